What follows belongs to an exercise in optimizing a design on an open flow for small area, a short achievable clock period and few clock cycles; a production flow would make more cautious choices. Where RTL was checked, it was by simulation tests only, not by an equivalence proof against the original. Runs are listed by start time; runs that overlapped did not see each other's results, and the first one shown may already differ from the original design. The series may have gaps, and a smaller design here may also do less where the tests do not look. Function not checked in runs 2 to 12, 15, 34, 36 to 38, 40 to 54, 60 to 69, 72 to 79, 106 to 119, 121, 122, 124, 126, 127 and 137 to 144: the RTL went through the layout flow alone. In runs 16 to 145 the design's own scripts or RTL, not TritonCTS, make the clock network. The clock input has no modelled driver; a real chip could not lean on it and would need a root buffer or a full tree.

--- flow/config.mk ---
export PLATFORM = sky130hd
export DESIGN_NAME = ELA
export DESIGN_NICKNAME = ELA
export VERILOG_FILES = /design/flow/design.v
export SDC_FILE = /design/flow/constraint.sdc
export NUM_CORES = 8
export LEC_CHECK = 0
export CAP_MARGIN = 20
export CORE_MARGIN = 2
export CORE_UTILIZATION = 40
export SLEW_MARGIN = 20
--- flow/constraint.sdc ---
create_clock -name core_clock -period 5.0 [get_ports {clk}]
set_input_delay 1.0000 -clock core_clock [delete_from_list [all_inputs] [get_ports {clk}]]
set_output_delay 1.0000 -clock core_clock [all_outputs]
set_load 0.01 [all_outputs]
--- flow/design.v ---
`timescale 1ns/10ps
module ELA(clk, rst, in_data, data_rd, req, wen, addr, data_wr, done);
	input				clk;
	input				rst;
	input		[7:0]	in_data;
	input		[7:0]	data_rd;
	output				req;
	output		reg		wen;
	output	reg	[9:0]	addr;
	output	reg	[7:0]	data_wr;
	output				done;
	reg [1:0]state, next_state;
	parameter IDLE = 2'b00;
	parameter READ = 2'b01;
	parameter CAL = 2'b10;
	parameter FINISH = 2'b11;
	reg [4:0]i;
	reg [4:0]j;
	reg [2:0]process;
    reg [7:0]min;
	reg ok;
	reg [7:0]data_tmp[0:5];
    reg [8:0]ans_tmp;
	wire [9:0]pos;
    wire [7:0]min1;
    wire [7:0]min2;
    wire [7:0]min3;
    assign min1 = (data_tmp[5] > data_tmp[0]) ? (data_tmp[5] - data_tmp[0]) : (data_tmp[0] - data_tmp[5]);  
    assign min2 = (data_tmp[3] > data_tmp[2]) ? (data_tmp[3] - data_tmp[2]) : (data_tmp[2] - data_tmp[3]);  
    assign min3 = (data_tmp[4] > data_tmp[1]) ? (data_tmp[4] - data_tmp[1]) : (data_tmp[1] - data_tmp[4]);  
	assign pos = (j << 5) + i;
	assign req = (next_state == READ) ? 1'd1 : 1'd0;
	assign done = (state == FINISH) ? 1'd1 : 1'd0;
	always@(posedge clk or posedge rst)begin
		if(rst)
			state <= IDLE;
		else 
			state <= next_state;
	end
	always@(*)begin
		if(rst)
			next_state = IDLE;
		else begin
			case(state)
				IDLE:
					next_state = READ;
				READ:begin
					if( pos == 991 ) next_state = CAL;
					else next_state = READ;  
				end
				CAL:begin
					if( j == 31 ) next_state = FINISH;
					else next_state = CAL;
				end 
				FINISH:
					next_state = FINISH;
				default:    next_state = IDLE;
			endcase
		end 
	end
	always@(posedge clk or posedge rst)begin	
		if(rst)begin
			i <= 0;
			j <= 0;
			ok <= 0;
			wen <= 0;
			addr <= 0;
			data_wr <= 0;
			process <= 0;
            min <= 255;
            data_tmp[5] <= 0;
            data_tmp[4] <= 0;
            data_tmp[3] <= 0;
            data_tmp[2] <= 0;
            data_tmp[1] <= 0;
            data_tmp[0] <= 0;
		end
		else begin
			if(state == READ)begin
				wen <= 1;
				addr <= pos;
				data_wr <= in_data;
				if(i == 31 && j == 30) begin
					j <= 1;
					i <= 0;
				end 
				else if(i == 31)begin
					j <= j + 5'd2;
					i <= 0;
				end
				else
					i <= i + 5'd1;
			end
			else if(state == CAL)begin
				if(ok == 1)begin
					wen <= 1;
					if(i == 31)begin
						j <= j + 5'd2;
						i <= 0;
						data_tmp[5] <= 0;
						data_tmp[4] <= 0;
						data_tmp[3] <= 0;
						data_tmp[2] <= 0;
						data_tmp[1] <= 0;
						data_tmp[0] <= 0;
					end
					else 
						i <= i + 5'd1;
					addr <= pos;
                    data_wr <= { 1'b0, ans_tmp[8:1] };
					ok <= 0;
				end
				else begin
					wen <= 0;
					case(process)
						0:begin
                            addr <= pos - 10'd32;
                            process <= process + 3'd1;
                        end
                        1:begin
                            addr <= pos + 10'd32;
                            data_tmp[3] <= data_rd;
                            process <= process + 3'd1;
                        end
                        2:begin
                            if(i == 5'd0)begin
                                data_tmp[4] <= data_rd;
                                data_tmp[5] <= data_tmp[3];
                                ans_tmp <= data_tmp[3] + data_rd;
                                ok <= 1;
                                process <= 0;
                            end
                            else if (i == 5'd31)begin
                                ans_tmp <= data_tmp[3] + data_tmp[2];
                                process <= 0;
                                ok <= 1;
                            end
                            else begin
                                addr <= pos - 10'd31;
                                data_tmp[2] <= data_rd;
                                process <= process + 3'd1;
                            end
                        end
                        3:begin
                            addr <= pos + 10'd33;
                            data_tmp[1] <= data_rd;
                            process <= process + 3'd1;
                        end
                        4:begin
                            data_tmp[0] <= data_rd;
                            min <= (min2 <= min3) ? min2 : min3;
                            ans_tmp <= (min2 <= min3) ? data_tmp[3] + data_tmp[2] : data_tmp[4] + data_tmp[1];
                            process <= process + 3'd1;
                        end
                        5:begin   
                            ans_tmp <= (min == min2 && min <= min1) ? ans_tmp : ((min >= min1) ? data_tmp[5] + data_tmp[0] : ans_tmp);
                            ok <= 1;
                            process <= 3'd6;
                        end
                        default:begin
                            data_tmp[5] <= data_tmp[3];
                            data_tmp[4] <= data_tmp[2];
                            data_tmp[3] <= data_tmp[1];
                            data_tmp[2] <= data_tmp[0];
                            addr <= pos - 10'd31;
                            process <= (i == 5'd31) ? 3'd2 : 3'd3;
                        end
					endcase
				end
			end
		end
	end
endmodule
--- flow/run.sh ---
#!/bin/bash
# synth_recipe.tcl (not shown) runs the flow's synth.tcl, then flattens the netlist and writes it again
# the make line also repeats each setting of config.mk as NAME=value (left out here)
make -C /OpenROAD-flow-scripts/flow DESIGN_CONFIG=/design/flow/config.mk WORK_HOME=/design/flow/orfs CLKGATE_MAP_FILE= SYNTH_SCRIPT=/design/flow/synth_recipe.tcl finish
==> results_dict.tcl, run 1 <==
set metrics [dict create \
    synth_cell_types 82 \
    fin_crit_sh_pct 91.5 \
    crit_buf_inv 2 \
    slew_viol_final 0 \
    status "complete, no violations" \
    cts_sinks 99 \
    r2r_slack_ns 0.42 \
    initial_core_util_pct 40.7 \
    fp.dieH_um 156 \
    clockRootBuffer "clkbuf_16" \
    antenna_left 0 \
    cts_tree "yes" \
    cp-start-kind "flop" \
    syn-num-nets 1242 \
    nNetsFinal 1271 \
    stdcell_count 1422 \
    area_growth_pct 11.5 \
    antenna_found_initial 1 \
    hold_violations 0 \
    postCtsSetupBuffers 0 \
    ys_ff_latch 99 \
    slowest_delay_ns 0.66 \
    firstDrtPassIters 6 \
    syn-instance-count 1102 \
    final_util_pct 45.4 \
    cp.arrival_ns 4.56 \
    cts_resized 0 \
    synth-main-ff-cell "dfrtp_1" \
    netlist.area_leader.share_pct 22.5 \
    numCtsBuffers 9 \
    min_period_ns 4.58 \
    wl_per_cell_um 18.8 \
    synth_area_leader_cell "dfrtp_1" \
    drc 0 \
    max_freq_mhz 219 \
    drv_cap 0 \
    rows 55 \
    clk_pin_slew_worst_paths_ns 0.07 \
    seq_area_frac_synth_pct 27.4 \
    slew_headroom_pct 32.2 \
    hold_buffers 0 \
    cp_slowest_cell "a31oi_1" \
    worstPathRequired_ns 4.98 \
    fp.dieArea_um2 24300 \
    end_kind "flop" \
    grt_max_degree 61 \
    placedCellCount 1405 \
    viasPerCell 5.55 \
    rsz0062_at_grt "false" \
    cts_htree_levels 3 \
    vias 7894 \
    die_w_um 156 \
    design.core.area_um2 22600 \
    async_flop_share_pct 91.9 \
    grt_pass1_wl_um 42500 \
    drive_gt1_share_pct 8.27 \
    grt_overflow 0 \
    gp_congestion 0.957 \
    path_cells "inv_1 > ha_1 > inv_1 > fa_1 > nand3_1 > a21oi_1 > o22ai_2 > mux2_2 > or3_1 > o21ai_0 > a21oi_1 > xnor2_1 > ha_1 > nand4_1 > nor2_1 > nand3_1 > a211oi_1 > and3_1 > a31oi_1" \
    hold_class "flop to flop" \
    yosys-top-cells-area "dfrtp_1 (23%), ha_1 (15%), nand2_1 (6.3%), o21ai_0 (5.1%), xnor2_1 (4.2%)" \
    wirelength_um 26700 \
    dp_hpwl_um 21400 \
    crit_type "flop to flop" \
    clk_latency_ns 0.36 \
    crit_fanout 9 \
    syn_area_um2 9230 \
    clock_skew_ns 0.0141 \
    path_delay_family "compound AO/OA/AOI/OAI gates" \
    setup_viol 0 \
    tightest_slew_ns 1.01 \
    grt_pass1_vias 7658 \
    clockBufferDepth 2 \
    portBuffers 38 \
    grt_usage_pct 22.6 \
    syn_area_per_cell_um2 8.37 \
    setup_tns_ns 0 \
    dr.first_iter.drc_count 446 \
    synth_edf_count 8 \
    yosys_warnings 2 \
    io_pins 39 \
]
routing by layer:
metal  track usage [%]  vias up  routed length [um]
met5                 0        -                   0
met3              4.25       51                1580
met1              30.3     3694               12200
met2              36.6      236               12200
li1                  -     3913                   -
met4              7.51        0                 725
cell type report:
type,count,area [um2]
fill,2260,12400
sequential,99,2530
multi-input combinational,858,6110
clock inverter,5,60.1
timing repair buffer,70,621
tap,285,357
inverter,93,352
clock buffer,11,254
antenna,1,2.50
worst reg2reg max path: stages, from the launching register on:
cell and delay [ns]:
dfrtp_1 0.41, inv_1 0.07, ha_1 0.13, inv_1 0.06, fa_1 0.39, nand3_1 0.10
a21oi_1 0.08, o22ai_2 0.40, mux2_2 0.42, or3_1 0.35, o21ai_0 0.09, a21oi_1 0.08
xnor2_1 0.19, ha_1 0.28, nand4_1 0.10, nor2_1 0.06, nand3_1 0.09, a211oi_1 0.06
and3_1 0.19, a31oi_1 0.66
path summary, 6_finish.rpt:
| path | to | start | depth (start not counted) |
|---|---|---|---|
| worst min-delay path | addr[1] | addr[1] | 2 |
| max in group asynchronous | data_tmp[2][1] | rst | 3 |
| min in group asynchronous | state[1] | rst | 2 |
| worst max register to register | ans_tmp[4] | data_tmp[5][0] | 19 |
| worst min register to register | addr[1] | addr[1] | 2 |
| worst max-delay path | ans_tmp[4] | data_tmp[5][0] | 19 |
placed cells by master, fill, tap and decap left out, types with 17 or more instances in the layout:
master           count
a211oi_1            27
a21o_1              32
a21oi_1             66
buf_4               32
clkdlybuf4s50_1     38
dfrtp_1             83
ha_1               111
inv_1               91
mux2i_1             30
nand2_1            156
nor2_1              63
nor3_1              17
o21ai_0             94
xnor2_1             44
xor2_1              18
kinds of logic (layout without fill, tap and decap cells):
| kind of cell | count (synthesis) | after routing | share of synthesized area (%) |
|---|---|---|---|
| buffers and inverters | 145 | 179 | 6.52 |
| other | 0 | 1 | 0 |
| xor gates and xnor gates | 62 | 62 | 5.89 |
| and+or+nand+nor | 310 | 310 | 15.1 |
| DFF | 99 | 99 | 27.4 |
| muxes | 42 | 42 | 4.80 |
| adders and majority gates | 122 | 122 | 17.4 |
| AOI/OAI and AO/OA | 322 | 322 | 22.8 |
synth_stat cells, types with 17 or more instances:
master and count:
xnor2_1 44, nor3_1 17, o21ai_0 94, nor2_1 63
dfrtp_1 83, a211oi_1 27, xor2_1 18, nand2_1 156
clkbuf_1 29, mux2i_1 30, a21o_1 33, ha_1 111
inv_1 92, a21oi_1 67
flip-flops by register name, summed over array words and instances (netlist names):
name / cells
min: 8
ans_tmp: 8
i: 5
process: 3
data_tmp: 48
ok: 1
j: 5
addr: 10
wen: 1
data_wr: 8
state: 2
metrics by stage:
| step | instance area (um2) | hold slack, ns | setup WS [ns] |
|---|---|---|---|
| finish | 10300 | 0.480 | 0.424 |
| global route | 10300 | 0.505 | 0.111 |
| CTS | 10300 | 0.488 | 0.293 |
| detailed placement | 9960 | 0.470 | 0.298 |
| global placement | 9960 | 0.460 | 0.423 |
| floorplan | 9230 | 0.471 | 0.806 |
Testbench counts, summed over its fixed seeds: cycles 92,800.
Power of run 1 is not shown: the default activity estimate is doubtful for this run.
--- run 2: outline of the changes from run 1 ---
flow/design.v: 173 -> 104 lines; modules unchanged: 0
  ELA: edited, 172 -> 103 lines, shown in part
==> module ELA, changes in run 2, first 27 of 254 lines <==
@@ -5,164 +5,95 @@
 	input		[7:0]	data_rd;
-	output				req;
-	output		reg		wen;
+	output	reg			req;
+	output	reg			wen;
 	output	reg	[9:0]	addr;
 	output	reg	[7:0]	data_wr;
-	output				done;
-	reg [1:0]state, next_state;
-	parameter IDLE = 2'b00;
-	parameter READ = 2'b01;
-	parameter CAL = 2'b10;
-	parameter FINISH = 2'b11;
-	reg [4:0]i;
-	reg [4:0]j;
-	reg [2:0]process;
-    reg [7:0]min;
-	reg ok;
-	reg [7:0]data_tmp[0:5];
-    reg [8:0]ans_tmp;
-	wire [9:0]pos;
-    wire [7:0]min1;
-    wire [7:0]min2;
-    wire [7:0]min3;
-    assign min1 = (data_tmp[5] > data_tmp[0]) ? (data_tmp[5] - data_tmp[0]) : (data_tmp[0] - data_tmp[5]);  
-    assign min2 = (data_tmp[3] > data_tmp[2]) ? (data_tmp[3] - data_tmp[2]) : (data_tmp[2] - data_tmp[3]);  
==> run 2 against run 1 <==
  * Clock skew down 0.0042 ns
  * Worst hold slack worse by 0.085 ns
  * Count of clock-buffer cells in the layout up 14
==> results_dict.tcl, run 2 <==
set metrics [dict create \
    status "complete, no violations" \
    nClkBuffers 25 \
    dr.first_iter.drc_count 214 \
    wirelength_um 9530 \
    synth_compound_area_share_pct 10.4 \
    path_cells "mux2i_1 > inv_1 > ha_1 > a21o_1 > a211o_1 > o21ai_4 > mux2i_1 > xor2_1" \
    cp_slowest_cell "dfrtp_1" \
    clkCellAreaFrac_pct 10.5 \
    design.seq.count 116 \
    min_path_cells 0 \
    fp.dieArea_um2 14200 \
    clockBufferDepth 2 \
    grt_util_met3_pct 4.21 \
    drive_gt1_share_pct 11.0 \
    fin_hold_ws_ns 0.396 \
    grt_pass1_vias 3301 \
    regArea_um2 3050 \
    ys_ff_latch 116 \
    clock_skew_ns 0.00999 \
    drv_cap 0 \
    num_tap_cells 176 \
    fin_crit_sh_pct 61.2 \
    pre_cts_ws_ns 1.98 \
    tightest_slew_ns 1.01 \
    multiInputGateArea_um2 2010 \
    crit_cells 8 \
    muxShareOfSynthArea_pct 7.07 \
    synth-main-ff-cell "edfxtp_1" \
    cts_sinks 116 \
    rows 42 \
    seq_area_frac_synth_pct 57.7 \
    crit_buf_inv 1 \
    die_w_um 119 \
    largestClassByArea "registers" \
    yosys.area_share.xor_xnor_pct 3.31 \
    portBuffers 38 \
    yosys-top-cells-area "edfxtp_1 (36%), dfxtp_1 (13%), ha_1 (9.0%), dfrtp_1 (8.0%), mux2i_1 (4.7%)" \
    setup_ws_ns 1.94 \
    setup_viol 0 \
    largest_register "addr" \
    vias 3258 \
    met2_length_um 4620 \
    multi_input_area_share_pct 30.9 \
    drc 0 \
    seq_share_pct 46.9 \
    yosys.area_share.simple_pct 6.93 \
    grt_pass1_wl_um 16000 \
    postCtsSetupBuffers 0 \
    cts_tree "yes" \
]
-- run 2: cell types whose count changed in the layout (fill, tap and decap cells not counted), moves of 13 or more --
cell,before,now
a211oi_1,27,3
xnor2_1,44,14
a21oi_1,66,23
nor2_1,63,20
a21o_1,32,4
o21bai_1,14,1
edfxtp_1,8,64
buf_4,32,2
dfrtp_1,83,17
ha_1,111,38
o21ai_0,94,20
inv_1,91,40
nand2_1,156,19
dfxtp_1,0,34
-- run 2: final timing paths --
kind / endpoint / startpoint / slack (ns)
setup reg to reg: dreg[2] / s1 / 1.94
hold / removal: bs[6] / sreg[6] / 0.40
min in group asynchronous: j[0] / rst / 1.02
setup / recovery: dreg[2] / s1 / 1.94
max in group asynchronous: k[3] / rst / 3.52
hold reg to reg: bs[6] / sreg[6] / 0.40
Power of run 2 is not shown: the default activity estimate is doubtful for this run.
==> run 3, diff against run 2 <==
--- a/flow/config.mk
+++ b/flow/config.mk
@@ -10,2 +10,3 @@
 export CORE_UTILIZATION = 40
+export SETUP_SLACK_MARGIN = 2.5
 export SLEW_MARGIN = 20
==> run 3 against run 2 <==
  * Flip-flop and latch count unchanged
  * Clock skew down 0.0031 ns
  * Setup slack better by 0.58 ns
  * Highest routed layer unchanged
  * Die area unchanged
  * Critical path type unchanged
  * Cell count is 1.7% higher
  * Wire length up 6.1%
  * Worst hold slack better by 0.0031 ns
==> results_dict.tcl, run 3 <==
set metrics [dict create \
    status "complete, no violations" \
    clockBufferDepth 2 \
    rows 42 \
    largest_register "addr" \
    seq_area_frac_synth_pct 57.7 \
    nClkBuffers 29 \
    vias 3304 \
    yosys-top-cells-area "edfxtp_1 (36%), dfxtp_1 (13%), ha_1 (9.0%), dfrtp_1 (8.0%), mux2i_1 (4.7%)" \
    multi_input_area_share_pct 32.9 \
    fin_crit_sh_pct 49.7 \
    yosys.area_share.xor_xnor_pct 3.31 \
    dr_wl_met3_um 345 \
    clock_skew_ns 0.00694 \
    wirelength_um 10100 \
    design.seq.count 116 \
    met2_length_um 4980 \
    drc 0 \
    grt_pass1_vias 3339 \
    largestClassByArea "registers" \
    regArea_um2 3060 \
    num_tap_cells 176 \
    synth-main-ff-cell "edfxtp_1" \
    die_w_um 119 \
    cts_tree "yes" \
    drive_gt1_share_pct 18.6 \
    setup_viol 0 \
    grt_pass1_wl_um 16800 \
    clkCellAreaFrac_pct 8.59 \
    dr.first_iter.drc_count 266 \
    grt_util_met3_pct 5.41 \
    fp.dieArea_um2 14200 \
    portBuffers 38 \
    muxShareOfSynthArea_pct 7.07 \
    yosys.area_share.simple_pct 6.93 \
]
run 3: cell counts after synthesis:
No cell type changed its count.
run 3: stage by stage:
step	hold WS (ns)	util (%)	area [um2]	setup slack, ns	instances
final	0.399	51.3	6720	2.52	670
after global routing	0.407	51.3	6720	2.39	670
after CTS	0.399	50.2	6570	2.45	667
after detailed placement	0.389	44.5	5830	1.83	626
after global placement	0.386	44.5	5830	1.92	626
after floorplan	0.386	-	5310	2.46	428
run 3: worst paths after layout:
kind / startpoint / endpoint / slack (ns) / cells after the start
setup / recovery: s1 / dreg[2] / 2.52 / 9
hold / removal: sreg[4] / bs[4] / 0.40 / 0
setup reg to reg: s1 / dreg[2] / 2.52 / 9
hold reg to reg: sreg[4] / bs[4] / 0.40 / 0
max in group asynchronous: rst / s1 / 3.42 / 2
min in group asynchronous: rst / go / 1.03 / 2
run 3: timing repair:
action	CTS	global route
cloned	0	0
gates resized for setup	23	26
setup buffers	9	3
pin swaps	2	4
hold buffers	0	0
setup endpoints to repair	30	28
Power of run 3 is not shown: the default activity estimate is doubtful for this run.
==> run 4, diff against run 3 <==
--- a/flow/config.mk
+++ b/flow/config.mk
@@ -10,3 +10,4 @@
 export CORE_UTILIZATION = 40
-export SETUP_SLACK_MARGIN = 2.5
+export CTS_BUF_LIST = sky130_fd_sc_hd__clkbuf_4
+export CTS_CLUSTER_SIZE = 40
 export SLEW_MARGIN = 20
==> run 4 against run 3 <==
  * Still clean
  * Register-to-register slack worse by 0.56 ns
  * Utilization is 4.0 points lower
  * Worst hold slack better by 0.0015 ns
  * Setup slack worse by 0.56 ns
  * Critical path type unchanged
  * Critical endpoint is now sreg[5]
  * Largest cell class unchanged
==> results_dict.tcl, run 4 <==
set metrics [dict create \
    status "complete, no violations" \
    crit_path_end "sreg[5]" \
    hold_buffers 0 \
    postCtsSetupBuffers 0 \
    portBuffers 38 \
    muxShareOfSynthArea_pct 7.07 \
    fin_hold_ws_ns 0.400 \
    min_to "bs[6]" \
    grt_pass1_wl_um 15600 \
    largestClassByArea "registers" \
    multi_input_area_share_pct 32.5 \
    r2r_cells 8 \
    viasPerCell 4.94 \
    rows 42 \
    vias 3254 \
    clock_skew_ns 0.0225 \
    yosys-top-cells-area "edfxtp_1 (36%), dfxtp_1 (13%), ha_1 (9.0%), dfrtp_1 (8.0%), mux2i_1 (4.7%)" \
    regArea_um2 3050 \
    grt_pass1_vias 3268 \
    design.core.area_um2 13100 \
    die_w_um 119 \
    dr.first_iter.drc_count 221 \
    design.seq.count 116 \
    placedCellCount 627 \
    stdcell_count 659 \
    nClkBuffers 20 \
    clkCellAreaFrac_pct 5.84 \
    path_cells "mux2i_1 > inv_1 > fa_1 > nand2b_1 > a21oi_1 > o21ba_2 > or4_1 > o311ai_0" \
    clockBufferDepth 2 \
    async_flop_share_pct 15.5 \
    slew_headroom_pct 31.1 \
    dr_wl_met3_um 439 \
    setup_viol 0 \
    gp_congestion 0.820 \
    cts_tree "yes" \
    crit_start "s1" \
    drive_gt1_share_pct 10.8 \
    num_tap_cells 176 \
    yosys.area_share.xor_xnor_pct 3.31 \
    rr_startpoint "s1" \
    fin_crit_sh_pct 60.8 \
    wirelength_um 9440 \
    synth-main-ff-cell "edfxtp_1" \
    yosys.area_share.simple_pct 6.93 \
    drc 0 \
    min_path_cells 0 \
    yosys_warnings 1 \
    seq_area_frac_synth_pct 57.7 \
    fp.dieArea_um2 14200 \
]
==> run 4: critical path: cells and delay by family, from the launching register on <==
kind / cells / cell delay (ns)
fa+ha+maj: 1 / 0.47
compound gates: 3 / 0.44
mux: 1 / 0.46
simple gates: 2 / 0.48
buf+inv: 1 / 0.20
flops: 1 / 0.86
==> run 4: per-stage QoR <==
stage	util [%]	cell area [um2]	setup slack, ns
4_1_cts	47.3	6190	1.95
3_5_place_dp	44.6	5830	1.98
2_1_floorplan	-	5290	2.13
5_1_grt	47.3	6190	1.75
6_report	47.3	6190	1.96
3_3_place_gp	44.6	5830	2.04
==> run 4: logic make-up (layout without fill, tap and decap cells) <==
group,after synthesis,after routing
flip-flops,116,116
AO/OA/AOI/OAI,83,83
AND/OR/NAND/NOR,75,75
buffers and inverters,57,112
adder cells (fa/ha/maj),41,41
multiplexers,36,36
XOR/XNOR,20,20
Power of run 4 is not shown: the default activity estimate is doubtful for this run.
--- run 5: outline of the changes from run 4 ---
flow/design.v: 104 -> 103 lines; modules unchanged: 0
  ELA: edited, 103 -> 102 lines, not shown
--- a/flow/config.mk
+++ b/flow/config.mk
@@ -10,4 +10,2 @@
 export CORE_UTILIZATION = 40
-export CTS_BUF_LIST = sky130_fd_sc_hd__clkbuf_4
-export CTS_CLUSTER_SIZE = 40
 export SLEW_MARGIN = 20
==> run 5 against run 4 <==
  * Count of clock-buffer cells in the layout fell by 8
  * Worst hold slack improved by 0.0041 ns
  * Critical path depth fell by 7
  * Cell count fell by 15%
  * Still clean
  * Utilization rose by 0.66 points
  * Largest cell class unchanged
  * Critical path type is now flop to output port
  * Final area fell by 12%
  * Wire length fell by 17%
  * First-iteration DRC count fell by 8.6%
  * Synthesized cell count fell by 12%
==> results_dict.tcl, run 5 <==
set metrics [dict create \
    fin_hold_ws_ns 0.404 \
    status "complete, no violations" \
    crit_cells 1 \
    seq_area_frac_synth_pct 58.0 \
    muxShareOfSynthArea_pct 7.00 \
    regArea_um2 2710 \
    yosys.area_share.simple_pct 7.43 \
    gp_congestion 0.764 \
    stdcell_count 560 \
    portBuffers 38 \
    r2r_cells 9 \
    path_delay_family "buffers and inverters" \
    grt_pass1_vias 2689 \
    viasPerCell 4.76 \
    clockBufferDepth 2 \
    clock_skew_ns 0.00457 \
    design.core.area_um2 11400 \
    final_util_pct 48.0 \
    postCtsSetupBuffers 0 \
    rr_startpoint "xr[0]" \
    die_w_um 112 \
    synth-main-ff-cell "edfxtp_1" \
    setup_ws_ns 2.50 \
    rows 39 \
    pre_cts_ws_ns 2.71 \
    crit_buf_inv 1 \
    drive_gt1_share_pct 12.0 \
    wirelength_um 7790 \
    placed_area_um2 5170 \
    async_flop_share_pct 15.9 \
    hold_buffers 0 \
    final_area_um2 5480 \
    slew_headroom_pct 31.1 \
    dr.first_iter.drc_count 202 \
]
## run 5: cell types whose count changed in the layout (fill, tap and decap cells not counted), moves of 8 or more
cell	delta
mux2i_1	-16
clkbuf_4	-20
o21ai_0	-10
nor2_1	+9
mux2_2	+9
a21oi_1	-9
clkbuf_16	+10
dfxtp_1	+8
edfxtp_1	-16
## run 5: how the worst max path moves through the flow
| stage | slack (ns) | to | startpoint |
|---|---|---|---|
| 5_1_grt | 2.43 | done | done |
| 3_3_place_gp | 2.77 | bs[4] | k[1] |
| 4_1_cts | 2.50 | done | done |
| 2_1_floorplan | 2.86 | bd[0] | s1 |
| 3_5_place_dp | 2.71 | bs[4] | k[1] |
| 6_report | 2.50 | done | done |
## run 5: cell type report
class | count | share of cell area [%]
repair buffers | 39 | 7.08
flip-flops and latches | 107 | 49.4
clock buffers | 12 | 4.70
multi-input cells | 221 | 32.2
clock inverters | 4 | 1.00
inverters | 34 | 2.33
well taps | 143 | 3.26
Power of run 5 is not shown: the default activity estimate is doubtful for this run.
==> run 6, diff against run 5 <==
--- a/flow/config.mk
+++ b/flow/config.mk
@@ -10,2 +10,3 @@
 export CORE_UTILIZATION = 40
+export SETUP_SLACK_MARGIN = 3.0
 export SLEW_MARGIN = 20
==> run 6 against run 5 <==
  * Still clean
  * Synthesized cell count did not move
  * Non-clock buffer count rose by 8
  * Setup slack improved by 0.33 ns
  * Wire length rose by 0.87%
  * Count of clock-buffer cells in the layout fell by 2
==> results_dict.tcl, run 6 <==
set metrics [dict create \
    final_util_pct 49.1 \
    stdcell_count 568 \
    placedCellCount 544 \
    grt_overflow 0 \
    slowest_delay_ns 0.40 \
    wirelength_um 7860 \
    cp-start-kind "flop" \
    crit_start "xr[0]" \
    synth-main-ff-cell "edfxtp_1" \
    fin_hold_ws_ns 0.400 \
    clockBufferDepth 2 \
    drive_gt1_share_pct 18.1 \
    rr_startpoint "xr[0]" \
    dr_wl_met3_um 304 \
    yosys.area_share.simple_pct 7.43 \
    final_area_um2 5610 \
    dr.first_iter.drc_count 130 \
    grt_pass1_vias 2642 \
    synth_compound_area_share_pct 8.07 \
    crit_buf_inv 2 \
    setup_ws_ns 2.83 \
    async_flop_share_pct 15.9 \
    viasPerCell 4.77 \
    regArea_um2 2720 \
    r2r_cells 10 \
    crit_type "flop to flop" \
    slew_headroom_pct 56.1 \
    cts_sinks 107 \
    muxShareOfSynthArea_pct 7.00 \
    cp_slowest_cell "edfxtp_1" \
    io_pins 39 \
    pre_cts_ws_ns 2.82 \
    die_w_um 112 \
    seq_area_frac_synth_pct 58.0 \
    hold_buffers 0 \
    gp_congestion 0.760 \
    r2r_slack_ns 2.83 \
    grt_pass1_wl_um 13000 \
    numCtsBuffers 9 \
    rows 39 \
    portBuffers 38 \
    design.core.area_um2 11400 \
    worstPathRequired_ns 5.24 \
    crit_path_end "dreg[7]" \
    status "complete, no violations" \
    clock_skew_ns 0.00933 \
    placed_area_um2 5170 \
    path_delay_family "compound AO/OA/AOI/OAI gates" \
    crit_cells 10 \
]
run 6: cell counts after synthesis:
Identical to the previous run, type by type.
run 6: area by class of cell:
| cell class | count | share of cell area (%) |
|---|---|---|
| Sequential cell | 107 | 48.4 |
| Clock inverter | 6 | 1.05 |
| Timing Repair Buffer | 47 | 8.12 |
| Inverter | 34 | 2.28 |
| Multi-Input combinational cell | 221 | 32.5 |
| Clock buffer | 10 | 4.46 |
| Tap cell | 143 | 3.19 |
run 6: metal layers:
metal,vias up,track usage [%]
li1,1390,-
met1,1268,17.3
met2,46,21.1
met3,8,5.02
met4,0,3.90
met5,-,0
run 6: repair_timing:
action	CTS	global route
setup buffers	4	4
gates cloned	0	0
gates resized for setup	29	19
endpoints found under the setup margin	47	34
pin swaps	5	8
Power of run 6 is not shown: the default activity estimate is doubtful for this run.
==> run 7, diff against run 6 <==
--- a/flow/config.mk
+++ b/flow/config.mk
@@ -10,2 +10,5 @@
 export CORE_UTILIZATION = 40
+export CTS_BUF_LIST = sky130_fd_sc_hd__clkbuf_8
+export CTS_CLUSTER_DIAMETER = 500
+export CTS_CLUSTER_SIZE = 100
 export SETUP_SLACK_MARGIN = 3.0
==> run 7 against run 6 <==
  * Still clean on timing, DRC and antenna
  * Setup slack lost 0.026 ns
  * Final area decreased by 1.8%
  * Flip-flop and latch count unchanged
  * Count of clock-buffer cells in the layout shrank 1
  * Fmax down 1.2%
  * Register-to-register slack lost 0.03 ns
  * Non-clock buffer count is the same
  * First-iteration DRC count up 22%
  * Critical path type unchanged
  * Critical endpoint unchanged
==> results_dict.tcl, run 7 <==
set metrics [dict create \
    io_pins 39 \
    cts_resized 46 \
    clock_skew_ns 0.0154 \
    grt_overflow 0 \
    regArea_um2 2720 \
    r2r_slack_ns 2.80 \
    design.seq.count 107 \
    postCtsSetupBuffers 4 \
    rr_startpoint "xr[0]" \
    async_flop_share_pct 15.9 \
    status "complete, no violations" \
    nClkBuffers 9 \
    slew_headroom_pct 55.8 \
    largestClassByArea "registers" \
    num_tap_cells 143 \
    yosys.area_share.simple_pct 7.43 \
    path_delay_family "compound AO/OA/AOI/OAI gates" \
    grt_pass1_vias 2665 \
    slowest_delay_ns 0.40 \
    muxShareOfSynthArea_pct 7.00 \
    seq_area_frac_synth_pct 58.0 \
    rows 39 \
    clkCellAreaFrac_pct 3.86 \
    drive_gt1_share_pct 22.1 \
    layout.non_clock_inverters 34 \
    gp_congestion 0.760 \
    worstPathRequired_ns 5.28 \
    cp-start-kind "flop" \
    r2r_cells 10 \
    multi_input_area_share_pct 33.3 \
    clockBufferDepth 2 \
    synth_compound_area_share_pct 8.07 \
    crit_buf_inv 2 \
    cp_slowest_cell "edfxtp_1" \
]
[run 7: metrics by stage]
step | instance area [um2] | std cells | utilization [%] | setup WS (ns)
6_report | 5510 | 568 | 48.3 | 2.80
5_1_grt | 5510 | 568 | 48.3 | 2.71
4_1_cts | 5440 | 564 | 47.6 | 2.87
3_5_place_dp | 5170 | 544 | 45.3 | 2.82
3_3_place_gp | 5170 | 544 | 45.3 | 2.90
2_1_floorplan | 4670 | 375 | - | 2.98
[run 7: routing by layer]
metal | global-route usage, % | wire length, um | vias up
li1 | - | - | 1380
met1 | 17.0 | 3800 | 1270
met2 | 21.2 | 3610 | 41
met3 | 4.70 | 271 | 8
met4 | 3.90 | 89 | 0
met5 | 0 | 0 | -
[run 7: how the worst max path moves through the flow]
stage                from      end  cells past startpoint
floorplan           xr[0]  dreg[7]                     10
CTS                 xr[0]  dreg[7]                     10
detailed placement  xr[0]  dreg[7]                     10
global route        xr[0]  dreg[7]                     10
finish              xr[0]  dreg[7]                     10
global placement    xr[0]  dreg[7]                     10
Power of run 7 is not shown: the default activity estimate is doubtful for this run.
==> run 8, diff against run 7 <==
--- a/flow/design.v
+++ b/flow/design.v
@@ -18,4 +18,5 @@
 	wire [8:0] sum = xr + yr;
-	wire [8:0] dif = {1'b0, xr} - {1'b0, yr};
-	wire [7:0] ad = dif[8] ? -dif[7:0] : dif[7:0];
+	wire [8:0] dxy = {1'b0, xr} - {1'b0, yr};
+	wire [8:0] dyx = {1'b0, yr} - {1'b0, xr};
+	wire [7:0] ad = dxy[8] ? dyx[7:0] : dxy[7:0];
 	wire lt = dreg < bd;
==> run 8 against run 7 <==
  * Die area rose by 5.1%
  * Wire length is 10% higher
  * Synthesized area rose by 5.3%
  * Register-to-register slack improved by 0.06 ns
  * Critical path depth decreased by 2
  * Utilization decreased by 0.15 points
  * Cell count grew 7.6%
  * Setup slack better by 0.064 ns
  * Sequential share of layout area down 2.2 points
==> results_dict.tcl, run 8 <==
set metrics [dict create \
    drive_gt1_share_pct 20.7 \
    nClkBuffers 9 \
    r2r_slack_ns 2.86 \
    crit_path_end "dreg[7]" \
    cts_resized 54 \
    postCtsSetupBuffers 8 \
    synth_edf_count 48 \
    r2r_cells 8 \
    clockBufferDepth 2 \
    hold_class "flop to flop" \
    dr_wl_met3_um 328 \
    nNonClkBuffers 50 \
    num_tap_cells 147 \
    die_w_um 115 \
    cp-start-kind "flop" \
    grtUsageMet1_pct 18.5 \
    wl_met1_um 4170 \
    largestClassByArea "registers" \
    final_util_pct 48.1 \
    cp_slowest_cell "edfxtp_1" \
    largest_reg_flops 10 \
    worstPathRequired_ns 5.28 \
    grt_util_met3_pct 4.53 \
    top_layer "met4" \
    clock_skew_ns 0.0104 \
    grt_pass1_vias 2916 \
    clkCellAreaFrac_pct 3.70 \
    netlist.area_leader.share_pct 29.3 \
    slew_headroom_pct 55.2 \
    seq_area_frac_synth_pct 55.1 \
    top_usage_layer "met2" \
    grt_max_degree 45 \
    status "complete, no violations" \
    min_to "bs[0]" \
    rows 40 \
    regArea_um2 2720 \
    setup_viol 0 \
    design.seq.count 107 \
    gp_congestion 0.912 \
    crit_cells 8 \
    grt_usage_pct 14.0 \
    io_pins 39 \
    crit_start "xr[0]" \
    async_flop_share_pct 15.9 \
    grt_overflow 0 \
    grt_util_met2_pct 22.1 \
    portBuffers 38 \
    slowest_delay_ns 0.46 \
    layout.non_clock_inverters 37 \
]
==> run 8: cell count changes in the layout (fill, tap and decap cells not counted), moves of 5 or more <==
cell      change
inv_1         +5
mux2i_1       +5
nand2_1      +10
ha_2          +6
xnor2_1       -6
nand2b_1      +5
a21oi_2       -6
a21oi_1      +11
o21ai_0       +8
==> run 8: through the flow <==
| stage | cell area, um2 | hold WS [ns] | cells | worst slack [ns] |
|---|---|---|---|---|
| floorplan | 4940 | 0.386 | 413 | 2.98 |
| global placement | 5440 | 0.390 | 584 | 2.81 |
| detailed placement | 5440 | 0.389 | 584 | 2.77 |
| CTS | 5770 | 0.408 | 608 | 2.83 |
| global route | 5780 | 0.415 | 611 | 2.78 |
| finish | 5780 | 0.409 | 611 | 2.86 |
==> run 8: cells by family after synthesis <==
logic type,synth area share (%)
muxes,7.21
xor gates and xnor gates,3.57
DFF,55.1
buffers and inverters,4.25
adders and majority gates,11.2
AOI/OAI and AO/OA,9.68
and+or+nand+nor,9.01
Power of run 8 is not shown: the default activity estimate is doubtful for this run.
==> run 9, diff against run 8 <==
--- a/flow/design.v
+++ b/flow/design.v
@@ -18,5 +18,4 @@
 	wire [8:0] sum = xr + yr;
-	wire [8:0] dxy = {1'b0, xr} - {1'b0, yr};
-	wire [8:0] dyx = {1'b0, yr} - {1'b0, xr};
-	wire [7:0] ad = dxy[8] ? dyx[7:0] : dxy[7:0];
+	wire [8:0] dif = {1'b0, xr} - {1'b0, yr};
+	wire [7:0] ad = dif[8] ? -dif[7:0] : dif[7:0];
 	wire lt = dreg < bd;
--- a/flow/config.mk
+++ b/flow/config.mk
@@ -7,2 +7,3 @@
 export LEC_CHECK = 0
+export ABC_CLOCK_PERIOD_IN_PS = 1500
 export CAP_MARGIN = 20
==> run 9 against run 8 <==
  * Synthesized area decreased by 5.0%
  * Clock skew increased by 0.0050 ns
  * Non-clock buffer count decreased by 3
  * Die area decreased by 4.8%
  * Final area decreased by 4.6%
==> results_dict.tcl, run 9 <==
set metrics [dict create \
    status "complete, no violations" \
    yosys.area_share.xor_xnor_pct 5.60 \
    stdcell_count 568 \
    setup_ws_ns 2.80 \
    portBuffers 38 \
    setup_viol 0 \
    pre_cts_ws_ns 2.82 \
    setup_tns_ns 0 \
    grt_pass1_vias 2665 \
    postCtsSetupBuffers 4 \
    netlist.area_leader.share_pct 30.9 \
    grt_max_degree 48 \
    final_util_pct 48.3 \
    crit_start "xr[0]" \
    io_pins 39 \
    synth_edf_count 48 \
    area_growth_pct 18.1 \
    largest_reg_flops 10 \
    placedCellCount 544 \
    final_area_um2 5510 \
    async_flop_share_pct 15.9 \
    placed_area_um2 5170 \
    synth_top_family_by_area "adder cells" \
    synth_compound_area_share_pct 8.07 \
    clock_skew_ns 0.0154 \
    seq_area_frac_synth_pct 58.0 \
    cp_slowest_cell "edfxtp_1" \
    gp_congestion 0.760 \
    cp.arrival_ns 2.48 \
    die_w_um 112 \
    clockBufferDepth 2 \
    grt_usage_pct 13.2 \
    slowest_delay_ns 0.40 \
    min_to "bs[1]" \
    drive_gt1_share_pct 22.1 \
    rows 39 \
    worstPathRequired_ns 5.28 \
    cts_resized 46 \
    r2r_slack_ns 2.80 \
    r2r_cells 10 \
    crit_cells 10 \
    crit_path_end "dreg[7]" \
    muxShareOfSynthArea_pct 7.00 \
    yosys.area_share.simple_pct 7.43 \
    cp-start-kind "flop" \
    hold_class "flop to flop" \
    synthAdderAreaFrac_pct 9.71 \
    fin_hold_ws_ns 0.405 \
    slew_headroom_pct 55.8 \
]
[run 9: cell count changes after synthesis, sizes merged, moves of 3 or more]
| cell | before | now |
|---|---|---|
| nor2 | 24 | 31 |
| a21o | 4 | 1 |
| nand2b | 9 | 4 |
| inv | 37 | 34 |
| o21bai | 1 | 6 |
| ha | 39 | 33 |
| nand2 | 25 | 15 |
| a21oi | 22 | 16 |
| mux2i | 14 | 9 |
| o21ai | 21 | 13 |
| xnor2 | 14 | 21 |
[run 9: routing by layer]
layer  global-route usage (%)  routed length (um)  up-vias
li1                         -                   -     1380
met1                     17.0                3800     1270
met2                     21.2                3610       41
met3                     4.70                 271        8
met4                     3.90                  89        0
met5                        0                   0        -
[run 9: area by class of cell]
type                    instances  area [um2]  share of cell area, %
flip-flops and latches        107        2720                   49.4
multi-input cells             221        1830                   33.3
repair buffers                 47         437                   7.92
well taps                     143         179                   3.25
inverters                      34         128                   2.32
clock buffers                   9         124                   2.25
clock inverters                 7        88.8                   1.61
Power of run 9 is not shown: the default activity estimate is doubtful for this run.
==> run 10, diff against run 9 <==
--- a/flow/design.v
+++ b/flow/design.v
@@ -16,7 +16,10 @@
 	reg	[7:0]	xr, v, yr, p, q;
-	reg	[7:0]	dreg, sreg, bd, bs;
+	reg	[8:0]	dreg;
+	reg	[7:0]	sreg, bd, bs;
 	wire [8:0] sum = xr + yr;
 	wire [8:0] dif = {1'b0, xr} - {1'b0, yr};
-	wire [7:0] ad = dif[8] ? -dif[7:0] : dif[7:0];
-	wire lt = dreg < bd;
+	wire signed [9:0] ds = {dreg[8], dreg};
+	wire signed [9:0] bp = {2'b00, bd};
+	wire lt = (ds < bp) && (-ds < bp);
+	wire [7:0] ad = dreg[8] ? -dreg[7:0] : dreg[7:0];
 	wire edge_col = (k == 5'd1) || (k == 5'd2);
@@ -25,6 +28,6 @@
 	always @(posedge clk) begin
-		dreg <= ad;
+		dreg <= dif;
 		sreg <= sum[8:1];
 		if (upd) begin
-			bd <= dreg;
+			bd <= ad;
 			bs <= sreg;
--- a/flow/config.mk
+++ b/flow/config.mk
@@ -7,3 +7,2 @@
 export LEC_CHECK = 0
-export ABC_CLOCK_PERIOD_IN_PS = 1500
 export CAP_MARGIN = 20
==> run 10 against run 9 <==
  * Critical path depth stayed put
  * Setup slack worse by 0.16 ns
  * Synthesized area is 4.5% higher
  * Non-clock buffer count is 1 higher
  * Utilization is 0.078 points lower
  * Via count is 13% higher
  * Flip-flop and latch count is 1 higher
  * Worst hold slack better by 0.010 ns
  * Critical path type unchanged
  * Still clean
  * Die area is 4.3% higher
  * First-iteration DRC count is 3.1% lower
  * Global-route usage is 1.9 points higher
  * Count of clock-buffer cells in the layout stayed put
==> results_dict.tcl, run 10 <==
set metrics [dict create \
    status "complete, no violations" \
    dr_wl_met3_um 384 \
    worstPathRequired_ns 5.09 \
    drive_gt1_share_pct 19.3 \
    cp.arrival_ns 2.46 \
    grtUsageMet1_pct 19.2 \
    clockBufferDepth 2 \
    seq_area_frac_synth_pct 56.0 \
    largest_reg_flops 10 \
    grt_util_met2_pct 24.9 \
    top_usage_layer "met2" \
    cts_resized 49 \
    slowest_delay_ns 0.38 \
    crit_path_end "bs[1]" \
    clk_pin_slew_worst_paths_ns 0.12 \
    final_util_pct 48.2 \
    grt_pass1_vias 3073 \
    postCtsSetupBuffers 3 \
    final_area_um2 5760 \
    rows 40 \
    grt_usage_pct 15.1 \
    cp-start-kind "flop" \
    min_to "bs[7]" \
    grt_util_met3_pct 4.71 \
    slew_headroom_pct 57.0 \
    r2r_slack_ns 2.64 \
    crit_cells 10 \
    met2_length_um 4420 \
    antenna_found_initial 0 \
    wl_met1_um 4220 \
    clock_skew_ns 0.0140 \
    syn_area_um2 4870 \
    cp_slowest_cell "dfxtp_2" \
    setup_tns_ns 0 \
    portBuffers 38 \
    io_pins 39 \
    netlist.area_leader.share_pct 29.6 \
    regArea_um2 2740 \
    nNetsFinal 516 \
    async_flop_share_pct 15.7 \
    hold_class "flop to flop" \
    fin_hold_ws_ns 0.415 \
    top_layer "met4" \
    synth-main-ff-cell "edfxtp_1" \
    placed_area_um2 5450 \
    area_growth_pct 18.2 \
    crit_start "dreg[0]" \
    gp_congestion 0.809 \
    multiInputGateArea_um2 2090 \
]
run 10: layout make-up:
cell class | instances | area share (%)
Clock inverter | 7 | 1.28
Multi-Input combinational cell | 254 | 36.2
Sequential cell | 108 | 47.6
Tap cell | 147 | 3.19
Inverter | 35 | 2.28
Clock buffer | 9 | 2.15
Timing Repair Buffer | 48 | 7.29
run 10: through the flow:
stage | instances | setup WS [ns]
floorplan | 406 | 2.83
finish | 608 | 2.64
global placement | 583 | 2.63
detailed placement | 583 | 2.53
global route | 608 | 2.57
CTS | 603 | 2.67
run 10: cells by family after synthesis:
| logic type | share of synthesized area, % |
|---|---|
| XOR/XNOR | 6.11 |
| adder cells (fa/ha/maj) | 11.1 |
| multiplexers | 6.70 |
| flip-flops | 56.0 |
| AO/OA/AOI/OAI | 7.93 |
| AND/OR/NAND/NOR | 8.62 |
| buffers and inverters | 3.57 |
Power of run 10 is not shown: the default activity estimate is doubtful for this run.
==> run 11, diff against run 10 <==
--- a/flow/config.mk
+++ b/flow/config.mk
@@ -13,3 +13,3 @@
 export CTS_CLUSTER_SIZE = 100
-export SETUP_SLACK_MARGIN = 3.0
+export SETUP_SLACK_MARGIN = 3.3
 export SLEW_MARGIN = 20
==> run 11 against run 10 <==
  * Count of clock-buffer cells in the layout did not move
  * Still clean
  * Setup slack improved by 0.029 ns
  * Critical path depth fell by 2
  * Clock skew fell by 0.0025 ns
  * Sequential share of layout area fell by 2.7 points
  * Critical path type unchanged
  * Critical endpoint is now bd[3]
  * Non-clock buffer count rose by 23
  * Wire length rose by 4.8%
  * Final area rose by 6.9%
==> results_dict.tcl, run 11 <==
set metrics [dict create \
    async_flop_share_pct 15.7 \
    grtUsageMet1_pct 19.5 \
    grt_usage_pct 15.6 \
    clockBufferDepth 2 \
    pre_cts_ws_ns 2.52 \
    synth_compound_area_share_pct 7.93 \
    final_util_pct 51.5 \
    clk_pin_slew_worst_paths_ns 0.11 \
    placedCellCount 583 \
    nNetsFinal 539 \
    rows 40 \
    grt_util_met2_pct 25.6 \
    synth_top_family_by_area "adder cells" \
    synthAdderAreaFrac_pct 11.1 \
    multiInputGateArea_um2 2230 \
    regArea_um2 2770 \
    final_area_um2 6160 \
    slowest_delay_ns 0.37 \
    clock_skew_ns 0.0115 \
    wl_met1_um 4380 \
    met2_length_um 4690 \
    synth-main-ff-cell "edfxtp_1" \
    syn_area_um2 4870 \
    synth_edf_count 48 \
    grt_pass1_vias 3221 \
    status "complete, no violations" \
    cp_slowest_cell "dfxtp_4" \
    setup_tns_ns 0 \
    fin_hold_ws_ns 0.412 \
    drive_gt1_share_pct 33.1 \
    seq_area_frac_synth_pct 56.0 \
    yosys.area_share.simple_pct 8.62 \
    largest_register "addr" \
    grt_util_met3_pct 4.50 \
    hold_class "flop to flop" \
    hold_violations 0 \
    dr_wl_met3_um 349 \
    antenna_found_initial 0 \
    muxShareOfSynthArea_pct 6.70 \
    slew_headroom_pct 56.9 \
    cp.arrival_ns 2.42 \
    top_layer "met4" \
    setup_ws_ns 2.67 \
    top_usage_layer "met2" \
    largest_reg_flops 10 \
    gp_congestion 0.817 \
    portBuffers 38 \
    cp-start-kind "flop" \
    yosys.area_share.xor_xnor_pct 6.11 \
]
-- run 11: what timing repair did --
action / in CTS / in global routing
endpoints found under the setup margin: 62 / 55
resized for setup: 131 / 43
pin swaps: 12 / 18
gates cloned: 2 / 0
setup buffers: 23 / 7
-- run 11: worst paths after layout --
| check | start | depth (start not counted) | to | slack [ns] |
|---|---|---|---|---|
| setup / recovery | dreg[0] | 8 | bd[3] | 2.67 |
| hold / removal | sreg[7] | 0 | bs[7] | 0.41 |
| hold reg to reg | sreg[7] | 0 | bs[7] | 0.41 |
| max in group asynchronous | rst | 2 | s1 | 3.53 |
| min in group asynchronous | rst | 2 | vld | 1.00 |
| setup reg to reg | dreg[0] | 8 | bd[3] | 2.67 |
-- run 11: final cells by class --
type,instances,share of cell area [%]
sequential,108,44.9
multi-input combinational,254,36.3
timing repair buffer,71,10.5
tap,147,2.99
inverter,35,2.21
clock buffer,9,2.01
clock inverter,7,1.10
Power of run 11 is not shown: the default activity estimate is doubtful for this run.
==> run 12, diff against run 11 <==
--- a/flow/design.v
+++ b/flow/design.v
@@ -16,10 +16,7 @@
 	reg	[7:0]	xr, v, yr, p, q;
-	reg	[8:0]	dreg;
-	reg	[7:0]	sreg, bd, bs;
+	reg	[7:0]	dreg, sreg, bd, bs;
 	wire [8:0] sum = xr + yr;
 	wire [8:0] dif = {1'b0, xr} - {1'b0, yr};
-	wire signed [9:0] ds = {dreg[8], dreg};
-	wire signed [9:0] bp = {2'b00, bd};
-	wire lt = (ds < bp) && (-ds < bp);
-	wire [7:0] ad = dreg[8] ? -dreg[7:0] : dreg[7:0];
+	wire [7:0] ad = dif[8] ? -dif[7:0] : dif[7:0];
+	wire lt = dreg < bd;
 	wire edge_col = (k == 5'd1) || (k == 5'd2);
@@ -28,6 +25,6 @@
 	always @(posedge clk) begin
-		dreg <= dif;
+		dreg <= ad;
 		sreg <= sum[8:1];
 		if (upd) begin
-			bd <= ad;
+			bd <= dreg;
 			bs <= sreg;
==> run 12 against run 11 <==
  * Critical path depth grew 2
  * Final area fell by 7.7%
  * Non-clock buffer count fell by 11
  * Fmax grew 9.8%
  * Highest routed layer unchanged
  * Utilization shrank 1.7 points
  * Die area is 4.1% lower
  * Sequential share of layout area increased by 3.1 points
  * Cell count is 7.9% lower
  * Register-to-register slack improved by 0.21 ns
==> results_dict.tcl, run 12 <==
set metrics [dict create \
    grt_util_met3_pct 4.54 \
    synth_edf_count 48 \
    crit_path_end "dreg[7]" \
    async_flop_share_pct 15.9 \
    cp.arrival_ns 2.39 \
    grt_usage_pct 13.6 \
    clock_skew_ns 0.0142 \
    postCtsSetupBuffers 13 \
    fin_hold_ws_ns 0.408 \
    rows 39 \
    top_layer "met4" \
    syn_area_um2 4670 \
    hold_class "flop to flop" \
    antenna_found_initial 0 \
    clk_pin_slew_worst_paths_ns 0.10 \
    seq_area_frac_synth_pct 58.0 \
    slowest_delay_ns 0.41 \
    stdcell_count 581 \
    crit_cells 10 \
    antenna_left 0 \
    worstHoldStart "sreg[1]" \
    setup_ws_ns 2.88 \
    grt_pass1_vias 2770 \
    slew_headroom_pct 55.6 \
    r2r_cells 10 \
    r2r_slack_ns 2.88 \
    largest_reg_flops 10 \
    synth-main-ff-cell "edfxtp_1" \
    wl_met1_um 3840 \
    met2_length_um 3920 \
    drive_gt1_share_pct 31.7 \
    clockBufferDepth 2 \
    setup_tns_ns 0 \
    grt_util_met2_pct 22.5 \
    placedCellCount 545 \
    final_util_pct 49.8 \
    worstReg2RegEnd "dreg[7]" \
    gp_congestion 0.761 \
    min_to "bs[1]" \
    pre_cts_ws_ns 2.83 \
    grtUsageMet1_pct 17.4 \
    dr_wl_met3_um 335 \
    crit_start "xr[0]" \
    portBuffers 38 \
    final_area_um2 5680 \
    cp-start-kind "flop" \
    status "complete, no violations" \
    cp_slowest_cell "edfxtp_1" \
    hold_violations 0 \
]
run 12: cell types whose count changed in the layout (fill, tap and decap cells not counted), sizes merged, moves of 4 or more:
| cell | delta |
|---|---|
| buf | -11 |
| ha | -7 |
| nand2 | -7 |
| nor2 | +7 |
| nor3 | -5 |
| o21ai | -5 |
| a21oi | -4 |
| nand2b | -4 |
| xnor2 | -4 |
run 12: logic make-up (layout without fill, tap and decap cells):
family / after synthesis / count (layout) / share of synthesized area (%)
simple gates: 73 / 73 / 7.43
fa+ha+maj: 35 / 35 / 9.71
buf+inv: 47 / 110 / 4.16
xor+xnor: 29 / 29 / 5.60
mux: 30 / 30 / 7.00
compound gates: 54 / 54 / 8.07
flops: 107 / 107 / 58.0
run 12: cell type report:
| type | instances | area (um2) |
|---|---|---|
| multi-input cells | 221 | 1900 |
| flip-flops and latches | 107 | 2730 |
| fillers | 1022 | 5740 |
| clock buffers | 9 | 124 |
| clock inverters | 7 | 57.6 |
| well taps | 143 | 179 |
| repair buffers | 60 | 571 |
| inverters | 34 | 128 |
Power of run 12 is not shown: the default activity estimate is doubtful for this run.
--- run 13: outline of the changes from run 12 ---
flow/design.v: 103 -> 107 lines; modules unchanged: 0
  ELA: edited, 102 -> 106 lines, not shown
==> run 13 against run 12 <==
  * Via count increased by 9.5%
  * First-iteration DRC count grew 4.8%
  * Worst hold slack improved by 0.0061 ns
  * Critical path type unchanged
  * Die area increased by 4.3%
  * Utilization increased by 0.63 points
  * Highest routed layer unchanged
  * Non-clock buffer count rose by 4
  * Clock skew increased by 0.0013 ns
  * Flip-flop and latch count increased by 2
  * Register-to-register slack improved by 0.17 ns
  * Sequential share of layout area decreased by 1.9 points
  * Wire length increased by 5.2%
==> results_dict.tcl, run 13 <==
set metrics [dict create \
    hold_violations 0 \
    synth-main-ff-cell "edfxtp_1" \
    status "complete, no violations" \
    drive_gt1_share_pct 29.0 \
    r2r_slack_ns 3.05 \
    setup_tns_ns 0 \
    grt_pass1_vias 2979 \
    stdcell_count 619 \
    grt_usage_pct 14.4 \
    grtUsageMet1_pct 18.9 \
    pre_cts_ws_ns 2.91 \
    portBuffers 38 \
    setup_ws_ns 3.05 \
    hold_class "flop to flop" \
    clk_pin_slew_worst_paths_ns 0.11 \
    min_to "bs[4]" \
    synth_compound_area_share_pct 8.57 \
    slowest_delay_ns 0.41 \
    top_layer "met4" \
    grt_util_met2_pct 23.5 \
    fin_hold_ws_ns 0.414 \
    async_flop_share_pct 15.6 \
    synthAdderAreaFrac_pct 9.55 \
    yosys.area_share.xor_xnor_pct 6.29 \
    synth_top_family_by_area "adder cells" \
    cp.arrival_ns 2.26 \
    syn_area_um2 4880 \
    grt_util_met3_pct 2.59 \
    dr_wl_met3_um 205 \
    gp_congestion 0.813 \
    synth_edf_count 49 \
    worstReg2RegEnd "dreg[7]" \
    slew_headroom_pct 72.2 \
    wl_met1_um 4050 \
]
run 13: area by class of cell:
cell class                      instances  area (um2)
Sequential cell                       109        2780
Clock inverter                          7        72.6
Multi-Input combinational cell        249        2120
Clock buffer                            9         124
Timing Repair Buffer                   64         613
Inverter                               34         131
Fill cell                            1065        5930
Tap cell                              147         184
run 13: worst max path at each step:
| stage | cells after the start | to | from | slack (ns) |
|---|---|---|---|---|
| finish | 7 | dreg[7] | xr[0] | 3.05 |
| global route | 7 | dreg[7] | xr[0] | 2.95 |
| CTS | 7 | dreg[7] | xr[0] | 3.04 |
| detailed placement | 1 | done | done | 2.91 |
| global placement | 1 | done | done | 2.94 |
| floorplan | 7 | dreg[7] | xr[0] | 3.12 |
run 13: logic make-up (layout without fill, tap and decap cells):
logic type	after synthesis	after routing
flip-flops	109	109
AND/OR/NAND/NOR	91	91
AO/OA/AOI/OAI	61	61
buffers and inverters	49	114
adder cells (fa/ha/maj)	36	36
XOR/XNOR	35	35
multiplexers	26	26
Testbench counts for the RTL of run 13, summed over its fixed seeds: cycles 47,392.
Power of run 13 is not shown: the default activity estimate is doubtful for this run.
==> run 14, diff against run 13 <==
--- a/flow/config.mk
+++ b/flow/config.mk
@@ -13,3 +13,3 @@
 export CTS_CLUSTER_SIZE = 100
-export SETUP_SLACK_MARGIN = 3.3
+export SETUP_SLACK_MARGIN = 3.0
 export SLEW_MARGIN = 20
==> run 14 against run 13 <==
  * Still clean on timing, DRC and antenna
  * Clock skew fell by 0.0036 ns
  * Utilization is 1.5 points lower
  * Sequential share of layout area is 1.3 points higher
  * Synthesized area unchanged
  * Largest cell class unchanged
  * Highest routed layer unchanged
==> results_dict.tcl, run 14 <==
set metrics [dict create \
    status "complete, no violations" \
    clk_pin_slew_worst_paths_ns 0.10 \
    dr.first_iter.drc_count 180 \
    setup_ws_ns 2.95 \
    cp_slowest_cell "edfxtp_1" \
    largest_reg_flops 10 \
    synth-main-ff-cell "edfxtp_1" \
    hold_violations 0 \
    r2r_slack_ns 2.95 \
    cp.arrival_ns 2.37 \
    grt_pass1_vias 2877 \
    min_to "bs[0]" \
    grt_overflow 0 \
    portBuffers 38 \
    stdcell_count 611 \
    crit_fanout 3 \
    grt_util_met3_pct 3.18 \
    antenna_left 0 \
    syn_area_um2 4880 \
    crit_path_end "dreg[7]" \
    drive_gt1_share_pct 20.9 \
    setup_tns_ns 0 \
    pre_cts_ws_ns 2.74 \
    top_layer "met4" \
    netlist.area_leader.share_pct 30.2 \
    worstHoldStart "sreg[0]" \
    gp_congestion 0.801 \
    worstPathRequired_ns 5.32 \
    ys_ff_latch 109 \
    slowest_delay_ns 0.41 \
    async_flop_share_pct 15.6 \
    crit_cells 7 \
    fin_hold_ws_ns 0.418 \
    viasPerCell 4.90 \
    dr_wl_met3_um 286 \
    hold_class "flop to flop" \
    synth_area_leader_cell "edfxtp_1" \
    grt_usage_pct 14.0 \
    yosys.cell_count.top_type "edfxtp_1" \
    synth_edf_count 49 \
    grtUsageMet1_pct 19.1 \
    wl_met1_um 4420 \
    clockRootBuffer "clkbuf_8" \
    grt_util_met2_pct 21.3 \
    rsz0062_at_grt "true" \
    io_pins 39 \
    crit_start "xr[0]" \
    worstReg2RegEnd "dreg[7]" \
    slew_headroom_pct 54.5 \
]
## run 14: cells by family (layout without fill, tap and decap cells)
family          Yosys count  after routing  share of synthesized area, %
simple gates             91             91                          9.16
buf+inv                  49            106                          4.08
fa+ha+maj                36             36                          9.55
flops                   109            109                          56.6
mux                      26             26                          5.80
compound gates           61             61                          8.57
xor+xnor                 35             35                          6.29
## run 14: area by class of cell
class	instances	area [um2]
Clock buffer	10	138
Clock inverter	6	72.6
Fill cell	1077	6110
Inverter	34	128
Multi-Input combinational cell	249	2030
Sequential cell	109	2770
Tap cell	147	184
Timing Repair Buffer	56	531
## run 14: repair_timing
| action | in CTS | in global routing |
|---|---|---|
| gates cloned | 0 | 0 |
| resized for setup | 52 | 31 |
| endpoints found under the setup margin | 52 | 28 |
| pin swaps | 5 | 11 |
| setup buffers | 8 | 9 |
| hold buffers | 0 | 0 |
Power of run 14 is not shown: the default activity estimate is doubtful for this run.
--- run 15: outline of the changes from run 14 ---
flow/design.v: 107 -> 103 lines; modules unchanged: 0
  ELA: edited, 106 -> 102 lines, not shown
new, not shown: flow/flow/run.sh
new, not shown: flow/flow/cts.tcl
removed: flow/run.sh
==> flow/standard.sh (new file) <==
#!/bin/bash
# synth_recipe.tcl (not shown) runs the flow's synth.tcl, then flattens the netlist and writes it again
# the make line also repeats each setting of config.mk as NAME=value (left out here)
make -C /OpenROAD-flow-scripts/flow DESIGN_CONFIG=/design/flow/config.mk WORK_HOME=/design/flow/orfs CLKGATE_MAP_FILE= SYNTH_SCRIPT=/design/flow/synth_recipe.tcl "${@:-finish}"
--- a/flow/config.mk
+++ b/flow/config.mk
@@ -10,6 +10,3 @@
 export CORE_UTILIZATION = 40
-export CTS_BUF_LIST = sky130_fd_sc_hd__clkbuf_8
-export CTS_CLUSTER_DIAMETER = 500
-export CTS_CLUSTER_SIZE = 100
-export SETUP_SLACK_MARGIN = 3.0
+export SETUP_SLACK_MARGIN = 3.3
 export SLEW_MARGIN = 20
==> run 15 against run 14 <==
  * The run now fails in clock tree synthesis (4_1_cts)
  * Synthesized cell count decreased by 7.9%
  * Synthesized area decreased by 4.3%
==> results_dict.tcl, run 15 <==
set metrics [dict create \
    async_flop_share_pct 15.9 \
    yosys_warnings 1 \
    firstError "[ERROR STA-0100] unsupported object type Port." \
    yosys.area_share.xor_xnor_pct 5.60 \
    initial_core_util_pct 40.9 \
    dp_hpwl_um 5380 \
    muxShareOfSynthArea_pct 7.00 \
    rows 39 \
    gp_congestion 0.761 \
    io_pins 39 \
    yosys.area_share.simple_pct 7.43 \
    synth_top_family_by_area "adder cells" \
    ys_top_cells_by_count "edfxtp_1 (48), dfxtp_1 (42), ha_1 (33), inv_1 (33), nor2_1 (29)" \
    synth_edf_count 48 \
    syn-num-nets 428 \
    yosys.cell_count.top_type "edfxtp_1" \
    synth_area_leader_cell "edfxtp_1" \
    die_w_um 112 \
    synth_compound_area_share_pct 8.07 \
    ys_ff_latch 107 \
    syn-instance-count 375 \
    haltStage "clock tree synthesis (4_1_cts)" \
    synth_cell_types 55 \
    status "did not finish" \
    syn_area_per_cell_um2 12.4 \
    fp.dieH_um 112 \
    yosys-top-cells-area "edfxtp_1 (31%), dfxtp_1 (18%), ha_1 (8.8%), dfrtp_1 (8.6%), mux2_2 (4.8%)" \
    seq_area_frac_synth_pct 58.0 \
    synthAdderAreaFrac_pct 9.71 \
    portBuffers 38 \
    netlist.area_leader.share_pct 30.9 \
    synth-main-ff-cell "edfxtp_1" \
    syn_area_um2 4670 \
]
-- run 15: cell families after synthesis --
logic type,after synthesis
xor+xnor,29
compound gates,54
mux,30
simple gates,73
flops,107
buf+inv,47
fa+ha+maj,35
-- run 15: worst min path at each step --
stage / to / depth (start not counted) / start
after detailed placement: bs[7] / 0 / sreg[7]
after global placement: bs[1] / 0 / sreg[1]
after floorplan: bs[0] / 0 / sreg[0]
-- run 15: stage by stage --
step                instances  setup slack [ns]  hold slack [ns]  cell area (um2)
detailed placement        545              2.83            0.389             5190
floorplan                 375              2.98            0.386             4680
global placement          545              2.89            0.389             5190
--- run 16: outline of the changes from run 15 ---
flow/design.v: 103 -> 107 lines; modules unchanged: 0
  ELA: edited, 102 -> 106 lines, not shown
--- a/flow/flow/cts.tcl
+++ b/flow/flow/cts.tcl
@@ -37,4 +37,3 @@
   set block [ord::get_db_block]
-  set clknet [[get_net -of_objects [get_ports clk]] name]
-  set clknet [$block findNet $clknet]
+  set clknet [[$block findBTerm clk] getNet]
   set master [[ord::get_db] findMaster $bufname]
--- a/flow/config.mk
+++ b/flow/config.mk
@@ -10,3 +10,3 @@
 export CORE_UTILIZATION = 40
-export SETUP_SLACK_MARGIN = 3.3
+export SETUP_SLACK_MARGIN = 3.5
 export SLEW_MARGIN = 20
==> run 16 against run 15 <==
  * Synthesized area grew 4.5%
  * Now clean on timing, DRC and antenna
  * Synthesized cell count grew 8.5%
==> results_dict.tcl, run 16 <==
set metrics [dict create \
    status "complete, no violations" \
    top_regs "addr x10, bd x9, dreg x9" \
    seq_area_frac_synth_pct 56.6 \
    yosys.area_share.simple_pct 9.16 \
    syn_area_per_cell_um2 12.0 \
    worstHoldStart "sreg[0]" \
    max_freq_mhz 490 \
    synth_cell_types 47 \
    fp.dieH_um 114 \
    crit_type "flop to flop" \
    ys_top_cells_by_count "edfxtp_1 (49), dfxtp_1 (43), ha_1 (34)" \
    yosys.cell_count.top_type "edfxtp_1" \
    synth_edf_count 49 \
    syn-instance-count 407 \
    initial_core_util_pct 40.8 \
    yosys-top-cells-area "edfxtp_1 (30%), dfxtp_1 (18%), dfrtp_1 (8.7%), ha_1 (8.7%), mux2_2 (4.2%)" \
    diodes 0 \
    portBuffers 38 \
    setup_ws_ns 2.96 \
    synth_area_leader_cell "edfxtp_1" \
    vias 3099 \
    syn-num-nets 461 \
    async_flop_share_pct 15.6 \
    ys_ff_latch 109 \
    syn_area_um2 4880 \
    netlist.area_leader.share_pct 30.2 \
    pre_cts_ws_ns 2.91 \
    synth_top_family_by_area "adder cells" \
    dp_hpwl_um 6230 \
    die_w_um 114 \
    gp_congestion 0.856 \
    regArea_um2 2780 \
    grt_pass1_wl_um 15400 \
    hold_class "flop to flop" \
    yosys.area_share.xor_xnor_pct 6.29 \
    end_kind "flop" \
    synth-main-ff-cell "edfxtp_1" \
    yosys_warnings 1 \
    clock_skew_ns 0.0144 \
    synthAdderAreaFrac_pct 9.55 \
    synth_compound_area_share_pct 8.57 \
    placedCellCount 579 \
    largest_reg_flops 10 \
    rows 40 \
    placed_area_um2 5450 \
    postCtsSetupBuffers 27 \
    muxShareOfSynthArea_pct 5.80 \
    antenna_left 0 \
    crit_fanout 3 \
]
==> run 16: cell types whose count changed after synthesis, sizes merged, moves of 4 or more <==
cell    before  now
nor2        31   17
nand2       15   28
o21ai       13   20
nor3         3    9
o211ai       0    5
nor4         1    5
xor2         8   12
==> run 16: worst reg2reg max path, delay by kind of cell, from the launching register on <==
| family | cells | cell delay [ns] |
|---|---|---|
| adder cells (fa/ha/maj) | 2 | 0.61 |
| flip-flops | 1 | 0.41 |
| AO/OA/AOI/OAI | 4 | 0.76 |
| XOR/XNOR | 1 | 0.20 |
==> run 16: cell type report <==
cell class / count / share of cell area [%]
buffer: 4 / 1.63
inverter: 34 / 2.14
multi-input combinational: 249 / 37.1
sequential: 109 / 45.3
tap: 147 / 2.99
timing repair buffer: 75 / 10.9
==> run 16: metal layers <==
metal,global-route usage (%),part of all wire (%)
met3,1.01,3.8
met4,1.63,0.64
met5,0,0
met1,19.0,44
met2,26.7,52
Testbench counts for the RTL of run 16, summed over its fixed seeds: cycles 47,392.
Power of run 16 is not shown: the default activity estimate is doubtful for this run.
==> run 17, diff against run 16 <==
--- a/flow/config.mk
+++ b/flow/config.mk
@@ -10,3 +10,3 @@
 export CORE_UTILIZATION = 40
-export SETUP_SLACK_MARGIN = 3.5
+export SETUP_SLACK_MARGIN = 3.3
 export SLEW_MARGIN = 20
==> run 17 against run 16 <==
  * Setup slack gained 0.088 ns
  * Still clean on timing, DRC and antenna
  * Wire length shrank 9.8%
  * Critical path type unchanged
  * First-iteration DRC count grew 5.1%
==> results_dict.tcl, run 17 <==
set metrics [dict create \
    top_usage_layer "met2" \
    placed_area_um2 5420 \
    netlist.area_leader.share_pct 30.2 \
    largestClassByArea "registers" \
    dp_hpwl_um 5650 \
    crit_type "flop to flop" \
    hold_class "flop to flop" \
    gp_congestion 0.813 \
    layout.non_clock_inverters 34 \
    seq_share_pct 47.2 \
    vias 2983 \
    setup_ws_ns 3.05 \
    synth_area_leader_cell "edfxtp_1" \
    design.seq.count 109 \
    met2_length_um 4220 \
    pre_cts_ws_ns 2.91 \
    clock_skew_ns 0.0305 \
    die_w_um 114 \
    async_flop_share_pct 15.6 \
    grt_util_met2_pct 22.8 \
    yosys-top-cells-area "edfxtp_1 (30%), dfxtp_1 (18%), dfrtp_1 (8.7%), ha_1 (8.7%), mux2_2 (4.2%)" \
    status "complete, no violations" \
    max_freq_mhz 512 \
    seq_area_frac_synth_pct 56.6 \
    wl_met1_um 3900 \
    multi_input_area_share_pct 36.6 \
    crit_fanout 3 \
    fp.dieH_um 114 \
    antenna_left 0 \
    synth-main-ff-cell "edfxtp_1" \
    end_kind "flop" \
    synth_edf_count 49 \
    top_regs "addr x10, bd x9, dreg x9" \
    rows 40 \
    regArea_um2 2780 \
    yosys.cell_count.top_type "edfxtp_1" \
    top_layer "met4" \
    num_tap_cells 147 \
    syn_area_um2 4880 \
    largest_reg_flops 10 \
    grt_util_met3_pct 1.01 \
    yosys_warnings 1 \
    placedCellCount 579 \
    portBuffers 38 \
    synth_cell_types 47 \
    num-multi-input-gates 249 \
    syn-num-nets 461 \
    ys_top_cells_by_count "edfxtp_1 (49), dfxtp_1 (43), ha_1 (34)" \
    diodes 0 \
]
-- run 17: cells by family after synthesis --
kind of cell | Yosys count | synth area share, %
AOI/OAI and AO/OA | 61 | 8.57
xor gates and xnor gates | 35 | 6.29
adders and majority gates | 36 | 9.55
buffers and inverters | 49 | 4.08
DFF | 109 | 56.6
muxes | 26 | 5.80
and+or+nand+nor | 91 | 9.16
-- run 17: worst paths after layout --
kind / from / end / slack (ns) / depth (start not counted)
hold reg to reg: sreg[6] / bs[6] / 0.39 / 0
hold / removal: sreg[6] / bs[6] / 0.39 / 0
setup / recovery: yr[0] / dreg[7] / 3.05 / 8
max in group asynchronous: rst / k[1] / 3.55 / 2
min in group asynchronous: rst / j[3] / 1.16 / 2
setup reg to reg: yr[0] / dreg[7] / 3.05 / 8
-- run 17: what timing repair did --
item,in CTS,in global routing
setup buffers,15,9
gates resized for setup,120,33
endpoints found under the hold margin,0,0
gates cloned,0,2
endpoints found under the setup margin,84,43
pin swaps,10,18
Power of run 17 is not shown: the default activity estimate is doubtful for this run.
==> run 18, diff against run 17 <==
--- a/flow/design.v
+++ b/flow/design.v
@@ -19,4 +19,24 @@
 	reg	[7:0]	sreg, bs;
-	wire [8:0] sum = xr + yr;
-	wire [8:0] e = {1'b0, xr} + {1'b0, ~yr};
+	wire [7:0] yn = ~yr;
+	wire [7:0] sp = xr ^ yr;	 
+	wire [7:0] ep = xr ^ yn;	 
+	reg [7:0] sg, sq, eg, eq;	 
+	integer l, i, t;
+	always @(*) begin
+		sg = xr & yr;
+		sq = sp;
+		eg = xr & yn;
+		eq = ep;
+		for (l = 0; l < 3; l = l + 1)
+			for (i = 0; i < 8; i = i + 1)
+				if ((i >> l) & 1) begin
+					t = ((i >> (l + 1)) << (l + 1)) + (1 << l) - 1;
+					sg[i] = sg[i] | (sq[i] & sg[t]);
+					sq[i] = sq[i] & sq[t];
+					eg[i] = eg[i] | (eq[i] & eg[t]);
+					eq[i] = eq[i] & eq[t];
+				end
+	end
+	wire [8:0] sum = {sg[7], sp ^ {sg[6:0], 1'b0}};
+	wire [8:0] e = {eg[7], ep ^ {eg[6:0], 1'b0}};
 	wire [7:0] m = e[8] ? e[7:0] : ~e[7:0];
==> run 18 against run 17 <==
  * Flip-flop and latch count is the same
  * Clock skew grew 0.010 ns
  * Sequential share of layout area grew 2.8 points
  * Final area shrank 5.6%
  * Synthesized area shrank 3.4%
  * Cell count shrank 8.0%
  * Highest routed layer unchanged
==> results_dict.tcl, run 18 <==
set metrics [dict create \
    yosys.area_share.simple_pct 6.27 \
    r2r_slack_ns 2.93 \
    multi_input_area_share_pct 34.6 \
    largest_reg_flops 10 \
    netlist.area_leader.share_pct 31.2 \
    rr_startpoint "xr[0]" \
    die_w_um 113 \
    clock_skew_ns 0.0408 \
    yosys.area_share.xor_xnor_pct 6.14 \
    yosys-top-cells-area "edfxtp_1 (31%), dfxtp_1 (18%), dfrtp_1 (9.0%), ha_1 (8.5%), mux2_2 (4.5%)" \
    fp.dieH_um 113 \
    diodes 0 \
    portBuffers 38 \
    syn_area_um2 4710 \
    vias 2701 \
    muxShareOfSynthArea_pct 6.88 \
    hold_violations 0 \
    dp_hpwl_um 5330 \
    crit_start "xr[0]" \
    layout.non_clock_inverters 36 \
    min_to "bs[4]" \
    synth_compound_area_share_pct 7.04 \
    regArea_um2 2780 \
    seq_area_frac_synth_pct 58.5 \
    syn-num-nets 428 \
    ys_top_cells_by_count "edfxtp_1 (49), dfxtp_1 (43), inv_1 (35)" \
    min_path_cells 0 \
    worstHoldStart "sreg[4]" \
    seq_share_pct 50.0 \
    status "complete, no violations" \
    crit_cells 6 \
    async_flop_share_pct 15.6 \
    synth_area_leader_cell "edfxtp_1" \
    end_kind "flop" \
    design.seq.count 109 \
    synthAdderAreaFrac_pct 11.0 \
    placedCellCount 541 \
    yosys_warnings 1 \
    synth_cell_types 44 \
    crit_type "flop to flop" \
    synth-main-ff-cell "edfxtp_1" \
    synth_top_family_by_area "adder cells" \
    rows 39 \
    synth_edf_count 49 \
    antenna_left 0 \
    max_freq_mhz 484 \
    num_tap_cells 143 \
    hold_class "flop to flop" \
    gp_congestion 0.765 \
]
run 18: stage by stage:
stage	hold slack (ns)	util [%]	area [um2]	worst slack (ns)
floorplan	0.386	-	4740	2.96
global placement	0.387	45.9	5260	2.87
detailed placement	0.389	45.9	5260	2.82
CTS	0.410	48.5	5560	2.87
global route	0.420	48.5	5560	2.84
finish	0.409	48.5	5560	2.93
run 18: routing by layer:
layer,up-vias,GRT usage [%],wire length [um]
li1,1361,-,-
met3,4,1.03,232
met4,0,0.894,74
met5,-,0,0
met2,30,21.0,3680
met1,1306,17.0,3650
run 18: worst register-to-register path, delay by kind of cell, from the launching register on:
family	cells	cell delay (ns)
compound gates	2	0.41
flops	1	0.41
xor+xnor	1	0.14
fa+ha+maj	3	1.05
run 18: repair_timing:
action,CTS,global route
setup buffers,13,1
resized for setup,110,27
cloned,1,0
pin swaps,8,9
endpoints found under the setup margin,88,55
Testbench counts for the RTL of run 18, summed over its fixed seeds: cycles 47,392.
Power of run 18 is not shown: the default activity estimate is doubtful for this run.
==> run 19, diff against run 18 <==
--- a/flow/design.v
+++ b/flow/design.v
@@ -19,24 +19,4 @@
 	reg	[7:0]	sreg, bs;
-	wire [7:0] yn = ~yr;
-	wire [7:0] sp = xr ^ yr;	 
-	wire [7:0] ep = xr ^ yn;	 
-	reg [7:0] sg, sq, eg, eq;	 
-	integer l, i, t;
-	always @(*) begin
-		sg = xr & yr;
-		sq = sp;
-		eg = xr & yn;
-		eq = ep;
-		for (l = 0; l < 3; l = l + 1)
-			for (i = 0; i < 8; i = i + 1)
-				if ((i >> l) & 1) begin
-					t = ((i >> (l + 1)) << (l + 1)) + (1 << l) - 1;
-					sg[i] = sg[i] | (sq[i] & sg[t]);
-					sq[i] = sq[i] & sq[t];
-					eg[i] = eg[i] | (eq[i] & eg[t]);
-					eq[i] = eq[i] & eq[t];
-				end
-	end
-	wire [8:0] sum = {sg[7], sp ^ {sg[6:0], 1'b0}};
-	wire [8:0] e = {eg[7], ep ^ {eg[6:0], 1'b0}};
+	wire [8:0] sum = xr + yr;
+	wire [8:0] e = {1'b0, xr} + {1'b0, ~yr};
 	wire [7:0] m = e[8] ? e[7:0] : ~e[7:0];
==> flow/flow/env.sh (new file) <==
export BUFFER_PORTS_ARGS="-buffer_cell sky130_fd_sc_hd__buf_1"
==> run 19 against run 18 <==
  * Critical path depth increased by 1
  * Fmax grew 4.1%
  * Synthesized cell count up 9.4%
  * Critical path type unchanged
==> results_dict.tcl, run 19 <==
set metrics [dict create \
    status "complete, no violations" \
    design.seq.count 109 \
    netlist.area_leader.share_pct 30.2 \
    met2_length_um 4520 \
    async_flop_share_pct 15.6 \
    portBuffers 38 \
    synth_cell_types 47 \
    seq_share_pct 47.7 \
    placed_area_um2 5180 \
    synth_area_leader_cell "edfxtp_1" \
    end_kind "flop" \
    rows 40 \
    largest_reg_flops 10 \
    yosys.area_share.xor_xnor_pct 6.29 \
    fin_hold_ws_ns 0.406 \
    yosys-top-cells-area "edfxtp_1 (30%), dfxtp_1 (18%), dfrtp_1 (8.7%), ha_1 (8.7%), mux2_2 (4.2%)" \
    synth_edf_count 49 \
    pre_cts_ws_ns 2.95 \
    wl_met1_um 4060 \
    layout.non_clock_inverters 34 \
    die_w_um 114 \
    hold_violations 0 \
    placedCellCount 579 \
    regArea_um2 2780 \
    grt_util_met2_pct 24.3 \
    synth_compound_area_share_pct 8.57 \
    yosys_warnings 1 \
    grt_util_met3_pct 1.06 \
    syn_area_um2 4880 \
    muxShareOfSynthArea_pct 5.80 \
    top_layer "met4" \
    dp_hpwl_um 5900 \
    synthAdderAreaFrac_pct 9.55 \
    multi_input_area_share_pct 37.3 \
    grtUsageMet1_pct 17.9 \
    synth-main-ff-cell "edfxtp_1" \
    synth_top_family_by_area "adder cells" \
    max_freq_mhz 504 \
    syn-num-nets 461 \
    gp_congestion 0.777 \
    clock_skew_ns 0.0253 \
    hold_class "flop to flop" \
    num_tap_cells 147 \
    crit_type "flop to flop" \
    seq_area_frac_synth_pct 56.6 \
    fp.dieH_um 114 \
    diodes 0 \
    ys_top_cells_by_count "edfxtp_1 (49), dfxtp_1 (43), ha_1 (34)" \
    final_area_um2 5820 \
]
==> run 19: cell count changes in the layout (fill, tap and decap cells not counted), moves of 8 or more <==
| cell | delta |
|---|---|
| buf_2 | -13 |
| clkdlybuf4s50_1 | -9 |
| dlygate4sd2_1 | -8 |
| buf_6 | +8 |
| mux2_4 | -8 |
| buf_1 | +27 |
==> run 19: path summary, 6_finish.rpt <==
check	from	end	slack, ns	cells past startpoint
max	xr[0]	dreg[7]	3.01	7
min	sreg[7]	bs[7]	0.41	0
max reg2reg	xr[0]	dreg[7]	3.01	7
min reg2reg	sreg[7]	bs[7]	0.41	0
max in group asynchronous	rst	done	3.63	2
min in group asynchronous	rst	s0	0.88	2
==> run 19: what timing repair did <==
action,in CTS,in global routing
gates cloned,2,0
resized for setup,37,39
setup endpoints to repair,45,54
pin swaps,13,13
buffers inserted,16,7
Testbench counts for the RTL of run 19, summed over its fixed seeds: cycles 47,392.
Power of run 19 is not shown: the default activity estimate is doubtful for this run.
--- run 20: outline of the changes from run 19 ---
changed, not shown: flow/flow/cts.tcl
==> flow/flow/env.sh (replaced) <==
export ADDER_MAP_FILE=""
==> run 20 against run 19 <==
  * Utilization is 3.5 points higher
  * Critical path depth is 1 lower
  * Setup slack worse by 0.17 ns
  * Clock skew is 0.019 ns lower
==> results_dict.tcl, run 20 <==
set metrics [dict create \
    status "complete, no violations" \
    synth_area_leader_cell "edfxtp_1" \
    synth_top_family_by_area "simple AND/OR/NAND/NOR gates" \
    slew_viol_final 0 \
    placed_area_um2 5060 \
    crit_type "flop to flop" \
    placedCellCount 525 \
    r2r_cells 6 \
    synth_edf_count 49 \
    synth_compound_area_share_pct 7.25 \
    synthAdderAreaFrac_pct 3.26 \
    grt_util_met2_pct 24.7 \
    synth-main-ff-cell "edfxtp_1" \
    num_tap_cells 140 \
    portBuffers 38 \
    gp_congestion 0.803 \
    hold_violations 0 \
    syn-num-nets 382 \
    multi_input_area_share_pct 32.4 \
    grt_pass1_wl_um 13600 \
    seq_share_pct 49.1 \
    design.seq.count 109 \
    postCtsSetupBuffers 33 \
    cts_resized 133 \
    min_path_cells 0 \
    grt_max_degree 29 \
    grtUsageMet1_pct 19.9 \
    muxShareOfSynthArea_pct 6.53 \
    yosys.area_share.xor_xnor_pct 9.18 \
    seq_area_frac_synth_pct 61.5 \
    hold_class "flop to flop" \
    layout.non_clock_inverters 16 \
    fin_hold_ws_ns 0.411 \
    max_freq_mhz 463 \
    crit_cells 6 \
    netlist.area_leader.share_pct 32.8 \
    end_kind "flop" \
    fp.dieH_um 110 \
    dp_hpwl_um 4940 \
    cp-start-kind "flop" \
    synth_cell_types 49 \
    grt_util_met3_pct 0.889 \
    yosys_warnings 1 \
    clock_skew_ns 0.00608 \
    yosys-top-cells-area "edfxtp_1 (33%), dfxtp_1 (19%), dfrtp_1 (9.5%), xnor2_1 (5.3%), xor2_1 (3.9%)" \
    diodes 0 \
    die_w_um 110 \
    final_area_um2 5680 \
    syn_area_um2 4490 \
]
-- run 20: cell count changes after synthesis, sizes merged, moves of 5 or more --
cell and delta:
ha -34, inv -19, maj3 +14, clkbuf +8, xor2 +8, a21oi -7, buf -6, nand2b +6
o21ai -6, nand2 -5, o21bai -5
-- run 20: path summary, 6_finish.rpt --
check                        start  endpoint  slack [ns]
setup / recovery             xr[1]   dreg[5]        2.84
max in group asynchronous      rst        s1        3.58
hold / removal             sreg[1]     bs[1]        0.41
min in group asynchronous      rst      j[2]        1.16
setup reg to reg             xr[1]   dreg[5]        2.84
hold reg to reg            sreg[1]     bs[1]        0.41
-- run 20: per-layer routing --
metal / part of all wire [%] / vias up
li1: - / 1404
met1: 48 / 1343
met2: 48 / 28
met3: 3.0 / 6
met4: 0.92 / 0
met5: 0 / -
Power of run 20 is not shown: the default activity estimate is doubtful for this run.
==> run 21, diff against run 20 <==
--- a/flow/design.v
+++ b/flow/design.v
@@ -19,4 +19,24 @@
 	reg	[7:0]	sreg, bs;
-	wire [8:0] sum = xr + yr;
-	wire [8:0] e = {1'b0, xr} + {1'b0, ~yr};
+	wire [7:0] yn = ~yr;
+	wire [7:0] sp = xr ^ yr;	 
+	wire [7:0] ep = xr ^ yn;	 
+	reg [7:0] sg, sq, eg, eq;	 
+	integer l, i, t;
+	always @(*) begin
+		sg = xr & yr;
+		sq = sp;
+		eg = xr & yn;
+		eq = ep;
+		for (l = 0; l < 3; l = l + 1)
+			for (i = 0; i < 8; i = i + 1)
+				if ((i >> l) & 1) begin
+					t = ((i >> (l + 1)) << (l + 1)) + (1 << l) - 1;
+					sg[i] = sg[i] | (sq[i] & sg[t]);
+					sq[i] = sq[i] & sq[t];
+					eg[i] = eg[i] | (eq[i] & eg[t]);
+					eq[i] = eq[i] & eq[t];
+				end
+	end
+	wire [8:0] sum = {sg[7], sp ^ {sg[6:0], 1'b0}};
+	wire [8:0] e = {eg[7], ep ^ {eg[6:0], 1'b0}};
 	wire [7:0] m = e[8] ? e[7:0] : ~e[7:0];
removed: flow/flow/env.sh
==> run 21 against run 20 <==
  * Wire length is 8.0% lower
  * Global-route usage is 2.0 points lower
  * Register-to-register slack better by 0.05 ns
  * Fmax is 2.6% higher
  * Setup slack better by 0.055 ns
  * Critical endpoint is now dreg[7]
  * Highest routed layer unchanged
==> results_dict.tcl, run 21 <==
set metrics [dict create \
    status "complete, no violations" \
    rr_startpoint "xr[0]" \
    num_tap_cells 143 \
    top_layer "met4" \
    cts_resized 118 \
    synth-main-ff-cell "edfxtp_1" \
    fp.dieH_um 113 \
    dr_wl_met3_um 221 \
    met2_length_um 3740 \
    clock_skew_ns 0.0125 \
    grt_max_degree 37 \
    crit_cells 9 \
    max_freq_mhz 475 \
    slew_viol_final 0 \
    crit_path_end "dreg[7]" \
    netlist.area_leader.share_pct 31.2 \
    gp_congestion 0.765 \
    synth_area_leader_cell "edfxtp_1" \
    grt_util_met2_pct 20.9 \
    wl_met1_um 3720 \
    design.seq.count 109 \
    grtUsageMet1_pct 17.2 \
    grt_util_met3_pct 1.03 \
    yosys-top-cells-area "edfxtp_1 (31%), dfxtp_1 (18%), dfrtp_1 (9.0%), ha_1 (8.5%), mux2_2 (4.5%)" \
    r2r_cells 9 \
    synth_edf_count 49 \
    grt_pass1_vias 2609 \
    r2r_slack_ns 2.89 \
    synth_cell_types 44 \
    seq_area_frac_synth_pct 58.5 \
    end_kind "flop" \
    yosys_warnings 1 \
    placed_area_um2 5260 \
    dp_hpwl_um 5330 \
    ys_top_cells_by_count "edfxtp_1 (49), dfxtp_1 (43), inv_1 (35)" \
    portBuffers 38 \
    seq_share_pct 49.3 \
    crit_type "flop to flop" \
    syn-instance-count 372 \
    hold_violations 0 \
    hold_class "flop to flop" \
    crit_start "xr[0]" \
    final_area_um2 5630 \
    postCtsSetupBuffers 14 \
    largestClassByArea "registers" \
    layout.non_clock_inverters 36 \
    die_w_um 113 \
    grt_pass1_wl_um 12900 \
    syn_area_um2 4710 \
]
## run 21: cell families (layout without fill, tap and decap cells)
family                     Yosys count  in the layout  share of synthesized area (%)
buffers and inverters               50            100                           4.09
adders and majority gates           38             38                           11.0
DFF                                109            109                           58.5
muxes                               30             30                           6.88
xor gates and xnor gates            33             33                           6.14
and+or+nand+nor                     61             61                           6.27
AOI/OAI and AO/OA                   51             51                           7.04
## run 21: worst min path at each step
| stage | start | endpoint | slack (ns) | cells after the start |
|---|---|---|---|---|
| 2_1_floorplan | sreg[0] | bs[0] | 0.39 | 0 |
| 3_5_place_dp | sreg[0] | bs[0] | 0.39 | 0 |
| 6_report | sreg[0] | bs[0] | 0.41 | 0 |
| 4_1_cts | sreg[0] | bs[0] | 0.41 | 0 |
| 5_1_grt | sreg[1] | bs[1] | 0.42 | 0 |
| 3_3_place_gp | sreg[2] | bs[2] | 0.39 | 0 |
Testbench counts for the RTL of run 21, summed over its fixed seeds: cycles 47,392.
Power of run 21 is not shown: the default activity estimate is doubtful for this run.
==> run 22, diff against run 21 <==
==> flow/flow/env.sh (new file) <==
export ADDER_MAP_FILE=""
==> run 22 against run 21 <==
  * Largest cell class unchanged
  * Worst hold slack worse by 0.00078 ns
  * Wire length up 4.1%
  * Fmax down 16%
  * First-iteration DRC count up 22%
  * Utilization up 1.5 points
  * Critical path type unchanged
  * Global-route usage up 1.4 points
  * Clock skew up 0.00063 ns
  * Setup slack worse by 0.39 ns
  * Final area down 1.7%
  * Critical path depth down 2
  * Synthesized cell count up 0.54%
==> results_dict.tcl, run 22 <==
set metrics [dict create \
    syn_area_um2 4520 \
    rr_startpoint "dreg[0]" \
    seq_area_frac_synth_pct 61.0 \
    end_kind "flop" \
    portBuffers 38 \
    status "complete, no violations" \
    grt_pass1_wl_um 13100 \
    placed_area_um2 5080 \
    slew_viol_final 0 \
    min_path_cells 0 \
    yosys.area_share.simple_pct 8.88 \
    synth_edf_count 49 \
    hold_violations 0 \
    yosys-top-cells-area "edfxtp_1 (33%), dfxtp_1 (19%), dfrtp_1 (9.4%), xnor2_1 (6.6%), mux2_2 (4.7%)" \
    gp_congestion 0.790 \
    min_to "bs[0]" \
    fp.dieH_um 110 \
    worstHoldStart "sreg[0]" \
    clock_skew_ns 0.0132 \
    synth_cell_types 45 \
    netlist.area_leader.share_pct 32.5 \
    ys_top_cells_by_count "edfxtp_1 (49), dfxtp_1 (43), xnor2_1 (34)" \
    grt_pass1_vias 2691 \
    synthAdderAreaFrac_pct 3.29 \
    yosys_warnings 1 \
    yosys.area_share.xor_xnor_pct 9.30 \
    synth_compound_area_share_pct 7.53 \
    r2r_cells 7 \
    synth_top_family_by_area "XOR/XNOR gates" \
    r2r_slack_ns 2.50 \
    synth-main-ff-cell "edfxtp_1" \
    dp_hpwl_um 5000 \
    grt_max_degree 38 \
    synth_area_leader_cell "edfxtp_1" \
]
==> run 22: cell count changes after synthesis, sizes merged, moves of 5 or more <==
cell,before,now
nor2,14,28
maj3,0,14
fa,6,0
inv,36,20
buf,5,0
clkbuf,9,17
ha,32,0
xnor2,22,34
nand2,21,27
==> run 22: repair_timing <==
action                                  in CTS  in global routing
pin swaps                                    7                 10
gates resized for setup                    127                 14
endpoints found under the setup margin      84                 40
hold endpoints to repair                     0                  0
buffers inserted                            25                  6
==> run 22: final cells by class <==
class | count | area (um2) | area share [%]
plain buffers | 4 | 100 | 1.81
inverters | 20 | 78.8 | 1.42
multi-input cells | 228 | 1820 | 32.8
flip-flops and latches | 109 | 2780 | 50.2
well taps | 140 | 175 | 3.16
repair buffers | 70 | 587 | 10.6
==> run 22: layer usage <==
metal / wire, um / part of all wire, % / global-route usage (%)
met1: 3750 / 46 / 18.7
met2: 3950 / 49 / 23.5
met3: 209 / 2.6 / 0.588
met4: 174 / 2.2 / 2.68
met5: 0 / 0 / 0
Power of run 22 is not shown: the default activity estimate is doubtful for this run.
==> run 23, diff against run 22 <==
--- a/flow/config.mk
+++ b/flow/config.mk
@@ -10,3 +10,3 @@
 export CORE_UTILIZATION = 40
-export SETUP_SLACK_MARGIN = 3.3
+export SETUP_SLACK_MARGIN = 3.2
 export SLEW_MARGIN = 20
removed: flow/flow/env.sh
==> run 23 against run 22 <==
  * Still clean
  * Die area increased by 4.0%
  * Wire length increased by 2.7%
  * Final area increased by 2.2%
  * Global-route usage decreased by 0.55 points
  * Via count decreased by 2.5%
  * Flip-flop and latch count unchanged
  * Setup slack improved by 0.43 ns
  * Critical endpoint is now dreg[0]
  * Largest cell class unchanged
==> results_dict.tcl, run 23 <==
set metrics [dict create \
    grt_pass1_wl_um 13800 \
    met2_length_um 3860 \
    worstHoldStart "sreg[3]" \
    placedCellCount 540 \
    grtUsageMet1_pct 18.3 \
    slew_viol_final 0 \
    yosys.area_share.xor_xnor_pct 6.14 \
    setup_viol 0 \
    synth-main-ff-cell "edfxtp_1" \
    top_usage_layer "met2" \
    clk_pin_slew_worst_paths_ns 0.10 \
    synthAdderAreaFrac_pct 11.0 \
    synth_compound_area_share_pct 7.04 \
    rows 39 \
    yosys.area_share.simple_pct 6.27 \
    netlist.area_leader.share_pct 31.2 \
    status "complete, no violations" \
    synth_top_family_by_area "adder cells" \
    io_pins 39 \
    yosys.cell_count.top_type "edfxtp_1" \
    syn_area_um2 4710 \
    r2r_slack_ns 2.94 \
    setup_ws_ns 2.94 \
    yosys_warnings 1 \
    hold_violations 0 \
    seq_area_frac_synth_pct 58.5 \
    dp_hpwl_um 5480 \
    end_kind "flop" \
    rr_startpoint "xr[0]" \
    fp.dieH_um 113 \
    ys_top_cells_by_count "edfxtp_1 (49), dfxtp_1 (43), inv_1 (35)" \
    gp_congestion 0.811 \
    wl_met1_um 4010 \
    synth_area_leader_cell "edfxtp_1" \
    dr_wl_met3_um 332 \
    top_layer "met4" \
    placed_area_um2 5240 \
    synth_cell_types 44 \
    grt_util_met2_pct 22.1 \
    antenna_left 0 \
    stdcell_count 560 \
    grt_max_degree 37 \
    portBuffers 38 \
    synth_edf_count 49 \
    grt_usage_pct 12.9 \
    clock_skew_ns 0.0103 \
    grt_pass1_vias 2742 \
    grt_util_met3_pct 1.24 \
    diodes 0 \
]
[run 23: path summary, 6_finish.rpt]
kind                       depth (start not counted)  endpoint
max                                                8   dreg[0]
min                                                0     bs[3]
max reg2reg                                        8   dreg[0]
min reg2reg                                        0     bs[3]
max in group asynchronous                          2        s1
min in group asynchronous                          2      j[2]
[run 23: cell families after synthesis]
| family | Yosys count |
|---|---|
| compound gates | 51 |
| xor+xnor | 33 |
| fa+ha+maj | 38 |
| buf+inv | 50 |
| flops | 109 |
| mux | 30 |
| simple gates | 61 |
[run 23: timing repair]
action	in CTS	in global routing
gates resized for setup	41	40
buffers inserted	11	3
setup endpoints to repair	71	61
gates cloned	0	2
hold buffers	0	0
pin swaps	11	16
[run 23: final cells by class]
| type | instances | area, um2 |
|---|---|---|
| buffer | 4 | 100 |
| fill | 1007 | 5810 |
| inverter | 36 | 141 |
| multi-input combinational | 213 | 1900 |
| sequential | 109 | 2770 |
| tap | 143 | 179 |
| timing repair buffer | 55 | 567 |
Power of run 23 is not shown: the default activity estimate is doubtful for this run.
==> run 24, diff against run 23 <==
--- a/flow/design.v
+++ b/flow/design.v
@@ -19,24 +19,4 @@
 	reg	[7:0]	sreg, bs;
-	wire [7:0] yn = ~yr;
-	wire [7:0] sp = xr ^ yr;	 
-	wire [7:0] ep = xr ^ yn;	 
-	reg [7:0] sg, sq, eg, eq;	 
-	integer l, i, t;
-	always @(*) begin
-		sg = xr & yr;
-		sq = sp;
-		eg = xr & yn;
-		eq = ep;
-		for (l = 0; l < 3; l = l + 1)
-			for (i = 0; i < 8; i = i + 1)
-				if ((i >> l) & 1) begin
-					t = ((i >> (l + 1)) << (l + 1)) + (1 << l) - 1;
-					sg[i] = sg[i] | (sq[i] & sg[t]);
-					sq[i] = sq[i] & sq[t];
-					eg[i] = eg[i] | (eq[i] & eg[t]);
-					eq[i] = eq[i] & eq[t];
-				end
-	end
-	wire [8:0] sum = {sg[7], sp ^ {sg[6:0], 1'b0}};
-	wire [8:0] e = {eg[7], ep ^ {eg[6:0], 1'b0}};
+	wire [8:0] sum = xr + yr;
+	wire [8:0] e = {1'b0, xr} + {1'b0, ~yr};
 	wire [7:0] m = e[8] ? e[7:0] : ~e[7:0];
--- a/flow/config.mk
+++ b/flow/config.mk
@@ -10,3 +10,3 @@
 export CORE_UTILIZATION = 40
-export SETUP_SLACK_MARGIN = 3.2
+export SETUP_SLACK_MARGIN = 3.0
 export SLEW_MARGIN = 20
==> run 24 against run 23 <==
  * Still clean
  * Final area is 0.88% lower
  * Setup slack better by 0.023 ns
  * Sequential share of layout area grew 0.37 points
  * Fmax up 1.1%
  * First-iteration DRC count shrank 21%
  * Utilization is 2.5 points lower
  * Wire length increased by 1.9%
  * Flip-flop and latch count stayed put
  * Synthesized area grew 3.5%
  * Register-to-register slack gained 0.02 ns
  * Critical path depth decreased by 1
  * Highest routed layer unchanged
==> results_dict.tcl, run 24 <==
set metrics [dict create \
    syn_area_um2 4880 \
    met2_length_um 3890 \
    postCtsSetupBuffers 5 \
    syn_area_per_cell_um2 12.0 \
    grtUsageMet1_pct 18.4 \
    regArea_um2 2770 \
    grt_util_met2_pct 21.5 \
    yosys_warnings 1 \
    end_kind "flop" \
    clock_skew_ns 0.00547 \
    hold_violations 0 \
    ys_top_cells_by_count "edfxtp_1 (49), dfxtp_1 (43), ha_1 (34)" \
    portBuffers 38 \
    io_pins 39 \
    hold_buffers 0 \
    status "complete, no violations" \
    fill_cells 1098 \
    gp_congestion 0.801 \
    clk_pin_slew_worst_paths_ns 0.10 \
    grt_pass1_wl_um 13800 \
    async_flop_share_pct 15.6 \
    wl_met1_um 4280 \
    syn-instance-count 407 \
    rows 40 \
    synth-main-ff-cell "edfxtp_1" \
    top_layer "met4" \
    setup_viol 0 \
    slew_viol_final 0 \
    fp.dieH_um 114 \
    dr.first_iter.drc_count 107 \
    synth_area_leader_cell "edfxtp_1" \
    crit_fanout 4 \
    seq_area_frac_synth_pct 56.6 \
    antenna_found_initial 0 \
    synth_cell_types 47 \
    wirelength_um 8470 \
    ys_ff_latch 109 \
    placed_area_um2 5380 \
    dp_hpwl_um 5820 \
    multiInputGateArea_um2 1960 \
    setup_ws_ns 2.96 \
    grt_pass1_vias 2779 \
    placedCellCount 578 \
    stdcell_count 593 \
    netlist.area_leader.share_pct 30.2 \
    yosys.cell_count.top_type "edfxtp_1" \
    dr_wl_met3_um 205 \
    top_usage_layer "met2" \
    cp-start-kind "flop" \
]
## run 24: final cells by class
class	instances	share of cell area, %
repair buffers	50	8.43
multi-input cells	249	34.9
inverters	34	2.27
flip-flops and latches	109	49.3
plain buffers	4	1.78
well taps	147	3.28
## run 24: cell families (layout without fill, tap and decap cells)
kind of cell             Yosys count  count (layout)  synth area share [%]
flip-flops                       109             109                  56.6
AND/OR/NAND/NOR                   91              91                  9.16
AO/OA/AOI/OAI                     61              61                  8.57
buffers and inverters             49              88                  4.08
adder cells (fa/ha/maj)           36              36                  9.55
XOR/XNOR                          35              35                  6.29
multiplexers                      26              26                  5.80
## run 24: worst paths after layout
path                       startpoint       to  slack [ns]  cells past startpoint
setup reg to reg                xr[0]  dreg[7]        2.96                      7
hold / removal                sreg[3]    bs[3]        0.41                      0
setup / recovery                xr[0]  dreg[7]        2.96                      7
hold reg to reg               sreg[3]    bs[3]        0.41                      0
min in group asynchronous         rst     k[1]        1.24                      2
max in group asynchronous         rst       s1        3.26                      2
Testbench counts for the RTL of run 24, summed over its fixed seeds: cycles 47,392.
Power of run 24 is not shown: the default activity estimate is doubtful for this run.
==> run 25, diff against run 24 <==
--- a/flow/design.v
+++ b/flow/design.v
@@ -19,4 +19,24 @@
 	reg	[7:0]	sreg, bs;
-	wire [8:0] sum = xr + yr;
-	wire [8:0] e = {1'b0, xr} + {1'b0, ~yr};
+	wire [7:0] yn = ~yr;
+	wire [7:0] sp = xr ^ yr;	 
+	wire [7:0] ep = xr ^ yn;	 
+	reg [7:0] sg, sq, eg, eq;	 
+	integer l, i, t;
+	always @(*) begin
+		sg = xr & yr;
+		sq = sp;
+		eg = xr & yn;
+		eq = ep;
+		for (l = 0; l < 3; l = l + 1)
+			for (i = 0; i < 8; i = i + 1)
+				if ((i >> l) & 1) begin
+					t = ((i >> (l + 1)) << (l + 1)) + (1 << l) - 1;
+					sg[i] = sg[i] | (sq[i] & sg[t]);
+					sq[i] = sq[i] & sq[t];
+					eg[i] = eg[i] | (eq[i] & eg[t]);
+					eq[i] = eq[i] & eq[t];
+				end
+	end
+	wire [8:0] sum = {sg[7], sp ^ {sg[6:0], 1'b0}};
+	wire [8:0] e = {eg[7], ep ^ {eg[6:0], 1'b0}};
 	wire [7:0] m = e[8] ? e[7:0] : ~e[7:0];
==> run 25 against run 24 <==
  * Wire length decreased by 6.6%
  * Highest routed layer unchanged
  * Synthesized area decreased by 3.4%
  * Via count decreased by 9.1%
  * First-iteration DRC count increased by 12%
  * Flip-flop and latch count unchanged
  * Synthesized cell count decreased by 8.6%
==> results_dict.tcl, run 25 <==
set metrics [dict create \
    synth-main-ff-cell "edfxtp_1" \
    yosys.area_share.simple_pct 6.27 \
    dp_hpwl_um 5310 \
    status "complete, no violations" \
    placed_area_um2 5230 \
    multi_input_area_share_pct 33.6 \
    antenna_found_initial 0 \
    yosys_warnings 1 \
    num_tap_cells 143 \
    rows 39 \
    regArea_um2 2760 \
    multiInputGateArea_um2 1850 \
    portBuffers 38 \
    layout.non_clock_inverters 36 \
    grt_pass1_wl_um 13300 \
    syn_area_per_cell_um2 12.7 \
    top_layer "met4" \
    synth_area_leader_cell "edfxtp_1" \
    synthAdderAreaFrac_pct 11.0 \
    syn_area_um2 4710 \
    fill_cells 1021 \
    largestClassByArea "registers" \
    yosys.cell_count.top_type "edfxtp_1" \
    async_flop_share_pct 15.6 \
    cp-start-kind "flop" \
    ys_ff_latch 109 \
    ys_top_cells_by_count "edfxtp_1 (49), dfxtp_1 (43), inv_1 (35)" \
    syn-instance-count 372 \
    crit_fanout 7 \
    stdcell_count 554 \
    synth_compound_area_share_pct 7.04 \
    muxShareOfSynthArea_pct 6.88 \
    seq_area_frac_synth_pct 58.5 \
    clock_skew_ns 0.0114 \
    netlist.area_leader.share_pct 31.2 \
    io_pins 39 \
    synth_top_family_by_area "adder cells" \
    hold_buffers 0 \
    min_path_cells 0 \
    top_usage_layer "met2" \
    yosys.area_share.xor_xnor_pct 6.14 \
    design.seq.count 109 \
    r2r_cells 7 \
    setup_ws_ns 2.91 \
    seq_share_pct 50.2 \
    slew_viol_final 0 \
    end_kind "flop" \
    clk_pin_slew_worst_paths_ns 0.10 \
    grt_util_met2_pct 21.8 \
]
## run 25: changes by cell type in the layout (fill, tap and decap cells not counted), moves of 4 or more
cell / change
xnor2_2: +4
nand3_1: -5
nor2b_1: -5
xnor2_1: -5
nand2_1: -7
o21ai_0: -5
o21bai_1: -4
## run 25: final timing paths
path / from / end
worst max-delay path: xr[2] / dreg[2]
worst min register to register: sreg[2] / bs[2]
min in group asynchronous: rst / nreq
max in group asynchronous: rst / s1
worst max register to register: xr[2] / dreg[2]
worst min-delay path: sreg[2] / bs[2]
## run 25: critical path, delay by kind of cell (launching register included)
| kind | cells | cell delay [ns] |
|---|---|---|
| adders and majority gates | 1 | 0.39 |
| AOI/OAI and AO/OA | 4 | 0.82 |
| buffers and inverters | 1 | 0.17 |
| xor gates and xnor gates | 1 | 0.12 |
| DFF | 1 | 0.52 |
## run 25: repair_timing
item / in CTS / in global routing
pin swaps: 11 / 8
resized for setup: 27 / 13
setup buffers: 7 / 3
setup endpoints to repair: 50 / 14
Testbench counts for the RTL of run 25, summed over its fixed seeds: cycles 47,392.
Power of run 25 is not shown: the default activity estimate is doubtful for this run.
==> run 26, diff against run 25 <==
--- a/flow/design.v
+++ b/flow/design.v
@@ -19,24 +19,4 @@
 	reg	[7:0]	sreg, bs;
-	wire [7:0] yn = ~yr;
-	wire [7:0] sp = xr ^ yr;	 
-	wire [7:0] ep = xr ^ yn;	 
-	reg [7:0] sg, sq, eg, eq;	 
-	integer l, i, t;
-	always @(*) begin
-		sg = xr & yr;
-		sq = sp;
-		eg = xr & yn;
-		eq = ep;
-		for (l = 0; l < 3; l = l + 1)
-			for (i = 0; i < 8; i = i + 1)
-				if ((i >> l) & 1) begin
-					t = ((i >> (l + 1)) << (l + 1)) + (1 << l) - 1;
-					sg[i] = sg[i] | (sq[i] & sg[t]);
-					sq[i] = sq[i] & sq[t];
-					eg[i] = eg[i] | (eq[i] & eg[t]);
-					eq[i] = eq[i] & eq[t];
-				end
-	end
-	wire [8:0] sum = {sg[7], sp ^ {sg[6:0], 1'b0}};
-	wire [8:0] e = {eg[7], ep ^ {eg[6:0], 1'b0}};
+	wire [8:0] sum = xr + yr;
+	wire [8:0] e = {1'b0, xr} + {1'b0, ~yr};
 	wire [7:0] m = e[8] ? e[7:0] : ~e[7:0];
--- a/flow/config.mk
+++ b/flow/config.mk
@@ -10,3 +10,3 @@
 export CORE_UTILIZATION = 40
-export SETUP_SLACK_MARGIN = 3.0
+export SETUP_SLACK_MARGIN = 3.2
 export SLEW_MARGIN = 20
==> run 26 against run 25 <==
  * Die area grew 3.4%
  * Critical path depth is the same
  * First-iteration DRC count shrank 10%
  * Via count grew 11%
  * Utilization shrank 0.42 points
  * Critical endpoint is now dreg[6]
==> results_dict.tcl, run 26 <==
set metrics [dict create \
    status "complete, no violations" \
    netlist.area_leader.share_pct 30.2 \
    crit_start "xr[0]" \
    cts_resized 38 \
    cp.arrival_ns 2.07 \
    slew_viol_final 0 \
    muxShareOfSynthArea_pct 5.80 \
    seq_area_frac_synth_pct 56.6 \
    top_layer "met4" \
    crit_path_end "dreg[6]" \
    yosys.area_share.simple_pct 9.16 \
    portBuffers 38 \
    yosys.area_share.xor_xnor_pct 6.29 \
    yosys_warnings 1 \
    path_delay_family "compound AO/OA/AOI/OAI gates" \
    multi_input_area_share_pct 35.9 \
    async_flop_share_pct 15.6 \
    regArea_um2 2770 \
    crit_cells 7 \
    ys_ff_latch 109 \
    grt_pass1_wl_um 13600 \
    crit_buf_inv 0 \
    synth-main-ff-cell "edfxtp_1" \
    synth_area_leader_cell "edfxtp_1" \
    seq_share_pct 48.6 \
    postCtsSetupBuffers 7 \
    syn-num-nets 461 \
    synthAdderAreaFrac_pct 9.55 \
    placed_area_um2 5410 \
    fill_cells 1095 \
    synth_top_family_by_area "adder cells" \
    top_usage_layer "met2" \
    multiInputGateArea_um2 2050 \
    synth_compound_area_share_pct 8.57 \
    ys_top_cells_by_count "edfxtp_1 (49), dfxtp_1 (43), ha_1 (34)" \
    stdcell_count 593 \
    clock_skew_ns 0.0188 \
    design.seq.count 109 \
    syn_area_um2 4880 \
    layout.non_clock_inverters 34 \
    rows 40 \
    rr_startpoint "xr[0]" \
    r2r_cells 7 \
    setup_ws_ns 3.01 \
    largestClassByArea "registers" \
    num_tap_cells 147 \
    syn-instance-count 407 \
    end_kind "flop" \
    antenna_found_initial 0 \
]
==> run 26: cell types whose count changed in the layout (fill, tap and decap cells not counted), sizes merged, moves of 4 or more <==
cell	before	now
fa	6	2
nand2	21	28
o21ai	16	20
nor2b	1	6
clkdlybuf4s15	0	7
dlygate4sd2	20	11
nand3	1	6
==> run 26: kinds of logic after synthesis <==
| family | Yosys count |
|---|---|
| muxes | 26 |
| DFF | 109 |
| buffers and inverters | 49 |
| xor gates and xnor gates | 35 |
| adders and majority gates | 36 |
| and+or+nand+nor | 91 |
| AOI/OAI and AO/OA | 61 |
==> run 26: how the worst min path moves through the flow <==
stage	from	depth (start not counted)	end	slack [ns]
2_1_floorplan	sreg[0]	0	bs[0]	0.39
3_3_place_gp	sreg[5]	0	bs[5]	0.39
3_5_place_dp	sreg[0]	0	bs[0]	0.39
4_1_cts	sreg[3]	0	bs[3]	0.41
5_1_grt	sreg[7]	0	bs[7]	0.41
6_report	sreg[3]	0	bs[3]	0.40
Testbench counts for the RTL of run 26, summed over its fixed seeds: cycles 47,392.
Power of run 26 is not shown: the default activity estimate is doubtful for this run.
==> run 27, diff against run 26 <==
--- a/flow/config.mk
+++ b/flow/config.mk
@@ -9,3 +9,3 @@
 export CORE_MARGIN = 2
-export CORE_UTILIZATION = 40
+export CORE_UTILIZATION = 55
 export SETUP_SLACK_MARGIN = 3.2
==> run 27 against run 26 <==
  * First-iteration DRC count fell by 17%
  * Sequential share of layout area is 0.17 points higher
  * Setup slack worse by 0.021 ns
  * Via count shrank 1.2%
  * Cell count decreased by 6.4%
  * Register-to-register slack worse by 0.02 ns
  * Still clean
  * Clock skew is 0.0066 ns lower
==> results_dict.tcl, run 27 <==
set metrics [dict create \
    yosys.area_share.xor_xnor_pct 6.29 \
    muxShareOfSynthArea_pct 5.80 \
    initial_core_util_pct 56.2 \
    rows 34 \
    seq_share_pct 48.8 \
    crit_fanout 3 \
    grt_util_met3_pct 1.43 \
    syn_area_um2 4880 \
    end_kind "flop" \
    largestClassByArea "registers" \
    syn-instance-count 407 \
    slew_viol_final 0 \
    synth_compound_area_share_pct 8.57 \
    design.seq.count 109 \
    grt_util_met2_pct 30.4 \
    hold_class "flop to flop" \
    ys_ff_latch 109 \
    top_usage_layer "met2" \
    yosys_warnings 1 \
    placed_area_um2 5360 \
    netlist.area_leader.share_pct 30.2 \
    clk_pin_slew_worst_paths_ns 0.10 \
    setup_viol 0 \
    regArea_um2 2770 \
    yosys.area_share.simple_pct 9.16 \
    yosys-top-cells-area "edfxtp_1 (30%), dfxtp_1 (18%), dfrtp_1 (8.7%), ha_1 (8.7%), mux2_2 (4.2%)" \
    grt_pass1_wl_um 13900 \
    status "complete, no violations" \
    fin_hold_ws_ns 0.412 \
    multiInputGateArea_um2 2060 \
    ys_top_cells_by_count "edfxtp_1 (49), dfxtp_1 (43), ha_1 (34)" \
    fill_cells 699 \
    synthAdderAreaFrac_pct 9.55 \
    path_delay_family "compound AO/OA/AOI/OAI gates" \
    stdcell_count 555 \
    syn-num-nets 461 \
    synth-main-ff-cell "edfxtp_1" \
    clock_skew_ns 0.0122 \
    setup_ws_ns 2.99 \
    seq_area_frac_synth_pct 56.6 \
    synth_area_leader_cell "edfxtp_1" \
    wl_met1_um 3890 \
    num_tap_cells 108 \
    max_freq_mhz 497 \
    portBuffers 38 \
    multi_input_area_share_pct 36.4 \
    yosys.cell_count.top_type "edfxtp_1" \
    crit_buf_inv 0 \
    cp.arrival_ns 2.08 \
]
[run 27: worst paths after layout]
check                        start  endpoint  depth (start not counted)
hold reg to reg            sreg[5]     bs[5]                          0
max in group asynchronous      rst      done                          2
hold / removal             sreg[5]     bs[5]                          0
min in group asynchronous      rst      k[3]                          2
setup reg to reg             xr[0]   dreg[7]                          7
setup / recovery             xr[0]   dreg[7]                          7
[run 27: logic make-up (layout without fill, tap and decap cells)]
family / Yosys count / after routing
muxes: 26 / 26
buffers and inverters: 49 / 89
DFF: 109 / 109
adders and majority gates: 36 / 36
xor gates and xnor gates: 35 / 35
and+or+nand+nor: 91 / 91
AOI/OAI and AO/OA: 61 / 61
[run 27: timing repair]
action | 4_1_cts | 5_1_grt
setup endpoints to repair | 60 | 44
pin swaps | 7 | 10
hold buffers | 0 | 0
hold endpoints to repair | 0 | 0
resized for setup | 41 | 32
setup buffers | 9 | 2
Power of run 27 is not shown: the default activity estimate is doubtful for this run.
==> run 28, diff against run 27 <==
--- a/flow/config.mk
+++ b/flow/config.mk
@@ -9,3 +9,3 @@
 export CORE_MARGIN = 2
-export CORE_UTILIZATION = 55
+export CORE_UTILIZATION = 70
 export SETUP_SLACK_MARGIN = 3.2
==> run 28 against run 27 <==
  * Die area decreased by 21%
  * Final area rose by 0.68%
  * Critical path type unchanged
  * Cell count down 4.1%
==> results_dict.tcl, run 28 <==
set metrics [dict create \
    status "complete, no violations" \
    max_freq_mhz 488 \
    synth-main-ff-cell "edfxtp_1" \
    cp.arrival_ns 2.15 \
    crit_type "flop to flop" \
    yosys-top-cells-area "edfxtp_1 (30%), dfxtp_1 (18%), dfrtp_1 (8.7%), ha_1 (8.7%), mux2_2 (4.2%)" \
    setup_tns_ns 0 \
    wl_met1_um 3850 \
    fin_hold_ws_ns 0.418 \
    muxShareOfSynthArea_pct 5.80 \
    syn-num-nets 461 \
    rr_startpoint "xr[0]" \
    fp.dieH_um 87.5 \
    placed_area_um2 5320 \
    grt_util_met2_pct 45.0 \
    synthAdderAreaFrac_pct 9.55 \
    grt_pass1_wl_um 15000 \
    min_path_cells 0 \
    synth_compound_area_share_pct 8.57 \
    rsz0062_at_grt "true" \
    yosys.area_share.xor_xnor_pct 6.29 \
    end_kind "flop" \
    crit_start "xr[0]" \
    seq_area_frac_synth_pct 56.6 \
    netlist.area_leader.share_pct 30.2 \
    crit_fanout 3 \
    yosys.area_share.simple_pct 9.16 \
    worstHoldStart "sreg[3]" \
    worstReg2RegEnd "dreg[7]" \
    worstPathRequired_ns 5.10 \
    r2r_cells 7 \
    synth_area_leader_cell "edfxtp_1" \
    syn-instance-count 407 \
    syn_area_um2 4880 \
    hold_violations 0 \
    stdcell_count 532 \
    ys_top_cells_by_count "edfxtp_1 (49), dfxtp_1 (43), ha_1 (34)" \
    setup_viol 0 \
    clk_pin_slew_worst_paths_ns 0.10 \
    grtUsageMet1_pct 31.9 \
    ys_ff_latch 109 \
    clock_skew_ns 0.0129 \
    initial_core_util_pct 72.2 \
    yosys_warnings 1 \
    top_usage_layer "met2" \
    slew_viol_final 0 \
    crit_path_end "dreg[7]" \
    min_to "bs[3]" \
    tightest_slew_ns 0.474 \
]
## run 28: cell counts after synthesis
No cell type changed its count.
## run 28: repair_timing
action                     in CTS  in global routing
setup endpoints to repair      60                 62
buffers inserted               14                  2
gates cloned                    0                  1
hold buffers                    0                  0
resized for setup              50                 25
pin swaps                      15                 11
## run 28: cell type report
type / instances / area (um2)
well taps: 80 / 100
fillers: 377 / 1050
flip-flops and latches: 109 / 2770
plain buffers: 4 / 100
multi-input cells: 249 / 2070
repair buffers: 56 / 538
inverters: 34 / 131
## run 28: cells by family (layout without fill, tap and decap cells)
group / Yosys count / count (layout)
AOI/OAI and AO/OA: 61 / 61
xor gates and xnor gates: 35 / 35
adders and majority gates: 36 / 36
buffers and inverters: 49 / 94
DFF: 109 / 109
muxes: 26 / 26
and+or+nand+nor: 91 / 91
## run 28: critical path, delay by kind of cell, from the launching register on
kind                       cells  cell delay [ns]
AOI/OAI and AO/OA              4             0.76
xor gates and xnor gates       1             0.16
adders and majority gates      2             0.60
DFF                            1             0.46
Power of run 28 is not shown: the default activity estimate is doubtful for this run.
==> run 29, diff against run 28 <==
--- a/flow/config.mk
+++ b/flow/config.mk
@@ -9,3 +9,4 @@
 export CORE_MARGIN = 2
-export CORE_UTILIZATION = 70
+export CORE_UTILIZATION = 55
+export PLACE_DENSITY = 0.8
 export SETUP_SLACK_MARGIN = 3.2
==> run 29 against run 28 <==
  * Register-to-register slack better by 0.08 ns
  * Critical endpoint unchanged
  * Clock skew is 0.0067 ns higher
  * Synthesized area stayed put
  * Still clean on timing, DRC and antenna
  * Worst hold slack worse by 0.021 ns
  * Via count is 3.3% lower
  * Fmax is 4.0% higher
  * Flip-flop and latch count stayed put
  * Final area is 2.2% higher
  * Global-route usage is 7.9 points lower
==> results_dict.tcl, run 29 <==
set metrics [dict create \
    grt_pass1_wl_um 13800 \
    crit_path_end "dreg[7]" \
    setup_tns_ns 0 \
    yosys.area_share.simple_pct 9.16 \
    hold_violations 0 \
    synth_compound_area_share_pct 8.57 \
    fp.dieH_um 98.2 \
    synth_area_leader_cell "edfxtp_1" \
    largest_reg_flops 10 \
    worstReg2RegEnd "dreg[7]" \
    setup_viol 0 \
    clock_skew_ns 0.0196 \
    fill_cells 630 \
    rr_startpoint "xr[0]" \
    max_freq_mhz 508 \
    worstHoldStart "sreg[5]" \
    syn_area_um2 4880 \
    syn-num-nets 461 \
    crit_cells 7 \
    min_path_cells 0 \
    min_to "bs[5]" \
    rsz0062_at_grt "true" \
    worstPathRequired_ns 5.10 \
    postCtsSetupBuffers 12 \
    grt_pass1_vias 3023 \
    muxShareOfSynthArea_pct 5.80 \
    synth-main-ff-cell "edfxtp_1" \
    netlist.area_leader.share_pct 30.2 \
    crit_start "xr[0]" \
    clk_pin_slew_worst_paths_ns 0.10 \
    synthAdderAreaFrac_pct 9.55 \
    status "complete, no violations" \
    crit_buf_inv 0 \
    drive_gt1_share_pct 20.2 \
    crit_fanout 4 \
    ys_ff_latch 109 \
    crit_type "flop to flop" \
    cts_resized 45 \
    pre_cts_ws_ns 2.91 \
    syn-instance-count 407 \
    hold_buffers 0 \
    initial_core_util_pct 56.2 \
    multiInputGateArea_um2 2100 \
    r2r_cells 7 \
    regArea_um2 2780 \
    synth_cell_types 47 \
    yosys_warnings 1 \
    yosys.area_share.xor_xnor_pct 6.29 \
    path_delay_family "compound AO/OA/AOI/OAI gates" \
]
## run 29: cell counts after synthesis
No cell type changed its count.
## run 29: layer usage
layer,vias up,track usage [%],part of all wire (%)
met1,1474,22.0,43
met5,-,0,0
met3,9,1.15,3.2
met4,0,2.74,1.4
li1,1502,-,-
met2,41,31.5,52
## run 29: per-stage QoR
| stage | hold slack (ns) | cell area (um2) | cells |
|---|---|---|---|
| final | 0.398 | 5830 | 563 |
| after global routing | 0.413 | 5830 | 563 |
| after CTS | 0.408 | 5630 | 555 |
| after detailed placement | 0.390 | 5350 | 539 |
| after global placement | 0.391 | 5350 | 539 |
| after floorplan | 0.386 | 4900 | 407 |
## run 29: final cells by class
| cell class | instances | share of cell area [%] |
|---|---|---|
| timing repair buffer | 59 | 10.2 |
| multi-input combinational | 249 | 35.9 |
| sequential | 109 | 47.6 |
| tap | 108 | 2.32 |
| inverter | 34 | 2.25 |
| buffer | 4 | 1.72 |
Power of run 29 is not shown: the default activity estimate is doubtful for this run.
==> run 30, diff against run 29 <==
--- a/flow/config.mk
+++ b/flow/config.mk
@@ -9,3 +9,3 @@
 export CORE_MARGIN = 2
-export CORE_UTILIZATION = 55
+export CORE_UTILIZATION = 40
 export PLACE_DENSITY = 0.8
==> run 30 against run 29 <==
  * Still clean
  * Final area increased by 0.36%
  * Register-to-register slack got worse by 0.03 ns
  * Critical endpoint unchanged
  * Cell count is 6.4% higher
  * Wire length increased by 10%
  * Critical path depth unchanged
  * Die area increased by 36%
  * Sequential share of layout area decreased by 0.28 points
  * Setup slack got worse by 0.029 ns
  * Via count up 1.7%
  * Flip-flop and latch count unchanged
  * Synthesized cell count stayed put
  * First-iteration DRC count is 44% higher
==> results_dict.tcl, run 30 <==
set metrics [dict create \
    dr_wl_met3_um 411 \
    synth-main-ff-cell "edfxtp_1" \
    crit_buf_inv 0 \
    max_freq_mhz 500 \
    path_delay_family "compound AO/OA/AOI/OAI gates" \
    top_layer "met4" \
    crit_fanout 4 \
    cts_resized 50 \
    status "complete, no violations" \
    grt_pass1_vias 3051 \
    hold_violations 0 \
    ys_ff_latch 109 \
    grt_util_met3_pct 0.900 \
    initial_core_util_pct 40.8 \
    synth_area_leader_cell "edfxtp_1" \
    crit_type "flop to flop" \
    largest_reg_flops 10 \
    wl_met1_um 4060 \
    synth_cell_types 47 \
    pre_cts_ws_ns 2.91 \
    postCtsSetupBuffers 10 \
    placedCellCount 578 \
    placed_area_um2 5400 \
    rsz0062_at_grt "true" \
    hold_buffers 0 \
    fin_hold_ws_ns 0.413 \
    syn-instance-count 407 \
    setup_viol 0 \
    stdcell_count 599 \
    clock_skew_ns 0.0118 \
    fp.dieH_um 114 \
    grtUsageMet1_pct 18.2 \
    final_area_um2 5850 \
    grt_util_met2_pct 25.1 \
]
[run 30: cell counts after synthesis]
No cell type changed its count.
[run 30: worst paths after layout]
check                      slack, ns  startpoint  cells after the start      end
min in group asynchronous       1.16         rst                      2     k[0]
max in group asynchronous       3.56         rst                      2       s1
max reg2reg                     3.00       xr[0]                      7  dreg[7]
min reg2reg                     0.41     sreg[6]                      0    bs[6]
min                             0.41     sreg[6]                      0    bs[6]
max                             3.00       xr[0]                      7  dreg[7]
[run 30: cells by family after synthesis]
kind of cell,Yosys count,synth area share [%]
AO/OA/AOI/OAI,61,8.57
buffers and inverters,49,4.08
adder cells (fa/ha/maj),36,9.55
flip-flops,109,56.6
XOR/XNOR,35,6.29
multiplexers,26,5.80
AND/OR/NAND/NOR,91,9.16
[run 30: final cells by class]
class                   count  area, um2
well taps                 147        184
flip-flops and latches    109       2770
repair buffers             56        551
fillers                  1013       6110
plain buffers               4        100
inverters                  34        131
multi-input cells         249       2120
Power of run 30 is not shown: the default activity estimate is doubtful for this run.
==> run 31, diff against run 30 <==
==> flow/flow/run.sh (replaced) <==
#!/bin/bash
# Own layout flow: the standard ORFS flow (standard.sh), except that
# - the clock tree is built by flow/cts.tcl, a copy of ORFS's cts.tcl whose
#   TritonCTS call is replaced by one level of clock buffers fed by the clock
#   port (manual_clock_tree there);
# - flow/env.sh may set MAKEVARS, extra ORFS variables for the steps after
#   synthesis. Synthesis is the standard one, unchanged.
# Every tool's output goes to a log in this folder.
set -euo pipefail
W=$(pwd)
rm -rf "$W/scripts"
cp -r "$FLOW_HOME/scripts" "$W/scripts"
cp "$W/flow/cts.tcl" "$W/scripts/cts.tcl"
export SCRIPTS_DIR="$W/scripts"
export CLKTREE_NBUF=4
export CLKTREE_BUF=sky130_fd_sc_hd__clkbuf_16
MAKEVARS=()
if [ -f "$W/flow/env.sh" ]; then source "$W/flow/env.sh"; fi
bash standard.sh synth > "$W/flow_synth.log" 2>&1
for step in floorplan place cts finish; do
  bash standard.sh "${MAKEVARS[@]}" $step > "$W/flow_$step.log" 2>&1
done
test -s "$W/out/final.def"
==> flow/flow/env.sh (new file) <==
export BUFFER_PORTS_ARGS="-buffer_cell sky130_fd_sc_hd__buf_2"
--- a/flow/config.mk
+++ b/flow/config.mk
@@ -10,3 +10,2 @@
 export CORE_UTILIZATION = 40
-export PLACE_DENSITY = 0.8
 export SETUP_SLACK_MARGIN = 3.2
==> run 31 against run 30 <==
  * Register-to-register slack is essentially flat
  * Wire length shrank 11%
  * Still clean on timing, DRC and antenna
  * Global-route usage shrank 1.4 points
  * First-iteration DRC count shrank 39%
  * Synthesized area is the same
  * Critical endpoint unchanged
  * Via count shrank 3.9%
  * Cell count grew 0.33%
==> results_dict.tcl, run 31 <==
set metrics [dict create \
    status "complete, no violations" \
    grt_util_met2_pct 21.7 \
    setup_viol 0 \
    rsz0062_at_grt "true" \
    grt_usage_pct 12.3 \
    wl_per_cell_um 14.0 \
    fin_crit_sh_pct 39.8 \
    final_area_um2 5710 \
    worstHoldStart "sreg[3]" \
    rr_startpoint "xr[0]" \
    syn-instance-count 407 \
    clock_skew_ns 0.0106 \
    crit_path_end "dreg[7]" \
    grtUsageMet1_pct 17.1 \
    largest_reg_flops 10 \
    fp.dieH_um 114 \
    end_kind "flop" \
    synth-main-ff-cell "edfxtp_1" \
    hold_violations 0 \
    min_to "bs[3]" \
    mostFrequentLayoutCells "edfxtp_1 (49), dfxtp_1 (38), buf_2 (38), inv_1 (31), nand2_1 (28)" \
    placed_area_um2 5220 \
    initial_core_util_pct 40.8 \
    synth_area_leader_cell "edfxtp_1" \
    hold_buffers 0 \
    placedCellCount 579 \
    ys_ff_latch 109 \
    io_pins 39 \
    crit_type "flop to flop" \
    syn-num-nets 461 \
    grt_util_met3_pct 0.741 \
    stdcell_count 601 \
    fin_hold_ws_ns 0.410 \
    crit_fanout 4 \
    wirelength_um 8400 \
    grt_pass1_vias 2854 \
    r2r_cells 7 \
    diodes 0 \
    min_path_cells 0 \
    synth_cell_types 47 \
    dr_wl_met3_um 156 \
    crit_start "xr[0]" \
    tightest_slew_ns 0.667 \
    worstReg2RegEnd "dreg[7]" \
    pre_cts_ws_ns 2.92 \
    top_regs "addr x10, bd x9, dreg x9" \
    max_freq_mhz 503 \
    r2r_slack_ns 3.01 \
    wl_met1_um 3980 \
]
==> run 31: cell counts after synthesis <==
No cell type changed its count.
==> run 31: cells by family (layout without fill, tap and decap cells) <==
logic type	count (synthesis)	count (layout)	share of synthesized area, %
compound gates	61	61	8.57
mux	26	26	5.80
simple gates	91	91	9.16
xor+xnor	35	35	6.29
flops	109	109	56.6
fa+ha+maj	36	36	9.55
buf+inv	49	96	4.08
==> run 31: area by class of cell <==
type / count / area (um2)
well taps: 147 / 184
repair buffers: 58 / 403
flip-flops and latches: 109 / 2770
plain buffers: 4 / 100
fillers: 1082 / 6250
multi-input cells: 249 / 2130
inverters: 34 / 128
==> run 31: repair_timing <==
action | CTS | global route
resized for setup | 18 | 30
cloned | 0 | 2
setup buffers | 7 | 9
pin swaps | 10 | 11
setup endpoints to repair | 31 | 41
==> run 31: critical path, delay by kind of cell, from the launching register on <==
family,cells,cell delay [ns]
AO/OA/AOI/OAI,4,0.76
adder cells (fa/ha/maj),2,0.59
flip-flops,1,0.42
XOR/XNOR,1,0.16
Power of run 31 is not shown: the default activity estimate is doubtful for this run.
==> run 32, diff against run 31 <==
==> flow/flow/env.sh (replaced) <==
export BUFFER_PORTS_ARGS="-buffer_cell sky130_fd_sc_hd__buf_2"; MAKEVARS=(MATCH_CELL_FOOTPRINT=0)
--- a/flow/config.mk
+++ b/flow/config.mk
@@ -10,3 +10,3 @@
 export CORE_UTILIZATION = 40
-export SETUP_SLACK_MARGIN = 3.2
+export SETUP_SLACK_MARGIN = 3.4
 export SLEW_MARGIN = 20
==> run 32 against run 31 <==
  * Highest routed layer unchanged
  * Worst hold slack improved by 0.0064 ns
  * Clock skew decreased by 0.00083 ns
  * Critical path depth decreased by 2
  * Largest cell class unchanged
  * Wire length up 3.0%
==> results_dict.tcl, run 32 <==
set metrics [dict create \
    crit_path_end "dreg[7]" \
    grt_pass1_vias 2941 \
    synth-main-ff-cell "edfxtp_1" \
    crit_fanout 5 \
    status "complete, no violations" \
    r2r_slack_ns 3.00 \
    grt_util_met3_pct 0.847 \
    fill_cells 1079 \
    r2r_cells 5 \
    diodes 0 \
    ys_ff_latch 109 \
    mostFrequentLayoutCells "edfxtp_1 (49), dfxtp_1 (33), inv_1 (30), buf_2 (28), nand2_1 (27)" \
    wirelength_um 8660 \
    path_cells "ha_1 > a21oi_1 > o211ai_1 > o41ai_1 > xor2_1" \
    io_pins 39 \
    path_delay_family "compound AO/OA/AOI/OAI gates" \
    tightest_slew_ns 0.688 \
    worstReg2RegEnd "dreg[7]" \
    setup_viol 0 \
    rr_startpoint "xr[1]" \
    top_regs "addr x10, bd x9, dreg x9" \
    cts_resized 53 \
    grt_util_met2_pct 23.0 \
    fp.dieH_um 114 \
    dr_wl_met3_um 197 \
    grt_usage_pct 13.1 \
    postCtsSetupBuffers 19 \
    hold_violations 0 \
    syn-num-nets 461 \
    worstHoldStart "sreg[0]" \
    crit_start "xr[1]" \
    wl_met1_um 4110 \
    max_freq_mhz 501 \
    grtUsageMet1_pct 18.4 \
    pre_cts_ws_ns 2.92 \
    crit_type "flop to flop" \
    clock_skew_ns 0.00980 \
    crit_buf_inv 0 \
    synth_cell_types 47 \
    crit_cells 5 \
    end_kind "flop" \
    regArea_um2 2780 \
    wl_per_cell_um 14.1 \
    placedCellCount 579 \
    rsz0062_at_grt "true" \
    min_path_cells 0 \
    largest_reg_flops 10 \
    syn-instance-count 407 \
    synth_area_leader_cell "edfxtp_1" \
]
## run 32: cell count changes in the layout (fill, tap and decap cells not counted), moves of 3 or more
cell,delta
buf_2,-10
dfxtp_1,-5
ha_2,+3
dfrtp_2,+3
dfxtp_2,+4
buf_6,+14
buf_4,+7
dfrtp_1,-3
## run 32: cell families after synthesis
logic type	after synthesis	synth area share, %
AOI/OAI and AO/OA	61	8.57
xor gates and xnor gates	35	6.29
adders and majority gates	36	9.55
buffers and inverters	49	4.08
DFF	109	56.6
muxes	26	5.80
and+or+nand+nor	91	9.16
## run 32: through the flow
stage	hold WS, ns	utilization (%)	cell area, um2
4_1_cts	0.419	48.0	5740
3_3_place_gp	0.389	43.7	5230
6_report	0.416	49.8	5960
5_1_grt	0.428	49.8	5960
3_5_place_dp	0.393	43.7	5230
2_1_floorplan	0.386	-	4920
## run 32: area by class of cell
type	instances	area share (%)
plain buffers	4	1.68
repair buffers	70	9.70
inverters	34	2.14
multi-input cells	249	36.7
flip-flops and latches	109	46.7
well taps	147	3.09
Power of run 32 is not shown: the default activity estimate is doubtful for this run.
==> run 33, diff against run 32 <==
--- a/flow/config.mk
+++ b/flow/config.mk
@@ -10,3 +10,3 @@
 export CORE_UTILIZATION = 40
-export SETUP_SLACK_MARGIN = 3.4
+export SETUP_SLACK_MARGIN = 3.2
 export SLEW_MARGIN = 20
==> run 33 against run 32 <==
  * Wire length decreased by 3.0%
  * Flip-flop and latch count unchanged
  * First-iteration DRC count decreased by 0.64%
  * Utilization decreased by 2.1 points
  * Critical path depth increased by 2
  * Largest cell class unchanged
==> results_dict.tcl, run 33 <==
set metrics [dict create \
    muxShareOfSynthArea_pct 5.80 \
    crit_start "xr[0]" \
    cts_resized 18 \
    pre_cts_ws_ns 2.92 \
    fp.dieH_um 114 \
    yosys_warnings 1 \
    wl_per_cell_um 14.0 \
    syn-instance-count 407 \
    placedCellCount 579 \
    io_pins 39 \
    tightest_slew_ns 0.667 \
    status "complete, no violations" \
    setup_viol 0 \
    diodes 0 \
    path_delay_family "compound AO/OA/AOI/OAI gates" \
    crit_cells 7 \
    synth_top_family_by_area "adder cells" \
    synth-main-ff-cell "edfxtp_1" \
    synth_area_leader_cell "edfxtp_1" \
    met2_length_um 4150 \
    dr_wl_met3_um 156 \
    rr_startpoint "xr[0]" \
    end_kind "flop" \
    postCtsSetupBuffers 7 \
    ys_ff_latch 109 \
    hold_class "flop to flop" \
    yosys.area_share.xor_xnor_pct 6.29 \
    wl_met1_um 3980 \
    largest_reg_flops 10 \
    portBuffers 38 \
    final_util_pct 47.7 \
    placed_area_um2 5220 \
    fill_cells 1082 \
    setup_ws_ns 3.01 \
    worstHoldStart "sreg[3]" \
    crit_buf_inv 0 \
    rsz0062_at_grt "true" \
    clock_skew_ns 0.0106 \
    synth_compound_area_share_pct 8.57 \
    setup_tns_ns 0 \
    regArea_um2 2770 \
    syn-num-nets 461 \
    r2r_cells 7 \
    yosys.area_share.simple_pct 9.16 \
    wirelength_um 8400 \
    path_cells "ha_2 > fa_2 > a21oi_4 > o221ai_4 > o21a_1 > o41ai_2 > xor2_1" \
    fin_hold_ws_ns 0.410 \
    min_path_cells 0 \
    mostFrequentLayoutCells "edfxtp_1 (49), dfxtp_1 (38), buf_2 (38), inv_1 (31), nand2_1 (28)" \
]
## run 33: cell counts after synthesis
Identical to the previous run, type by type.
## run 33: per-layer routing
layer  GRT usage, %  up-vias
met5              0        -
met4           1.87        0
met1           17.1     1414
met3          0.741       10
met2           21.7       32
li1               -     1499
## run 33: path summary, 6_finish.rpt
| kind | to | slack (ns) |
|---|---|---|
| min in group asynchronous | k[4] | 0.91 |
| worst max-delay path | dreg[7] | 3.01 |
| max in group asynchronous | s1 | 3.59 |
| worst min register to register | bs[3] | 0.41 |
| worst max register to register | dreg[7] | 3.01 |
| worst min-delay path | bs[3] | 0.41 |
## run 33: final cells by class
type                            instances  area share [%]
Buffer                                  4            1.75
Inverter                               34            2.23
Multi-Input combinational cell        249            37.2
Sequential cell                       109            48.5
Tap cell                              147            3.22
Timing Repair Buffer                   58            7.06
Power of run 33 is not shown: the default activity estimate is doubtful for this run.
==> run 34, diff against run 33 <==
--- a/flow/design.v
+++ b/flow/design.v
@@ -20,7 +20,10 @@
 	wire [8:0] sum = xr + yr;
-	wire [8:0] e = {1'b0, xr} + {1'b0, ~yr};
-	wire [7:0] m = e[8] ? e[7:0] : ~e[7:0];
-	wire [10:0] cmp = {2'b00, dreg[7:0], 1'b1} + {~bd[8], ~bd, dreg[8]};
-	wire lt = cmp[10];
-	wire [8:0] dm1 = dreg[8] ? {1'b0, dreg[7:0]} : {1'b0, dreg[7:0]} - 9'd1;
+	wire [8:0] t = {1'b0, xr} + {1'b0, ~yr};
+	wire [7:0] e = dreg[7:0];
+	wire signed [9:0] bds = {bd[8], bd};
+	wire lt1 = $signed({2'b00, e}) < bds;
+	wire [9:0] eb = {2'b00, e} + {bd[8], bd};
+	wire lt0 = $signed(eb) > 10'sd254;
+	wire lt = dreg[8] ? lt1 : lt0;
+	wire [8:0] dm1 = dreg[8] ? {1'b0, e} : 9'd254 - {1'b0, e};
 	wire edge_col = (k == 5'd1) || (k == 5'd2);
@@ -29,3 +32,3 @@
 	always @(posedge clk) begin
-		dreg <= {e[8], m};
+		dreg <= t;
 		sreg <= sum[8:1];
==> flow/flow/env.sh (replaced) <==
export BUFFER_PORTS_ARGS="-buffer_cell sky130_fd_sc_hd__buf_2"
==> run 34 against run 33 <==
  * Flip-flop and latch count unchanged
  * Critical path depth increased by 3
  * Synthesized cell count increased by 4.9%
  * Critical path type unchanged
  * Final area increased by 2.5%
  * Setup slack got worse by 0.86 ns
  * Via count increased by 7.1%
  * Register-to-register slack got worse by 0.86 ns
  * Utilization decreased by 0.78 points
  * Critical endpoint is now bd[5]
  * Largest cell class unchanged
  * Clock skew increased by 0.0033 ns
  * Still clean on timing, DRC and antenna
  * Worst hold slack improved by 0.0023 ns
==> results_dict.tcl, run 34 <==
set metrics [dict create \
    setup_viol 0 \
    status "complete, no violations" \
    crit_buf_inv 2 \
    top_usage_layer "met2" \
    min_to "bs[5]" \
    tightest_slew_ns 0.672 \
    wirelength_um 9110 \
    r2r_slack_ns 2.15 \
    postCtsSetupBuffers 11 \
    synth_area_leader_cell "edfxtp_1" \
    wl_per_cell_um 14.0 \
    rsz0062_at_grt "true" \
    setup_tns_ns 0 \
    synth-main-ff-cell "edfxtp_1" \
    clock_skew_ns 0.0139 \
    cts_resized 31 \
    worstHoldStart "sreg[5]" \
    fill_cells 1136 \
    portBuffers 38 \
    regArea_um2 2770 \
    met2_length_um 4530 \
    largest_reg_flops 10 \
    min_path_cells 0 \
    diodes 0 \
    ys_ff_latch 109 \
    grt_util_met3_pct 0.623 \
    r2r_cells 10 \
    crit_cells 10 \
    path_delay_family "compound AO/OA/AOI/OAI gates" \
    fp.dieH_um 116 \
    hold_class "flop to flop" \
    wl_met1_um 4260 \
    dr_wl_met3_um 172 \
    grt_util_met2_pct 24.4 \
]
-- run 34: through the flow --
stage	cells	instance area, um2	utilization [%]	worst slack (ns)
3_5_place_dp	629	5440	43.6	1.77
4_1_cts	644	5750	46.2	2.13
5_1_grt	650	5850	47.0	2.05
2_1_floorplan	427	5080	-	2.11
3_3_place_gp	628	5430	43.5	1.69
6_report	650	5850	47.0	2.15
-- run 34: kinds of logic (layout without fill, tap and decap cells) --
logic type | Yosys count | after routing | synth area share [%]
AND/OR/NAND/NOR | 87 | 87 | 8.28
multiplexers | 29 | 29 | 6.25
buffers and inverters | 49 | 100 | 4.22
XOR/XNOR | 32 | 32 | 5.55
flip-flops | 109 | 109 | 54.6
adder cells (fa/ha/maj) | 45 | 45 | 11.6
AO/OA/AOI/OAI | 76 | 76 | 9.45
-- run 34: area by class of cell --
type	instances	area share, %
inverters	38	2.48
multi-input cells	269	38.5
plain buffers	4	1.71
repair buffers	58	6.37
well taps	172	3.68
flip-flops and latches	109	47.3
Power of run 34 is not shown: the default activity estimate is doubtful for this run.
==> run 35, diff against run 34 <==
--- a/flow/design.v
+++ b/flow/design.v
@@ -19,11 +19,28 @@
 	reg	[7:0]	sreg, bs;
-	wire [8:0] sum = xr + yr;
-	wire [8:0] t = {1'b0, xr} + {1'b0, ~yr};
-	wire [7:0] e = dreg[7:0];
-	wire signed [9:0] bds = {bd[8], bd};
-	wire lt1 = $signed({2'b00, e}) < bds;
-	wire [9:0] eb = {2'b00, e} + {bd[8], bd};
-	wire lt0 = $signed(eb) > 10'sd254;
-	wire lt = dreg[8] ? lt1 : lt0;
-	wire [8:0] dm1 = dreg[8] ? {1'b0, e} : 9'd254 - {1'b0, e};
+	wire [7:0] yn = ~yr;
+	wire [7:0] sp = xr ^ yr;	 
+	wire [7:0] ep = xr ^ yn;	 
+	reg [7:0] sg, sq, eg, eq;	 
+	integer l, i, t;
+	always @(*) begin
+		sg = xr & yr;
+		sq = sp;
+		eg = xr & yn;
+		eq = ep;
+		for (l = 0; l < 3; l = l + 1)
+			for (i = 0; i < 8; i = i + 1)
+				if ((i >> l) & 1) begin
+					t = ((i >> (l + 1)) << (l + 1)) + (1 << l) - 1;
+					sg[i] = sg[i] | (sq[i] & sg[t]);
+					sq[i] = sq[i] & sq[t];
+					eg[i] = eg[i] | (eq[i] & eg[t]);
+					eq[i] = eq[i] & eq[t];
+				end
+	end
+	wire [8:0] sum = {sg[7], sp ^ {sg[6:0], 1'b0}};
+	wire [8:0] e = {eg[7], ep ^ {eg[6:0], 1'b0}};
+	wire [7:0] m = e[8] ? e[7:0] : ~e[7:0];
+	wire [10:0] cmp = {2'b00, dreg[7:0], 1'b1} + {~bd[8], ~bd, dreg[8]};
+	wire lt = cmp[10];
+	wire [8:0] dm1 = dreg[8] ? {1'b0, dreg[7:0]} : {1'b0, dreg[7:0]} - 9'd1;
 	wire edge_col = (k == 5'd1) || (k == 5'd2);
@@ -32,3 +49,3 @@
 	always @(posedge clk) begin
-		dreg <= t;
+		dreg <= {e[8], m};
 		sreg <= sum[8:1];
==> run 35 against run 34 <==
  * Fmax grew 37%
  * Synthesized area shrank 6.6%
  * Utilization is 0.65 points higher
  * Sequential share of layout area grew 3.4 points
  * Flip-flop and latch count unchanged
  * First-iteration DRC count decreased by 12%
  * Setup slack improved by 0.78 ns
  * Wire length decreased by 12%
  * Register-to-register slack gained 0.78 ns
  * Clock skew shrank 0.0027 ns
  * Via count fell by 13%
  * Die area shrank 6.4%
==> results_dict.tcl, run 35 <==
set metrics [dict create \
    status "complete, no violations" \
    largestClassByArea "registers" \
    hold_class "flop to flop" \
    grt_util_met3_pct 0.864 \
    fill_cells 1013 \
    postCtsSetupBuffers 12 \
    worstReg2RegEnd "dreg[5]" \
    diodes 0 \
    num-multi-input-gates 213 \
    crit_fanout 2 \
    wl_met1_um 3800 \
    design.seq.count 109 \
    synth_area_leader_cell "edfxtp_1" \
    final_area_um2 5460 \
    wirelength_um 8060 \
    multi_input_area_share_pct 34.5 \
    seq_share_pct 50.7 \
    r2r_slack_ns 2.93 \
    min_path_cells 0 \
    ys_ff_latch 109 \
    fp.dieH_um 113 \
    setup_ws_ns 2.93 \
    pre_cts_ws_ns 2.85 \
    layout.non_clock_inverters 36 \
    cp-start-kind "flop" \
    met2_length_um 3900 \
    yosys.cell_count.top_type "edfxtp_1" \
    die_w_um 113 \
    r2r_cells 7 \
    final_util_pct 47.6 \
    wl_per_cell_um 14.4 \
    regArea_um2 2770 \
    num_tap_cells 143 \
    placedCellCount 540 \
    setup_tns_ns 0 \
    vias 2758 \
    stdcell_count 560 \
    min_to "bs[3]" \
    dr_wl_met3_um 188 \
    largest_reg_flops 10 \
    design.core.area_um2 11500 \
    synth-main-ff-cell "edfxtp_1" \
    clock_skew_ns 0.0112 \
    cts_resized 24 \
    top_usage_layer "met2" \
    placed_area_um2 5050 \
    synth_edf_count 49 \
    portBuffers 38 \
    setup_viol 0 \
]
-- run 35: cell families after synthesis --
logic type	Yosys count	share of synthesized area (%)
multiplexers	30	6.88
AND/OR/NAND/NOR	61	6.27
flip-flops	109	58.5
buffers and inverters	50	4.09
AO/OA/AOI/OAI	51	7.04
XOR/XNOR	33	6.14
adder cells (fa/ha/maj)	38	11.0
-- run 35: worst max path at each step --
stage	start	to	slack, ns	cells past startpoint
floorplan	xr[0]	dreg[4]	2.96	6
global placement	xr[0]	dreg[5]	2.86	7
detailed placement	xr[0]	dreg[3]	2.85	7
CTS	xr[0]	dreg[2]	2.90	8
global route	xr[0]	dreg[4]	2.82	6
finish	xr[0]	dreg[5]	2.93	7
-- run 35: worst max-delay path, cell delays in order, from the launching register on --
cell and delay (ns):
edfxtp_1 0.41, ha_2 0.20, fa_2 0.35, a21o_1 0.18, a21o_2 0.22, fa_2 0.35
xnor2_2 0.14, xnor2_1 0.12
Testbench counts for the RTL of run 35, summed over its fixed seeds: cycles 47,392.
Power of run 35 is not shown: the default activity estimate is doubtful for this run.
--- run 36: outline of the changes from run 35 ---
flow/design.v: 127 -> 110 lines; modules unchanged: 0
  ELA: edited, 126 -> 109 lines, not shown
--- a/flow/config.mk
+++ b/flow/config.mk
@@ -10,3 +10,3 @@
 export CORE_UTILIZATION = 40
-export SETUP_SLACK_MARGIN = 3.2
+export SETUP_SLACK_MARGIN = 3.0
 export SLEW_MARGIN = 20
==> run 36 against run 35 <==
  * Still clean
  * Global-route usage rose by 0.24 points
  * Wire length rose by 10%
  * Setup slack worse by 0.66 ns
  * Clock skew is essentially flat
  * Via count is 14% higher
  * Cell count grew 14%
  * Utilization decreased by 2.3 points
  * Critical endpoint is now bs[3]
  * Highest routed layer unchanged
==> results_dict.tcl, run 36 <==
set metrics [dict create \
    status "complete, no violations" \
    synth-main-ff-cell "edfxtp_1" \
    synth_cell_types 52 \
    muxShareOfSynthArea_pct 6.25 \
    vias 3132 \
    portBuffers 38 \
    path_delay_family "compound AO/OA/AOI/OAI gates" \
    largest_reg_flops 10 \
    min_path_cells 0 \
    path_cells "ha_2 > fa_2 > nor2b_4 > o21ba_1 > or3_1 > a211oi_2 > a32oi_1 > o41ai_4 > buf_6" \
    synthAdderAreaFrac_pct 11.6 \
    wl_met1_um 4220 \
    hold_class "flop to flop" \
    design.core.area_um2 12500 \
    slew_headroom_pct 55.9 \
    ys_top_cells_by_count "edfxtp_1 (49), dfxtp_1 (43), ha_1 (42)" \
    setup_viol 0 \
    crit_cells 9 \
    yosys.area_share.simple_pct 8.28 \
    crit_fanout 9 \
    fill_cells 1167 \
    syn-num-nets 490 \
    ys_ff_latch 109 \
    synth_top_family_by_area "adder cells" \
    postCtsSetupBuffers 4 \
    pre_cts_ws_ns 1.91 \
    setup_ws_ns 2.26 \
    viasPerCell 4.91 \
    r2r_cells 9 \
    cts_resized 7 \
    yosys.area_share.xor_xnor_pct 5.55 \
    fin_crit_sh_pct 54.7 \
    slowest_delay_ns 0.42 \
    die_w_um 116 \
    crit_buf_inv 1 \
    wl_per_cell_um 13.9 \
    met2_length_um 4340 \
    setup_tns_ns 0 \
    cp_slowest_cell "edfxtp_1" \
    synth_edf_count 49 \
    diodes 0 \
    grt_util_met3_pct 0.623 \
    fp.dieH_um 116 \
    top_usage_layer "met2" \
    cp-start-kind "flop" \
    synth_compound_area_share_pct 9.45 \
    crit_type "flop to flop" \
    synth_area_leader_cell "edfxtp_1" \
    yosys.cell_count.top_type "edfxtp_1" \
]
## run 36: per-stage QoR
stage / hold slack (ns) / area (um2) / std cells / util (%)
after CTS: 0.416 / 5580 / 637 / 44.8
after global placement: 0.387 / 5420 / 628 / 43.5
final: 0.413 / 5640 / 638 / 45.3
after detailed placement: 0.390 / 5440 / 629 / 43.6
after floorplan: 0.386 / 5070 / 427 / -
after global routing: 0.423 / 5640 / 638 / 45.3
## run 36: worst paths after layout
| check | to | slack, ns |
|---|---|---|
| worst min-delay path | bs[3] | 0.41 |
| worst min register to register | bs[3] | 0.41 |
| max in group asynchronous | s1 | 3.63 |
| worst max-delay path | bs[3] | 2.26 |
| min in group asynchronous | done | 0.91 |
| worst max register to register | bs[3] | 2.26 |
## run 36: layout make-up
cell class	instances	area share, %
repair buffers	46	4.63
plain buffers	4	1.77
inverters	38	2.53
well taps	172	3.81
multi-input cells	269	38.2
flip-flops and latches	109	49.0
Power of run 36 is not shown: the default activity estimate is doubtful for this run.
--- run 37: outline of the changes from run 36 ---
flow/design.v: 110 -> 126 lines; modules unchanged: 0
  ELA: edited, 109 -> 125 lines, not shown
--- a/flow/config.mk
+++ b/flow/config.mk
@@ -10,3 +10,3 @@
 export CORE_UTILIZATION = 40
-export SETUP_SLACK_MARGIN = 3.0
+export SETUP_SLACK_MARGIN = 3.2
 export SLEW_MARGIN = 20
==> run 37 against run 36 <==
  * Highest routed layer unchanged
  * Synthesized cell count shrank 10%
  * Fmax grew 21%
  * Synthesized area shrank 4.7%
  * Clock skew shrank 0.00061 ns
  * Utilization grew 1.5 points
  * Flip-flop and latch count is the same
  * Final area shrank 1.7%
  * Critical path type unchanged
  * Worst hold slack lost 0.0080 ns
==> results_dict.tcl, run 37 <==
set metrics [dict create \
    synth_compound_area_share_pct 7.52 \
    ys_ff_latch 109 \
    met2_length_um 4070 \
    worstReg2RegEnd "bd[1]" \
    fin_hold_ws_ns 0.405 \
    crit_path_end "bd[1]" \
    hold_class "flop to flop" \
    diodes 0 \
    fp.dieH_um 114 \
    ys_top_cells_by_count "edfxtp_1 (49), dfxtp_1 (43), inv_1 (41)" \
    wl_per_cell_um 14.2 \
    portBuffers 38 \
    min_path_cells 0 \
    vias 2840 \
    pre_cts_ws_ns 2.40 \
    path_cells "inv_2 > ha_4 > or4_4 > a21oi_2 > a211oi_2 > a211oi_4 > buf_6 > clkbuf_16" \
    setup_tns_ns 0 \
    yosys.area_share.simple_pct 6.89 \
    synth-main-ff-cell "edfxtp_1" \
    die_w_um 114 \
    cp_slowest_cell "or4_4" \
    yosys.area_share.xor_xnor_pct 4.55 \
    syn-num-nets 448 \
    fill_cells 1052 \
    grt_util_met3_pct 0.903 \
    synth_area_leader_cell "edfxtp_1" \
    status "complete, no violations" \
    muxShareOfSynthArea_pct 6.56 \
    synth_cell_types 50 \
    top_usage_layer "met2" \
    fin_crit_sh_pct 45.1 \
    min_to "bs[2]" \
    design.core.area_um2 11900 \
    largest_reg_flops 10 \
]
## run 37: cell type report
cell class | instances | area share [%]
sequential | 109 | 49.9
multi-input combinational | 223 | 35.6
timing repair buffer | 52 | 6.52
tap | 147 | 3.32
inverter | 42 | 2.84
buffer | 4 | 1.80
## run 37: critical path: cells and delay by family, from the launching register on
kind                     cells  cell delay [ns]
adder cells (fa/ha/maj)      1             0.21
flip-flops                   1             0.42
AND/OR/NAND/NOR              1             0.52
buffers and inverters        3             0.41
AO/OA/AOI/OAI                3             0.43
## run 37: repair_timing
item,in CTS,in global routing
pin swaps,9,10
setup buffers,4,6
hold buffers,0,0
cloned,0,2
setup endpoints to repair,38,34
resized for setup,12,22
## run 37: stage by stage
| step | instances | cell area, um2 | utilization [%] |
|---|---|---|---|
| detailed placement | 561 | 5170 | 43.6 |
| floorplan | 384 | 4820 | - |
| global route | 577 | 5550 | 46.8 |
| CTS | 569 | 5350 | 45.1 |
| finish | 577 | 5550 | 46.8 |
| global placement | 561 | 5170 | 43.6 |
Power of run 37 is not shown: the default activity estimate is doubtful for this run.
==> run 38, diff against run 37 <==
--- a/flow/config.mk
+++ b/flow/config.mk
@@ -10,3 +10,3 @@
 export CORE_UTILIZATION = 40
-export SETUP_SLACK_MARGIN = 3.2
+export SETUP_SLACK_MARGIN = 3.4
 export SLEW_MARGIN = 20
==> run 38 against run 37 <==
  * Still clean on timing, DRC and antenna
  * Synthesized cell count unchanged
  * Synthesized area unchanged
  * Die area unchanged
  * Register-to-register slack better by 0.02 ns
  * Final area up 4.2%
  * Global-route usage up 0.67 points
  * Flip-flop and latch count unchanged
  * Fmax up 1.0%
  * Clock skew down 0.0013 ns
  * Sequential share of layout area down 1.7 points
  * First-iteration DRC count down 20%
==> results_dict.tcl, run 38 <==
set metrics [dict create \
    seq_share_pct 48.2 \
    status "complete, no violations" \
    design.core.area_um2 11900 \
    clock_skew_ns 0.00934 \
    num_tap_cells 147 \
    slew_viol_final 0 \
    synth_cell_types 50 \
    diodes 0 \
    wl_per_cell_um 14.5 \
    grt_util_met3_pct 0.956 \
    cp-start-kind "flop" \
    grt_usage_pct 12.9 \
    dp_hpwl_um 5380 \
    hold_class "flop to flop" \
    mostFrequentLayoutCells "edfxtp_1 (49), inv_1 (37), ha_1 (35), dfxtp_1 (28), buf_2 (26)" \
    largestClassByArea "registers" \
    vias 2869 \
    r2r_slack_ns 2.77 \
    synth_compound_area_share_pct 7.52 \
    top_usage_layer "met2" \
    fin_crit_sh_pct 44.6 \
    portBuffers 38 \
    multi_input_area_share_pct 34.7 \
    syn_area_per_cell_um2 12.5 \
    fp.dieH_um 114 \
    yosys.area_share.simple_pct 6.89 \
    layout.non_clock_inverters 42 \
    synth_area_leader_cell "edfxtp_1" \
    ys_ff_latch 109 \
    yosys.area_share.xor_xnor_pct 4.55 \
    fill_cells 1051 \
    num-multi-input-gates 223 \
    syn-num-nets 448 \
    min_path_cells 0 \
    min_to "bs[3]" \
    die_w_um 114 \
    crit_path_end "bs[3]" \
    fp.dieArea_um2 12900 \
    cts_resized 31 \
    muxShareOfSynthArea_pct 6.56 \
    ys_top_cells_by_count "edfxtp_1 (49), dfxtp_1 (43), inv_1 (41)" \
    top_layer "met4" \
    viasPerCell 4.88 \
    synth-main-ff-cell "edfxtp_1" \
    grt_util_met2_pct 23.7 \
    design.seq.count 109 \
    met2_length_um 4310 \
    postCtsSetupBuffers 15 \
    largest_reg_flops 10 \
]
## run 38: stage by stage
step | hold slack (ns) | setup WS, ns | std cells | cell area, um2 | util [%]
after floorplan | 0.386 | 2.70 | 384 | 4840 | -
after global placement | 0.387 | 2.37 | 560 | 5180 | 43.6
after detailed placement | 0.390 | 2.34 | 560 | 5180 | 43.6
after CTS | 0.414 | 2.77 | 579 | 5540 | 46.7
after global routing | 0.424 | 2.72 | 588 | 5780 | 48.7
final | 0.411 | 2.77 | 588 | 5780 | 48.7
## run 38: worst max-delay path: stages, from the launching register on
cell       delay (ns)
edfxtp_1         0.37
inv_1            0.05
ha_1             0.30
or4_4            0.52
a21oi_2          0.13
a211oi_2         0.09
a211oi_4         0.18
buf_6            0.16
clkbuf_16        0.16
## run 38: logic make-up after synthesis
kind of cell    after synthesis
mux                          29
simple gates                 67
compound gates               56
buf+inv                      52
fa+ha+maj                    46
flops                       109
xor+xnor                     25
Power of run 38 is not shown: the default activity estimate is doubtful for this run.
==> run 39, diff against run 38 <==
--- a/flow/design.v
+++ b/flow/design.v
@@ -41,5 +41,6 @@
 	wire [8:0] e = {eg[7], ep ^ {eg[6:0], 1'b0}};
-	wire [7:0] de = dreg[7:0];
-	wire lt = ~bd[8] & (dreg[8] ? (de < bd[7:0]) : (de >= ~bd[7:0]));
-	wire [8:0] dm1 = dreg[8] ? {1'b0, de} : 9'd254 - {1'b0, de};
+	wire [7:0] m = e[8] ? e[7:0] : ~e[7:0];
+	wire [10:0] cmp = {2'b00, dreg[7:0], 1'b1} + {~bd[8], ~bd, dreg[8]};
+	wire lt = cmp[10];
+	wire [8:0] dm1 = dreg[8] ? {1'b0, dreg[7:0]} : {1'b0, dreg[7:0]} - 9'd1;
 	wire edge_col = (k == 5'd1) || (k == 5'd2);
@@ -48,3 +49,3 @@
 	always @(posedge clk) begin
-		dreg <= e;
+		dreg <= {e[8], m};
 		sreg <= sum[8:1];
--- a/flow/config.mk
+++ b/flow/config.mk
@@ -10,3 +10,3 @@
 export CORE_UTILIZATION = 40
-export SETUP_SLACK_MARGIN = 3.4
+export SETUP_SLACK_MARGIN = 3.0
 export SLEW_MARGIN = 20
==> run 39 against run 38 <==
  * Die area decreased by 2.0%
  * Synthesized area decreased by 2.1%
  * First-iteration DRC count decreased by 4.7%
  * Sequential share of layout area rose by 3.8 points
  * Largest cell class unchanged
  * Highest routed layer unchanged
==> results_dict.tcl, run 39 <==
set metrics [dict create \
    multi_input_area_share_pct 34.4 \
    yosys.area_share.xor_xnor_pct 6.14 \
    layout.non_clock_inverters 36 \
    fp.dieH_um 113 \
    max_freq_mhz 486 \
    largestClassByArea "registers" \
    synth_area_leader_cell "edfxtp_1" \
    crit_path_end "dreg[5]" \
    crit_top_cell "fa_2" \
    ys_top_cells_by_count "edfxtp_1 (49), dfxtp_1 (43), inv_1 (35)" \
    cts_resized 8 \
    die_w_um 113 \
    yosys.area_share.simple_pct 6.27 \
    yosys.cell_count.top_type "edfxtp_1" \
    design.core.area_um2 11500 \
    crit_cells 7 \
    synth-main-ff-cell "edfxtp_1" \
    path_delay_family "adder cells" \
    num_tap_cells 143 \
    muxShareOfSynthArea_pct 6.88 \
    grt_usage_pct 12.0 \
    hold_class "flop to flop" \
    synth_compound_area_share_pct 7.04 \
    placed_area_um2 5050 \
    status "complete, no violations" \
    diodes 0 \
    slowest_delay_ns 0.40 \
    fp.dieArea_um2 12700 \
    syn_area_per_cell_um2 12.7 \
    slew_viol_final 0 \
    postCtsSetupBuffers 6 \
    design.seq.count 109 \
    portBuffers 38 \
    ys_ff_latch 109 \
    path_cells "ha_2 > fa_2 > a21o_1 > a21o_2 > fa_2 > xnor2_2 > xnor2_1" \
    grt_overflow 0 \
    wl_per_cell_um 13.7 \
    cp-start-kind "flop" \
    min_path_cells 0 \
    clock_skew_ns 0.00641 \
    dp_hpwl_um 5440 \
    synth_cell_types 44 \
    min_to "bs[2]" \
    top_regs "addr x10, bd x9, dreg x9" \
    fin_crit_sh_pct 41.1 \
    setup_viol 0 \
    syn-num-nets 428 \
    r2r_slack_ns 2.94 \
    seq_share_pct 52.0 \
]
[run 39: layer usage]
| layer | vias to the layer above | global-route usage (%) | part of all wire, % |
|---|---|---|---|
| met5 | - | 0 | 0 |
| met4 | 0 | 1.22 | 1.1 |
| met3 | 6 | 1.24 | 2.9 |
| met2 | 32 | 21.8 | 48 |
| met1 | 1252 | 16.1 | 48 |
| li1 | 1344 | - | - |
[run 39: cells by family after synthesis]
family,Yosys count
flip-flops,109
AND/OR/NAND/NOR,61
AO/OA/AOI/OAI,51
buffers and inverters,50
adder cells (fa/ha/maj),38
XOR/XNOR,33
multiplexers,30
[run 39: through the flow]
stage	worst slack, ns	cells	hold slack [ns]	util [%]
2_1_floorplan	2.96	372	0.386	-
3_3_place_gp	2.77	541	0.389	44.0
3_5_place_dp	2.71	541	0.390	44.0
4_1_cts	2.88	551	0.412	45.9
5_1_grt	2.85	555	0.419	46.3
6_report	2.94	555	0.412	46.3
Testbench counts for the RTL of run 39, summed over its fixed seeds: cycles 47,392.
Power of run 39 is not shown: the default activity estimate is doubtful for this run.
==> run 40, diff against run 39 <==
--- a/flow/design.v
+++ b/flow/design.v
@@ -41,6 +41,7 @@
 	wire [8:0] e = {eg[7], ep ^ {eg[6:0], 1'b0}};
-	wire [7:0] m = e[8] ? e[7:0] : ~e[7:0];
-	wire [10:0] cmp = {2'b00, dreg[7:0], 1'b1} + {~bd[8], ~bd, dreg[8]};
-	wire lt = cmp[10];
-	wire [8:0] dm1 = dreg[8] ? {1'b0, dreg[7:0]} : {1'b0, dreg[7:0]} - 9'd1;
+	wire [7:0] de = dreg[7:0];
+	wire [10:0] cmp1 = {2'b00, de, 1'b1} + {~bd[8], ~bd, 1'b1};
+	wire [10:0] cmp0 = {2'b00, ~de, 1'b1} + {~bd[8], ~bd, 1'b0};
+	wire lt = dreg[8] ? cmp1[10] : cmp0[10];
+	wire [8:0] dm1 = dreg[8] ? {1'b0, de} : {1'b0, ~de} - 9'd1;
 	wire edge_col = (k == 5'd1) || (k == 5'd2);
@@ -49,3 +50,3 @@
 	always @(posedge clk) begin
-		dreg <= {e[8], m};
+		dreg <= e;
 		sreg <= sum[8:1];
==> run 40 against run 39 <==
  * Flip-flop and latch count did not move
  * Setup slack improved by 0.027 ns
  * Critical path depth did not move
  * Cell count rose by 4.7%
  * Register-to-register slack improved by 0.03 ns
  * Via count rose by 7.4%
  * Synthesized area rose by 2.3%
  * Worst hold slack improved by 0.0011 ns
  * Utilization rose by 0.50 points
  * Sequential share of layout area fell by 2.0 points
  * Die area rose by 2.2%
  * First-iteration DRC count rose by 18%
==> results_dict.tcl, run 40 <==
set metrics [dict create \
    syn_area_per_cell_um2 12.4 \
    wl_met1_um 4020 \
    synth-main-ff-cell "edfxtp_1" \
    crit_buf_inv 2 \
    hold_class "flop to flop" \
    synth_edf_count 49 \
    path_delay_family "compound AO/OA/AOI/OAI gates" \
    grt_overflow 0 \
    fin_hold_ws_ns 0.413 \
    synth_cell_types 46 \
    slowest_delay_ns 0.43 \
    top_regs "addr x10, bd x9, dreg x9" \
    cp-start-kind "flop" \
    design.core.area_um2 11900 \
    fin_crit_sh_pct 40.6 \
    placed_area_um2 5170 \
    met2_length_um 4050 \
    min_period_ns 2.03 \
    crit_cells 7 \
    final_util_pct 46.8 \
    clock_skew_ns 0.0106 \
    max_freq_mhz 493 \
    setup_viol 0 \
    min_path_cells 0 \
    placedCellCount 566 \
    dp_hpwl_um 5700 \
    path_cells "inv_1 > ha_1 > nand2_1 > a211oi_2 > nor4_2 > a311o_2 > clkbuf_16" \
    yosys.cell_count.top_type "edfxtp_1" \
    fp.dieH_um 114 \
    wl_per_cell_um 14.3 \
    setup_ws_ns 2.97 \
    grt_max_degree 37 \
    stdcell_count 581 \
    slew_viol_final 0 \
    ys_ff_latch 109 \
    status "complete, no violations" \
    top_layer "met4" \
    dr_wl_met3_um 200 \
    grt_usage_pct 12.3 \
    die_w_um 114 \
    r2r_slack_ns 2.97 \
    syn-num-nets 451 \
    grt_pass1_vias 2759 \
    pre_cts_ws_ns 2.73 \
    portBuffers 38 \
    synth_area_leader_cell "edfxtp_1" \
    ys_top_cells_by_count "edfxtp_1 (49), inv_1 (44), dfxtp_1 (43)" \
    diodes 0 \
    crit_path_end "bd[0]" \
]
-- run 40: routing by layer --
metal | vias up | GRT usage (%)
met5 | - | 0
met2 | 31 | 21.4
met4 | 0 | 0.894
li1 | 1424 | -
met3 | 5 | 0.850
met1 | 1370 | 17.7
-- run 40: cell type report --
cell class | instances | area, um2
plain buffers | 4 | 100
fillers | 1077 | 6320
multi-input cells | 226 | 2000
well taps | 147 | 184
repair buffers | 51 | 322
inverters | 44 | 165
flip-flops and latches | 109 | 2770
-- run 40: cells by family after synthesis --
kind of cell / share of synthesized area, %
compound gates: 7.04
xor+xnor: 4.55
fa+ha+maj: 12.4
buf+inv: 4.26
flops: 57.2
mux: 6.52
simple gates: 8.03
-- run 40: what timing repair did --
item / in CTS / in global routing
resized for setup: 8 / 31
cloned: 0 / 1
pin swaps: 2 / 7
buffers inserted: 3 / 7
setup endpoints to repair: 20 / 22
hold buffers: 0 / 0
Power of run 40 is not shown: the default activity estimate is doubtful for this run.
==> run 41, diff against run 40 <==
--- a/flow/config.mk
+++ b/flow/config.mk
@@ -10,3 +10,3 @@
 export CORE_UTILIZATION = 40
-export SETUP_SLACK_MARGIN = 3.0
+export SETUP_SLACK_MARGIN = 3.2
 export SLEW_MARGIN = 20
==> run 41 against run 40 <==
  * Still clean on timing, DRC and antenna
  * Register-to-register slack better by 0.07 ns
  * First-iteration DRC count is 2.5% lower
  * Cell count is 0.34% higher
  * Critical path depth stayed put
  * Utilization is 0.18 points higher
  * Global-route usage is 0.51 points higher
  * Highest routed layer unchanged
  * Wire length is 0.50% lower
  * Critical path type unchanged
  * Synthesized cell count stayed put
==> results_dict.tcl, run 41 <==
set metrics [dict create \
    top_layer "met4" \
    hold_buffers 0 \
    top_usage_layer "met2" \
    syn_area_per_cell_um2 12.4 \
    synthAdderAreaFrac_pct 12.4 \
    path_cells "inv_2 > ha_4 > a21o_1 > a211o_1 > nor4_1 > a311o_2 > buf_12" \
    synth_top_family_by_area "adder cells" \
    multi_input_area_share_pct 36.4 \
    slew_viol_final 0 \
    yosys.area_share.xor_xnor_pct 4.55 \
    fin_crit_sh_pct 39.1 \
    ys_top_cells_by_count "edfxtp_1 (49), inv_1 (44), dfxtp_1 (43)" \
    grt_util_met3_pct 0.797 \
    num-multi-input-gates 226 \
    portBuffers 38 \
    fp.dieH_um 114 \
    wl_met1_um 3810 \
    max_freq_mhz 511 \
    grt_util_met2_pct 23.6 \
    cp-start-kind "flop" \
    fill_cells 1054 \
    grtUsageMet1_pct 16.9 \
    multiInputGateArea_um2 2030 \
    num_tap_cells 147 \
    grt_overflow 0 \
    status "complete, no violations" \
    postCtsSetupBuffers 10 \
    dp_hpwl_um 5860 \
    hold_class "flop to flop" \
    grt_usage_pct 12.8 \
    met2_length_um 4140 \
    synth_edf_count 49 \
    ys_ff_latch 109 \
    regArea_um2 2770 \
]
run 41: cell counts after synthesis:
No cell type changed its count.
run 41: metrics by stage:
stage	cells	setup slack, ns	util (%)	area [um2]	hold slack [ns]
finish	583	3.04	46.9	5570	0.412
global route	583	3.01	46.9	5570	0.417
CTS	580	3.06	46.1	5460	0.414
detailed placement	566	2.79	43.7	5190	0.390
global placement	566	2.89	43.7	5190	0.387
floorplan	389	3.11	-	4840	0.386
run 41: final timing paths:
path	to	depth (start not counted)	from	slack (ns)
worst max-delay path	bs[0]	7	bd[6]	3.04
worst min-delay path	bs[2]	0	sreg[2]	0.41
worst max register to register	bs[0]	7	bd[6]	3.04
worst min register to register	bs[2]	0	sreg[2]	0.41
max in group asynchronous	k[3]	2	rst	3.64
min in group asynchronous	s0	2	rst	0.91
run 41: worst max-delay path: cells and delay by family, from the launching register on:
family	cells	cell delay, ns
compound gates	3	0.63
flops	1	0.39
buf+inv	2	0.24
fa+ha+maj	1	0.22
simple gates	1	0.18
Power of run 41 is not shown: the default activity estimate is doubtful for this run.
--- run 42: outline of the changes from run 41 ---
flow/design.v: 128 -> 117 lines; modules unchanged: 0
  ELA: edited, 127 -> 116 lines, not shown
==> run 42 against run 41 <==
  * Wire length grew 10%
  * Setup slack worse by 1.0 ns
  * Cell count fell by 1.7%
  * Clock skew shrank 0.0027 ns
  * Global-route usage up 1.3 points
  * First-iteration DRC count shrank 5.2%
  * Critical path depth rose by 8
  * Die area decreased by 2.9%
  * Critical path type unchanged
  * Highest routed layer unchanged
==> results_dict.tcl, run 42 <==
set metrics [dict create \
    status "complete, no violations" \
    synthAdderAreaFrac_pct 12.3 \
    portBuffers 38 \
    fin_crit_sh_pct 59.4 \
    cp-start-kind "flop" \
    pre_cts_ws_ns 1.60 \
    grt_usage_pct 14.1 \
    placed_area_um2 5040 \
    num-multi-input-gates 218 \
    grt_overflow 0 \
    fill_cells 1016 \
    postCtsSetupBuffers 24 \
    hold_class "flop to flop" \
    ys_top_cells_by_count "edfxtp_1 (49), inv_1 (35), dfxtp_1 (33), ha_1 (33)" \
    grt_pass1_vias 2827 \
    regArea_um2 2610 \
    fp.dieH_um 112 \
    crit_buf_inv 1 \
    clock_skew_ns 0.00827 \
    wl_met1_um 4360 \
    slew_viol_final 0 \
    dp_hpwl_um 5790 \
    multi_input_area_share_pct 37.7 \
    grt_util_met3_pct 0.972 \
    multiInputGateArea_um2 2140 \
    viasPerCell 4.95 \
    placedCellCount 536 \
    yosys.cell_count.top_type "edfxtp_1" \
    min_path_cells 0 \
    top_regs "addr x10, bd x9, dreg x9" \
    num_tap_cells 143 \
    r2r_cells 15 \
    cp_slowest_cell "dfrtp_4" \
    fin_hold_ws_ns 0.411 \
    path_delay_family "adder cells" \
    yosys.area_share.xor_xnor_pct 6.27 \
    async_flop_share_pct 18.0 \
    met2_length_um 4450 \
    top_usage_layer "met2" \
    max_freq_mhz 337 \
    syn-num-nets 427 \
    top_layer "met4" \
    stdcell_count 573 \
    final_area_um2 5680 \
    syn_area_per_cell_um2 12.7 \
    crit_cells 15 \
    final_util_pct 49.7 \
    hold_buffers 0 \
    grtUsageMet1_pct 20.6 \
]
==> run 42: cell types whose count changed after synthesis, moves of 3 or more <==
cell,delta
inv_1,-9
nor2b_1,-7
xnor2_1,-9
a21o_1,+4
xor2_1,+10
o21bai_1,+4
dfxtp_1,-10
nor2_1,-10
ha_1,-5
mux2_2,+3
a31oi_1,-3
xnor2_2,+4
==> run 42: final timing paths <==
kind | start | end | slack, ns
max in group asynchronous | rst | s0 | 3.55
max reg2reg | s1 | wen | 2.03
min | sreg[3] | bs[3] | 0.41
min in group asynchronous | rst | addr[5] | 0.93
min reg2reg | sreg[3] | bs[3] | 0.41
max | s1 | wen | 2.03
==> run 42: cell families (layout without fill, tap and decap cells) <==
logic type | after synthesis | count (layout)
flops | 100 | 100
simple gates | 53 | 53
mux | 33 | 33
xor+xnor | 30 | 30
buf+inv | 50 | 112
fa+ha+maj | 41 | 41
compound gates | 61 | 61
Power of run 42 is not shown: the default activity estimate is doubtful for this run.
==> run 43, diff against run 42 <==
--- a/flow/config.mk
+++ b/flow/config.mk
@@ -10,3 +10,3 @@
 export CORE_UTILIZATION = 40
-export SETUP_SLACK_MARGIN = 3.2
+export SETUP_SLACK_MARGIN = 3.0
 export SLEW_MARGIN = 20
==> run 43 against run 42 <==
  * Critical endpoint unchanged
  * Worst hold slack better by 0.0054 ns
  * Setup slack worse by 0.16 ns
  * Register-to-register slack worse by 0.16 ns
  * Die area stayed put
  * Largest cell class unchanged
  * Still clean on timing, DRC and antenna
  * Critical path type unchanged
  * Critical path depth stayed put
  * Synthesized area stayed put
==> results_dict.tcl, run 43 <==
set metrics [dict create \
    dr_wl_met3_um 268 \
    fin_hold_ws_ns 0.416 \
    met2_length_um 4260 \
    min_path_cells 0 \
    pre_cts_ws_ns 1.59 \
    yosys.cell_count.top_type "edfxtp_1" \
    viasPerCell 4.95 \
    stdcell_count 560 \
    dp_hpwl_um 5770 \
    fp.dieH_um 112 \
    top_regs "addr x10, bd x9, dreg x9" \
    slew_viol_final 0 \
    wirelength_um 8860 \
    cp_slowest_cell "dfrtp_4" \
    hold_class "flop to flop" \
    setup_viol 0 \
    grt_util_met3_pct 0.702 \
    top_layer "met4" \
    path_delay_family "adder cells" \
    setup_ws_ns 1.87 \
    async_flop_share_pct 18.0 \
    grt_pass1_vias 2797 \
    cp-start-kind "flop" \
    final_area_um2 5510 \
    placed_area_um2 5030 \
    grtUsageMet1_pct 19.7 \
    r2r_cells 15 \
    status "complete, no violations" \
    worstHoldStart "sreg[0]" \
    r2r_slack_ns 1.87 \
    final_util_pct 48.2 \
    synthAdderAreaFrac_pct 12.3 \
    min_to "bs[0]" \
    syn_area_per_cell_um2 12.7 \
    syn-num-nets 427 \
    top_usage_layer "met2" \
    fin_crit_sh_pct 62.5 \
    rr_startpoint "s1" \
    clock_skew_ns 0.00867 \
    ys_top_cells_by_count "edfxtp_1 (49), inv_1 (35), dfxtp_1 (33), ha_1 (33)" \
    grt_usage_pct 13.6 \
    grt_overflow 0 \
    crit_start "s1" \
    diodes 0 \
    yosys.area_share.xor_xnor_pct 6.27 \
    placedCellCount 536 \
    max_freq_mhz 320 \
    portBuffers 38 \
    worstReg2RegEnd "wen" \
]
==> run 43: cell counts after synthesis <==
No cell type changed its count.
==> run 43: repair_timing <==
| item | 4_1_cts | 5_1_grt |
|---|---|---|
| pin swaps | 18 | 23 |
| setup endpoints to repair | 33 | 34 |
| setup buffers | 12 | 8 |
| gates resized for setup | 16 | 30 |
| hold buffers | 0 | 0 |
==> run 43: layout make-up <==
class | count | area [um2]
fillers | 1069 | 5910
inverters | 36 | 135
well taps | 143 | 179
plain buffers | 4 | 100
flip-flops and latches | 100 | 2600
repair buffers | 59 | 395
multi-input cells | 218 | 2100
==> run 43: how the worst max path moves through the flow <==
stage	to	slack, ns	depth (start not counted)
after floorplan	wen	1.89	16
after global placement	wen	1.70	15
after detailed placement	wen	1.59	15
after CTS	wen	1.93	15
after global routing	wen	1.79	15
final	wen	1.87	15
Power of run 43 is not shown: the default activity estimate is doubtful for this run.
--- run 44: outline of the changes from run 43 ---
flow/design.v: 117 -> 115 lines; modules unchanged: 0
  ELA: edited, 116 -> 114 lines, not shown
==> run 44 against run 43 <==
  * Still clean
  * Flip-flop and latch count is 2 lower
  * Register-to-register slack better by 0.94 ns
  * Via count is 2.5% lower
  * Clock skew is 0.0036 ns higher
  * Synthesized area is 4.0% lower
  * Sequential share of layout area is 0.67 points higher
  * Worst hold slack worse by 0.0065 ns
  * Die area is 3.8% lower
  * Setup slack better by 0.94 ns
  * Critical path depth is 7 lower
  * Final area is 3.2% lower
  * First-iteration DRC count is 9.8% higher
==> results_dict.tcl, run 44 <==
set metrics [dict create \
    placedCellCount 524 \
    portBuffers 38 \
    multiInputGateArea_um2 1930 \
    slew_viol_final 0 \
    min_to "bs[4]" \
    grt_overflow 0 \
    fp.dieH_um 110 \
    placed_area_um2 4880 \
    cp_slowest_cell "edfxtp_1" \
    num_tap_cells 140 \
    multi_input_area_share_pct 36.1 \
    stdcell_count 548 \
    yosys.area_share.xor_xnor_pct 5.46 \
    fin_crit_sh_pct 43.7 \
    cts_resized 12 \
    pre_cts_ws_ns 2.29 \
    postCtsSetupBuffers 17 \
    largestClassByArea "registers" \
    top_regs "addr x10, bd x9, dreg x9" \
    grt_pass1_vias 2816 \
    path_delay_family "compound AO/OA/AOI/OAI gates" \
    syn_area_per_cell_um2 12.7 \
    clock_skew_ns 0.0123 \
    seq_share_pct 47.9 \
    ys_top_cells_by_count "edfxtp_1 (49), inv_1 (39), dfxtp_1 (33)" \
    r2r_cells 8 \
    syn-num-nets 411 \
    wirelength_um 8390 \
    final_util_pct 49.0 \
    hold_buffers 0 \
    layout.non_clock_inverters 39 \
    min_path_cells 0 \
    async_flop_share_pct 16.3 \
    status "complete, no violations" \
    grt_usage_pct 14.2 \
    yosys.cell_count.top_type "edfxtp_1" \
    crit_start "xr[0]" \
    hold_class "flop to flop" \
    diodes 0 \
    rr_startpoint "xr[0]" \
    worstHoldStart "sreg[4]" \
    cp-start-kind "flop" \
    viasPerCell 4.93 \
    setup_viol 0 \
    worstReg2RegEnd "dreg[0]" \
    setup_ws_ns 2.82 \
    design.seq.count 98 \
    num-multi-input-gates 208 \
    dp_hpwl_um 5420 \
]
[run 44: cell types whose count changed after synthesis, moves of 3 or more]
cell / change
dfrtp_1: -10
inv_1: +4
nand3_1: +3
dfstp_2: +8
o21bai_1: -3
xnor2_1: +4
nand2_1: -6
a21oi_1: +3
o21ai_0: +3
mux2_2: -3
xnor2_2: -4
nor2_1: -3
[run 44: how the worst max path moves through the flow]
stage	end	slack [ns]	depth (start not counted)
after floorplan	addr[4]	2.65	11
after global placement	addr[9]	2.32	10
after detailed placement	addr[9]	2.29	10
after CTS	dreg[1]	2.87	8
after global routing	addr[9]	2.71	10
final	dreg[0]	2.82	8
[run 44: metal layers]
layer	routed length, um	share of wire, %	GRT usage, %	up-vias
met2	4000	48	24.9	36
met4	111	1.3	1.72	0
met5	0	0	0	-
met1	4030	48	19.6	1327
li1	-	-	-	1331
met3	254	3.0	1.24	10
Power of run 44 is not shown: the default activity estimate is doubtful for this run.
==> run 45, diff against run 44 <==
--- a/flow/config.mk
+++ b/flow/config.mk
@@ -10,3 +10,3 @@
 export CORE_UTILIZATION = 40
-export SETUP_SLACK_MARGIN = 3.0
+export SETUP_SLACK_MARGIN = 3.2
 export SLEW_MARGIN = 20
==> run 45 against run 44 <==
  * Still clean on timing, DRC and antenna
  * Global-route usage grew 0.19 points
  * Cell count is 4.2% higher
  * Synthesized area is the same
  * Via count up 4.5%
  * Sequential share of layout area fell by 2.6 points
  * First-iteration DRC count decreased by 22%
  * Critical path depth did not move
  * Flip-flop and latch count unchanged
  * Utilization rose by 2.8 points
  * Wire length up 2.7%
  * Critical endpoint unchanged
  * Highest routed layer unchanged
==> results_dict.tcl, run 45 <==
set metrics [dict create \
    status "complete, no violations" \
    top_layer "met4" \
    setup_viol 0 \
    io_pins 39 \
    grt_usage_pct 14.4 \
    top_regs "addr x10, bd x9, dreg x9" \
    largestClassByArea "registers" \
    multi_input_area_share_pct 35.0 \
    syn-num-nets 411 \
    num-multi-input-gates 208 \
    path_delay_family "compound AO/OA/AOI/OAI gates" \
    pre_cts_ws_ns 2.23 \
    grt_pass1_vias 2819 \
    ys_top_cells_by_count "edfxtp_1 (49), inv_1 (39), dfxtp_1 (33)" \
    clock_skew_ns 0.0127 \
    worstHoldStart "sreg[6]" \
    wl_met1_um 4060 \
    final_util_pct 51.8 \
    placed_area_um2 4880 \
    seq_share_pct 45.3 \
    grt_overflow 0 \
    end_kind "flop" \
    yosys.cell_count.top_type "edfxtp_1" \
    dr_wl_met3_um 294 \
    design.seq.count 98 \
    rows 38 \
    wirelength_um 8620 \
    placedCellCount 524 \
    worstReg2RegEnd "dreg[0]" \
    layout.non_clock_inverters 39 \
    multiInputGateArea_um2 1970 \
    crit_type "flop to flop" \
    stdcell_count 571 \
    portBuffers 38 \
    postCtsSetupBuffers 29 \
    cts_resized 40 \
    hold_class "flop to flop" \
    cp-start-kind "flop" \
    r2r_cells 8 \
    num_tap_cells 140 \
    max_freq_mhz 462 \
    setup_ws_ns 2.83 \
    min_path_cells 0 \
    slew_viol_final 0 \
    min_to "bs[6]" \
    met2_length_um 4060 \
    rr_startpoint "xr[0]" \
    diodes 0 \
    fin_crit_sh_pct 43.3 \
]
run 45: metal layers:
| layer | global-route usage [%] | up-vias |
|---|---|---|
| met1 | 20.0 | 1371 |
| met3 | 0.771 | 15 |
| met5 | 0 | - |
| li1 | - | 1392 |
| met2 | 24.8 | 47 |
| met4 | 2.98 | 0 |
run 45: logic make-up after synthesis:
family / after synthesis / synth area share, %
and+or+nand+nor: 52 / 5.91
AOI/OAI and AO/OA: 58 / 8.28
muxes: 31 / 7.44
DFF: 98 / 56.6
buffers and inverters: 48 / 4.04
xor gates and xnor gates: 28 / 5.46
adders and majority gates: 39 / 12.2
run 45: how the worst max path moves through the flow:
stage	start	to	slack, ns	cells after the start
after global routing	xr[0]	dreg[0]	2.72	8
final	xr[0]	dreg[0]	2.83	8
after floorplan	s1	addr[4]	2.65	11
after detailed placement	s1	addr[9]	2.23	10
after global placement	s1	addr[9]	2.30	10
after CTS	xr[0]	dreg[4]	2.84	6
Power of run 45 is not shown: the default activity estimate is doubtful for this run.
==> run 46, diff against run 45 <==
--- a/flow/design.v
+++ b/flow/design.v
@@ -76,2 +76,3 @@
 		data_wr <= s1 ? bs : in_data;
+		addr <= (!main && !wen) ? 10'd991 : {rowp, colp};
 	end
@@ -82,3 +83,2 @@
 			s2 <= 1'b0;
-			addr <= 10'd990;
 			nreq <= 1'b0;
@@ -90,3 +90,2 @@
 		end else begin
-			addr <= {rowp, colp};
 			if (!main) begin
--- a/flow/config.mk
+++ b/flow/config.mk
@@ -10,3 +10,3 @@
 export CORE_UTILIZATION = 40
-export SETUP_SLACK_MARGIN = 3.2
+export SETUP_SLACK_MARGIN = 3.0
 export SLEW_MARGIN = 20
==> run 46 against run 45 <==
  * Still clean on timing, DRC and antenna
  * Die area down 1.8%
  * Synthesized area fell by 1.9%
  * Via count down 7.2%
  * Register-to-register slack is essentially flat
  * Critical path depth did not move
  * Cell count shrank 5.8%
  * Synthesized cell count fell by 2.0%
  * First-iteration DRC count shrank 25%
  * Sequential share of layout area rose by 2.9 points
==> results_dict.tcl, run 46 <==
set metrics [dict create \
    status "complete, no violations" \
    synthAdderAreaFrac_pct 12.4 \
    synth_top_family_by_area "adder cells" \
    worstReg2RegEnd "dreg[4]" \
    top_regs "addr x10, bd x9, dreg x9" \
    yosys.area_share.xor_xnor_pct 5.57 \
    min_to "bs[2]" \
    portBuffers 38 \
    worstHoldStart "sreg[2]" \
    fin_crit_sh_pct 43.5 \
    synth_compound_area_share_pct 8.24 \
    multiInputGateArea_um2 1880 \
    design.seq.count 98 \
    yosys.area_share.simple_pct 5.83 \
    min_path_cells 0 \
    syn-num-nets 404 \
    setup_viol 0 \
    num_tap_cells 140 \
    netlist.area_leader.share_pct 33.4 \
    largestClassByArea "registers" \
    setup_ws_ns 2.83 \
    io_pins 39 \
    stdcell_count 538 \
    yosys.cell_count.top_type "edfxtp_1" \
    wirelength_um 8250 \
    clock_skew_ns 0.0171 \
    pre_cts_ws_ns 2.46 \
    layout.non_clock_inverters 39 \
    end_kind "flop" \
    placedCellCount 515 \
    max_freq_mhz 460 \
    grt_usage_pct 14.1 \
    synth_edf_count 49 \
    rows 38 \
    crit_type "flop to flop" \
    cp-start-kind "flop" \
    diodes 0 \
    slew_viol_final 0 \
    rr_startpoint "xr[0]" \
    die_w_um 109 \
    crit_fanout 3 \
    muxShareOfSynthArea_pct 7.33 \
    path_delay_family "compound AO/OA/AOI/OAI gates" \
    multi_input_area_share_pct 36.3 \
    r2r_cells 8 \
    hold_class "flop to flop" \
    ys_top_cells_by_count "edfxtp_1 (49), dfxtp_1 (43), inv_1 (39)" \
    cp_slowest_cell "edfxtp_1" \
    largest_register "addr" \
]
==> run 46: worst max-delay path by stage <==
stage           from  endpoint  cells past startpoint
3_3_place_gp      s1   addr[9]                     10
4_1_cts        xr[0]   dreg[4]                      6
5_1_grt        xr[0]   dreg[4]                      8
3_5_place_dp      s1   addr[9]                     10
2_1_floorplan     s1   addr[9]                     11
6_report       xr[0]   dreg[4]                      8
==> run 46: metal layers <==
metal  GRT usage (%)  part of all wire, %
met1            19.5                   48
met2            25.3                   49
met3           0.658                  1.8
met4            1.28                 0.99
met5               0                    0
==> run 46: through the flow <==
stage	area (um2)	utilization, %
after floorplan	4460	-
after CTS	5070	47.0
after global placement	4770	44.2
after detailed placement	4770	44.2
after global routing	5180	48.0
final	5180	48.0
==> run 46: timing repair <==
action                     in CTS  in global routing
hold buffers                    0                  0
setup endpoints to repair      35                 34
buffers inserted               13                  5
gates resized for setup        12                 16
pin swaps                      13                  6
cloned                          0                  1
Power of run 46 is not shown: the default activity estimate is doubtful for this run.
--- run 47: outline of the changes from run 46 ---
flow/design.v: 114 -> 124 lines; modules unchanged: 0
  ELA: edited, 113 -> 123 lines, not shown
==> run 47 against run 46 <==
  * Synthesized area is 6.0% higher
  * Flip-flop and latch count is 9 higher
  * Utilization is 1.1 points lower
  * Cell count is 2.4% higher
  * Fmax is 4.5% lower
  * Final area is 3.4% higher
  * Sequential share of layout area is 2.6 points higher
  * Register-to-register slack worse by 0.10 ns
  * Wire length is 3.8% lower
==> results_dict.tcl, run 47 <==
set metrics [dict create \
    status "complete, no violations" \
    muxShareOfSynthArea_pct 6.94 \
    crit_path_end "bs[2]" \
    min_path_cells 0 \
    crit_cells 7 \
    max_freq_mhz 439 \
    top_regs "addr x10, bd x9, dreg x9" \
    crit_start "k[0]" \
    diodes 0 \
    final_area_um2 5350 \
    placed_area_um2 5040 \
    num_tap_cells 143 \
    grt_usage_pct 12.5 \
    io_pins 39 \
    crit_type "flop to flop" \
    yosys.area_share.simple_pct 6.51 \
    min_to "bs[4]" \
    crit_fanout 5 \
    setup_viol 0 \
    stdcell_count 551 \
    multiInputGateArea_um2 1920 \
    ys_top_cells_by_count "edfxtp_1 (49), dfxtp_1 (43), ha_1 (32), inv_1 (32), xnor2_1 (22)" \
    cp_slowest_cell "dfstp_2" \
    portBuffers 38 \
    largest_register "addr" \
    layout.non_clock_inverters 32 \
    yosys.cell_count.top_type "edfxtp_1" \
    hold_class "flop to flop" \
    wl_per_cell_um 14.4 \
    worstReg2RegEnd "bs[2]" \
    synth_compound_area_share_pct 7.83 \
    syn-num-nets 418 \
    end_kind "flop" \
    placedCellCount 532 \
    multi_input_area_share_pct 35.9 \
    worstHoldStart "sreg[4]" \
    rows 39 \
    synth_top_family_by_area "adder cells" \
    path_delay_family "compound AO/OA/AOI/OAI gates" \
    fin_crit_sh_pct 45.5 \
    largestClassByArea "registers" \
    final_util_pct 46.9 \
    wirelength_um 7930 \
    synth_edf_count 49 \
    hold_buffers 0 \
    r2r_slack_ns 2.72 \
    die_w_um 112 \
    setup_ws_ns 2.72 \
    yosys.area_share.xor_xnor_pct 5.82 \
]
[run 47: changes by cell type after synthesis, moves of 3 or more]
cell	delta
a211oi_1	+5
a21o_1	-8
a21oi_1	-6
dfrtp_1	+4
dfstp_2	+5
inv_1	-7
nand4_1	-3
nor2_1	+6
nor4_1	-3
o21ai_0	+4
xnor2_1	+6
xor2_1	-3
[run 47: worst register-to-register path: stages, from the launching register on]
cell,delay [ns]
dfstp_2,0.55
inv_2,0.05
ha_4,0.15
or2_4,0.24
a2111o_1,0.43
a211oi_4,0.26
buf_6,0.15
a211o_4,0.16
[run 47: routing by layer]
metal	wire, um	GRT usage (%)
met1	3820	18.3
met2	3810	21.4
met3	195	0.594
met4	115	1.71
met5	0	0
[run 47: what timing repair did]
item | in CTS | in global routing
setup buffers | 7 | 6
gates cloned | 2 | 0
setup endpoints to repair | 36 | 29
pin swaps | 7 | 9
resized for setup | 6 | 12
Power of run 47 is not shown: the default activity estimate is doubtful for this run.
--- run 48: outline of the changes from run 47 ---
flow/design.v: 124 -> 114 lines; modules unchanged: 0
  ELA: edited, 123 -> 113 lines, not shown
--- a/flow/config.mk
+++ b/flow/config.mk
@@ -10,3 +10,3 @@
 export CORE_UTILIZATION = 40
-export SETUP_SLACK_MARGIN = 3.0
+export SETUP_SLACK_MARGIN = 3.2
 export SLEW_MARGIN = 20
==> run 48 against run 47 <==
  * Sequential share of layout area down 3.8 points
  * Synthesized cell count down 4.1%
  * Synthesized area down 5.7%
  * First-iteration DRC count down 53%
  * Wire length up 4.4%
==> results_dict.tcl, run 48 <==
set metrics [dict create \
    wl_met1_um 3780 \
    portBuffers 38 \
    muxShareOfSynthArea_pct 7.33 \
    min_path_cells 0 \
    max_freq_mhz 477 \
    crit_start "xr[0]" \
    final_area_um2 5320 \
    nNetsFinal 468 \
    status "complete, no violations" \
    ys_top_cells_by_count "edfxtp_1 (49), dfxtp_1 (43), inv_1 (39)" \
    r2r_cells 6 \
    dr_wl_met3_um 274 \
    hold_class "flop to flop" \
    met2_length_um 4040 \
    syn-num-nets 404 \
    min_to "bs[6]" \
    seq_area_frac_synth_pct 56.4 \
    synth_compound_area_share_pct 8.24 \
    crit_path_end "dreg[4]" \
    diodes 0 \
    die_w_um 109 \
    synth_edf_count 49 \
    grt_pass1_vias 2740 \
    largest_register "addr" \
    clock_skew_ns 0.00952 \
    top_regs "addr x10, bd x9, dreg x9" \
    end_kind "flop" \
    io_pins 39 \
    worstHoldStart "sreg[6]" \
    grt_usage_pct 14.4 \
    top_layer "met4" \
    placed_area_um2 4780 \
    gp_congestion 0.773 \
    crit_type "flop to flop" \
    wirelength_um 8280 \
    yosys-top-cells-area "edfxtp_1 (33%), dfxtp_1 (20%), ha_1 (8.8%), mux2_2 (4.6%), fa_1 (3.6%)" \
    synth_top_family_by_area "adder cells" \
    worstReg2RegEnd "dreg[4]" \
    yosys.cell_count.top_type "edfxtp_1" \
    crit_fanout 2 \
    path_delay_family "adder cells" \
    yosys_warnings 1 \
    yosys.area_share.xor_xnor_pct 5.57 \
    stdcell_count 549 \
    fin_crit_sh_pct 41.9 \
    crit_cells 6 \
    cp_slowest_cell "fa_2" \
    wl_per_cell_um 15.1 \
    grt_max_degree 26 \
]
==> run 48: what timing repair did <==
item	in CTS	in global routing
setup buffers	21	7
pin swaps	18	11
resized for setup	35	10
cloned	2	0
hold buffers	0	0
hold endpoints to repair	0	0
endpoints found under the setup margin	46	41
==> run 48: cell type report <==
class                   count  area, um2  share of cell area, %
plain buffers               4        100                   1.88
inverters                  39        146                   2.75
multi-input cells         202       1930                   36.2
flip-flops and latches     98       2500                   47.0
well taps                 140        175                   3.29
repair buffers             66        470                   8.84
==> run 48: through the flow <==
step                worst slack, ns  utilization (%)
floorplan                      2.92                -
global placement               2.55             44.3
detailed placement             2.47             44.3
CTS                            2.89             48.5
global route                   2.82             49.3
finish                         2.90             49.3
==> run 48: per-layer routing <==
| layer | up-vias | track usage (%) |
|---|---|---|
| li1 | 1330 | - |
| met3 | 12 | 1.20 |
| met2 | 35 | 26.2 |
| met4 | 0 | 2.56 |
| met1 | 1290 | 18.8 |
| met5 | - | 0 |
Power of run 48 is not shown: the default activity estimate is doubtful for this run.
==> run 49, diff against run 48 <==
--- a/flow/design.v
+++ b/flow/design.v
@@ -47,6 +47,7 @@
 	wire [8:0] e = {eg[7], ep ^ {eg[6:0], 1'b0}};
-	wire [7:0] m = e[8] ? e[7:0] : ~e[7:0];
-	wire [10:0] cmp = {2'b00, dreg[7:0], 1'b1} + {~bd[8], ~bd, dreg[8]};
-	wire lt = cmp[10];
-	wire [8:0] dm1 = dreg[8] ? {1'b0, dreg[7:0]} : {1'b0, dreg[7:0]} - 9'd1;
+	wire [7:0] de = dreg[7:0];
+	wire [10:0] cmp1 = {2'b00, de, 1'b1} + {~bd[8], ~bd, 1'b1};
+	wire [10:0] cmp0 = {2'b00, ~de, 1'b1} + {~bd[8], ~bd, 1'b0};
+	wire lt = dreg[8] ? cmp1[10] : cmp0[10];
+	wire [8:0] dm1 = dreg[8] ? {1'b0, de} : {1'b0, ~de} - 9'd1;
 	wire edge_col = s2 ? (col[4:1] == 4'hf) : (col == 5'd1 || col == 5'd2);
@@ -54,3 +55,3 @@
 	always @(posedge clk) begin
-		dreg <= {e[8], m};
+		dreg <= e;
 		sreg <= sum[8:1];
==> run 49 against run 48 <==
  * Fmax rose by 5.2%
  * Global-route usage barely moved
  * Synthesized cell count rose by 3.5%
  * Critical path type unchanged
  * Setup slack improved by 0.10 ns
  * Cell count rose by 1.6%
  * Critical path depth rose by 2
  * Wire length rose by 4.3%
  * Synthesized area rose by 1.7%
  * Utilization rose by 0.90 points
  * Clock skew barely moved
==> results_dict.tcl, run 49 <==
set metrics [dict create \
    wirelength_um 8640 \
    worstReg2RegEnd "bs[3]" \
    hold_class "flop to flop" \
    grt_max_degree 40 \
    final_util_pct 50.2 \
    grt_usage_pct 14.4 \
    crit_type "flop to flop" \
    synth_compound_area_share_pct 8.44 \
    status "complete, no violations" \
    crit_fanout 7 \
    hold_buffers 0 \
    postCtsSetupBuffers 12 \
    synth_edf_count 49 \
    cp_slowest_cell "edfxtp_1" \
    min_path_cells 0 \
    crit_path_end "bs[3]" \
    r2r_cells 8 \
    top_regs "addr x10, bd x9, dreg x9" \
    path_delay_family "compound AO/OA/AOI/OAI gates" \
    ys_top_cells_by_count "edfxtp_1 (49), dfxtp_1 (43), inv_1 (43)" \
    setup_ws_ns 3.01 \
    portBuffers 38 \
    yosys_warnings 1 \
    nNetsFinal 483 \
    end_kind "flop" \
    syn-num-nets 422 \
    min_to "bs[6]" \
    yosys.area_share.xor_xnor_pct 4.50 \
    die_w_um 110 \
    yosys.cell_count.top_type "edfxtp_1" \
    clock_skew_ns 0.00925 \
    muxShareOfSynthArea_pct 6.54 \
    max_freq_mhz 502 \
    io_pins 39 \
]
==> run 49: area by class of cell <==
| cell class | count | area [um2] | share of cell area, % |
|---|---|---|---|
| plain buffers | 4 | 100 | 1.83 |
| inverters | 44 | 165 | 3.02 |
| multi-input cells | 208 | 2060 | 37.7 |
| flip-flops and latches | 98 | 2520 | 46.0 |
| well taps | 140 | 175 | 3.20 |
| repair buffers | 64 | 452 | 8.26 |
==> run 49: layer usage <==
metal  vias to the layer above  routed length, um  global-route usage [%]
met2                        32               4070                    24.7
met4                         0                 90                    1.27
li1                       1359                  -                       -
met5                         -                  0                       0
met1                      1339               4210                    20.7
met3                         7                272                    1.13
==> run 49: per-stage QoR <==
step / hold slack [ns] / cells / area (um2)
finish: 0.411 / 558 / 5470
global placement: 0.389 / 529 / 4900
CTS: 0.412 / 545 / 5250
detailed placement: 0.389 / 529 / 4900
global route: 0.423 / 558 / 5470
floorplan: 0.386 / 359 / 4600
Power of run 49 is not shown: the default activity estimate is doubtful for this run.
==> run 50, diff against run 49 <==
--- a/flow/config.mk
+++ b/flow/config.mk
@@ -10,3 +10,3 @@
 export CORE_UTILIZATION = 40
-export SETUP_SLACK_MARGIN = 3.2
+export SETUP_SLACK_MARGIN = 3.0
 export SLEW_MARGIN = 20
==> run 50 against run 49 <==
  * Fmax fell by 4.2%
  * Critical path depth down 1
  * Worst hold slack worse by 0.00057 ns
  * Cell count is 0.54% lower
  * Critical path type unchanged
  * Sequential share of layout area increased by 0.93 points
  * Register-to-register slack worse by 0.09 ns
  * Clock skew grew 0.00085 ns
  * First-iteration DRC count fell by 25%
  * Final area down 2.5%
  * Global-route usage is 0.065 points higher
==> results_dict.tcl, run 50 <==
set metrics [dict create \
    grtUsageMet1_pct 21.9 \
    top_layer "met4" \
    seq_share_pct 46.9 \
    top_usage_layer "met2" \
    placed_area_um2 4850 \
    multi_input_area_share_pct 36.9 \
    status "complete, no violations" \
    crit_type "flop to flop" \
    layout.non_clock_inverters 44 \
    cp_slowest_cell "o32ai_2" \
    met2_length_um 4070 \
    wl_met1_um 4210 \
    largestClassByArea "registers" \
    top_regs "addr x10, bd x9, dreg x9" \
    portBuffers 38 \
    end_kind "flop" \
    yosys.cell_count.top_type "edfxtp_1" \
    grt_util_met3_pct 1.19 \
    design.seq.count 98 \
    grt_util_met2_pct 23.7 \
    stdcell_count 555 \
    final_util_pct 49.0 \
    max_freq_mhz 480 \
    nNetsFinal 480 \
    io_pins 39 \
    clock_skew_ns 0.0101 \
    fin_hold_ws_ns 0.410 \
    multiInputGateArea_um2 1970 \
    syn-num-nets 422 \
    num-multi-input-gates 209 \
    final_area_um2 5330 \
    path_delay_family "compound AO/OA/AOI/OAI gates" \
    synth_edf_count 49 \
    crit_fanout 8 \
]
[run 50: cell families (layout without fill, tap and decap cells)]
| logic type | count (synthesis) | after routing | synth area share [%] |
|---|---|---|---|
| fa+ha+maj | 45 | 45 | 13.9 |
| simple gates | 55 | 55 | 6.29 |
| buf+inv | 53 | 108 | 4.86 |
| xor+xnor | 23 | 23 | 4.50 |
| compound gates | 58 | 59 | 8.44 |
| flops | 98 | 98 | 55.4 |
| mux | 27 | 27 | 6.54 |
[run 50: path summary, 6_finish.rpt]
check	startpoint	endpoint	slack [ns]	cells past startpoint
setup / recovery	dreg[6]	bs[3]	2.92	7
hold / removal	sreg[3]	bs[3]	0.41	0
setup reg to reg	dreg[6]	bs[3]	2.92	7
hold reg to reg	sreg[3]	bs[3]	0.41	0
max in group asynchronous	rst	s0	4.04	2
min in group asynchronous	rst	s0	0.74	2
[run 50: what timing repair did]
action,CTS,global route
buffers inserted,9,10
endpoints found under the setup margin,24,27
resized for setup,25,16
pin swaps,6,15
hold buffers,0,0
gates cloned,2,1
Power of run 50 is not shown: the default activity estimate is doubtful for this run.
==> run 51, diff against run 50 <==
--- a/flow/design.v
+++ b/flow/design.v
@@ -93,5 +93,5 @@
 				wen <= 1'b1;
-				if (addr == 10'd30)
+				if (wen && addr == 10'd30)
 					nreq <= 1'b1;
-				if (addr == 10'd31)
+				if (wen && addr == 10'd31)
 					s0 <= 1'b1;
==> run 51 against run 50 <==
  * Flip-flop and latch count stayed put
  * Via count grew 2.6%
  * Cell count is 3.4% higher
  * Critical path depth rose by 4
  * Wire length increased by 2.5%
  * Sequential share of layout area is 1.5 points lower
  * Global-route usage increased by 0.49 points
  * Utilization increased by 1.8 points
==> results_dict.tcl, run 51 <==
set metrics [dict create \
    slew_viol_final 0 \
    slew_headroom_pct 72.7 \
    setup_viol 0 \
    yosys.area_share.xor_xnor_pct 4.50 \
    synth_edf_count 49 \
    synth_top_family_by_area "adder cells" \
    top_regs "addr x10, bd x9, dreg x9" \
    clk_latency_ns 0.16 \
    grt_usage_pct 14.9 \
    grt_pass1_wl_um 14300 \
    fp.dieH_um 110 \
    cp.arrival_ns 2.19 \
    fin_hold_ws_ns 0.413 \
    antenna_found_initial 0 \
    cp_slowest_cell "dfrtp_2" \
    ys_ff_latch 98 \
    crit_fanout 2 \
    syn-num-nets 423 \
    seq_area_frac_synth_pct 55.5 \
    status "complete, no violations" \
    final_area_um2 5530 \
    max_freq_mhz 466 \
    yosys.cell_count.top_type "edfxtp_1" \
    final_util_pct 50.8 \
    wl_per_cell_um 15.7 \
    synth-main-ff-cell "edfxtp_1" \
    wirelength_um 9020 \
    nNetsFinal 499 \
    crit_type "flop to flop" \
    tightest_slew_ns 0.406 \
    yosys.area_share.simple_pct 6.74 \
    path_delay_family "compound AO/OA/AOI/OAI gates" \
    fp.dieArea_um2 12000 \
    diodes 0 \
    synth_compound_area_share_pct 7.97 \
    fill_cells 957 \
    clock_skew_ns 0.0128 \
    netlist.area_leader.share_pct 32.9 \
    synthAdderAreaFrac_pct 13.9 \
    muxShareOfSynthArea_pct 6.55 \
    io_pins 39 \
    async_flop_share_pct 6.12 \
    syn-instance-count 360 \
    hold_buffers 0 \
    placed_area_um2 4820 \
    end_kind "flop" \
    stdcell_count 574 \
    yosys_warnings 1 \
    portBuffers 38 \
]
run 51: path summary, 6_finish.rpt:
path	from	endpoint	slack [ns]	depth (start not counted)
worst min-delay path	sreg[7]	bs[7]	0.41	0
worst min register to register	sreg[7]	bs[7]	0.41	0
worst max register to register	s2	addr[9]	2.86	11
worst max-delay path	s2	addr[9]	2.86	11
min in group asynchronous	rst	done	0.74	2
max in group asynchronous	rst	s0	4.04	2
run 51: final cells by class:
class | count | area, um2 | area share (%)
plain buffers | 4 | 100 | 1.81
multi-input cells | 212 | 2040 | 36.9
flip-flops and latches | 98 | 2510 | 45.4
inverters | 43 | 161 | 2.92
repair buffers | 77 | 543 | 9.83
well taps | 140 | 175 | 3.17
run 51: timing repair:
item	in CTS	in global routing
pin swaps	14	30
gates resized for setup	31	41
setup buffers	25	12
cloned	2	1
endpoints found under the setup margin	30	28
run 51: layer usage:
metal	track usage (%)	part of all wire [%]
met2	24.5	47
met4	1.81	0.84
met3	1.13	3.7
met5	0	0
met1	22.4	48
Power of run 51 is not shown: the default activity estimate is doubtful for this run.
==> run 52, diff against run 51 <==
--- a/flow/config.mk
+++ b/flow/config.mk
@@ -10,3 +10,3 @@
 export CORE_UTILIZATION = 40
-export SETUP_SLACK_MARGIN = 3.0
+export SETUP_SLACK_MARGIN = 3.2
 export SLEW_MARGIN = 20
==> run 52 against run 51 <==
  * Critical path type unchanged
  * Fmax rose by 0.31%
  * Via count rose by 2.0%
  * Final area fell by 0.11%
  * Register-to-register slack barely moved
==> results_dict.tcl, run 52 <==
set metrics [dict create \
    yosys.area_share.simple_pct 6.74 \
    ys_ff_latch 98 \
    io_pins 39 \
    grt_usage_pct 15.0 \
    wl_met1_um 4400 \
    nNetsFinal 493 \
    postCtsSetupBuffers 25 \
    crit_start "s1" \
    max_freq_mhz 468 \
    netlist.area_leader.share_pct 32.9 \
    clock_skew_ns 0.0145 \
    rr_startpoint "s1" \
    grt_util_met3_pct 0.711 \
    r2r_cells 10 \
    synth_edf_count 49 \
    diodes 0 \
    yosys.area_share.xor_xnor_pct 4.50 \
    wl_per_cell_um 16.2 \
    crit_fanout 3 \
    seq_share_pct 45.5 \
    design.seq.count 98 \
    cp_slowest_cell "dfrtp_4" \
    status "complete, no violations" \
    num-multi-input-gates 212 \
    synth_top_family_by_area "adder cells" \
    muxShareOfSynthArea_pct 6.55 \
    top_regs "addr x10, bd x9, dreg x9" \
    met2_length_um 4370 \
    dr_wl_met3_um 199 \
    synth_compound_area_share_pct 7.97 \
    largestClassByArea "registers" \
    fp.dieH_um 110 \
    syn-instance-count 360 \
    grt_util_met2_pct 26.0 \
    top_layer "met4" \
    fin_hold_ws_ns 0.415 \
    multi_input_area_share_pct 37.5 \
    layout.non_clock_inverters 43 \
    grtUsageMet1_pct 21.0 \
    slew_viol_final 0 \
    yosys_warnings 1 \
    grt_pass1_wl_um 14300 \
    worstReg2RegEnd "addr[9]" \
    regArea_um2 2510 \
    end_kind "flop" \
    clk_latency_ns 0.16 \
    num_tap_cells 140 \
    r2r_slack_ns 2.86 \
    antenna_found_initial 0 \
]
## run 52: cell counts after synthesis
Identical to the previous run, type by type.
## run 52: cells by family (layout without fill, tap and decap cells)
kind of cell	count (synthesis)	count (layout)
compound gates	56	58
xor+xnor	23	23
fa+ha+maj	45	45
buf+inv	52	118
flops	98	98
mux	27	27
simple gates	59	59
## run 52: worst max-delay path: cells and delay by family (launching register included)
kind	cells	cell delay [ns]
simple gates	3	0.21
flops	1	0.52
buf+inv	1	0.14
xor+xnor	2	0.27
compound gates	2	0.32
fa+ha+maj	2	0.56
## run 52: how the worst min path moves through the flow
stage          cells after the start  endpoint     from
3_5_place_dp                       0     bs[1]  sreg[1]
5_1_grt                            0     bs[6]  sreg[6]
4_1_cts                            0     bs[1]  sreg[1]
2_1_floorplan                      0     bs[0]  sreg[0]
6_report                           0     bs[1]  sreg[1]
3_3_place_gp                       0     bs[1]  sreg[1]
Power of run 52 is not shown: the default activity estimate is doubtful for this run.
==> run 53, diff against run 52 <==
--- a/flow/design.v
+++ b/flow/design.v
@@ -47,7 +47,6 @@
 	wire [8:0] e = {eg[7], ep ^ {eg[6:0], 1'b0}};
-	wire [7:0] de = dreg[7:0];
-	wire [10:0] cmp1 = {2'b00, de, 1'b1} + {~bd[8], ~bd, 1'b1};
-	wire [10:0] cmp0 = {2'b00, ~de, 1'b1} + {~bd[8], ~bd, 1'b0};
-	wire lt = dreg[8] ? cmp1[10] : cmp0[10];
-	wire [8:0] dm1 = dreg[8] ? {1'b0, de} : {1'b0, ~de} - 9'd1;
+	wire [7:0] m = e[8] ? e[7:0] : ~e[7:0];
+	wire [10:0] cmp = {2'b00, dreg[7:0], 1'b1} + {~bd[8], ~bd, dreg[8]};
+	wire lt = cmp[10];
+	wire [8:0] dm1 = dreg[8] ? {1'b0, dreg[7:0]} : {1'b0, dreg[7:0]} - 9'd1;
 	wire edge_col = s2 ? (col[4:1] == 4'hf) : (col == 5'd1 || col == 5'd2);
@@ -55,3 +54,3 @@
 	always @(posedge clk) begin
-		dreg <= e;
+		dreg <= {e[8], m};
 		sreg <= sum[8:1];
--- a/flow/config.mk
+++ b/flow/config.mk
@@ -10,3 +10,3 @@
 export CORE_UTILIZATION = 40
-export SETUP_SLACK_MARGIN = 3.2
+export SETUP_SLACK_MARGIN = 3.0
 export SLEW_MARGIN = 20
==> run 53 against run 52 <==
  * Fmax is 1.1% lower
  * Critical endpoint unchanged
  * Die area is 1.4% lower
  * Utilization is 0.81 points lower
  * Global-route usage hardly changed
  * Via count is 4.0% lower
  * Cell count is 3.0% lower
  * Wire length is 5.8% lower
  * First-iteration DRC count is 34% lower
  * Clock skew is 0.0032 ns lower
  * Still clean on timing, DRC and antenna
  * Critical path depth is 1 lower
  * Final area is 2.4% lower
  * Synthesized area is 1.4% lower
==> results_dict.tcl, run 53 <==
set metrics [dict create \
    nNetsFinal 470 \
    fp.dieH_um 109 \
    diodes 0 \
    wl_met1_um 4200 \
    synth_edf_count 49 \
    r2r_cells 9 \
    min_to "bs[2]" \
    final_common_cell "edfxtp_1" \
    hold_class "flop to flop" \
    worstHoldStart "sreg[2]" \
    stdcell_count 551 \
    grt_util_met2_pct 24.7 \
    grtUsageMet1_pct 22.0 \
    path_delay_family "flip-flops" \
    crit_buf_inv 2 \
    fill_cells 934 \
    antenna_left 0 \
    ys_ff_latch 98 \
    dr_wl_met3_um 312 \
    worstReg2RegEnd "addr[9]" \
    syn-instance-count 351 \
    grt_usage_pct 15.0 \
    grt_pass1_wl_um 14100 \
    cp_slowest_cell "dfrtp_2" \
    top_layer "met4" \
    io_pins 39 \
    postCtsSetupBuffers 16 \
    largest_register "addr" \
    crit_fanout 5 \
    drc 0 \
    status "complete, no violations" \
    largest_reg_flops 10 \
    clk_latency_ns 0.16 \
    syn_area_per_cell_um2 12.6 \
    end_kind "flop" \
    regArea_um2 2510 \
    r2r_slack_ns 2.84 \
    grt_util_met3_pct 1.26 \
    wl_per_cell_um 15.7 \
    drive_gt1_share_pct 34.1 \
    fin_hold_ws_ns 0.413 \
    min_path_cells 0 \
    placed_area_um2 4780 \
    clock_skew_ns 0.0113 \
    yosys_warnings 1 \
    antenna_found_initial 0 \
    met2_length_um 4000 \
    slew_viol_final 0 \
    rr_startpoint "s1" \
]
[run 53: changes by cell type after synthesis, sizes merged, moves of 4 or more]
cell    before  now
a31oi        5    1
nor3        10    3
xor2         6   12
ha          37   31
clkbuf       4    8
[run 53: final cells by class]
cell class	count	area share (%)
Timing Repair Buffer	64	8.57
Multi-Input combinational cell	205	36.9
Buffer	4	1.86
Tap cell	140	3.25
Inverter	40	2.83
Sequential cell	98	46.6
[run 53: worst max path at each step]
stage	startpoint	end	slack, ns	cells after the start
3_3_place_gp	dreg[0]	bd[2]	2.59	6
2_1_floorplan	s1	addr[9]	2.73	11
4_1_cts	addr[3]	addr[9]	2.85	10
6_report	s1	addr[9]	2.84	9
5_1_grt	s1	addr[9]	2.74	10
3_5_place_dp	s0	addr[9]	2.52	7
[run 53: kinds of logic after synthesis]
| family | share of synthesized area (%) |
|---|---|
| simple gates | 6.50 |
| mux | 7.35 |
| xor+xnor | 5.56 |
| compound gates | 7.61 |
| flops | 56.3 |
| fa+ha+maj | 12.4 |
| buf+inv | 4.26 |
Power of run 53 is not shown: the default activity estimate is doubtful for this run.
==> run 54, diff against run 53 <==
--- a/flow/config.mk
+++ b/flow/config.mk
@@ -10,3 +10,3 @@
 export CORE_UTILIZATION = 40
-export SETUP_SLACK_MARGIN = 3.0
+export SETUP_SLACK_MARGIN = 3.2
 export SLEW_MARGIN = 20
==> run 54 against run 53 <==
  * Setup slack gained 0.016 ns
  * Flip-flop and latch count did not move
  * First-iteration DRC count down 3.1%
  * Synthesized area did not move
  * Fmax increased by 0.74%
  * Wire length down 1.2%
  * Register-to-register slack improved by 0.02 ns
  * Critical endpoint unchanged
  * Largest cell class unchanged
==> results_dict.tcl, run 54 <==
set metrics [dict create \
    status "complete, no violations" \
    yosys.area_share.xor_xnor_pct 5.56 \
    nNetsFinal 482 \
    path_delay_family "simple AND/OR/NAND/NOR gates" \
    largest_reg_flops 10 \
    ys_ff_latch 98 \
    top_layer "met4" \
    clk_latency_ns 0.17 \
    slew_headroom_pct 61.6 \
    placed_area_um2 4790 \
    syn_area_per_cell_um2 12.6 \
    clock_skew_ns 0.0121 \
    grtUsageMet1_pct 21.1 \
    min_path_cells 0 \
    yosys.area_share.simple_pct 6.50 \
    final_common_cell "edfxtp_1" \
    fp.dieH_um 109 \
    syn-instance-count 351 \
    min_to "bs[7]" \
    stdcell_count 563 \
    grt_util_met3_pct 0.956 \
    synthAdderAreaFrac_pct 12.4 \
    synth_compound_area_share_pct 7.60 \
    slowest_delay_ns 0.38 \
    grt_usage_pct 14.5 \
    synth_edf_count 49 \
    fin_hold_ws_ns 0.410 \
    antenna_found_initial 0 \
    worstHoldStart "sreg[7]" \
    r2r_cells 10 \
    antenna_left 0 \
    end_kind "flop" \
    dr_wl_met3_um 231 \
    cp_slowest_cell "dfxtp_4" \
    wl_per_cell_um 15.2 \
    met2_length_um 4200 \
    largest_register "addr" \
    slew_viol_final 0 \
    muxShareOfSynthArea_pct 7.35 \
    postCtsSetupBuffers 24 \
    crit_fanout 6 \
    drive_gt1_share_pct 39.0 \
    rr_startpoint "addr[1]" \
    io_pins 39 \
    worstReg2RegEnd "addr[9]" \
    grt_pass1_wl_um 13700 \
    crit_buf_inv 2 \
    grt_util_met2_pct 24.8 \
    hold_class "flop to flop" \
]
-- run 54: worst max path at each step --
stage,start,endpoint,slack (ns),depth (start not counted)
2_1_floorplan,s1,addr[9],2.73,11
3_3_place_gp,dreg[0],bs[4],2.55,6
3_5_place_dp,s0,addr[9],2.45,7
4_1_cts,addr[3],addr[9],2.83,10
5_1_grt,addr[1],addr[9],2.72,10
6_report,addr[1],addr[9],2.86,10
-- run 54: layout make-up --
class / instances / area (um2)
timing repair buffer: 76 / 578
fill: 943 / 5250
sequential: 98 / 2510
tap: 140 / 175
buffer: 4 / 100
multi-input combinational: 205 / 2020
inverter: 40 / 153
-- run 54: cell families (layout without fill, tap and decap cells) --
group / after synthesis / after routing
muxes: 30 / 30
adders and majority gates: 39 / 39
xor gates and xnor gates: 28 / 28
buffers and inverters: 50 / 120
AOI/OAI and AO/OA: 51 / 53
and+or+nand+nor: 55 / 55
DFF: 98 / 98
Power of run 54 is not shown: the default activity estimate is doubtful for this run.
--- run 55: outline of the changes from run 54 ---
flow/design.v: 114 -> 127 lines; modules unchanged: 0
  ELA: edited, 113 -> 126 lines, not shown
--- a/flow/config.mk
+++ b/flow/config.mk
@@ -9,4 +9,4 @@
 export CORE_MARGIN = 2
-export CORE_UTILIZATION = 40
-export SETUP_SLACK_MARGIN = 3.2
+export CORE_UTILIZATION = 30
+export SETUP_SLACK_MARGIN = 3.0
 export SLEW_MARGIN = 20
==> run 55 against run 54 <==
  * Still clean
  * Register-to-register slack improved by 0.06 ns
  * Setup slack improved by 0.056 ns
  * Synthesized area grew 6.8%
  * Critical endpoint is now dreg[5]
==> results_dict.tcl, run 55 <==
set metrics [dict create \
    hold_buffers 0 \
    antenna_left 0 \
    diodes 0 \
    io_pins 39 \
    fill_cells 1481 \
    syn-instance-count 372 \
    grt_util_met2_pct 16.8 \
    seq_share_pct 51.2 \
    end_kind "flop" \
    clk_latency_ns 0.17 \
    final_common_cell "edfxtp_1" \
    largest_register "addr" \
    ys_ff_latch 109 \
    synth_compound_area_share_pct 7.04 \
    min_to "bs[6]" \
    multiInputGateArea_um2 1840 \
    worstHoldStart "sreg[6]" \
    multi_input_area_share_pct 34.1 \
    worstReg2RegEnd "dreg[5]" \
    nNetsFinal 468 \
    slew_headroom_pct 55.8 \
    r2r_cells 7 \
    muxShareOfSynthArea_pct 6.88 \
    yosys.area_share.xor_xnor_pct 6.14 \
    drive_gt1_share_pct 23.2 \
    grt_pass1_wl_um 12900 \
    layout.non_clock_inverters 36 \
    synth_edf_count 49 \
    antenna_found_initial 0 \
    crit_path_end "dreg[5]" \
    synthAdderAreaFrac_pct 11.0 \
    num_tap_cells 211 \
    crit_start "xr[0]" \
    num-multi-input-gates 213 \
    syn_area_per_cell_um2 12.7 \
    grt_usage_pct 9.26 \
    crit_fanout 2 \
    fp.dieH_um 129 \
    design.seq.count 109 \
    yosys.area_share.simple_pct 6.27 \
    rr_startpoint "xr[0]" \
    grtUsageMet1_pct 12.5 \
    largestClassByArea "registers" \
    hold_class "flop to flop" \
    status "complete, no violations" \
    grt_util_met3_pct 0.991 \
    largest_reg_flops 10 \
    wl_per_cell_um 12.6 \
    clock_skew_ns 0.0113 \
]
run 55: through the flow:
step / cell area [um2] / setup slack (ns) / util [%] / std cells / hold WS, ns
finish: 5400 / 2.91 / 35.4 / 621 / 0.413
floorplan: 4720 / 2.96 / - / 372 / 0.386
global placement: 5130 / 2.80 / 33.7 / 609 / 0.390
CTS: 5350 / 2.86 / 35.1 / 620 / 0.414
detailed placement: 5130 / 2.75 / 33.7 / 609 / 0.390
global route: 5400 / 2.81 / 35.4 / 621 / 0.421
run 55: critical path, stage by stage (launching register included):
cell      delay, ns
edfxtp_1       0.42
ha_2           0.19
fa_2           0.35
a21o_1         0.19
a21o_2         0.22
fa_2           0.35
xnor2_2        0.15
xnor2_1        0.13
run 55: layer usage:
layer	part of all wire [%]	routed length [um]
met4	0.75	59
met5	0	0
met2	49	3830
met1	47	3650
met3	3.9	303
run 55: timing repair:
action	4_1_cts	5_1_grt
gates resized for setup	7	9
endpoints found under the setup margin	26	16
setup buffers	7	1
pin swaps	7	9
Testbench counts for the RTL of run 55, summed over its fixed seeds: cycles 47,392.
Power of run 55 is not shown: the default activity estimate is doubtful for this run.
==> run 56, diff against run 55 <==
==> flow/flow/env.sh (replaced) <==
export BUFFER_PORTS_ARGS="-buffer_cell sky130_fd_sc_hd__buf_2"; MAKEVARS=(RECOVER_POWER=50)
--- a/flow/config.mk
+++ b/flow/config.mk
@@ -9,3 +9,3 @@
 export CORE_MARGIN = 2
-export CORE_UTILIZATION = 30
+export CORE_UTILIZATION = 40
 export SETUP_SLACK_MARGIN = 3.0
==> run 56 against run 55 <==
  * The layout now fails its checks (capacitance limit, slew limit)
  * Utilization increased by 11 points
  * Clock skew decreased by 0.0048 ns
  * Worst hold slack got worse by 0.0011 ns
  * Sequential share of layout area increased by 0.93 points
  * Wire length decreased by 2.9%
==> results_dict.tcl, run 56 <==
set metrics [dict create \
    status "complete, but fails checks" \
    so_faults "capacitance limit, slew limit" \
    synth_edf_count 49 \
    fin_hold_ws_ns 0.412 \
    fp.dieH_um 113 \
    final_util_pct 46.2 \
    cp_slowest_cell "clkbuf_1" \
    placedCellCount 541 \
    slew_headroom_pct -12.4 \
    layout.non_clock_inverters 36 \
    drive_gt1_share_pct 21.6 \
    design.seq.count 109 \
    met2_length_um 3630 \
    nNetsFinal 470 \
    drv_cap 2 \
    io_pins 39 \
    antenna_found_initial 0 \
    multiInputGateArea_um2 1820 \
    min_period_ns 2.78 \
    clock_skew_ns 0.00642 \
    slew_viol_final 64 \
    synth_cell_types 44 \
    num_tap_cells 143 \
    cp.arrival_ns 2.63 \
    r2r_cells 2 \
    grt_util_met3_pct 1.24 \
    stdcell_count 555 \
    grtUsageMet1_pct 16.1 \
    final_common_cell "edfxtp_1" \
    dr_wl_met3_um 224 \
    seq_share_pct 52.1 \
    largestClassByArea "registers" \
    largest_register "addr" \
    hold_class "flop to flop" \
    hold_buffers 0 \
    grt_usage_pct 12.0 \
    largest_reg_flops 10 \
    diodes 0 \
    syn-instance-count 372 \
    ys_ff_latch 109 \
    syn_area_per_cell_um2 12.7 \
    num-multi-input-gates 213 \
    grt_util_met2_pct 21.8 \
    pre_cts_ws_ns 2.71 \
    top_layer "met4" \
    placed_area_um2 5050 \
    antenna_left 0 \
    fill_cells 1023 \
    wl_met1_um 3680 \
]
run 56: final timing paths:
kind / startpoint / endpoint / slack [ns]
hold / removal: sreg[2] / bs[2] / 0.41
min in group asynchronous: rst / j[3] / 0.91
setup reg to reg: s1 / xr[1] / 2.22
max in group asynchronous: rst / wen / 3.67
setup / recovery: s1 / xr[1] / 2.22
hold reg to reg: sreg[2] / bs[2] / 0.41
run 56: cell families after synthesis:
logic type,count (synthesis),share of synthesized area [%]
buf+inv,50,4.09
fa+ha+maj,38,11.0
compound gates,51,7.04
flops,109,58.5
mux,30,6.88
xor+xnor,33,6.14
simple gates,61,6.27
run 56: repair_timing:
action                                  in CTS  in global routing
pin swaps                                    9                  5
setup buffers                                6                  4
endpoints found under the setup margin      26                 14
resized for setup                            8                  3
run 56: critical path, delay by kind of cell, from the launching register on:
kind	cells	cell delay, ns
buf+inv	1	1.16
flops	1	0.85
simple gates	1	0.45
Power of run 56 is not shown: the default activity estimate is doubtful for this run.
==> run 57, diff against run 56 <==
==> flow/flow/env.sh (replaced) <==
export BUFFER_PORTS_ARGS="-buffer_cell sky130_fd_sc_hd__buf_2"
--- a/flow/config.mk
+++ b/flow/config.mk
@@ -10,3 +10,3 @@
 export CORE_UTILIZATION = 40
-export SETUP_SLACK_MARGIN = 3.0
+export SETUP_SLACK_MARGIN = 2.8
 export SLEW_MARGIN = 20
==> run 57 against run 56 <==
  * Clock skew up 0.0043 ns
  * Now clean on timing, DRC and antenna
  * Setup slack improved by 0.66 ns
  * Synthesized area stayed put
  * Register-to-register slack improved by 0.66 ns
  * Wire length is 0.80% higher
  * Cell count is 0.90% lower
  * Flip-flop and latch count unchanged
  * Fmax increased by 31%
  * Global-route usage is essentially flat
  * Sequential share of layout area increased by 0.79 points
  * Die area stayed put
  * Critical path depth rose by 5
==> results_dict.tcl, run 57 <==
set metrics [dict create \
    viasPerCell 4.83 \
    drive_gt1_share_pct 20.1 \
    antenna_left 0 \
    synth_area_leader_cell "edfxtp_1" \
    r2r_slack_ns 2.88 \
    final_util_pct 45.5 \
    end_kind "flop" \
    cp_slowest_cell "edfxtp_1" \
    top_layer "met4" \
    gp_congestion 0.769 \
    io_pins 39 \
    r2r_cells 7 \
    crit_cells 7 \
    hold_class "flop to flop" \
    path_delay_family "adder cells" \
    stdcell_count 550 \
    hold_buffers 0 \
    slew_viol_final 0 \
    die_w_um 113 \
    worstReg2RegEnd "dreg[5]" \
    crit_start "xr[0]" \
    ys_ff_latch 109 \
    diodes 0 \
    largest_reg_flops 10 \
    min_to "bs[1]" \
    grtUsageMet1_pct 16.6 \
    drv_cap 0 \
    largest_register "addr" \
    grt_util_met2_pct 21.2 \
    placedCellCount 541 \
    synth_edf_count 49 \
    fin_hold_ws_ns 0.413 \
    worstHoldStart "sreg[1]" \
    grt_usage_pct 12.0 \
    wl_met1_um 3610 \
    crit_buf_inv 0 \
    status "complete, no violations" \
    drc 0 \
    slew_headroom_pct 55.4 \
    met2_length_um 3740 \
    syn-instance-count 372 \
    antenna_found_initial 0 \
    grt_util_met3_pct 1.08 \
    dr_wl_met3_um 231 \
    rr_startpoint "xr[0]" \
    pre_cts_ws_ns 2.71 \
    clock_skew_ns 0.0107 \
    fp.dieH_um 113 \
    synth_cell_types 44 \
]
run 57: cell counts after synthesis:
No cell type changed its count.
run 57: worst reg2reg max path, cell delays in order (launching register included):
cell and delay (ns):
edfxtp_1 0.42, ha_2 0.21, fa_2 0.34, a21o_1 0.19, a21o_2 0.22, fa_2 0.35, xnor2_2 0.15, xnor2_1 0.13
run 57: what timing repair did:
action / 4_1_cts / 5_1_grt
pin swaps: 3 / 5
buffers inserted: 3 / 2
gates cloned: 0 / 0
resized for setup: 5 / 3
endpoints found under the setup margin: 24 / 8
run 57: logic make-up (layout without fill, tap and decap cells):
family,Yosys count,count (layout),synth area share (%)
flops,109,109,58.5
compound gates,51,51,7.04
xor+xnor,33,33,6.14
mux,30,30,6.88
simple gates,61,61,6.27
buf+inv,50,85,4.09
fa+ha+maj,38,38,11.0
run 57: cell type report:
cell class	instances	area (um2)
well taps	143	179
repair buffers	45	250
flip-flops and latches	109	2760
multi-input cells	213	1790
fillers	1072	6250
inverters	36	135
plain buffers	4	100
Power of run 57 is not shown: the default activity estimate is doubtful for this run.
==> run 58, diff against run 57 <==
--- a/flow/config.mk
+++ b/flow/config.mk
@@ -10,3 +10,3 @@
 export CORE_UTILIZATION = 40
-export SETUP_SLACK_MARGIN = 2.8
+export SETUP_SLACK_MARGIN = 3.1
 export SLEW_MARGIN = 20
==> run 58 against run 57 <==
  * Still clean
  * Critical path depth did not move
  * Setup slack better by 0.023 ns
  * Register-to-register slack better by 0.02 ns
  * Wire length down 0.13%
  * Final area grew 1.8%
  * Via count up 0.41%
  * First-iteration DRC count is 0.86% higher
  * Synthesized cell count stayed put
  * Highest routed layer unchanged
==> results_dict.tcl, run 58 <==
set metrics [dict create \
    postCtsSetupBuffers 7 \
    ys_ff_latch 109 \
    largest_reg_flops 10 \
    top_layer "met4" \
    end_kind "flop" \
    fill_cells 1033 \
    yosys.area_share.simple_pct 6.27 \
    synth_area_leader_cell "edfxtp_1" \
    multiInputGateArea_um2 1850 \
    synthAdderAreaFrac_pct 11.0 \
    hold_violations 0 \
    placedCellCount 541 \
    yosys_warnings 1 \
    final_util_pct 46.3 \
    io_pins 39 \
    pre_cts_ws_ns 2.81 \
    drv_cap 0 \
    met2_length_um 3500 \
    slew_headroom_pct 54.5 \
    r2r_cells 7 \
    status "complete, no violations" \
    synth_edf_count 49 \
    dr.first_iter.drc_count 117 \
    dr_wl_met3_um 282 \
    synth_cell_types 44 \
    cp_slowest_cell "edfxtp_1" \
    design.core.area_um2 11500 \
    antenna_left 0 \
    yosys.area_share.xor_xnor_pct 6.14 \
    cts_resized 8 \
    hold_buffers 0 \
    slew_viol_final 0 \
    clock_skew_ns 0.00864 \
    muxShareOfSynthArea_pct 6.88 \
    stdcell_count 552 \
    gp_congestion 0.764 \
    diodes 0 \
    grt_usage_pct 12.4 \
    path_delay_family "adder cells" \
    die_w_um 113 \
    crit_buf_inv 0 \
    hold_class "flop to flop" \
    syn-num-nets 428 \
    largest_register "addr" \
    fp.dieH_um 113 \
    antenna_found_initial 0 \
    drc 0 \
    synth_top_family_by_area "adder cells" \
    fin_hold_ws_ns 0.414 \
]
-- run 58: cell counts after synthesis --
Identical to the previous run, type by type.
-- run 58: path summary, 6_finish.rpt --
check	start	end	slack, ns
worst min register to register	sreg[6]	bs[6]	0.41
worst min-delay path	sreg[6]	bs[6]	0.41
max in group asynchronous	rst	done	3.60
min in group asynchronous	rst	j[3]	0.92
worst max-delay path	xr[0]	dreg[5]	2.90
worst max register to register	xr[0]	dreg[5]	2.90
-- run 58: area by class of cell --
cell class                      instances  area share (%)
Multi-Input combinational cell        213            34.8
Tap cell                              143            3.37
Timing Repair Buffer                   47            5.33
Inverter                               36            2.55
Sequential cell                       109            52.1
Buffer                                  4            1.89
-- run 58: routing by layer --
layer / up-vias / track usage [%]
li1: 1352 / -
met1: 1265 / 18.3
met2: 41 / 20.6
met3: 8 / 1.19
met4: 0 / 1.38
met5: - / 0
Power of run 58 is not shown: the default activity estimate is doubtful for this run.
==> run 59, diff against run 58 <==
--- a/flow/config.mk
+++ b/flow/config.mk
@@ -10,3 +10,3 @@
 export CORE_UTILIZATION = 40
-export SETUP_SLACK_MARGIN = 3.1
+export SETUP_SLACK_MARGIN = 2.9
 export SLEW_MARGIN = 20
==> run 59 against run 58 <==
  * Final area down 0.68%
  * Utilization is 0.32 points lower
  * Wire length up 1.6%
  * Via count shrank 0.56%
  * First-iteration DRC count fell by 19%
  * Worst hold slack got worse by 0.0016 ns
  * Synthesized cell count stayed put
  * Critical path depth did not move
  * Sequential share of layout area is 0.29 points higher
  * Highest routed layer unchanged
==> results_dict.tcl, run 59 <==
set metrics [dict create \
    area_growth_pct 11.9 \
    synthAdderAreaFrac_pct 11.0 \
    slew_viol_final 0 \
    muxShareOfSynthArea_pct 6.88 \
    dp_hpwl_um 5370 \
    max_freq_mhz 477 \
    drc 0 \
    postCtsSetupBuffers 4 \
    slew_headroom_pct 55.6 \
    design.core.area_um2 11500 \
    min_to "bs[3]" \
    status "complete, no violations" \
    crit_start "xr[0]" \
    clock_skew_ns 0.00476 \
    hold_class "flop to flop" \
    end_kind "flop" \
    largest_register "addr" \
    largest_reg_flops 10 \
    synth_edf_count 49 \
    synth_cell_types 44 \
    syn-instance-count 372 \
    yosys.area_share.simple_pct 6.27 \
    synth_area_leader_cell "edfxtp_1" \
    r2r_slack_ns 2.90 \
    mostFrequentLayoutCells "edfxtp_1 (49), dfxtp_1 (42), buf_2 (38), inv_1 (35), ha_1 (31)" \
    fill_cells 1032 \
    r2r_cells 7 \
    dr.first_iter.drc_count 95 \
    syn-num-nets 428 \
    cts_resized 5 \
    clk_latency_ns 0.16 \
    gp_congestion 0.759 \
    die_w_um 113 \
    ys_ff_latch 109 \
    synth_top_family_by_area "adder cells" \
    fp.dieH_um 113 \
    rr_startpoint "xr[0]" \
    antenna_left 0 \
    fin_hold_ws_ns 0.412 \
    worstReg2RegEnd "dreg[5]" \
    drv_cap 0 \
    crit_path_end "dreg[5]" \
    diodes 0 \
    io_pins 39 \
    hold_buffers 0 \
    antenna_found_initial 0 \
    yosys_warnings 1 \
    hold_violations 0 \
    worstHoldStart "sreg[3]" \
]
==> run 59: metal layers <==
layer	vias up	share of wire, %	global-route usage [%]
li1	1337	-	-
met1	1270	48	17.2
met2	37	48	20.8
met3	7	3.1	1.19
met4	0	1.3	1.54
met5	-	0	0
==> run 59: metrics by stage <==
stage	worst slack (ns)	utilization (%)	cells
floorplan	2.91	-	372
global placement	2.78	44.0	541
detailed placement	2.76	44.0	541
finish	2.90	46.0	550
CTS	2.87	45.4	549
global route	2.80	46.0	550
==> run 59: critical path: stages, from the launching register on <==
cell and delay, ns:
edfxtp_1 0.42, ha_2 0.21, fa_2 0.34, a21o_1 0.19, a21o_2 0.20, fa_2 0.36, xnor2_2 0.15, xnor2_1 0.13
==> run 59: layout make-up <==
cell class              instances  area (um2)  share of cell area, %
plain buffers                   4         100                   1.90
inverters                      36         135                   2.56
multi-input cells             213        1830                   34.6
flip-flops and latches        109        2760                   52.3
well taps                     143         179                   3.39
repair buffers                 45         272                   5.15
Power of run 59 is not shown: the default activity estimate is doubtful for this run.
==> run 60, diff against run 59 <==
--- a/flow/design.v
+++ b/flow/design.v
@@ -11,5 +11,6 @@
 	output	reg			done;
-	reg			main, vld, nreq;
+	reg			nreq;
 	assign req = ~nreq;
 	reg			s0, s1, s2;
+	wire		main = s0 | s1 | s2;
 	reg	[4:0]	k;
@@ -84,4 +85,2 @@
 		if (rst) begin
-			main <= 1'b0;
-			vld <= 1'b0;
 			s0 <= 1'b0;
@@ -89,3 +88,3 @@
 			s2 <= 1'b0;
-			k <= 5'd0;
+			k <= 5'd31;
 			j <= 4'd0;
@@ -98,7 +97,5 @@
 		end else if (!main) begin
-			vld <= ~nreq;
-			if (vld) k <= k1;
-			wen <= vld;
-			if (vld && k == 5'd31) begin
-				main <= 1'b1;
+			k <= k1;
+			wen <= 1'b1;
+			if (wen && k == 5'd31) begin
 				s2 <= 1'b1;
@@ -119,3 +116,3 @@
 					done <= 1'b1;
-					main <= 1'b0;
+					s0 <= 1'b0;
 					wen <= 1'b0;
==> run 60 against run 59 <==
  * Worst hold slack barely moved
  * Fmax fell by 5.8%
  * Critical path depth did not move
  * Critical path type unchanged
  * First-iteration DRC count rose by 32%
  * Sequential share of layout area fell by 0.87 points
  * Utilization rose by 0.23 points
  * Wire length fell by 0.94%
  * Synthesized area fell by 0.93%
  * Still clean on timing, DRC and antenna
  * Die area fell by 0.90%
==> results_dict.tcl, run 60 <==
set metrics [dict create \
    status "complete, no violations" \
    design.seq.count 107 \
    top_layer "met4" \
    r2r_cells 7 \
    syn-instance-count 362 \
    hold_buffers 0 \
    gp_congestion 0.728 \
    pre_cts_ws_ns 2.69 \
    drv_cap 0 \
    synth_edf_count 49 \
    met2_length_um 3670 \
    postCtsSetupBuffers 9 \
    slew_headroom_pct 56.2 \
    cts_resized 8 \
    rr_startpoint "k[0]" \
    hold_class "flop to flop" \
    ys_ff_latch 107 \
    grt_util_met2_pct 22.5 \
    clk_latency_ns 0.17 \
    clock_skew_ns 0.0128 \
    antenna_left 0 \
    synth_cell_types 52 \
    num_tap_cells 143 \
    area_growth_pct 13.1 \
    slowest_delay_ns 0.55 \
    largest_register "addr" \
    largest_reg_flops 10 \
    fill_cells 1070 \
    multiInputGateArea_um2 1880 \
    top_usage_layer "met2" \
    yosys_warnings 1 \
    crit_start "k[0]" \
    wl_met1_um 3800 \
    io_pins 39 \
    syn-num-nets 418 \
    setup_ws_ns 2.77 \
    dp_hpwl_um 5160 \
    fp.dieH_um 112 \
    mostFrequentLayoutCells "edfxtp_1 (49), dfxtp_1 (42), buf_2 (38), inv_1 (30), ha_1 (29)" \
    path_delay_family "compound AO/OA/AOI/OAI gates" \
    num-multi-input-gates 213 \
    drc 0 \
    design.core.area_um2 11400 \
    hold_violations 0 \
    seq_share_pct 51.5 \
    largestClassByArea "registers" \
    end_kind "flop" \
    crit_path_end "bd[5]" \
    dr.first_iter.drc_count 125 \
]
==> run 60: how the worst min path moves through the flow <==
stage	slack, ns	cells past startpoint	startpoint	endpoint
floorplan	0.39	0	sreg[0]	bs[0]
global placement	0.39	0	sreg[6]	bs[6]
detailed placement	0.39	0	sreg[0]	bs[0]
CTS	0.41	0	sreg[0]	bs[0]
global route	0.43	0	sreg[6]	bs[6]
finish	0.41	0	sreg[7]	bs[7]
==> run 60: cell families (layout without fill, tap and decap cells) <==
group	count (synthesis)	count (layout)	synth area share, %
muxes	30	30	6.94
and+or+nand+nor	57	57	6.51
buffers and inverters	44	86	3.59
adders and majority gates	38	38	11.2
xor gates and xnor gates	31	31	5.82
DFF	107	107	58.2
AOI/OAI and AO/OA	55	57	7.83
==> run 60: through the flow <==
stage	std cells	utilization (%)
floorplan	362	-
global placement	533	44.1
detailed placement	533	44.1
CTS	548	46.1
global route	549	46.2
finish	549	46.2
Power of run 60 is not shown: the default activity estimate is doubtful for this run.
==> run 61, diff against run 60 <==
--- a/flow/config.mk
+++ b/flow/config.mk
@@ -10,3 +10,3 @@
 export CORE_UTILIZATION = 40
-export SETUP_SLACK_MARGIN = 2.9
+export SETUP_SLACK_MARGIN = 3.1
 export SLEW_MARGIN = 20
==> run 61 against run 60 <==
  * Still clean on timing, DRC and antenna
  * Global-route usage shrank 0.94 points
  * Clock skew grew 0.0040 ns
  * Cell count rose by 1.1%
  * Synthesized cell count stayed put
  * Wire length grew 3.7%
  * Worst hold slack got worse by 0.0056 ns
  * Die area unchanged
  * Critical path type unchanged
  * Largest cell class unchanged
  * Highest routed layer unchanged
==> results_dict.tcl, run 61 <==
set metrics [dict create \
    largest_reg_flops 10 \
    synth_edf_count 49 \
    synthAdderAreaFrac_pct 11.2 \
    antenna_found_initial 0 \
    dp_hpwl_um 5200 \
    antenna_left 0 \
    num-multi-input-gates 213 \
    hold_buffers 0 \
    yosys.area_share.xor_xnor_pct 5.82 \
    postCtsSetupBuffers 7 \
    status "complete, no violations" \
    clock_skew_ns 0.0169 \
    wl_per_cell_um 14.4 \
    cp.arrival_ns 2.13 \
    drc 0 \
    gp_congestion 0.725 \
    synth_cell_types 52 \
    end_kind "flop" \
    muxShareOfSynthArea_pct 6.94 \
    yosys_warnings 1 \
    synth-main-ff-cell "edfxtp_1" \
    dr.first_iter.drc_count 103 \
    seq_share_pct 49.8 \
    slew_headroom_pct 59.3 \
    top_layer "met4" \
    largestClassByArea "registers" \
    fp.dieH_um 112 \
    hold_class "flop to flop" \
    drv_cap 0 \
    wl_met1_um 3910 \
    multiInputGateArea_um2 2000 \
    area_growth_pct 17.0 \
    clk_latency_ns 0.17 \
    max_freq_mhz 445 \
    met2_length_um 3770 \
    grt_util_met2_pct 20.1 \
    syn-instance-count 362 \
    clk_pin_slew_worst_paths_ns 0.10 \
    fill_cells 1021 \
    design.seq.count 107 \
    io_pins 39 \
    hold_violations 0 \
    yosys.area_share.simple_pct 6.51 \
    design.core.area_um2 11400 \
    synth_top_family_by_area "adder cells" \
    ys_ff_latch 107 \
    final_util_pct 47.8 \
    pre_cts_ws_ns 2.73 \
    top_usage_layer "met2" \
]
run 61: path summary, 6_finish.rpt:
path | startpoint | slack (ns) | cells past startpoint | end
max in group asynchronous | rst | 3.69 | 2 | s1
worst min-delay path | sreg[1] | 0.41 | 0 | bs[1]
worst max register to register | k[0] | 2.75 | 6 | bs[6]
worst max-delay path | k[0] | 2.75 | 6 | bs[6]
worst min register to register | sreg[1] | 0.41 | 0 | bs[1]
min in group asynchronous | rst | 0.88 | 2 | nreq
run 61: through the flow:
| step | hold WS (ns) | area [um2] | std cells |
|---|---|---|---|
| final | 0.407 | 5460 | 555 |
| after global routing | 0.422 | 5460 | 555 |
| after CTS | 0.412 | 5260 | 546 |
| after detailed placement | 0.391 | 5050 | 533 |
| after global placement | 0.388 | 5050 | 533 |
| after floorplan | 0.386 | 4720 | 362 |
run 61: critical path: stages (launching register included):
cell and delay (ns):
dfstp_2 0.55, inv_2 0.05, ha_4 0.15, or2_4 0.23, a2111o_1 0.42, a211oi_4 0.29
a211o_4 0.26
Power of run 61 is not shown: the default activity estimate is doubtful for this run.
==> run 62, diff against run 61 <==
--- a/flow/config.mk
+++ b/flow/config.mk
@@ -10,3 +10,3 @@
 export CORE_UTILIZATION = 40
-export SETUP_SLACK_MARGIN = 3.1
+export SETUP_SLACK_MARGIN = 3.2
 export SLEW_MARGIN = 20
==> run 62 against run 61 <==
  * Still clean on timing, DRC and antenna
  * Register-to-register slack improved by 0.03 ns
  * Sequential share of layout area increased by 0.52 points
  * Worst hold slack improved by 0.0049 ns
  * Global-route usage increased by 0.43 points
  * Largest cell class unchanged
  * Highest routed layer unchanged
==> results_dict.tcl, run 62 <==
set metrics [dict create \
    status "complete, no violations" \
    hold_violations 0 \
    max_freq_mhz 452 \
    hold_buffers 0 \
    clk_pin_slew_worst_paths_ns 0.10 \
    top_layer "met4" \
    area_growth_pct 15.8 \
    grt_overflow 0 \
    placed_area_um2 5050 \
    cp.arrival_ns 2.08 \
    drv_cap 0 \
    clock_skew_ns 0.0133 \
    slew_headroom_pct 58.5 \
    wl_per_cell_um 14.2 \
    grt_util_met2_pct 20.6 \
    fin_hold_ws_ns 0.412 \
    stdcell_count 553 \
    synth_cell_types 52 \
    wirelength_um 7880 \
    met2_length_um 3710 \
    yosys_warnings 1 \
    largest_reg_flops 10 \
    dp_hpwl_um 5260 \
    wl_met1_um 3870 \
    cp_slowest_cell "dfstp_2" \
    netlist.area_leader.share_pct 31.5 \
    synth-main-ff-cell "edfxtp_1" \
    gp_congestion 0.706 \
    ys_ff_latch 107 \
    syn_area_per_cell_um2 12.9 \
    final_util_pct 47.3 \
    path_cells "inv_2 > ha_4 > or2_4 > a2111o_1 > a211oi_4 > a211o_4" \
    end_kind "flop" \
    final_area_um2 5410 \
    antenna_left 0 \
    io_pins 39 \
    clk_latency_ns 0.17 \
    antenna_found_initial 0 \
    placedCellCount 533 \
    slowest_delay_ns 0.55 \
    postCtsSetupBuffers 12 \
    top_usage_layer "met2" \
    async_flop_share_pct 14.0 \
    pre_cts_ws_ns 2.71 \
    fp.dieH_um 112 \
    path_delay_family "compound AO/OA/AOI/OAI gates" \
    drc 0 \
    crit_buf_inv 1 \
    dr.first_iter.drc_count 143 \
]
-- run 62: cell counts after synthesis --
Identical to the previous run, type by type.
-- run 62: path summary, 6_finish.rpt --
kind,startpoint,to,slack [ns],cells past startpoint
worst max-delay path,k[0],bs[6],2.79,6
worst min-delay path,sreg[7],bs[7],0.41,0
worst max register to register,k[0],bs[6],2.79,6
worst min register to register,sreg[7],bs[7],0.41,0
max in group asynchronous,rst,s1,3.67,2
min in group asynchronous,rst,s2,0.89,2
-- run 62: layout make-up --
class	instances	area (um2)
buffer	4	100
fill	1055	6010
inverter	32	120
multi-input combinational	212	1950
sequential	107	2720
tap	143	179
timing repair buffer	55	333
-- run 62: logic make-up after synthesis --
kind of cell | Yosys count | share of synthesized area, %
xor gates and xnor gates | 31 | 5.82
AOI/OAI and AO/OA | 55 | 7.83
adders and majority gates | 38 | 11.2
and+or+nand+nor | 57 | 6.51
muxes | 30 | 6.94
DFF | 107 | 58.2
buffers and inverters | 44 | 3.59
Power of run 62 is not shown: the default activity estimate is doubtful for this run.
--- run 63: outline of the changes from run 62 ---
flow/design.v: 124 -> 114 lines; modules unchanged: 0
  ELA: edited, 123 -> 113 lines, not shown
--- a/flow/config.mk
+++ b/flow/config.mk
@@ -10,3 +10,3 @@
 export CORE_UTILIZATION = 40
-export SETUP_SLACK_MARGIN = 3.2
+export SETUP_SLACK_MARGIN = 2.9
 export SLEW_MARGIN = 20
==> run 63 against run 62 <==
  * Still clean
  * Die area shrank 5.3%
  * Sequential share of layout area down 2.4 points
  * Global-route usage up 1.5 points
  * First-iteration DRC count decreased by 39%
  * Via count up 0.52%
==> results_dict.tcl, run 63 <==
set metrics [dict create \
    status "complete, no violations" \
    placedCellCount 520 \
    final_util_pct 48.5 \
    end_kind "flop" \
    max_freq_mhz 463 \
    worstReg2RegEnd "addr[9]" \
    final_common_cell "edfxtp_1" \
    stdcell_count 545 \
    clock_skew_ns 0.00718 \
    area_growth_pct 18.7 \
    clk_latency_ns 0.16 \
    rr_startpoint "addr[1]" \
    dp_hpwl_um 5650 \
    async_flop_share_pct 6.12 \
    placed_area_um2 4770 \
    slew_headroom_pct 50.4 \
    postCtsSetupBuffers 14 \
    worstHoldStart "sreg[0]" \
    largest_reg_flops 10 \
    dr.first_iter.drc_count 87 \
    hold_buffers 0 \
    met2_length_um 3990 \
    cp.arrival_ns 2.22 \
    synth-main-ff-cell "edfxtp_1" \
    path_delay_family "compound AO/OA/AOI/OAI gates" \
    path_cells "nor4_4 > a21oi_2 > inv_1 > ha_1 > a21o_1 > a21oi_2 > xor2_1 > mux2_2" \
    syn_area_per_cell_um2 12.6 \
    grt_overflow 0 \
    gp_congestion 0.747 \
    r2r_slack_ns 2.84 \
    fp.dieH_um 109 \
    antenna_left 0 \
    cp_slowest_cell "dfxtp_4" \
    wl_met1_um 4020 \
    drv_cap 0 \
    grt_util_met2_pct 24.2 \
    clk_pin_slew_worst_paths_ns 0.09 \
    wirelength_um 8370 \
    fin_hold_ws_ns 0.412 \
    min_to "bs[0]" \
    yosys_warnings 1 \
    final_area_um2 5240 \
    min_path_cells 0 \
    r2r_cells 8 \
    io_pins 39 \
    synth_cell_types 43 \
    top_usage_layer "met2" \
    wl_per_cell_um 15.4 \
    crit_buf_inv 1 \
]
run 63: kinds of logic (layout without fill, tap and decap cells):
logic type / Yosys count / count (layout) / share of synthesized area [%]
xor gates and xnor gates: 28 / 28 / 5.56
buffers and inverters: 50 / 102 / 4.26
DFF: 98 / 98 / 56.3
and+or+nand+nor: 55 / 55 / 6.50
AOI/OAI and AO/OA: 51 / 53 / 7.61
adders and majority gates: 39 / 39 / 12.4
muxes: 30 / 30 / 7.35
run 63: final cells by class:
type / count / area (um2)
Timing Repair Buffer: 58 / 398
Inverter: 40 / 150
Tap cell: 140 / 175
Multi-Input combinational cell: 205 / 1900
Fill cell: 963 / 5560
Sequential cell: 98 / 2510
Buffer: 4 / 100
run 63: worst max path at each step:
stage                     depth (start not counted)  endpoint     from
after floorplan                                  11   addr[9]       s1
after global placement                            7   addr[9]       s0
after detailed placement                          7   addr[9]       s0
after CTS                                         9   addr[9]       s1
after global routing                             10   addr[9]  addr[1]
final                                             8   addr[9]  addr[1]
Power of run 63 is not shown: the default activity estimate is doubtful for this run.
==> run 64, diff against run 63 <==
--- a/flow/config.mk
+++ b/flow/config.mk
@@ -10,3 +10,3 @@
 export CORE_UTILIZATION = 40
-export SETUP_SLACK_MARGIN = 2.9
+export SETUP_SLACK_MARGIN = 3.1
 export SLEW_MARGIN = 20
==> run 64 against run 63 <==
  * Wire length increased by 2.0%
  * Utilization increased by 2.0 points
  * Via count increased by 0.59%
  * Synthesized cell count unchanged
  * Worst hold slack got worse by 0.00074 ns
  * Register-to-register slack got worse by 0.05 ns
  * Die area unchanged
==> results_dict.tcl, run 64 <==
set metrics [dict create \
    status "complete, no violations" \
    area_growth_pct 23.6 \
    rr_startpoint "s2" \
    wl_per_cell_um 15.4 \
    multi_input_area_share_pct 37.4 \
    hold_buffers 0 \
    crit_start "s2" \
    crit_path_end "addr[9]" \
    top_usage_layer "met2" \
    fin_hold_ws_ns 0.411 \
    regArea_um2 2510 \
    num-multi-input-gates 205 \
    min_path_cells 0 \
    synth-main-ff-cell "edfxtp_1" \
    clk_latency_ns 0.17 \
    max_freq_mhz 452 \
    worstHoldStart "sreg[3]" \
    placed_area_um2 4780 \
    end_kind "flop" \
    yosys_warnings 1 \
    drv_cap 0 \
    async_flop_share_pct 6.12 \
    stdcell_count 556 \
    largest_reg_flops 10 \
    final_area_um2 5450 \
    clk_pin_slew_worst_paths_ns 0.11 \
    dr.first_iter.drc_count 148 \
    final_util_pct 50.5 \
    design.seq.count 98 \
    cp.arrival_ns 2.28 \
    r2r_slack_ns 2.79 \
    fill_cells 925 \
    slew_headroom_pct 68.1 \
    layout.non_clock_inverters 40 \
    final_common_cell "edfxtp_1" \
    synth_compound_area_share_pct 7.60 \
    dp_hpwl_um 5410 \
    muxShareOfSynthArea_pct 7.35 \
    fp.dieH_um 109 \
    grt_util_met2_pct 25.9 \
    synthAdderAreaFrac_pct 12.4 \
    min_to "bs[3]" \
    r2r_cells 11 \
    grt_overflow 0 \
    wl_met1_um 4030 \
    yosys.area_share.simple_pct 6.50 \
    yosys.area_share.xor_xnor_pct 5.56 \
    seq_share_pct 46.0 \
    largestClassByArea "registers" \
]
[run 64: cell counts after synthesis]
Identical to the previous run, type by type.
[run 64: repair_timing]
| item | 4_1_cts | 5_1_grt |
|---|---|---|
| cloned | 2 | 0 |
| endpoints found under the hold margin | 0 | 0 |
| gates resized for setup | 51 | 23 |
| buffers inserted | 20 | 10 |
| pin swaps | 23 | 22 |
| endpoints found under the setup margin | 39 | 37 |
[run 64: critical path: stages, from the launching register on]
cell and delay [ns]:
dfrtp_2 0.48, buf_6 0.14, nor2_4 0.12, nor2_1 0.06
ha_2 0.17, inv_1 0.07, fa_2 0.21, inv_2 0.03
a21o_1 0.17, a21oi_2 0.12, xor2_1 0.21, mux2_4 0.32
[run 64: kinds of logic (layout without fill, tap and decap cells)]
kind of cell / count (synthesis) / after routing
flip-flops: 98 / 98
AND/OR/NAND/NOR: 55 / 55
AO/OA/AOI/OAI: 51 / 53
buffers and inverters: 50 / 113
adder cells (fa/ha/maj): 39 / 39
multiplexers: 30 / 30
XOR/XNOR: 28 / 28
Power of run 64 is not shown: the default activity estimate is doubtful for this run.
==> run 65, diff against run 64 <==
--- a/flow/design.v
+++ b/flow/design.v
@@ -47,6 +47,7 @@
 	wire [8:0] e = {eg[7], ep ^ {eg[6:0], 1'b0}};
-	wire [7:0] m = e[8] ? e[7:0] : ~e[7:0];
-	wire [10:0] cmp = {2'b00, dreg[7:0], 1'b1} + {~bd[8], ~bd, dreg[8]};
-	wire lt = cmp[10];
-	wire [8:0] dm1 = dreg[8] ? {1'b0, dreg[7:0]} : {1'b0, dreg[7:0]} - 9'd1;
+	wire [7:0] de = dreg[7:0];
+	wire [10:0] cmp1 = {2'b00, de, 1'b1} + {~bd[8], ~bd, 1'b1};
+	wire [10:0] cmp0 = {2'b00, ~de, 1'b1} + {~bd[8], ~bd, 1'b0};
+	wire lt = dreg[8] ? cmp1[10] : cmp0[10];
+	wire [8:0] dm1 = dreg[8] ? {1'b0, de} : {1'b0, ~de} - 9'd1;
 	wire edge_col = s2 ? (col[4:1] == 4'hf) : (col == 5'd1 || col == 5'd2);
@@ -54,3 +55,3 @@
 	always @(posedge clk) begin
-		dreg <= {e[8], m};
+		dreg <= e;
 		sreg <= sum[8:1];
--- a/flow/config.mk
+++ b/flow/config.mk
@@ -10,3 +10,3 @@
 export CORE_UTILIZATION = 40
-export SETUP_SLACK_MARGIN = 3.1
+export SETUP_SLACK_MARGIN = 2.9
 export SLEW_MARGIN = 20
==> run 65 against run 64 <==
  * Still clean on timing, DRC and antenna
  * Cell count rose by 1.1%
  * Synthesized cell count rose by 2.6%
  * Global-route usage rose by 0.27 points
  * Wire length rose by 6.9%
  * Die area rose by 1.4%
  * Utilization fell by 1.3 points
  * Sequential share of layout area rose by 0.81 points
  * First-iteration DRC count fell by 39%
  * Flip-flop and latch count did not move
  * Critical path type unchanged
  * Critical endpoint unchanged
  * Largest cell class unchanged
==> results_dict.tcl, run 65 <==
set metrics [dict create \
    status "complete, no violations" \
    crit_top_cell "xnor2_1" \
    async_flop_share_pct 6.12 \
    yosys.area_share.xor_xnor_pct 4.50 \
    fin_hold_ws_ns 0.410 \
    clk_pin_slew_worst_paths_ns 0.10 \
    yosys.area_share.simple_pct 6.74 \
    fp.dieH_um 110 \
    postCtsSetupBuffers 15 \
    path_delay_family "compound AO/OA/AOI/OAI gates" \
    dr.first_iter.drc_count 90 \
    worstHoldStart "sreg[2]" \
    min_to "bs[2]" \
    muxShareOfSynthArea_pct 6.55 \
    crit_start "s1" \
    path_cells "a31o_4 > or2_4 > fa_2 > a21o_1 > a21oi_2 > xnor2_1 > xnor2_1 > nand2_1" \
    cts_resized 24 \
    yosys_warnings 1 \
    area_growth_pct 19.9 \
    max_freq_mhz 460 \
    hold_buffers 0 \
    slowest_delay_ns 0.53 \
    synthAdderAreaFrac_pct 13.9 \
    rr_startpoint "s1" \
    final_common_cell "edfxtp_1" \
    grt_overflow 0 \
    slew_headroom_pct 70.9 \
    crit_cells 8 \
    synth-main-ff-cell "edfxtp_1" \
    r2r_slack_ns 2.83 \
    synth_compound_area_share_pct 7.97 \
    cp_slowest_cell "dfrtp_4" \
    r2r_cells 8 \
    cp.arrival_ns 2.23 \
]
-- run 65: cell types whose count changed in the layout (fill, tap and decap cells not counted), moves of 4 or more --
cell,delta
o21bai_1,+4
buf_6,-4
a21oi_2,-5
dfxtp_1,-4
nor3_1,+6
fa_1,+5
a31oi_1,+4
fa_2,-5
a21oi_1,+4
xor2_1,-5
dfxtp_2,+6
ha_1,+7
-- run 65: layout make-up --
cell class                 count  area, um2
multi-input combinational    212       1990
buffer                         4        100
fill                         973       5530
tap                          140        175
inverter                      43        161
timing repair buffer          65        428
sequential                    98       2510
-- run 65: routing by layer --
metal	up-vias	wire (um)	track usage, %
met1	1364	4290	21.2
met2	39	4490	24.9
met5	-	0	0
li1	1377	-	-
met3	9	237	1.13
met4	0	112	2.35
-- run 65: worst reg2reg max path: cells and delay by family (launching register included) --
kind	cells	cell delay, ns
AOI/OAI and AO/OA	3	0.58
xor gates and xnor gates	2	0.30
adders and majority gates	1	0.38
DFF	1	0.53
and+or+nand+nor	2	0.30
Power of run 65 is not shown: the default activity estimate is doubtful for this run.
==> run 66, diff against run 65 <==
--- a/flow/config.mk
+++ b/flow/config.mk
@@ -10,3 +10,3 @@
 export CORE_UTILIZATION = 40
-export SETUP_SLACK_MARGIN = 2.9
+export SETUP_SLACK_MARGIN = 3.1
 export SLEW_MARGIN = 20
==> run 66 against run 65 <==
  * Cell count stayed put
  * Critical endpoint unchanged
  * Global-route usage is 0.39 points higher
  * First-iteration DRC count is 14% higher
  * Die area stayed put
  * Register-to-register slack hardly changed
  * Largest cell class unchanged
  * Still clean
  * Wire length is 0.43% lower
==> results_dict.tcl, run 66 <==
set metrics [dict create \
    status "complete, no violations" \
    synth-main-ff-cell "edfxtp_1" \
    setup_viol 0 \
    async_flop_share_pct 6.12 \
    portBuffers 38 \
    cp.arrival_ns 2.21 \
    yosys_warnings 1 \
    yosys.area_share.xor_xnor_pct 4.50 \
    mostFrequentLayoutCells "edfxtp_1 (49), inv_1 (38), buf_2 (38), dfxtp_1 (36), ha_1 (31)" \
    crit_start "s1" \
    multiInputGateArea_um2 2000 \
    synth_compound_area_share_pct 7.97 \
    largestClassByArea "registers" \
    regArea_um2 2500 \
    min_to "bs[1]" \
    hold_buffers 0 \
    firstDrtPassIters 4 \
    synth_cell_types 42 \
    r2r_cells 8 \
    cp-start-kind "flop" \
    max_freq_mhz 462 \
    clock_skew_ns 0.0101 \
    num-multi-input-gates 212 \
    num_tap_cells 140 \
    rows 38 \
    rr_startpoint "s1" \
    muxShareOfSynthArea_pct 6.55 \
    grt_overflow 0 \
    multi_input_area_share_pct 37.1 \
    worstHoldStart "sreg[1]" \
    seq_area_frac_synth_pct 55.5 \
    fill_cells 959 \
    synthAdderAreaFrac_pct 13.9 \
    wl_per_cell_um 16.2 \
    nNetsFinal 487 \
    clk_pin_slew_worst_paths_ns 0.10 \
    slew_headroom_pct 50.1 \
    dr.first_iter.drc_count 103 \
    design.seq.count 98 \
    area_growth_pct 20.7 \
    r2r_slack_ns 2.83 \
    seq_share_pct 46.4 \
    final_common_cell "edfxtp_1" \
    grt_usage_pct 15.1 \
    layout.non_clock_inverters 43 \
    design.core.area_um2 10900 \
    yosys.area_share.simple_pct 6.74 \
    antenna_found_initial 0 \
    fp.dieH_um 110 \
]
## run 66: per-layer routing
layer	global-route usage [%]	vias up	share of wire, %
met3	1.07	6	2.4
met1	22.5	1385	50
li1	-	1374	-
met5	0	-	0
met2	25.3	45	47
met4	1.27	0	0.84
## run 66: timing repair
action	4_1_cts	5_1_grt
setup buffers	15	12
cloned	2	0
setup endpoints to repair	36	28
pin swaps	11	21
resized for setup	33	15
## run 66: worst max-delay path: stages, from the launching register on
cell and delay (ns):
dfrtp_4 0.52, a31o_4 0.24, or2_4 0.26, fa_2 0.37
a21o_1 0.17, a21oi_2 0.14, xnor2_1 0.14, xnor2_1 0.14
nand2_1 0.06
## run 66: per-stage QoR
step                hold WS [ns]  worst slack (ns)  utilization [%]  area [um2]  std cells
floorplan                  0.386              2.76                -        4530        360
global placement           0.390              2.41             44.4        4840        529
detailed placement         0.389              2.32             44.4        4840        529
CTS                        0.413              2.86             47.9        5220        550
global route               0.430              2.74             49.6        5400        562
finish                     0.417              2.83             49.6        5400        562
Power of run 66 is not shown: the default activity estimate is doubtful for this run.
--- run 67: outline of the changes from run 66 ---
flow/design.v: 115 -> 128 lines; modules unchanged: 0
  ELA: edited, 114 -> 127 lines, not shown
--- a/flow/config.mk
+++ b/flow/config.mk
@@ -10,3 +10,3 @@
 export CORE_UTILIZATION = 40
-export SETUP_SLACK_MARGIN = 3.1
+export SETUP_SLACK_MARGIN = 2.9
 export SLEW_MARGIN = 20
==> run 67 against run 66 <==
  * Setup slack better by 0.089 ns
  * Still clean
  * Utilization is 3.6 points lower
  * Flip-flop and latch count is 12 higher
  * Critical endpoint is now bs[5]
==> results_dict.tcl, run 67 <==
set metrics [dict create \
    final_area_um2 5300 \
    crit_buf_inv 0 \
    rr_startpoint "dreg[7]" \
    path_cells "ha_1 > or3b_2 > a211oi_4 > a211o_1 > a31o_4" \
    placedCellCount 544 \
    path_delay_family "compound AO/OA/AOI/OAI gates" \
    design.core.area_um2 11500 \
    grt_overflow 0 \
    antenna_found_initial 0 \
    slew_headroom_pct 51.5 \
    wl_met1_um 3680 \
    min_to "bs[3]" \
    synth-main-ff-cell "edfxtp_1" \
    cp_slowest_cell "or3b_2" \
    portBuffers 38 \
    dr.first_iter.drc_count 88 \
    placed_area_um2 5100 \
    fin_hold_ws_ns 0.412 \
    grtUsageMet1_pct 17.1 \
    dr_wl_met3_um 275 \
    synth_cell_types 51 \
    rows 39 \
    setup_ws_ns 2.92 \
    ys_top_cells_by_count "edfxtp_1 (49), dfxtp_1 (44), ha_1 (32), inv_1 (32), xnor2_1 (23)" \
    clock_skew_ns 0.0140 \
    r2r_slack_ns 2.92 \
    stdcell_count 552 \
    grt_util_met2_pct 22.3 \
    met2_length_um 3850 \
    status "complete, no violations" \
    crit_cells 5 \
    firstDrtPassIters 15 \
    yosys_warnings 1 \
    worstHoldStart "sreg[3]" \
    crit_start "dreg[7]" \
    grt_usage_pct 12.5 \
    top_usage_layer "met2" \
    r2r_cells 5 \
    top_regs "addr x10, bd x9, dreg x9" \
    seq_area_frac_synth_pct 58.3 \
    setup_viol 0 \
    cp.arrival_ns 1.95 \
    clk_pin_slew_worst_paths_ns 0.10 \
    mostFrequentLayoutCells "edfxtp_1 (49), dfxtp_1 (43), buf_2 (38), inv_1 (32), ha_1 (31)" \
    pre_cts_ws_ns 2.75 \
    wl_per_cell_um 14.4 \
    top_layer "met4" \
    async_flop_share_pct 15.5 \
    fp.dieH_um 113 \
]
==> run 67: cell families after synthesis <==
group / after synthesis / share of synthesized area [%]
AND/OR/NAND/NOR: 69 / 7.53
multiplexers: 31 / 7.01
flip-flops: 110 / 58.3
adder cells (fa/ha/maj): 38 / 10.9
buffers and inverters: 46 / 3.78
AO/OA/AOI/OAI: 49 / 6.64
XOR/XNOR: 32 / 5.88
==> run 67: what timing repair did <==
| action | 4_1_cts | 5_1_grt |
|---|---|---|
| cloned | 0 | 1 |
| gates resized for setup | 9 | 6 |
| endpoints found under the hold margin | 0 | 0 |
| endpoints found under the setup margin | 25 | 26 |
| buffers inserted | 1 | 2 |
| hold buffers | 0 | 0 |
| pin swaps | 3 | 2 |
==> run 67: cell type report <==
type	instances	area (um2)
inverters	32	120
fillers	1059	6220
multi-input cells	220	1880
plain buffers	4	100
repair buffers	43	231
well taps	143	179
flip-flops and latches	110	2780
Power of run 67 is not shown: the default activity estimate is doubtful for this run.
==> run 68, diff against run 67 <==
--- a/flow/config.mk
+++ b/flow/config.mk
@@ -10,3 +10,3 @@
 export CORE_UTILIZATION = 40
-export SETUP_SLACK_MARGIN = 2.9
+export SETUP_SLACK_MARGIN = 3.0
 export SLEW_MARGIN = 20
==> run 68 against run 67 <==
  * Still clean
  * Wire length down 3.1%
  * Die area unchanged
  * Global-route usage down 0.27 points
  * First-iteration DRC count is 11% higher
  * Sequential share of layout area down 0.31 points
  * Utilization is 0.34 points higher
  * Critical path type unchanged
  * Critical endpoint is now dreg[5]
  * Largest cell class unchanged
  * Highest routed layer unchanged
==> results_dict.tcl, run 68 <==
set metrics [dict create \
    path_cells "ha_2 > fa_2 > a21o_1 > a21o_1 > fa_2 > xor2_1 > xnor2_1" \
    fp.dieArea_um2 12800 \
    fp.dieH_um 113 \
    synth_top_family_by_area "adder cells" \
    clock_skew_ns 0.00686 \
    stdcell_count 555 \
    grt_usage_pct 12.3 \
    largestClassByArea "registers" \
    async_flop_share_pct 15.5 \
    status "complete, no violations" \
    clk_pin_slew_worst_paths_ns 0.10 \
    fin_hold_ws_ns 0.412 \
    synth-main-ff-cell "edfxtp_1" \
    layout.non_clock_inverters 32 \
    cp.arrival_ns 2.10 \
    seq_share_pct 52.2 \
    design.core.area_um2 11500 \
    pre_cts_ws_ns 2.84 \
    synth_cell_types 51 \
    path_delay_family "adder cells" \
    ys_top_cells_by_count "edfxtp_1 (49), dfxtp_1 (44), ha_1 (32), inv_1 (32), xnor2_1 (23)" \
    multiInputGateArea_um2 1900 \
    slew_headroom_pct 55.9 \
    setup_viol 0 \
    grtUsageMet1_pct 17.7 \
    grt_overflow 0 \
    placed_area_um2 5110 \
    synth_compound_area_share_pct 6.64 \
    antenna_found_initial 0 \
    wl_per_cell_um 13.9 \
    num-multi-input-gates 221 \
    wl_met1_um 3710 \
    syn-num-nets 431 \
    fill_cells 1066 \
    muxShareOfSynthArea_pct 7.01 \
    seq_area_frac_synth_pct 58.3 \
    regArea_um2 2780 \
    yosys_warnings 1 \
    num_tap_cells 143 \
    cp_slowest_cell "edfxtp_1" \
    yosys.area_share.simple_pct 7.53 \
    top_usage_layer "met2" \
    met2_length_um 3730 \
    firstDrtPassIters 15 \
    dr_wl_met3_um 209 \
    setup_ws_ns 2.95 \
    yosys.area_share.xor_xnor_pct 5.88 \
    crit_buf_inv 0 \
    dr.first_iter.drc_count 98 \
]
[run 68: cell counts after synthesis]
Identical to the previous run, type by type.
[run 68: final timing paths]
kind / from / end / slack [ns] / cells after the start
max reg2reg: xr[0] / dreg[5] / 2.95 / 7
max: xr[0] / dreg[5] / 2.95 / 7
min: sreg[5] / bs[5] / 0.41 / 0
min reg2reg: sreg[5] / bs[5] / 0.41 / 0
max in group asynchronous: rst / s1 / 3.59 / 2
min in group asynchronous: rst / done / 0.91 / 2
[run 68: logic make-up after synthesis]
logic type / after synthesis
flops: 110
simple gates: 69
compound gates: 49
buf+inv: 46
fa+ha+maj: 38
xor+xnor: 32
mux: 31
[run 68: what timing repair did]
action	4_1_cts	5_1_grt
resized for setup	7	8
pin swaps	7	4
setup endpoints to repair	26	30
hold buffers	0	0
endpoints found under the hold margin	0	0
buffers inserted	3	2
gates cloned	2	0
Power of run 68 is not shown: the default activity estimate is doubtful for this run.
==> run 69, diff against run 68 <==
--- a/flow/config.mk
+++ b/flow/config.mk
@@ -10,3 +10,3 @@
 export CORE_UTILIZATION = 40
-export SETUP_SLACK_MARGIN = 3.0
+export SETUP_SLACK_MARGIN = 3.1
 export SLEW_MARGIN = 20
==> run 69 against run 68 <==
  * Setup slack worse by 0.011 ns
  * Via count is 1.9% lower
  * First-iteration DRC count is 4.1% higher
  * Critical path type unchanged
  * Critical endpoint unchanged
==> results_dict.tcl, run 69 <==
set metrics [dict create \
    pre_cts_ws_ns 2.85 \
    slew_headroom_pct 55.1 \
    r2r_cells 7 \
    postCtsSetupBuffers 8 \
    yosys_warnings 1 \
    clk_pin_slew_worst_paths_ns 0.10 \
    stdcell_count 558 \
    clock_skew_ns 0.0145 \
    dr_wl_met3_um 192 \
    multiInputGateArea_um2 1930 \
    num_tap_cells 143 \
    regArea_um2 2790 \
    grt_usage_pct 12.5 \
    rr_startpoint "xr[0]" \
    cp.arrival_ns 2.12 \
    grtUsageMet1_pct 17.2 \
    r2r_slack_ns 2.94 \
    fin_hold_ws_ns 0.412 \
    worstReg2RegEnd "dreg[5]" \
    seq_share_pct 51.0 \
    cp_slowest_cell "edfxtp_1" \
    met2_length_um 3930 \
    path_delay_family "adder cells" \
    final_area_um2 5470 \
    fp.dieH_um 113 \
    fp.dieArea_um2 12800 \
    seq_area_frac_synth_pct 58.3 \
    layout.non_clock_inverters 32 \
    ys_top_cells_by_count "edfxtp_1 (49), dfxtp_1 (44), ha_1 (32), inv_1 (32), xnor2_1 (23)" \
    worstHoldStart "sreg[6]" \
    design.core.area_um2 11500 \
    min_path_cells 0 \
    cts_resized 10 \
    async_flop_share_pct 15.5 \
    synth_cell_types 51 \
    placedCellCount 544 \
    placed_area_um2 5120 \
    firstDrtPassIters 4 \
    crit_buf_inv 0 \
    top_usage_layer "met2" \
    antenna_found_initial 0 \
    num-multi-input-gates 219 \
    fill_cells 1036 \
    grt_overflow 0 \
    min_to "bs[6]" \
    status "complete, no violations" \
    setup_ws_ns 2.94 \
    hold_buffers 0 \
    synth-main-ff-cell "edfxtp_1" \
]
[run 69: cell counts after synthesis]
No cell type changed its count.
[run 69: how the worst max path moves through the flow]
stage	cells after the start	slack, ns	start	endpoint
6_report	7	2.94	xr[0]	dreg[5]
5_1_grt	7	2.85	xr[0]	dreg[5]
4_1_cts	7	2.92	xr[0]	dreg[5]
3_5_place_dp	8	2.85	yr[0]	dreg[5]
3_3_place_gp	7	2.92	xr[0]	dreg[5]
2_1_floorplan	7	2.98	xr[0]	dreg[5]
[run 69: logic make-up (layout without fill, tap and decap cells)]
kind of cell | after synthesis | in the layout | share of synthesized area (%)
compound gates | 49 | 49 | 6.64
xor+xnor | 32 | 32 | 5.88
fa+ha+maj | 38 | 38 | 10.9
buf+inv | 46 | 86 | 3.78
flops | 110 | 110 | 58.3
mux | 31 | 31 | 7.01
simple gates | 69 | 69 | 7.53
Power of run 69 is not shown: the default activity estimate is doubtful for this run.
==> run 70, diff against run 69 <==
--- a/flow/design.v
+++ b/flow/design.v
@@ -17,3 +17,3 @@
 	reg	[7:0]	xr, v, yr, p, q;
-	reg	[8:0]	dreg, bd;
+	reg	[7:0]	dreg, bd;
 	reg	[7:0]	sreg, bs;
@@ -40,7 +40,7 @@
 	wire [8:0] sum = {sg[7], sp ^ {sg[6:0], 1'b0}};
-	wire [8:0] e = {eg[7], ep ^ {eg[6:0], 1'b0}};
-	wire [7:0] m = e[8] ? e[7:0] : ~e[7:0];
-	wire [10:0] cmp = {2'b00, dreg[7:0], 1'b1} + {~bd[8], ~bd, dreg[8]};
-	wire lt = cmp[10];
-	wire [8:0] dm1 = dreg[8] ? {1'b0, dreg[7:0]} : {1'b0, dreg[7:0]} - 9'd1;
+	wire [7:0] e0 = ep ^ {eg[6:0], 1'b0};
+	wire [7:0] e1 = ep ^ {eg[6:0] | eq[6:0], 1'b1};
+	wire [7:0] dm = eg[7] ? e0 : ~e1;
+	wire bzero = &bd;
+	wire lt = ~bzero & ((&dreg) | (dreg < bd));
 	reg cen;
@@ -49,6 +49,6 @@
 	always @(posedge clk) begin
-		dreg <= {e[8], m};
+		dreg <= dm;
 		sreg <= sum[8:1];
 		if (upd) begin
-			bd <= dm1;
+			bd <= dreg;
 			bs <= sreg;
--- a/flow/config.mk
+++ b/flow/config.mk
@@ -10,3 +10,3 @@
 export CORE_UTILIZATION = 40
-export SETUP_SLACK_MARGIN = 3.1
+export SETUP_SLACK_MARGIN = 3.0
 export SLEW_MARGIN = 20
==> run 70 against run 69 <==
  * Still clean
  * Setup slack gained 0.042 ns
  * Sequential share of layout area grew 0.29 points
  * Synthesized cell count grew 1.3%
  * Die area shrank 0.60%
  * First-iteration DRC count grew 53%
  * Worst hold slack gained 0.0040 ns
  * Register-to-register slack gained 0.04 ns
  * Global-route usage grew 0.33 points
  * Largest cell class unchanged
==> results_dict.tcl, run 70 <==
set metrics [dict create \
    synthAdderAreaFrac_pct 11.0 \
    muxShareOfSynthArea_pct 7.71 \
    top_usage_layer "met2" \
    num_tap_cells 143 \
    hold_violations 0 \
    crit_buf_inv 3 \
    async_flop_share_pct 15.7 \
    yosys.area_share.xor_xnor_pct 4.25 \
    seq_area_frac_synth_pct 57.6 \
    grtUsageMet1_pct 19.3 \
    syn_area_per_cell_um2 12.5 \
    design.core.area_um2 11500 \
    rows 39 \
    ys_top_cells_by_count "edfxtp_1 (48), dfxtp_1 (43), inv_1 (36)" \
    area_growth_pct 12.6 \
    grt_usage_pct 12.9 \
    fp.dieH_um 113 \
    postCtsSetupBuffers 9 \
    placed_area_um2 5070 \
    fp.dieArea_um2 12700 \
    cp.arrival_ns 2.08 \
    cp_slowest_cell "dfxtp_2" \
    yosys_warnings 1 \
    status "complete, no violations" \
    regArea_um2 2730 \
    seq_share_pct 51.3 \
    clk_pin_slew_worst_paths_ns 0.11 \
    yosys.area_share.simple_pct 7.82 \
    r2r_slack_ns 2.98 \
    syn-instance-count 380 \
    firstDrtPassIters 7 \
    synth_top_family_by_area "adder cells" \
    met2_length_um 3770 \
    synth_compound_area_share_pct 7.47 \
    path_delay_family "adder cells" \
    cts_resized 7 \
    synth-main-ff-cell "edfxtp_1" \
    synth_cell_types 50 \
    layout.non_clock_inverters 37 \
    slew_headroom_pct 55.0 \
    num-multi-input-gates 223 \
    clock_skew_ns 0.00921 \
    largestClassByArea "registers" \
    grt_overflow 0 \
    dr_wl_met3_um 224 \
    final_area_um2 5330 \
    fill_cells 1031 \
    netlist.area_leader.share_pct 30.4 \
    multiInputGateArea_um2 1870 \
]
## run 70: changes by cell type in the layout (fill, tap and decap cells not counted), moves of 3 or more
cell / change
buf_12: -4
inv_1: +3
xnor2_1: -6
nand4_1: +8
buf_4: +7
nor2b_1: -5
nor2_1: +6
## run 70: through the flow
step	worst slack [ns]	hold slack, ns	utilization (%)	instances
final	2.98	0.416	46.5	568
after global routing	2.90	0.424	46.5	568
after CTS	2.94	0.419	45.9	564
after detailed placement	2.74	0.401	44.2	551
after global placement	2.82	0.390	44.2	551
after floorplan	2.97	0.386	-	380
## run 70: final timing paths
| check | start | to | cells after the start |
|---|---|---|---|
| worst max register to register | yr[0] | dreg[5] | 11 |
| worst min-delay path | sreg[4] | bs[4] | 0 |
| max in group asynchronous | rst | s1 | 2 |
| min in group asynchronous | rst | vld | 2 |
| worst min register to register | sreg[4] | bs[4] | 0 |
| worst max-delay path | yr[0] | dreg[5] | 11 |
Testbench counts for the RTL of run 70, summed over its fixed seeds: cycles 47,392.
Power of run 70 is not shown: the default activity estimate is doubtful for this run.
==> run 71, diff against run 70 <==
--- a/flow/config.mk
+++ b/flow/config.mk
@@ -10,3 +10,3 @@
 export CORE_UTILIZATION = 40
-export SETUP_SLACK_MARGIN = 3.0
+export SETUP_SLACK_MARGIN = 3.1
 export SLEW_MARGIN = 20
==> run 71 against run 70 <==
  * Critical endpoint is now dreg[7]
  * Setup slack worse by 0.072 ns
  * Via count down 0.47%
  * Cell count unchanged
  * Flip-flop and latch count unchanged
  * Critical path depth down 1
  * Still clean
  * Die area unchanged
  * Final area up 0.89%
  * First-iteration DRC count down 9.6%
  * Wire length down 5.0%
  * Critical path type unchanged
==> results_dict.tcl, run 71 <==
set metrics [dict create \
    status "complete, no violations" \
    top_usage_layer "met2" \
    met2_length_um 3610 \
    r2r_slack_ns 2.91 \
    crit_start "xr[0]" \
    dr_wl_met3_um 232 \
    worstReg2RegEnd "dreg[7]" \
    min_path_cells 0 \
    yosys_warnings 1 \
    fill_cells 1032 \
    synth_cell_types 50 \
    fp.dieArea_um2 12700 \
    cp_slowest_cell "edfxtp_1" \
    pre_cts_ws_ns 2.81 \
    slew_headroom_pct 55.8 \
    r2r_cells 10 \
    grt_util_met2_pct 20.6 \
    async_flop_share_pct 15.7 \
    clock_skew_ns 0.0162 \
    yosys.cell_count.top_type "edfxtp_1" \
    area_growth_pct 13.6 \
    worstHoldStart "sreg[2]" \
    initial_core_util_pct 41.3 \
    seq_area_frac_synth_pct 57.6 \
    rr_startpoint "xr[0]" \
    hold_violations 0 \
    design.core.area_um2 11500 \
    cp.arrival_ns 2.14 \
    rows 39 \
    min_to "bs[2]" \
    multiInputGateArea_um2 1880 \
    path_delay_family "adder cells" \
    clk_pin_slew_worst_paths_ns 0.11 \
    postCtsSetupBuffers 9 \
    syn-instance-count 380 \
    fin_crit_sh_pct 41.9 \
    synth-main-ff-cell "edfxtp_1" \
    nNetsFinal 483 \
    ys_top_cells_by_count "edfxtp_1 (48), dfxtp_1 (43), inv_1 (36)" \
    crit_cells 10 \
    firstDrtPassIters 5 \
    grtUsageMet1_pct 19.1 \
    netlist.area_leader.share_pct 30.4 \
    crit_buf_inv 3 \
    grt_usage_pct 12.5 \
    syn_area_per_cell_um2 12.5 \
    regArea_um2 2740 \
    fp.dieH_um 113 \
    cts_resized 17 \
]
[run 71: logic make-up (layout without fill, tap and decap cells)]
family	Yosys count	count (layout)	share of synthesized area [%]
AND/OR/NAND/NOR	77	77	7.82
adder cells (fa/ha/maj)	38	38	11.0
multiplexers	34	34	7.71
buffers and inverters	49	94	4.20
XOR/XNOR	23	23	4.25
AO/OA/AOI/OAI	51	51	7.47
flip-flops	108	108	57.6
[run 71: stage by stage]
step / hold WS [ns] / cells / instance area (um2) / utilization, %
2_1_floorplan: 0.386 / 380 / 4750 / -
3_5_place_dp: 0.389 / 551 / 5070 / 44.2
5_1_grt: 0.419 / 568 / 5380 / 46.9
3_3_place_gp: 0.390 / 551 / 5070 / 44.2
4_1_cts: 0.415 / 564 / 5300 / 46.2
6_report: 0.412 / 568 / 5380 / 46.9
[run 71: area by class of cell]
class,instances,area share (%)
well taps,143,3.32
inverters,37,2.58
multi-input cells,223,35.0
plain buffers,4,1.86
flip-flops and latches,108,50.9
repair buffers,53,6.37
Power of run 71 is not shown: the default activity estimate is doubtful for this run.
==> run 72, diff against run 71 <==
--- a/flow/design.v
+++ b/flow/design.v
@@ -45,4 +45,4 @@
 	wire lt = ~bzero & ((&dreg) | (dreg < bd));
-	reg cen;
-	wire upd = s1 | (lt & cen);
+	wire edge_col = (k == 5'd1) || (k == 5'd2);
+	wire upd = s1 | (lt & ~edge_col & (s2 | s0));
 	wire [4:0] k1 = k + 5'd1;
@@ -70,3 +70,2 @@
 		end
-		cen <= s1 ? (k[4:1] != 4'd0) : s2 ? (k != 5'd1 && k != 5'd2) : 1'b0;
 		data_wr <= s1 ? bs : in_data;
--- a/flow/config.mk
+++ b/flow/config.mk
@@ -10,3 +10,3 @@
 export CORE_UTILIZATION = 40
-export SETUP_SLACK_MARGIN = 3.1
+export SETUP_SLACK_MARGIN = 2.9
 export SLEW_MARGIN = 20
==> run 72 against run 71 <==
  * First-iteration DRC count decreased by 42%
  * Final area down 0.72%
  * Global-route usage rose by 0.23 points
==> results_dict.tcl, run 72 <==
set metrics [dict create \
    status "complete, no violations" \
    min_path_cells 0 \
    placed_area_um2 5040 \
    met2_length_um 4020 \
    area_growth_pct 14.0 \
    grt_usage_pct 12.7 \
    rr_startpoint "xr[0]" \
    netlist.area_leader.share_pct 30.7 \
    path_delay_family "adder cells" \
    seq_area_frac_synth_pct 57.8 \
    grtUsageMet1_pct 18.3 \
    clk_pin_slew_worst_paths_ns 0.11 \
    async_flop_share_pct 15.9 \
    worstReg2RegEnd "dreg[5]" \
    syn-instance-count 372 \
    syn_area_per_cell_um2 12.6 \
    synth_cell_types 50 \
    grt_util_met2_pct 21.8 \
    firstDrtPassIters 5 \
    syn-num-nets 428 \
    slew_headroom_pct 54.7 \
    rows 39 \
    hold_violations 0 \
    final_area_um2 5340 \
    drv_cap 0 \
    synth-main-ff-cell "edfxtp_1" \
    r2r_cells 9 \
    fp.dieArea_um2 12600 \
    fill_cells 1055 \
    fin_crit_sh_pct 42.2 \
    crit_buf_inv 2 \
    cp-start-kind "flop" \
    stdcell_count 561 \
    r2r_slack_ns 2.89 \
    final_util_pct 46.8 \
    grt_pass1_wl_um 13500 \
    postCtsSetupBuffers 6 \
    design.core.area_um2 11400 \
    top_usage_layer "met2" \
    cp.arrival_ns 2.17 \
    grt_util_met3_pct 0.972 \
    ys_top_cells_by_count "edfxtp_1 (48), dfxtp_1 (42), inv_1 (35)" \
    cts_resized 9 \
    initial_core_util_pct 41.1 \
    worstHoldStart "sreg[7]" \
    cp_slowest_cell "fa_2" \
    yosys.cell_count.top_type "edfxtp_1" \
    min_to "bs[7]" \
    fin_hold_ws_ns 0.413 \
]
## run 72: final cells by class
class                           count  area, um2  share of cell area, %
Timing Repair Buffer               53        323                   6.04
Multi-Input combinational cell    218       1890                   35.3
Inverter                           36        135                   2.53
Buffer                              4        100                   1.87
Tap cell                          143        179                   3.35
Sequential cell                   107       2720                   50.9
## run 72: cell families (layout without fill, tap and decap cells)
family / Yosys count / after routing / share of synthesized area (%)
fa+ha+maj: 38 / 38 / 11.1
compound gates: 59 / 59 / 8.41
buf+inv: 47 / 93 / 3.90
mux: 31 / 31 / 7.15
xor+xnor: 22 / 22 / 4.11
flops: 107 / 107 / 57.8
simple gates: 68 / 68 / 7.58
## run 72: worst max-delay path by stage
| stage | start | to | cells after the start |
|---|---|---|---|
| floorplan | xr[0] | dreg[5] | 9 |
| global placement | bd[5] | bs[6] | 6 |
| detailed placement | bd[5] | bs[7] | 6 |
| CTS | yr[3] | dreg[5] | 9 |
| global route | yr[0] | dreg[5] | 10 |
| finish | xr[0] | dreg[5] | 9 |
Power of run 72 is not shown: the default activity estimate is doubtful for this run.
==> run 73, diff against run 72 <==
--- a/flow/config.mk
+++ b/flow/config.mk
@@ -10,3 +10,3 @@
 export CORE_UTILIZATION = 40
-export SETUP_SLACK_MARGIN = 2.9
+export SETUP_SLACK_MARGIN = 3.0
 export SLEW_MARGIN = 20
==> run 73 against run 72 <==
  * Fmax is essentially flat
  * Still clean on timing, DRC and antenna
  * Register-to-register slack is essentially flat
  * Clock skew shrank 0.0050 ns
  * Via count grew 1.2%
  * Synthesized area is the same
  * Sequential share of layout area shrank 0.79 points
==> results_dict.tcl, run 73 <==
set metrics [dict create \
    firstDrtPassIters 4 \
    area_growth_pct 15.7 \
    min_path_cells 0 \
    muxShareOfSynthArea_pct 7.15 \
    top_usage_layer "met2" \
    path_delay_family "adder cells" \
    synth_compound_area_share_pct 8.41 \
    grt_overflow 0 \
    crit_cells 10 \
    cp-start-kind "flop" \
    stdcell_count 563 \
    design.core.area_um2 11400 \
    async_flop_share_pct 15.9 \
    placed_area_um2 5040 \
    clk_pin_slew_worst_paths_ns 0.10 \
    hold_violations 0 \
    drive_gt1_share_pct 27.4 \
    grt_util_met3_pct 0.702 \
    min_period_ns 2.11 \
    met2_length_um 4150 \
    final_util_pct 47.5 \
    synthAdderAreaFrac_pct 11.1 \
    status "complete, no violations" \
    fin_crit_sh_pct 42.2 \
    crit_buf_inv 3 \
    rows 39 \
    synth-main-ff-cell "edfxtp_1" \
    initial_core_util_pct 41.1 \
    syn-num-nets 428 \
    cp.arrival_ns 2.16 \
    diodes 0 \
    r2r_cells 10 \
    grt_pass1_wl_um 13300 \
    worstHoldStart "sreg[1]" \
    fp.dieArea_um2 12600 \
    seq_area_frac_synth_pct 57.8 \
    crit_start "xr[0]" \
    netlist.area_leader.share_pct 30.7 \
    die_w_um 112 \
    cp_slowest_cell "fa_2" \
    drv_cap 0 \
    fin_hold_ws_ns 0.414 \
    yosys.area_share.xor_xnor_pct 4.11 \
    final_area_um2 5420 \
    antenna_found_initial 0 \
    yosys.cell_count.top_type "edfxtp_1" \
    synth_top_family_by_area "adder cells" \
    grt_util_met2_pct 23.5 \
    slew_headroom_pct 55.3 \
]
-- run 73: cell counts after synthesis --
Identical to the previous run, type by type.
-- run 73: worst paths after layout --
path	end	slack, ns
setup / recovery	dreg[5]	2.89
hold / removal	bs[1]	0.41
setup reg to reg	dreg[5]	2.89
hold reg to reg	bs[1]	0.41
max in group asynchronous	s1	3.58
min in group asynchronous	k[2]	0.92
-- run 73: layout make-up --
| type | instances | area (um2) |
|---|---|---|
| repair buffers | 55 | 368 |
| flip-flops and latches | 107 | 2720 |
| inverters | 36 | 135 |
| well taps | 143 | 179 |
| multi-input cells | 218 | 1920 |
| fillers | 1044 | 5990 |
| plain buffers | 4 | 100 |
-- run 73: repair_timing --
item / 4_1_cts / 5_1_grt
pin swaps: 5 / 11
buffers inserted: 10 / 5
setup endpoints to repair: 28 / 32
resized for setup: 14 / 21
gates cloned: 0 / 1
Power of run 73 is not shown: the default activity estimate is doubtful for this run.
==> run 74, diff against run 73 <==
--- a/flow/config.mk
+++ b/flow/config.mk
@@ -10,3 +10,3 @@
 export CORE_UTILIZATION = 40
-export SETUP_SLACK_MARGIN = 3.0
+export SETUP_SLACK_MARGIN = 3.1
 export SLEW_MARGIN = 20
==> run 74 against run 73 <==
  * Global-route usage rose by 0.66 points
  * Sequential share of layout area rose by 0.26 points
  * Cell count fell by 0.36%
  * Worst hold slack barely moved
  * Setup slack improved by 0.081 ns
  * First-iteration DRC count fell by 5.3%
  * Final area fell by 0.46%
  * Synthesized cell count did not move
  * Critical endpoint is now sreg[6]
  * Fmax rose by 4.0%
  * Register-to-register slack improved by 0.08 ns
==> results_dict.tcl, run 74 <==
set metrics [dict create \
    design.seq.count 107 \
    r2r_cells 9 \
    muxShareOfSynthArea_pct 7.15 \
    synthAdderAreaFrac_pct 11.1 \
    drv_cap 0 \
    crit_start "xr[0]" \
    synth-main-ff-cell "edfxtp_1" \
    hold_violations 0 \
    rows 39 \
    cp-start-kind "flop" \
    num_tap_cells 143 \
    num-multi-input-gates 218 \
    final_util_pct 47.3 \
    placed_area_um2 5060 \
    fp.dieArea_um2 12600 \
    design.core.area_um2 11400 \
    multi_input_area_share_pct 35.9 \
    clk_pin_slew_worst_paths_ns 0.10 \
    cp_slowest_cell "edfxtp_1" \
    cp.arrival_ns 2.12 \
    final_area_um2 5400 \
    seq_share_pct 50.4 \
    fin_crit_sh_pct 40.5 \
    largestClassByArea "registers" \
    drive_gt1_share_pct 26.6 \
    yosys.cell_count.top_type "edfxtp_1" \
    crit_buf_inv 2 \
    die_w_um 112 \
    path_delay_family "compound AO/OA/AOI/OAI gates" \
    initial_core_util_pct 41.1 \
    status "complete, no violations" \
    syn-num-nets 428 \
    fin_hold_ws_ns 0.414 \
    crit_path_end "sreg[6]" \
    grt_overflow 0 \
    r2r_slack_ns 2.97 \
    stdcell_count 561 \
    fill_cells 1056 \
    async_flop_share_pct 15.9 \
    seq_area_frac_synth_pct 57.8 \
    layout.non_clock_inverters 36 \
    synth_cell_types 50 \
    multiInputGateArea_um2 1940 \
    syn_area_per_cell_um2 12.6 \
    min_period_ns 2.03 \
    antenna_found_initial 0 \
    crit_cells 9 \
    firstDrtPassIters 4 \
    slowest_delay_ns 0.43 \
]
-- run 74: repair_timing --
action	in CTS	in global routing
endpoints found under the setup margin	34	29
buffers inserted	13	1
resized for setup	22	4
pin swaps	13	0
hold endpoints to repair	0	0
-- run 74: metal layers --
metal | GRT usage, % | vias up | wire length (um) | part of all wire (%)
li1 | - | 1381 | - | -
met5 | 0 | - | 0 | 0
met3 | 0.918 | 3 | 273 | 3.3
met4 | 0.569 | 0 | 48 | 0.58
met1 | 18.8 | 1348 | 3970 | 48
met2 | 23.2 | 43 | 4050 | 49
-- run 74: worst min path at each step --
stage                     endpoint  startpoint  cells after the start  slack, ns
after detailed placement     bs[3]     sreg[3]                      0       0.39
final                        bs[4]     sreg[4]                      0       0.41
after floorplan              bs[0]     sreg[0]                      0       0.39
after global routing         bs[4]     sreg[4]                      0       0.42
after global placement       bs[4]     sreg[4]                      0       0.39
after CTS                    bs[5]     sreg[5]                      0       0.41
Power of run 74 is not shown: the default activity estimate is doubtful for this run.
==> run 75, diff against run 74 <==
--- a/flow/design.v
+++ b/flow/design.v
@@ -17,3 +17,3 @@
 	reg	[7:0]	xr, v, yr, p, q;
-	reg	[7:0]	dreg, bd;
+	reg	[8:0]	dreg, bd;
 	reg	[7:0]	sreg, bs;
@@ -42,5 +42,4 @@
 	wire [7:0] e1 = ep ^ {eg[6:0] | eq[6:0], 1'b1};
-	wire [7:0] dm = eg[7] ? e0 : ~e1;
-	wire bzero = &bd;
-	wire lt = ~bzero & ((&dreg) | (dreg < bd));
+	wire [8:0] dm = {eq[7], eg[7] ? e0 : ~e1};
+	wire lt = $signed(dreg) < $signed(bd);
 	wire edge_col = (k == 5'd1) || (k == 5'd2);
--- a/flow/config.mk
+++ b/flow/config.mk
@@ -10,3 +10,3 @@
 export CORE_UTILIZATION = 40
-export SETUP_SLACK_MARGIN = 3.1
+export SETUP_SLACK_MARGIN = 2.9
 export SLEW_MARGIN = 20
==> run 75 against run 74 <==
  * Highest routed layer unchanged
  * Die area grew 0.44%
  * Still clean on timing, DRC and antenna
  * Setup slack lost 0.12 ns
  * Synthesized cell count is 0.81% lower
  * Synthesized area is 0.45% higher
  * Critical path depth grew 1
==> results_dict.tcl, run 75 <==
set metrics [dict create \
    yosys_warnings 1 \
    async_flop_share_pct 15.6 \
    viasPerCell 4.93 \
    synth_compound_area_share_pct 6.99 \
    setup_viol 0 \
    firstDrtPassIters 5 \
    pre_cts_ws_ns 2.67 \
    fin_crit_sh_pct 42.9 \
    top_usage_layer "met2" \
    final_area_um2 5420 \
    diodes 0 \
    wl_met1_um 3710 \
    drive_gt1_share_pct 28.6 \
    syn_area_per_cell_um2 12.8 \
    crit_start "xr[0]" \
    muxShareOfSynthArea_pct 7.73 \
    clk_pin_slew_worst_paths_ns 0.10 \
    fin_hold_ws_ns 0.413 \
    path_delay_family "adder cells" \
    fp.dieArea_um2 12700 \
    rows 39 \
    worstHoldStart "sreg[4]" \
    stdcell_count 562 \
    top_layer "met4" \
    grtUsageMet1_pct 16.4 \
    final_util_pct 47.2 \
    synthAdderAreaFrac_pct 11.3 \
    drv_cap 0 \
    met2_length_um 4350 \
    slowest_delay_ns 0.40 \
    status "complete, no violations" \
    syn-num-nets 426 \
    grt_overflow 0 \
    wirelength_um 8400 \
    portBuffers 38 \
    synth_area_leader_cell "edfxtp_1" \
    synth-main-ff-cell "edfxtp_1" \
    fill_cells 1034 \
    placed_area_um2 5050 \
    cp-start-kind "flop" \
    synth_cell_types 47 \
    seq_area_frac_synth_pct 58.6 \
    hold_violations 0 \
    dr_wl_met3_um 228 \
    design.core.area_um2 11500 \
    cp.arrival_ns 2.21 \
    antenna_found_initial 0 \
    initial_core_util_pct 41.1 \
    grt_util_met2_pct 24.8 \
]
## run 75: cell families (layout without fill, tap and decap cells)
family,count (synthesis),in the layout
flip-flops,109,109
XOR/XNOR,23,23
buffers and inverters,51,99
adder cells (fa/ha/maj),39,39
multiplexers,34,34
AND/OR/NAND/NOR,66,68
AO/OA/AOI/OAI,47,47
## run 75: cell type report
cell class                 count  area, um2  area share [%]
sequential                   109       2770            51.1
tap                          143        179            3.30
buffer                         4        100            1.85
inverter                      38        143            2.63
timing repair buffer          57        333            6.14
multi-input combinational    211       1890            35.0
## run 75: final timing paths
kind                            cells past startpoint      end  slack, ns
max in group asynchronous                           2       s1       3.61
worst max register to register                     10  dreg[5]       2.85
min in group asynchronous                           2     j[3]       0.91
worst min-delay path                                0    bs[4]       0.41
worst min register to register                      0    bs[4]       0.41
worst max-delay path                               10  dreg[5]       2.85
## run 75: what timing repair did
item,in CTS,in global routing
setup endpoints to repair,24,27
cloned,1,1
hold endpoints to repair,0,0
pin swaps,9,11
resized for setup,13,20
buffers inserted,7,10
Power of run 75 is not shown: the default activity estimate is doubtful for this run.
==> run 76, diff against run 75 <==
--- a/flow/config.mk
+++ b/flow/config.mk
@@ -10,3 +10,3 @@
 export CORE_UTILIZATION = 40
-export SETUP_SLACK_MARGIN = 2.9
+export SETUP_SLACK_MARGIN = 3.0
 export SLEW_MARGIN = 20
==> run 76 against run 75 <==
  * Clock skew up 0.0027 ns
  * Sequential share of layout area is 0.64 points lower
  * First-iteration DRC count rose by 64%
  * Synthesized area is the same
  * Via count hardly changed
  * Utilization up 0.58 points
  * Synthesized cell count did not move
  * Flip-flop and latch count unchanged
  * Largest cell class unchanged
  * Highest routed layer unchanged
==> results_dict.tcl, run 76 <==
set metrics [dict create \
    status "complete, no violations" \
    rows 39 \
    worstHoldStart "sreg[2]" \
    slowest_delay_ns 0.45 \
    firstDrtPassIters 4 \
    postCtsSetupBuffers 11 \
    setup_viol 0 \
    cp-start-kind "flop" \
    synth-main-ff-cell "edfxtp_1" \
    min_to "bs[2]" \
    initial_core_util_pct 41.1 \
    synthAdderAreaFrac_pct 11.3 \
    drv_cap 0 \
    top_layer "met4" \
    largest_register "addr" \
    hold_violations 0 \
    grt_overflow 0 \
    min_period_ns 2.12 \
    path_delay_family "compound AO/OA/AOI/OAI gates" \
    dr_wl_met3_um 275 \
    crit_start "xr[5]" \
    synth_area_leader_cell "edfxtp_1" \
    portBuffers 38 \
    crit_cells 7 \
    syn_area_per_cell_um2 12.8 \
    r2r_cells 7 \
    viasPerCell 4.97 \
    r2r_slack_ns 2.88 \
    met2_length_um 4320 \
    syn-num-nets 426 \
    fill_cells 1041 \
    fp.dieArea_um2 12700 \
    synth_compound_area_share_pct 6.99 \
    clk_pin_slew_worst_paths_ns 0.11 \
    final_area_um2 5480 \
    wl_met1_um 3720 \
    cts_resized 21 \
    yosys_warnings 1 \
    antenna_found_initial 0 \
    crit_fanout 7 \
    seq_area_frac_synth_pct 58.6 \
    synth_cell_types 47 \
    cp.arrival_ns 2.22 \
    diodes 0 \
    worstReg2RegEnd "dreg[6]" \
    drive_gt1_share_pct 29.2 \
    yosys.area_share.simple_pct 6.91 \
    placed_area_um2 5050 \
    fin_crit_sh_pct 42.3 \
]
[run 76: cell counts after synthesis]
No cell type changed its count.
[run 76: metal layers]
metal / global-route usage [%] / vias to the layer above
li1: - / 1365
met1: 17.4 / 1338
met2: 24.7 / 61
met3: 0.864 / 7
met4: 1.46 / 0
met5: 0 / -
[run 76: per-stage QoR]
step                setup slack [ns]  hold slack [ns]  cells  util [%]
floorplan                       2.89            0.386    369         -
global placement                2.77            0.388    539      44.0
detailed placement              2.73            0.391    539      44.0
CTS                             2.89            0.415    554      46.5
global route                    2.79            0.418    558      47.8
finish                          2.88            0.410    558      47.8
[run 76: final cells by class]
type / count / area [um2] / area share [%]
inverter: 38 / 143 / 2.60
timing repair buffer: 55 / 372 / 6.78
buffer: 4 / 100 / 1.83
tap: 143 / 179 / 3.26
multi-input combinational: 209 / 1920 / 35.1
sequential: 109 / 2770 / 50.5
Power of run 76 is not shown: the default activity estimate is doubtful for this run.
==> run 77, diff against run 76 <==
--- a/flow/config.mk
+++ b/flow/config.mk
@@ -10,3 +10,3 @@
 export CORE_UTILIZATION = 40
-export SETUP_SLACK_MARGIN = 3.0
+export SETUP_SLACK_MARGIN = 3.1
 export SLEW_MARGIN = 20
==> run 77 against run 76 <==
  * Worst hold slack better by 0.0030 ns
  * Via count decreased by 0.51%
  * Sequential share of layout area increased by 0.12 points
  * Synthesized area unchanged
  * Critical path depth is the same
  * Synthesized cell count is the same
  * Die area did not move
  * Register-to-register slack improved by 0.06 ns
  * Cell count up 1.3%
  * Final area fell by 0.18%
  * Fmax increased by 2.8%
  * Wire length hardly changed
  * Highest routed layer unchanged
==> results_dict.tcl, run 77 <==
set metrics [dict create \
    worstHoldStart "sreg[4]" \
    slowest_delay_ns 0.45 \
    grt_util_met3_pct 0.864 \
    met2_length_um 4260 \
    vias 2757 \
    design.core.area_um2 11500 \
    hold_violations 0 \
    grtUsageMet1_pct 17.2 \
    yosys_warnings 1 \
    clock_skew_ns 0.00862 \
    portBuffers 38 \
    clk_pin_slew_worst_paths_ns 0.11 \
    crit_path_end "dreg[6]" \
    top_layer "met4" \
    status "complete, no violations" \
    drive_gt1_share_pct 30.6 \
    wl_met1_um 3810 \
    rows 39 \
    initial_core_util_pct 41.1 \
    fp.dieH_um 113 \
    top_usage_layer "met2" \
    syn-num-nets 426 \
    r2r_cells 7 \
    yosys.area_share.simple_pct 6.91 \
    cp.arrival_ns 2.17 \
    grt_util_met2_pct 24.5 \
    drv_cap 0 \
    crit_start "xr[5]" \
    seq_area_frac_synth_pct 58.6 \
    fin_crit_sh_pct 41.2 \
    min_period_ns 2.06 \
    fin_hold_ws_ns 0.413 \
    path_delay_family "compound AO/OA/AOI/OAI gates" \
    fp.dieArea_um2 12700 \
    largest_register "addr" \
    synthAdderAreaFrac_pct 11.3 \
    crit_cells 7 \
    diodes 0 \
    min_to "bs[4]" \
    viasPerCell 4.88 \
    worstReg2RegEnd "dreg[6]" \
    cp-start-kind "flop" \
    crit_fanout 4 \
    synth-main-ff-cell "edfxtp_1" \
    dr_wl_met3_um 241 \
    synth_cell_types 47 \
    grt_overflow 0 \
    antenna_found_initial 0 \
    firstDrtPassIters 4 \
]
## run 77: changes by cell type in the layout (fill, tap and decap cells not counted), sizes merged
cell	change
buf	+6
nand2	+2
clkbuf	-1
## run 77: timing repair
action | 4_1_cts | 5_1_grt
cloned | 2 | 0
gates resized for setup | 33 | 7
hold endpoints to repair | 0 | 0
setup endpoints to repair | 29 | 31
pin swaps | 13 | 6
setup buffers | 18 | 2
## run 77: area by class of cell
| class | count | area, um2 |
|---|---|---|
| fill | 1009 | 5990 |
| sequential | 109 | 2770 |
| multi-input combinational | 211 | 1910 |
| timing repair buffer | 60 | 372 |
| tap | 143 | 179 |
| inverter | 38 | 143 |
| buffer | 4 | 100 |
## run 77: metrics by stage
stage / area (um2) / utilization (%) / cells / worst slack (ns)
floorplan: 4730 / - / 369 / 2.90
finish: 5470 / 47.7 / 565 / 2.94
global placement: 5050 / 44.1 / 539 / 2.76
detailed placement: 5050 / 44.1 / 539 / 2.72
CTS: 5420 / 47.3 / 563 / 2.96
global route: 5470 / 47.7 / 565 / 2.83
Power of run 77 is not shown: the default activity estimate is doubtful for this run.
==> run 78, diff against run 77 <==
--- a/flow/design.v
+++ b/flow/design.v
@@ -40,14 +40,16 @@
 	wire [8:0] sum = {sg[7], sp ^ {sg[6:0], 1'b0}};
-	wire [7:0] e0 = ep ^ {eg[6:0], 1'b0};
-	wire [7:0] e1 = ep ^ {eg[6:0] | eq[6:0], 1'b1};
-	wire [8:0] dm = {eq[7], eg[7] ? e0 : ~e1};
-	wire lt = $signed(dreg) < $signed(bd);
-	wire edge_col = (k == 5'd1) || (k == 5'd2);
-	wire upd = s1 | (lt & ~edge_col & (s2 | s0));
+	wire [8:0] e = {eg[7], ep ^ {eg[6:0], 1'b0}};
+	wire [7:0] de = dreg[7:0];
+	wire [10:0] cmp1 = {2'b00, de, 1'b1} + {~bd[8], ~bd, 1'b1};
+	wire [10:0] cmp0 = {2'b00, ~de, 1'b1} + {~bd[8], ~bd, 1'b0};
+	wire lt = dreg[8] ? cmp1[10] : cmp0[10];
+	wire [8:0] dm1 = dreg[8] ? {1'b0, de} : {1'b0, ~de} - 9'd1;
+	reg cen;
+	wire upd = s1 | (lt & cen);
 	wire [4:0] k1 = k + 5'd1;
 	always @(posedge clk) begin
-		dreg <= dm;
+		dreg <= e;
 		sreg <= sum[8:1];
 		if (upd) begin
-			bd <= dreg;
+			bd <= dm1;
 			bs <= sreg;
@@ -69,2 +71,3 @@
 		end
+		cen <= s1 ? (k[4:1] != 4'd0) : s2 ? (k != 5'd1 && k != 5'd2) : 1'b0;
 		data_wr <= s1 ? bs : in_data;
--- a/flow/config.mk
+++ b/flow/config.mk
@@ -10,3 +10,3 @@
 export CORE_UTILIZATION = 40
-export SETUP_SLACK_MARGIN = 3.1
+export SETUP_SLACK_MARGIN = 2.7
 export SLEW_MARGIN = 20
==> run 78 against run 77 <==
  * Final area decreased by 1.6%
  * Sequential share of layout area grew 1.1 points
  * Worst hold slack about the same
  * Setup slack got worse by 0.19 ns
  * First-iteration DRC count fell by 7.3%
  * Cell count rose by 1.4%
  * Via count is 3.5% higher
  * Critical path type unchanged
==> results_dict.tcl, run 78 <==
set metrics [dict create \
    status "complete, no violations" \
    grt_util_met3_pct 0.794 \
    cp.arrival_ns 2.15 \
    fin_hold_ws_ns 0.413 \
    largest_register "addr" \
    rows 40 \
    setup_ws_ns 2.75 \
    min_to "bs[3]" \
    fill_cells 1071 \
    antenna_found_initial 0 \
    final_util_pct 45.0 \
    fp.dieH_um 115 \
    cp-start-kind "flop" \
    final_area_um2 5380 \
    max_freq_mhz 444 \
    viasPerCell 4.98 \
    min_period_ns 2.25 \
    path_delay_family "compound AO/OA/AOI/OAI gates" \
    crit_path_end "bd[8]" \
    crit_start "dreg[6]" \
    top_usage_layer "met2" \
    placed_area_um2 5240 \
    drive_gt1_share_pct 17.8 \
    pre_cts_ws_ns 2.63 \
    stdcell_count 573 \
    firstDrtPassIters 6 \
    end_kind "flop" \
    clk_pin_slew_worst_paths_ns 0.11 \
    synthAdderAreaFrac_pct 12.2 \
    fin_crit_sh_pct 45.1 \
    drv_cap 0 \
    vias 2854 \
    grtUsageMet1_pct 19.1 \
    crit_cells 7 \
    seq_area_frac_synth_pct 56.8 \
    yosys_warnings 1 \
    worstHoldStart "sreg[3]" \
    clock_skew_ns 0.00656 \
    grt_overflow 0 \
    mostFrequentLayoutCells "edfxtp_1 (49), inv_1 (45), dfxtp_1 (44), ha_1 (38), buf_2 (38)" \
    design.core.area_um2 12000 \
    portBuffers 38 \
    crit_fanout 9 \
    diodes 0 \
    syn-num-nets 453 \
    r2r_cells 7 \
    worstReg2RegEnd "bd[8]" \
    synth-main-ff-cell "edfxtp_1" \
    grt_util_met2_pct 22.3 \
]
-- run 78: what timing repair did --
item / CTS / global route
setup buffers: 0 / 2
endpoints found under the hold margin: 0 / 0
pin swaps: 0 / 1
setup endpoints to repair: 17 / 17
gates resized for setup: 1 / 0
-- run 78: kinds of logic after synthesis --
logic type,Yosys count
XOR/XNOR,24
AO/OA/AOI/OAI,52
adder cells (fa/ha/maj),44
multiplexers,31
buffers and inverters,56
AND/OR/NAND/NOR,74
flip-flops,110
-- run 78: cell type report --
class                           count  area, um2  area share [%]
Timing Repair Buffer               42        245            4.56
Buffer                              4        100            1.86
Inverter                           45        169            3.14
Multi-Input combinational cell    225       1910            35.4
Tap cell                          147        184            3.42
Sequential cell                   110       2780            51.6
-- run 78: layer usage --
layer | vias to the layer above | wire, um
li1 | 1416 | -
met5 | - | 0
met1 | 1387 | 4250
met4 | 0 | 133
met2 | 40 | 3990
met3 | 11 | 205
Power of run 78 is not shown: the default activity estimate is doubtful for this run.
==> run 79, diff against run 78 <==
--- a/flow/config.mk
+++ b/flow/config.mk
@@ -10,3 +10,3 @@
 export CORE_UTILIZATION = 40
-export SETUP_SLACK_MARGIN = 2.7
+export SETUP_SLACK_MARGIN = 2.8
 export SLEW_MARGIN = 20
==> run 79 against run 78 <==
  * Wire length increased by 0.96%
  * Critical path depth did not move
  * Cell count up 0.17%
  * Final area is 0.77% higher
  * Utilization grew 0.35 points
  * Setup slack better by 0.12 ns
  * Fmax is 5.8% higher
  * Critical path type unchanged
  * Critical endpoint is now bd[0]
  * Largest cell class unchanged
==> results_dict.tcl, run 79 <==
set metrics [dict create \
    viasPerCell 4.96 \
    fill_cells 1062 \
    num_tap_cells 147 \
    status "complete, no violations" \
    vias 2846 \
    synth-main-ff-cell "edfxtp_1" \
    fin_crit_sh_pct 42.6 \
    multiInputGateArea_um2 1940 \
    seq_share_pct 51.2 \
    setup_ws_ns 2.87 \
    drv_cap 0 \
    final_util_pct 45.3 \
    r2r_cells 7 \
    layout.non_clock_inverters 45 \
    stdcell_count 574 \
    placed_area_um2 5240 \
    worstHoldStart "sreg[3]" \
    final_area_um2 5420 \
    wl_met1_um 4230 \
    die_w_um 115 \
    crit_fanout 9 \
    largestClassByArea "registers" \
    antenna_found_initial 0 \
    max_freq_mhz 470 \
    cts_resized 2 \
    clock_skew_ns 0.00619 \
    diodes 0 \
    design.seq.count 110 \
    fin_hold_ws_ns 0.413 \
    multi_input_area_share_pct 35.8 \
    fp.dieArea_um2 13100 \
    cp-start-kind "flop" \
    top_layer "met4" \
    seq_area_frac_synth_pct 56.8 \
    clk_pin_slew_worst_paths_ns 0.11 \
    min_to "bs[3]" \
    path_delay_family "simple AND/OR/NAND/NOR gates" \
    drive_gt1_share_pct 19.0 \
    portBuffers 38 \
    largest_register "addr" \
    fp.dieH_um 115 \
    regArea_um2 2780 \
    num-multi-input-gates 225 \
    postCtsSetupBuffers 2 \
    met2_length_um 4060 \
    mostFrequentLayoutCells "edfxtp_1 (49), inv_1 (45), dfxtp_1 (44), buf_2 (38), ha_1 (37)" \
    design.core.area_um2 12000 \
    end_kind "flop" \
    worstReg2RegEnd "bd[0]" \
]
==> run 79: cell counts after synthesis <==
No cell type changed its count.
==> run 79: per-layer routing <==
metal / GRT usage [%] / vias to the layer above
met5: 0 / -
met4: 1.63 / 0
met3: 0.794 / 9
met2: 23.0 / 37
met1: 19.1 / 1382
li1: - / 1418
==> run 79: cell families after synthesis <==
logic type | synth area share (%)
AOI/OAI and AO/OA | 7.63
xor gates and xnor gates | 4.30
adders and majority gates | 12.2
buffers and inverters | 4.45
DFF | 56.8
muxes | 6.83
and+or+nand+nor | 7.80
==> run 79: how the worst max path moves through the flow <==
stage,startpoint,to,slack [ns],depth (start not counted)
2_1_floorplan,dreg[6],bd[0],2.87,5
3_3_place_gp,dreg[2],bs[3],2.67,6
3_5_place_dp,dreg[2],bs[5],2.63,6
4_1_cts,dreg[6],bs[0],2.83,7
5_1_grt,dreg[7],bs[0],2.80,7
6_report,dreg[7],bd[0],2.87,7
Power of run 79 is not shown: the default activity estimate is doubtful for this run.
==> run 80, diff against run 79 <==
--- a/flow/design.v
+++ b/flow/design.v
@@ -17,3 +17,3 @@
 	reg	[7:0]	xr, v, yr, p, q;
-	reg	[8:0]	dreg, bd;
+	reg	[7:0]	dreg, bd;
 	reg	[7:0]	sreg, bs;
@@ -40,8 +40,7 @@
 	wire [8:0] sum = {sg[7], sp ^ {sg[6:0], 1'b0}};
-	wire [8:0] e = {eg[7], ep ^ {eg[6:0], 1'b0}};
-	wire [7:0] de = dreg[7:0];
-	wire [10:0] cmp1 = {2'b00, de, 1'b1} + {~bd[8], ~bd, 1'b1};
-	wire [10:0] cmp0 = {2'b00, ~de, 1'b1} + {~bd[8], ~bd, 1'b0};
-	wire lt = dreg[8] ? cmp1[10] : cmp0[10];
-	wire [8:0] dm1 = dreg[8] ? {1'b0, de} : {1'b0, ~de} - 9'd1;
+	wire [7:0] e0 = ep ^ {eg[6:0], 1'b0};
+	wire [7:0] e1 = ep ^ {eg[6:0] | eq[6:0], 1'b1};
+	wire [7:0] dm = eg[7] ? e0 : ~e1;
+	wire bzero = &bd;
+	wire lt = ~bzero & ((&dreg) | (dreg < bd));
 	reg cen;
@@ -50,6 +49,6 @@
 	always @(posedge clk) begin
-		dreg <= e;
+		dreg <= dm;
 		sreg <= sum[8:1];
 		if (upd) begin
-			bd <= dm1;
+			bd <= dreg;
 			bs <= sreg;
--- a/flow/config.mk
+++ b/flow/config.mk
@@ -10,3 +10,3 @@
 export CORE_UTILIZATION = 40
-export SETUP_SLACK_MARGIN = 2.8
+export SETUP_SLACK_MARGIN = 2.7
 export SLEW_MARGIN = 20
==> run 80 against run 79 <==
  * Flip-flop and latch count fell by 2
  * Global-route usage fell by 0.48 points
  * Clock skew is 0.0084 ns higher
  * Largest cell class unchanged
  * Via count fell by 4.4%
  * Sequential share of layout area grew 1.5 points
  * Setup slack lost 0.060 ns
==> results_dict.tcl, run 80 <==
set metrics [dict create \
    fp.dieH_um 113 \
    stdcell_count 556 \
    yosys.cell_count.top_type "edfxtp_1" \
    fill_cells 1049 \
    largest_register "addr" \
    status "complete, no violations" \
    mostFrequentLayoutCells "edfxtp_1 (48), dfxtp_1 (43), buf_2 (38), inv_1 (36), ha_1 (32)" \
    top_usage_layer "met2" \
    design.seq.count 108 \
    final_area_um2 5180 \
    num-multi-input-gates 223 \
    design.core.area_um2 11500 \
    synth_compound_area_share_pct 7.47 \
    muxShareOfSynthArea_pct 7.71 \
    fin_hold_ws_ns 0.413 \
    drv_cap 0 \
    diodes 0 \
    portBuffers 38 \
    vias 2722 \
    wl_met1_um 3880 \
    final_util_pct 45.1 \
    num_tap_cells 143 \
    placed_area_um2 5060 \
    clk_pin_slew_worst_paths_ns 0.11 \
    synth_top_family_by_area "adder cells" \
    seq_share_pct 52.8 \
    die_w_um 113 \
    synth-main-ff-cell "edfxtp_1" \
    synthAdderAreaFrac_pct 11.0 \
    met2_length_um 3930 \
    seq_area_frac_synth_pct 57.6 \
    yosys.area_share.xor_xnor_pct 4.25 \
    regArea_um2 2730 \
    largestClassByArea "registers" \
    grt_util_met2_pct 23.2 \
    viasPerCell 4.90 \
    setup_ws_ns 2.81 \
    yosys.area_share.simple_pct 7.82 \
    clock_skew_ns 0.0146 \
    crit_fanout 4 \
    top_layer "met4" \
    drive_gt1_share_pct 18.9 \
    end_kind "flop" \
    fp.dieArea_um2 12700 \
    antenna_found_initial 0 \
    layout.non_clock_inverters 37 \
    cp-start-kind "flop" \
    multi_input_area_share_pct 35.0 \
    grt_util_met3_pct 0.857 \
]
## run 80: changes by cell type in the layout (fill, tap and decap cells not counted), sizes merged, moves of 4 or more
cell / change
nand2: +4
nor2b: -4
or4: -4
a21oi: +4
nand4: +8
ha: -6
inv: -8
nor2: +4
a31oi: -4
## run 80: path summary, 6_finish.rpt
path,depth (start not counted),startpoint,endpoint,slack [ns]
max,11,yr[0],dreg[5],2.81
min,0,sreg[6],bs[6],0.41
max reg2reg,11,yr[0],dreg[5],2.81
min reg2reg,0,sreg[6],bs[6],0.41
max in group asynchronous,2,rst,s1,3.61
min in group asynchronous,2,rst,k[4],0.91
## run 80: repair_timing
action	CTS	global route
endpoints found under the setup margin	0	18
setup buffers	0	1
resized for setup	0	2
## run 80: critical path: stages, from the launching register on
cell and delay, ns:
dfxtp_1 0.35, inv_1 0.06, ha_1 0.12, inv_1 0.05, fa_1 0.41, nand3b_1 0.20
nand2_2 0.12, inv_2 0.06, fa_1 0.37, o21ai_0 0.08, mux2i_1 0.11, xor2_1 0.15
Testbench counts for the RTL of run 80, summed over its fixed seeds: cycles 47,392.
Power of run 80 is not shown: the default activity estimate is doubtful for this run.
==> run 81, diff against run 80 <==
--- a/flow/config.mk
+++ b/flow/config.mk
@@ -10,3 +10,3 @@
 export CORE_UTILIZATION = 40
-export SETUP_SLACK_MARGIN = 2.7
+export SETUP_SLACK_MARGIN = 2.8
 export SLEW_MARGIN = 20
==> run 81 against run 80 <==
  * Worst hold slack worse by 0.00082 ns
  * Via count is 0.55% higher
  * Clock skew is 0.00053 ns lower
  * Die area stayed put
  * Global-route usage hardly changed
  * First-iteration DRC count is 10% higher
  * Setup slack better by 0.044 ns
  * Synthesized area stayed put
  * Fmax is 2.1% higher
  * Synthesized cell count stayed put
  * Cell count is 0.54% higher
  * Sequential share of layout area is 0.39 points lower
==> results_dict.tcl, run 81 <==
set metrics [dict create \
    crit_fanout 3 \
    min_path_cells 0 \
    top_usage_layer "met2" \
    mostFrequentLayoutCells "edfxtp_1 (48), dfxtp_1 (41), buf_2 (38), inv_1 (36), ha_1 (32)" \
    crit_buf_inv 3 \
    postCtsSetupBuffers 1 \
    setup_ws_ns 2.85 \
    grt_util_met2_pct 23.3 \
    drv_cap 0 \
    crit_top_cell "inv_1" \
    fp.dieH_um 113 \
    fill_cells 1046 \
    seq_area_frac_synth_pct 57.6 \
    crit_start "yr[0]" \
    stdcell_count 559 \
    cp_slowest_cell "fa_2" \
    cts_resized 1 \
    final_area_um2 5220 \
    drive_gt1_share_pct 20.4 \
    path_cells "inv_1 > ha_1 > inv_1 > fa_2 > nand3b_1 > nand2_2 > inv_2 > fa_1 > o21ai_0 > mux2i_1 > xor2_1" \
    worstReg2RegEnd "dreg[5]" \
    status "complete, no violations" \
    grt_util_met3_pct 0.857 \
    die_w_um 113 \
    slowest_delay_ns 0.38 \
    clk_pin_slew_worst_paths_ns 0.11 \
    clock_skew_ns 0.0141 \
    diodes 0 \
    synth-main-ff-cell "edfxtp_1" \
    vias 2737 \
    antenna_found_initial 0 \
    final_util_pct 45.5 \
    largest_register "addr" \
    design.core.area_um2 11500 \
]
## run 81: cell counts after synthesis
No cell type changed its count.
## run 81: routing by layer
layer | vias to the layer above | wire length (um)
li1 | 1378 | -
met1 | 1305 | 3960
met2 | 47 | 3970
met3 | 7 | 247
met4 | 0 | 119
met5 | - | 0
## run 81: cell families (layout without fill, tap and decap cells)
| group | count (synthesis) | count (layout) | share of synthesized area [%] |
|---|---|---|---|
| AOI/OAI and AO/OA | 51 | 51 | 7.47 |
| xor gates and xnor gates | 23 | 23 | 4.25 |
| adders and majority gates | 38 | 38 | 11.0 |
| buffers and inverters | 49 | 85 | 4.20 |
| DFF | 108 | 108 | 57.6 |
| muxes | 34 | 34 | 7.71 |
| and+or+nand+nor | 77 | 77 | 7.82 |
## run 81: area by class of cell
class | instances | area [um2] | share of cell area (%)
sequential | 108 | 2730 | 52.4
multi-input combinational | 223 | 1820 | 34.9
timing repair buffer | 44 | 248 | 4.75
tap | 143 | 179 | 3.43
inverter | 37 | 139 | 2.66
buffer | 4 | 100 | 1.92
Power of run 81 is not shown: the default activity estimate is doubtful for this run.
==> run 82, diff against run 81 <==
--- a/flow/config.mk
+++ b/flow/config.mk
@@ -10,3 +10,3 @@
 export CORE_UTILIZATION = 40
-export SETUP_SLACK_MARGIN = 2.8
+export SETUP_SLACK_MARGIN = 2.9
 export SLEW_MARGIN = 20
==> run 82 against run 81 <==
  * Synthesized cell count unchanged
  * Register-to-register slack improved by 0.11 ns
  * Cell count is the same
  * Critical endpoint is now sreg[6]
  * Highest routed layer unchanged
  * Die area stayed put
  * Still clean
  * Sequential share of layout area down 0.13 points
  * Clock skew shrank 0.00072 ns
  * Wire length down 0.28%
  * Utilization up 0.13 points
  * Synthesized area did not move
  * Worst hold slack improved by 0.0010 ns
==> results_dict.tcl, run 82 <==
set metrics [dict create \
    drive_gt1_share_pct 21.6 \
    crit_fanout 3 \
    grt_util_met2_pct 23.3 \
    clock_skew_ns 0.0134 \
    vias 2735 \
    setup_ws_ns 2.96 \
    stdcell_count 559 \
    fp.dieH_um 113 \
    diodes 0 \
    synth-main-ff-cell "edfxtp_1" \
    status "complete, no violations" \
    min_path_cells 0 \
    grt_util_met3_pct 0.857 \
    top_usage_layer "met2" \
    grt_overflow 0 \
    mostFrequentLayoutCells "edfxtp_1 (48), dfxtp_1 (40), buf_2 (38), inv_1 (36), ha_1 (30)" \
    die_w_um 113 \
    crit_buf_inv 2 \
    final_util_pct 45.7 \
    cp_slowest_cell "fa_1" \
    wirelength_um 8280 \
    dr_wl_met3_um 258 \
    slowest_delay_ns 0.40 \
    final_area_um2 5240 \
    wl_met1_um 3930 \
    gp_congestion 0.847 \
    largest_register "addr" \
    crit_top_cell "o21bai_1" \
    drv_cap 0 \
    clk_pin_slew_worst_paths_ns 0.10 \
    hold_class "flop to flop" \
    met2_length_um 3980 \
    antenna_found_initial 0 \
    design.core.area_um2 11500 \
]
==> run 82: cell counts after synthesis <==
Identical to the previous run, type by type.
==> run 82: worst paths after layout <==
path                         start       to  slack, ns
max                          xr[0]  sreg[6]       2.96
min                        sreg[6]    bs[6]       0.41
max reg2reg                  xr[0]  sreg[6]       2.96
min reg2reg                sreg[6]    bs[6]       0.41
max in group asynchronous      rst       s1       3.61
min in group asynchronous      rst     k[4]       0.91
==> run 82: kinds of logic after synthesis <==
kind of cell / share of synthesized area, %
mux: 7.71
compound gates: 7.47
simple gates: 7.82
flops: 57.6
buf+inv: 4.20
xor+xnor: 4.25
fa+ha+maj: 11.0
==> run 82: layout make-up <==
class	count	area (um2)
buffer	4	100
fill	1048	6230
inverter	37	139
multi-input combinational	223	1830
sequential	108	2740
tap	143	179
timing repair buffer	44	251
==> run 82: repair_timing <==
action	4_1_cts	5_1_grt
setup buffers	2	2
gates resized for setup	3	10
pin swaps	1	3
endpoints found under the setup margin	22	26
Power of run 82 is not shown: the default activity estimate is doubtful for this run.
==> run 83, diff against run 82 <==
--- a/flow/config.mk
+++ b/flow/config.mk
@@ -9,3 +9,3 @@
 export CORE_MARGIN = 2
-export CORE_UTILIZATION = 40
+export CORE_UTILIZATION = 30
 export SETUP_SLACK_MARGIN = 2.9
==> run 83 against run 82 <==
  * Final area increased by 2.7%
  * Register-to-register slack got worse by 0.05 ns
  * Setup slack got worse by 0.048 ns
  * Flip-flop and latch count unchanged
  * Synthesized cell count unchanged
  * Die area increased by 32%
  * Clock skew increased by 0.0013 ns
  * Critical path type unchanged
  * Largest cell class unchanged
==> results_dict.tcl, run 83 <==
set metrics [dict create \
    rr_startpoint "yr[0]" \
    path_delay_family "adder cells" \
    mostFrequentLayoutCells "edfxtp_1 (48), dfxtp_1 (40), buf_2 (38), inv_1 (34), ha_1 (30)" \
    final_util_pct 35.1 \
    wirelength_um 8420 \
    synth_top_family_by_area "adder cells" \
    crit_path_end "dreg[5]" \
    crit_start "yr[0]" \
    synth-main-ff-cell "edfxtp_1" \
    synthAdderAreaFrac_pct 11.0 \
    drive_gt1_share_pct 24.3 \
    clk_pin_slew_worst_paths_ns 0.11 \
    setup_ws_ns 2.91 \
    worstReg2RegEnd "dreg[5]" \
    status "complete, no violations" \
    antenna_found_initial 0 \
    yosys.area_share.simple_pct 7.82 \
    hold_class "flop to flop" \
    diodes 0 \
    yosys-top-cells-area "edfxtp_1 (30%), dfxtp_1 (18%), dfrtp_1 (9.0%), ha_1 (8.4%), mux2_2 (4.8%)" \
    cp_slowest_cell "fa_2" \
    synth_compound_area_share_pct 7.47 \
    die_w_um 130 \
    gp_congestion 0.786 \
    crit_buf_inv 3 \
    final_area_um2 5380 \
    stdcell_count 630 \
    slowest_delay_ns 0.39 \
    crit_top_cell "inv_2" \
    r2r_slack_ns 2.91 \
    worstHoldStart "sreg[5]" \
    drv_cap 0 \
    clock_skew_ns 0.0147 \
    fp.dieH_um 130 \
]
[run 83: how the worst min path moves through the flow]
stage	cells past startpoint	to	slack, ns
2_1_floorplan	0	bs[0]	0.39
3_3_place_gp	0	bs[3]	0.39
3_5_place_dp	0	bs[5]	0.39
4_1_cts	0	bs[5]	0.41
5_1_grt	0	bs[1]	0.42
6_report	0	bs[5]	0.41
[run 83: per-layer routing]
layer | GRT usage [%] | part of all wire, % | vias up
met1 | 14.1 | 48 | 1333
li1 | - | - | 1391
met2 | 16.0 | 46 | 49
met5 | 0 | 0 | -
met4 | 1.71 | 2.1 | 0
met3 | 0.702 | 3.1 | 9
[run 83: repair_timing]
item                                    in CTS  in global routing
setup buffers                                2                  4
gates resized for setup                      2                 22
endpoints found under the setup margin      19                 23
gates cloned                                 0                  1
pin swaps                                    1                 10
[run 83: area by class of cell]
type | count | area (um2)
multi-input combinational | 224 | 1890
tap | 211 | 264
buffer | 4 | 100
inverter | 37 | 139
timing repair buffer | 46 | 254
sequential | 108 | 2730
fill | 1532 | 9940
Power of run 83 is not shown: the default activity estimate is doubtful for this run.
==> run 84, diff against run 83 <==
--- a/flow/config.mk
+++ b/flow/config.mk
@@ -9,3 +9,3 @@
 export CORE_MARGIN = 2
-export CORE_UTILIZATION = 30
+export CORE_UTILIZATION = 50
 export SETUP_SLACK_MARGIN = 2.9
==> run 84 against run 83 <==
  * Still clean
  * First-iteration DRC count fell by 22%
  * Critical path depth unchanged
  * Clock skew increased by 0.0039 ns
  * Wire length is 6.2% lower
  * Cell count down 16%
  * Die area shrank 39%
  * Register-to-register slack gained 0.04 ns
  * Synthesized cell count unchanged
  * Setup slack better by 0.043 ns
  * Worst hold slack lost 0.0011 ns
==> results_dict.tcl, run 84 <==
set metrics [dict create \
    rr_startpoint "yr[0]" \
    top_usage_layer "met2" \
    status "complete, no violations" \
    crit_buf_inv 3 \
    grt_max_degree 37 \
    fill_cells 783 \
    diodes 0 \
    path_delay_family "adder cells" \
    drive_gt1_share_pct 23.4 \
    placedCellCount 519 \
    final_area_um2 5250 \
    stdcell_count 530 \
    wl_met1_um 3510 \
    gp_congestion 0.793 \
    mostFrequentLayoutCells "edfxtp_1 (48), dfxtp_1 (42), buf_2 (38), inv_1 (34), ha_1 (29)" \
    wl_per_cell_um 14.9 \
    setup_viol 0 \
    top_layer "met4" \
    yosys-top-cells-area "edfxtp_1 (30%), dfxtp_1 (18%), dfrtp_1 (9.0%), ha_1 (8.4%), mux2_2 (4.8%)" \
    pre_cts_ws_ns 2.74 \
    crit_start "yr[0]" \
    setup_ws_ns 2.96 \
    max_freq_mhz 489 \
    r2r_slack_ns 2.96 \
    die_w_um 101 \
    met2_length_um 4060 \
    fp.dieH_um 101 \
    grt_usage_pct 16.0 \
    vias 2754 \
    grt_util_met3_pct 0.759 \
    min_path_cells 0 \
    clk_pin_slew_worst_paths_ns 0.11 \
    synth_area_leader_cell "edfxtp_1" \
    grtUsageMet1_pct 21.2 \
    tightest_slew_ns 0.655 \
    clock_skew_ns 0.0186 \
    cp-start-kind "flop" \
    antenna_found_initial 0 \
    slowest_delay_ns 0.39 \
    cp_slowest_cell "fa_2" \
    synth-main-ff-cell "edfxtp_1" \
    dr_wl_met3_um 180 \
    drv_cap 0 \
    grt_util_met2_pct 30.1 \
    worstHoldStart "sreg[7]" \
    final_util_pct 57.1 \
    r2r_cells 11 \
    hold_class "flop to flop" \
    wirelength_um 7900 \
]
## run 84: what timing repair did
item / CTS / global route
pin swaps: 1 / 6
setup endpoints to repair: 18 / 27
setup buffers: 4 / 3
hold buffers: 0 / 0
resized for setup: 4 / 16
## run 84: worst paths after layout
kind,to
min,bs[7]
max reg2reg,dreg[5]
min reg2reg,bs[7]
min in group asynchronous,k[0]
max,dreg[5]
max in group asynchronous,s1
## run 84: cells by family after synthesis
kind of cell	synth area share, %
simple gates	7.82
mux	7.71
fa+ha+maj	11.0
compound gates	7.47
xor+xnor	4.25
buf+inv	4.20
flops	57.6
## run 84: final cells by class
| cell class | count | area [um2] | area share [%] |
|---|---|---|---|
| plain buffers | 4 | 100 | 1.91 |
| inverters | 37 | 141 | 2.69 |
| multi-input cells | 223 | 1870 | 35.5 |
| flip-flops and latches | 108 | 2730 | 52.0 |
| well taps | 111 | 139 | 2.65 |
| repair buffers | 47 | 274 | 5.22 |
Power of run 84 is not shown: the default activity estimate is doubtful for this run.
==> run 85, diff against run 84 <==
==> flow/flow/env.sh (replaced) <==
export BUFFER_PORTS_ARGS="-buffer_cell sky130_fd_sc_hd__buf_1"
--- a/flow/config.mk
+++ b/flow/config.mk
@@ -9,3 +9,3 @@
 export CORE_MARGIN = 2
-export CORE_UTILIZATION = 50
+export CORE_UTILIZATION = 40
 export SETUP_SLACK_MARGIN = 2.9
==> run 85 against run 84 <==
  * Still clean on timing, DRC and antenna
  * Cell count up 5.8%
  * Clock skew down 0.011 ns
  * Global-route usage down 3.2 points
  * Wire length up 3.6%
  * Critical path depth unchanged
  * Via count up 0.69%
  * Final area down 0.19%
  * Utilization down 11 points
  * Die area up 24%
  * Critical path type unchanged
==> results_dict.tcl, run 85 <==
set metrics [dict create \
    multi_input_area_share_pct 35.6 \
    drive_gt1_share_pct 13.9 \
    largestClassByArea "registers" \
    path_delay_family "adder cells" \
    tightest_slew_ns 0.688 \
    mostFrequentLayoutCells "edfxtp_1 (48), dfxtp_1 (41), buf_1 (38), inv_1 (34), ha_1 (29)" \
    setup_viol 0 \
    antenna_found_initial 0 \
    cts_resized 4 \
    wirelength_um 8180 \
    max_freq_mhz 479 \
    design.seq.count 108 \
    gp_congestion 0.862 \
    synth-main-ff-cell "edfxtp_1" \
    cp_slowest_cell "edfxtp_1" \
    hold_class "flop to flop" \
    wl_per_cell_um 14.6 \
    placedCellCount 551 \
    status "complete, no violations" \
    die_w_um 113 \
    regArea_um2 2740 \
    layout.non_clock_inverters 37 \
    fill_cells 1059 \
    grt_usage_pct 12.8 \
    vias 2773 \
    hold_buffers 0 \
    clk_pin_slew_worst_paths_ns 0.10 \
    stdcell_count 561 \
    yosys-top-cells-area "edfxtp_1 (30%), dfxtp_1 (18%), dfrtp_1 (9.0%), ha_1 (8.4%), mux2_2 (4.8%)" \
    pre_cts_ws_ns 2.76 \
    slowest_delay_ns 0.36 \
    multiInputGateArea_um2 1870 \
    postCtsSetupBuffers 2 \
    drv_cap 0 \
]
-- run 85: logic make-up (layout without fill, tap and decap cells) --
kind of cell / Yosys count / after routing / share of synthesized area (%)
multiplexers: 34 / 34 / 7.71
buffers and inverters: 49 / 87 / 4.20
AND/OR/NAND/NOR: 77 / 77 / 7.82
XOR/XNOR: 23 / 23 / 4.25
adder cells (fa/ha/maj): 38 / 38 / 11.0
flip-flops: 108 / 108 / 57.6
AO/OA/AOI/OAI: 51 / 51 / 7.47
-- run 85: final timing paths --
path	cells after the start	slack [ns]	to	startpoint
max	11	2.91	dreg[5]	xr[0]
min	0	0.41	bs[4]	sreg[4]
max reg2reg	11	2.91	dreg[5]	xr[0]
min reg2reg	0	0.41	bs[4]	sreg[4]
max in group asynchronous	2	3.60	s1	rst
min in group asynchronous	2	0.90	wen	rst
-- run 85: routing by layer --
layer	vias up	global-route usage, %	wire length, um
met5	-	0	0
met4	0	1.71	126
met3	8	0.750	254
met2	53	23.2	4020
met1	1325	17.5	3790
li1	1387	-	-
Power of run 85 is not shown: the default activity estimate is doubtful for this run.
==> run 86, diff against run 85 <==
==> flow/flow/env.sh (replaced) <==
export BUFFER_PORTS_ARGS="-buffer_cell sky130_fd_sc_hd__buf_4"
==> run 86 against run 85 <==
  * Clock skew increased by 0.0059 ns
  * Critical endpoint unchanged
  * Synthesized area unchanged
  * Synthesized cell count unchanged
  * Cell count unchanged
  * Global-route usage decreased by 0.47 points
  * Fmax decreased by 0.33%
  * Final area increased by 2.1%
  * Highest routed layer unchanged
  * First-iteration DRC count decreased by 2.6%
  * Critical path type unchanged
  * Sequential share of layout area decreased by 1.2 points
  * Setup slack got worse by 0.0069 ns
  * Die area unchanged
  * Via count decreased by 0.40%
==> results_dict.tcl, run 86 <==
set metrics [dict create \
    multi_input_area_share_pct 34.4 \
    die_w_um 113 \
    regArea_um2 2730 \
    pre_cts_ws_ns 2.75 \
    met2_length_um 3880 \
    placedCellCount 551 \
    top_layer "met4" \
    drive_gt1_share_pct 22.2 \
    clk_pin_slew_worst_paths_ns 0.11 \
    synth-main-ff-cell "edfxtp_1" \
    grt_usage_pct 12.3 \
    tightest_slew_ns 0.652 \
    wl_met1_um 3640 \
    setup_viol 0 \
    worstPathRequired_ns 5.06 \
    grt_util_met3_pct 0.696 \
    slowest_delay_ns 0.40 \
    grt_util_met2_pct 22.6 \
    yosys-top-cells-area "edfxtp_1 (30%), dfxtp_1 (18%), dfrtp_1 (9.0%), ha_1 (8.4%), mux2_2 (4.8%)" \
    rows 39 \
    stdcell_count 561 \
    layout.non_clock_inverters 37 \
    cp_slowest_cell "fa_2" \
    vias 2762 \
    largestClassByArea "registers" \
    design.seq.count 108 \
    fill_cells 1069 \
    wirelength_um 7920 \
    status "complete, no violations" \
    multiInputGateArea_um2 1840 \
    wl_per_cell_um 14.1 \
    syn_area_um2 4740 \
    antenna_found_initial 0 \
    yosys.cell_count.top_type "edfxtp_1" \
]
run 86: cell counts after synthesis:
Identical to the previous run, type by type.
run 86: worst paths after layout:
check	startpoint	end	slack, ns	cells after the start
worst min register to register	sreg[0]	bs[0]	0.41	0
worst max register to register	yr[0]	dreg[5]	2.90	11
max in group asynchronous	rst	s1	3.62	2
worst min-delay path	sreg[0]	bs[0]	0.41	0
min in group asynchronous	rst	wen	0.92	2
worst max-delay path	yr[0]	dreg[5]	2.90	11
run 86: cell families after synthesis:
group                      after synthesis  synth area share (%)
muxes                                   34                  7.71
and+or+nand+nor                         77                  7.82
adders and majority gates               38                  11.0
DFF                                    108                  57.6
xor gates and xnor gates                23                  4.25
buffers and inverters                   49                  4.20
AOI/OAI and AO/OA                       51                  7.47
run 86: what timing repair did:
action | 4_1_cts | 5_1_grt
gates cloned | 0 | 0
setup endpoints to repair | 18 | 22
pin swaps | 1 | 6
resized for setup | 3 | 11
buffers inserted | 3 | 3
Power of run 86 is not shown: the default activity estimate is doubtful for this run.
==> run 87, diff against run 86 <==
==> flow/flow/env.sh (replaced) <==
export BUFFER_PORTS_ARGS="-buffer_cell sky130_fd_sc_hd__buf_2"
--- a/flow/config.mk
+++ b/flow/config.mk
@@ -10,3 +10,3 @@
 export CORE_UTILIZATION = 40
-export SETUP_SLACK_MARGIN = 2.9
+export SETUP_SLACK_MARGIN = 2.95
 export SLEW_MARGIN = 20
==> run 87 against run 86 <==
  * Cell count rose by 0.53%
  * Critical path type unchanged
  * Setup slack improved by 0.12 ns
  * Still clean on timing, DRC and antenna
  * Critical endpoint unchanged
  * Synthesized area unchanged
  * Synthesized cell count did not move
==> results_dict.tcl, run 87 <==
set metrics [dict create \
    syn_area_um2 4740 \
    clk_pin_slew_worst_paths_ns 0.11 \
    drive_gt1_share_pct 23.5 \
    wl_per_cell_um 13.8 \
    worstPathRequired_ns 5.06 \
    design.core.area_um2 11500 \
    grt_util_met3_pct 0.750 \
    met2_length_um 3570 \
    synth_compound_area_share_pct 7.47 \
    min_path_cells 0 \
    fill_cells 1052 \
    setup_viol 0 \
    antenna_found_initial 0 \
    r2r_slack_ns 3.02 \
    multiInputGateArea_um2 1860 \
    synthAdderAreaFrac_pct 11.0 \
    min_to "bs[0]" \
    path_delay_family "adder cells" \
    cp.arrival_ns 2.04 \
    hold_buffers 0 \
    slowest_delay_ns 0.37 \
    grt_pass1_wl_um 13300 \
    vias 2797 \
    wl_met1_um 3900 \
    synth_top_family_by_area "adder cells" \
    regArea_um2 2740 \
    grt_usage_pct 12.4 \
    worstHoldStart "sreg[0]" \
    cp_slowest_cell "edfxtp_1" \
    yosys.area_share.xor_xnor_pct 4.25 \
    rr_startpoint "xr[0]" \
    yosys.area_share.simple_pct 7.82 \
    status "complete, no violations" \
    synth-main-ff-cell "edfxtp_1" \
    cts_resized 4 \
    rows 39 \
    yosys.cell_count.top_type "edfxtp_1" \
    ys_ff_latch 108 \
    worstReg2RegEnd "dreg[5]" \
    yosys-top-cells-area "edfxtp_1 (30%), dfxtp_1 (18%), dfrtp_1 (9.0%), ha_1 (8.4%), mux2_2 (4.8%)" \
    crit_path_end "dreg[5]" \
    crit_start "xr[0]" \
    tightest_slew_ns 0.669 \
    top_layer "met4" \
    grt_util_met2_pct 20.4 \
    crit_cells 10 \
    muxShareOfSynthArea_pct 7.71 \
    die_w_um 113 \
    wirelength_um 7800 \
]
[run 87: cell type report]
type	count	share of cell area, %
plain buffers	4	1.89
flip-flops and latches	108	51.6
well taps	143	3.37
inverters	37	2.62
multi-input cells	223	35.1
repair buffers	49	5.45
[run 87: cells by family (layout without fill, tap and decap cells)]
logic type	after synthesis	in the layout
mux	34	34
simple gates	77	77
buf+inv	49	90
fa+ha+maj	38	38
flops	108	108
xor+xnor	23	23
compound gates	51	51
[run 87: metrics by stage]
| stage | hold WS, ns | area, um2 | util (%) | setup WS (ns) | cells |
|---|---|---|---|---|---|
| 2_1_floorplan | 0.386 | 4740 | - | 2.97 | 380 |
| 3_3_place_gp | 0.388 | 5070 | 44.2 | 2.82 | 551 |
| 3_5_place_dp | 0.392 | 5070 | 44.2 | 2.68 | 551 |
| 4_1_cts | 0.419 | 5230 | 45.6 | 2.93 | 561 |
| 5_1_grt | 0.431 | 5300 | 46.3 | 2.91 | 564 |
| 6_report | 0.417 | 5300 | 46.3 | 3.02 | 564 |
Power of run 87 is not shown: the default activity estimate is doubtful for this run.
==> run 88, diff against run 87 <==
--- a/flow/config.mk
+++ b/flow/config.mk
@@ -9,4 +9,4 @@
 export CORE_MARGIN = 2
-export CORE_UTILIZATION = 40
-export SETUP_SLACK_MARGIN = 2.95
+export CORE_UTILIZATION = 35
+export SETUP_SLACK_MARGIN = 3.0
 export SLEW_MARGIN = 20
==> run 88 against run 87 <==
  * Sequential share of layout area fell by 0.71 points
  * Final area up 1.3%
  * Critical endpoint unchanged
  * Worst hold slack lost 0.011 ns
  * Fmax shrank 6.0%
  * Cell count up 5.9%
  * Wire length grew 9.9%
  * Critical path type unchanged
  * Critical path depth stayed put
  * Register-to-register slack worse by 0.13 ns
  * First-iteration DRC count rose by 0.79%
==> results_dict.tcl, run 88 <==
set metrics [dict create \
    status "complete, no violations" \
    worstPathRequired_ns 5.05 \
    antenna_found_initial 0 \
    wl_per_cell_um 14.4 \
    grt_util_met2_pct 22.0 \
    multiInputGateArea_um2 1870 \
    regArea_um2 2730 \
    slowest_delay_ns 0.42 \
    grt_pass1_wl_um 14000 \
    viasPerCell 4.74 \
    setup_ws_ns 2.90 \
    crit_path_end "dreg[5]" \
    grt_util_met3_pct 0.943 \
    synth-main-ff-cell "edfxtp_1" \
    crit_start "xr[0]" \
    wl_met1_um 3800 \
    vias 2830 \
    ys_ff_latch 108 \
    clk_pin_slew_worst_paths_ns 0.12 \
    yosys-top-cells-area "edfxtp_1 (30%), dfxtp_1 (18%), dfrtp_1 (9.0%), ha_1 (8.4%), mux2_2 (4.8%)" \
    drv_cap 0 \
    top_layer "met4" \
    netlist.area_leader.share_pct 30.4 \
    pre_cts_ws_ns 2.65 \
    design.core.area_um2 13200 \
    stdcell_count 597 \
    final_area_um2 5370 \
    hold_buffers 0 \
    wirelength_um 8570 \
    rr_startpoint "xr[0]" \
    drive_gt1_share_pct 24.7 \
    fill_cells 1302 \
    grt_usage_pct 11.7 \
    rows 42 \
    die_w_um 120 \
    worstHoldStart "sreg[5]" \
    cp.arrival_ns 2.16 \
    worstReg2RegEnd "dreg[5]" \
    met2_length_um 4380 \
    min_period_ns 2.10 \
    min_to "bs[5]" \
    cts_resized 8 \
    final_util_pct 40.6 \
    placedCellCount 584 \
    placed_area_um2 5110 \
    crit_cells 10 \
    path_delay_family "adder cells" \
    syn_area_um2 4740 \
    min_path_cells 0 \
]
## run 88: cell types whose count changed in the layout (fill, tap and decap cells not counted), moves of 2 or more
cell | before | now
fa_2 | 2 | 4
buf_6 | 1 | 3
ha_2 | 1 | 3
fa_1 | 4 | 2
buf_4 | 9 | 6
ha_1 | 31 | 29
## run 88: cell families after synthesis
group / Yosys count / share of synthesized area [%]
AND/OR/NAND/NOR: 77 / 7.82
flip-flops: 108 / 57.6
XOR/XNOR: 23 / 4.25
multiplexers: 34 / 7.71
AO/OA/AOI/OAI: 51 / 7.47
adder cells (fa/ha/maj): 38 / 11.0
buffers and inverters: 49 / 4.20
## run 88: layout make-up
type                            count  area share, %
Multi-Input combinational cell    223           34.8
Inverter                           37           2.59
Tap cell                          176           4.10
Buffer                              4           1.86
Sequential cell                   108           50.9
Timing Repair Buffer               49           5.75
Power of run 88 is not shown: the default activity estimate is doubtful for this run.
==> run 89, diff against run 88 <==
--- a/flow/design.v
+++ b/flow/design.v
@@ -11,5 +11,6 @@
 	output	reg			done;
-	reg			main, vld, nreq;
+	reg			nreq;
 	assign req = ~nreq;
 	reg			s0, s1, s2;
+	wire		main = s0 | s1 | s2;
 	reg	[4:0]	k;
@@ -85,4 +86,2 @@
 		if (rst) begin
-			main <= 1'b0;
-			vld <= 1'b0;
 			s0 <= 1'b0;
@@ -90,3 +89,3 @@
 			s2 <= 1'b0;
-			k <= 5'd0;
+			k <= 5'd31;
 			j <= 4'd0;
@@ -99,7 +98,5 @@
 		end else if (!main) begin
-			vld <= ~nreq;
-			if (vld) k <= k1;
-			wen <= vld;
-			if (vld && k == 5'd31) begin
-				main <= 1'b1;
+			k <= k1;
+			wen <= 1'b1;
+			if (wen && k == 5'd31) begin
 				s2 <= 1'b1;
@@ -120,3 +117,3 @@
 					done <= 1'b1;
-					main <= 1'b0;
+					s0 <= 1'b0;
 					wen <= 1'b0;
--- a/flow/config.mk
+++ b/flow/config.mk
@@ -9,4 +9,4 @@
 export CORE_MARGIN = 2
-export CORE_UTILIZATION = 35
-export SETUP_SLACK_MARGIN = 3.0
+export CORE_UTILIZATION = 40
+export SETUP_SLACK_MARGIN = 2.9
 export SLEW_MARGIN = 20
==> run 89 against run 88 <==
  * Still clean
  * Synthesized area shrank 2.1%
  * Worst hold slack gained 0.0059 ns
  * Flip-flop and latch count shrank 2
  * Global-route usage grew 1.3 points
  * Final area shrank 2.3%
  * Register-to-register slack gained 0.05 ns
  * Setup slack gained 0.052 ns
  * Critical path depth is the same
==> results_dict.tcl, run 89 <==
set metrics [dict create \
    largestClassByArea "registers" \
    placedCellCount 547 \
    worstPathRequired_ns 5.05 \
    synthAdderAreaFrac_pct 11.2 \
    final_util_pct 46.2 \
    muxShareOfSynthArea_pct 7.74 \
    wl_per_cell_um 14.6 \
    design.seq.count 106 \
    pre_cts_ws_ns 2.64 \
    synth_top_family_by_area "adder cells" \
    num_tap_cells 143 \
    placed_area_um2 4970 \
    cts_resized 7 \
    grt_pass1_wl_um 13800 \
    hold_buffers 0 \
    cp.arrival_ns 2.10 \
    netlist.area_leader.share_pct 31.1 \
    synth_compound_area_share_pct 7.93 \
    design.core.area_um2 11400 \
    drive_gt1_share_pct 25.2 \
    vias 2806 \
    synth-main-ff-cell "edfxtp_1" \
    crit_start "yr[0]" \
    multiInputGateArea_um2 1850 \
    layout.non_clock_inverters 37 \
    die_w_um 112 \
    grt_usage_pct 12.9 \
    ys_ff_latch 106 \
    multi_input_area_share_pct 35.3 \
    stdcell_count 559 \
    min_period_ns 2.05 \
    path_delay_family "adder cells" \
    status "complete, no violations" \
    rr_startpoint "yr[0]" \
]
==> run 89: cell types whose count changed after synthesis, moves of 4 or more <==
cell / change
nor2_1: -4
dfstp_2: +5
nand2_1: +7
xnor2_1: -4
o21ai_0: +4
dfrtp_1: -7
==> run 89: logic make-up (layout without fill, tap and decap cells) <==
kind of cell,Yosys count,count (layout)
flops,106,106
simple gates,73,73
compound gates,57,57
buf+inv,48,88
fa+ha+maj,38,38
mux,33,33
xor+xnor,21,21
==> run 89: path summary, 6_finish.rpt <==
| kind | to | slack (ns) | cells after the start |
|---|---|---|---|
| setup / recovery | dreg[5] | 2.95 | 10 |
| hold / removal | bs[0] | 0.41 | 0 |
| setup reg to reg | dreg[5] | 2.95 | 10 |
| hold reg to reg | bs[0] | 0.41 | 0 |
| max in group asynchronous | s1 | 3.64 | 2 |
| min in group asynchronous | wen | 0.90 | 2 |
==> run 89: per-layer routing <==
metal	routed length [um]	vias to the layer above
li1	-	1382
met1	4070	1371
met2	3720	45
met3	263	8
met4	117	0
met5	0	-
Testbench counts for the RTL of run 89, summed over its fixed seeds: cycles 47,392.
Power of run 89 is not shown: the default activity estimate is doubtful for this run.
==> run 90, diff against run 89 <==
--- a/flow/config.mk
+++ b/flow/config.mk
@@ -10,3 +10,3 @@
 export CORE_UTILIZATION = 40
-export SETUP_SLACK_MARGIN = 2.9
+export SETUP_SLACK_MARGIN = 3.0
 export SLEW_MARGIN = 20
==> run 90 against run 89 <==
  * Wire length decreased by 1.7%
  * Clock skew decreased by 0.00070 ns
  * Register-to-register slack better by 0.04 ns
  * Critical path depth is 1 lower
  * Setup slack improved by 0.036 ns
==> results_dict.tcl, run 90 <==
set metrics [dict create \
    drv_cap 0 \
    cp.arrival_ns 2.06 \
    synth-main-ff-cell "edfxtp_1" \
    synth_edf_count 48 \
    placedCellCount 547 \
    min_to "bs[4]" \
    placed_area_um2 4970 \
    portBuffers 38 \
    largest_register "addr" \
    cts_resized 11 \
    r2r_slack_ns 2.98 \
    dr_wl_met3_um 231 \
    fill_cells 1045 \
    wl_met1_um 3990 \
    wl_per_cell_um 14.2 \
    vias 2782 \
    grt_usage_pct 12.5 \
    multi_input_area_share_pct 35.1 \
    largestClassByArea "registers" \
    design.seq.count 106 \
    worstPathRequired_ns 5.05 \
    multiInputGateArea_um2 1860 \
    met2_length_um 3700 \
    hold_buffers 0 \
    r2r_cells 9 \
    grt_util_met2_pct 20.9 \
    design.core.area_um2 11400 \
    num_tap_cells 143 \
    die_w_um 112 \
    yosys.cell_count.top_type "edfxtp_1" \
    min_path_cells 0 \
    rr_startpoint "xr[0]" \
    stdcell_count 566 \
    pre_cts_ws_ns 2.76 \
    crit_start "xr[0]" \
    drive_gt1_share_pct 27.7 \
    mostFrequentLayoutCells "edfxtp_1 (48), dfxtp_1 (39), buf_2 (38), inv_1 (34), ha_1 (27)" \
    io_pins 39 \
    status "complete, no violations" \
    grt_pass1_wl_um 13100 \
    layout.non_clock_inverters 37 \
    netlist.area_leader.share_pct 31.1 \
    top_layer "met4" \
    min_period_ns 2.02 \
    worstReg2RegEnd "dreg[5]" \
    clock_skew_ns 0.00732 \
    ys_ff_latch 106 \
    top_usage_layer "met2" \
    crit_path_end "dreg[5]" \
]
## run 90: logic make-up after synthesis
group / share of synthesized area, %
AO/OA/AOI/OAI: 7.93
XOR/XNOR: 3.97
adder cells (fa/ha/maj): 11.2
buffers and inverters: 4.02
flip-flops: 57.9
multiplexers: 7.74
AND/OR/NAND/NOR: 7.26
## run 90: through the flow
| step | util, % | hold WS (ns) |
|---|---|---|
| 3_5_place_dp | 43.7 | 0.395 |
| 4_1_cts | 45.4 | 0.416 |
| 2_1_floorplan | - | 0.386 |
| 3_3_place_gp | 43.7 | 0.388 |
| 6_report | 46.5 | 0.413 |
| 5_1_grt | 46.5 | 0.419 |
## run 90: worst max-delay path, cell delays in order, from the launching register on
cell and delay, ns:
edfxtp_1 0.40, ha_2 0.19, inv_2 0.04, fa_2 0.36, o21ai_4 0.18, inv_2 0.08, fa_2 0.36, o21ai_2 0.07
mux2i_1 0.09, xor2_1 0.14
Power of run 90 is not shown: the default activity estimate is doubtful for this run.
==> run 91, diff against run 90 <==
--- a/flow/config.mk
+++ b/flow/config.mk
@@ -10,3 +10,3 @@
 export CORE_UTILIZATION = 40
-export SETUP_SLACK_MARGIN = 3.0
+export SETUP_SLACK_MARGIN = 3.1
 export SLEW_MARGIN = 20
==> run 91 against run 90 <==
  * Critical endpoint unchanged
  * Largest cell class unchanged
  * Worst hold slack lost 0.0012 ns
  * Still clean
  * Highest routed layer unchanged
  * Fmax grew 0.61%
  * Via count grew 1.9%
  * Die area is the same
==> results_dict.tcl, run 91 <==
set metrics [dict create \
    netlist.area_leader.share_pct 31.1 \
    worstReg2RegEnd "dreg[5]" \
    cp.arrival_ns 2.06 \
    r2r_slack_ns 3.00 \
    io_pins 39 \
    drv_cap 0 \
    antenna_left 0 \
    crit_path_end "dreg[5]" \
    clock_skew_ns 0.0112 \
    stdcell_count 565 \
    wl_per_cell_um 15.6 \
    pre_cts_ws_ns 2.84 \
    drive_gt1_share_pct 27.7 \
    path_cells "ha_1 > inv_1 > fa_2 > o21ai_4 > inv_2 > fa_2 > o21ai_0 > mux2i_1 > xor2_1" \
    synth-main-ff-cell "edfxtp_1" \
    rr_startpoint "xr[0]" \
    grt_usage_pct 13.5 \
    min_period_ns 2.00 \
    syn-instance-count 376 \
    min_to "bs[2]" \
    synth_edf_count 48 \
    mostFrequentLayoutCells "edfxtp_1 (48), dfxtp_1 (39), buf_2 (38), inv_1 (34), ha_1 (28)" \
    fin_hold_ws_ns 0.412 \
    yosys_warnings 1 \
    die_w_um 112 \
    yosys.area_share.simple_pct 7.26 \
    grt_pass1_wl_um 14300 \
    yosys.cell_count.top_type "edfxtp_1" \
    placedCellCount 547 \
    slowest_delay_ns 0.40 \
    portBuffers 38 \
    largest_register "addr" \
    synthAdderAreaFrac_pct 11.2 \
    crit_start "xr[0]" \
    path_delay_family "adder cells" \
    crit_cells 9 \
    status "complete, no violations" \
    crit_buf_inv 2 \
    syn-num-nets 432 \
    fin_crit_sh_pct 40.1 \
    vias 2834 \
    r2r_cells 9 \
    min_path_cells 0 \
    design.core.area_um2 11400 \
    synth_compound_area_share_pct 7.93 \
    crit_top_cell "fa_2" \
    synth_top_family_by_area "adder cells" \
    muxShareOfSynthArea_pct 7.74 \
    worstPathRequired_ns 5.06 \
]
[run 91: cell counts after synthesis]
No cell type changed its count.
[run 91: repair_timing]
item,in CTS,in global routing
gates resized for setup,21,11
endpoints found under the setup margin,45,31
cloned,0,0
hold buffers,0,0
pin swaps,7,3
buffers inserted,8,6
[run 91: cell type report]
type	instances	area, um2
fillers	1042	6020
flip-flops and latches	106	2700
multi-input cells	222	1880
repair buffers	53	353
well taps	143	179
inverters	37	139
plain buffers	4	100
[run 91: per-layer routing]
| layer | track usage [%] | routed length, um | vias up |
|---|---|---|---|
| li1 | - | - | 1398 |
| met1 | 19.2 | 4270 | 1384 |
| met2 | 23.8 | 4180 | 43 |
| met3 | 0.762 | 232 | 9 |
| met4 | 1.40 | 124 | 0 |
| met5 | 0 | 0 | - |
[run 91: stage by stage]
step	area, um2	util [%]
global route	5350	47.1
global placement	4980	43.8
detailed placement	4980	43.8
CTS	5230	46.0
finish	5350	47.1
floorplan	4650	-
Power of run 91 is not shown: the default activity estimate is doubtful for this run.
==> run 92, diff against run 91 <==
--- a/flow/config.mk
+++ b/flow/config.mk
@@ -9,4 +9,4 @@
 export CORE_MARGIN = 2
-export CORE_UTILIZATION = 40
-export SETUP_SLACK_MARGIN = 3.1
+export CORE_UTILIZATION = 50
+export SETUP_SLACK_MARGIN = 3.0
 export SLEW_MARGIN = 20
==> run 92 against run 91 <==
  * Register-to-register slack got worse by 0.03 ns
  * Worst hold slack barely moved
  * Flip-flop and latch count stayed put
  * Clock skew decreased by 0.0032 ns
  * Utilization rose by 10 points
  * Cell count down 6.0%
  * Critical path type unchanged
  * Global-route usage increased by 2.0 points
  * First-iteration DRC count down 59%
  * Fmax down 1.5%
  * Critical path depth unchanged
==> results_dict.tcl, run 92 <==
set metrics [dict create \
    status "complete, no violations" \
    largest_register "addr" \
    fin_hold_ws_ns 0.412 \
    portBuffers 38 \
    top_usage_layer "met2" \
    multiInputGateArea_um2 1830 \
    wl_met1_um 3900 \
    mostFrequentLayoutCells "edfxtp_1 (48), dfxtp_1 (41), buf_2 (38), inv_1 (35), ha_1 (28)" \
    grtUsageMet1_pct 23.6 \
    clock_skew_ns 0.00808 \
    drive_gt1_share_pct 24.8 \
    num-multi-input-gates 222 \
    min_path_cells 0 \
    path_delay_family "adder cells" \
    syn-instance-count 376 \
    die_w_um 100 \
    final_util_pct 57.2 \
    pre_cts_ws_ns 2.78 \
    multi_input_area_share_pct 35.1 \
    yosys.cell_count.top_type "edfxtp_1" \
    synth_edf_count 48 \
    met2_length_um 3720 \
    crit_buf_inv 2 \
    grt_usage_pct 15.5 \
    min_period_ns 2.03 \
    vias 2731 \
    min_to "bs[6]" \
    top_layer "met4" \
    grt_util_met2_pct 25.7 \
    wl_per_cell_um 14.8 \
    path_cells "ha_2 > inv_2 > fa_2 > o21ai_4 > inv_2 > fa_2 > o21ai_1 > mux2i_1 > xor2_1" \
    dr_wl_met3_um 164 \
    grt_util_met3_pct 0.696 \
    worstReg2RegEnd "dreg[5]" \
    seq_share_pct 51.6 \
    r2r_slack_ns 2.97 \
    final_area_um2 5210 \
    rr_startpoint "xr[0]" \
    design.seq.count 106 \
    grt_pass1_wl_um 12700 \
    fill_cells 785 \
    layout.non_clock_inverters 37 \
    syn-num-nets 432 \
    regArea_um2 2690 \
    antenna_left 0 \
    r2r_cells 9 \
    fin_crit_sh_pct 40.7 \
    worstPathRequired_ns 5.06 \
    dp_hpwl_um 5570 \
]
-- run 92: repair_timing --
item	in CTS	in global routing
buffers inserted	8	3
setup endpoints to repair	22	27
gates cloned	0	0
gates resized for setup	12	9
pin swaps	5	2
-- run 92: logic make-up after synthesis --
group,count (synthesis),synth area share (%)
mux,33,7.74
xor+xnor,21,3.97
compound gates,57,7.93
buf+inv,48,4.02
fa+ha+maj,38,11.2
flops,106,57.9
simple gates,73,7.26
-- run 92: how the worst max path moves through the flow --
| stage | from | endpoint | depth (start not counted) |
|---|---|---|---|
| CTS | xr[0] | dreg[5] | 9 |
| finish | xr[0] | dreg[5] | 9 |
| detailed placement | bd[5] | bd[1] | 7 |
| global placement | bd[5] | bs[0] | 7 |
| global route | xr[0] | dreg[5] | 9 |
| floorplan | bd[5] | bd[0] | 7 |
Power of run 92 is not shown: the default activity estimate is doubtful for this run.
==> run 93, diff against run 92 <==
--- a/flow/config.mk
+++ b/flow/config.mk
@@ -9,4 +9,4 @@
 export CORE_MARGIN = 2
-export CORE_UTILIZATION = 50
-export SETUP_SLACK_MARGIN = 3.0
+export CORE_UTILIZATION = 40
+export SETUP_SLACK_MARGIN = 3.05
 export SLEW_MARGIN = 20
==> run 93 against run 92 <==
  * Still clean on timing, DRC and antenna
  * Cell count grew 6.8%
  * Setup slack improved by 0.058 ns
  * Die area increased by 24%
  * Utilization decreased by 10 points
  * Flip-flop and latch count unchanged
  * Sequential share of layout area decreased by 1.2 points
==> results_dict.tcl, run 93 <==
set metrics [dict create \
    r2r_slack_ns 3.02 \
    wl_per_cell_um 14.9 \
    worstReg2RegEnd "dreg[5]" \
    fin_hold_ws_ns 0.408 \
    min_to "bs[0]" \
    setup_viol 0 \
    ys_top_cells_by_count "edfxtp_1 (48), dfxtp_1 (43), inv_1 (36)" \
    cp_slowest_cell "edfxtp_1" \
    mostFrequentLayoutCells "edfxtp_1 (48), dfxtp_1 (39), buf_2 (38), inv_1 (34)" \
    path_delay_family "adder cells" \
    grt_max_degree 49 \
    placed_area_um2 4970 \
    vias 2810 \
    grt_pass1_wl_um 14400 \
    largest_register "addr" \
    antenna_left 0 \
    rr_startpoint "xr[0]" \
    hold_violations 0 \
    status "complete, no violations" \
    crit_start "xr[0]" \
    largest_reg_flops 10 \
    yosys.cell_count.top_type "edfxtp_1" \
    syn-num-nets 432 \
    crit_cells 9 \
    io_pins 39 \
    final_util_pct 47.1 \
    crit_path_end "dreg[5]" \
    drive_gt1_share_pct 29.7 \
    r2r_cells 9 \
    fin_crit_sh_pct 39.5 \
    min_period_ns 1.98 \
    crit_buf_inv 2 \
    syn-instance-count 376 \
    dp_hpwl_um 5900 \
    dr.first_iter.drc_count 157 \
    cts_resized 12 \
    clock_skew_ns 0.0115 \
    portBuffers 38 \
    worstPathRequired_ns 5.05 \
    min_path_cells 0 \
    grt_usage_pct 13.8 \
    clk_latency_ns 0.17 \
    nNetsFinal 482 \
    synth_edf_count 48 \
    final_area_um2 5360 \
    die_w_um 112 \
    postCtsSetupBuffers 9 \
    path_cells "ha_2 > inv_2 > fa_2 > o21ai_4 > inv_2 > fa_2 > o21ai_0 > mux2i_1 > xor2_1" \
    synth_area_leader_cell "edfxtp_1" \
]
[run 93: cell counts after synthesis]
No cell type changed its count.
[run 93: through the flow]
stage,instances,worst slack (ns)
global route,567,2.86
floorplan,376,3.06
CTS,560,2.95
finish,567,3.02
detailed placement,547,2.87
global placement,547,2.88
[run 93: cells by family after synthesis]
logic type | Yosys count | synth area share [%]
buffers and inverters | 48 | 4.02
xor gates and xnor gates | 21 | 3.97
muxes | 33 | 7.74
AOI/OAI and AO/OA | 57 | 7.93
adders and majority gates | 38 | 11.2
and+or+nand+nor | 73 | 7.26
DFF | 106 | 57.9
[run 93: cell type report]
class                   count  area [um2]
fillers                  1024        6010
flip-flops and latches    106        2700
multi-input cells         222        1900
repair buffers             55         343
well taps                 143         179
inverters                  37         139
plain buffers               4         100
[run 93: layer usage]
metal	vias up	global-route usage [%]	wire, um
met3	9	0.653	239
met2	50	23.0	3890
li1	1398	-	-
met1	1353	20.5	4190
met4	0	1.73	126
met5	-	0	0
Power of run 93 is not shown: the default activity estimate is doubtful for this run.
==> run 94, diff against run 93 <==
--- a/flow/config.mk
+++ b/flow/config.mk
@@ -9,4 +9,4 @@
 export CORE_MARGIN = 2
-export CORE_UTILIZATION = 40
-export SETUP_SLACK_MARGIN = 3.05
+export CORE_UTILIZATION = 45
+export SETUP_SLACK_MARGIN = 3.0
 export SLEW_MARGIN = 20
==> run 94 against run 93 <==
  * Cell count down 1.9%
  * Setup slack worse by 0.075 ns
  * First-iteration DRC count down 36%
  * Utilization up 4.8 points
  * Sequential share of layout area up 0.57 points
  * Final area down 1.3%
  * Critical endpoint is now dreg[7]
  * Highest routed layer unchanged
==> results_dict.tcl, run 94 <==
set metrics [dict create \
    r2r_cells 9 \
    syn-num-nets 432 \
    grt_util_met3_pct 0.866 \
    dr.first_iter.drc_count 101 \
    worstPathRequired_ns 5.04 \
    status "complete, no violations" \
    clk_pin_slew_worst_paths_ns 0.10 \
    fin_crit_sh_pct 41.0 \
    placedCellCount 540 \
    nNetsFinal 478 \
    vias 2772 \
    clock_skew_ns 0.00471 \
    die_w_um 106 \
    syn-instance-count 376 \
    final_area_um2 5290 \
    rr_startpoint "yr[0]" \
    hold_violations 0 \
    dp_hpwl_um 5510 \
    mostFrequentLayoutCells "edfxtp_1 (48), dfxtp_1 (40), buf_2 (38), inv_1 (34)" \
    r2r_slack_ns 2.95 \
    grt_usage_pct 13.9 \
    clk_latency_ns 0.16 \
    ys_top_cells_by_count "edfxtp_1 (48), dfxtp_1 (43), inv_1 (36)" \
    cts_resized 12 \
    largest_register "addr" \
    pre_cts_ws_ns 2.71 \
    portBuffers 38 \
    min_period_ns 2.05 \
    grt_max_degree 49 \
    grtUsageMet1_pct 20.7 \
    stdcell_count 556 \
    top_usage_layer "met2" \
    io_pins 39 \
    setup_ws_ns 2.95 \
    final_util_pct 51.9 \
    largest_reg_flops 10 \
    crit_start "yr[0]" \
    grt_util_met2_pct 23.5 \
    drive_gt1_share_pct 26.9 \
    min_to "bs[2]" \
    postCtsSetupBuffers 8 \
    placed_area_um2 4960 \
    top_layer "met4" \
    synth_edf_count 48 \
    crit_path_end "dreg[7]" \
    dr_wl_met3_um 207 \
    synth_area_leader_cell "edfxtp_1" \
    fin_hold_ws_ns 0.412 \
    met2_length_um 4000 \
]
[run 94: cell counts after synthesis]
Identical to the previous run, type by type.
[run 94: layout make-up]
cell class              count  area, um2  share of cell area [%]
well taps                 136        170                    3.22
multi-input cells         222       1860                    35.2
inverters                  37        139                    2.63
flip-flops and latches    106       2690                    50.9
plain buffers               4        100                    1.89
repair buffers             51        325                    6.15
[run 94: kinds of logic (layout without fill, tap and decap cells)]
kind of cell	Yosys count	in the layout	share of synthesized area [%]
xor+xnor	21	21	3.97
compound gates	57	57	7.93
simple gates	73	73	7.26
buf+inv	48	92	4.02
flops	106	106	57.9
fa+ha+maj	38	38	11.2
mux	33	33	7.74
[run 94: worst max-delay path: stages (launching register included)]
cell,delay [ns]
dfxtp_4,0.36
inv_2,0.04
ha_2,0.16
inv_2,0.04
fa_2,0.39
o21ai_4,0.20
inv_2,0.08
o21a_4,0.24
a211oi_1,0.27
o211ai_1,0.15
Power of run 94 is not shown: the default activity estimate is doubtful for this run.
==> run 95, diff against run 94 <==
--- a/flow/config.mk
+++ b/flow/config.mk
@@ -9,4 +9,4 @@
 export CORE_MARGIN = 2
-export CORE_UTILIZATION = 45
-export SETUP_SLACK_MARGIN = 3.0
+export CORE_UTILIZATION = 40
+export SETUP_SLACK_MARGIN = 2.95
 export SLEW_MARGIN = 20
==> run 95 against run 94 <==
  * Critical path type unchanged
  * Cell count is 0.90% higher
  * Still clean on timing, DRC and antenna
  * Via count increased by 1.9%
  * Synthesized cell count is the same
  * Die area is 12% higher
==> results_dict.tcl, run 95 <==
set metrics [dict create \
    antenna_found_initial 0 \
    num_tap_cells 143 \
    path_delay_family "adder cells" \
    nNetsFinal 476 \
    vias 2824 \
    largest_reg_flops 10 \
    io_pins 39 \
    yosys.area_share.xor_xnor_pct 3.97 \
    grt_max_degree 49 \
    ys_top_cells_by_count "edfxtp_1 (48), dfxtp_1 (43), inv_1 (36)" \
    yosys.area_share.simple_pct 7.26 \
    drive_gt1_share_pct 25.4 \
    grt_util_met3_pct 0.871 \
    grtUsageMet1_pct 19.6 \
    hold_violations 0 \
    crit_start "yr[0]" \
    multiInputGateArea_um2 1850 \
    largestClassByArea "registers" \
    dp_hpwl_um 5820 \
    clk_latency_ns 0.16 \
    portBuffers 38 \
    worstPathRequired_ns 5.08 \
    muxShareOfSynthArea_pct 7.74 \
    syn-num-nets 432 \
    dr.first_iter.drc_count 139 \
    regArea_um2 2700 \
    slew_headroom_pct 58.5 \
    crit_buf_inv 3 \
    syn-instance-count 376 \
    slowest_delay_ns 0.37 \
    dr_wl_met3_um 237 \
    largest_register "addr" \
    path_cells "inv_2 > ha_2 > inv_1 > fa_2 > o21ai_4 > inv_2 > o21a_4 > or3_4 > o211ai_1" \
    clock_skew_ns 0.00653 \
    status "complete, no violations" \
    seq_share_pct 51.2 \
    grt_usage_pct 13.0 \
    synth_edf_count 48 \
    cts_resized 14 \
    min_period_ns 1.99 \
    crit_top_cell "inv_2" \
    design.seq.count 106 \
    mostFrequentLayoutCells "edfxtp_1 (48), dfxtp_1 (39), buf_2 (38), inv_1 (35), ha_1 (29)" \
    synth_area_leader_cell "edfxtp_1" \
    top_layer "met4" \
    clk_pin_slew_worst_paths_ns 0.10 \
    postCtsSetupBuffers 5 \
    synthAdderAreaFrac_pct 11.2 \
    synth_top_family_by_area "adder cells" \
]
==> run 95: cell types whose count changed in the layout (fill, tap and decap cells not counted), sizes merged <==
cell  before  now
buf       51   49
==> run 95: path summary, 6_finish.rpt <==
| check | end | slack, ns | depth (start not counted) |
|---|---|---|---|
| max | dreg[7] | 3.01 | 9 |
| min | bs[0] | 0.41 | 0 |
| max reg2reg | dreg[7] | 3.01 | 9 |
| min reg2reg | bs[0] | 0.41 | 0 |
| max in group asynchronous | s1 | 3.65 | 2 |
| min in group asynchronous | wen | 0.89 | 2 |
==> run 95: per-stage QoR <==
stage	hold WS, ns	std cells	worst slack [ns]	util, %	area, um2
final	0.412	561	3.01	46.3	5260
after global routing	0.425	561	2.87	46.3	5260
after CTS	0.414	556	2.95	45.5	5170
after detailed placement	0.390	547	2.64	43.7	4970
after global placement	0.389	547	2.82	43.7	4970
after floorplan	0.386	376	2.97	-	4640
Power of run 95 is not shown: the default activity estimate is doubtful for this run.
==> run 96, diff against run 95 <==
--- a/flow/config.mk
+++ b/flow/config.mk
@@ -7,3 +7,3 @@
 export LEC_CHECK = 0
-export CAP_MARGIN = 20
+export CAP_MARGIN = 0
 export CORE_MARGIN = 2
@@ -11,2 +11,2 @@
 export SETUP_SLACK_MARGIN = 2.95
-export SLEW_MARGIN = 20
+export SLEW_MARGIN = 0
==> run 96 against run 95 <==
  * Register-to-register slack barely moved
  * Synthesized cell count unchanged
  * Critical path depth stayed put
  * Synthesized area unchanged
  * Global-route usage unchanged
==> results_dict.tcl, run 96 <==
set metrics [dict create \
    multiInputGateArea_um2 1850 \
    clock_skew_ns 0.00653 \
    largestClassByArea "registers" \
    stdcell_count 561 \
    ys_top_cells_by_count "edfxtp_1 (48), dfxtp_1 (43), inv_1 (36)" \
    hold_violations 0 \
    clk_pin_slew_worst_paths_ns 0.10 \
    worstPathRequired_ns 5.08 \
    pre_cts_ws_ns 2.64 \
    regArea_um2 2700 \
    synth_area_leader_cell "edfxtp_1" \
    cts_resized 14 \
    mostFrequentLayoutCells "edfxtp_1 (48), dfxtp_1 (39), buf_2 (38), inv_1 (35), ha_1 (29)" \
    dp_hpwl_um 5820 \
    grt_pass1_vias 2825 \
    drv_cap 0 \
    setup_ws_ns 3.01 \
    slew_headroom_pct 58.5 \
    drive_gt1_share_pct 25.4 \
    largest_register "addr" \
    syn-instance-count 376 \
    portBuffers 38 \
    rsz0062_at_grt "true" \
    path_cells "inv_2 > ha_2 > inv_1 > fa_2 > o21ai_4 > inv_2 > o21a_4 > or3_4 > o211ai_1" \
    antenna_found_initial 0 \
    status "complete, no violations" \
    cp.arrival_ns 2.08 \
    largest_reg_flops 10 \
    io_pins 39 \
    synth_edf_count 48 \
    dr.first_iter.drc_count 139 \
    seq_share_pct 51.2 \
    design.seq.count 106 \
    grt_max_degree 49 \
    final_area_um2 5260 \
    num_tap_cells 143 \
    postCtsSetupBuffers 5 \
    slowest_delay_ns 0.37 \
    syn-num-nets 432 \
    final_util_pct 46.3 \
    min_period_ns 1.99 \
    placed_area_um2 4970 \
    grt_usage_pct 13.0 \
    die_w_um 112 \
    clk_latency_ns 0.16 \
    vias 2824 \
    fill_cells 1041 \
    crit_buf_inv 3 \
    nNetsFinal 476 \
]
-- run 96: cell counts after synthesis --
Identical to the previous run, type by type.
-- run 96: logic make-up after synthesis --
kind of cell    Yosys count  synth area share (%)
flops                   106                  57.9
simple gates             73                  7.26
compound gates           57                  7.93
buf+inv                  48                  4.02
fa+ha+maj                38                  11.2
mux                      33                  7.74
xor+xnor                 21                  3.97
-- run 96: path summary, 6_finish.rpt --
kind                            endpoint  slack, ns  cells past startpoint    start
min in group asynchronous            wen       0.89                      2      rst
worst max register to register   dreg[7]       3.01                      9    yr[0]
worst min register to register     bs[0]       0.41                      0  sreg[0]
worst max-delay path             dreg[7]       3.01                      9    yr[0]
worst min-delay path               bs[0]       0.41                      0  sreg[0]
max in group asynchronous             s1       3.65                      2      rst
-- run 96: layer usage --
metal / track usage (%) / vias up / routed length [um]
met4: 1.56 / 0 / 117
met2: 21.4 / 44 / 3750
li1: - / 1387 / -
met5: 0 / - / 0
met1: 19.6 / 1385 / 4110
met3: 0.871 / 8 / 237
Power of run 96 is not shown: the default activity estimate is doubtful for this run.
==> run 97, diff against run 96 <==
--- a/flow/config.mk
+++ b/flow/config.mk
@@ -7,6 +7,7 @@
 export LEC_CHECK = 0
-export CAP_MARGIN = 0
+export CAP_MARGIN = 20
 export CORE_MARGIN = 2
 export CORE_UTILIZATION = 40
+export GPL_TIMING_DRIVEN = 0
 export SETUP_SLACK_MARGIN = 2.95
-export SLEW_MARGIN = 0
+export SLEW_MARGIN = 20
==> run 97 against run 96 <==
  * Flip-flop and latch count stayed put
  * Worst hold slack improved by 0.00058 ns
  * Via count is 0.85% lower
  * Utilization down 0.11 points
  * Sequential share of layout area about the same
  * Wire length up 6.7%
  * Synthesized area stayed put
  * Critical path depth stayed put
  * Cell count up 1.6%
  * Clock skew rose by 0.0049 ns
  * Still clean
  * Global-route usage is 0.56 points higher
  * Die area unchanged
==> results_dict.tcl, run 97 <==
set metrics [dict create \
    rsz0062_at_grt "true" \
    grt_pass1_vias 2787 \
    stdcell_count 570 \
    dp_hpwl_um 6250 \
    met2_length_um 3900 \
    synthAdderAreaFrac_pct 11.2 \
    portBuffers 38 \
    antenna_found_initial 0 \
    largest_reg_flops 10 \
    crit_buf_inv 2 \
    ys_top_cells_by_count "edfxtp_1 (48), dfxtp_1 (43), inv_1 (36)" \
    slowest_delay_ns 0.39 \
    syn-num-nets 432 \
    dr_wl_met3_um 374 \
    synth_area_leader_cell "edfxtp_1" \
    final_area_um2 5250 \
    clk_latency_ns 0.17 \
    nNetsFinal 485 \
    synth_edf_count 48 \
    setup_ws_ns 2.99 \
    postCtsSetupBuffers 6 \
    placed_area_um2 5010 \
    mostFrequentLayoutCells "edfxtp_1 (48), buf_2 (42), dfxtp_1 (41), inv_1 (35), ha_1 (30)" \
    path_cells "ha_1 > inv_1 > fa_2 > o21ai_4 > inv_2 > fa_2 > o21ai_0 > mux2i_1 > xor2_1" \
    drv_cap 0 \
    dr.first_iter.drc_count 115 \
    vias 2800 \
    status "complete, no violations" \
    synth_compound_area_share_pct 7.93 \
    pre_cts_ws_ns 2.34 \
    syn-instance-count 376 \
    min_period_ns 2.01 \
    muxShareOfSynthArea_pct 7.74 \
    drive_gt1_share_pct 24.4 \
]
-- run 97: final timing paths --
kind                       cells after the start  slack [ns]       to  startpoint
min                                            0        0.41    bs[6]     sreg[6]
max in group asynchronous                      2        3.64       s1         rst
min in group asynchronous                      2        0.89     done         rst
min reg2reg                                    0        0.41    bs[6]     sreg[6]
max                                            9        2.99  dreg[5]       xr[0]
max reg2reg                                    9        2.99  dreg[5]       xr[0]
-- run 97: area by class of cell --
type | instances | area (um2)
fill | 1050 | 6120
sequential | 106 | 2690
multi-input combinational | 222 | 1820
timing repair buffer | 47 | 270
tap | 143 | 179
buffer | 15 | 153
inverter | 37 | 139
-- run 97: metal layers --
| metal | vias to the layer above | global-route usage, % |
|---|---|---|
| li1 | 1402 | - |
| met1 | 1341 | 20.6 |
| met3 | 6 | 1.25 |
| met2 | 51 | 22.1 |
| met4 | 0 | 1.23 |
| met5 | - | 0 |
Power of run 97 is not shown: the default activity estimate is doubtful for this run.
==> run 98, diff against run 97 <==
--- a/flow/config.mk
+++ b/flow/config.mk
@@ -10,3 +10,3 @@
 export CORE_UTILIZATION = 40
-export GPL_TIMING_DRIVEN = 0
+export GPL_ROUTABILITY_DRIVEN = 0
 export SETUP_SLACK_MARGIN = 2.95
==> run 98 against run 97 <==
  * Synthesized area did not move
  * Cell count shrank 1.6%
  * Synthesized cell count is the same
  * Register-to-register slack gained 0.02 ns
  * Critical path depth stayed put
  * Largest cell class unchanged
  * Wire length down 6.3%
==> results_dict.tcl, run 98 <==
set metrics [dict create \
    grtUsageMet1_pct 19.6 \
    ys_top_cells_by_count "edfxtp_1 (48), dfxtp_1 (43), inv_1 (36)" \
    path_cells "inv_2 > ha_2 > inv_1 > fa_2 > o21ai_4 > inv_2 > o21a_4 > or3_4 > o211ai_1" \
    design.seq.count 106 \
    status "complete, no violations" \
    num-multi-input-gates 222 \
    synth_area_leader_cell "edfxtp_1" \
    largestClassByArea "registers" \
    min_to "bs[0]" \
    crit_start "yr[0]" \
    drv_cap 0 \
    syn-num-nets 432 \
    met2_length_um 3750 \
    nNetsFinal 476 \
    dr.first_iter.drc_count 139 \
    grt_pass1_vias 2825 \
    min_period_ns 1.99 \
    rsz0062_at_grt "true" \
    worstHoldStart "sreg[0]" \
    clk_latency_ns 0.16 \
    fin_crit_sh_pct 39.9 \
    fill_cells 1041 \
    syn-instance-count 376 \
    regArea_um2 2700 \
    postCtsSetupBuffers 5 \
    synth_top_family_by_area "adder cells" \
    wl_per_cell_um 14.6 \
    grt_util_met3_pct 0.871 \
    worstReg2RegEnd "dreg[7]" \
    rr_startpoint "yr[0]" \
    r2r_cells 9 \
    synth_compound_area_share_pct 7.93 \
    antenna_left 0 \
    drive_gt1_share_pct 25.4 \
    muxShareOfSynthArea_pct 7.74 \
    seq_share_pct 51.2 \
    synth_edf_count 48 \
    vias 2824 \
    top_usage_layer "met2" \
    multiInputGateArea_um2 1850 \
    portBuffers 38 \
    grt_util_met2_pct 21.4 \
    layout.non_clock_inverters 37 \
    cts_resized 14 \
    dp_hpwl_um 5820 \
    wirelength_um 8210 \
    largest_reg_flops 10 \
    top_layer "met4" \
    num_tap_cells 143 \
]
==> run 98: cell count changes in the layout (fill, tap and decap cells not counted), moves of 2 or more <==
cell | previous run | this run
buf_2 | 42 | 38
clkbuf_1 | 4 | 0
clkbuf_2 | 2 | 0
dfxtp_1 | 41 | 39
==> run 98: critical path, delay by kind of cell, from the launching register on <==
family / cells / cell delay, ns
flip-flops: 1 / 0.35
AO/OA/AOI/OAI: 3 / 0.52
adder cells (fa/ha/maj): 2 / 0.52
AND/OR/NAND/NOR: 1 / 0.36
buffers and inverters: 3 / 0.17
==> run 98: per-stage QoR <==
step / hold WS (ns) / util [%] / cell area, um2 / worst slack (ns) / instances
after floorplan: 0.386 / - / 4640 / 2.97 / 376
after global placement: 0.389 / 43.7 / 4970 / 2.82 / 547
after detailed placement: 0.390 / 43.7 / 4970 / 2.64 / 547
after CTS: 0.414 / 45.5 / 5170 / 2.95 / 556
after global routing: 0.425 / 46.3 / 5260 / 2.87 / 561
final: 0.412 / 46.3 / 5260 / 3.01 / 561
Power of run 98 is not shown: the default activity estimate is doubtful for this run.
==> run 99, diff against run 98 <==
--- a/flow/config.mk
+++ b/flow/config.mk
@@ -10,3 +10,3 @@
 export CORE_UTILIZATION = 40
-export GPL_ROUTABILITY_DRIVEN = 0
+export PLACE_DENSITY = 0.7
 export SETUP_SLACK_MARGIN = 2.95
==> run 99 against run 98 <==
  * Register-to-register slack about the same
  * Global-route usage down 0.16 points
  * Synthesized area unchanged
  * Sequential share of layout area up 0.46 points
  * Die area unchanged
  * First-iteration DRC count up 35%
  * Via count down 0.35%
  * Worst hold slack worse by 0.0016 ns
  * Critical path type unchanged
  * Largest cell class unchanged
==> results_dict.tcl, run 99 <==
set metrics [dict create \
    status "complete, no violations" \
    crit_path_end "dreg[5]" \
    placedCellCount 547 \
    fin_crit_sh_pct 40.0 \
    wl_per_cell_um 14.4 \
    pre_cts_ws_ns 2.63 \
    grt_overflow 0 \
    r2r_cells 9 \
    seq_area_frac_synth_pct 57.9 \
    crit_cells 9 \
    min_period_ns 2.00 \
    path_cells "ha_1 > inv_1 > fa_2 > o21ai_4 > inv_2 > fa_2 > o21ai_1 > mux2i_1 > xor2_1" \
    synth_area_leader_cell "edfxtp_1" \
    placed_area_um2 4970 \
    crit_type "flop to flop" \
    worstHoldStart "sreg[3]" \
    nNetsFinal 473 \
    drive_gt1_share_pct 22.9 \
    worstReg2RegEnd "dreg[5]" \
    min_to "bs[3]" \
    hold_class "flop to flop" \
    crit_start "xr[0]" \
    fill_cells 1060 \
    clk_latency_ns 0.17 \
    grt_pass1_vias 2828 \
    crit_buf_inv 2 \
    final_util_pct 45.8 \
    syn-instance-count 376 \
    multiInputGateArea_um2 1820 \
    drv_cap 0 \
    final_area_um2 5200 \
    vias 2814 \
    ys_top_cells_by_count "edfxtp_1 (48), dfxtp_1 (43), inv_1 (36)" \
    fin_hold_ws_ns 0.411 \
    largest_reg_flops 10 \
    antenna_left 0 \
    dp_hpwl_um 5820 \
    fp.dieH_um 112 \
    stdcell_count 558 \
    setup_ws_ns 3.00 \
    portBuffers 38 \
    syn_area_per_cell_um2 12.3 \
    fp.dieArea_um2 12500 \
    setup_viol 0 \
    syn-num-nets 432 \
    dr.first_iter.drc_count 188 \
    rr_startpoint "xr[0]" \
    path_delay_family "adder cells" \
    wirelength_um 8030 \
]
==> run 99: kinds of logic after synthesis <==
logic type | share of synthesized area, %
flops | 57.9
simple gates | 7.26
compound gates | 7.93
buf+inv | 4.02
fa+ha+maj | 11.2
mux | 7.74
xor+xnor | 3.97
==> run 99: area by class of cell <==
class / count / share of cell area [%]
timing repair buffer: 46 / 5.29
buffer: 4 / 1.92
tap: 143 / 3.44
inverter: 37 / 2.67
sequential: 106 / 51.7
multi-input combinational: 222 / 35.0
==> run 99: layer usage <==
layer | track usage (%) | up-vias | part of all wire, %
met3 | 0.599 | 7 | 3.2
met1 | 17.9 | 1376 | 46
met2 | 22.9 | 49 | 49
met5 | 0 | - | 0
met4 | 1.65 | 0 | 1.2
li1 | - | 1382 | -
==> run 99: timing repair <==
action	in CTS	in global routing
pin swaps	3	4
setup buffers	5	2
gates resized for setup	10	8
setup endpoints to repair	22	25
hold buffers	0	0
Power of run 99 is not shown: the default activity estimate is doubtful for this run.
==> run 100, diff against run 99 <==
--- a/flow/config.mk
+++ b/flow/config.mk
@@ -10,4 +10,4 @@
 export CORE_UTILIZATION = 40
-export PLACE_DENSITY = 0.7
 export SETUP_SLACK_MARGIN = 2.95
 export SLEW_MARGIN = 20
+export TNS_END_PERCENT = 0
==> run 100 against run 99 <==
  * Still clean
  * Register-to-register slack got worse by 0.06 ns
  * Worst hold slack improved by 0.0017 ns
  * Synthesized area did not move
  * Utilization barely moved
  * Via count fell by 0.36%
  * Die area did not move
  * Critical path type unchanged
==> results_dict.tcl, run 100 <==
set metrics [dict create \
    grt_overflow 0 \
    ys_top_cells_by_count "edfxtp_1 (48), dfxtp_1 (43), inv_1 (36)" \
    muxShareOfSynthArea_pct 7.74 \
    min_period_ns 2.05 \
    setup_viol 0 \
    drv_cap 0 \
    fin_crit_sh_pct 41.1 \
    fin_hold_ws_ns 0.412 \
    synth_area_leader_cell "edfxtp_1" \
    syn-instance-count 376 \
    hold_class "flop to flop" \
    hold_buffers 0 \
    worstReg2RegEnd "dreg[5]" \
    nNetsFinal 473 \
    fill_cells 1043 \
    portBuffers 38 \
    wirelength_um 8130 \
    status "complete, no violations" \
    num_tap_cells 143 \
    viasPerCell 5.03 \
    crit_start "yr[0]" \
    multi_input_area_share_pct 35.0 \
    dr.first_iter.drc_count 171 \
    seq_area_frac_synth_pct 57.9 \
    synth_top_family_by_area "adder cells" \
    crit_type "flop to flop" \
    seq_share_pct 51.7 \
    wl_per_cell_um 14.6 \
    syn-num-nets 432 \
    crit_path_end "dreg[5]" \
    postCtsSetupBuffers 4 \
    drive_gt1_share_pct 23.9 \
    multiInputGateArea_um2 1820 \
    grt_pass1_vias 2809 \
    synthAdderAreaFrac_pct 11.2 \
    yosys.area_share.simple_pct 7.26 \
    cts_resized 5 \
    clk_latency_ns 0.16 \
    largestClassByArea "registers" \
    yosys_warnings 1 \
    antenna_left 0 \
    worstHoldStart "sreg[0]" \
    yosys.area_share.xor_xnor_pct 3.97 \
    syn_area_per_cell_um2 12.3 \
    dp_hpwl_um 5820 \
    min_to "bs[0]" \
    slowest_delay_ns 0.42 \
    largest_reg_flops 10 \
    vias 2804 \
]
## run 100: cell counts after synthesis
No cell type changed its count.
## run 100: through the flow
stage / worst slack, ns / cell area (um2) / instances / util [%]
final: 2.95 / 5210 / 558 / 45.8
after global routing: 2.85 / 5210 / 558 / 45.8
after CTS: 2.88 / 5130 / 555 / 45.2
after detailed placement: 2.64 / 4970 / 547 / 43.7
after global placement: 2.82 / 4970 / 547 / 43.7
after floorplan: 2.97 / 4640 / 376 / -
## run 100: worst max-delay path: cells and delay by family (launching register included)
kind                       cells  cell delay [ns]
adders and majority gates      3             0.90
DFF                            1             0.35
AOI/OAI and AO/OA              2             0.27
buffers and inverters          3             0.18
xor gates and xnor gates       1             0.15
muxes                          1             0.09
## run 100: per-layer routing
metal  up-vias  GRT usage [%]  share of wire (%)
met5         -              0                  0
met4         0           1.56                1.4
met3         8          0.871                3.2
met2        49           21.3                 45
met1      1365           19.5                 50
li1       1382              -                  -
Power of run 100 is not shown: the default activity estimate is doubtful for this run.
==> run 101, diff against run 100 <==
--- a/flow/config.mk
+++ b/flow/config.mk
@@ -10,4 +10,4 @@
 export CORE_UTILIZATION = 40
+export PLACE_DENSITY = 0.6
 export SETUP_SLACK_MARGIN = 2.95
 export SLEW_MARGIN = 20
-export TNS_END_PERCENT = 0
==> run 101 against run 100 <==
  * Still clean on timing, DRC and antenna
  * Final area is 1.0% higher
  * Flip-flop and latch count stayed put
  * Fmax increased by 3.0%
  * Worst hold slack is essentially flat
  * First-iteration DRC count down 19%
  * Synthesized area is the same
  * Sequential share of layout area fell by 0.46 points
  * Critical path depth is 1 lower
  * Global-route usage up 0.058 points
  * Setup slack improved by 0.060 ns
  * Die area unchanged
  * Clock skew is essentially flat
==> results_dict.tcl, run 101 <==
set metrics [dict create \
    syn-instance-count 376 \
    clk_latency_ns 0.16 \
    fin_crit_sh_pct 39.9 \
    antenna_left 0 \
    viasPerCell 5.03 \
    setup_viol 0 \
    nNetsFinal 476 \
    yosys_warnings 1 \
    crit_path_end "dreg[7]" \
    final_area_um2 5260 \
    fill_cells 1041 \
    final_util_pct 46.3 \
    min_to "bs[0]" \
    placedCellCount 547 \
    fp.dieArea_um2 12500 \
    vias 2824 \
    worstReg2RegEnd "dreg[7]" \
    largest_reg_flops 10 \
    num_tap_cells 143 \
    largestClassByArea "registers" \
    crit_start "yr[0]" \
    hold_class "flop to flop" \
    placed_area_um2 4970 \
    pre_cts_ws_ns 2.64 \
    syn_area_per_cell_um2 12.3 \
    wl_per_cell_um 14.6 \
    syn-num-nets 432 \
    met2_length_um 3750 \
    worstHoldStart "sreg[0]" \
    ys_top_cells_by_count "edfxtp_1 (48), dfxtp_1 (43), inv_1 (36)" \
    status "complete, no violations" \
    grt_util_met2_pct 21.4 \
    dp_hpwl_um 5820 \
    dr_wl_met3_um 237 \
    hold_buffers 0 \
    portBuffers 38 \
    grtUsageMet1_pct 19.6 \
    top_usage_layer "met2" \
    grt_pass1_vias 2825 \
    setup_tns_ns 0 \
    drive_gt1_share_pct 25.4 \
    multiInputGateArea_um2 1850 \
    seq_share_pct 51.2 \
    fin_hold_ws_ns 0.412 \
    grt_util_met3_pct 0.871 \
    dr.first_iter.drc_count 139 \
    min_period_ns 1.99 \
    crit_type "flop to flop" \
    drv_cap 0 \
]
-- run 101: cell counts after synthesis --
No cell type changed its count.
-- run 101: cells by family after synthesis --
family	share of synthesized area, %
XOR/XNOR	3.97
AND/OR/NAND/NOR	7.26
buffers and inverters	4.02
multiplexers	7.74
flip-flops	57.9
AO/OA/AOI/OAI	7.93
adder cells (fa/ha/maj)	11.2
-- run 101: timing repair --
| item | 4_1_cts | 5_1_grt |
|---|---|---|
| buffers inserted | 5 | 5 |
| pin swaps | 3 | 7 |
| setup endpoints to repair | 34 | 26 |
| gates resized for setup | 14 | 15 |
| hold endpoints to repair | 0 | 0 |
-- run 101: worst max-delay path: stages, from the launching register on --
cell and delay [ns]:
dfxtp_2 0.35, inv_2 0.05, ha_2 0.15, inv_1 0.04, fa_2 0.37, o21ai_4 0.19
inv_2 0.08, o21a_4 0.22, or3_4 0.36, o211ai_1 0.11
Power of run 101 is not shown: the default activity estimate is doubtful for this run.
==> run 102, diff against run 101 <==
--- a/flow/config.mk
+++ b/flow/config.mk
@@ -10,3 +10,3 @@
 export CORE_UTILIZATION = 40
-export PLACE_DENSITY = 0.6
+export PLACE_DENSITY = 0.8
 export SETUP_SLACK_MARGIN = 2.95
==> run 102 against run 101 <==
  * First-iteration DRC count is 30% higher
  * Synthesized area unchanged
  * Worst hold slack better by 0.0020 ns
  * Critical path type unchanged
  * Critical path depth unchanged
==> results_dict.tcl, run 102 <==
set metrics [dict create \
    fin_hold_ws_ns 0.414 \
    setup_tns_ns 0 \
    final_area_um2 5220 \
    vias 2795 \
    crit_path_end "dreg[5]" \
    rsz0062_at_grt "true" \
    hold_buffers 0 \
    setup_viol 0 \
    rows 39 \
    fill_cells 994 \
    dp_hpwl_um 5900 \
    worstHoldStart "sreg[5]" \
    pre_cts_ws_ns 2.50 \
    crit_start "xr[0]" \
    crit_top_cell "fa_2" \
    min_period_ns 2.06 \
    fp.dieArea_um2 12500 \
    largest_reg_flops 10 \
    postCtsSetupBuffers 5 \
    cp_slowest_cell "fa_2" \
    syn_area_per_cell_um2 12.3 \
    path_delay_family "adder cells" \
    drv_cap 0 \
    syn-instance-count 376 \
    cts_resized 13 \
    grt_pass1_wl_um 13800 \
    worstReg2RegEnd "dreg[5]" \
    fin_crit_sh_pct 41.2 \
    hold_class "flop to flop" \
    yosys_warnings 1 \
    portBuffers 38 \
    yosys.cell_count.top_type "edfxtp_1" \
    crit_cells 9 \
    viasPerCell 5.01 \
    nNetsFinal 473 \
    placedCellCount 547 \
    min_to "bs[5]" \
    dr.first_iter.drc_count 181 \
    status "complete, no violations" \
    final_util_pct 45.9 \
    antenna_left 0 \
    drive_gt1_share_pct 23.4 \
    r2r_cells 9 \
    path_cells "ha_1 > inv_1 > fa_2 > o21ai_4 > inv_2 > fa_2 > o21ai_0 > mux2i_1 > xor2_1" \
    ys_top_cells_by_count "edfxtp_1 (48), dfxtp_1 (43), inv_1 (36)" \
    slowest_delay_ns 0.39 \
    clk_latency_ns 0.16 \
    wl_per_cell_um 14.7 \
    syn-num-nets 432 \
]
## run 102: metal layers
layer / vias up / part of all wire (%) / GRT usage, % / wire length (um)
met2: 43 / 49 / 23.6 / 4030
met1: 1361 / 47 / 17.5 / 3830
li1: 1384 / - / - / -
met5: - / 0 / 0 / 0
met4: 0 / 1.3 / 1.65 / 109
met3: 7 / 2.6 / 0.762 / 214
## run 102: cells by family (layout without fill, tap and decap cells)
logic type                 count (synthesis)  count (layout)  share of synthesized area (%)
DFF                                      106             106                           57.9
buffers and inverters                     48              87                           4.02
AOI/OAI and AO/OA                         57              57                           7.93
and+or+nand+nor                           73              73                           7.26
muxes                                     33              33                           7.74
adders and majority gates                 38              38                           11.2
xor gates and xnor gates                  21              21                           3.97
## run 102: final cells by class
class	count	area [um2]	share of cell area, %
Tap cell	143	179	3.43
Sequential cell	106	2690	51.6
Buffer	4	100	1.92
Timing Repair Buffer	46	275	5.27
Multi-Input combinational cell	222	1830	35.1
Inverter	37	139	2.66
Power of run 102 is not shown: the default activity estimate is doubtful for this run.
==> run 103, diff against run 102 <==
--- a/flow/config.mk
+++ b/flow/config.mk
@@ -10,4 +10,4 @@
 export CORE_UTILIZATION = 40
-export PLACE_DENSITY = 0.8
-export SETUP_SLACK_MARGIN = 2.95
+export PLACE_DENSITY = 0.7
+export SETUP_SLACK_MARGIN = 3.0
 export SLEW_MARGIN = 20
==> run 103 against run 102 <==
  * Utilization rose by 0.95 points
  * Synthesized area did not move
  * Fmax rose by 2.0%
  * Global-route usage rose by 0.17 points
  * Flip-flop and latch count did not move
  * Critical path type unchanged
==> results_dict.tcl, run 103 <==
set metrics [dict create \
    grt_util_met2_pct 23.0 \
    synth-main-ff-cell "edfxtp_1" \
    largest_reg_flops 10 \
    min_to "bs[6]" \
    syn_area_per_cell_um2 12.3 \
    final_area_um2 5330 \
    clk_latency_ns 0.17 \
    final_util_pct 46.9 \
    antenna_left 0 \
    status "complete, no violations" \
    yosys-top-cells-area "edfxtp_1 (31%), dfxtp_1 (19%), ha_1 (8.6%), dfrtp_1 (5.4%), mux2_2 (4.6%)" \
    placedCellCount 547 \
    dr.first_iter.drc_count 184 \
    cts_resized 18 \
    slew_headroom_pct 57.4 \
    grt_util_met3_pct 0.544 \
    wl_met1_um 3950 \
    worstReg2RegEnd "dreg[4]" \
    dp_hpwl_um 5760 \
    placed_area_um2 4970 \
    setup_viol 0 \
    fin_crit_sh_pct 40.4 \
    fp.dieArea_um2 12500 \
    syn-num-nets 432 \
    ys_top_cells_by_count "edfxtp_1 (48), dfxtp_1 (43), inv_1 (36)" \
    dr_wl_met3_um 256 \
    fin_hold_ws_ns 0.412 \
    hold_class "flop to flop" \
    pre_cts_ws_ns 2.77 \
    nNetsFinal 483 \
    setup_tns_ns 0 \
    vias 2834 \
    worstHoldStart "sreg[6]" \
    viasPerCell 4.99 \
    wl_per_cell_um 14.9 \
    crit_path_end "dreg[4]" \
    min_period_ns 2.02 \
    top_usage_layer "met2" \
    syn-instance-count 376 \
    postCtsSetupBuffers 10 \
    r2r_cells 10 \
    portBuffers 38 \
    rows 39 \
    design.core.area_um2 11400 \
    grt_usage_pct 13.1 \
    drv_cap 0 \
    clk_pin_slew_worst_paths_ns 0.10 \
    top_layer "met4" \
    wirelength_um 8480 \
]
-- run 103: cell families (layout without fill, tap and decap cells) --
logic type               count (synthesis)  after routing  synth area share [%]
AO/OA/AOI/OAI                           57             57                  7.93
multiplexers                            33             33                  7.74
XOR/XNOR                                21             21                  3.97
flip-flops                             106            106                  57.9
AND/OR/NAND/NOR                         73             73                  7.26
buffers and inverters                   48             97                  4.02
adder cells (fa/ha/maj)                 38             38                  11.2
-- run 103: area by class of cell --
cell class                 instances  area, um2
tap                              143        179
multi-input combinational        222       1860
buffer                             4        100
timing repair buffer              56        350
sequential                       106       2700
inverter                          37        139
fill                            1040       6040
-- run 103: critical path, cell delays in order, from the launching register on --
cell,delay [ns]
edfxtp_1,0.39
ha_2,0.19
inv_2,0.04
fa_2,0.37
o21ai_4,0.17
inv_2,0.08
buf_4,0.14
buf_4,0.12
and3_2,0.19
nor3_2,0.16
a21oi_1,0.07
Power of run 103 is not shown: the default activity estimate is doubtful for this run.
==> run 104, diff against run 103 <==
--- a/flow/config.mk
+++ b/flow/config.mk
@@ -11,3 +11,3 @@
 export PLACE_DENSITY = 0.7
-export SETUP_SLACK_MARGIN = 3.0
+export SETUP_SLACK_MARGIN = 2.9
 export SLEW_MARGIN = 20
==> run 104 against run 103 <==
  * Still clean on timing, DRC and antenna
  * Clock skew is 0.00054 ns higher
  * Critical path depth shrank 1
  * Die area stayed put
  * Final area is 3.0% lower
  * Flip-flop and latch count did not move
  * Synthesized cell count unchanged
  * Register-to-register slack got worse by 0.04 ns
  * First-iteration DRC count is 0.54% lower
  * Sequential share of layout area increased by 1.4 points
  * Fmax decreased by 1.9%
  * Critical endpoint is now dreg[5]
  * Largest cell class unchanged
==> results_dict.tcl, run 104 <==
set metrics [dict create \
    fin_crit_sh_pct 41.2 \
    hold_class "flop to flop" \
    syn-num-nets 432 \
    status "complete, no violations" \
    r2r_cells 9 \
    crit_path_end "dreg[5]" \
    path_cells "ha_1 > inv_1 > fa_2 > o21ai_4 > inv_2 > fa_1 > o21ai_0 > mux2i_1 > xor2_1" \
    ys_top_cells_by_count "edfxtp_1 (48), dfxtp_1 (43), inv_1 (36)" \
    worstReg2RegEnd "dreg[5]" \
    synth-main-ff-cell "edfxtp_1" \
    wirelength_um 8030 \
    setup_tns_ns 0 \
    setup_viol 0 \
    dr.first_iter.drc_count 183 \
    drv_cap 0 \
    syn_area_per_cell_um2 12.3 \
    crit_buf_inv 2 \
    rows 39 \
    vias 2774 \
    clk_latency_ns 0.17 \
    fin_hold_ws_ns 0.411 \
    crit_cells 9 \
    syn-instance-count 376 \
    grt_usage_pct 12.8 \
    dp_hpwl_um 5820 \
    portBuffers 38 \
    fp.dieArea_um2 12500 \
    placedCellCount 547 \
    design.core.area_um2 11400 \
    cp_slowest_cell "edfxtp_1" \
    path_delay_family "adder cells" \
    viasPerCell 5.01 \
    final_area_um2 5170 \
    final_util_pct 45.5 \
]
## run 104: cell counts after synthesis
No cell type changed its count.
## run 104: cell type report
type,count,area [um2]
buffer,4,100
fill,1062,6200
inverter,37,139
multi-input combinational,222,1820
sequential,106,2690
tap,143,179
timing repair buffer,42,245
## run 104: kinds of logic after synthesis
| family | Yosys count | synth area share (%) |
|---|---|---|
| buffers and inverters | 48 | 4.02 |
| xor gates and xnor gates | 21 | 3.97 |
| DFF | 106 | 57.9 |
| AOI/OAI and AO/OA | 57 | 7.93 |
| adders and majority gates | 38 | 11.2 |
| muxes | 33 | 7.74 |
| and+or+nand+nor | 73 | 7.26 |
## run 104: metal layers
| layer | share of wire (%) | wire length [um] | track usage (%) |
|---|---|---|---|
| met4 | 1.2 | 98 | 1.65 |
| met5 | 0 | 0 | 0 |
| met1 | 47 | 3800 | 18.0 |
| met3 | 2.5 | 203 | 0.599 |
| met2 | 49 | 3930 | 22.9 |
Power of run 104 is not shown: the default activity estimate is doubtful for this run.
==> run 105, diff against run 104 <==
--- a/flow/config.mk
+++ b/flow/config.mk
@@ -9,5 +9,5 @@
 export CORE_MARGIN = 2
-export CORE_UTILIZATION = 40
+export CORE_UTILIZATION = 50
 export PLACE_DENSITY = 0.7
-export SETUP_SLACK_MARGIN = 2.9
+export SETUP_SLACK_MARGIN = 2.95
 export SLEW_MARGIN = 20
==> run 105 against run 104 <==
  * Global-route usage up 3.0 points
  * Cell count down 4.7%
  * Critical endpoint unchanged
  * Wire length down 0.91%
  * Critical path type unchanged
  * Highest routed layer unchanged
  * Clock skew down 0.0091 ns
  * Worst hold slack better by 0.0012 ns
  * First-iteration DRC count down 50%
  * Still clean on timing, DRC and antenna
==> results_dict.tcl, run 105 <==
set metrics [dict create \
    viasPerCell 5.26 \
    grt_util_met2_pct 26.2 \
    yosys.area_share.simple_pct 7.26 \
    drv_cap 0 \
    synth_compound_area_share_pct 7.93 \
    status "complete, no violations" \
    synthAdderAreaFrac_pct 11.2 \
    initial_core_util_pct 50.9 \
    multi_input_area_share_pct 35.8 \
    clk_latency_ns 0.16 \
    dp_hpwl_um 5500 \
    crit_cells 10 \
    yosys_warnings 1 \
    syn-instance-count 376 \
    grtUsageMet1_pct 24.0 \
    setup_viol 0 \
    portBuffers 38 \
    path_cells "inv_4 > ha_4 > inv_2 > fa_2 > o21ai_4 > inv_2 > fa_2 > o21ai_1 > mux2i_1 > xor2_1" \
    setup_tns_ns 0 \
    seq_share_pct 51.4 \
    num-multi-input-gates 222 \
    fin_hold_ws_ns 0.412 \
    fp.dieArea_um2 10100 \
    rows 35 \
    grt_util_met3_pct 0.836 \
    wirelength_um 7960 \
    r2r_cells 10 \
    layout.non_clock_inverters 37 \
    syn-num-nets 432 \
    largestClassByArea "registers" \
    grt_usage_pct 15.8 \
    cp_slowest_cell "fa_2" \
    stdcell_count 528 \
    placedCellCount 515 \
    hold_violations 0 \
    design.core.area_um2 9110 \
    synth-main-ff-cell "edfxtp_1" \
    design.seq.count 106 \
    fin_crit_sh_pct 40.5 \
    final_util_pct 57.6 \
    dr.first_iter.drc_count 92 \
    top_usage_layer "met2" \
    hold_class "flop to flop" \
    yosys.area_share.xor_xnor_pct 3.97 \
    num_tap_cells 111 \
    muxShareOfSynthArea_pct 7.74 \
    vias 2775 \
    fill_cells 750 \
    final_area_um2 5240 \
]
run 105: changes by cell type in the layout (fill, tap and decap cells not counted), moves of 3 or more:
cell | before | now
buf_4 | 2 | 8
inv_1 | 36 | 32
inv_2 | 1 | 4
fa_1 | 5 | 2
fa_2 | 1 | 4
run 105: final timing paths:
check	startpoint	end	slack, ns
worst max-delay path	yr[0]	dreg[5]	2.98
worst min-delay path	sreg[6]	bs[6]	0.41
worst max register to register	yr[0]	dreg[5]	2.98
worst min register to register	sreg[6]	bs[6]	0.41
max in group asynchronous	rst	s1	3.63
min in group asynchronous	rst	done	0.90
run 105: what timing repair did:
| action | 4_1_cts | 5_1_grt |
|---|---|---|
| pin swaps | 3 | 11 |
| buffers inserted | 5 | 4 |
| gates resized for setup | 11 | 25 |
| setup endpoints to repair | 21 | 25 |
run 105: per-layer routing:
metal / part of all wire [%] / vias up
met5: 0 / -
met3: 2.7 / 5
met1: 50 / 1344
li1: - / 1388
met2: 46 / 38
met4: 1.1 / 0
Power of run 105 is not shown: the default activity estimate is doubtful for this run.
==> run 106, diff against run 105 <==
--- a/flow/design.v
+++ b/flow/design.v
@@ -16,3 +16,5 @@
 	reg	[4:0]	k;
-	reg	[3:0]	j;
+	wire [3:0] rf = addr[9:6];
+	wire klow = (k[4:2] == 3'd0) & ~(k[1] & k[0]);	 
+	wire last = addr[5] & klow & (rf == 4'd14);	 
 	reg	[7:0]	xr, v, yr, p, q;
@@ -77,8 +79,6 @@
 			addr[9:6] <= 4'd0;
+		else if (s0 || (s1 && k[4:1] == 4'd0))
+			addr[9:6] <= rf - 4'd1;
 		else if (s2)
-			addr[9:6] <= j + 4'd1;
-		else if (s1 && k[4:1] == 4'd0)
-			addr[9:6] <= j - 4'd1;
-		else
-			addr[9:6] <= j;
+			addr[9:6] <= rf + ((addr[5] & klow) ? 4'd2 : 4'd1);
 	end
@@ -90,3 +90,2 @@
 			k <= 5'd31;
-			j <= 4'd0;
 			nreq <= 1'b0;
@@ -109,9 +108,7 @@
 			nreq <= ~s0;
-			if (s1) begin
+			if (s1)
 				k <= k1;
-				if (k == 5'd31) j <= j + 4'd1;
-			end
 			if (s2) begin
-				wen <= (j != 4'd15);
-				if (j == 4'd15 && k == 5'd2) begin
+				wen <= ~last;
+				if (last && k == 5'd2) begin
 					done <= 1'b1;
--- a/flow/config.mk
+++ b/flow/config.mk
@@ -9,4 +9,3 @@
 export CORE_MARGIN = 2
-export CORE_UTILIZATION = 50
-export PLACE_DENSITY = 0.7
+export CORE_UTILIZATION = 40
 export SETUP_SLACK_MARGIN = 2.95
==> run 106 against run 105 <==
  * Flip-flop and latch count fell by 4
  * Wire length rose by 5.9%
  * Synthesized cell count is 1.3% lower
  * Critical path depth grew 1
  * Highest routed layer unchanged
==> results_dict.tcl, run 106 <==
set metrics [dict create \
    vias 2814 \
    setup_viol 0 \
    crit_cells 11 \
    grt_pass1_wl_um 13900 \
    worstReg2RegEnd "addr[9]" \
    firstDrtPassIters 7 \
    final_area_um2 5330 \
    portBuffers 38 \
    seq_area_frac_synth_pct 56.4 \
    netlist.area_leader.share_pct 31.5 \
    setup_ws_ns 2.77 \
    grt_usage_pct 13.3 \
    cp_slowest_cell "dfstp_2" \
    crit_start "k[2]" \
    dp_hpwl_um 5830 \
    syn-instance-count 371 \
    drc 0 \
    cts_resized 17 \
    rows 39 \
    min_to "bs[6]" \
    postCtsSetupBuffers 15 \
    status "complete, no violations" \
    r2r_slack_ns 2.77 \
    initial_core_util_pct 40.6 \
    hold_violations 0 \
    mostFrequentLayoutCells "edfxtp_1 (48), dfxtp_1 (40), buf_2 (38), inv_1 (31), ha_1 (26)" \
    synth-main-ff-cell "edfxtp_1" \
    fin_crit_sh_pct 44.6 \
    gp_congestion 0.843 \
    clk_latency_ns 0.16 \
    r2r_cells 11 \
    nNetsFinal 486 \
    hold_class "flop to flop" \
    design.core.area_um2 11300 \
    crit_path_end "addr[9]" \
    worstPathRequired_ns 5.04 \
    syn-num-nets 429 \
    path_cells "inv_2 > ha_4 > and4bb_2 > nor2_4 > nand4b_1 > ha_2 > inv_2 > a21o_1 > a21o_1 > mux2i_1 > o311ai_1" \
    wirelength_um 8420 \
    die_w_um 111 \
    viasPerCell 4.95 \
    dr.first_iter.drc_count 114 \
    yosys_warnings 1 \
    wl_per_cell_um 14.8 \
    cp-start-kind "flop" \
    rr_startpoint "k[2]" \
    drv_cap 0 \
    fp.dieArea_um2 12300 \
    setup_tns_ns 0 \
]
run 106: final cells by class:
class	count	area (um2)
fill	1036	5940
sequential	102	2590
multi-input combinational	220	1930
timing repair buffer	62	390
tap	143	179
inverter	38	145
buffer	4	100
run 106: cell families after synthesis:
group,count (synthesis),synth area share (%)
buf+inv,49,4.51
fa+ha+maj,40,12.1
flops,102,56.4
simple gates,76,8.25
mux,30,7.05
compound gates,57,8.42
xor+xnor,17,3.25
run 106: metrics by stage:
stage | util, % | hold WS [ns] | instances
3_5_place_dp | 43.9 | 0.390 | 543
4_1_cts | 46.2 | 0.405 | 562
2_1_floorplan | - | 0.386 | 371
6_report | 47.3 | 0.414 | 569
3_3_place_gp | 43.9 | 0.387 | 543
5_1_grt | 47.3 | 0.421 | 569
run 106: routing by layer:
layer	part of all wire [%]	global-route usage [%]	vias to the layer above	wire (um)
li1	-	-	1403	-
met1	47	19.3	1363	3980
met2	48	22.6	38	4060
met3	3.3	1.31	10	278
met4	1.2	1.50	0	105
met5	0	0	-	0
Power of run 106 is not shown: the default activity estimate is doubtful for this run.
==> run 107, diff against run 106 <==
--- a/flow/config.mk
+++ b/flow/config.mk
@@ -10,3 +10,3 @@
 export CORE_UTILIZATION = 40
-export SETUP_SLACK_MARGIN = 2.95
+export SETUP_SLACK_MARGIN = 3.0
 export SLEW_MARGIN = 20
==> run 107 against run 106 <==
  * Worst hold slack hardly changed
  * Via count is 0.25% higher
  * Clock skew is 0.0052 ns higher
  * Fmax is 1.2% higher
  * Critical path type unchanged
  * Critical endpoint is now addr[7]
==> results_dict.tcl, run 107 <==
set metrics [dict create \
    status "complete, no violations" \
    firstDrtPassIters 4 \
    final_util_pct 47.9 \
    worstReg2RegEnd "addr[7]" \
    drv_cap 0 \
    fill_cells 1014 \
    rr_startpoint "k[2]" \
    initial_core_util_pct 40.6 \
    top_layer "met4" \
    cp_slowest_cell "dfstp_2" \
    grt_usage_pct 13.4 \
    syn-num-nets 429 \
    yosys_warnings 1 \
    rows 39 \
    crit_cells 10 \
    wl_met1_um 4050 \
    syn-instance-count 371 \
    multiInputGateArea_um2 1960 \
    fin_crit_sh_pct 44.1 \
    gp_congestion 0.822 \
    synth-main-ff-cell "edfxtp_1" \
    num-multi-input-gates 220 \
    worstPathRequired_ns 5.05 \
    crit_start "k[2]" \
    portBuffers 38 \
    seq_area_frac_synth_pct 56.4 \
    multi_input_area_share_pct 36.4 \
    dr_wl_met3_um 196 \
    dp_hpwl_um 5760 \
    largestClassByArea "registers" \
    seq_share_pct 48.0 \
    cp-start-kind "flop" \
    hold_class "flop to flop" \
    drc 0 \
    r2r_slack_ns 2.80 \
    setup_viol 0 \
    nNetsFinal 489 \
    dr.first_iter.drc_count 112 \
    layout.non_clock_inverters 38 \
    fp.dieArea_um2 12300 \
    num_tap_cells 143 \
    fin_hold_ws_ns 0.414 \
    min_to "bs[3]" \
    path_cells "inv_2 > ha_4 > and4bb_2 > nor2_4 > nand4b_1 > ha_2 > inv_2 > fa_2 > inv_1 > o21ai_0" \
    vias 2821 \
    netlist.area_leader.share_pct 31.5 \
    crit_path_end "addr[7]" \
    regArea_um2 2590 \
    design.seq.count 102 \
]
-- run 107: cell count changes in the layout (fill, tap and decap cells not counted), sizes merged --
| cell | before | now |
|---|---|---|
| buf | 62 | 65 |
-- run 107: per-layer routing --
layer  vias up  GRT usage, %
met3         7         0.765
met5         -             0
met1      1365          19.0
met2        38          23.6
li1       1411             -
met4         0          1.25
-- run 107: cells by family (layout without fill, tap and decap cells) --
kind of cell	after synthesis	in the layout	share of synthesized area [%]
flip-flops	102	102	56.4
AND/OR/NAND/NOR	76	76	8.25
AO/OA/AOI/OAI	57	57	8.42
buffers and inverters	49	107	4.51
adder cells (fa/ha/maj)	40	40	12.1
multiplexers	30	30	7.05
XOR/XNOR	17	17	3.25
-- run 107: what timing repair did --
| action | in CTS | in global routing |
|---|---|---|
| gates cloned | 0 | 0 |
| gates resized for setup | 25 | 24 |
| pin swaps | 14 | 10 |
| hold buffers | 0 | 0 |
| buffers inserted | 17 | 8 |
| endpoints found under the setup margin | 29 | 31 |
Power of run 107 is not shown: the default activity estimate is doubtful for this run.
==> run 108, diff against run 107 <==
--- a/flow/config.mk
+++ b/flow/config.mk
@@ -10,3 +10,3 @@
 export CORE_UTILIZATION = 40
-export SETUP_SLACK_MARGIN = 3.0
+export SETUP_SLACK_MARGIN = 3.05
 export SLEW_MARGIN = 20
==> run 108 against run 107 <==
  * Synthesized cell count unchanged
  * Critical path depth unchanged
  * Utilization up 0.17 points
  * Via count is 0.35% lower
  * Synthesized area stayed put
  * Setup slack got worse by 0.0074 ns
  * Sequential share of layout area fell by 0.14 points
  * Flip-flop and latch count unchanged
  * Critical path type unchanged
  * Largest cell class unchanged
==> results_dict.tcl, run 108 <==
set metrics [dict create \
    status "complete, no violations" \
    rows 39 \
    worstReg2RegEnd "addr[9]" \
    largest_register "addr" \
    drv_cap 0 \
    design.core.area_um2 11300 \
    rr_startpoint "k[2]" \
    synth_area_leader_cell "edfxtp_1" \
    dp_hpwl_um 5740 \
    syn-instance-count 371 \
    path_cells "inv_2 > ha_4 > and4bb_2 > nor2_4 > inv_4 > ha_4 > a21o_1 > a21o_1 > mux2i_1 > o311ai_1" \
    crit_cells 10 \
    crit_path_end "addr[9]" \
    yosys_warnings 1 \
    grt_usage_pct 13.5 \
    vias 2811 \
    end_kind "flop" \
    r2r_slack_ns 2.79 \
    dr.first_iter.drc_count 160 \
    hold_class "flop to flop" \
    r2r_cells 10 \
    portBuffers 38 \
    worstPathRequired_ns 5.07 \
    setup_tns_ns 0 \
    fin_crit_sh_pct 44.2 \
    max_freq_mhz 452 \
    synth-main-ff-cell "edfxtp_1" \
    gp_congestion 0.882 \
    seq_area_frac_synth_pct 56.4 \
    cp-start-kind "flop" \
    setup_ws_ns 2.79 \
    stdcell_count 569 \
    cp_slowest_cell "dfstp_2" \
    grt_pass1_wl_um 14100 \
    setup_viol 0 \
    final_util_pct 48.1 \
    min_to "bs[3]" \
    fp.dieArea_um2 12300 \
    crit_buf_inv 2 \
    firstDrtPassIters 4 \
    initial_core_util_pct 40.6 \
    drc 0 \
    antenna_left 0 \
    fin_hold_ws_ns 0.409 \
    nNetsFinal 486 \
    netlist.area_leader.share_pct 31.5 \
    syn-num-nets 429 \
    crit_start "k[2]" \
    min_period_ns 2.21 \
]
run 108: cell counts after synthesis:
No cell type changed its count.
run 108: layout make-up:
type / instances / area (um2)
fill: 988 / 5860
sequential: 102 / 2590
inverter: 38 / 145
tap: 143 / 179
buffer: 4 / 100
timing repair buffer: 61 / 382
multi-input combinational: 221 / 2020
run 108: kinds of logic after synthesis:
logic type               share of synthesized area [%]
AO/OA/AOI/OAI                                     8.42
AND/OR/NAND/NOR                                   8.25
adder cells (fa/ha/maj)                           12.1
flip-flops                                        56.4
multiplexers                                      7.05
buffers and inverters                             4.51
XOR/XNOR                                          3.25
run 108: layer usage:
layer	vias up	wire length [um]	track usage [%]	part of all wire, %
met5	-	0	0	0
met1	1351	4090	19.5	48
met4	0	91	1.33	1.1
li1	1398	-	-	-
met2	53	4040	23.3	47
met3	9	292	0.929	3.4
run 108: what timing repair did:
action                                  CTS  global route
gates resized for setup                  37            18
pin swaps                                24             5
buffers inserted                         18             3
endpoints found under the setup margin   29            26
hold buffers                              0             0
gates cloned                              1             0
Power of run 108 is not shown: the default activity estimate is doubtful for this run.
==> run 109, diff against run 108 <==
--- a/flow/config.mk
+++ b/flow/config.mk
@@ -10,3 +10,4 @@
 export CORE_UTILIZATION = 40
-export SETUP_SLACK_MARGIN = 3.05
+export PLACE_DENSITY = 0.7
+export SETUP_SLACK_MARGIN = 2.95
 export SLEW_MARGIN = 20
==> run 109 against run 108 <==
  * Still clean
  * Critical path depth increased by 1
  * Utilization shrank 0.26 points
  * Synthesized area stayed put
  * Setup slack improved by 0.019 ns
  * Global-route usage up 0.66 points
  * Via count up 2.5%
  * Clock skew rose by 0.0018 ns
  * Fmax up 0.89%
  * Flip-flop and latch count is the same
  * Critical path type unchanged
  * Critical endpoint unchanged
  * Largest cell class unchanged
==> results_dict.tcl, run 109 <==
set metrics [dict create \
    vias 2880 \
    status "complete, no violations" \
    syn-num-nets 429 \
    dr.first_iter.drc_count 158 \
    path_cells "inv_2 > ha_4 > and4bb_2 > nor2_4 > nand4b_1 > ha_2 > inv_2 > a21o_1 > a21o_1 > mux2i_1 > o311ai_1" \
    design.seq.count 102 \
    netlist.area_leader.share_pct 31.5 \
    grt_pass1_wl_um 14600 \
    seq_share_pct 48.0 \
    design.core.area_um2 11300 \
    setup_ws_ns 2.81 \
    seq_area_frac_synth_pct 56.4 \
    min_period_ns 2.19 \
    postCtsSetupBuffers 16 \
    drc 0 \
    r2r_cells 11 \
    setup_viol 0 \
    layout.non_clock_inverters 38 \
    top_layer "met4" \
    multiInputGateArea_um2 1960 \
    grtUsageMet1_pct 19.0 \
    yosys.area_share.xor_xnor_pct 3.25 \
    portBuffers 38 \
    num-multi-input-gates 220 \
    fin_crit_sh_pct 43.8 \
    cts_resized 19 \
    max_freq_mhz 456 \
    gp_congestion 0.856 \
    crit_buf_inv 2 \
    fp.dieArea_um2 12300 \
    yosys_warnings 1 \
    stdcell_count 568 \
    largest_register "addr" \
    cp_slowest_cell "dfstp_2" \
]
-- run 109: cell counts after synthesis --
Identical to the previous run, type by type.
-- run 109: cells by family after synthesis --
logic type,Yosys count
AO/OA/AOI/OAI,57
XOR/XNOR,17
adder cells (fa/ha/maj),40
buffers and inverters,49
flip-flops,102
multiplexers,30
AND/OR/NAND/NOR,76
-- run 109: stage by stage --
step,util (%),instance area [um2]
6_report,47.8,5390
5_1_grt,47.8,5390
4_1_cts,46.5,5250
3_5_place_dp,43.9,4950
3_3_place_gp,43.9,4950
2_1_floorplan,-,4630
-- run 109: worst max path at each step --
stage | startpoint | slack (ns) | cells past startpoint | to
5_1_grt | k[2] | 2.67 | 11 | addr[9]
2_1_floorplan | k[1] | 2.83 | 10 | addr[9]
3_3_place_gp | k[1] | 2.77 | 10 | addr[9]
3_5_place_dp | bd[5] | 2.59 | 7 | bs[3]
6_report | k[2] | 2.81 | 11 | addr[9]
4_1_cts | k[2] | 2.81 | 11 | addr[9]
Power of run 109 is not shown: the default activity estimate is doubtful for this run.
--- run 110: outline of the changes from run 109 ---
flow/design.v: 122 -> 122 lines; modules unchanged: 0
  ELA: edited, 121 -> 121 lines, not shown
--- a/flow/config.mk
+++ b/flow/config.mk
@@ -10,3 +10,2 @@
 export CORE_UTILIZATION = 40
-export PLACE_DENSITY = 0.7
 export SETUP_SLACK_MARGIN = 2.95
==> run 110 against run 109 <==
  * Critical endpoint is now dreg[7]
  * Utilization is 0.37 points lower
  * Sequential share of layout area fell by 0.058 points
  * Highest routed layer unchanged
  * Register-to-register slack improved by 0.08 ns
  * Still clean
==> results_dict.tcl, run 110 <==
set metrics [dict create \
    synth-main-ff-cell "edfxtp_1" \
    drc 0 \
    wl_per_cell_um 15.7 \
    largest_register "addr" \
    tightest_slew_ns 0.516 \
    final_util_pct 47.4 \
    cp_slowest_cell "dfxtp_4" \
    rows 38 \
    fin_crit_sh_pct 42.2 \
    seq_area_frac_synth_pct 55.2 \
    grt_pass1_wl_um 13400 \
    die_w_um 109 \
    gp_congestion 0.821 \
    drive_gt1_share_pct 25.7 \
    dr.first_iter.drc_count 133 \
    hold_buffers 0 \
    placedCellCount 541 \
    hold_class "flop to flop" \
    final_area_um2 5140 \
    yosys-top-cells-area "edfxtp_1 (32%), dfxtp_1 (19%), ha_1 (8.4%), mux2_2 (4.3%), fa_1 (3.6%)" \
    synthAdderAreaFrac_pct 12.0 \
    crit_buf_inv 2 \
    placed_area_um2 4800 \
    path_cells "inv_2 > ha_2 > inv_2 > fa_2 > nand2b_4 > a21oi_2 > o22ai_2 > a221oi_1 > o211ai_1" \
    grt_max_degree 34 \
    min_period_ns 2.11 \
    max_freq_mhz 474 \
    design.core.area_um2 10800 \
    yosys.area_share.xor_xnor_pct 2.76 \
    area_growth_pct 15.6 \
    synth_area_leader_cell "edfxtp_1" \
    top_layer "met4" \
    portBuffers 38 \
    stdcell_count 557 \
    syn-num-nets 428 \
    setup_ws_ns 2.89 \
    postCtsSetupBuffers 7 \
    yosys_warnings 1 \
    final_common_cell "edfxtp_1" \
    fp.dieH_um 109 \
    setup_viol 0 \
    yosys.cell_count.top_type "edfxtp_1" \
    netlist.area_leader.share_pct 32.4 \
    ys_ff_latch 97 \
    vias 2812 \
    cts_resized 21 \
    status "complete, no violations" \
    synth_cell_types 50 \
    fp.dieArea_um2 12000 \
]
## run 110: changes by cell type after synthesis, moves of 4 or more
| cell | change |
|---|---|
| buf_2 | +4 |
| nand2_1 | +7 |
| nor3_1 | -4 |
| dfstp_2 | -5 |
## run 110: area by class of cell
type                    count  area, um2
multi-input cells         226       1930
well taps                 140        175
plain buffers               4        100
repair buffers             50        324
flip-flops and latches     97       2470
fillers                   995       5700
inverters                  40        150
## run 110: worst paths after layout
check | from | to | slack (ns) | cells past startpoint
worst max-delay path | yr[0] | dreg[7] | 2.89 | 9
worst min-delay path | sreg[0] | bs[0] | 0.41 | 0
worst max register to register | yr[0] | dreg[7] | 2.89 | 9
worst min register to register | sreg[0] | bs[0] | 0.41 | 0
max in group asynchronous | rst | s1 | 4.02 | 2
min in group asynchronous | rst | s0 | 0.75 | 2
## run 110: layer usage
layer  track usage [%]  up-vias
li1                  -     1399
met1              20.0     1365
met2              23.7       40
met3             0.830        8
met4              1.36        0
met5                 0        -
Power of run 110 is not shown: the default activity estimate is doubtful for this run.
==> run 111, diff against run 110 <==
--- a/flow/config.mk
+++ b/flow/config.mk
@@ -10,3 +10,3 @@
 export CORE_UTILIZATION = 40
-export SETUP_SLACK_MARGIN = 2.95
+export SETUP_SLACK_MARGIN = 3.0
 export SLEW_MARGIN = 20
==> run 111 against run 110 <==
  * Still clean on timing, DRC and antenna
  * Fmax shrank 1.9%
  * Worst hold slack lost 0.011 ns
  * Synthesized cell count is the same
  * Sequential share of layout area shrank 1.7 points
  * Flip-flop and latch count is the same
  * Utilization grew 1.7 points
  * Critical endpoint is now dreg[5]
  * Largest cell class unchanged
==> results_dict.tcl, run 111 <==
set metrics [dict create \
    yosys-top-cells-area "edfxtp_1 (32%), dfxtp_1 (19%), ha_1 (8.4%), mux2_2 (4.3%), fa_1 (3.6%)" \
    gp_congestion 0.873 \
    wl_per_cell_um 15.1 \
    worstReg2RegEnd "dreg[5]" \
    vias 2853 \
    cp_slowest_cell "fa_2" \
    final_area_um2 5320 \
    postCtsSetupBuffers 12 \
    hold_class "flop to flop" \
    setup_viol 0 \
    worstHoldStart "sreg[3]" \
    largestClassByArea "registers" \
    num-multi-input-gates 225 \
    ys_ff_latch 97 \
    top_layer "met4" \
    layout.non_clock_inverters 40 \
    final_common_cell "edfxtp_1" \
    fp.dieArea_um2 12000 \
    grt_pass1_wl_um 13800 \
    die_w_um 109 \
    regArea_um2 2460 \
    min_path_cells 0 \
    grt_util_met3_pct 0.771 \
    grtUsageMet1_pct 22.0 \
    drive_gt1_share_pct 30.4 \
    synth_cell_types 50 \
    final_util_pct 49.1 \
    fin_crit_sh_pct 43.0 \
    design.seq.count 97 \
    min_period_ns 2.15 \
    area_growth_pct 19.7 \
    num_tap_cells 140 \
    placed_area_um2 4800 \
    r2r_slack_ns 2.85 \
    seq_area_frac_synth_pct 55.2 \
    dr.first_iter.drc_count 133 \
    multi_input_area_share_pct 36.5 \
    placedCellCount 541 \
    rows 38 \
    largest_register "addr" \
    portBuffers 38 \
    yosys.cell_count.top_type "edfxtp_1" \
    status "complete, no violations" \
    stdcell_count 574 \
    hold_buffers 0 \
    grt_max_degree 26 \
    design.core.area_um2 10800 \
    max_freq_mhz 465 \
    synth_area_leader_cell "edfxtp_1" \
]
==> run 111: cell types whose count changed in the layout (fill, tap and decap cells not counted), sizes merged <==
| cell | change |
|---|---|
| buf | +19 |
| bufbuf | +1 |
| a211o | -1 |
| clkbuf | -2 |
==> run 111: worst max-delay path by stage <==
stage / startpoint / end
floorplan: s0 / addr[4]
global placement: s1 / addr[8]
detailed placement: s1 / addr[8]
CTS: xr[0] / dreg[5]
global route: xr[0] / dreg[5]
finish: yr[0] / dreg[5]
==> run 111: critical path, delay by kind of cell, from the launching register on <==
kind            cells  cell delay (ns)
compound gates      2             0.26
fa+ha+maj           3             0.88
buf+inv             2             0.10
flops               1             0.35
simple gates        4             0.42
==> run 111: kinds of logic after synthesis <==
logic type               after synthesis  share of synthesized area (%)
flip-flops                            97                           55.2
buffers and inverters                 50                           4.42
AND/OR/NAND/NOR                       78                           8.44
adder cells (fa/ha/maj)               38                           12.0
AO/OA/AOI/OAI                         65                           9.94
XOR/XNOR                              14                           2.76
multiplexers                          30                           7.23
Power of run 111 is not shown: the default activity estimate is doubtful for this run.
==> run 112, diff against run 111 <==
--- a/flow/config.mk
+++ b/flow/config.mk
@@ -10,3 +10,3 @@
 export CORE_UTILIZATION = 40
-export SETUP_SLACK_MARGIN = 3.0
+export SETUP_SLACK_MARGIN = 3.05
 export SLEW_MARGIN = 20
==> run 112 against run 111 <==
  * Flip-flop and latch count unchanged
  * Setup slack better by 0.0065 ns
  * Final area down 0.66%
  * Utilization down 0.32 points
  * Via count up 0.95%
  * Critical path type unchanged
  * Largest cell class unchanged
  * Still clean
  * Register-to-register slack about the same
==> results_dict.tcl, run 112 <==
set metrics [dict create \
    setup_viol 0 \
    synth_edf_count 48 \
    placed_area_um2 4800 \
    worstPathRequired_ns 5.04 \
    yosys-top-cells-area "edfxtp_1 (32%), dfxtp_1 (19%), ha_1 (8.4%), mux2_2 (4.3%), fa_1 (3.6%)" \
    cp_slowest_cell "edfxtp_1" \
    top_layer "met4" \
    grt_util_met3_pct 0.948 \
    fin_crit_sh_pct 42.9 \
    seq_area_frac_synth_pct 55.2 \
    yosys.cell_count.top_type "edfxtp_1" \
    stdcell_count 569 \
    portBuffers 38 \
    synth_area_leader_cell "edfxtp_1" \
    worstHoldStart "sreg[6]" \
    max_freq_mhz 466 \
    final_area_um2 5290 \
    status "complete, no violations" \
    largest_register "addr" \
    grt_max_degree 29 \
    die_w_um 109 \
    syn-num-nets 428 \
    grt_util_met2_pct 24.2 \
    r2r_slack_ns 2.86 \
    grtUsageMet1_pct 21.5 \
    final_util_pct 48.8 \
    gp_congestion 0.784 \
    final_common_cell "edfxtp_1" \
    crit_buf_inv 1 \
    antenna_found_initial 0 \
    postCtsSetupBuffers 13 \
    min_period_ns 2.14 \
    fp.dieArea_um2 12000 \
    synth_cell_types 50 \
    hold_violations 0 \
    setup_tns_ns 0 \
    dr.first_iter.drc_count 104 \
    crit_start "xr[0]" \
    wl_per_cell_um 15.8 \
    rows 38 \
    design.core.area_um2 10800 \
    vias 2880 \
    placedCellCount 541 \
    path_delay_family "compound AO/OA/AOI/OAI gates" \
    area_growth_pct 18.9 \
    wl_met1_um 4260 \
    ys_ff_latch 97 \
    drive_gt1_share_pct 31.5 \
    hold_buffers 0 \
]
==> run 112: area by class of cell <==
class,instances,area (um2)
Inverter,40,150
Tap cell,140,175
Buffer,4,100
Multi-Input combinational cell,226,1980
Sequential cell,97,2470
Fill cell,991,5550
Timing Repair Buffer,62,415
==> run 112: worst paths after layout <==
kind                            endpoint  cells past startpoint
worst max-delay path             dreg[7]                      8
worst min-delay path               bs[6]                      0
max in group asynchronous             s0                      2
worst min register to register     bs[6]                      0
min in group asynchronous             s1                      2
worst max register to register   dreg[7]                      8
==> run 112: kinds of logic after synthesis <==
family | count (synthesis) | synth area share (%)
flip-flops | 97 | 55.2
AND/OR/NAND/NOR | 78 | 8.44
AO/OA/AOI/OAI | 65 | 9.94
buffers and inverters | 50 | 4.42
adder cells (fa/ha/maj) | 38 | 12.0
multiplexers | 30 | 7.23
XOR/XNOR | 14 | 2.76
Power of run 112 is not shown: the default activity estimate is doubtful for this run.
==> run 113, diff against run 112 <==
--- a/flow/config.mk
+++ b/flow/config.mk
@@ -10,3 +10,4 @@
 export CORE_UTILIZATION = 40
-export SETUP_SLACK_MARGIN = 3.05
+export PLACE_DENSITY = 0.7
+export SETUP_SLACK_MARGIN = 2.95
 export SLEW_MARGIN = 20
==> run 113 against run 112 <==
  * Still clean on timing, DRC and antenna
  * First-iteration DRC count did not move
  * Utilization fell by 0.92 points
  * Clock skew rose by 0.0056 ns
  * Global-route usage rose by 0.42 points
  * Wire length fell by 0.76%
  * Setup slack got worse by 0.073 ns
  * Synthesized area did not move
  * Flip-flop and latch count did not move
  * Sequential share of layout area rose by 0.85 points
  * Die area did not move
  * Critical endpoint is now dreg[5]
  * Largest cell class unchanged
==> results_dict.tcl, run 113 <==
set metrics [dict create \
    synth_edf_count 48 \
    fp.dieArea_um2 12000 \
    final_area_um2 5190 \
    max_freq_mhz 451 \
    stdcell_count 561 \
    status "complete, no violations" \
    final_common_cell "edfxtp_1" \
    postCtsSetupBuffers 10 \
    fin_crit_sh_pct 44.4 \
    final_util_pct 47.9 \
    vias 2892 \
    hold_violations 0 \
    placedCellCount 540 \
    design.core.area_um2 10800 \
    top_layer "met4" \
    setup_viol 0 \
    antenna_found_initial 0 \
    ys_ff_latch 97 \
    crit_buf_inv 2 \
    dr.first_iter.drc_count 104 \
    cp_slowest_cell "fa_2" \
    portBuffers 38 \
    die_w_um 109 \
    seq_area_frac_synth_pct 55.2 \
    rows 38 \
    min_period_ns 2.22 \
    gp_congestion 0.891 \
    crit_start "yr[0]" \
    area_growth_pct 16.7 \
    dr_wl_met3_um 320 \
    grt_util_met3_pct 1.07 \
    worstPathRequired_ns 5.03 \
    worstHoldStart "sreg[3]" \
    setup_tns_ns 0 \
    placed_area_um2 4790 \
    hold_buffers 0 \
    synth_area_leader_cell "edfxtp_1" \
    wl_per_cell_um 15.9 \
    drive_gt1_share_pct 27.8 \
    yosys-top-cells-area "edfxtp_1 (32%), dfxtp_1 (19%), ha_1 (8.4%), mux2_2 (4.3%), fa_1 (3.6%)" \
    synth_cell_types 50 \
    path_delay_family "adder cells" \
    grtUsageMet1_pct 21.0 \
    syn-num-nets 428 \
    cp.arrival_ns 2.24 \
    largest_register "addr" \
    top_usage_layer "met2" \
    grt_max_degree 26 \
    yosys.cell_count.top_type "edfxtp_1" \
]
-- run 113: layout make-up --
cell class / count / area (um2)
multi-input cells: 225 / 1930
inverters: 40 / 153
plain buffers: 4 / 100
flip-flops and latches: 97 / 2470
repair buffers: 55 / 365
well taps: 140 / 175
fillers: 977 / 5650
-- run 113: cell families (layout without fill, tap and decap cells) --
logic type	after synthesis	in the layout	share of synthesized area (%)
flip-flops	97	97	55.2
adder cells (fa/ha/maj)	38	38	12.0
AO/OA/AOI/OAI	65	65	9.94
multiplexers	30	30	7.23
XOR/XNOR	14	14	2.76
AND/OR/NAND/NOR	78	78	8.44
buffers and inverters	50	99	4.42
-- run 113: final timing paths --
check	end	slack [ns]	depth (start not counted)
hold reg to reg	bs[3]	0.41	0
max in group asynchronous	s1	4.04	2
min in group asynchronous	s0	0.74	2
setup / recovery	dreg[5]	2.78	11
setup reg to reg	dreg[5]	2.78	11
hold / removal	bs[3]	0.41	0
Power of run 113 is not shown: the default activity estimate is doubtful for this run.
==> run 114, diff against run 113 <==
--- a/flow/config.mk
+++ b/flow/config.mk
@@ -10,4 +10,3 @@
 export CORE_UTILIZATION = 40
-export PLACE_DENSITY = 0.7
-export SETUP_SLACK_MARGIN = 2.95
+export SETUP_SLACK_MARGIN = 2.9
 export SLEW_MARGIN = 20
==> run 114 against run 113 <==
  * Still clean
  * Synthesized area stayed put
  * Via count is 3.1% lower
  * Flip-flop and latch count unchanged
==> results_dict.tcl, run 114 <==
set metrics [dict create \
    grt_util_met3_pct 0.889 \
    top_layer "met4" \
    largestClassByArea "registers" \
    largest_register "addr" \
    crit_buf_inv 1 \
    seq_area_frac_synth_pct 55.2 \
    final_common_cell "edfxtp_1" \
    drive_gt1_share_pct 25.2 \
    synth_cell_types 50 \
    yosys.area_share.simple_pct 8.44 \
    synth_edf_count 48 \
    num_tap_cells 140 \
    synth_compound_area_share_pct 9.94 \
    final_area_um2 5100 \
    num-multi-input-gates 225 \
    seq_share_pct 48.2 \
    hold_buffers 0 \
    die_w_um 109 \
    design.core.area_um2 10800 \
    portBuffers 38 \
    setup_viol 0 \
    dr_wl_met3_um 246 \
    cp.arrival_ns 2.19 \
    synth_top_family_by_area "adder cells" \
    worstPathRequired_ns 5.04 \
    top_usage_layer "met2" \
    regArea_um2 2460 \
    fill_cells 1018 \
    status "complete, no violations" \
    max_freq_mhz 465 \
    fp.dieArea_um2 12000 \
    wl_per_cell_um 15.6 \
    synth_area_leader_cell "edfxtp_1" \
    cp_slowest_cell "fa_2" \
    rows 38 \
    yosys.area_share.xor_xnor_pct 2.76 \
    design.seq.count 97 \
    area_growth_pct 14.8 \
    vias 2802 \
    yosys-top-cells-area "edfxtp_1 (32%), dfxtp_1 (19%), ha_1 (8.4%), mux2_2 (4.3%), fa_1 (3.6%)" \
    gp_congestion 0.845 \
    postCtsSetupBuffers 4 \
    setup_tns_ns 0 \
    multiInputGateArea_um2 1880 \
    placed_area_um2 4780 \
    muxShareOfSynthArea_pct 7.23 \
    dr.first_iter.drc_count 111 \
    path_delay_family "adder cells" \
    layout.non_clock_inverters 40 \
]
-- run 114: cell counts after synthesis --
Identical to the previous run, type by type.
-- run 114: final timing paths --
path	slack (ns)	cells past startpoint	end	startpoint
worst max-delay path	2.85	10	dreg[5]	xr[0]
worst min-delay path	0.41	0	bs[3]	sreg[3]
worst max register to register	2.85	10	dreg[5]	xr[0]
worst min register to register	0.41	0	bs[3]	sreg[3]
max in group asynchronous	4.02	2	s0	rst
min in group asynchronous	0.75	2	nreq	rst
-- run 114: metrics by stage --
stage          setup WS, ns  hold WS (ns)  utilization [%]  instances
6_report               2.85         0.411             47.1        556
5_1_grt                2.77         0.424             47.1        556
4_1_cts                2.75         0.413             45.5        549
3_5_place_dp           2.59         0.391             44.1        541
3_3_place_gp           2.66         0.387             44.1        541
2_1_floorplan          2.88         0.386                -        372
Power of run 114 is not shown: the default activity estimate is doubtful for this run.
==> run 115, diff against run 114 <==
--- a/flow/config.mk
+++ b/flow/config.mk
@@ -10,3 +10,3 @@
 export CORE_UTILIZATION = 40
-export SETUP_SLACK_MARGIN = 2.9
+export SETUP_SLACK_MARGIN = 2.97
 export SLEW_MARGIN = 20
==> run 115 against run 114 <==
  * Setup slack improved by 0.031 ns
  * Global-route usage fell by 0.27 points
  * First-iteration DRC count rose by 29%
  * Wire length rose by 1.7%
  * Sequential share of layout area fell by 0.60 points
  * Largest cell class unchanged
  * Highest routed layer unchanged
==> results_dict.tcl, run 115 <==
set metrics [dict create \
    design.core.area_um2 10800 \
    muxShareOfSynthArea_pct 7.23 \
    synth_cell_types 50 \
    setup_tns_ns 0 \
    fin_hold_ws_ns 0.416 \
    placed_area_um2 4800 \
    cp.arrival_ns 2.16 \
    yosys.area_share.xor_xnor_pct 2.76 \
    status "complete, no violations" \
    postCtsSetupBuffers 7 \
    placedCellCount 541 \
    cp_slowest_cell "dfxtp_4" \
    synth_area_leader_cell "edfxtp_1" \
    rows 38 \
    stdcell_count 559 \
    max_freq_mhz 472 \
    final_area_um2 5180 \
    yosys-top-cells-area "edfxtp_1 (32%), dfxtp_1 (19%), ha_1 (8.4%), mux2_2 (4.3%), fa_1 (3.6%)" \
    worstPathRequired_ns 5.04 \
    final_common_cell "edfxtp_1" \
    yosys.area_share.simple_pct 8.44 \
    die_w_um 109 \
    synth_compound_area_share_pct 9.94 \
    setup_viol 0 \
    setup_ws_ns 2.88 \
    seq_area_frac_synth_pct 55.2 \
    synth_edf_count 48 \
    gp_congestion 0.821 \
    area_growth_pct 16.5 \
    fp.dieArea_um2 12000 \
    vias 2820 \
    drive_gt1_share_pct 26.5 \
    final_util_pct 47.8 \
    largest_register "addr" \
]
run 115: worst paths after layout:
| kind | end | from | slack (ns) | cells after the start |
|---|---|---|---|---|
| max | dreg[7] | yr[0] | 2.88 | 9 |
| max in group asynchronous | s0 | rst | 4.02 | 2 |
| min | bs[3] | sreg[3] | 0.42 | 0 |
| min in group asynchronous | s1 | rst | 0.74 | 2 |
| min reg2reg | bs[3] | sreg[3] | 0.42 | 0 |
| max reg2reg | dreg[7] | yr[0] | 2.88 | 9 |
run 115: area by class of cell:
class | instances | area (um2) | share of cell area (%)
repair buffers | 52 | 347 | 6.69
multi-input cells | 226 | 1940 | 37.4
plain buffers | 4 | 100 | 1.93
inverters | 40 | 153 | 2.95
well taps | 140 | 175 | 3.38
flip-flops and latches | 97 | 2470 | 47.6
run 115: worst max-delay path, delay by kind of cell, from the launching register on:
family                   cells  cell delay, ns
AO/OA/AOI/OAI                4            0.90
adder cells (fa/ha/maj)      2            0.50
flip-flops                   1            0.36
AND/OR/NAND/NOR              1            0.17
buffers and inverters        2            0.07
Power of run 115 is not shown: the default activity estimate is doubtful for this run.
==> run 116, diff against run 115 <==
--- a/flow/config.mk
+++ b/flow/config.mk
@@ -9,4 +9,4 @@
 export CORE_MARGIN = 2
-export CORE_UTILIZATION = 40
-export SETUP_SLACK_MARGIN = 2.97
+export CORE_UTILIZATION = 45
+export SETUP_SLACK_MARGIN = 2.95
 export SLEW_MARGIN = 20
==> run 116 against run 115 <==
  * Worst hold slack got worse by 0.0047 ns
  * Global-route usage increased by 2.3 points
  * Still clean
  * Cell count decreased by 0.89%
  * Setup slack got worse by 0.0014 ns
  * Sequential share of layout area increased by 0.23 points
  * Wire length increased by 0.57%
  * Critical endpoint is now dreg[5]
  * Flip-flop and latch count unchanged
  * Highest routed layer unchanged
==> results_dict.tcl, run 116 <==
set metrics [dict create \
    largestClassByArea "registers" \
    max_freq_mhz 472 \
    largest_register "addr" \
    stdcell_count 554 \
    worstPathRequired_ns 5.04 \
    worstHoldStart "sreg[5]" \
    synth_edf_count 48 \
    grt_usage_pct 16.4 \
    synth_area_leader_cell "edfxtp_1" \
    drive_gt1_share_pct 27.3 \
    seq_share_pct 47.9 \
    num_tap_cells 133 \
    vias 2770 \
    gp_congestion 0.780 \
    layout.non_clock_inverters 40 \
    cp.arrival_ns 2.16 \
    ys_top_cells_by_count "edfxtp_1 (48), dfxtp_1 (43), inv_1 (40)" \
    final_util_pct 53.2 \
    regArea_um2 2470 \
    multiInputGateArea_um2 1930 \
    area_growth_pct 16.0 \
    drc 0 \
    final_common_cell "edfxtp_1" \
    placedCellCount 533 \
    fin_hold_ws_ns 0.411 \
    setup_viol 0 \
    rr_startpoint "xr[0]" \
    status "complete, no violations" \
    rows 36 \
    setup_ws_ns 2.88 \
    cp_slowest_cell "edfxtp_1" \
    path_delay_family "adder cells" \
    synth_cell_types 50 \
    rsz0062_at_grt "true" \
    final_area_um2 5160 \
    setup_tns_ns 0 \
    multi_input_area_share_pct 37.4 \
    placed_area_um2 4780 \
    seq_area_frac_synth_pct 55.2 \
    design.core.area_um2 9680 \
    met2_length_um 4210 \
    die_w_um 103 \
    fp.dieArea_um2 10700 \
    num-multi-input-gates 226 \
    crit_start "xr[0]" \
    nNetsFinal 479 \
    largest_reg_flops 10 \
    design.seq.count 97 \
    crit_buf_inv 1 \
]
-- run 116: cell counts after synthesis --
No cell type changed its count.
-- run 116: cells by family (layout without fill, tap and decap cells) --
group / after synthesis / after routing / share of synthesized area (%)
xor gates and xnor gates: 14 / 14 / 2.76
muxes: 30 / 30 / 7.23
buffers and inverters: 50 / 98 / 4.42
and+or+nand+nor: 78 / 78 / 8.44
adders and majority gates: 38 / 38 / 12.0
DFF: 97 / 97 / 55.2
AOI/OAI and AO/OA: 65 / 66 / 9.94
-- run 116: final timing paths --
kind	to	slack (ns)	depth (start not counted)
setup / recovery	dreg[5]	2.88	10
min in group asynchronous	nreq	0.74	2
setup reg to reg	dreg[5]	2.88	10
max in group asynchronous	s1	4.04	2
hold reg to reg	bs[5]	0.41	0
hold / removal	bs[5]	0.41	0
-- run 116: timing repair --
action	4_1_cts	5_1_grt
endpoints found under the setup margin	29	27
gates cloned	0	1
gates resized for setup	7	25
pin swaps	1	2
buffers inserted	10	6
Power of run 116 is not shown: the default activity estimate is doubtful for this run.
==> run 117, diff against run 116 <==
--- a/flow/config.mk
+++ b/flow/config.mk
@@ -9,3 +9,3 @@
 export CORE_MARGIN = 2
-export CORE_UTILIZATION = 45
+export CORE_UTILIZATION = 35
 export SETUP_SLACK_MARGIN = 2.95
==> run 117 against run 116 <==
  * Critical path type unchanged
  * Sequential share of layout area down 0.91 points
  * Largest cell class unchanged
  * Setup slack better by 0.044 ns
  * Flip-flop and latch count did not move
  * Via count increased by 1.9%
  * Still clean on timing, DRC and antenna
==> results_dict.tcl, run 117 <==
set metrics [dict create \
    multi_input_area_share_pct 36.9 \
    muxShareOfSynthArea_pct 7.23 \
    crit_path_end "dreg[5]" \
    seq_area_frac_synth_pct 55.2 \
    largest_register "addr" \
    status "complete, no violations" \
    setup_ws_ns 2.92 \
    design.core.area_um2 12500 \
    rsz0062_at_grt "true" \
    multiInputGateArea_um2 1940 \
    cp.arrival_ns 2.12 \
    regArea_um2 2470 \
    final_common_cell "edfxtp_1" \
    crit_start "xr[1]" \
    largest_reg_flops 10 \
    met2_length_um 3920 \
    min_path_cells 0 \
    cp_slowest_cell "edfxtp_1" \
    worstHoldStart "sreg[1]" \
    crit_cells 9 \
    synth_edf_count 48 \
    antenna_found_initial 0 \
    area_growth_pct 18.4 \
    max_freq_mhz 482 \
    synthAdderAreaFrac_pct 12.0 \
    num_tap_cells 172 \
    synth_cell_types 50 \
    synth_area_leader_cell "edfxtp_1" \
    setup_tns_ns 0 \
    die_w_um 117 \
    clk_latency_ns 0.16 \
    min_to "bs[1]" \
    r2r_cells 9 \
    rows 41 \
    num-multi-input-gates 225 \
    gp_congestion 0.807 \
    vias 2824 \
    drc 0 \
    drive_gt1_share_pct 27.9 \
    fp.dieArea_um2 13600 \
    path_delay_family "adder cells" \
    nNetsFinal 478 \
    fp.dieH_um 117 \
    worstPathRequired_ns 5.04 \
    largestClassByArea "registers" \
    grt_usage_pct 12.6 \
    r2r_slack_ns 2.92 \
    layout.non_clock_inverters 40 \
    yosys.area_share.simple_pct 8.44 \
]
[run 117: cell counts after synthesis]
Identical to the previous run, type by type.
[run 117: kinds of logic after synthesis]
group                      count (synthesis)
buffers and inverters                     50
xor gates and xnor gates                  14
and+or+nand+nor                           78
muxes                                     30
DFF                                       97
AOI/OAI and AO/OA                         65
adders and majority gates                 38
[run 117: per-layer routing]
layer / global-route usage [%] / vias up
met4: 1.96 / 0
met2: 20.1 / 50
met1: 19.1 / 1367
met5: 0 / -
li1: - / 1399
met3: 0.934 / 8
[run 117: metrics by stage]
stage                     hold WS, ns  util, %  cells  instance area (um2)
final                           0.403     42.0    592                 5260
after detailed placement        0.392     38.6    572                 4830
after global routing            0.414     42.0    592                 5260
after floorplan                 0.386        -    372                 4480
after CTS                       0.404     41.1    591                 5140
after global placement          0.387     38.6    572                 4830
[run 117: repair_timing]
item                       4_1_cts  5_1_grt
gates resized for setup          8       25
setup endpoints to repair       38       28
setup buffers                   15        1
pin swaps                        1        2
Power of run 117 is not shown: the default activity estimate is doubtful for this run.
--- run 118: outline of the changes from run 117 ---
flow/design.v: 122 -> 119 lines; modules unchanged: 0
  ELA: edited, 121 -> 99 lines, not shown
  ela_eval: new, 19 lines, not shown
--- a/flow/config.mk
+++ b/flow/config.mk
@@ -9,4 +9,5 @@
 export CORE_MARGIN = 2
-export CORE_UTILIZATION = 35
+export CORE_UTILIZATION = 40
 export SETUP_SLACK_MARGIN = 2.95
 export SLEW_MARGIN = 20
+export SYNTH_HIERARCHICAL = 1
==> run 118 against run 117 <==
  * Still clean on timing, DRC and antenna
  * Fmax up 1.3%
  * Register-to-register slack better by 0.03 ns
  * Sequential share of layout area increased by 0.50 points
  * First-iteration DRC count down 5.7%
  * Critical path depth is 1 lower
  * Clock skew grew 0.0022 ns
  * Die area shrank 10%
  * Cell count shrank 5.7%
  * Worst hold slack got worse by 0.0039 ns
==> results_dict.tcl, run 118 <==
set metrics [dict create \
    status "complete, no violations" \
    r2r_slack_ns 2.95 \
    stdcell_count 558 \
    max_freq_mhz 488 \
    worstHoldStart "sreg[4]" \
    min_to "bs[4]" \
    worstPathRequired_ns 5.05 \
    grtUsageMet1_pct 20.2 \
    largest_register "addr" \
    nNetsFinal 473 \
    clk_latency_ns 0.16 \
    placed_area_um2 4830 \
    placedCellCount 540 \
    antenna_found_initial 0 \
    design.core.area_um2 11000 \
    fp.dieH_um 111 \
    min_path_cells 0 \
    area_growth_pct 14.5 \
    muxShareOfSynthArea_pct 7.32 \
    final_util_pct 47.4 \
    viasPerCell 5.02 \
    synth_cell_types 56 \
    dr_wl_met3_um 196 \
    path_delay_family "compound AO/OA/AOI/OAI gates" \
    cp_slowest_cell "nor4_4" \
    drc 0 \
    met2_length_um 4040 \
    final_common_cell "edfxtp_1" \
    grt_util_met2_pct 22.2 \
    rows 38 \
    grt_overflow 0 \
    grt_usage_pct 13.5 \
    vias 2800 \
    yosys.area_share.simple_pct 8.06 \
    synth_edf_count 48 \
    largest_reg_flops 10 \
    r2r_cells 8 \
    setup_tns_ns 0 \
    fp.dieArea_um2 12200 \
    gp_congestion 0.811 \
    synth_area_leader_cell "edfxtp_1" \
    final_area_um2 5200 \
    top_usage_layer "met2" \
    drive_gt1_share_pct 31.1 \
    portBuffers 38 \
    setup_ws_ns 2.95 \
    fin_crit_sh_pct 41.0 \
    rsz0062_at_grt "true" \
    cp-start-kind "flop" \
]
run 118: worst max path at each step:
stage	start	endpoint	depth (start not counted)
after floorplan	s0	addr[4]	11
after global routing	addr[1]	addr[9]	8
after global placement	s0	addr[9]	7
final	addr[1]	addr[9]	8
after detailed placement	s0	addr[9]	7
after CTS	addr[3]	addr[9]	8
run 118: modules after synthesis, one instance, submodules excluded:
module / copies in the design / flops+latches / cells inside / area (um2)
ela_eval: 1 / 0 / 115 / 933
ELA: 1 / 97 / 261 / 3610
run 118: cell type report:
| class | instances | area (um2) | area share [%] |
|---|---|---|---|
| multi-input cells | 227 | 1980 | 38.0 |
| repair buffers | 53 | 337 | 6.47 |
| plain buffers | 4 | 100 | 1.92 |
| well taps | 140 | 175 | 3.37 |
| flip-flops and latches | 97 | 2470 | 47.4 |
| inverters | 37 | 144 | 2.77 |
run 118: repair_timing:
action	CTS	global route
pin swaps	3	17
hold endpoints to repair	0	0
gates resized for setup	14	28
gates cloned	0	0
setup buffers	3	11
endpoints found under the setup margin	26	28
Power of run 118 is not shown: the default activity estimate is doubtful for this run.
==> run 119, diff against run 118 <==
--- a/flow/config.mk
+++ b/flow/config.mk
@@ -10,3 +10,3 @@
 export CORE_UTILIZATION = 40
-export SETUP_SLACK_MARGIN = 2.95
+export SETUP_SLACK_MARGIN = 3.0
 export SLEW_MARGIN = 20
==> run 119 against run 118 <==
  * Critical endpoint unchanged
  * Critical path depth stayed put
  * Flip-flop and latch count stayed put
  * Via count is 0.50% higher
  * Highest routed layer unchanged
==> results_dict.tcl, run 119 <==
set metrics [dict create \
    status "complete, no violations" \
    rows 38 \
    antenna_found_initial 0 \
    placedCellCount 540 \
    worstHoldStart "sreg[3]" \
    firstDrtPassIters 4 \
    grtUsageMet1_pct 20.3 \
    grt_util_met2_pct 22.3 \
    ys_ff_latch 97 \
    path_delay_family "compound AO/OA/AOI/OAI gates" \
    setup_tns_ns 0 \
    fin_crit_sh_pct 40.3 \
    synth_area_leader_cell "edfxtp_1" \
    synth_cell_types 56 \
    synth_edf_count 48 \
    cp_slowest_cell "dfxtp_2" \
    crit_cells 8 \
    min_path_cells 0 \
    viasPerCell 5.03 \
    cts_resized 23 \
    hold_class "flop to flop" \
    final_common_cell "edfxtp_1" \
    cp-start-kind "flop" \
    largest_reg_flops 10 \
    fp.dieArea_um2 12200 \
    r2r_slack_ns 2.98 \
    grt_usage_pct 13.5 \
    crit_start "addr[1]" \
    clk_latency_ns 0.16 \
    area_growth_pct 14.4 \
    crit_type "flop to flop" \
    nNetsFinal 475 \
    top_usage_layer "met2" \
    r2r_cells 8 \
    fp.dieH_um 111 \
    setup_ws_ns 2.98 \
    min_to "bs[3]" \
    postCtsSetupBuffers 9 \
    placed_area_um2 4830 \
    max_freq_mhz 496 \
    portBuffers 38 \
    largest_register "addr" \
    final_util_pct 47.3 \
    worstPathRequired_ns 5.05 \
    design.core.area_um2 11000 \
    gp_congestion 0.811 \
    stdcell_count 560 \
    rsz0062_at_grt "true" \
    grt_overflow 0 \
]
## run 119: layer usage
| layer | vias to the layer above | part of all wire (%) |
|---|---|---|
| met1 | 1349 | 49 |
| met3 | 5 | 3.7 |
| met4 | 0 | 0.92 |
| li1 | 1416 | - |
| met2 | 44 | 47 |
| met5 | - | 0 |
## run 119: layout make-up
class,count,area [um2],share of cell area (%)
multi-input cells,227,1970,37.9
flip-flops and latches,97,2470,47.5
plain buffers,4,100,1.93
inverters,37,144,2.77
well taps,140,175,3.37
repair buffers,55,342,6.57
## run 119: cells by family (layout without fill, tap and decap cells)
family                   Yosys count  count (layout)  synth area share (%)
adder cells (fa/ha/maj)           35              35                  10.3
flip-flops                        97              97                  53.9
multiplexers                      31              31                  7.32
AO/OA/AOI/OAI                     70              70                  11.1
XOR/XNOR                          18              18                  3.47
buffers and inverters             52              96                  5.75
AND/OR/NAND/NOR                   73              73                  8.07
Power of run 119 is not shown: the default activity estimate is doubtful for this run.
==> run 120, diff against run 119 <==
--- a/flow/design.v
+++ b/flow/design.v
@@ -101,13 +101,23 @@
 module ela_eval(x, y, s, d);
-	input [7:0] x, y;
-	output [7:0] s, d;
+	input		[7:0]	x, y;
+	output		[7:0]	s, d;
 	wire [7:0] yn = ~y;
-	wire [7:0] sp = x ^ y; wire [7:0] ep = x ^ yn;
-	reg [7:0] sg, sq, eg, eq, g2, p2, h2, q2; integer l, i;
-	always @(*) begin sg = x & y; sq = sp; eg = x & yn; eq = ep;
-		for (l = 0; l < 3; l = l + 1) begin g2 = sg; p2 = sq; h2 = eg; q2 = eq;
-			for (i = 0; i < 8; i = i + 1) if (i >= (1 << l)) begin
-				g2[i] = sg[i] | (sq[i] & sg[i - (1 << l)]); p2[i] = sq[i] & sq[i - (1 << l)];
-				h2[i] = eg[i] | (eq[i] & eg[i - (1 << l)]); q2[i] = eq[i] & eq[i - (1 << l)]; end
-			sg = g2; sq = p2; eg = h2; eq = q2; end
+	wire [7:0] sp = x ^ y;	 
+	wire [7:0] ep = x ^ yn;	 
+	reg [7:0] sg, sq, eg, eq;	 
+	integer l, i, t;
+	always @(*) begin
+		sg = x & y;
+		sq = sp;
+		eg = x & yn;
+		eq = ep;
+		for (l = 0; l < 3; l = l + 1)
+			for (i = 0; i < 8; i = i + 1)
+				if ((i >> l) & 1) begin
+					t = ((i >> (l + 1)) << (l + 1)) + (1 << l) - 1;
+					sg[i] = sg[i] | (sq[i] & sg[t]);
+					sq[i] = sq[i] & sq[t];
+					eg[i] = eg[i] | (eq[i] & eg[t]);
+					eq[i] = eq[i] & eq[t];
+				end
 	end
==> run 120 against run 119 <==
  * Clock skew is 0.0017 ns lower
  * Still clean
  * Wire length is 3.5% lower
  * First-iteration DRC count down 53%
  * Via count decreased by 4.3%
==> results_dict.tcl, run 120 <==
set metrics [dict create \
    synth_area_leader_cell "edfxtp_1" \
    grt_usage_pct 13.8 \
    synth_cell_types 53 \
    top_layer "met4" \
    largest_register "addr" \
    antenna_found_initial 0 \
    area_growth_pct 17.5 \
    placed_area_um2 4720 \
    max_freq_mhz 490 \
    wl_met1_um 4140 \
    r2r_slack_ns 2.96 \
    synth_compound_area_share_pct 8.12 \
    placedCellCount 522 \
    path_delay_family "adder cells" \
    muxShareOfSynthArea_pct 8.04 \
    cp-start-kind "flop" \
    nNetsFinal 465 \
    grt_util_met2_pct 22.8 \
    dr_wl_met3_um 221 \
    final_common_cell "edfxtp_1" \
    rows 38 \
    stdcell_count 547 \
    crit_start "xr[0]" \
    worstHoldStart "sreg[0]" \
    crit_type "flop to flop" \
    cts_resized 19 \
    grt_overflow 0 \
    largest_reg_flops 10 \
    final_util_pct 47.8 \
    yosys.area_share.simple_pct 7.47 \
    firstDrtPassIters 5 \
    grtUsageMet1_pct 20.8 \
    viasPerCell 4.92 \
    r2r_cells 10 \
    design.core.area_um2 10800 \
    status "complete, no violations" \
    met2_length_um 3920 \
    min_to "bs[0]" \
    min_path_cells 0 \
    synth_edf_count 48 \
    rsz0062_at_grt "true" \
    portBuffers 38 \
    fin_crit_sh_pct 40.8 \
    gp_congestion 0.814 \
    yosys.area_share.xor_xnor_pct 3.19 \
    fp.dieH_um 109 \
    grt_util_met3_pct 0.658 \
    clk_latency_ns 0.16 \
    top_usage_layer "met2" \
]
[run 120: changes by cell type in the layout (fill, tap and decap cells not counted), sizes merged, moves of 3 or more]
cell | before | now
buf | 55 | 60
a21o | 9 | 5
fa | 4 | 8
nor2 | 14 | 10
a21oi | 17 | 14
a31oi | 5 | 2
[run 120: worst max-delay path by stage]
stage               to  slack [ns]  cells past startpoint
2_1_floorplan  addr[9]        2.96                      8
3_3_place_gp   addr[9]        2.78                      7
3_5_place_dp     bs[0]        2.70                      6
4_1_cts        dreg[7]        2.95                      8
5_1_grt        dreg[5]        2.85                     10
6_report       dreg[5]        2.96                     10
[run 120: final cells by class]
type                            instances  area (um2)  area share (%)
Buffer                                  4         100            1.94
Inverter                               39         151            2.93
Multi-Input combinational cell        207        1860            36.1
Sequential cell                        97        2480            48.0
Tap cell                              140         175            3.40
Timing Repair Buffer                   60         392            7.59
[run 120: Yosys stat by module, one instance, submodules excluded]
module	cells inside	flip-flops and latches	times used
ela_eval	94	0	1
ELA	261	97	1
Testbench counts for the RTL of run 120, summed over its fixed seeds: cycles 47,392.
Power of run 120 is not shown: the default activity estimate is doubtful for this run.
==> run 121, diff against run 120 <==
--- a/flow/design.v
+++ b/flow/design.v
@@ -101,23 +101,13 @@
 module ela_eval(x, y, s, d);
-	input		[7:0]	x, y;
-	output		[7:0]	s, d;
+	input [7:0] x, y;
+	output [7:0] s, d;
 	wire [7:0] yn = ~y;
-	wire [7:0] sp = x ^ y;	 
-	wire [7:0] ep = x ^ yn;	 
-	reg [7:0] sg, sq, eg, eq;	 
-	integer l, i, t;
-	always @(*) begin
-		sg = x & y;
-		sq = sp;
-		eg = x & yn;
-		eq = ep;
-		for (l = 0; l < 3; l = l + 1)
-			for (i = 0; i < 8; i = i + 1)
-				if ((i >> l) & 1) begin
-					t = ((i >> (l + 1)) << (l + 1)) + (1 << l) - 1;
-					sg[i] = sg[i] | (sq[i] & sg[t]);
-					sq[i] = sq[i] & sq[t];
-					eg[i] = eg[i] | (eq[i] & eg[t]);
-					eq[i] = eq[i] & eq[t];
-				end
+	wire [7:0] sp = x ^ y; wire [7:0] ep = x ^ yn;
+	reg [7:0] sg, sq, eg, eq, g2, p2, h2, q2; integer l, i;
+	always @(*) begin sg = x & y; sq = sp; eg = x & yn; eq = ep;
+		for (l = 0; l < 3; l = l + 1) begin g2 = sg; p2 = sq; h2 = eg; q2 = eq;
+			for (i = 0; i < 8; i = i + 1) if (i >= (1 << l)) begin
+				g2[i] = sg[i] | (sq[i] & sg[i - (1 << l)]); p2[i] = sq[i] & sq[i - (1 << l)];
+				h2[i] = eg[i] | (eq[i] & eg[i - (1 << l)]); q2[i] = eq[i] & eq[i - (1 << l)]; end
+			sg = g2; sq = p2; eg = h2; eq = q2; end
 	end
--- a/flow/config.mk
+++ b/flow/config.mk
@@ -10,3 +10,3 @@
 export CORE_UTILIZATION = 40
-export SETUP_SLACK_MARGIN = 3.0
+export SETUP_SLACK_MARGIN = 3.1
 export SLEW_MARGIN = 20
==> run 121 against run 120 <==
  * Setup slack better by 0.045 ns
  * Synthesized cell count is 5.9% higher
  * Fmax rose by 2.3%
  * Final area is 3.9% higher
==> results_dict.tcl, run 121 <==
set metrics [dict create \
    synth_edf_count 48 \
    grt_util_met2_pct 22.1 \
    fp.dieH_um 111 \
    gp_congestion 0.767 \
    crit_type "flop to flop" \
    cts_resized 28 \
    slew_viol_final 0 \
    top_layer "met4" \
    ys_ff_latch 97 \
    worstHoldStart "sreg[0]" \
    r2r_cells 8 \
    met2_length_um 4090 \
    yosys.area_share.xor_xnor_pct 3.47 \
    placedCellCount 540 \
    rsz0062_at_grt "true" \
    hold_buffers 0 \
    largest_reg_flops 10 \
    muxShareOfSynthArea_pct 7.32 \
    status "complete, no violations" \
    top_usage_layer "met2" \
    grt_overflow 0 \
    crit_start "addr[4]" \
    synth_cell_types 56 \
    placed_area_um2 4830 \
    grtUsageMet1_pct 20.6 \
    final_common_cell "edfxtp_1" \
    synth_compound_area_share_pct 11.1 \
    min_to "bs[0]" \
    synth_area_leader_cell "edfxtp_1" \
    firstDrtPassIters 4 \
    wl_met1_um 4500 \
    min_path_cells 0 \
    syn-instance-count 376 \
    stdcell_count 570 \
    grt_usage_pct 13.6 \
    crit_cells 8 \
    crit_path_end "addr[9]" \
    r2r_slack_ns 3.01 \
    cp-start-kind "flop" \
    final_util_pct 48.8 \
    antenna_found_initial 0 \
    portBuffers 38 \
    area_growth_pct 17.9 \
    largest_register "addr" \
    design.core.area_um2 11000 \
    max_freq_mhz 501 \
    viasPerCell 5.04 \
    dr_wl_met3_um 277 \
    grt_util_met3_pct 1.26 \
]
==> run 121: changes by cell type after synthesis, sizes merged, moves of 3 or more <==
| cell | before | now |
|---|---|---|
| a21o | 5 | 9 |
| a31oi | 2 | 5 |
| buf | 8 | 12 |
| a21oi | 14 | 17 |
| nor2 | 10 | 14 |
| fa | 8 | 4 |
==> run 121: area by class of cell <==
cell class | count | area, um2 | area share [%]
Buffer | 4 | 100 | 1.87
Inverter | 37 | 144 | 2.69
Multi-Input combinational cell | 227 | 2020 | 37.7
Sequential cell | 97 | 2480 | 46.2
Tap cell | 140 | 175 | 3.27
Timing Repair Buffer | 65 | 442 | 8.24
==> run 121: logic make-up (layout without fill, tap and decap cells) <==
kind of cell             Yosys count  count (layout)
AND/OR/NAND/NOR                   73              73
adder cells (fa/ha/maj)           35              35
AO/OA/AOI/OAI                     70              70
buffers and inverters             52             106
multiplexers                      31              31
flip-flops                        97              97
XOR/XNOR                          18              18
Power of run 121 is not shown: the default activity estimate is doubtful for this run.
==> run 122, diff against run 121 <==
--- a/flow/config.mk
+++ b/flow/config.mk
@@ -10,3 +10,3 @@
 export CORE_UTILIZATION = 40
-export SETUP_SLACK_MARGIN = 3.1
+export SETUP_SLACK_MARGIN = 3.2
 export SLEW_MARGIN = 20
==> run 122 against run 121 <==
  * Still clean on timing, DRC and antenna
  * Die area unchanged
  * Via count up 4.6%
  * Cell count increased by 3.2%
  * Synthesized area stayed put
  * Final area rose by 4.9%
  * Clock skew rose by 0.0045 ns
  * Worst hold slack got worse by 0.0025 ns
  * Wire length increased by 9.5%
  * Sequential share of layout area shrank 2.0 points
  * Fmax is 0.56% lower
  * Flip-flop and latch count stayed put
  * Critical endpoint unchanged
  * Largest cell class unchanged
  * Highest routed layer unchanged
==> results_dict.tcl, run 122 <==
set metrics [dict create \
    status "complete, no violations" \
    min_to "bs[1]" \
    crit_cells 8 \
    min_path_cells 0 \
    num_tap_cells 140 \
    grt_overflow 0 \
    design.seq.count 97 \
    gp_congestion 0.786 \
    dr_wl_met3_um 314 \
    r2r_slack_ns 2.99 \
    r2r_cells 8 \
    synth_edf_count 48 \
    largestClassByArea "registers" \
    area_growth_pct 23.7 \
    final_common_cell "edfxtp_1" \
    top_usage_layer "met2" \
    final_util_pct 51.2 \
    worstHoldStart "sreg[1]" \
    crit_path_end "addr[9]" \
    num-multi-input-gates 228 \
    grt_usage_pct 15.3 \
    grt_util_met3_pct 1.04 \
    ys_top_cells_by_count "edfxtp_1 (48), dfxtp_1 (43), inv_1 (36)" \
    regArea_um2 2480 \
    rows 38 \
    wl_met1_um 4780 \
    crit_type "flop to flop" \
    design.core.area_um2 11000 \
    syn-instance-count 376 \
    top_layer "met4" \
    crit_start "s1" \
    multiInputGateArea_um2 2140 \
    seq_share_pct 44.2 \
    fp.dieH_um 111 \
    rsz0062_at_grt "true" \
    max_freq_mhz 499 \
    met2_length_um 4560 \
    hold_buffers 0 \
    viasPerCell 5.11 \
    largest_register "addr" \
    grt_util_met2_pct 25.6 \
    antenna_found_initial 0 \
    slew_viol_final 0 \
    layout.non_clock_inverters 37 \
    synth_cell_types 56 \
    placedCellCount 539 \
    cp-start-kind "flop" \
    largest_reg_flops 10 \
    firstDrtPassIters 4 \
]
==> run 122: changes by cell type in the layout (fill, tap and decap cells not counted), sizes merged <==
cell    change
buf        +18
clkbuf      -1
a211o       +1
==> run 122: what timing repair did <==
item	CTS	global route
buffers inserted	29	15
gates cloned	1	0
setup endpoints to repair	47	36
pin swaps	27	25
gates resized for setup	44	24
==> run 122: cells by family after synthesis <==
logic type	Yosys count	synth area share [%]
flops	97	53.9
simple gates	73	8.07
compound gates	70	11.1
buf+inv	52	5.75
fa+ha+maj	35	10.3
mux	31	7.32
xor+xnor	18	3.47
==> run 122: modules after synthesis (local to each module, per instance) <==
module | cell area (um2) | flip-flops and latches | cells inside | times used
ELA | 3610 | 97 | 261 | 1
ela_eval | 933 | 0 | 115 | 1
==> run 122: worst reg2reg max path, delay by kind of cell (launching register included) <==
family	cells	cell delay, ns
AOI/OAI and AO/OA	4	0.71
DFF	1	0.51
adders and majority gates	1	0.28
buffers and inverters	2	0.24
and+or+nand+nor	1	0.18
Power of run 122 is not shown: the default activity estimate is doubtful for this run.
==> run 123, diff against run 122 <==
--- a/flow/design.v
+++ b/flow/design.v
@@ -101,13 +101,23 @@
 module ela_eval(x, y, s, d);
-	input [7:0] x, y;
-	output [7:0] s, d;
+	input		[7:0]	x, y;
+	output		[7:0]	s, d;
 	wire [7:0] yn = ~y;
-	wire [7:0] sp = x ^ y; wire [7:0] ep = x ^ yn;
-	reg [7:0] sg, sq, eg, eq, g2, p2, h2, q2; integer l, i;
-	always @(*) begin sg = x & y; sq = sp; eg = x & yn; eq = ep;
-		for (l = 0; l < 3; l = l + 1) begin g2 = sg; p2 = sq; h2 = eg; q2 = eq;
-			for (i = 0; i < 8; i = i + 1) if (i >= (1 << l)) begin
-				g2[i] = sg[i] | (sq[i] & sg[i - (1 << l)]); p2[i] = sq[i] & sq[i - (1 << l)];
-				h2[i] = eg[i] | (eq[i] & eg[i - (1 << l)]); q2[i] = eq[i] & eq[i - (1 << l)]; end
-			sg = g2; sq = p2; eg = h2; eq = q2; end
+	wire [7:0] sp = x ^ y;	 
+	wire [7:0] ep = x ^ yn;	 
+	reg [7:0] sg, sq, eg, eq;	 
+	integer l, i, t;
+	always @(*) begin
+		sg = x & y;
+		sq = sp;
+		eg = x & yn;
+		eq = ep;
+		for (l = 0; l < 3; l = l + 1)
+			for (i = 0; i < 8; i = i + 1)
+				if ((i >> l) & 1) begin
+					t = ((i >> (l + 1)) << (l + 1)) + (1 << l) - 1;
+					sg[i] = sg[i] | (sq[i] & sg[t]);
+					sq[i] = sq[i] & sq[t];
+					eg[i] = eg[i] | (eq[i] & eg[t]);
+					eq[i] = eq[i] & eq[t];
+				end
 	end
--- a/flow/config.mk
+++ b/flow/config.mk
@@ -10,3 +10,3 @@
 export CORE_UTILIZATION = 40
-export SETUP_SLACK_MARGIN = 3.2
+export SETUP_SLACK_MARGIN = 2.95
 export SLEW_MARGIN = 20
==> run 123 against run 122 <==
  * Critical path depth increased by 3
  * First-iteration DRC count fell by 25%
  * Synthesized area shrank 3.4%
  * Clock skew is essentially flat
  * Flip-flop and latch count stayed put
  * Via count fell by 11%
  * Final area fell by 9.6%
  * Fmax is 1.1% lower
  * Cell count is 7.1% lower
  * Die area shrank 3.3%
  * Wire length shrank 15%
==> results_dict.tcl, run 123 <==
set metrics [dict create \
    largest_reg_flops 10 \
    mostFrequentLayoutCells "edfxtp_1 (48), dfxtp_1 (38), buf_2 (38), inv_1 (36), ha_1 (27)" \
    status "complete, no violations" \
    design.core.area_um2 10800 \
    io_pins 39 \
    met2_length_um 3850 \
    rows 38 \
    synth_cell_types 53 \
    rr_startpoint "yr[0]" \
    slew_viol_final 0 \
    min_to "bs[4]" \
    top_usage_layer "met2" \
    syn-instance-count 355 \
    crit_cells 11 \
    largest_register "addr" \
    ys_top_cells_by_count "edfxtp_1 (48), dfxtp_1 (43), inv_1 (37)" \
    top_layer "met4" \
    r2r_slack_ns 2.97 \
    viasPerCell 4.89 \
    area_growth_pct 15.8 \
    yosys.area_share.xor_xnor_pct 3.19 \
    regArea_um2 2470 \
    r2r_cells 11 \
    cp-start-kind "flop" \
    synth_top_family_by_area "adder cells" \
    max_freq_mhz 493 \
    dr_wl_met3_um 243 \
    crit_start "yr[0]" \
    synth_edf_count 48 \
    crit_path_end "dreg[5]" \
    gp_congestion 0.803 \
    rsz0062_at_grt "true" \
    multiInputGateArea_um2 1800 \
    grt_overflow 0 \
    grt_pass1_wl_um 13000 \
    grt_usage_pct 13.6 \
    synth_compound_area_share_pct 8.12 \
    final_common_cell "edfxtp_1" \
    postCtsSetupBuffers 7 \
    placedCellCount 522 \
    cts_resized 13 \
    min_path_cells 0 \
    wl_met1_um 4090 \
    crit_type "flop to flop" \
    hold_buffers 0 \
    muxShareOfSynthArea_pct 8.04 \
    synthAdderAreaFrac_pct 12.2 \
    final_util_pct 47.1 \
    fp.dieH_um 109 \
]
[run 123: changes by cell type in the layout (fill, tap and decap cells not counted), sizes merged, moves of 3 or more]
cell,delta
buf,-23
a21o,-4
fa,+4
a31oi,-3
nor2,-4
a21oi,-3
[run 123: logic make-up (layout without fill, tap and decap cells)]
kind of cell / after synthesis / in the layout
multiplexers: 33 / 33
flip-flops: 97 / 97
adder cells (fa/ha/maj): 38 / 38
buffers and inverters: 51 / 102
AND/OR/NAND/NOR: 65 / 65
XOR/XNOR: 16 / 16
AO/OA/AOI/OAI: 55 / 55
[run 123: layout make-up]
cell class              count  share of cell area (%)
plain buffers               4                    1.97
inverters                  39                    2.98
multi-input cells         207                    35.4
flip-flops and latches     97                    48.6
well taps                 140                    3.45
repair buffers             59                    7.56
[run 123: Yosys stat by module (local to each module, per instance)]
module	area, um2	cells
ela_eval	777	94
ELA	3610	261
Testbench counts for the RTL of run 123, summed over its fixed seeds: cycles 47,392.
Power of run 123 is not shown: the default activity estimate is doubtful for this run.
==> run 124, diff against run 123 <==
--- a/flow/design.v
+++ b/flow/design.v
@@ -25,4 +25,4 @@
 	ela_eval u_eval (.x(xr), .y(yr), .s(sum8), .d(dm));
-	wire bzero = &bd;
-	wire lt = ~bzero & ((&dreg) | (dreg < bd));
+	wire lt;
+	ela_cmp u_cmp (.c(dreg), .b(bd), .lt(lt));
 	reg cen;
@@ -129 +129,6 @@
 endmodule
+module ela_cmp(c, b, lt);
+	input		[7:0]	c, b;
+	output				lt;
+	assign lt = ~(&b) & ((&c) | (c < b));
+endmodule
==> run 124 against run 123 <==
  * Cell count is 1.6% lower
  * Setup slack worse by 0.075 ns
  * Critical endpoint unchanged
  * Register-to-register slack got worse by 0.07 ns
  * Synthesized cell count fell by 0.56%
==> results_dict.tcl, run 124 <==
set metrics [dict create \
    fp.dieH_um 108 \
    synth_top_family_by_area "adder cells" \
    viasPerCell 4.97 \
    clk_pin_slew_worst_paths_ns 0.10 \
    syn-instance-count 353 \
    max_freq_mhz 475 \
    cp-start-kind "flop" \
    r2r_slack_ns 2.90 \
    area_growth_pct 14.1 \
    synthAdderAreaFrac_pct 12.3 \
    regArea_um2 2460 \
    rows 38 \
    clk_latency_ns 0.16 \
    postCtsSetupBuffers 4 \
    cts_resized 16 \
    rsz0062_at_grt "true" \
    status "complete, no violations" \
    min_to "bs[1]" \
    slew_viol_final 0 \
    antenna_found_initial 0 \
    multiInputGateArea_um2 1800 \
    top_usage_layer "met2" \
    final_util_pct 46.4 \
    crit_start "xr[0]" \
    yosys.area_share.xor_xnor_pct 3.41 \
    grt_pass1_wl_um 12700 \
    synth_cell_types 49 \
    synth_edf_count 48 \
    design.core.area_um2 10700 \
    largest_reg_flops 10 \
    wl_met1_um 4100 \
    mostFrequentLayoutCells "edfxtp_1 (48), dfxtp_1 (40), buf_2 (38), inv_1 (32), ha_1 (26)" \
    rr_startpoint "xr[0]" \
    top_layer "met4" \
    crit_type "flop to flop" \
    fill_cells 1000 \
    final_common_cell "edfxtp_1" \
    io_pins 39 \
    synth_compound_area_share_pct 7.97 \
    grt_usage_pct 13.5 \
    met2_length_um 3920 \
    crit_path_end "dreg[5]" \
    yosys.cell_count.top_type "edfxtp_1" \
    gp_congestion 0.851 \
    grt_overflow 0 \
    r2r_cells 10 \
    placedCellCount 520 \
    hold_buffers 0 \
    min_path_cells 0 \
]
run 124: changes by cell type after synthesis, sizes merged, moves of 2 or more:
cell,previous run,this run
a21oi,14,21
inv,38,36
nor2,10,12
xnor2,11,13
nand4,9,7
nand3,6,4
run 124: worst max-delay path: cells and delay by family (launching register included):
| kind | cells | cell delay [ns] |
|---|---|---|
| AO/OA/AOI/OAI | 1 | 0.08 |
| XOR/XNOR | 1 | 0.14 |
| adder cells (fa/ha/maj) | 3 | 0.87 |
| buffers and inverters | 2 | 0.08 |
| flip-flops | 1 | 0.42 |
| multiplexers | 1 | 0.10 |
| AND/OR/NAND/NOR | 2 | 0.30 |
run 124: layout make-up:
class / count / share of cell area, %
timing repair buffer: 52 / 6.23
sequential: 97 / 49.4
multi-input combinational: 208 / 36.1
tap: 140 / 3.51
inverter: 36 / 2.71
buffer: 4 / 2.01
Power of run 124 is not shown: the default activity estimate is doubtful for this run.
==> run 125, diff against run 124 <==
--- a/flow/design.v
+++ b/flow/design.v
@@ -25,4 +25,4 @@
 	ela_eval u_eval (.x(xr), .y(yr), .s(sum8), .d(dm));
-	wire lt;
-	ela_cmp u_cmp (.c(dreg), .b(bd), .lt(lt));
+	wire bzero = &bd;
+	wire lt = ~bzero & ((&dreg) | (dreg < bd));
 	reg cen;
@@ -129,6 +129 @@
 endmodule
-module ela_cmp(c, b, lt);
-	input		[7:0]	c, b;
-	output				lt;
-	assign lt = ~(&b) & ((&c) | (c < b));
-endmodule
--- a/flow/config.mk
+++ b/flow/config.mk
@@ -10,3 +10,3 @@
 export CORE_UTILIZATION = 40
-export SETUP_SLACK_MARGIN = 2.95
+export SETUP_SLACK_MARGIN = 3.05
 export SLEW_MARGIN = 20
==> run 125 against run 124 <==
  * Utilization rose by 2.4 points
  * Wire length grew 1.0%
  * Worst hold slack worse by 0.0047 ns
  * Die area up 0.49%
  * First-iteration DRC count fell by 16%
  * Synthesized area rose by 0.52%
  * Setup slack better by 0.033 ns
  * Critical path depth stayed put
  * Clock skew fell by 0.00052 ns
  * Flip-flop and latch count unchanged
  * Global-route usage grew 0.84 points
==> results_dict.tcl, run 125 <==
set metrics [dict create \
    area_growth_pct 19.9 \
    clk_pin_slew_worst_paths_ns 0.09 \
    io_pins 39 \
    min_path_cells 0 \
    final_common_cell "edfxtp_1" \
    wl_met1_um 4340 \
    synth_cell_types 53 \
    hold_buffers 0 \
    largest_reg_flops 10 \
    viasPerCell 4.96 \
    synth_top_family_by_area "adder cells" \
    design.core.area_um2 10800 \
    rr_startpoint "xr[0]" \
    final_util_pct 48.7 \
    gp_congestion 0.783 \
    grt_overflow 0 \
    grt_pass1_wl_um 13600 \
    postCtsSetupBuffers 17 \
    yosys.area_share.xor_xnor_pct 3.19 \
    syn-instance-count 355 \
    synthAdderAreaFrac_pct 12.2 \
    antenna_found_initial 0 \
    rsz0062_at_grt "true" \
    mostFrequentLayoutCells "edfxtp_1 (48), buf_2 (38), dfxtp_1 (36), inv_1 (32), buf_4 (25)" \
    r2r_cells 10 \
    status "complete, no violations" \
    cts_resized 24 \
    cp-start-kind "flop" \
    synth_compound_area_share_pct 8.12 \
    top_layer "met4" \
    clk_latency_ns 0.16 \
    met2_length_um 3810 \
    crit_buf_inv 2 \
    min_to "bs[3]" \
]
## run 125: changes by cell type in the layout (fill, tap and decap cells not counted), moves of 3 or more
cell	before	now
dfxtp_1	40	36
dfxtp_2	2	6
buf_4	11	25
ha_4	0	5
a21oi_1	16	10
ha_1	26	23
## run 125: layout make-up
type                            instances  area, um2  area share [%]
Buffer                                  4        100            1.90
Multi-Input combinational cell        207       1880            35.7
Sequential cell                        97       2470            47.0
Inverter                               39        151            2.88
Timing Repair Buffer                   69        483            9.18
Tap cell                              140        175            3.33
## run 125: how the worst max path moves through the flow
stage / start / endpoint / slack (ns) / depth (start not counted)
6_report: xr[0] / dreg[5] / 2.93 / 10
5_1_grt: xr[0] / dreg[5] / 2.81 / 10
4_1_cts: xr[0] / dreg[5] / 2.95 / 10
3_5_place_dp: s0 / addr[9] / 2.75 / 7
3_3_place_gp: s0 / addr[9] / 2.81 / 7
2_1_floorplan: s1 / addr[9] / 2.96 / 8
Testbench counts for the RTL of run 125, summed over its fixed seeds: cycles 47,392.
Power of run 125 is not shown: the default activity estimate is doubtful for this run.
==> run 126, diff against run 125 <==
--- a/flow/design.v
+++ b/flow/design.v
@@ -25,4 +25,4 @@
 	ela_eval u_eval (.x(xr), .y(yr), .s(sum8), .d(dm));
-	wire bzero = &bd;
-	wire lt = ~bzero & ((&dreg) | (dreg < bd));
+	wire lt;
+	ela_cmp u_cmp (.c(dreg), .b(bd), .lt(lt));
 	reg cen;
@@ -129 +129,6 @@
 endmodule
+module ela_cmp(c, b, lt);
+	input		[7:0]	c, b;
+	output				lt;
+	assign lt = ~(&b) & ((&c) | (c < b));
+endmodule
--- a/flow/config.mk
+++ b/flow/config.mk
@@ -10,3 +10,3 @@
 export CORE_UTILIZATION = 40
-export SETUP_SLACK_MARGIN = 3.05
+export SETUP_SLACK_MARGIN = 3.0
 export SLEW_MARGIN = 20
==> run 126 against run 125 <==
  * Still clean on timing, DRC and antenna
  * Wire length is 1.5% lower
  * Final area down 3.1%
  * Cell count shrank 2.3%
  * Register-to-register slack worse by 0.15 ns
==> results_dict.tcl, run 126 <==
set metrics [dict create \
    area_growth_pct 16.7 \
    hold_buffers 0 \
    gp_congestion 0.828 \
    rr_startpoint "xr[0]" \
    syn-num-nets 409 \
    status "complete, no violations" \
    grt_overflow 0 \
    antenna_found_initial 0 \
    ys_ff_latch 97 \
    largest_reg_flops 10 \
    hold_violations 0 \
    crit_fanout 3 \
    design.core.area_um2 10700 \
    met2_length_um 4020 \
    clk_pin_slew_worst_paths_ns 0.10 \
    setup_viol 0 \
    path_cells "ha_2 > inv_2 > fa_2 > nand3b_1 > nand2_2 > inv_2 > fa_2 > o21ai_2 > mux2i_1 > xnor2_1" \
    worstPathRequired_ns 5.05 \
    viasPerCell 4.91 \
    syn-instance-count 353 \
    grtUsageMet1_pct 20.4 \
    cp.arrival_ns 2.27 \
    cp-start-kind "flop" \
    rsz0062_at_grt "true" \
    grt_max_degree 26 \
    grt_pass1_wl_um 13100 \
    final_common_cell "edfxtp_1" \
    antenna_left 0 \
    top_layer "met4" \
    rows 38 \
    clk_latency_ns 0.16 \
    synth_cell_types 49 \
    postCtsSetupBuffers 8 \
    io_pins 39 \
    grt_util_met2_pct 23.4 \
    dr_wl_met3_um 290 \
    syn_area_per_cell_um2 12.4 \
    crit_start "xr[0]" \
    stdcell_count 543 \
    fin_hold_ws_ns 0.407 \
    mostFrequentLayoutCells "edfxtp_1 (48), dfxtp_1 (39), buf_2 (38), inv_1 (32), ha_1 (26)" \
    cts_resized 19 \
    final_util_pct 47.4 \
    crit_buf_inv 2 \
    wl_met1_um 3950 \
    drive_gt1_share_pct 29.5 \
    grt_util_met3_pct 1.21 \
    portBuffers 38 \
    wirelength_um 8340 \
]
==> run 126: area by class of cell <==
type                    count  area [um2]  share of cell area, %
inverters                  36         135                   2.65
well taps                 140         175                   3.44
flip-flops and latches     97        2470                   48.4
plain buffers               4         100                   1.96
multi-input cells         208        1840                   36.1
repair buffers             58         379                   7.44
==> run 126: cells by family after synthesis <==
| kind of cell | count (synthesis) | share of synthesized area, % |
|---|---|---|
| compound gates | 57 | 7.97 |
| mux | 33 | 8.08 |
| flops | 97 | 56.2 |
| buf+inv | 48 | 4.64 |
| fa+ha+maj | 38 | 12.3 |
| simple gates | 63 | 7.48 |
| xor+xnor | 17 | 3.41 |
==> run 126: final timing paths <==
check                           cells after the start  endpoint
worst max-delay path                               10   dreg[5]
worst min-delay path                                0     bs[7]
worst max register to register                     10   dreg[5]
worst min register to register                      0     bs[7]
max in group asynchronous                           2        s1
min in group asynchronous                           2      nreq
Power of run 126 is not shown: the default activity estimate is doubtful for this run.
==> run 127, diff against run 126 <==
--- a/flow/config.mk
+++ b/flow/config.mk
@@ -10,3 +10,3 @@
 export CORE_UTILIZATION = 40
-export SETUP_SLACK_MARGIN = 3.0
+export SETUP_SLACK_MARGIN = 3.05
 export SLEW_MARGIN = 20
==> run 127 against run 126 <==
  * Still clean on timing, DRC and antenna
  * Critical path depth is the same
  * Flip-flop and latch count is the same
  * Utilization up 0.41 points
  * Worst hold slack improved by 0.0058 ns
  * Cell count is 1.7% higher
  * Clock skew fell by 0.0085 ns
  * Global-route usage increased by 0.69 points
  * Fmax rose by 8.0%
  * Wire length grew 3.4%
  * Final area grew 0.86%
==> results_dict.tcl, run 127 <==
set metrics [dict create \
    io_pins 39 \
    postCtsSetupBuffers 17 \
    wirelength_um 8620 \
    rows 38 \
    antenna_found_initial 0 \
    min_path_cells 0 \
    drive_gt1_share_pct 31.6 \
    cts_resized 21 \
    portBuffers 38 \
    final_common_cell "edfxtp_1" \
    path_cells "ha_2 > inv_2 > fa_2 > nand3b_1 > nand2_2 > inv_2 > fa_2 > o21ai_1 > mux2i_1 > xnor2_1" \
    status "complete, no violations" \
    regArea_um2 2470 \
    syn-instance-count 353 \
    grt_util_met2_pct 23.9 \
    syn_area_per_cell_um2 12.4 \
    mostFrequentLayoutCells "edfxtp_1 (48), buf_2 (38), dfxtp_1 (37), inv_1 (32), ha_1 (26)" \
    rsz0062_at_grt "true" \
    largest_reg_flops 10 \
    grt_util_met3_pct 0.723 \
    grt_max_degree 35 \
    grtUsageMet1_pct 21.8 \
    synth_cell_types 49 \
    clk_pin_slew_worst_paths_ns 0.10 \
    grt_pass1_wl_um 13600 \
    ys_ff_latch 97 \
    cp-start-kind "flop" \
    rr_startpoint "xr[0]" \
    worstPathRequired_ns 5.05 \
    viasPerCell 4.92 \
    wl_met1_um 4090 \
    synth_top_family_by_area "adder cells" \
    multiInputGateArea_um2 1800 \
    dr_wl_met3_um 318 \
]
==> run 127: cell counts after synthesis <==
Identical to the previous run, type by type.
==> run 127: how the worst max path moves through the flow <==
stage,slack (ns),to,startpoint,cells after the start
floorplan,2.98,addr[4],s1,9
global placement,2.72,addr[4],s1,8
detailed placement,2.71,addr[4],s1,8
CTS,2.95,dreg[5],xr[0],10
global route,2.84,dreg[5],xr[0],10
finish,2.94,dreg[5],xr[0],10
==> run 127: logic make-up after synthesis <==
logic type / after synthesis
compound gates: 57
xor+xnor: 17
fa+ha+maj: 38
buf+inv: 48
flops: 97
mux: 33
simple gates: 63
==> run 127: area by class of cell <==
type / instances / share of cell area (%)
Buffer: 4 / 1.95
Sequential cell: 97 / 48.1
Timing Repair Buffer: 67 / 8.98
Tap cell: 140 / 3.41
Multi-Input combinational cell: 208 / 35.0
Inverter: 36 / 2.63
==> run 127: metrics by stage <==
stage,util [%],std cells
after detailed placement,43.8,520
after global routing,47.8,552
final,47.8,552
after floorplan,-,353
after global placement,43.8,520
after CTS,46.6,541
Power of run 127 is not shown: the default activity estimate is doubtful for this run.
==> run 128, diff against run 127 <==
--- a/flow/design.v
+++ b/flow/design.v
@@ -25,4 +25,4 @@
 	ela_eval u_eval (.x(xr), .y(yr), .s(sum8), .d(dm));
-	wire lt;
-	ela_cmp u_cmp (.c(dreg), .b(bd), .lt(lt));
+	wire bzero = &bd;
+	wire lt = ~bzero & ((&dreg) | (dreg < bd));
 	reg cen;
@@ -129,6 +129 @@
 endmodule
-module ela_cmp(c, b, lt);
-	input		[7:0]	c, b;
-	output				lt;
-	assign lt = ~(&b) & ((&c) | (c < b));
-endmodule
--- a/flow/config.mk
+++ b/flow/config.mk
@@ -10,3 +10,3 @@
 export CORE_UTILIZATION = 40
-export SETUP_SLACK_MARGIN = 3.05
+export SETUP_SLACK_MARGIN = 2.8
 export SLEW_MARGIN = 20
==> run 128 against run 127 <==
  * Synthesized area is 0.52% higher
  * Still clean
  * Synthesized cell count is 0.57% higher
  * Wire length is 9.3% lower
  * Utilization is 2.4 points lower
  * Final area is 4.5% lower
  * Die area is 0.49% higher
  * Sequential share of layout area is 2.1 points higher
  * Setup slack worse by 0.081 ns
  * Register-to-register slack worse by 0.08 ns
  * Largest cell class unchanged
  * Critical path depth is 3 lower
  * Flip-flop and latch count stayed put
  * Global-route usage is 1.4 points lower
==> results_dict.tcl, run 128 <==
set metrics [dict create \
    mostFrequentLayoutCells "edfxtp_1 (48), dfxtp_1 (40), buf_2 (38), inv_1 (37), ha_1 (29)" \
    placedCellCount 522 \
    final_common_cell "edfxtp_1" \
    pre_cts_ws_ns 2.62 \
    multiInputGateArea_um2 1750 \
    rr_startpoint "s0" \
    portBuffers 38 \
    synth_top_family_by_area "adder cells" \
    antenna_found_initial 0 \
    clk_pin_slew_worst_paths_ns 0.10 \
    status "complete, no violations" \
    stdcell_count 532 \
    min_path_cells 0 \
    ys_ff_latch 97 \
    largest_reg_flops 10 \
    io_pins 39 \
    grt_max_degree 46 \
    fin_hold_ws_ns 0.410 \
    regArea_um2 2460 \
    final_util_pct 45.5 \
    drive_gt1_share_pct 23.2 \
    syn_area_per_cell_um2 12.4 \
    crit_start "s0" \
    dp_hpwl_um 5430 \
    grt_usage_pct 13.2 \
    cp-start-kind "flop" \
    viasPerCell 4.90 \
    wirelength_um 7820 \
    synth_cell_types 53 \
    worstPathRequired_ns 5.05 \
    ys_top_cells_by_count "edfxtp_1 (48), dfxtp_1 (43), inv_1 (37)" \
    grt_pass1_wl_um 12600 \
    rsz0062_at_grt "true" \
    rows 38 \
]
run 128: metal layers:
layer	GRT usage, %	wire length [um]
met4	0.916	62
met2	20.9	3590
met3	1.14	269
met1	20.6	3890
met5	0	0
run 128: Yosys stat by module (local to each module, per instance):
module | area [um2] | cells | flip-flops and latches
ELA | 3610 | 261 | 97
ela_eval | 777 | 94 | 0
run 128: cell type report:
cell class | instances | area share (%)
Buffer | 4 | 2.04
Inverter | 39 | 3.03
Multi-Input combinational cell | 207 | 35.6
Sequential cell | 97 | 50.2
Tap cell | 140 | 3.57
Timing Repair Buffer | 45 | 5.63
run 128: critical path: stages, from the launching register on:
cell	delay, ns
dfrtp_4	0.58
a21oi_2	0.25
inv_4	0.09
ha_1	0.33
a21o_1	0.16
a31oi_1	0.21
nor2_1	0.07
o311a_1	0.32
run 128: repair_timing:
action                     CTS  global route
setup endpoints to repair   21            24
buffers inserted             1             5
hold buffers                 0             0
gates resized for setup      5            13
pin swaps                    0             3
gates cloned                 0             0
Testbench counts for the RTL of run 128, summed over its fixed seeds: cycles 47,392.
Power of run 128 is not shown: the default activity estimate is doubtful for this run.
==> run 129, diff against run 128 <==
--- a/flow/config.mk
+++ b/flow/config.mk
@@ -10,3 +10,3 @@
 export CORE_UTILIZATION = 40
-export SETUP_SLACK_MARGIN = 2.8
+export SETUP_SLACK_MARGIN = 2.85
 export SLEW_MARGIN = 20
==> run 129 against run 128 <==
  * Still clean on timing, DRC and antenna
  * Critical path depth stayed put
  * Largest cell class unchanged
  * Fmax is 0.26% lower
  * Final area is 1.0% higher
  * Sequential share of layout area is 0.46 points lower
==> results_dict.tcl, run 129 <==
set metrics [dict create \
    io_pins 39 \
    largestClassByArea "registers" \
    cp-start-kind "flop" \
    num_tap_cells 140 \
    fin_crit_sh_pct 42.8 \
    crit_start "s0" \
    regArea_um2 2460 \
    status "complete, no violations" \
    pre_cts_ws_ns 2.62 \
    num-multi-input-gates 207 \
    cp_slowest_cell "dfrtp_4" \
    clk_pin_slew_worst_paths_ns 0.10 \
    final_util_pct 45.9 \
    fin_hold_ws_ns 0.410 \
    worstPathRequired_ns 5.05 \
    path_cells "a21oi_2 > inv_4 > ha_1 > a21o_1 > a31oi_1 > nor2_1 > o311a_1" \
    design.seq.count 97 \
    rsz0062_at_grt "true" \
    wirelength_um 8040 \
    syn_area_per_cell_um2 12.4 \
    final_common_cell "edfxtp_1" \
    mostFrequentLayoutCells "edfxtp_1 (48), dfxtp_1 (40), buf_2 (38), inv_1 (37), ha_1 (30)" \
    portBuffers 38 \
    end_kind "flop" \
    ys_ff_latch 97 \
    seq_share_pct 49.7 \
    path_delay_family "compound AO/OA/AOI/OAI gates" \
    grt_pass1_wl_um 12600 \
    cts_resized 8 \
    slowest_delay_ns 0.58 \
    hold_buffers 0 \
    grt_max_degree 46 \
    antenna_found_initial 0 \
    ys_top_cells_by_count "edfxtp_1 (48), dfxtp_1 (43), inv_1 (37)" \
]
## run 129: final timing paths
kind,slack (ns),endpoint,cells after the start
max,2.86,addr[9],7
min,0.41,bs[5],0
max reg2reg,2.86,addr[9],7
min reg2reg,0.41,bs[5],0
max in group asynchronous,4.06,s0,2
min in group asynchronous,0.73,wen,2
## run 129: routing by layer
layer / up-vias / part of all wire [%] / wire (um) / global-route usage (%)
met4: 0 / 0.77 / 62 / 0.916
met3: 4 / 3.5 / 283 / 1.14
met5: - / 0 / 0 / 0
met2: 49 / 46 / 3680 / 21.0
met1: 1238 / 50 / 4010 / 20.6
li1: 1314 / - / - / -
## run 129: through the flow
| step | instance area, um2 | instances |
|---|---|---|
| floorplan | 4390 | 355 |
| global placement | 4690 | 522 |
| detailed placement | 4690 | 522 |
| CTS | 4830 | 528 |
| global route | 4960 | 535 |
| finish | 4960 | 535 |
## run 129: modules after synthesis (local to each module, per instance)
module / cells / area, um2 / times used / flops+latches
ELA: 261 / 3610 / 1 / 97
ela_eval: 94 / 777 / 1 / 0
Power of run 129 is not shown: the default activity estimate is doubtful for this run.
==> run 130, diff against run 129 <==
--- a/flow/config.mk
+++ b/flow/config.mk
@@ -10,3 +10,3 @@
 export CORE_UTILIZATION = 40
-export SETUP_SLACK_MARGIN = 2.85
+export SETUP_SLACK_MARGIN = 2.7
 export SLEW_MARGIN = 20
==> run 130 against run 129 <==
  * Setup slack worse by 0.11 ns
  * Global-route usage down 0.14 points
  * Critical path depth unchanged
  * Fmax down 4.9%
  * Via count about the same
  * Worst hold slack better by 0.00096 ns
  * Utilization down 1.1 points
  * First-iteration DRC count down 28%
  * Flip-flop and latch count unchanged
  * Cell count down 1.1%
  * Sequential share of layout area up 1.1 points
  * Synthesized cell count unchanged
  * Critical path type unchanged
  * Critical endpoint unchanged
==> results_dict.tcl, run 130 <==
set metrics [dict create \
    portBuffers 38 \
    worstReg2RegEnd "addr[9]" \
    regArea_um2 2460 \
    wl_met1_um 3870 \
    met2_length_um 3630 \
    worstPathRequired_ns 5.05 \
    crit_path_end "addr[9]" \
    min_to "bs[1]" \
    end_kind "flop" \
    fin_crit_sh_pct 45.1 \
    mostFrequentLayoutCells "edfxtp_1 (48), dfxtp_1 (42), buf_2 (38), inv_1 (37), ha_1 (30)" \
    grtUsageMet1_pct 20.0 \
    num-multi-input-gates 207 \
    r2r_slack_ns 2.75 \
    grt_max_degree 28 \
    status "complete, no violations" \
    path_delay_family "compound AO/OA/AOI/OAI gates" \
    grt_util_met3_pct 1.14 \
    grt_util_met2_pct 21.1 \
    hold_buffers 0 \
    largestClassByArea "registers" \
    num_tap_cells 140 \
    antenna_found_initial 0 \
    ys_ff_latch 97 \
    grt_pass1_wl_um 12600 \
    crit_start "s1" \
    min_path_cells 0 \
    top_usage_layer "met2" \
    path_cells "a21oi_2 > clkinv_2 > ha_1 > a21o_1 > a31oi_1 > nor2_1 > o311a_1" \
    crit_cells 7 \
    final_common_cell "edfxtp_1" \
    syn_area_per_cell_um2 12.4 \
    clk_pin_slew_worst_paths_ns 0.09 \
    dr_wl_met3_um 246 \
]
run 130: changes by cell type in the layout (fill, tap and decap cells not counted), moves of 2 or more:
cell	before	now
a21oi_1	11	13
dfxtp_1	40	42
a21oi_2	3	1
buf_4	5	2
run 130: logic make-up (layout without fill, tap and decap cells):
logic type               Yosys count  count (layout)  synth area share [%]
adder cells (fa/ha/maj)           38              38                  12.2
multiplexers                      33              33                  8.04
flip-flops                        97              97                  55.9
AO/OA/AOI/OAI                     55              55                  8.12
XOR/XNOR                          16              16                  3.19
AND/OR/NAND/NOR                   65              65                  7.47
buffers and inverters             51              85                  5.10
run 130: stage by stage:
| stage | hold slack, ns | utilization (%) | instances | setup WS, ns |
|---|---|---|---|---|
| global route | 0.422 | 44.9 | 529 | 2.62 |
| floorplan | 0.386 | - | 355 | 2.73 |
| CTS | 0.406 | 44.4 | 527 | 2.62 |
| global placement | 0.387 | 43.5 | 523 | 2.66 |
| finish | 0.411 | 44.9 | 529 | 2.75 |
| detailed placement | 0.389 | 43.5 | 523 | 2.58 |
Power of run 130 is not shown: the default activity estimate is doubtful for this run.
==> run 131, diff against run 130 <==
--- a/flow/config.mk
+++ b/flow/config.mk
@@ -10,3 +10,4 @@
 export CORE_UTILIZATION = 40
-export SETUP_SLACK_MARGIN = 2.7
+export PLACE_DENSITY = 0.7
+export SETUP_SLACK_MARGIN = 2.9
 export SLEW_MARGIN = 20
==> run 131 against run 130 <==
  * Still clean
  * Flip-flop and latch count did not move
  * Fmax rose by 9.5%
  * Register-to-register slack improved by 0.20 ns
  * Final area rose by 3.0%
  * Critical path depth rose by 3
  * Setup slack improved by 0.20 ns
  * Clock skew fell by 0.0028 ns
  * Die area did not move
  * First-iteration DRC count rose by 130%
  * Via count rose by 3.2%
  * Critical path type unchanged
==> results_dict.tcl, run 131 <==
set metrics [dict create \
    status "complete, no violations" \
    muxShareOfSynthArea_pct 8.04 \
    path_delay_family "adder cells" \
    worstReg2RegEnd "dreg[5]" \
    synth_edf_count 48 \
    synth_compound_area_share_pct 8.12 \
    synth_top_family_by_area "adder cells" \
    postCtsSetupBuffers 7 \
    fin_crit_sh_pct 41.2 \
    largest_reg_flops 10 \
    synth_cell_types 53 \
    wirelength_um 8380 \
    crit_cells 10 \
    antenna_found_initial 0 \
    final_common_cell "edfxtp_1" \
    netlist.area_leader.share_pct 32.8 \
    syn_area_per_cell_um2 12.4 \
    crit_fanout 4 \
    min_to "bs[0]" \
    min_path_cells 0 \
    portBuffers 38 \
    final_util_pct 46.2 \
    path_cells "ha_2 > inv_2 > fa_2 > nand3b_1 > nand2_2 > inv_2 > fa_2 > o21ai_1 > mux2i_1 > xnor2_1" \
    ys_ff_latch 97 \
    r2r_slack_ns 2.94 \
    synthAdderAreaFrac_pct 12.2 \
    regArea_um2 2460 \
    cts_resized 6 \
    crit_start "xr[0]" \
    hold_buffers 0 \
    end_kind "flop" \
    largest_register "addr" \
    crit_path_end "dreg[5]" \
    yosys.area_share.xor_xnor_pct 3.19 \
]
==> run 131: stage by stage <==
step | hold WS (ns) | worst slack, ns
floorplan | 0.386 | 2.92
detailed placement | 0.391 | 2.69
global route | 0.418 | 2.84
finish | 0.412 | 2.94
CTS | 0.414 | 2.90
global placement | 0.386 | 2.78
==> run 131: area by class of cell <==
class	instances	share of cell area (%)
Buffer	4	2.01
Inverter	39	3.03
Multi-Input combinational cell	207	35.7
Sequential cell	97	49.4
Tap cell	140	3.51
Timing Repair Buffer	51	6.42
==> run 131: metal layers <==
metal / vias to the layer above / GRT usage, % / share of wire (%)
li1: 1320 / - / -
met3: 10 / 0.837 / 2.9
met5: - / 0 / 0
met1: 1310 / 19.6 / 47
met4: 0 / 1.56 / 1.5
met2: 51 / 23.5 / 49
==> run 131: per-module statistics from Yosys, one instance, submodules excluded <==
module,flip-flops and latches,cells,copies in the design
ELA,97,261,1
ela_eval,0,94,1
Power of run 131 is not shown: the default activity estimate is doubtful for this run.
==> run 132, diff against run 131 <==
--- a/flow/config.mk
+++ b/flow/config.mk
@@ -10,3 +10,2 @@
 export CORE_UTILIZATION = 40
-export PLACE_DENSITY = 0.7
 export SETUP_SLACK_MARGIN = 2.9
==> run 132 against run 131 <==
  * Still clean
  * Synthesized cell count is the same
  * Synthesized area is the same
  * Fmax grew 2.1%
  * Worst hold slack lost 0.0012 ns
  * Highest routed layer unchanged
==> results_dict.tcl, run 132 <==
set metrics [dict create \
    grt_util_met3_pct 0.837 \
    fin_crit_sh_pct 40.3 \
    yosys_warnings 8 \
    syn_area_per_cell_um2 12.4 \
    syn-num-nets 411 \
    hold_buffers 0 \
    worstReg2RegEnd "addr[9]" \
    wl_met1_um 3960 \
    hold_violations 0 \
    fin_hold_ws_ns 0.411 \
    clk_latency_ns 0.16 \
    r2r_slack_ns 2.98 \
    top_layer "met4" \
    portBuffers 38 \
    synth_edf_count 48 \
    min_path_cells 0 \
    postCtsSetupBuffers 3 \
    grt_max_degree 27 \
    tightest_slew_ns 0.470 \
    grtUsageMet1_pct 20.6 \
    end_kind "flop" \
    wirelength_um 8020 \
    largest_register "addr" \
    yosys-top-cells-area "edfxtp_1 (33%), dfxtp_1 (20%), ha_1 (8.6%), mux2_2 (4.6%), fa_1 (3.6%)" \
    grt_usage_pct 13.5 \
    cts_resized 8 \
    grt_util_met2_pct 21.9 \
    diodes 0 \
    setup_ws_ns 2.98 \
    synth_cell_types 53 \
    final_util_pct 46.1 \
    min_to "bs[3]" \
    pre_cts_ws_ns 2.74 \
    dr_wl_met3_um 281 \
    cp.arrival_ns 2.07 \
    crit_start "addr[2]" \
    met2_length_um 3680 \
    top_usage_layer "met2" \
    antenna_found_initial 0 \
    crit_path_end "addr[9]" \
    slew_viol_final 0 \
    crit_fanout 9 \
    ys_ff_latch 97 \
    netlist.area_leader.share_pct 32.8 \
    final_common_cell "edfxtp_1" \
    status "complete, no violations" \
    largest_reg_flops 10 \
    drv_cap 0 \
    vias 2685 \
]
## run 132: changes by cell type in the layout (fill, tap and decap cells not counted), sizes merged
cell,change
clkbuf,+1
buf,-4
## run 132: cells by family (layout without fill, tap and decap cells)
logic type      after synthesis  in the layout  share of synthesized area [%]
flops                        97             97                           55.9
simple gates                 65             65                           7.47
compound gates               55             55                           8.12
buf+inv                      51             91                           5.10
fa+ha+maj                    38             38                           12.2
mux                          33             33                           8.04
xor+xnor                     16             16                           3.19
## run 132: final cells by class
class | count | area [um2] | area share [%]
sequential | 97 | 2460 | 49.5
timing repair buffer | 48 | 308 | 6.18
inverter | 39 | 151 | 3.04
buffer | 4 | 100 | 2.01
multi-input combinational | 207 | 1780 | 35.7
tap | 140 | 175 | 3.52
## run 132: critical path, stage by stage, from the launching register on
cell and delay [ns]:
dfxtp_1 0.38, nor4_4 0.39, a21oi_4 0.12, clkinv_4 0.10, ha_4 0.21, a21o_1 0.16
a31oi_2 0.18, nor2_1 0.06, o311a_1 0.32
Power of run 132 is not shown: the default activity estimate is doubtful for this run.
==> run 133, diff against run 132 <==
--- a/flow/config.mk
+++ b/flow/config.mk
@@ -9,3 +9,3 @@
 export CORE_MARGIN = 2
-export CORE_UTILIZATION = 40
+export CORE_UTILIZATION = 35
 export SETUP_SLACK_MARGIN = 2.9
==> run 133 against run 132 <==
  * Still clean
  * Utilization decreased by 4.7 points
  * Flip-flop and latch count unchanged
  * Wire length increased by 1.5%
  * Final area rose by 0.80%
  * Global-route usage down 1.7 points
  * Die area rose by 14%
  * Synthesized area unchanged
  * Register-to-register slack lost 0.05 ns
  * Critical path depth rose by 3
  * Cell count rose by 5.2%
  * Largest cell class unchanged
==> results_dict.tcl, run 133 <==
set metrics [dict create \
    dr_wl_met3_um 291 \
    r2r_slack_ns 2.94 \
    setup_ws_ns 2.94 \
    syn_area_per_cell_um2 12.4 \
    hold_violations 0 \
    grt_usage_pct 11.8 \
    antenna_found_initial 0 \
    clk_latency_ns 0.16 \
    fin_hold_ws_ns 0.411 \
    cp.arrival_ns 2.11 \
    diodes 0 \
    path_cells "inv_1 > ha_1 > inv_1 > fa_2 > nand3b_1 > nand2_2 > inv_2 > fa_2 > o21ai_1 > mux2i_1 > xnor2_1" \
    pre_cts_ws_ns 2.73 \
    netlist.area_leader.share_pct 32.8 \
    synth_edf_count 48 \
    status "complete, no violations" \
    met2_length_um 3850 \
    grtUsageMet1_pct 17.6 \
    slew_viol_final 0 \
    largest_reg_flops 10 \
    path_delay_family "adder cells" \
    postCtsSetupBuffers 2 \
    cp_slowest_cell "fa_2" \
    final_util_pct 41.4 \
    synth_cell_types 53 \
    worstReg2RegEnd "dreg[5]" \
    wirelength_um 8140 \
    vias 2648 \
    top_layer "met4" \
    drv_cap 0 \
    syn-num-nets 411 \
    grt_util_met3_pct 0.732 \
    min_to "bs[0]" \
    fin_crit_sh_pct 41.2 \
]
==> run 133: worst max path at each step <==
stage                      from  slack, ns  depth (start not counted)      end
after CTS                 yr[0]       2.80                         11  dreg[5]
final                     yr[0]       2.94                         11  dreg[5]
after floorplan           xr[0]       2.92                         10  dreg[5]
after global placement       s0       2.77                          7  addr[9]
after global routing      yr[0]       2.85                         11  dreg[5]
after detailed placement  xr[0]       2.73                         10  dreg[5]
==> run 133: cell type report <==
cell class	count	area [um2]	share of cell area, %
multi-input cells	207	1800	35.8
well taps	168	210	4.19
flip-flops and latches	97	2470	49.2
plain buffers	4	100	1.99
repair buffers	48	293	5.83
inverters	39	151	3.02
==> run 133: kinds of logic after synthesis <==
family          share of synthesized area, %
xor+xnor                                3.19
flops                                   55.9
compound gates                          8.12
mux                                     8.04
simple gates                            7.47
buf+inv                                 5.10
fa+ha+maj                               12.2
Power of run 133 is not shown: the default activity estimate is doubtful for this run.
==> run 134, diff against run 133 <==
--- a/flow/config.mk
+++ b/flow/config.mk
@@ -9,3 +9,3 @@
 export CORE_MARGIN = 2
-export CORE_UTILIZATION = 35
+export CORE_UTILIZATION = 45
 export SETUP_SLACK_MARGIN = 2.9
==> run 134 against run 133 <==
  * Die area shrank 22%
  * Wire length is 2.4% lower
  * Critical endpoint unchanged
  * Utilization increased by 11 points
  * Synthesized cell count unchanged
==> results_dict.tcl, run 134 <==
set metrics [dict create \
    status "complete, no violations" \
    mostFrequentLayoutCells "edfxtp_1 (48), dfxtp_1 (39), buf_2 (38), inv_1 (37), ha_1 (27)" \
    netlist.area_leader.share_pct 32.8 \
    firstDrtPassIters 6 \
    num_tap_cells 133 \
    syn_area_um2 4390 \
    synth_top_family_by_area "adder cells" \
    largestClassByArea "registers" \
    fin_crit_sh_pct 40.9 \
    antenna_found_initial 0 \
    syn-num-nets 411 \
    final_util_pct 52.0 \
    fin_hold_ws_ns 0.411 \
    yosys.area_share.xor_xnor_pct 3.19 \
    yosys.area_share.simple_pct 7.47 \
    synth_compound_area_share_pct 8.12 \
    placed_area_um2 4710 \
    max_freq_mhz 489 \
    multi_input_area_share_pct 35.7 \
    grt_usage_pct 15.2 \
    multiInputGateArea_um2 1790 \
    synthAdderAreaFrac_pct 12.2 \
    synth_edf_count 48 \
    yosys.cell_count.top_type "edfxtp_1" \
    layout.non_clock_inverters 39 \
    path_delay_family "adder cells" \
    pre_cts_ws_ns 2.63 \
    wirelength_um 7950 \
    slew_viol_final 0 \
    largest_reg_flops 10 \
    seq_share_pct 49.2 \
    design.seq.count 97 \
    syn_area_per_cell_um2 12.4 \
    hold_violations 0 \
    vias 2677 \
    cp_slowest_cell "edfxtp_1" \
    hold_buffers 0 \
    regArea_um2 2470 \
    diodes 0 \
    setup_ws_ns 2.95 \
    muxShareOfSynthArea_pct 8.04 \
    synth_cell_types 53 \
    drv_cap 0 \
    postCtsSetupBuffers 9 \
    num-multi-input-gates 207 \
    cp.arrival_ns 2.10 \
    path_cells "ha_2 > inv_1 > fa_2 > nand3b_1 > nand2_2 > inv_2 > fa_2 > o21ai_2 > mux2i_1 > xnor2_1" \
    clk_latency_ns 0.16 \
    grt_max_degree 26 \
]
[run 134: cell counts after synthesis]
Identical to the previous run, type by type.
[run 134: path summary, 6_finish.rpt]
| path | start | to | slack, ns | cells past startpoint |
|---|---|---|---|---|
| worst max-delay path | xr[0] | dreg[5] | 2.95 | 10 |
| worst min-delay path | sreg[1] | bs[1] | 0.41 | 0 |
| worst max register to register | xr[0] | dreg[5] | 2.95 | 10 |
| worst min register to register | sreg[1] | bs[1] | 0.41 | 0 |
| max in group asynchronous | rst | s1 | 4.04 | 2 |
| min in group asynchronous | rst | nreq | 0.74 | 2 |
[run 134: per-layer routing]
layer / vias to the layer above / GRT usage [%] / part of all wire, %
li1: 1321 / - / -
met1: 1297 / 22.2 / 48
met2: 49 / 25.4 / 47
met3: 10 / 1.08 / 3.4
met4: 0 / 3.04 / 2.1
met5: - / 0 / 0
[run 134: Yosys stat by module, one instance, submodules excluded]
module	flops+latches	copies in the design	cell area, um2
ELA	97	1	3610
ela_eval	0	1	777
Power of run 134 is not shown: the default activity estimate is doubtful for this run.
==> run 135, diff against run 134 <==
--- a/flow/config.mk
+++ b/flow/config.mk
@@ -9,3 +9,3 @@
 export CORE_MARGIN = 2
-export CORE_UTILIZATION = 45
+export CORE_UTILIZATION = 50
 export SETUP_SLACK_MARGIN = 2.9
==> run 135 against run 134 <==
  * Global-route usage increased by 1.2 points
  * Critical path depth grew 1
  * Cell count fell by 3.9%
  * Setup slack got worse by 0.072 ns
==> results_dict.tcl, run 135 <==
set metrics [dict create \
    status "complete, no violations" \
    netlist.area_leader.share_pct 32.8 \
    die_w_um 97.7 \
    largest_reg_flops 10 \
    met2_length_um 3930 \
    fin_hold_ws_ns 0.410 \
    grt_util_met3_pct 0.863 \
    worstHoldStart "sreg[6]" \
    r2r_slack_ns 2.88 \
    firstDrtPassIters 4 \
    placed_area_um2 4680 \
    grtUsageMet1_pct 24.7 \
    wirelength_um 8270 \
    dr_wl_met3_um 285 \
    multiInputGateArea_um2 1790 \
    largestClassByArea "registers" \
    syn_area_um2 4390 \
    layout.non_clock_inverters 39 \
    top_usage_layer "met2" \
    crit_path_end "dreg[5]" \
    synth_cell_types 53 \
    grt_usage_pct 16.4 \
    largest_register "addr" \
    rr_startpoint "yr[0]" \
    clk_latency_ns 0.16 \
    setup_ws_ns 2.88 \
    grt_max_degree 26 \
    wl_met1_um 3950 \
    cp.arrival_ns 2.19 \
    slew_headroom_pct 64.7 \
    antenna_found_initial 0 \
    num_tap_cells 108 \
    r2r_cells 11 \
    final_util_pct 57.9 \
    multi_input_area_share_pct 35.8 \
    min_path_cells 0 \
    path_cells "inv_1 > ha_2 > inv_2 > fa_2 > nand3b_1 > nand2_2 > inv_2 > fa_2 > o21ai_1 > mux2i_1 > xnor2_1" \
    seq_share_pct 49.4 \
    pre_cts_ws_ns 2.72 \
    yosys.cell_count.top_type "edfxtp_1" \
    syn_area_per_cell_um2 12.4 \
    grt_util_met2_pct 27.3 \
    syn-num-nets 411 \
    slew_viol_final 0 \
    worstReg2RegEnd "dreg[5]" \
    cp_slowest_cell "fa_2" \
    crit_start "yr[0]" \
    max_freq_mhz 472 \
    top_layer "met4" \
]
==> run 135: cell families (layout without fill, tap and decap cells) <==
group,Yosys count,after routing,synth area share [%]
xor+xnor,16,16,3.19
fa+ha+maj,38,38,12.2
compound gates,55,55,8.12
flops,97,97,55.9
buf+inv,51,99,5.10
simple gates,65,65,7.47
mux,33,33,8.04
==> run 135: critical path, delay by kind of cell, from the launching register on <==
| kind | cells | cell delay, ns |
|---|---|---|
| xor gates and xnor gates | 1 | 0.19 |
| adders and majority gates | 3 | 0.86 |
| DFF | 1 | 0.34 |
| muxes | 1 | 0.11 |
| and+or+nand+nor | 2 | 0.31 |
| AOI/OAI and AO/OA | 1 | 0.08 |
| buffers and inverters | 3 | 0.15 |
==> run 135: modules after synthesis, one instance, submodules excluded <==
module	cell area (um2)	times used
ELA	3610	1
ela_eval	777	1
==> run 135: repair_timing <==
action	CTS	global route
hold buffers	0	0
setup buffers	4	13
setup endpoints to repair	27	27
hold endpoints to repair	0	0
resized for setup	8	18
pin swaps	1	8
Power of run 135 is not shown: the default activity estimate is doubtful for this run.
==> run 136, diff against run 135 <==
==> flow/flow/env.sh (replaced) <==
export BUFFER_PORTS_ARGS="-buffer_cell sky130_fd_sc_hd__buf_1"
--- a/flow/config.mk
+++ b/flow/config.mk
@@ -9,3 +9,3 @@
 export CORE_MARGIN = 2
-export CORE_UTILIZATION = 50
+export CORE_UTILIZATION = 40
 export SETUP_SLACK_MARGIN = 2.9
==> run 136 against run 135 <==
  * Worst hold slack improved by 0.0029 ns
  * Register-to-register slack improved by 0.07 ns
  * Synthesized area did not move
  * Global-route usage fell by 2.9 points
==> results_dict.tcl, run 136 <==
set metrics [dict create \
    yosys.cell_count.top_type "edfxtp_1" \
    syn_area_per_cell_um2 12.4 \
    cp_slowest_cell "nor4_4" \
    grt_util_met3_pct 0.837 \
    netlist.area_leader.share_pct 32.8 \
    placed_area_um2 4670 \
    path_delay_family "compound AO/OA/AOI/OAI gates" \
    grtUsageMet1_pct 20.3 \
    grt_util_met2_pct 22.0 \
    pre_cts_ws_ns 2.70 \
    grt_usage_pct 13.5 \
    path_cells "nor4_4 > a21oi_4 > clkinv_4 > ha_4 > a21o_1 > a31oi_2 > nor2_1 > o311a_1" \
    firstDrtPassIters 4 \
    hold_buffers 0 \
    yosys.area_share.simple_pct 7.47 \
    ys_top_cells_by_count "edfxtp_1 (48), dfxtp_1 (43), inv_1 (37)" \
    antenna_found_initial 0 \
    diodes 0 \
    met2_length_um 3730 \
    wl_met1_um 4020 \
    cp.arrival_ns 2.10 \
    muxShareOfSynthArea_pct 8.04 \
    cp-start-kind "flop" \
    syn-num-nets 411 \
    slew_headroom_pct 66.0 \
    syn_area_um2 4390 \
    placedCellCount 522 \
    synth_cell_types 53 \
    fin_hold_ws_ns 0.413 \
    grt_max_degree 40 \
    wirelength_um 8030 \
    clk_latency_ns 0.16 \
    synth_compound_area_share_pct 8.12 \
    slew_viol_final 0 \
    max_freq_mhz 487 \
    top_layer "met4" \
    setup_ws_ns 2.95 \
    crit_buf_inv 1 \
    top_usage_layer "met2" \
    die_w_um 109 \
    final_common_cell "edfxtp_1" \
    largest_register "addr" \
    synthAdderAreaFrac_pct 12.2 \
    status "complete, no violations" \
    dr_wl_met3_um 161 \
    yosys.area_share.xor_xnor_pct 3.19 \
    synth_top_family_by_area "adder cells" \
    final_util_pct 45.8 \
    largest_reg_flops 10 \
]
[run 136: worst paths after layout]
path | startpoint | cells after the start | slack, ns | end
hold reg to reg | sreg[7] | 0 | 0.41 | bs[7]
min in group asynchronous | rst | 2 | 0.71 | wen
hold / removal | sreg[7] | 0 | 0.41 | bs[7]
setup reg to reg | addr[2] | 8 | 2.95 | addr[9]
setup / recovery | addr[2] | 8 | 2.95 | addr[9]
max in group asynchronous | rst | 2 | 4.06 | s0
[run 136: repair_timing]
| item | CTS | global route |
|---|---|---|
| pin swaps | 0 | 6 |
| buffers inserted | 3 | 6 |
| gates resized for setup | 8 | 16 |
| setup endpoints to repair | 28 | 28 |
[run 136: cell type report]
cell class,count,area [um2],area share (%)
Buffer,4,100,2.03
Inverter,39,151,3.06
Multi-Input combinational cell,207,1790,36.3
Sequential cell,97,2460,49.8
Tap cell,140,175,3.55
Timing Repair Buffer,48,258,5.22
[run 136: per-module statistics from Yosys (local to each module, per instance)]
module    flip-flops and latches  cells inside
ELA                           97           261
ela_eval                       0            94
Power of run 136 is not shown: the default activity estimate is doubtful for this run.
==> run 137, diff against run 136 <==
--- a/flow/design.v
+++ b/flow/design.v
@@ -106,3 +106,3 @@
 	wire [7:0] ep = x ^ yn;	 
-	reg [7:0] sg, sq, eg, eq;	 
+	reg [7:0] sg, sq, eg, eq, hg, hq;	 
 	integer l, i, t;
@@ -111,4 +111,2 @@
 		sq = sp;
-		eg = x & yn;
-		eq = ep;
 		for (l = 0; l < 3; l = l + 1)
@@ -119,5 +117,16 @@
 					sq[i] = sq[i] & sq[t];
-					eg[i] = eg[i] | (eq[i] & eg[t]);
-					eq[i] = eq[i] & eq[t];
 				end
+		eg = x & yn;
+		eq = ep;
+		for (l = 0; l < 3; l = l + 1) begin
+			hg = eg;
+			hq = eq;
+			for (i = 0; i < 8; i = i + 1)
+				if (i >= (1 << l)) begin
+					hg[i] = eg[i] | (eq[i] & eg[i - (1 << l)]);
+					hq[i] = eq[i] & eq[i - (1 << l)];
+				end
+			eg = hg;
+			eq = hq;
+		end
 	end
==> flow/flow/env.sh (replaced) <==
export BUFFER_PORTS_ARGS="-buffer_cell sky130_fd_sc_hd__buf_2"
==> run 137 against run 136 <==
  * Via count up 4.0%
  * Wire length up 6.2%
  * Critical path type unchanged
  * Fmax up 1.4%
  * Still clean
  * Largest cell class unchanged
  * Highest routed layer unchanged
==> results_dict.tcl, run 137 <==
set metrics [dict create \
    diodes 0 \
    ys_top_cells_by_count "edfxtp_1 (48), dfxtp_1 (43), inv_1 (35)" \
    cts_resized 7 \
    grt_max_degree 32 \
    top_layer "met4" \
    r2r_cells 9 \
    mostFrequentLayoutCells "edfxtp_1 (48), buf_2 (38), dfxtp_1 (37), inv_1 (32), nand2_1 (24)" \
    clk_latency_ns 0.16 \
    slew_viol_final 0 \
    yosys.cell_count.top_type "edfxtp_1" \
    final_common_cell "edfxtp_1" \
    top_usage_layer "met2" \
    syn_area_um2 4500 \
    cp-start-kind "flop" \
    gp_congestion 0.804 \
    syn-num-nets 415 \
    max_freq_mhz 494 \
    wl_met1_um 4150 \
    drv_cap 0 \
    grt_util_met3_pct 0.941 \
    pre_cts_ws_ns 2.63 \
    dr_wl_met3_um 234 \
    crit_cells 9 \
    status "complete, no violations" \
    hold_buffers 0 \
    setup_ws_ns 2.98 \
    postCtsSetupBuffers 2 \
    fin_hold_ws_ns 0.410 \
    final_util_pct 47.3 \
    placed_area_um2 4780 \
    slew_headroom_pct 69.8 \
    grt_util_met2_pct 22.5 \
    placedCellCount 528 \
    syn_area_per_cell_um2 12.5 \
    io_pins 39 \
    netlist.area_leader.share_pct 32.1 \
    largest_reg_flops 10 \
    grt_pass1_wl_um 13200 \
    syn-instance-count 361 \
    synth_cell_types 57 \
    cp.arrival_ns 2.13 \
    grt_usage_pct 13.7 \
    cp_slowest_cell "fa_2" \
    path_cells "nor4_4 > a21oi_4 > buf_6 > nand3_2 > ha_4 > inv_2 > fa_2 > o21ai_1 > nand2_1" \
    path_delay_family "adder cells" \
    grtUsageMet1_pct 20.2 \
    crit_buf_inv 2 \
    drive_gt1_share_pct 30.5 \
    antenna_found_initial 0 \
]
## run 137: cell type report
cell class	count	area [um2]	area share, %
sequential	97	2470	48.0
multi-input combinational	215	1910	37.2
timing repair buffer	54	344	6.68
tap	140	175	3.40
inverter	37	144	2.79
buffer	4	100	1.94
## run 137: worst paths after layout
path | from | to | slack (ns)
worst max-delay path | addr[3] | addr[7] | 2.98
worst min-delay path | sreg[3] | bs[3] | 0.41
worst max register to register | addr[3] | addr[7] | 2.98
worst min register to register | sreg[3] | bs[3] | 0.41
max in group asynchronous | rst | s0 | 4.00
min in group asynchronous | rst | s0 | 0.75
## run 137: kinds of logic after synthesis
group / Yosys count / synth area share, %
xor gates and xnor gates: 17 / 3.31
AOI/OAI and AO/OA: 66 / 11.1
DFF: 97 / 54.6
adders and majority gates: 36 / 11.0
and+or+nand+nor: 65 / 7.43
muxes: 31 / 7.40
buffers and inverters: 49 / 5.18
## run 137: modules after synthesis, one instance, submodules excluded
module	flops+latches	cells inside	cell area, um2
ela_eval	0	100	878
ELA	97	261	3620
Power of run 137 is not shown: the default activity estimate is doubtful for this run.
==> run 138, diff against run 137 <==
--- a/flow/config.mk
+++ b/flow/config.mk
@@ -10,3 +10,3 @@
 export CORE_UTILIZATION = 40
-export SETUP_SLACK_MARGIN = 2.9
+export SETUP_SLACK_MARGIN = 2.95
 export SLEW_MARGIN = 20
==> run 138 against run 137 <==
  * Critical path type unchanged
  * Via count grew 0.84%
  * Worst hold slack gained 0.00091 ns
  * Global-route usage grew 0.29 points
  * Final area increased by 1.9%
  * Register-to-register slack gained 0.03 ns
  * Synthesized area unchanged
  * Flip-flop and latch count unchanged
  * Sequential share of layout area is 0.88 points lower
  * Synthesized cell count unchanged
  * Critical path depth shrank 2
  * First-iteration DRC count down 9.8%
  * Fmax increased by 1.3%
==> results_dict.tcl, run 138 <==
set metrics [dict create \
    placed_area_um2 4790 \
    r2r_slack_ns 3.00 \
    slew_headroom_pct 69.1 \
    rr_startpoint "xr[0]" \
    status "complete, no violations" \
    hold_buffers 0 \
    cp_slowest_cell "fa_1" \
    synth_compound_area_share_pct 11.1 \
    netlist.area_leader.share_pct 32.1 \
    grt_util_met3_pct 0.764 \
    syn_area_um2 4500 \
    largest_reg_flops 10 \
    mostFrequentLayoutCells "edfxtp_1 (48), buf_2 (38), dfxtp_1 (37), inv_1 (33), nand2_1 (24)" \
    diodes 0 \
    grt_util_met2_pct 23.2 \
    crit_buf_inv 2 \
    slew_viol_final 0 \
    yosys.area_share.simple_pct 7.43 \
    grt_max_degree 26 \
    max_freq_mhz 500 \
    drv_cap 0 \
    syn-num-nets 415 \
    grt_usage_pct 14.0 \
    cp-start-kind "flop" \
    syn_area_per_cell_um2 12.5 \
    path_cells "buf_6 > ha_4 > inv_2 > fa_2 > o21ba_4 > o21bai_4 > fa_1" \
    synth_top_family_by_area "compound AO/OA/AOI/OAI gates" \
    grtUsageMet1_pct 21.0 \
    r2r_cells 7 \
    multiInputGateArea_um2 1940 \
    antenna_found_initial 0 \
    fin_hold_ws_ns 0.411 \
    min_to "bs[0]" \
    grt_pass1_wl_um 13400 \
]
[run 138: final cells by class]
class / count / share of cell area (%)
flip-flops and latches: 97 / 47.1
inverters: 37 / 2.70
repair buffers: 63 / 7.87
multi-input cells: 215 / 37.1
well taps: 140 / 3.34
plain buffers: 4 / 1.91
[run 138: how the worst max path moves through the flow]
stage               start      end  slack, ns  cells after the start
floorplan              s1  addr[9]       2.94                      9
global placement       s0  addr[9]       2.73                      8
detailed placement     s0  addr[9]       2.64                      8
CTS                    s0  addr[9]       2.87                      8
global route        bd[5]    bs[0]       2.92                      7
finish              xr[0]  sreg[3]       3.00                      7
[run 138: Yosys stat by module (local to each module, per instance)]
module / copies in the design / cell area [um2] / flip-flops and latches / cells inside
ELA: 1 / 3620 / 97 / 261
ela_eval: 1 / 878 / 0 / 100
[run 138: timing repair]
item / CTS / global route
setup endpoints to repair: 28 / 32
pin swaps: 2 / 19
buffers inserted: 4 / 20
gates resized for setup: 11 / 33
Power of run 138 is not shown: the default activity estimate is doubtful for this run.
==> run 139, diff against run 138 <==
--- a/flow/config.mk
+++ b/flow/config.mk
@@ -10,3 +10,3 @@
 export CORE_UTILIZATION = 40
-export SETUP_SLACK_MARGIN = 2.95
+export SETUP_SLACK_MARGIN = 3.0
 export SLEW_MARGIN = 20
==> run 139 against run 138 <==
  * Register-to-register slack lost 0.02 ns
  * Utilization shrank 0.18 points
  * Cell count is the same
  * Synthesized area is the same
  * Clock skew shrank 0.0017 ns
  * Critical path depth grew 1
==> results_dict.tcl, run 139 <==
set metrics [dict create \
    dp_hpwl_um 5940 \
    r2r_cells 8 \
    fin_hold_ws_ns 0.405 \
    cts_resized 14 \
    diodes 0 \
    slew_viol_final 0 \
    hold_buffers 0 \
    hold_violations 0 \
    crit_start "xr[0]" \
    grt_usage_pct 14.4 \
    crit_buf_inv 1 \
    min_to "bs[7]" \
    rr_startpoint "xr[0]" \
    setup_viol 0 \
    postCtsSetupBuffers 12 \
    dr_wl_met3_um 286 \
    syn-num-nets 415 \
    min_period_ns 2.02 \
    path_cells "ha_2 > inv_2 > fa_2 > nand3b_1 > nand2_2 > a31o_4 > mux2i_1 > xnor2_1" \
    r2r_slack_ns 2.98 \
    grt_util_met3_pct 0.823 \
    grtUsageMet1_pct 20.6 \
    grt_util_met2_pct 24.7 \
    cp_slowest_cell "edfxtp_1" \
    synth-main-ff-cell "edfxtp_1" \
    wl_per_cell_um 15.6 \
    largest_register "addr" \
    drv_cap 0 \
    cp-start-kind "flop" \
    slew_headroom_pct 68.6 \
    syn-instance-count 361 \
    crit_cells 8 \
    antenna_found_initial 0 \
    crit_type "flop to flop" \
    netlist.area_leader.share_pct 32.1 \
    largest_reg_flops 10 \
    max_freq_mhz 495 \
    portBuffers 38 \
    syn_area_per_cell_um2 12.5 \
    clk_latency_ns 0.16 \
    mostFrequentLayoutCells "edfxtp_1 (48), buf_2 (38), dfxtp_1 (36), inv_1 (34), nand2_1 (24)" \
    slowest_delay_ns 0.42 \
    crit_path_end "dreg[5]" \
    status "complete, no violations" \
    area_growth_pct 16.2 \
    syn_area_um2 4500 \
    placed_area_um2 4790 \
    grt_pass1_wl_um 13800 \
    grt_max_degree 32 \
]
==> run 139: cell counts after synthesis <==
No cell type changed its count.
==> run 139: kinds of logic after synthesis <==
logic type | after synthesis | share of synthesized area, %
adder cells (fa/ha/maj) | 36 | 11.0
flip-flops | 97 | 54.6
buffers and inverters | 49 | 5.18
multiplexers | 31 | 7.40
AO/OA/AOI/OAI | 66 | 11.1
XOR/XNOR | 17 | 3.31
AND/OR/NAND/NOR | 65 | 7.43
==> run 139: worst register-to-register path: stages, from the launching register on <==
cell and delay [ns]:
edfxtp_1 0.42, ha_2 0.22, inv_2 0.04, fa_2 0.34
nand3b_1 0.22, nand2_2 0.15, a31o_4 0.19, mux2i_1 0.21
xnor2_1 0.15
==> run 139: area by class of cell <==
type	count	area, um2	area share (%)
buffer	4	100	1.92
inverter	37	141	2.71
multi-input combinational	215	1930	37.0
sequential	97	2470	47.3
tap	140	175	3.35
timing repair buffer	63	407	7.78
Power of run 139 is not shown: the default activity estimate is doubtful for this run.
==> run 140, diff against run 139 <==
--- a/flow/config.mk
+++ b/flow/config.mk
@@ -10,3 +10,3 @@
 export CORE_UTILIZATION = 40
-export SETUP_SLACK_MARGIN = 3.0
+export SETUP_SLACK_MARGIN = 3.1
 export SLEW_MARGIN = 20
==> run 140 against run 139 <==
  * Critical path depth is 1 higher
  * Wire length is 7.5% higher
  * Die area did not move
  * Utilization increased by 2.3 points
  * Via count is 2.8% higher
  * Worst hold slack gained 0.0055 ns
  * Register-to-register slack improved by 0.05 ns
  * Cell count up 3.1%
  * Final area increased by 4.7%
  * Sequential share of layout area fell by 2.0 points
  * Flip-flop and latch count is the same
  * Global-route usage up 0.20 points
==> results_dict.tcl, run 140 <==
set metrics [dict create \
    status "complete, no violations" \
    hold_violations 0 \
    cp-start-kind "flop" \
    r2r_cells 9 \
    drv_cap 0 \
    syn_area_um2 4500 \
    postCtsSetupBuffers 20 \
    fin_hold_ws_ns 0.411 \
    antenna_found_initial 0 \
    min_to "bs[6]" \
    syn-num-nets 415 \
    mostFrequentLayoutCells "edfxtp_1 (48), buf_2 (38), buf_4 (35), dfxtp_1 (34), inv_1 (31)" \
    max_freq_mhz 508 \
    syn-instance-count 361 \
    grtUsageMet1_pct 21.1 \
    area_growth_pct 21.7 \
    largest_reg_flops 10 \
    setup_viol 0 \
    rr_startpoint "yr[0]" \
    muxShareOfSynthArea_pct 7.40 \
    portBuffers 38 \
    syn_area_per_cell_um2 12.5 \
    slew_headroom_pct 69.1 \
    placed_area_um2 4800 \
    largest_register "addr" \
    synth-main-ff-cell "edfxtp_1" \
    yosys.area_share.simple_pct 7.43 \
    min_period_ns 1.97 \
    dr_wl_met3_um 385 \
    slew_viol_final 0 \
    grt_usage_pct 14.6 \
    diodes 0 \
    clk_latency_ns 0.16 \
    netlist.area_leader.share_pct 32.1 \
]
==> run 140: cell count changes in the layout (fill, tap and decap cells not counted), sizes merged <==
cell    before  now
buf         62   78
bufbuf       0    1
==> run 140: logic make-up after synthesis <==
family / Yosys count
buffers and inverters: 49
xor gates and xnor gates: 17
adders and majority gates: 36
AOI/OAI and AO/OA: 66
muxes: 31
DFF: 97
and+or+nand+nor: 65
==> run 140: worst max-delay path: stages (launching register included) <==
cell and delay [ns]:
dfxtp_2 0.36, inv_1 0.07, ha_2 0.18, inv_2 0.04
fa_2 0.34, nand3b_1 0.22, nand2_2 0.14, a31o_4 0.18
mux2i_2 0.21, xnor2_1 0.15
==> run 140: area by class of cell <==
type	count	area, um2	area share [%]
multi-input combinational	215	1990	36.4
tap	140	175	3.20
buffer	4	100	1.83
timing repair buffer	80	588	10.7
inverter	37	141	2.58
sequential	97	2480	45.3
==> run 140: Yosys stat by module, one instance, submodules excluded <==
module	cells	times used	flops+latches
ela_eval	100	1	0
ELA	261	1	97
Power of run 140 is not shown: the default activity estimate is doubtful for this run.
==> run 141, diff against run 140 <==
--- a/flow/design.v
+++ b/flow/design.v
@@ -56,3 +56,3 @@
 		else begin
-			addr[4:0] <= col + (s1 ? 5'd30 : s2 ? 5'd3 : s0 ? 5'd0 : 5'd1);
+			addr[4:0] <= s1 ? col - 5'd2 : s2 ? col + 5'd3 : s0 ? col : col + 5'd1;
 			addr[5] <= s1;
@@ -62,4 +62,6 @@
 				addr[9:6] <= rf - 4'd1;
+			else if (s2 && addr[5] && klow)
+				addr[9:6] <= rf + 4'd2;
 			else if (s2)
-				addr[9:6] <= rf + ((addr[5] & klow) ? 4'd2 : 4'd1);
+				addr[9:6] <= rf + 4'd1;
 		end
@@ -106,3 +108,3 @@
 	wire [7:0] ep = x ^ yn;	 
-	reg [7:0] sg, sq, eg, eq, hg, hq;	 
+	reg [7:0] sg, sq, eg, eq;	 
 	integer l, i, t;
@@ -111,2 +113,4 @@
 		sq = sp;
+		eg = x & yn;
+		eq = ep;
 		for (l = 0; l < 3; l = l + 1)
@@ -117,16 +121,5 @@
 					sq[i] = sq[i] & sq[t];
+					eg[i] = eg[i] | (eq[i] & eg[t]);
+					eq[i] = eq[i] & eq[t];
 				end
-		eg = x & yn;
-		eq = ep;
-		for (l = 0; l < 3; l = l + 1) begin
-			hg = eg;
-			hq = eq;
-			for (i = 0; i < 8; i = i + 1)
-				if (i >= (1 << l)) begin
-					hg[i] = eg[i] | (eq[i] & eg[i - (1 << l)]);
-					hq[i] = eq[i] & eq[i - (1 << l)];
-				end
-			eg = hg;
-			eq = hq;
-		end
 	end
--- a/flow/config.mk
+++ b/flow/config.mk
@@ -10,3 +10,3 @@
 export CORE_UTILIZATION = 40
-export SETUP_SLACK_MARGIN = 3.1
+export SETUP_SLACK_MARGIN = 2.9
 export SLEW_MARGIN = 20
==> run 141 against run 140 <==
  * Still clean on timing, DRC and antenna
  * Global-route usage shrank 1.4 points
  * Largest cell class unchanged
  * Flip-flop and latch count unchanged
  * Critical endpoint unchanged
  * Synthesized area increased by 1.3%
==> results_dict.tcl, run 141 <==
set metrics [dict create \
    status "complete, no violations" \
    wl_per_cell_um 15.5 \
    drv_cap 0 \
    met2_length_um 3880 \
    stdcell_count 551 \
    crit_buf_inv 3 \
    clk_latency_ns 0.16 \
    largest_register "addr" \
    syn-num-nets 426 \
    hold_class "flop to flop" \
    mostFrequentLayoutCells "edfxtp_1 (48), dfxtp_1 (41), buf_2 (38), inv_1 (37), ha_1 (29)" \
    path_delay_family "adder cells" \
    diodes 0 \
    syn_area_um2 4550 \
    grt_usage_pct 13.3 \
    setup_ws_ns 2.89 \
    drc 0 \
    syn_area_per_cell_um2 12.3 \
    setup_viol 0 \
    portBuffers 38 \
    postCtsSetupBuffers 5 \
    yosys.area_share.simple_pct 7.86 \
    cp_slowest_cell "dfxtp_4" \
    ys_top_cells_by_count "edfxtp_1 (48), dfxtp_1 (43), inv_1 (39)" \
    min_period_ns 2.11 \
    hold_violations 0 \
    grtUsageMet1_pct 20.2 \
    netlist.area_leader.share_pct 31.7 \
    cp-start-kind "flop" \
    placed_area_um2 4860 \
    slew_viol_final 0 \
    muxShareOfSynthArea_pct 7.72 \
    tightest_slew_ns 0.527 \
    dp_hpwl_um 6060 \
    io_pins 39 \
    syn-instance-count 369 \
    largest_reg_flops 10 \
    slew_headroom_pct 64.9 \
    slowest_delay_ns 0.36 \
    clock_skew_ns 0.00557 \
    synth-main-ff-cell "edfxtp_1" \
    path_cells "inv_2 > ha_2 > inv_2 > fa_2 > nand3b_1 > nand2_2 > inv_2 > fa_2 > o21ai_0 > mux2i_1 > xnor2_1" \
    area_growth_pct 12.4 \
    fin_hold_ws_ns 0.410 \
    wl_met1_um 4330 \
    crit_top_cell "inv_2" \
    dr_wl_met3_um 227 \
    antenna_found_initial 0 \
    max_freq_mhz 474 \
]
run 141: cell count changes after synthesis, sizes merged, moves of 4 or more:
cell / before / now
a21o: 9 / 2
o21a: 1 / 5
a21oi: 15 / 9
nor2: 13 / 8
run 141: area by class of cell:
| cell class | instances | area, um2 | area share (%) |
|---|---|---|---|
| tap | 140 | 175 | 3.42 |
| multi-input combinational | 217 | 1920 | 37.5 |
| inverter | 40 | 150 | 2.93 |
| timing repair buffer | 53 | 310 | 6.06 |
| buffer | 4 | 100 | 1.96 |
| sequential | 97 | 2460 | 48.1 |
run 141: modules after synthesis (local to each module, per instance):
module	times used	flops+latches	cells
ELA	1	97	275
ela_eval	1	0	94
run 141: path summary, 6_finish.rpt:
check / start / to / cells after the start
worst min register to register: sreg[1] / bs[1] / 0
worst min-delay path: sreg[1] / bs[1] / 0
min in group asynchronous: rst / wen / 2
worst max register to register: yr[0] / dreg[5] / 11
worst max-delay path: yr[0] / dreg[5] / 11
max in group asynchronous: rst / s2 / 2
Power of run 141 is not shown: the default activity estimate is doubtful for this run.
==> run 142, diff against run 141 <==
--- a/flow/config.mk
+++ b/flow/config.mk
@@ -10,3 +10,3 @@
 export CORE_UTILIZATION = 40
-export SETUP_SLACK_MARGIN = 2.9
+export SETUP_SLACK_MARGIN = 2.95
 export SLEW_MARGIN = 20
==> run 142 against run 141 <==
  * Clock skew is 0.00070 ns lower
  * Global-route usage is 0.070 points higher
  * Sequential share of layout area is 0.084 points higher
  * Critical path type unchanged
  * Final area hardly changed
  * Critical endpoint unchanged
  * Synthesized area stayed put
  * Synthesized cell count stayed put
  * Worst hold slack hardly changed
  * Cell count is 0.18% lower
==> results_dict.tcl, run 142 <==
set metrics [dict create \
    drv_cap 0 \
    drc 0 \
    clk_latency_ns 0.16 \
    yosys.area_share.simple_pct 7.86 \
    status "complete, no violations" \
    syn-num-nets 426 \
    muxShareOfSynthArea_pct 7.72 \
    syn-instance-count 369 \
    largest_reg_flops 10 \
    syn_area_um2 4550 \
    wl_met1_um 4390 \
    antenna_found_initial 0 \
    tightest_slew_ns 0.533 \
    regArea_um2 2460 \
    dp_hpwl_um 6060 \
    ys_top_cells_by_count "edfxtp_1 (48), dfxtp_1 (43), inv_1 (39)" \
    hold_class "flop to flop" \
    multiInputGateArea_um2 1930 \
    slew_viol_final 0 \
    hold_violations 0 \
    grt_usage_pct 13.3 \
    met2_length_um 3900 \
    dr_wl_met3_um 206 \
    portBuffers 38 \
    setup_ws_ns 2.91 \
    fin_hold_ws_ns 0.411 \
    path_cells "ha_4 > inv_2 > fa_2 > nand3b_1 > nand2_2 > inv_2 > fa_2 > o21ai_1 > mux2i_1 > xnor2_1" \
    grtUsageMet1_pct 20.2 \
    io_pins 39 \
    cp_slowest_cell "edfxtp_1" \
    syn_area_per_cell_um2 12.3 \
    netlist.area_leader.share_pct 31.7 \
    setup_viol 0 \
    wl_per_cell_um 15.6 \
]
-- run 142: cell counts after synthesis --
Identical to the previous run, type by type.
-- run 142: final cells by class --
class	count	area share, %
Multi-Input combinational cell	217	37.7
Tap cell	140	3.42
Inverter	40	2.94
Buffer	4	1.96
Timing Repair Buffer	52	5.77
Sequential cell	97	48.2
-- run 142: path summary, 6_finish.rpt --
check                              from      end  cells after the start
worst max-delay path              xr[0]  dreg[5]                     10
worst min-delay path            sreg[1]    bs[1]                      0
worst max register to register    xr[0]  dreg[5]                     10
worst min register to register  sreg[1]    bs[1]                      0
max in group asynchronous           rst       s2                      2
min in group asynchronous           rst      wen                      2
-- run 142: logic make-up after synthesis --
logic type | Yosys count
flops | 97
simple gates | 66
compound gates | 65
buf+inv | 55
fa+ha+maj | 39
mux | 33
xor+xnor | 14
-- run 142: through the flow --
stage | instances | instance area, um2
after floorplan | 369 | 4570
final | 550 | 5110
after global routing | 550 | 5110
after global placement | 534 | 4860
after CTS | 543 | 5010
after detailed placement | 534 | 4860
Power of run 142 is not shown: the default activity estimate is doubtful for this run.
==> run 143, diff against run 142 <==
--- a/flow/config.mk
+++ b/flow/config.mk
@@ -10,3 +10,3 @@
 export CORE_UTILIZATION = 40
-export SETUP_SLACK_MARGIN = 2.95
+export SETUP_SLACK_MARGIN = 3.0
 export SLEW_MARGIN = 20
==> run 143 against run 142 <==
  * Clock skew increased by 0.0012 ns
  * Setup slack better by 0.046 ns
  * Register-to-register slack better by 0.05 ns
  * Wire length down 2.8%
  * First-iteration DRC count decreased by 22%
  * Cell count is 1.1% higher
  * Utilization up 0.38 points
  * Die area stayed put
  * Critical path depth unchanged
  * Worst hold slack improved by 0.00086 ns
  * Largest cell class unchanged
==> results_dict.tcl, run 143 <==
set metrics [dict create \
    placed_area_um2 4860 \
    path_cells "ha_2 > inv_2 > fa_2 > nand3b_1 > nand2_2 > inv_2 > fa_2 > o21ai_1 > mux2i_1 > xnor2_1" \
    design.seq.count 97 \
    largestClassByArea "registers" \
    num-multi-input-gates 217 \
    ys_top_cells_by_count "edfxtp_1 (48), dfxtp_1 (43), inv_1 (39)" \
    drv_cap 0 \
    cp_slowest_cell "edfxtp_1" \
    dr_wl_met3_um 276 \
    final_area_um2 5160 \
    met2_length_um 3840 \
    hold_class "flop to flop" \
    placedCellCount 534 \
    stdcell_count 556 \
    seq_share_pct 47.7 \
    wl_met1_um 4160 \
    portBuffers 38 \
    wl_per_cell_um 15.0 \
    setup_viol 0 \
    antenna_found_initial 0 \
    fin_hold_ws_ns 0.411 \
    status "complete, no violations" \
    num_tap_cells 140 \
    io_pins 39 \
    syn-instance-count 369 \
    layout.non_clock_inverters 40 \
    grt_usage_pct 13.8 \
    regArea_um2 2460 \
    clk_latency_ns 0.16 \
    dp_hpwl_um 6040 \
    tightest_slew_ns 0.508 \
    netlist.area_leader.share_pct 31.7 \
    largest_reg_flops 10 \
    slew_viol_final 0 \
]
[run 143: cell counts after synthesis]
No cell type changed its count.
[run 143: cell families after synthesis]
logic type / synth area share (%)
adders and majority gates: 11.9
and+or+nand+nor: 7.86
xor gates and xnor gates: 2.69
buffers and inverters: 5.44
muxes: 7.72
DFF: 53.9
AOI/OAI and AO/OA: 10.6
[run 143: what timing repair did]
item | CTS | global route
gates resized for setup | 10 | 15
buffers inserted | 8 | 10
endpoints found under the setup margin | 36 | 39
pin swaps | 4 | 5
[run 143: worst paths after layout]
| kind | slack (ns) | end | start | cells past startpoint |
|---|---|---|---|---|
| min reg2reg | 0.41 | bs[0] | sreg[0] | 0 |
| min in group asynchronous | 0.74 | wen | rst | 2 |
| max in group asynchronous | 4.04 | s0 | rst | 2 |
| min | 0.41 | bs[0] | sreg[0] | 0 |
| max reg2reg | 2.95 | dreg[5] | xr[0] | 10 |
| max | 2.95 | dreg[5] | xr[0] | 10 |
Power of run 143 is not shown: the default activity estimate is doubtful for this run.
==> run 144, diff against run 143 <==
--- a/flow/config.mk
+++ b/flow/config.mk
@@ -10,3 +10,3 @@
 export CORE_UTILIZATION = 40
-export SETUP_SLACK_MARGIN = 3.0
+export SETUP_SLACK_MARGIN = 3.1
 export SLEW_MARGIN = 20
==> run 144 against run 143 <==
  * Still clean on timing, DRC and antenna
  * Synthesized cell count is the same
  * Utilization shrank 0.057 points
  * Clock skew increased by 0.0042 ns
  * Critical path depth stayed put
  * Flip-flop and latch count is the same
  * Sequential share of layout area rose by 0.082 points
  * Register-to-register slack hardly changed
  * Wire length increased by 2.3%
  * Critical path type unchanged
==> results_dict.tcl, run 144 <==
set metrics [dict create \
    status "complete, no violations" \
    worstHoldStart "sreg[3]" \
    wl_per_cell_um 15.5 \
    rr_startpoint "xr[0]" \
    io_pins 39 \
    crit_path_end "dreg[5]" \
    hold_class "flop to flop" \
    r2r_cells 10 \
    synth_top_family_by_area "adder cells" \
    placedCellCount 534 \
    dr_wl_met3_um 319 \
    synth_compound_area_share_pct 10.6 \
    r2r_slack_ns 2.94 \
    yosys-top-cells-area "edfxtp_1 (32%), dfxtp_1 (19%), ha_1 (8.8%), mux2_2 (4.2%), mux2i_1 (3.5%)" \
    stdcell_count 553 \
    crit_cells 10 \
    setup_viol 0 \
    yosys.area_share.simple_pct 7.86 \
    syn-instance-count 369 \
    min_to "bs[3]" \
    largest_reg_flops 10 \
    grt_usage_pct 13.6 \
    yosys.area_share.xor_xnor_pct 2.69 \
    tightest_slew_ns 0.506 \
    final_common_cell "edfxtp_1" \
    vias 2820 \
    met2_length_um 3920 \
    netlist.area_leader.share_pct 31.7 \
    muxShareOfSynthArea_pct 7.72 \
    synthAdderAreaFrac_pct 11.9 \
    worstReg2RegEnd "dreg[5]" \
    drv_cap 0 \
    cp_slowest_cell "edfxtp_1" \
    area_growth_pct 13.1 \
]
[run 144: per-module statistics from Yosys, one instance, submodules excluded]
module | cell area, um2 | cells
ELA | 3780 | 275
ela_eval | 773 | 94
[run 144: area by class of cell]
class | instances | area (um2) | share of cell area, %
flip-flops and latches | 97 | 2460 | 47.8
repair buffers | 55 | 333 | 6.46
well taps | 140 | 175 | 3.40
plain buffers | 4 | 100 | 1.94
multi-input cells | 217 | 1930 | 37.5
inverters | 40 | 150 | 2.92
[run 144: through the flow]
step / hold WS (ns) / setup slack (ns)
3_5_place_dp: 0.395 / 2.83
4_1_cts: 0.414 / 2.95
3_3_place_gp: 0.387 / 2.91
5_1_grt: 0.420 / 2.81
6_report: 0.412 / 2.94
2_1_floorplan: 0.386 / 3.02
[run 144: what timing repair did]
| item | 4_1_cts | 5_1_grt |
|---|---|---|
| cloned | 0 | 1 |
| pin swaps | 5 | 8 |
| gates resized for setup | 13 | 14 |
| setup endpoints to repair | 31 | 32 |
| setup buffers | 10 | 4 |
Power of run 144 is not shown: the default activity estimate is doubtful for this run.
==> run 145, diff against run 144 <==
--- a/flow/design.v
+++ b/flow/design.v
@@ -56,3 +56,3 @@
 		else begin
-			addr[4:0] <= s1 ? col - 5'd2 : s2 ? col + 5'd3 : s0 ? col : col + 5'd1;
+			addr[4:0] <= col + (s1 ? 5'd30 : s2 ? 5'd3 : s0 ? 5'd0 : 5'd1);
 			addr[5] <= s1;
@@ -62,6 +62,4 @@
 				addr[9:6] <= rf - 4'd1;
-			else if (s2 && addr[5] && klow)
-				addr[9:6] <= rf + 4'd2;
 			else if (s2)
-				addr[9:6] <= rf + 4'd1;
+				addr[9:6] <= rf + ((addr[5] & klow) ? 4'd2 : 4'd1);
 		end
--- a/flow/flow/cts.tcl
+++ b/flow/flow/cts.tcl
@@ -159,2 +159,7 @@
   repair_timing_helper
+  # optional second repair pass (flow/env.sh sets CTS_EXTRA_REPAIR)
+  if { [info exists ::env(CTS_EXTRA_REPAIR)] && $::env(CTS_EXTRA_REPAIR) ne "" } {
+    estimate_parasitics -placement
+    log_cmd repair_timing {*}$::env(CTS_EXTRA_REPAIR)
+  }
 
==> flow/flow/env.sh (replaced) <==
export BUFFER_PORTS_ARGS="-buffer_cell sky130_fd_sc_hd__buf_2"; export CTS_EXTRA_REPAIR="-setup -setup_margin 3.1 -repair_tns 100 -verbose"
--- a/flow/config.mk
+++ b/flow/config.mk
@@ -10,3 +10,3 @@
 export CORE_UTILIZATION = 40
-export SETUP_SLACK_MARGIN = 3.1
+export SETUP_SLACK_MARGIN = 2.9
 export SLEW_MARGIN = 20
==> run 145 against run 144 <==
  * Die area down 3.5%
  * Via count down 0.71%
  * Sequential share of layout area down 0.16 points
  * Final area up 0.75%
  * Clock skew down 0.0025 ns
  * Register-to-register slack better by 0.08 ns
  * Wire length up 0.78%
  * Flip-flop and latch count unchanged
  * Critical path depth down 2
  * Synthesized cell count down 3.8%
  * Critical path type unchanged
  * Critical endpoint is now addr[9]
  * Largest cell class unchanged
  * Highest routed layer unchanged
==> results_dict.tcl, run 145 <==
set metrics [dict create \
    status "complete, no violations" \
    placedCellCount 522 \
    crit_path_end "addr[9]" \
    rr_startpoint "addr[3]" \
    netlist.area_leader.share_pct 32.8 \
    design.seq.count 97 \
    drv_cap 0 \
    setup_ws_ns 3.01 \
    min_to "bs[3]" \
    layout.non_clock_inverters 39 \
    worstPathRequired_ns 5.05 \
    hold_class "flop to flop" \
    met2_length_um 4020 \
    wl_per_cell_um 15.6 \
    fill_cells 990 \
    stdcell_count 553 \
    crit_cells 8 \
    num-multi-input-gates 208 \
    multi_input_area_share_pct 36.1 \
    seq_share_pct 47.6 \
    area_growth_pct 18.2 \
    largestClassByArea "registers" \
    vias 2800 \
    grt_usage_pct 14.6 \
    yosys-top-cells-area "edfxtp_1 (33%), dfxtp_1 (20%), ha_1 (8.6%), mux2_2 (4.6%), fa_1 (3.6%)" \
    max_freq_mhz 504 \
    cp_slowest_cell "nor4_4" \
    dr_wl_met3_um 276 \
    largest_reg_flops 10 \
    r2r_slack_ns 3.01 \
    regArea_um2 2470 \
    multiInputGateArea_um2 1870 \
    worstReg2RegEnd "addr[9]" \
    num_tap_cells 140 \
    drc 0 \
    crit_start "addr[3]" \
    io_pins 39 \
    async_flop_share_pct 6.19 \
    crit_buf_inv 1 \
    syn-instance-count 355 \
    pre_cts_ws_ns 2.74 \
    r2r_cells 8 \
    fin_hold_ws_ns 0.410 \
    worstHoldStart "sreg[3]" \
    final_common_cell "edfxtp_1" \
    setup_viol 0 \
    tightest_slew_ns 0.544 \
    ys_ff_latch 97 \
    clock_skew_ns 0.00774 \
]
-- run 145: changes by cell type after synthesis, sizes merged, moves of 3 or more --
| cell | before | now |
|---|---|---|
| a211oi | 5 | 1 |
| a21o | 2 | 5 |
| a21oi | 9 | 14 |
| buf | 11 | 8 |
| nor4 | 4 | 1 |
| o211ai | 4 | 0 |
| o21a | 5 | 1 |
| o22ai | 3 | 0 |
-- run 145: cell families (layout without fill, tap and decap cells) --
logic type,count (synthesis),in the layout,share of synthesized area (%)
flops,97,97,55.9
buf+inv,51,108,5.10
mux,33,33,8.04
compound gates,55,56,8.12
xor+xnor,16,16,3.19
simple gates,65,65,7.47
fa+ha+maj,38,38,12.2
-- run 145: what timing repair did --
action,in CTS,in global routing
endpoints found under the hold margin,0,0
pin swaps,11,0
resized for setup,36,2
setup endpoints to repair,24,1
gates cloned,1,0
buffers inserted,26,0
Testbench counts for the RTL of run 145, summed over its fixed seeds: cycles 47,392.
Power of run 145 is not shown: the default activity estimate is doubtful for this run.

port drivers added, routing unchanged:
Ports are ideal in the flow. The routed layouts listed here were re-timed in OpenROAD. Step 1: set_driving_cell puts a clkbuf_16 on clk and a buf_2 on each other input, an assumption about the parent block. Step 2 times the ports against the registers' clock, not the clock port: input delays grow and output delays shrink by t, the midpoint of the rising clock arrivals with the driver on. Slacks: ideal / step 1 / step 2; pairs: ideal / step 1.
run | shift t [ns] | slack for setup (ns)
run 1 | 0.399 | 0.424 / 0.424 / 0.424
run 2 | 0.447 | 1.938 / 1.938 / 1.938
run 3 | 0.449 | 2.515 / 2.515 / 2.515
run 4 | 0.549 | 1.960 / 1.960 / 1.960
run 5 | 0.384 | 2.497 / 2.457 / 2.749
run 6 | 0.386 | 2.826 / 2.826 / 2.826
run 7 | 0.405 | 2.800 / 2.800 / 2.800
run 8 | 0.405 | 2.865 / 2.865 / 2.865
run 9 | 0.405 | 2.800 / 2.800 / 2.800
run 10 | 0.417 | 2.637 / 2.637 / 2.637
run 11 | 0.408 | 2.667 / 2.667 / 2.667
run 12 | 0.405 | 2.876 / 2.876 / 2.876
run 13 | 0.400 | 3.049 / 3.046 / 3.049
run 14 | 0.409 | 2.951 / 2.951 / 2.951
run 16 | 0.240 | 2.959 / 2.959 / 2.959
run 17 | 0.242 | 3.047 / 3.047 / 3.047
run 18 | 0.240 | 2.933 / 2.933 / 2.933
run 19 | 0.244 | 3.015 / 3.015 / 3.015
run 20 | 0.240 | 2.840 / 2.840 / 2.840
run 21 | 0.241 | 2.895 / 2.895 / 2.895
run 22 | 0.246 | 2.504 / 2.504 / 2.504
run 23 | 0.239 | 2.938 / 2.938 / 2.938
run 24 | 0.239 | 2.961 / 2.961 / 2.961
run 25 | 0.245 | 2.913 / 2.913 / 2.913
run 26 | 0.241 | 3.010 / 3.010 / 3.010
run 27 | 0.237 | 2.989 / 2.989 / 2.989
run 28 | 0.241 | 2.952 / 2.953 / 2.953
run 29 | 0.236 | 3.031 / 3.031 / 3.031
run 30 | 0.243 | 3.001 / 3.001 / 3.001
run 31 | 0.238 | 3.011 / 3.011 / 3.011
run 32 | 0.243 | 3.002 / 3.003 / 3.003
run 33 | 0.238 | 3.011 / 3.011 / 3.011
run 34 | 0.243 | 2.149 / 2.149 / 2.149
run 35 | 0.239 | 2.926 / 2.926 / 2.926
run 36 | 0.241 | 2.265 / 2.265 / 2.265
run 37 | 0.238 | 2.745 / 2.745 / 2.745
run 38 | 0.244 | 2.768 / 2.768 / 2.768
run 39 | 0.244 | 2.943 / 2.943 / 2.943
run 40 | 0.243 | 2.970 / 2.970 / 2.970
run 41 | 0.243 | 3.044 / 3.044 / 3.044
run 42 | 0.239 | 2.031 / 2.031 / 2.031
run 43 | 0.239 | 1.874 / 1.874 / 1.874
run 44 | 0.237 | 2.817 / 2.817 / 2.817
run 45 | 0.235 | 2.834 / 2.834 / 2.834
run 46 | 0.234 | 2.826 / 2.826 / 2.826
run 47 | 0.237 | 2.723 / 2.723 / 2.723
run 48 | 0.237 | 2.904 / 2.904 / 2.904
run 49 | 0.243 | 3.007 / 3.007 / 3.007
run 50 | 0.235 | 2.919 / 2.919 / 2.919
run 51 | 0.233 | 2.855 / 2.855 / 2.855
run 52 | 0.234 | 2.862 / 2.862 / 2.862
run 53 | 0.236 | 2.839 / 2.839 / 2.839
run 54 | 0.239 | 2.855 / 2.855 / 2.855
run 55 | 0.244 | 2.911 / 2.911 / 2.911
run 56 | 0.244 | 2.224 / 2.224 / 2.224
run 57 | 0.242 | 2.879 / 2.879 / 2.879
run 58 | 0.240 | 2.902 / 2.902 / 2.902
run 59 | 0.240 | 2.903 / 2.903 / 2.903
run 60 | 0.243 | 2.775 / 2.775 / 2.775
run 61 | 0.237 | 2.754 / 2.754 / 2.754
run 62 | 0.238 | 2.788 / 2.788 / 2.788
run 63 | 0.234 | 2.840 / 2.840 / 2.840
run 64 | 0.238 | 2.787 / 2.787 / 2.787
run 65 | 0.234 | 2.826 / 2.826 / 2.826
run 66 | 0.238 | 2.835 / 2.835 / 2.835
run 67 | 0.245 | 2.923 / 2.923 / 2.923
run 68 | 0.236 | 2.948 / 2.948 / 2.948
run 69 | 0.243 | 2.937 / 2.937 / 2.937
run 70 | 0.242 | 2.979 / 2.979 / 2.979
run 71 | 0.244 | 2.907 / 2.907 / 2.907
run 72 | 0.238 | 2.891 / 2.891 / 2.891
run 73 | 0.237 | 2.891 / 2.891 / 2.891
run 74 | 0.239 | 2.973 / 2.973 / 2.973
run 75 | 0.237 | 2.855 / 2.855 / 2.855
run 76 | 0.238 | 2.883 / 2.883 / 2.883
run 77 | 0.238 | 2.940 / 2.940 / 2.940
run 78 | 0.246 | 2.746 / 2.747 / 2.747
run 79 | 0.246 | 2.871 / 2.871 / 2.871
run 80 | 0.241 | 2.810 / 2.810 / 2.810
run 81 | 0.241 | 2.855 / 2.855 / 2.855
run 82 | 0.242 | 2.962 / 2.962 / 2.962
run 83 | 0.253 | 2.913 / 2.913 / 2.913
run 84 | 0.242 | 2.956 / 2.956 / 2.956
run 85 | 0.236 | 2.911 / 2.911 / 2.911
run 86 | 0.237 | 2.904 / 2.904 / 2.904
run 87 | 0.239 | 3.021 / 3.022 / 3.022
run 88 | 0.244 | 2.895 / 2.895 / 2.895
run 89 | 0.234 | 2.948 / 2.948 / 2.948
run 90 | 0.236 | 2.984 / 2.984 / 2.984
run 91 | 0.244 | 2.996 / 2.996 / 2.996
run 92 | 0.237 | 2.966 / 2.966 / 2.966
run 93 | 0.241 | 3.024 / 3.024 / 3.024
run 94 | 0.235 | 2.949 / 2.949 / 2.949
run 95 | 0.232 | 3.005 / 3.005 / 3.005
run 96 | 0.232 | 3.005 / 3.005 / 3.005
run 97 | 0.239 | 2.990 / 2.990 / 2.990
run 98 | 0.232 | 3.005 / 3.005 / 3.005
run 99 | 0.242 | 3.001 / 3.001 / 3.001
run 100 | 0.232 | 2.945 / 2.945 / 2.945
run 101 | 0.232 | 3.005 / 3.005 / 3.005
run 102 | 0.234 | 2.941 / 2.941 / 2.941
run 103 | 0.238 | 2.980 / 2.980 / 2.980
run 104 | 0.242 | 2.941 / 2.941 / 2.941
run 105 | 0.236 | 2.975 / 2.975 / 2.975
run 106 | 0.235 | 2.770 / 2.770 / 2.770
run 107 | 0.235 | 2.796 / 2.796 / 2.796
run 108 | 0.233 | 2.789 / 2.789 / 2.789
run 109 | 0.236 | 2.808 / 2.808 / 2.808
run 110 | 0.239 | 2.890 / 2.890 / 2.890
run 111 | 0.231 | 2.849 / 2.849 / 2.849
run 112 | 0.233 | 2.855 / 2.855 / 2.855
run 113 | 0.232 | 2.782 / 2.782 / 2.782
run 114 | 0.235 | 2.850 / 2.851 / 2.851
run 115 | 0.239 | 2.882 / 2.882 / 2.882
run 116 | 0.230 | 2.880 / 2.880 / 2.880
run 117 | 0.233 | 2.924 / 2.924 / 2.924
run 118 | 0.233 | 2.950 / 2.950 / 2.950
run 119 | 0.228 | 2.983 / 2.983 / 2.983
run 120 | 0.234 | 2.960 / 2.960 / 2.960
run 121 | 0.236 | 3.005 / 3.005 / 3.005
run 122 | 0.240 | 2.994 / 2.994 / 2.994
run 123 | 0.239 | 2.971 / 2.971 / 2.971
run 124 | 0.233 | 2.896 / 2.896 / 2.896
run 125 | 0.232 | 2.930 / 2.930 / 2.930
run 126 | 0.231 | 2.780 / 2.780 / 2.780
run 127 | 0.236 | 2.945 / 2.945 / 2.945
run 128 | 0.237 | 2.864 / 2.864 / 2.864
run 129 | 0.236 | 2.858 / 2.858 / 2.858
run 130 | 0.236 | 2.746 / 2.746 / 2.746
run 131 | 0.232 | 2.942 / 2.941 / 2.941
run 132 | 0.237 | 2.983 / 2.983 / 2.983
run 133 | 0.236 | 2.938 / 2.938 / 2.938
run 134 | 0.236 | 2.954 / 2.954 / 2.954
run 135 | 0.232 | 2.883 / 2.883 / 2.883
run 136 | 0.234 | 2.948 / 2.948 / 2.948
run 137 | 0.233 | 2.976 / 2.976 / 2.976
run 138 | 0.236 | 3.002 / 3.002 / 3.002
run 139 | 0.237 | 2.981 / 2.981 / 2.981
run 140 | 0.235 | 3.031 / 3.031 / 3.031
run 141 | 0.236 | 2.889 / 2.889 / 2.889
run 142 | 0.234 | 2.907 / 2.907 / 2.907
run 143 | 0.231 | 2.952 / 2.952 / 2.952
run 144 | 0.242 | 2.937 / 2.938 / 2.938
run 145 | 0.239 | 3.014 / 3.014 / 3.014
